What follows belongs to an exercise in optimizing a design on an open flow for small area, a short achievable clock period and few clock cycles per item; a production flow would make more cautious choices.
Where RTL was checked, it was by simulation tests only, not by an equivalence proof against the original.
Order is by start time. A run may have started before the one above it ended, and the first run may already hold edits.
The series may have gaps, and a smaller design here may also do less where the tests do not look.
Only the layout flow was run in runs 1, 2, 8 to 12, 18 and 19; the RTL was not checked for function there.
Power and IR drop assume default switching activity.

--- flow/run.sh ---
#!/bin/bash
# synth_recipe.tcl (not shown) runs the flow's synth.tcl, then flattens the netlist and writes it again
# the make line also repeats each setting of config.mk as NAME=value (left out here)
make -C /OpenROAD-flow-scripts/flow DESIGN_CONFIG=/design/flow/config.mk WORK_HOME=/design/flow/orfs CLKGATE_MAP_FILE= SYNTH_SCRIPT=/design/flow/synth_recipe.tcl finish
--- flow/config.mk ---
export PLATFORM = sky130hd
export DESIGN_NAME = matrix_pipeline_mac_top
export DESIGN_NICKNAME = matrix_pipeline_mac_top
export VERILOG_FILES = /design/flow/design.v
export SDC_FILE = /design/flow/constraint.sdc
export NUM_CORES = 4
export LEC_CHECK = 0
export CAP_MARGIN = 20
export CORE_MARGIN = 2
export CORE_UTILIZATION = 40
export SLEW_MARGIN = 20
--- flow/constraint.sdc ---
create_clock -name core_clock -period 6.0 [get_ports {clk}]
set_input_delay 1.2000 -clock core_clock [delete_from_list [all_inputs] [get_ports {clk}]]
set_output_delay 1.2000 -clock core_clock [all_outputs]
set_load 0.01 [all_outputs]
--- flow/design.v ---
module mac_dot3 (
    input wire [7:0] x1, x2, x3,
    input wire [7:0] y1, y2, y3,
    output wire [15:0] s
);
    assign s = x1 * y1 + x2 * y2 + x3 * y3;
endmodule
module matrix_pipeline_mac_top (
    input wire clk,
    input wire rst,
    input wire start,
    input wire [7:0] a11, a12, a13,
    input wire [7:0] a21, a22, a23,
    input wire [7:0] a31, a32, a33,
    input wire [7:0] b11, b12, b13,
    input wire [7:0] b21, b22, b23,
    input wire [7:0] b31, b32, b33,
    output reg [15:0] c11, c12, c13,
    output reg [15:0] c21, c22, c23,
    output reg [15:0] c31, c32, c33,
    output reg done
);
    wire [15:0] p11, p12, p13, p21, p22, p23, p31, p32, p33;
    mac_dot3 d11 (.x1(a11), .x2(a12), .x3(a13), .y1(b11), .y2(b21), .y3(b31), .s(p11));
    mac_dot3 d12 (.x1(a11), .x2(a12), .x3(a13), .y1(b12), .y2(b22), .y3(b32), .s(p12));
    mac_dot3 d13 (.x1(a11), .x2(a12), .x3(a13), .y1(b13), .y2(b23), .y3(b33), .s(p13));
    mac_dot3 d21 (.x1(a21), .x2(a22), .x3(a23), .y1(b11), .y2(b21), .y3(b31), .s(p21));
    mac_dot3 d22 (.x1(a21), .x2(a22), .x3(a23), .y1(b12), .y2(b22), .y3(b32), .s(p22));
    mac_dot3 d23 (.x1(a21), .x2(a22), .x3(a23), .y1(b13), .y2(b23), .y3(b33), .s(p23));
    mac_dot3 d31 (.x1(a31), .x2(a32), .x3(a33), .y1(b11), .y2(b21), .y3(b31), .s(p31));
    mac_dot3 d32 (.x1(a31), .x2(a32), .x3(a33), .y1(b12), .y2(b22), .y3(b32), .s(p32));
    mac_dot3 d33 (.x1(a31), .x2(a32), .x3(a33), .y1(b13), .y2(b23), .y3(b33), .s(p33));
    always @(posedge clk) begin
        if (start) begin
            c11 <= p11; c12 <= p12; c13 <= p13;
            c21 <= p21; c22 <= p22; c23 <= p23;
            c31 <= p31; c32 <= p32; c33 <= p33;
        end
    end
    always @(posedge clk or posedge rst) begin
        if (rst)
            done <= 1'b0;
        else if (start)
            done <= 1'b1;
    end
endmodule
==> results of run 1 <==
## cells by family (layout without fill, tap and decap cells)
family | Yosys count | count (layout) | share of synthesized area (%)
AND/OR/NAND/NOR | 1900 | 1900 | 15.9
multiplexers | 3 | 3 | 0.0466
adder cells (fa/ha/maj) | 2241 | 2241 | 60.0
flip-flops | 145 | 145 | 6.74
other | 0 | 12 | 0
buffers and inverters | 2305 | 3529 | 13.4
AO/OA/AOI/OAI | 174 | 174 | 1.78
XOR/XNOR | 150 | 150 | 2.04
## worst max-delay path, cell delays in order
cell and delay (ns):
buf_12 0.10, buf_12 0.12, buf_12 0.12, buf_8 0.13, and2_4 0.14, fa_1 0.48
inv_1 0.05, fa_1 0.48, inv_1 0.05, fa_1 0.48, fa_1 0.60, fa_1 0.46
fa_1 0.50, inv_1 0.05, fa_1 0.51, inv_2 0.05, ha_4 0.22, a21o_1 0.20
a21o_1 0.19, o21ai_2 0.15, or4b_4 0.47, o311ai_2 0.10
## timing repair
item | in CTS | in global routing
cloned | 100 | 7
pin swaps | 446 | 428
endpoints found under the setup margin | 88 | 83
setup buffers | 359 | 88
resized for setup | 1246 | 491
hold buffers | 0 | 0
## state kept, by name (all words and copies together), names as in the netlist
register	count
c33	16
c12	16
c21	16
c11	16
c23	16
done	1
c22	16
c31	16
c32	16
c13	16
## metal layers
| metal | track usage [%] | vias up |
|---|---|---|
| met3 | 4.81 | 605 |
| met2 | 46.7 | 1857 |
| li1 | - | 22300 |
| met1 | 34.8 | 26000 |
| met5 | 0 | - |
| met4 | 18.2 | 6 |
## cell usage after synthesis (3+ instances only)
library cell,instances,share of area (%)
a221oi_1,5,0.068
xor2_1,38,0.52
clkbuf_1,291,1.7
nor4_1,6,0.058
nand2_1,603,3.5
a21oi_1,42,0.33
nor3_1,26,0.20
nor2b_1,18,0.17
o21ai_0,31,0.24
inv_1,2014,12
nand4b_1,3,0.041
o31ai_1,3,0.035
a21o_1,39,0.45
and3_1,7,0.068
fa_1,1422,44
nor2_1,24,0.14
and2_1,1171,11
o21a_1,6,0.070
o221ai_1,3,0.041
or2_2,5,0.049
nand3_1,19,0.15
xnor2_1,112,1.5
edfxtp_1,144,6.7
o211ai_1,5,0.058
nand2b_1,9,0.087
a41oi_1,5,0.068
mux2i_1,3,0.047
a31oi_1,10,0.097
o21bai_1,5,0.058
a21boi_0,4,0.047
ha_1,819,16
## layout by cell type (no fill, tap or decap), types with 49 or more instances in the layout
cell,n
and2_1,965
and2_4,206
buf_12,237
buf_4,738
buf_6,171
bufbuf_16,49
clkdlybuf4s50_1,146
edfxtp_1,144
fa_1,1293
fa_2,129
ha_1,738
ha_4,71
inv_1,1844
inv_2,170
nand2_1,528
nand2_2,56
xnor2_1,100
## area by class of cell
| cell class | instances | area [um2] |
|---|---|---|
| diodes | 12 | 30.0 |
| clock buffers | 17 | 425 |
| clock inverters | 14 | 214 |
| fillers | 13900 | 72800 |
| inverters | 2014 | 7560 |
| multi-input cells | 4468 | 54700 |
| flip-flops and latches | 145 | 4350 |
| well taps | 2160 | 2700 |
| repair buffers | 1484 | 17600 |
## stage by stage
stage,util (%),cell area [um2],cells,setup TNS (ns)
6_report,54.6,87600,10300,-17.90
4_1_cts,53.5,85900,10200,-17.74
5_1_grt,54.6,87600,10300,-27.51
3_5_place_dp,48.4,77600,9769,-105.04
3_3_place_gp,48.4,77600,9769,-102.15
2_1_floorplan,-,66700,6918,-15.58
## worst paths after layout
| kind | slack, ns | startpoint | cells after the start | to |
|---|---|---|---|---|
| max | -0.49 | b32[6] | 22 | c12[13] |
| min | 0.48 | done | 1 | done |
| max reg2reg | 5.22 | done | 1 | done |
| min reg2reg | 0.48 | done | 1 | done |
| max in group asynchronous | 5.15 | rst | 2 | done |
| min in group asynchronous | 0.76 | rst | 2 | done |
==> summary.md, run 1 <==
| Metric | Value |
|---|---|
| Fraction of layout cells with a size suffix above 1 | `26.8%` |
| Post-synthesis sequential area ratio | `6.74%` |
| Min cycle time layout | `6.49 ns` |
| Netlist cell types | `52` |
| Final Hold Slack | `0.479 ns` |
| Met2 Wirelength | `107 mm` |
| Rel. slew slack | `45.7%` |
| Clock Skew | `0 ns` |
| Max-cap violations | `0` |
| Clock slew at reported path FFs | `0.08 ns` |
| Post-route ant nets | `0` |
| Wl on met1 | `87.2 mm` |
| Mapped Nets | `9306` |
| Largest net degree at the start of global routing | `79` |
| Critical Path Sink Type | `register` |
| Vias/cell | `4.92` |
| CP Data Required Time | `6.39 ns` |
| Ys async rst share | `0.690%` |
| Seq cells post-synth | `145` |
| Row cnt | `147` |
| Die Wd | `406 um` |
| Full die area | `0.164 mm2` |
| Initial antenna violation count | `23` |
| EDFF count, synth | `144` |
| Post-synth top flop | `edfxtp_1` |
| Outcome | `complete, but fails checks` |
| Vias in the first global route | `55800` |
| DR iter-0 viols | `3490` |
| H-tree levels | `4` |
| PnR worst setup slack | `-0.486 ns` |
| Core area | `0.160 mm2` |
| Total CTS buffers | `17` |
| Hold Crit Class | `register to register` |
| Area growth, synth to finish | `35.8%` |
| Critical path arrival | `6.88 ns` |
| Die Ht | `406 um` |
| Setup Slack @ Placement | `-1.34 ns` |
| Worst slew pin tran | `0.815 ns` |
| Drt drc | `0` |
| Setup-failing EPs final | `73` |
| Io pins | `292` |
| Initial core utilization | `40.2%` |
| Syn avg cell area | `9.32 um2` |
| Final period util | `108%` |
| Final slew viol count | `0` |
| Top Metal Used | `met5` |
| Yosys warnings | `1` |
| Via count | `50800` |
| DR WL/cell | `22.2 um` |
| CP Class | `input pin to register` |
| CTS max path bufs | `2` |
| Total grt overflow | `0` |
| Estimated wirelength of the detail-placed design | `150 mm` |
| CP Max Fanout | `5` |
| Max Freq | `154 MHz` |
| Final WL | `229 mm` |
| Final GP Congestion | `0.869` |
| Overall routing resource usage | `28.5%` |
| Root buf cell | `clkbuf_16` |
| Post-Synthesis Cells | `6918` |
| Startpoint Class | `input pin` |
| Mapped Area | `0.0645 mm2` |
| Worst skew pair latency | `0.57 ns` |
| Clock Sinks | `145` |
| Hold Vio Cnt, Final | `0` |
| RSZ-0062 raised after global routing | `yes` |
| Fail Reasons | `negative setup slack` |
| CTS tree | `done` |
| Fin nets | `10500` |
| Global-route wire length before repair | `343 mm` |
| Met3 WL | `16.1 mm` |
| Input/output buffers | `291` |
| DR pass1 iterations | `5` |
Power of run 1 is left out: the tool's default activity adds up to more than one toggle a clock period on the data nets, which glitch-free logic cannot reach.
--- run 2: outline of the changes from run 1 ---
flow/design.v: 46 -> 5412 lines; modules unchanged: 0
  fa3: new, 4 lines
  matrix_pipeline_mac_top: edited, 39 -> 5408 lines, shown in part
  removed: mac_dot3
==> module fa3 as of run 2 <==
module fa3 (input wire a, input wire b, input wire c, output wire s, output wire co);
    assign s = a ^ b ^ c;
    assign co = (a & b) | (a & c) | (b & c);
endmodule
==> module matrix_pipeline_mac_top, changes in run 2, first 34 of 5410 lines <==
@@ -10,24 +10,5393 @@
     input wire [7:0] b31, b32, b33,
-    output reg [15:0] c11, c12, c13,
-    output reg [15:0] c21, c22, c23,
-    output reg [15:0] c31, c32, c33,
+    output wire [15:0] c11, c12, c13,
+    output wire [15:0] c21, c22, c23,
+    output wire [15:0] c31, c32, c33,
     output reg done
 );
-    wire [15:0] p11, p12, p13, p21, p22, p23, p31, p32, p33;
-    mac_dot3 d11 (.x1(a11), .x2(a12), .x3(a13), .y1(b11), .y2(b21), .y3(b31), .s(p11));
-    mac_dot3 d12 (.x1(a11), .x2(a12), .x3(a13), .y1(b12), .y2(b22), .y3(b32), .s(p12));
-    mac_dot3 d13 (.x1(a11), .x2(a12), .x3(a13), .y1(b13), .y2(b23), .y3(b33), .s(p13));
-    mac_dot3 d21 (.x1(a21), .x2(a22), .x3(a23), .y1(b11), .y2(b21), .y3(b31), .s(p21));
-    mac_dot3 d22 (.x1(a21), .x2(a22), .x3(a23), .y1(b12), .y2(b22), .y3(b32), .s(p22));
-    mac_dot3 d23 (.x1(a21), .x2(a22), .x3(a23), .y1(b13), .y2(b23), .y3(b33), .s(p23));
-    mac_dot3 d31 (.x1(a31), .x2(a32), .x3(a33), .y1(b11), .y2(b21), .y3(b31), .s(p31));
-    mac_dot3 d32 (.x1(a31), .x2(a32), .x3(a33), .y1(b12), .y2(b22), .y3(b32), .s(p32));
-    mac_dot3 d33 (.x1(a31), .x2(a32), .x3(a33), .y1(b13), .y2(b23), .y3(b33), .s(p33));
+    wire t11_p1_0_0 = ~(a11[0] & b11[0]);
+    wire t11_p1_0_1 = ~(a11[0] & b11[1]);
+    wire t11_p1_0_2 = ~(a11[0] & b11[2]);
+    wire t11_p1_0_3 = ~(a11[0] & b11[3]);
+    wire t11_p1_0_4 = ~(a11[0] & b11[4]);
+    wire t11_p1_0_5 = ~(a11[0] & b11[5]);
+    wire t11_p1_0_6 = ~(a11[0] & b11[6]);
+    wire t11_p1_0_7 = ~(a11[0] & b11[7]);
+    wire t11_p1_1_0 = ~(a11[1] & b11[0]);
+    wire t11_p1_1_1 = ~(a11[1] & b11[1]);
+    wire t11_p1_1_2 = ~(a11[1] & b11[2]);
+    wire t11_p1_1_3 = ~(a11[1] & b11[3]);
+    wire t11_p1_1_4 = ~(a11[1] & b11[4]);
+    wire t11_p1_1_5 = ~(a11[1] & b11[5]);
--- a/flow/config.mk
+++ b/flow/config.mk
@@ -11 +11,3 @@
 export SLEW_MARGIN = 20
+export SYNTH_HIERARCHICAL = 1
+export SYNTH_MINIMUM_KEEP_SIZE = 0
==> summary.md, run 2 <==
| Metric | Value |
|---|---|
| Core area | `0.134 mm2 (was 0.160 mm2)` |
| Peak supply drop | `854 uV` |
| Input/output buffers | `291 (unchanged)` |
| Pwr Total | `28.5 mW` |
| Worst skew pair latency | `0.63 ns (was 0.57 ns)` |
| Hold Crit Class | `register to register (unchanged)` |
| Netlist cell types | `57 (was 52)` |
| Filler cells | `12300 (was 13900)` |
| Final WL | `174 mm (was 229 mm)` |
| Post-synth top cells | `1647 x nand2_1, 1440 x fa_1, 293 x clkbuf_1, 288 x edfxtp_1, 272 x inv_1 (was 2014 x inv_1, 1422 x fa_1, 1171 x and2_1, 819 x ha_1, 603 x nand2_1)` |
| Initial antenna violation count | `4 (was 23)` |
| Setup TNS | `0 ns (was -17.90 ns)` |
| Commonest non-fill, non-tap cell in the layout | `nand2_1 (was inv_1)` |
| Max-cap violations | `0 (unchanged)` |
| Die Wd | `372 um (was 406 um)` |
| Setup-failing EPs final | `0 (was 73)` |
| Final period util | `85.8% (was 108%)` |
| Top post-synthesis cells by area | `fa_1 53%, edfxtp_1 16%, nand2_1 11% (was fa_1 44%, ha_1 16%, inv_1 12%)` |
| EDFF count, synth | `288 (was 144)` |
| Top cell family by delay on the critical path | `adder cells (unchanged)` |
| Post-synth top flop | `edfxtp_1 (unchanged)` |
| Clock Power Share | `8.0%` |
| CP peak stage delay | `0.91 ns (was 0.60 ns)` |
| Placed cell count | `6901 (was 9769)` |
| Worst slew pin tran | `0.807 ns (was 0.815 ns)` |
| Fin nets | `7004 (was 10500)` |
| Setup Slack @ Placement | `0.254 ns (was -1.34 ns)` |
| Post-synthesis sequential area ratio | `16.1% (was 6.74%)` |
| Final slew viol count | `0 (unchanged)` |
| Critical path arrival | `5.48 ns (was 6.88 ns)` |
| Switch Pwr | `12.8 mW` |
| CTS max path bufs | `3 (was 2)` |
| Post-Synthesis Cells | `4948 (was 6918)` |
| Outcome | `timing/DRC/antenna clean (was complete, but fails checks)` |
| Total grt overflow | `0 (unchanged)` |
| Max Freq | `194 MHz (was 154 MHz)` |
| Pwr/cell area | `461 mW/mm2` |
| DR pass1 iterations | `8 (was 5)` |
| Total CTS buffers | `39 (was 17)` |
| Post-synth top area cell | `fa_1 (unchanged)` |
| Final GP Congestion | `0.898 (was 0.869)` |
| Mapped Area | `0.0540 mm2 (was 0.0645 mm2)` |
| Hold Vio Cnt, Final | `0 (unchanged)` |
| # resized after CTS | `0 (was 1246)` |
| Worst path buffer plus inverter count | `1 (was 8)` |
| Critical Path Sink Type | `register (unchanged)` |
| Startpoint Class | `input pin (unchanged)` |
| Row cnt | `134 (was 147)` |
| Hold Buf Count CTS | `0 (unchanged)` |
| Synth top area share | `53.4% (was 44.1%)` |
| Io pins | `292 (unchanged)` |
| Estimated wirelength of the detail-placed design | `128 mm (was 150 mm)` |
| Drt drc | `0 (unchanged)` |
| Clock Skew | `0 ns (unchanged)` |
| Largest net degree at the start of global routing | `113 (was 79)` |
| Most frequent cell after synthesis | `nand2_1 (was inv_1)` |
| Area after DPL | `0.0607 mm2 (was 0.0776 mm2)` |
| CP Data Required Time | `6.33 ns (was 6.39 ns)` |
| Area growth, synth to finish | `14.5% (was 35.8%)` |
| CP Max Fanout | `5 (unchanged)` |
| Rel. slew slack | `46.2% (was 45.7%)` |
| Vias/cell | `5.64 (was 4.92)` |
| Seq cells post-synth | `289 (was 145)` |
| Highest-count cells in the layout ignoring fill and taps | `1647 x nand2_1, 1440 x fa_1, 290 x clkdlybuf4s50_1, 288 x edfxtp_1, 272 x inv_1 (was 1844 x inv_1, 1293 x fa_1, 965 x and2_1, 738 x ha_1, 738 x buf_4)` |
| CP Class | `input pin to register (unchanged)` |
| Post-route ant nets | `0 (unchanged)` |
| Overall routing resource usage | `25.9% (was 28.5%)` |
| Full die area | `0.138 mm2 (was 0.164 mm2)` |
| Non-filler instance count after layout | `6976 (was 10300)` |
| Root buf cell | `clkbuf_16 (unchanged)` |
| Crit path top cell by count | `fa_1 (unchanged)` |
| Comb pwr share | `76.2%` |
| Vias in the first global route | `44100 (was 55800)` |
| CTS tree | `done (unchanged)` |
| Fin area | `0.0619 mm2 (was 0.0876 mm2)` |
| Clock Sinks | `289 (was 145)` |
| CP max-delay cell | `clkdlybuf4s50_1 (was fa_1)` |
| DR WL/cell | `25.0 um (was 22.2 um)` |
| DR iter-0 viols | `3871 (was 3490)` |
| Lkg Pwr | `22.2 nW` |
| Fraction of layout cells with a size suffix above 1 | `5.38% (was 26.8%)` |
| Mapped Nets | `6778 (was 9306)` |
| Syn avg cell area | `10.9 um2 (was 9.32 um2)` |
| RSZ-0062 raised after global routing | `no (was yes)` |
| Flop pwr share | `15.9%` |
| H-tree levels | `2 (was 4)` |
| Sw Ratio | `44.7%` |
| Clock slew at reported path FFs | `0.07 ns (was 0.08 ns)` |
| Global-route wire length before repair | `267 mm (was 343 mm)` |
| Yosys warnings | `7 (was 1)` |
| Worst path cell trace | `clkdlybuf4s50_1 -> nand2_1 -> fa_1 -> fa_1 -> fa_1 -> fa_1 -> fa_1 -> fa_1 -> fa_1 (was buf_12 -> buf_12 -> buf_12 -> buf_8 -> and2_4 -> fa_1 -> inv_1 -> fa_1 -> inv_1 -> fa_1 -> fa_1 -> fa_1 -> fa_1 -> inv_1 -> fa_1 -> inv_2 -> ha_4 -> a21o_1 -> a21o_1 -> o21ai_2 -> or4b_4 -> o311ai_2)` |
| PnR worst setup slack | `0.855 ns (was -0.486 ns)` |
| Initial core utilization | `40.4% (was 40.2%)` |
| Via count | `39400 (was 50800)` |
| Ys async rst share | `0.346% (was 0.690%)` |
| Internal Pwr Total | `15.8 mW` |
| Die Ht | `372 um (was 406 um)` |
| Setup bufs post-CTS | `0 (was 359)` |
| Min cycle time layout | `5.15 ns (was 6.49 ns)` |
run 2: cell type report:
cell class	instances	area, um2	share of cell area [%]
clock inverter	30	203	0.328
multi-input combinational	4088	43200	69.8
inverter	272	1020	1.65
timing repair buffer	484	5580	9.02
sequential	289	8670	14.0
antenna	3	7.51	0.0121
tap	1768	2210	3.58
clock buffer	42	987	1.60
run 2: cells by family (layout without fill, tap and decap cells):
family | count (synthesis) | in the layout | share of synthesized area (%)
AND/OR/NAND/NOR | 1977 | 1977 | 15.1
adder cells (fa/ha/maj) | 1683 | 1683 | 59.0
buffers and inverters | 571 | 828 | 4.03
AO/OA/AOI/OAI | 310 | 310 | 3.89
flip-flops | 289 | 289 | 16.1
XOR/XNOR | 106 | 106 | 1.72
multiplexers | 12 | 12 | 0.222
other | 0 | 3 | 0
run 2: worst paths after layout:
kind | startpoint | end | slack [ns] | cells after the start
worst max-delay path | b11[0] | t31_r21 | 0.85 | 9
worst min-delay path | done | done | 0.48 | 1
worst max register to register | done | done | 5.22 | 1
worst min register to register | done | done | 0.48 | 1
max in group asynchronous | rst | done | 5.21 | 2
min in group asynchronous | rst | done | 0.70 | 2
run 2: through the flow:
stage	util, %	hold slack (ns)
after global routing	46.2	0.484
after floorplan	-	0.512
after CTS	46.2	0.477
after detailed placement	45.3	0.462
after global placement	45.3	0.456
final	46.2	0.477
run 2: power by group through the flow:
| stage | Clock [mW] | Sequential (mW) | Combinational [mW] |
|---|---|---|---|
| after floorplan | 0 | 4.45 | 13.3 |
| after global placement | 0 | 4.55 | 21.5 |
| after detailed placement | 0 | 4.55 | 21.8 |
| after CTS | 2.35 | 4.53 | 22.0 |
| after global routing | 2.41 | 4.61 | 24.2 |
| final | 2.28 | 4.53 | 21.7 |
run 2: modules after synthesis, one instance, submodules excluded:
| module | cells inside | area (um2) | copies in the design | flops+latches |
|---|---|---|---|---|
| matrix_pipeline_mac_top | 3517 | 25400 | 1 | 289 |
| fa3 | 1 | 20.0 | 1431 | 0 |
run 2: routing by layer:
metal / GRT usage [%] / share of wire, %
met1: 33.6 / 38
met2: 41.6 / 47
met3: 7.02 / 12
met4: 9.34 / 3.7
met5: 0 / 0.0052
==> run 3, diff against run 2 <==
--- a/flow/design.v
+++ b/flow/design.v
@@ -551,2 +551,15 @@
     fa3 t11_u169 (.a(t11_c138), .b(t11_c139), .c(t11_c153), .s(t11_s169), .co(t11_c169));
+    wire t11_s170 = ~(t11_p3_0_0 ^ t11_s154);
+    wire t11_c170 = t11_p3_0_0 | t11_s154;
+    wire t11_s171, t11_c171;
+    fa3 t11_u171 (.a(t11_c154), .b(t11_c170), .c(t11_s155), .s(t11_s171), .co(t11_c171));
+    wire t11_s172, t11_c172;
+    fa3 t11_u172 (.a(t11_c155), .b(t11_c171), .c(t11_s156), .s(t11_s172), .co(t11_c172));
+    wire t11_s173, t11_c173;
+    fa3 t11_u173 (.a(t11_c156), .b(t11_c172), .c(t11_s157), .s(t11_s173), .co(t11_c173));
+    wire t11_s174, t11_c174;
+    fa3 t11_u174 (.a(t11_c157), .b(t11_s158), .c(t11_c173), .s(t11_s174), .co(t11_c174));
+    wire t11_s175, t11_c175;
+    fa3 t11_u175 (.a(t11_c158), .b(t11_s159), .c(t11_c174), .s(t11_s175), .co(t11_c175));
+    wire t11_x2 = ~(t11_s169 ^ t11_c168);
     wire t12_p1_0_0 = ~(a11[0] & b12[0]);
@@ -1083,2 +1096,15 @@
     fa3 t12_u169 (.a(t12_c138), .b(t12_c139), .c(t12_c153), .s(t12_s169), .co(t12_c169));
+    wire t12_s170 = ~(t12_p3_0_0 ^ t12_s154);
+    wire t12_c170 = t12_p3_0_0 | t12_s154;
+    wire t12_s171, t12_c171;
+    fa3 t12_u171 (.a(t12_c154), .b(t12_c170), .c(t12_s155), .s(t12_s171), .co(t12_c171));
+    wire t12_s172, t12_c172;
+    fa3 t12_u172 (.a(t12_c155), .b(t12_c171), .c(t12_s156), .s(t12_s172), .co(t12_c172));
+    wire t12_s173, t12_c173;
+    fa3 t12_u173 (.a(t12_c156), .b(t12_c172), .c(t12_s157), .s(t12_s173), .co(t12_c173));
+    wire t12_s174, t12_c174;
+    fa3 t12_u174 (.a(t12_c157), .b(t12_s158), .c(t12_c173), .s(t12_s174), .co(t12_c174));
+    wire t12_s175, t12_c175;
+    fa3 t12_u175 (.a(t12_c158), .b(t12_s159), .c(t12_c174), .s(t12_s175), .co(t12_c175));
+    wire t12_x2 = ~(t12_s169 ^ t12_c168);
     wire t13_p1_0_0 = ~(a11[0] & b13[0]);
@@ -1615,2 +1641,15 @@
     fa3 t13_u169 (.a(t13_c138), .b(t13_c139), .c(t13_c153), .s(t13_s169), .co(t13_c169));
+    wire t13_s170 = ~(t13_p3_0_0 ^ t13_s154);
+    wire t13_c170 = t13_p3_0_0 | t13_s154;
+    wire t13_s171, t13_c171;
+    fa3 t13_u171 (.a(t13_c154), .b(t13_c170), .c(t13_s155), .s(t13_s171), .co(t13_c171));
+    wire t13_s172, t13_c172;
+    fa3 t13_u172 (.a(t13_c155), .b(t13_c171), .c(t13_s156), .s(t13_s172), .co(t13_c172));
+    wire t13_s173, t13_c173;
+    fa3 t13_u173 (.a(t13_c156), .b(t13_c172), .c(t13_s157), .s(t13_s173), .co(t13_c173));
+    wire t13_s174, t13_c174;
+    fa3 t13_u174 (.a(t13_c157), .b(t13_s158), .c(t13_c173), .s(t13_s174), .co(t13_c174));
+    wire t13_s175, t13_c175;
+    fa3 t13_u175 (.a(t13_c158), .b(t13_s159), .c(t13_c174), .s(t13_s175), .co(t13_c175));
+    wire t13_x2 = ~(t13_s169 ^ t13_c168);
     wire t21_p1_0_0 = ~(a21[0] & b11[0]);
@@ -2147,2 +2186,15 @@
     fa3 t21_u169 (.a(t21_c138), .b(t21_c139), .c(t21_c153), .s(t21_s169), .co(t21_c169));
+    wire t21_s170 = ~(t21_p3_0_0 ^ t21_s154);
+    wire t21_c170 = t21_p3_0_0 | t21_s154;
+    wire t21_s171, t21_c171;
+    fa3 t21_u171 (.a(t21_c154), .b(t21_c170), .c(t21_s155), .s(t21_s171), .co(t21_c171));
+    wire t21_s172, t21_c172;
+    fa3 t21_u172 (.a(t21_c155), .b(t21_c171), .c(t21_s156), .s(t21_s172), .co(t21_c172));
+    wire t21_s173, t21_c173;
+    fa3 t21_u173 (.a(t21_c156), .b(t21_c172), .c(t21_s157), .s(t21_s173), .co(t21_c173));
+    wire t21_s174, t21_c174;
+    fa3 t21_u174 (.a(t21_c157), .b(t21_s158), .c(t21_c173), .s(t21_s174), .co(t21_c174));
+    wire t21_s175, t21_c175;
+    fa3 t21_u175 (.a(t21_c158), .b(t21_s159), .c(t21_c174), .s(t21_s175), .co(t21_c175));
+    wire t21_x2 = ~(t21_s169 ^ t21_c168);
     wire t22_p1_0_0 = ~(a21[0] & b12[0]);
@@ -2679,2 +2731,15 @@
     fa3 t22_u169 (.a(t22_c138), .b(t22_c139), .c(t22_c153), .s(t22_s169), .co(t22_c169));
+    wire t22_s170 = ~(t22_p3_0_0 ^ t22_s154);
+    wire t22_c170 = t22_p3_0_0 | t22_s154;
+    wire t22_s171, t22_c171;
+    fa3 t22_u171 (.a(t22_c154), .b(t22_c170), .c(t22_s155), .s(t22_s171), .co(t22_c171));
+    wire t22_s172, t22_c172;
+    fa3 t22_u172 (.a(t22_c155), .b(t22_c171), .c(t22_s156), .s(t22_s172), .co(t22_c172));
+    wire t22_s173, t22_c173;
+    fa3 t22_u173 (.a(t22_c156), .b(t22_c172), .c(t22_s157), .s(t22_s173), .co(t22_c173));
+    wire t22_s174, t22_c174;
+    fa3 t22_u174 (.a(t22_c157), .b(t22_s158), .c(t22_c173), .s(t22_s174), .co(t22_c174));
+    wire t22_s175, t22_c175;
+    fa3 t22_u175 (.a(t22_c158), .b(t22_s159), .c(t22_c174), .s(t22_s175), .co(t22_c175));
+    wire t22_x2 = ~(t22_s169 ^ t22_c168);
     wire t23_p1_0_0 = ~(a21[0] & b13[0]);
@@ -3211,2 +3276,15 @@
     fa3 t23_u169 (.a(t23_c138), .b(t23_c139), .c(t23_c153), .s(t23_s169), .co(t23_c169));
+    wire t23_s170 = ~(t23_p3_0_0 ^ t23_s154);
+    wire t23_c170 = t23_p3_0_0 | t23_s154;
+    wire t23_s171, t23_c171;
+    fa3 t23_u171 (.a(t23_c154), .b(t23_c170), .c(t23_s155), .s(t23_s171), .co(t23_c171));
+    wire t23_s172, t23_c172;
+    fa3 t23_u172 (.a(t23_c155), .b(t23_c171), .c(t23_s156), .s(t23_s172), .co(t23_c172));
+    wire t23_s173, t23_c173;
+    fa3 t23_u173 (.a(t23_c156), .b(t23_c172), .c(t23_s157), .s(t23_s173), .co(t23_c173));
+    wire t23_s174, t23_c174;
+    fa3 t23_u174 (.a(t23_c157), .b(t23_s158), .c(t23_c173), .s(t23_s174), .co(t23_c174));
+    wire t23_s175, t23_c175;
+    fa3 t23_u175 (.a(t23_c158), .b(t23_s159), .c(t23_c174), .s(t23_s175), .co(t23_c175));
+    wire t23_x2 = ~(t23_s169 ^ t23_c168);
     wire t31_p1_0_0 = ~(a31[0] & b11[0]);
@@ -3743,2 +3821,15 @@
     fa3 t31_u169 (.a(t31_c138), .b(t31_c139), .c(t31_c153), .s(t31_s169), .co(t31_c169));
+    wire t31_s170 = ~(t31_p3_0_0 ^ t31_s154);
+    wire t31_c170 = t31_p3_0_0 | t31_s154;
+    wire t31_s171, t31_c171;
+    fa3 t31_u171 (.a(t31_c154), .b(t31_c170), .c(t31_s155), .s(t31_s171), .co(t31_c171));
+    wire t31_s172, t31_c172;
+    fa3 t31_u172 (.a(t31_c155), .b(t31_c171), .c(t31_s156), .s(t31_s172), .co(t31_c172));
+    wire t31_s173, t31_c173;
+    fa3 t31_u173 (.a(t31_c156), .b(t31_c172), .c(t31_s157), .s(t31_s173), .co(t31_c173));
+    wire t31_s174, t31_c174;
+    fa3 t31_u174 (.a(t31_c157), .b(t31_s158), .c(t31_c173), .s(t31_s174), .co(t31_c174));
+    wire t31_s175, t31_c175;
+    fa3 t31_u175 (.a(t31_c158), .b(t31_s159), .c(t31_c174), .s(t31_s175), .co(t31_c175));
+    wire t31_x2 = ~(t31_s169 ^ t31_c168);
     wire t32_p1_0_0 = ~(a31[0] & b12[0]);
@@ -4275,2 +4366,15 @@
     fa3 t32_u169 (.a(t32_c138), .b(t32_c139), .c(t32_c153), .s(t32_s169), .co(t32_c169));
+    wire t32_s170 = ~(t32_p3_0_0 ^ t32_s154);
+    wire t32_c170 = t32_p3_0_0 | t32_s154;
+    wire t32_s171, t32_c171;
+    fa3 t32_u171 (.a(t32_c154), .b(t32_c170), .c(t32_s155), .s(t32_s171), .co(t32_c171));
+    wire t32_s172, t32_c172;
+    fa3 t32_u172 (.a(t32_c155), .b(t32_c171), .c(t32_s156), .s(t32_s172), .co(t32_c172));
+    wire t32_s173, t32_c173;
+    fa3 t32_u173 (.a(t32_c156), .b(t32_c172), .c(t32_s157), .s(t32_s173), .co(t32_c173));
+    wire t32_s174, t32_c174;
+    fa3 t32_u174 (.a(t32_c157), .b(t32_s158), .c(t32_c173), .s(t32_s174), .co(t32_c174));
+    wire t32_s175, t32_c175;
+    fa3 t32_u175 (.a(t32_c158), .b(t32_s159), .c(t32_c174), .s(t32_s175), .co(t32_c175));
+    wire t32_x2 = ~(t32_s169 ^ t32_c168);
     wire t33_p1_0_0 = ~(a31[0] & b13[0]);
@@ -4807,2 +4911,15 @@
     fa3 t33_u169 (.a(t33_c138), .b(t33_c139), .c(t33_c153), .s(t33_s169), .co(t33_c169));
+    wire t33_s170 = ~(t33_p3_0_0 ^ t33_s154);
+    wire t33_c170 = t33_p3_0_0 | t33_s154;
+    wire t33_s171, t33_c171;
+    fa3 t33_u171 (.a(t33_c154), .b(t33_c170), .c(t33_s155), .s(t33_s171), .co(t33_c171));
+    wire t33_s172, t33_c172;
+    fa3 t33_u172 (.a(t33_c155), .b(t33_c171), .c(t33_s156), .s(t33_s172), .co(t33_c172));
+    wire t33_s173, t33_c173;
+    fa3 t33_u173 (.a(t33_c156), .b(t33_c172), .c(t33_s157), .s(t33_s173), .co(t33_c173));
+    wire t33_s174, t33_c174;
+    fa3 t33_u174 (.a(t33_c157), .b(t33_s158), .c(t33_c173), .s(t33_s174), .co(t33_c174));
+    wire t33_s175, t33_c175;
+    fa3 t33_u175 (.a(t33_c158), .b(t33_s159), .c(t33_c174), .s(t33_s175), .co(t33_c175));
+    wire t33_x2 = ~(t33_s169 ^ t33_c168);
     reg t11_r0;
@@ -4833,8 +4950,2 @@
     reg t11_r25;
-    reg t11_r26;
-    reg t11_r27;
-    reg t11_r28;
-    reg t11_r29;
-    reg t11_r30;
-    reg t11_r31;
     reg t12_r0;
@@ -4865,8 +4976,2 @@
     reg t12_r25;
-    reg t12_r26;
-    reg t12_r27;
-    reg t12_r28;
-    reg t12_r29;
-    reg t12_r30;
-    reg t12_r31;
     reg t13_r0;
@@ -4897,8 +5002,2 @@
     reg t13_r25;
-    reg t13_r26;
-    reg t13_r27;
-    reg t13_r28;
-    reg t13_r29;
-    reg t13_r30;
-    reg t13_r31;
     reg t21_r0;
@@ -4929,8 +5028,2 @@
     reg t21_r25;
-    reg t21_r26;
-    reg t21_r27;
-    reg t21_r28;
-    reg t21_r29;
-    reg t21_r30;
-    reg t21_r31;
     reg t22_r0;
@@ -4961,8 +5054,2 @@
     reg t22_r25;
-    reg t22_r26;
-    reg t22_r27;
-    reg t22_r28;
-    reg t22_r29;
-    reg t22_r30;
-    reg t22_r31;
     reg t23_r0;
@@ -4993,8 +5080,2 @@
     reg t23_r25;
-    reg t23_r26;
-    reg t23_r27;
-    reg t23_r28;
-    reg t23_r29;
-    reg t23_r30;
-    reg t23_r31;
     reg t31_r0;
@@ -5025,8 +5106,2 @@
     reg t31_r25;
-    reg t31_r26;
-    reg t31_r27;
-    reg t31_r28;
-    reg t31_r29;
-    reg t31_r30;
-    reg t31_r31;
     reg t32_r0;
@@ -5057,8 +5132,2 @@
     reg t32_r25;
-    reg t32_r26;
-    reg t32_r27;
-    reg t32_r28;
-    reg t32_r29;
-    reg t32_r30;
-    reg t32_r31;
     reg t33_r0;
@@ -5089,309 +5158,258 @@
     reg t33_r25;
-    reg t33_r26;
-    reg t33_r27;
-    reg t33_r28;
-    reg t33_r29;
-    reg t33_r30;
-    reg t33_r31;
     always @(posedge clk) begin
         if (start) begin
-            t11_r0 <= t11_s154;
-            t11_r1 <= t11_p3_0_0;
-            t11_r2 <= t11_c154;
-            t11_r3 <= t11_s155;
-            t11_r4 <= t11_c155;
-            t11_r5 <= t11_s156;
-            t11_r6 <= t11_c156;
-            t11_r7 <= t11_s157;
-            t11_r8 <= t11_c157;
-            t11_r9 <= t11_s158;
-            t11_r10 <= t11_c158;
-            t11_r11 <= t11_s159;
-            t11_r12 <= t11_c159;
-            t11_r13 <= t11_s160;
-            t11_r14 <= t11_c160;
-            t11_r15 <= t11_s161;
-            t11_r16 <= t11_c161;
-            t11_r17 <= t11_s162;
-            t11_r18 <= t11_c162;
-            t11_r19 <= t11_s163;
-            t11_r20 <= t11_c163;
-            t11_r21 <= t11_s164;
-            t11_r22 <= t11_c164;
-            t11_r23 <= t11_s165;
-            t11_r24 <= t11_c165;
-            t11_r25 <= t11_s166;
-            t11_r26 <= t11_c166;
-            t11_r27 <= t11_s167;
-            t11_r28 <= t11_c167;
-            t11_r29 <= t11_s168;
-            t11_r30 <= t11_c168;
-            t11_r31 <= t11_s169;
-            t12_r0 <= t12_s154;
-            t12_r1 <= t12_p3_0_0;
-            t12_r2 <= t12_c154;
-            t12_r3 <= t12_s155;
-            t12_r4 <= t12_c155;
-            t12_r5 <= t12_s156;
-            t12_r6 <= t12_c156;
-            t12_r7 <= t12_s157;
-            t12_r8 <= t12_c157;
-            t12_r9 <= t12_s158;
-            t12_r10 <= t12_c158;
-            t12_r11 <= t12_s159;
-            t12_r12 <= t12_c159;
-            t12_r13 <= t12_s160;
-            t12_r14 <= t12_c160;
-            t12_r15 <= t12_s161;
-            t12_r16 <= t12_c161;
-            t12_r17 <= t12_s162;
-            t12_r18 <= t12_c162;
-            t12_r19 <= t12_s163;
-            t12_r20 <= t12_c163;
-            t12_r21 <= t12_s164;
-            t12_r22 <= t12_c164;
-            t12_r23 <= t12_s165;
-            t12_r24 <= t12_c165;
-            t12_r25 <= t12_s166;
-            t12_r26 <= t12_c166;
-            t12_r27 <= t12_s167;
-            t12_r28 <= t12_c167;
-            t12_r29 <= t12_s168;
-            t12_r30 <= t12_c168;
-            t12_r31 <= t12_s169;
-            t13_r0 <= t13_s154;
-            t13_r1 <= t13_p3_0_0;
-            t13_r2 <= t13_c154;
-            t13_r3 <= t13_s155;
-            t13_r4 <= t13_c155;
-            t13_r5 <= t13_s156;
-            t13_r6 <= t13_c156;
-            t13_r7 <= t13_s157;
-            t13_r8 <= t13_c157;
-            t13_r9 <= t13_s158;
-            t13_r10 <= t13_c158;
-            t13_r11 <= t13_s159;
-            t13_r12 <= t13_c159;
-            t13_r13 <= t13_s160;
-            t13_r14 <= t13_c160;
-            t13_r15 <= t13_s161;
-            t13_r16 <= t13_c161;
-            t13_r17 <= t13_s162;
-            t13_r18 <= t13_c162;
-            t13_r19 <= t13_s163;
-            t13_r20 <= t13_c163;
-            t13_r21 <= t13_s164;
-            t13_r22 <= t13_c164;
-            t13_r23 <= t13_s165;
-            t13_r24 <= t13_c165;
-            t13_r25 <= t13_s166;
-            t13_r26 <= t13_c166;
-            t13_r27 <= t13_s167;
-            t13_r28 <= t13_c167;
-            t13_r29 <= t13_s168;
-            t13_r30 <= t13_c168;
-            t13_r31 <= t13_s169;
-            t21_r0 <= t21_s154;
-            t21_r1 <= t21_p3_0_0;
-            t21_r2 <= t21_c154;
-            t21_r3 <= t21_s155;
-            t21_r4 <= t21_c155;
-            t21_r5 <= t21_s156;
-            t21_r6 <= t21_c156;
-            t21_r7 <= t21_s157;
-            t21_r8 <= t21_c157;
-            t21_r9 <= t21_s158;
-            t21_r10 <= t21_c158;
-            t21_r11 <= t21_s159;
-            t21_r12 <= t21_c159;
-            t21_r13 <= t21_s160;
-            t21_r14 <= t21_c160;
-            t21_r15 <= t21_s161;
-            t21_r16 <= t21_c161;
-            t21_r17 <= t21_s162;
-            t21_r18 <= t21_c162;
-            t21_r19 <= t21_s163;
-            t21_r20 <= t21_c163;
-            t21_r21 <= t21_s164;
-            t21_r22 <= t21_c164;
-            t21_r23 <= t21_s165;
-            t21_r24 <= t21_c165;
-            t21_r25 <= t21_s166;
-            t21_r26 <= t21_c166;
-            t21_r27 <= t21_s167;
-            t21_r28 <= t21_c167;
-            t21_r29 <= t21_s168;
-            t21_r30 <= t21_c168;
-            t21_r31 <= t21_s169;
-            t22_r0 <= t22_s154;
-            t22_r1 <= t22_p3_0_0;
-            t22_r2 <= t22_c154;
-            t22_r3 <= t22_s155;
-            t22_r4 <= t22_c155;
-            t22_r5 <= t22_s156;
-            t22_r6 <= t22_c156;
-            t22_r7 <= t22_s157;
-            t22_r8 <= t22_c157;
-            t22_r9 <= t22_s158;
-            t22_r10 <= t22_c158;
-            t22_r11 <= t22_s159;
-            t22_r12 <= t22_c159;
-            t22_r13 <= t22_s160;
-            t22_r14 <= t22_c160;
-            t22_r15 <= t22_s161;
-            t22_r16 <= t22_c161;
-            t22_r17 <= t22_s162;
-            t22_r18 <= t22_c162;
-            t22_r19 <= t22_s163;
-            t22_r20 <= t22_c163;
-            t22_r21 <= t22_s164;
-            t22_r22 <= t22_c164;
-            t22_r23 <= t22_s165;
-            t22_r24 <= t22_c165;
-            t22_r25 <= t22_s166;
-            t22_r26 <= t22_c166;
-            t22_r27 <= t22_s167;
-            t22_r28 <= t22_c167;
-            t22_r29 <= t22_s168;
-            t22_r30 <= t22_c168;
-            t22_r31 <= t22_s169;
-            t23_r0 <= t23_s154;
-            t23_r1 <= t23_p3_0_0;
-            t23_r2 <= t23_c154;
-            t23_r3 <= t23_s155;
-            t23_r4 <= t23_c155;
-            t23_r5 <= t23_s156;
-            t23_r6 <= t23_c156;
-            t23_r7 <= t23_s157;
-            t23_r8 <= t23_c157;
-            t23_r9 <= t23_s158;
-            t23_r10 <= t23_c158;
-            t23_r11 <= t23_s159;
-            t23_r12 <= t23_c159;
-            t23_r13 <= t23_s160;
-            t23_r14 <= t23_c160;
-            t23_r15 <= t23_s161;
-            t23_r16 <= t23_c161;
-            t23_r17 <= t23_s162;
-            t23_r18 <= t23_c162;
-            t23_r19 <= t23_s163;
-            t23_r20 <= t23_c163;
-            t23_r21 <= t23_s164;
-            t23_r22 <= t23_c164;
-            t23_r23 <= t23_s165;
-            t23_r24 <= t23_c165;
-            t23_r25 <= t23_s166;
-            t23_r26 <= t23_c166;
-            t23_r27 <= t23_s167;
-            t23_r28 <= t23_c167;
-            t23_r29 <= t23_s168;
-            t23_r30 <= t23_c168;
-            t23_r31 <= t23_s169;
-            t31_r0 <= t31_s154;
-            t31_r1 <= t31_p3_0_0;
-            t31_r2 <= t31_c154;
-            t31_r3 <= t31_s155;
-            t31_r4 <= t31_c155;
-            t31_r5 <= t31_s156;
-            t31_r6 <= t31_c156;
-            t31_r7 <= t31_s157;
-            t31_r8 <= t31_c157;
-            t31_r9 <= t31_s158;
-            t31_r10 <= t31_c158;
-            t31_r11 <= t31_s159;
-            t31_r12 <= t31_c159;
-            t31_r13 <= t31_s160;
-            t31_r14 <= t31_c160;
-            t31_r15 <= t31_s161;
-            t31_r16 <= t31_c161;
-            t31_r17 <= t31_s162;
-            t31_r18 <= t31_c162;
-            t31_r19 <= t31_s163;
-            t31_r20 <= t31_c163;
-            t31_r21 <= t31_s164;
-            t31_r22 <= t31_c164;
-            t31_r23 <= t31_s165;
-            t31_r24 <= t31_c165;
-            t31_r25 <= t31_s166;
-            t31_r26 <= t31_c166;
-            t31_r27 <= t31_s167;
-            t31_r28 <= t31_c167;
-            t31_r29 <= t31_s168;
-            t31_r30 <= t31_c168;
-            t31_r31 <= t31_s169;
-            t32_r0 <= t32_s154;
-            t32_r1 <= t32_p3_0_0;
-            t32_r2 <= t32_c154;
-            t32_r3 <= t32_s155;
-            t32_r4 <= t32_c155;
-            t32_r5 <= t32_s156;
-            t32_r6 <= t32_c156;
-            t32_r7 <= t32_s157;
-            t32_r8 <= t32_c157;
-            t32_r9 <= t32_s158;
-            t32_r10 <= t32_c158;
-            t32_r11 <= t32_s159;
-            t32_r12 <= t32_c159;
-            t32_r13 <= t32_s160;
-            t32_r14 <= t32_c160;
-            t32_r15 <= t32_s161;
-            t32_r16 <= t32_c161;
-            t32_r17 <= t32_s162;
-            t32_r18 <= t32_c162;
-            t32_r19 <= t32_s163;
-            t32_r20 <= t32_c163;
-            t32_r21 <= t32_s164;
-            t32_r22 <= t32_c164;
-            t32_r23 <= t32_s165;
-            t32_r24 <= t32_c165;
-            t32_r25 <= t32_s166;
-            t32_r26 <= t32_c166;
-            t32_r27 <= t32_s167;
-            t32_r28 <= t32_c167;
-            t32_r29 <= t32_s168;
-            t32_r30 <= t32_c168;
-            t32_r31 <= t32_s169;
-            t33_r0 <= t33_s154;
-            t33_r1 <= t33_p3_0_0;
-            t33_r2 <= t33_c154;
-            t33_r3 <= t33_s155;
-            t33_r4 <= t33_c155;
-            t33_r5 <= t33_s156;
-            t33_r6 <= t33_c156;
-            t33_r7 <= t33_s157;
-            t33_r8 <= t33_c157;
-            t33_r9 <= t33_s158;
-            t33_r10 <= t33_c158;
-            t33_r11 <= t33_s159;
-            t33_r12 <= t33_c159;
-            t33_r13 <= t33_s160;
-            t33_r14 <= t33_c160;
-            t33_r15 <= t33_s161;
-            t33_r16 <= t33_c161;
-            t33_r17 <= t33_s162;
-            t33_r18 <= t33_c162;
-            t33_r19 <= t33_s163;
-            t33_r20 <= t33_c163;
-            t33_r21 <= t33_s164;
-            t33_r22 <= t33_c164;
-            t33_r23 <= t33_s165;
-            t33_r24 <= t33_c165;
-            t33_r25 <= t33_s166;
-            t33_r26 <= t33_c166;
-            t33_r27 <= t33_s167;
-            t33_r28 <= t33_c167;
-            t33_r29 <= t33_s168;
-            t33_r30 <= t33_c168;
-            t33_r31 <= t33_s169;
+            t11_r0 <= t11_s170;
+            t11_r1 <= t11_s171;
+            t11_r2 <= t11_s172;
+            t11_r3 <= t11_s173;
+            t11_r4 <= t11_s174;
+            t11_r5 <= t11_s175;
+            t11_r6 <= t11_c159;
+            t11_r7 <= t11_s160;
+            t11_r8 <= t11_c160;
+            t11_r9 <= t11_s161;
+            t11_r10 <= t11_c161;
+            t11_r11 <= t11_s162;
+            t11_r12 <= t11_c162;
+            t11_r13 <= t11_s163;
+            t11_r14 <= t11_c163;
+            t11_r15 <= t11_s164;
+            t11_r16 <= t11_c164;
+            t11_r17 <= t11_s165;
+            t11_r18 <= t11_c165;
+            t11_r19 <= t11_s166;
+            t11_r20 <= t11_c166;
+            t11_r21 <= t11_s167;
+            t11_r22 <= t11_c167;
+            t11_r23 <= t11_s168;
+            t11_r24 <= t11_x2;
+            t11_r25 <= t11_c175;
+            t12_r0 <= t12_s170;
+            t12_r1 <= t12_s171;
+            t12_r2 <= t12_s172;
+            t12_r3 <= t12_s173;
+            t12_r4 <= t12_s174;
+            t12_r5 <= t12_s175;
+            t12_r6 <= t12_c159;
+            t12_r7 <= t12_s160;
+            t12_r8 <= t12_c160;
+            t12_r9 <= t12_s161;
+            t12_r10 <= t12_c161;
+            t12_r11 <= t12_s162;
+            t12_r12 <= t12_c162;
+            t12_r13 <= t12_s163;
+            t12_r14 <= t12_c163;
+            t12_r15 <= t12_s164;
+            t12_r16 <= t12_c164;
+            t12_r17 <= t12_s165;
+            t12_r18 <= t12_c165;
+            t12_r19 <= t12_s166;
+            t12_r20 <= t12_c166;
+            t12_r21 <= t12_s167;
+            t12_r22 <= t12_c167;
+            t12_r23 <= t12_s168;
+            t12_r24 <= t12_x2;
+            t12_r25 <= t12_c175;
+            t13_r0 <= t13_s170;
+            t13_r1 <= t13_s171;
+            t13_r2 <= t13_s172;
+            t13_r3 <= t13_s173;
+            t13_r4 <= t13_s174;
+            t13_r5 <= t13_s175;
+            t13_r6 <= t13_c159;
+            t13_r7 <= t13_s160;
+            t13_r8 <= t13_c160;
+            t13_r9 <= t13_s161;
+            t13_r10 <= t13_c161;
+            t13_r11 <= t13_s162;
+            t13_r12 <= t13_c162;
+            t13_r13 <= t13_s163;
+            t13_r14 <= t13_c163;
+            t13_r15 <= t13_s164;
+            t13_r16 <= t13_c164;
+            t13_r17 <= t13_s165;
+            t13_r18 <= t13_c165;
+            t13_r19 <= t13_s166;
+            t13_r20 <= t13_c166;
+            t13_r21 <= t13_s167;
+            t13_r22 <= t13_c167;
+            t13_r23 <= t13_s168;
+            t13_r24 <= t13_x2;
+            t13_r25 <= t13_c175;
+            t21_r0 <= t21_s170;
+            t21_r1 <= t21_s171;
+            t21_r2 <= t21_s172;
+            t21_r3 <= t21_s173;
+            t21_r4 <= t21_s174;
+            t21_r5 <= t21_s175;
+            t21_r6 <= t21_c159;
+            t21_r7 <= t21_s160;
+            t21_r8 <= t21_c160;
+            t21_r9 <= t21_s161;
+            t21_r10 <= t21_c161;
+            t21_r11 <= t21_s162;
+            t21_r12 <= t21_c162;
+            t21_r13 <= t21_s163;
+            t21_r14 <= t21_c163;
+            t21_r15 <= t21_s164;
+            t21_r16 <= t21_c164;
+            t21_r17 <= t21_s165;
+            t21_r18 <= t21_c165;
+            t21_r19 <= t21_s166;
+            t21_r20 <= t21_c166;
+            t21_r21 <= t21_s167;
+            t21_r22 <= t21_c167;
+            t21_r23 <= t21_s168;
+            t21_r24 <= t21_x2;
+            t21_r25 <= t21_c175;
+            t22_r0 <= t22_s170;
+            t22_r1 <= t22_s171;
+            t22_r2 <= t22_s172;
+            t22_r3 <= t22_s173;
+            t22_r4 <= t22_s174;
+            t22_r5 <= t22_s175;
+            t22_r6 <= t22_c159;
+            t22_r7 <= t22_s160;
+            t22_r8 <= t22_c160;
+            t22_r9 <= t22_s161;
+            t22_r10 <= t22_c161;
+            t22_r11 <= t22_s162;
+            t22_r12 <= t22_c162;
+            t22_r13 <= t22_s163;
+            t22_r14 <= t22_c163;
+            t22_r15 <= t22_s164;
+            t22_r16 <= t22_c164;
+            t22_r17 <= t22_s165;
+            t22_r18 <= t22_c165;
+            t22_r19 <= t22_s166;
+            t22_r20 <= t22_c166;
+            t22_r21 <= t22_s167;
+            t22_r22 <= t22_c167;
+            t22_r23 <= t22_s168;
+            t22_r24 <= t22_x2;
+            t22_r25 <= t22_c175;
+            t23_r0 <= t23_s170;
+            t23_r1 <= t23_s171;
+            t23_r2 <= t23_s172;
+            t23_r3 <= t23_s173;
+            t23_r4 <= t23_s174;
+            t23_r5 <= t23_s175;
+            t23_r6 <= t23_c159;
+            t23_r7 <= t23_s160;
+            t23_r8 <= t23_c160;
+            t23_r9 <= t23_s161;
+            t23_r10 <= t23_c161;
+            t23_r11 <= t23_s162;
+            t23_r12 <= t23_c162;
+            t23_r13 <= t23_s163;
+            t23_r14 <= t23_c163;
+            t23_r15 <= t23_s164;
+            t23_r16 <= t23_c164;
+            t23_r17 <= t23_s165;
+            t23_r18 <= t23_c165;
+            t23_r19 <= t23_s166;
+            t23_r20 <= t23_c166;
+            t23_r21 <= t23_s167;
+            t23_r22 <= t23_c167;
+            t23_r23 <= t23_s168;
+            t23_r24 <= t23_x2;
+            t23_r25 <= t23_c175;
+            t31_r0 <= t31_s170;
+            t31_r1 <= t31_s171;
+            t31_r2 <= t31_s172;
+            t31_r3 <= t31_s173;
+            t31_r4 <= t31_s174;
+            t31_r5 <= t31_s175;
+            t31_r6 <= t31_c159;
+            t31_r7 <= t31_s160;
+            t31_r8 <= t31_c160;
+            t31_r9 <= t31_s161;
+            t31_r10 <= t31_c161;
+            t31_r11 <= t31_s162;
+            t31_r12 <= t31_c162;
+            t31_r13 <= t31_s163;
+            t31_r14 <= t31_c163;
+            t31_r15 <= t31_s164;
+            t31_r16 <= t31_c164;
+            t31_r17 <= t31_s165;
+            t31_r18 <= t31_c165;
+            t31_r19 <= t31_s166;
+            t31_r20 <= t31_c166;
+            t31_r21 <= t31_s167;
+            t31_r22 <= t31_c167;
+            t31_r23 <= t31_s168;
+            t31_r24 <= t31_x2;
+            t31_r25 <= t31_c175;
+            t32_r0 <= t32_s170;
+            t32_r1 <= t32_s171;
+            t32_r2 <= t32_s172;
+            t32_r3 <= t32_s173;
+            t32_r4 <= t32_s174;
+            t32_r5 <= t32_s175;
+            t32_r6 <= t32_c159;
+            t32_r7 <= t32_s160;
+            t32_r8 <= t32_c160;
+            t32_r9 <= t32_s161;
+            t32_r10 <= t32_c161;
+            t32_r11 <= t32_s162;
+            t32_r12 <= t32_c162;
+            t32_r13 <= t32_s163;
+            t32_r14 <= t32_c163;
+            t32_r15 <= t32_s164;
+            t32_r16 <= t32_c164;
+            t32_r17 <= t32_s165;
+            t32_r18 <= t32_c165;
+            t32_r19 <= t32_s166;
+            t32_r20 <= t32_c166;
+            t32_r21 <= t32_s167;
+            t32_r22 <= t32_c167;
+            t32_r23 <= t32_s168;
+            t32_r24 <= t32_x2;
+            t32_r25 <= t32_c175;
+            t33_r0 <= t33_s170;
+            t33_r1 <= t33_s171;
+            t33_r2 <= t33_s172;
+            t33_r3 <= t33_s173;
+            t33_r4 <= t33_s174;
+            t33_r5 <= t33_s175;
+            t33_r6 <= t33_c159;
+            t33_r7 <= t33_s160;
+            t33_r8 <= t33_c160;
+            t33_r9 <= t33_s161;
+            t33_r10 <= t33_c161;
+            t33_r11 <= t33_s162;
+            t33_r12 <= t33_c162;
+            t33_r13 <= t33_s163;
+            t33_r14 <= t33_c163;
+            t33_r15 <= t33_s164;
+            t33_r16 <= t33_c164;
+            t33_r17 <= t33_s165;
+            t33_r18 <= t33_c165;
+            t33_r19 <= t33_s166;
+            t33_r20 <= t33_c166;
+            t33_r21 <= t33_s167;
+            t33_r22 <= t33_c167;
+            t33_r23 <= t33_s168;
+            t33_r24 <= t33_x2;
+            t33_r25 <= t33_c175;
         end
     end
-    wire [15:0] t11_sum = ~({t11_r30, t11_r28, t11_r26, t11_r24, t11_r22, t11_r20, t11_r18, t11_r16, t11_r14, t11_r12, t11_r10, t11_r8, t11_r6, t11_r4, t11_r2, t11_r0} + {t11_r31, t11_r29, t11_r27, t11_r25, t11_r23, t11_r21, t11_r19, t11_r17, t11_r15, t11_r13, t11_r11, t11_r9, t11_r7, t11_r5, t11_r3, t11_r1} + 16'd1);
-    wire [15:0] t12_sum = ~({t12_r30, t12_r28, t12_r26, t12_r24, t12_r22, t12_r20, t12_r18, t12_r16, t12_r14, t12_r12, t12_r10, t12_r8, t12_r6, t12_r4, t12_r2, t12_r0} + {t12_r31, t12_r29, t12_r27, t12_r25, t12_r23, t12_r21, t12_r19, t12_r17, t12_r15, t12_r13, t12_r11, t12_r9, t12_r7, t12_r5, t12_r3, t12_r1} + 16'd1);
-    wire [15:0] t13_sum = ~({t13_r30, t13_r28, t13_r26, t13_r24, t13_r22, t13_r20, t13_r18, t13_r16, t13_r14, t13_r12, t13_r10, t13_r8, t13_r6, t13_r4, t13_r2, t13_r0} + {t13_r31, t13_r29, t13_r27, t13_r25, t13_r23, t13_r21, t13_r19, t13_r17, t13_r15, t13_r13, t13_r11, t13_r9, t13_r7, t13_r5, t13_r3, t13_r1} + 16'd1);
-    wire [15:0] t21_sum = ~({t21_r30, t21_r28, t21_r26, t21_r24, t21_r22, t21_r20, t21_r18, t21_r16, t21_r14, t21_r12, t21_r10, t21_r8, t21_r6, t21_r4, t21_r2, t21_r0} + {t21_r31, t21_r29, t21_r27, t21_r25, t21_r23, t21_r21, t21_r19, t21_r17, t21_r15, t21_r13, t21_r11, t21_r9, t21_r7, t21_r5, t21_r3, t21_r1} + 16'd1);
-    wire [15:0] t22_sum = ~({t22_r30, t22_r28, t22_r26, t22_r24, t22_r22, t22_r20, t22_r18, t22_r16, t22_r14, t22_r12, t22_r10, t22_r8, t22_r6, t22_r4, t22_r2, t22_r0} + {t22_r31, t22_r29, t22_r27, t22_r25, t22_r23, t22_r21, t22_r19, t22_r17, t22_r15, t22_r13, t22_r11, t22_r9, t22_r7, t22_r5, t22_r3, t22_r1} + 16'd1);
-    wire [15:0] t23_sum = ~({t23_r30, t23_r28, t23_r26, t23_r24, t23_r22, t23_r20, t23_r18, t23_r16, t23_r14, t23_r12, t23_r10, t23_r8, t23_r6, t23_r4, t23_r2, t23_r0} + {t23_r31, t23_r29, t23_r27, t23_r25, t23_r23, t23_r21, t23_r19, t23_r17, t23_r15, t23_r13, t23_r11, t23_r9, t23_r7, t23_r5, t23_r3, t23_r1} + 16'd1);
-    wire [15:0] t31_sum = ~({t31_r30, t31_r28, t31_r26, t31_r24, t31_r22, t31_r20, t31_r18, t31_r16, t31_r14, t31_r12, t31_r10, t31_r8, t31_r6, t31_r4, t31_r2, t31_r0} + {t31_r31, t31_r29, t31_r27, t31_r25, t31_r23, t31_r21, t31_r19, t31_r17, t31_r15, t31_r13, t31_r11, t31_r9, t31_r7, t31_r5, t31_r3, t31_r1} + 16'd1);
-    wire [15:0] t32_sum = ~({t32_r30, t32_r28, t32_r26, t32_r24, t32_r22, t32_r20, t32_r18, t32_r16, t32_r14, t32_r12, t32_r10, t32_r8, t32_r6, t32_r4, t32_r2, t32_r0} + {t32_r31, t32_r29, t32_r27, t32_r25, t32_r23, t32_r21, t32_r19, t32_r17, t32_r15, t32_r13, t32_r11, t32_r9, t32_r7, t32_r5, t32_r3, t32_r1} + 16'd1);
-    wire [15:0] t33_sum = ~({t33_r30, t33_r28, t33_r26, t33_r24, t33_r22, t33_r20, t33_r18, t33_r16, t33_r14, t33_r12, t33_r10, t33_r8, t33_r6, t33_r4, t33_r2, t33_r0} + {t33_r31, t33_r29, t33_r27, t33_r25, t33_r23, t33_r21, t33_r19, t33_r17, t33_r15, t33_r13, t33_r11, t33_r9, t33_r7, t33_r5, t33_r3, t33_r1} + 16'd1);
+    wire [9:0] t11_hi = {t11_r24, t11_r22, t11_r20, t11_r18, t11_r16, t11_r14, t11_r12, t11_r10, t11_r8, t11_r6} + {1'b1, t11_r23, t11_r21, t11_r19, t11_r17, t11_r15, t11_r13, t11_r11, t11_r9, t11_r7} + {9'd0, t11_r25};
+    wire [15:0] t11_sum = ~{t11_hi, {t11_r5, t11_r4, t11_r3, t11_r2, t11_r1, t11_r0}};
+    wire [9:0] t12_hi = {t12_r24, t12_r22, t12_r20, t12_r18, t12_r16, t12_r14, t12_r12, t12_r10, t12_r8, t12_r6} + {1'b1, t12_r23, t12_r21, t12_r19, t12_r17, t12_r15, t12_r13, t12_r11, t12_r9, t12_r7} + {9'd0, t12_r25};
+    wire [15:0] t12_sum = ~{t12_hi, {t12_r5, t12_r4, t12_r3, t12_r2, t12_r1, t12_r0}};
+    wire [9:0] t13_hi = {t13_r24, t13_r22, t13_r20, t13_r18, t13_r16, t13_r14, t13_r12, t13_r10, t13_r8, t13_r6} + {1'b1, t13_r23, t13_r21, t13_r19, t13_r17, t13_r15, t13_r13, t13_r11, t13_r9, t13_r7} + {9'd0, t13_r25};
+    wire [15:0] t13_sum = ~{t13_hi, {t13_r5, t13_r4, t13_r3, t13_r2, t13_r1, t13_r0}};
+    wire [9:0] t21_hi = {t21_r24, t21_r22, t21_r20, t21_r18, t21_r16, t21_r14, t21_r12, t21_r10, t21_r8, t21_r6} + {1'b1, t21_r23, t21_r21, t21_r19, t21_r17, t21_r15, t21_r13, t21_r11, t21_r9, t21_r7} + {9'd0, t21_r25};
+    wire [15:0] t21_sum = ~{t21_hi, {t21_r5, t21_r4, t21_r3, t21_r2, t21_r1, t21_r0}};
+    wire [9:0] t22_hi = {t22_r24, t22_r22, t22_r20, t22_r18, t22_r16, t22_r14, t22_r12, t22_r10, t22_r8, t22_r6} + {1'b1, t22_r23, t22_r21, t22_r19, t22_r17, t22_r15, t22_r13, t22_r11, t22_r9, t22_r7} + {9'd0, t22_r25};
+    wire [15:0] t22_sum = ~{t22_hi, {t22_r5, t22_r4, t22_r3, t22_r2, t22_r1, t22_r0}};
+    wire [9:0] t23_hi = {t23_r24, t23_r22, t23_r20, t23_r18, t23_r16, t23_r14, t23_r12, t23_r10, t23_r8, t23_r6} + {1'b1, t23_r23, t23_r21, t23_r19, t23_r17, t23_r15, t23_r13, t23_r11, t23_r9, t23_r7} + {9'd0, t23_r25};
+    wire [15:0] t23_sum = ~{t23_hi, {t23_r5, t23_r4, t23_r3, t23_r2, t23_r1, t23_r0}};
+    wire [9:0] t31_hi = {t31_r24, t31_r22, t31_r20, t31_r18, t31_r16, t31_r14, t31_r12, t31_r10, t31_r8, t31_r6} + {1'b1, t31_r23, t31_r21, t31_r19, t31_r17, t31_r15, t31_r13, t31_r11, t31_r9, t31_r7} + {9'd0, t31_r25};
+    wire [15:0] t31_sum = ~{t31_hi, {t31_r5, t31_r4, t31_r3, t31_r2, t31_r1, t31_r0}};
+    wire [9:0] t32_hi = {t32_r24, t32_r22, t32_r20, t32_r18, t32_r16, t32_r14, t32_r12, t32_r10, t32_r8, t32_r6} + {1'b1, t32_r23, t32_r21, t32_r19, t32_r17, t32_r15, t32_r13, t32_r11, t32_r9, t32_r7} + {9'd0, t32_r25};
+    wire [15:0] t32_sum = ~{t32_hi, {t32_r5, t32_r4, t32_r3, t32_r2, t32_r1, t32_r0}};
+    wire [9:0] t33_hi = {t33_r24, t33_r22, t33_r20, t33_r18, t33_r16, t33_r14, t33_r12, t33_r10, t33_r8, t33_r6} + {1'b1, t33_r23, t33_r21, t33_r19, t33_r17, t33_r15, t33_r13, t33_r11, t33_r9, t33_r7} + {9'd0, t33_r25};
+    wire [15:0] t33_sum = ~{t33_hi, {t33_r5, t33_r4, t33_r3, t33_r2, t33_r1, t33_r0}};
     assign c11 = t11_sum;
==> summary.md, run 3 <==
| Metric | Value |
|---|---|
| Outcome | `timing/DRC/antenna clean (unchanged)` |
| Io pins | `292 (unchanged)` |
| Top post-synthesis cells by area | `fa_1 59%, edfxtp_1 14%, nand2_1 12% (was fa_1 53%, edfxtp_1 16%, nand2_1 11%)` |
| Clock Sinks | `235 (was 289)` |
| Yosys warnings | `7 (unchanged)` |
| Mapped Nets | `6422 (was 6778)` |
| Seq cells post-synth | `235 (was 289)` |
| Peak supply drop | `542 uV (was 854 uV)` |
| Critical path arrival | `3.88 ns (was 5.48 ns)` |
| Setup bufs post-CTS | `0 (unchanged)` |
| Worst slew pin tran | `0.907 ns (was 0.807 ns)` |
| CP peak stage delay | `0.68 ns (was 0.91 ns)` |
| Synth top area share | `58.8% (was 53.4%)` |
| Setup-failing EPs final | `0 (unchanged)` |
| Non-filler instance count after layout | `6495 (was 6976)` |
| RSZ-0062 raised after global routing | `no (unchanged)` |
| Full die area | `0.130 mm2 (was 0.138 mm2)` |
| DR pass1 iterations | `7 (was 8)` |
| Hold Vio Cnt, Final | `0 (unchanged)` |
| HP Start | `done (unchanged)` |
| Final GP Congestion | `0.897 (was 0.898)` |
| Initial core utilization | `40.4% (about the same)` |
| Post-synth top flop | `edfxtp_1 (unchanged)` |
| Drt drc | `0 (unchanged)` |
| Top cell family by delay on the critical path | `adder cells (unchanged)` |
| Ys async rst share | `0.426% (was 0.346%)` |
| Most frequent cell after synthesis | `nand2_1 (unchanged)` |
| Area growth, synth to finish | `15.6% (was 14.5%)` |
| Max Freq | `197 MHz (was 194 MHz)` |
| Placed cell count | `6427 (was 6901)` |
| Commonest non-fill, non-tap cell in the layout | `nand2_1 (unchanged)` |
| Fin nets | `6637 (was 7004)` |
| Global-route wire length before repair | `254 mm (was 267 mm)` |
| Crit path top cell by count | `fa_1 (unchanged)` |
| Die Ht | `361 um (was 372 um)` |
| Clock slew at reported path FFs | `0.05 ns (was 0.07 ns)` |
| Fraction of layout cells with a size suffix above 1 | `5.37% (was 5.38%)` |
| Total grt overflow | `0 (unchanged)` |
| CTS tree | `done (unchanged)` |
| Total CTS buffers | `37 (was 39)` |
| Netlist cell types | `36 (was 57)` |
| Pwr Total | `26.3 mW (was 28.5 mW)` |
| DR iter-0 viols | `3420 (was 3871)` |
| DR WL/cell | `25.5 um (was 25.0 um)` |
| Row cnt | `130 (was 134)` |
| Mapped Area | `0.0509 mm2 (was 0.0540 mm2)` |
| Overall routing resource usage | `26.0% (was 25.9%)` |
| Worst skew pair latency | `0.61 ns (was 0.63 ns)` |
| Setup TNS | `0 ns (unchanged)` |
| R2R Path Start | `done (unchanged)` |
| Core area | `0.126 mm2 (was 0.134 mm2)` |
| Largest net degree at the start of global routing | `101 (was 113)` |
| Vias/cell | `5.70 (was 5.64)` |
| CP max-delay cell | `clkdlybuf4s50_1 (unchanged)` |
| Post-route ant nets | `0 (unchanged)` |
| Root buf cell | `clkbuf_16 (unchanged)` |
| Post-synth top cells | `1593 x nand2_1, 1494 x fa_1, 316 x inv_1, 288 x clkbuf_1, 234 x edfxtp_1 (was 1647 x nand2_1, 1440 x fa_1, 293 x clkbuf_1, 288 x edfxtp_1, 272 x inv_1)` |
| Lkg Pwr | `21.1 nW (was 22.2 nW)` |
| Post-synth top area cell | `fa_1 (unchanged)` |
| Area after DPL | `0.0576 mm2 (was 0.0607 mm2)` |
| Fin area | `0.0588 mm2 (was 0.0619 mm2)` |
| Initial antenna violation count | `9 (was 4)` |
| CP Max Fanout | `3 (was 5)` |
| Input/output buffers | `291 (unchanged)` |
| Vias in the first global route | `42400 (was 44100)` |
| Pwr/cell area | `447 mW/mm2 (was 461 mW/mm2)` |
| Highest-count cells in the layout ignoring fill and taps | `1593 x nand2_1, 1494 x fa_1, 316 x inv_1, 290 x clkdlybuf4s50_1, 234 x edfxtp_1 (was 1647 x nand2_1, 1440 x fa_1, 290 x clkdlybuf4s50_1, 288 x edfxtp_1, 272 x inv_1)` |
| Rel. slew slack | `39.4% (was 46.2%)` |
| Fin util | `46.7% (was 46.2%)` |
| H-tree levels | `2 (unchanged)` |
| EDFF count, synth | `234 (was 288)` |
| Clock Skew | `0 ns (unchanged)` |
| Worst path cell trace | `fa_1 -> fa_1 -> a21oi_1 -> o2111ai_1 -> a31oi_1 -> xor2_1 -> clkdlybuf4s50_1 (was clkdlybuf4s50_1 -> nand2_1 -> fa_1 -> fa_1 -> fa_1 -> fa_1 -> fa_1 -> fa_1 -> fa_1)` |
| Max-cap violations | `0 (unchanged)` |
| Syn avg cell area | `11.1 um2 (was 10.9 um2)` |
| CP Class | `register to output port (was input pin to register)` |
| Startpoint Class | `register (was input pin)` |
| Critical Path Sink Type | `output port (was register)` |
| # resized after CTS | `0 (unchanged)` |
| Final period util | `84.6% (was 85.8%)` |
| Hold Buf Count CTS | `0 (unchanged)` |
| Beginning of the critical path | `t22_r6 (was b11[0])` |
| CTS max path bufs | `3 (unchanged)` |
| Min cycle time layout | `5.08 ns (was 5.15 ns)` |
| Die Wd | `361 um (was 372 um)` |
| Post-Synthesis Cells | `4601 (was 4948)` |
| Post-synthesis sequential area ratio | `13.9% (was 16.1%)` |
| Worst path buffer plus inverter count | `1 (unchanged)` |
| Estimated wirelength of the detail-placed design | `119 mm (was 128 mm)` |
| Via count | `37000 (was 39400)` |
| CP Data Required Time | `4.80 ns (was 6.33 ns)` |
| Final WL | `166 mm (was 174 mm)` |
| Hold Crit Class | `register to register (unchanged)` |
| Final slew viol count | `0 (unchanged)` |
==> run 3: cell families after synthesis <==
family	after synthesis	share of synthesized area [%]
simple gates	1885	15.2
fa+ha+maj	1674	63.2
buf+inv	604	4.46
flops	235	13.9
compound gates	131	2.03
xor+xnor	72	1.24
==> run 3: final timing paths <==
path	end	depth (start not counted)	slack [ns]
worst max-delay path	c22[14]	7	0.92
worst min-delay path	done	1	0.47
worst max register to register	done	1	5.22
worst min register to register	done	1	0.47
max in group asynchronous	done	2	5.18
min in group asynchronous	done	2	0.73
==> run 3: final cells by class <==
type                            count  area, um2
Inverter                          316       1190
Clock inverter                     25        229
Antenna cell                        2       5.00
Tap cell                         1650       2060
Timing Repair Buffer              464       5760
Clock buffer                       41        941
Fill cell                       11600      67100
Sequential cell                   235       7050
Multi-Input combinational cell   3762      41600
==> run 3: per-layer routing <==
layer | GRT usage (%) | vias to the layer above | share of wire, %
met4 | 10.9 | 12 | 4.7
met5 | 0 | - | 0.039
met1 | 32.5 | 19500 | 37
met3 | 7.50 | 598 | 11
li1 | - | 14400 | -
met2 | 42.2 | 2494 | 47
==> run 3: metrics by stage <==
step | hold WS, ns | setup slack [ns]
2_1_floorplan | 0.512 | 1.09
3_3_place_gp | 0.461 | 0.398
5_1_grt | 0.490 | 0.832
4_1_cts | 0.479 | 0.972
3_5_place_dp | 0.466 | 0.343
6_report | 0.474 | 0.923
==> run 3: modules after synthesis (local to each module, per instance) <==
module	cells inside	times used	flip-flops and latches	cell area, um2
fa3	1	1476	0	20.0
matrix_pipeline_mac_top	3125	1	235	21300
==> run 3: power breakdown <==
part           switching [mW]  leakage (nW)  total, mW  internal [mW]
logic                    10.5          18.2       19.9           9.41
clock network           0.913         0.574       2.18           1.27
registers               0.351          2.31       4.22           3.87
Testbench counts for the RTL of run 3, summed over its fixed seeds: cycles 960, items 960.
==> run 4, diff against run 3 <==
--- a/flow/config.mk
+++ b/flow/config.mk
@@ -10,2 +10,3 @@
 export CORE_UTILIZATION = 40
+export GPL_TIMING_DRIVEN = 0
 export SLEW_MARGIN = 20
==> summary.md, run 4 <==
| Metric | Value |
|---|---|
| Post-synth top area cell | `fa_1 (unchanged)` |
| Fraction of layout cells with a size suffix above 1 | `1.60% (was 5.37%)` |
| Switch Pwr | `11.8 mW (about the same)` |
| Total grt overflow | `0 (unchanged)` |
| Largest net degree at the start of global routing | `98 (was 101)` |
| Input/output buffers | `291 (unchanged)` |
| RSZ-0062 raised after global routing | `no (unchanged)` |
| Pwr Total | `26.1 mW (was 26.3 mW)` |
| Wl on met1 | `69.1 mm (was 60.6 mm)` |
| Root buf cell | `clkbuf_16 (unchanged)` |
| Worst skew pair latency | `0.63 ns (was 0.61 ns)` |
| EDFF count, synth | `234 (unchanged)` |
| Total CTS buffers | `30 (was 37)` |
| HP Start | `done (unchanged)` |
| CTS max path bufs | `3 (unchanged)` |
| Mapped Area | `0.0509 mm2 (unchanged)` |
| Setup crit end | `t22_r5 (was c22[14])` |
| Compound-gate portion of the synthesized area | `2.03% (unchanged)` |
| Post-synthesis sequential area ratio | `13.9% (unchanged)` |
| Final period util | `102% (was 84.6%)` |
| Critical path arrival | `6.45 ns (was 3.88 ns)` |
| Multiplexer share of the synthesized area | `0% (unchanged)` |
| Final slew viol count | `0 (unchanged)` |
| Rel. slew slack | `16.7% (was 39.4%)` |
| Max-cap violations | `0 (unchanged)` |
| Main combinational cell family by area after synthesis | `adder cells (unchanged)` |
| Simple-Gate Fraction of Synth Area | `15.2% (unchanged)` |
| Yosys warnings | `7 (unchanged)` |
| CP Max Fanout | `10 (was 3)` |
| Fin area | `0.0569 mm2 (was 0.0588 mm2)` |
| Flop pwr share | `16.0% (about the same)` |
| Hold Crit Class | `register to register (unchanged)` |
| Pwr/cell area | `459 mW/mm2 (was 447 mW/mm2)` |
| Clock Sinks | `235 (unchanged)` |
| Internal Pwr Total | `14.3 mW (was 14.5 mW)` |
| DR pass1 iterations | `8 (was 7)` |
| CP Class | `input pin to register (was register to output port)` |
| Via count | `37900 (was 37000)` |
| Post-route ant nets | `0 (unchanged)` |
| Most frequent cell after synthesis | `nand2_1 (unchanged)` |
| Synth top area share | `58.8% (unchanged)` |
| Peak supply drop | `605 uV (was 542 uV)` |
| Worst slew pin tran | `1.25 ns (was 0.907 ns)` |
| Drt drc | `0 (unchanged)` |
| Comb pwr share | `77.1% (was 75.7%)` |
| Reg2reg setup slack | `5.23 ns (was 5.22 ns)` |
| Synth Area in Adders | `63.2% (unchanged)` |
| Hold Vio Cnt, Final | `0 (unchanged)` |
| Critical Path Sink Type | `register (was output port)` |
| Setup TNS | `-0.229 ns (was 0 ns)` |
| Setup-failing EPs final | `3 (was 0)` |
| Seq cells post-synth | `235 (unchanged)` |
| Full die area | `0.130 mm2 (unchanged)` |
| Post-synth top cells | `1593 x nand2_1, 1494 x fa_1, 316 x inv_1, 288 x clkbuf_1, 234 x edfxtp_1 (unchanged)` |
| Commonest non-fill, non-tap cell in the layout | `nand2_1 (unchanged)` |
| Global-route wire length before repair | `277 mm (was 254 mm)` |
| R2R Path Start | `done (unchanged)` |
| Fin util | `45.2% (was 46.7%)` |
| Top Metal Used | `met5 (unchanged)` |
| Post-Synthesis Cells | `4601 (unchanged)` |
| Beginning of the critical path | `b22[1] (was t22_r6)` |
| DR iter-0 viols | `3953 (was 3420)` |
| Highest-count cells in the layout ignoring fill and taps | `1593 x nand2_1, 1494 x fa_1, 316 x inv_1, 289 x clkdlybuf4s50_1, 287 x clkbuf_1 (was 1593 x nand2_1, 1494 x fa_1, 316 x inv_1, 290 x clkdlybuf4s50_1, 234 x edfxtp_1)` |
| Startpoint Class | `input pin (was register)` |
| Clock Skew | `0 ns (unchanged)` |
| DR WL/cell | `28.6 um (was 25.5 um)` |
| CP Data Required Time | `6.34 ns (was 4.80 ns)` |
| Max Freq | `163 MHz (was 197 MHz)` |
| Met2 Wirelength | `82.7 mm (was 78.6 mm)` |
| Fail Reasons | `negative setup slack` |
| Estimated wirelength of the detail-placed design | `155 mm (was 119 mm)` |
| Top post-synthesis cells by area | `fa_1 59%, edfxtp_1 14%, nand2_1 12% (unchanged)` |
| Io pins | `292 (unchanged)` |
| Vias/cell | `5.72 (was 5.70)` |
| Final GP Congestion | `1.00 (was 0.897)` |
| Reg2reg end | `done (unchanged)` |
| Outcome | `complete, but fails checks (was timing/DRC/antenna clean)` |
| PnR worst setup slack | `-0.117 ns (was 0.923 ns)` |
| Clock Power Share | `6.9% (was 8.3%)` |
| Filler cells | `12000 (was 11600)` |
| Met3 WL | `25.8 mm (was 18.8 mm)` |
| Die Ht | `361 um (unchanged)` |
| XOR/XNOR Fraction of Synth Area | `1.24% (unchanged)` |
| Min cycle time layout | `6.12 ns (was 5.08 ns)` |
| Setup bufs post-CTS | `0 (unchanged)` |
| Overall routing resource usage | `29.5% (was 26.0%)` |
| R2R cell count | `1 (unchanged)` |
| Row cnt | `130 (unchanged)` |
| Fin nets | `6747 (was 6637)` |
| Initial core utilization | `40.4% (unchanged)` |
| Area growth, synth to finish | `11.8% (was 15.6%)` |
| Mapped Nets | `6422 (unchanged)` |
| CTS tree | `done (unchanged)` |
| Die Wd | `361 um (unchanged)` |
| Ys async rst share | `0.426% (unchanged)` |
| Clock slew at reported path FFs | `0.06 ns (was 0.05 ns)` |
| H-tree levels | `1 (was 2)` |
| Post-synth top flop | `edfxtp_1 (unchanged)` |
| Core area | `0.126 mm2 (unchanged)` |
| Area after DPL | `0.0559 mm2 (was 0.0576 mm2)` |
| Vias in the first global route | `42200 (was 42400)` |
| Netlist cell types | `36 (unchanged)` |
| Lkg Pwr | `20.0 nW (was 21.1 nW)` |
| Final WL | `189 mm (was 166 mm)` |
| Initial antenna violation count | `33 (was 9)` |
| Syn avg cell area | `11.1 um2 (unchanged)` |
| Sw Ratio | `45.3% (was 44.7%)` |
## run 4: worst min path at each step
| stage | slack, ns | end | depth (start not counted) |
|---|---|---|---|
| floorplan | 0.51 | done | 1 |
| global placement | 0.46 | done | 1 |
| detailed placement | 0.47 | done | 1 |
| CTS | 0.48 | done | 1 |
| global route | 0.51 | done | 1 |
| finish | 0.47 | done | 1 |
## run 4: area by class of cell
class | count | area, um2 | share of cell area, %
flip-flops and latches | 235 | 7050 | 12.4
clock buffers | 39 | 806 | 1.42
plain buffers | 288 | 1090 | 1.92
clock inverters | 17 | 134 | 0.235
diodes | 16 | 40.0 | 0.0704
inverters | 316 | 1190 | 2.08
well taps | 1650 | 2060 | 3.63
repair buffers | 293 | 2980 | 5.23
multi-input cells | 3762 | 41600 | 73.0
## run 4: cells by family after synthesis
group / after synthesis
fa+ha+maj: 1674
flops: 235
xor+xnor: 72
buf+inv: 604
simple gates: 1885
compound gates: 131
## run 4: power by group through the flow
stage                     registers [mW]  clock network, mW  logic, mW
after floorplan                     4.12                  0       12.0
after global placement              4.24                  0       20.0
after detailed placement            4.22                  0       20.3
after CTS                           4.20               1.87       20.4
after global routing                4.28               1.93       22.5
final                               4.18               1.81       20.2
## run 4: modules after synthesis, one instance, submodules excluded
module / times used / flops+latches / cell area, um2 / cells
matrix_pipeline_mac_top: 1 / 235 / 21300 / 3125
fa3: 1476 / 0 / 20.0 / 1
## run 4: routing by layer
layer	global-route usage, %	vias to the layer above
li1	-	14700
met1	37.6	19800
met2	43.8	2689
met3	11.6	612
met4	14.8	42
met5	0	-
## run 4: stage by stage
| step | worst slack (ns) | hold WS, ns | std cells |
|---|---|---|---|
| after floorplan | 1.09 | 0.512 | 4601 |
| after global placement | -4.77 | 0.456 | 6542 |
| after detailed placement | -0.634 | 0.466 | 6544 |
| after CTS | 0.0375 | 0.481 | 6600 |
| after global routing | 0.00815 | 0.512 | 6601 |
| final | -0.117 | 0.470 | 6616 |
## run 4: critical path, stage by stage
cell and delay [ns]:
clkdlybuf4s50_1 0.94, clkbuf_1 0.64, nand2_1 0.17, fa_1 0.54, fa_1 0.53, fa_1 0.54, fa_1 0.47, fa_1 0.43
fa_1 0.41, fa_1 0.57
## run 4: what timing repair did
item	CTS	global route
resized for setup	0	21
endpoints found under the setup margin	0	11
hold buffers	0	0
==> run 5, diff against run 4 <==
==> flow/flow/run.sh (new file) <==
#!/bin/bash
# The standard layout, with sky130_fd_sc_hd__buf_4 as the port buffers
# (ORFS otherwise buffers the ports with the slow clkdlybuf4s50_1 delay cell).
set -o pipefail
bash standard.sh BUFFER_PORTS_ARGS="-buffer_cell sky130_fd_sc_hd__buf_4" finish 2>&1 | tee standard_make.log
==> flow/standard.sh (new file) <==
#!/bin/bash
# synth_recipe.tcl (not shown) runs the flow's synth.tcl, then flattens the netlist and writes it again
# the make line also repeats each setting of config.mk as NAME=value (left out here)
make -C /OpenROAD-flow-scripts/flow DESIGN_CONFIG=/design/flow/config.mk WORK_HOME=/design/flow/orfs CLKGATE_MAP_FILE= SYNTH_SCRIPT=/design/flow/synth_recipe.tcl "${@:-finish}"
--- a/flow/config.mk
+++ b/flow/config.mk
@@ -10,3 +10,2 @@
 export CORE_UTILIZATION = 40
-export GPL_TIMING_DRIVEN = 0
 export SLEW_MARGIN = 20
removed: flow/run.sh
==> summary.md, run 5 <==
| Metric | Value |
|---|---|
| Drt drc | `0 (unchanged)` |
| H-tree levels | `2 (was 1)` |
| Fraction of layout cells with a size suffix above 1 | `8.33% (was 1.60%)` |
| Seq cells post-synth | `235 (unchanged)` |
| Synth top area share | `58.8% (unchanged)` |
| Max Freq | `215 MHz (was 163 MHz)` |
| XOR/XNOR Fraction of Synth Area | `1.24% (unchanged)` |
| Clock Skew | `0 ns (unchanged)` |
| Yosys warnings | `7 (unchanged)` |
| Setup Slack @ Placement | `0.800 ns (was -0.634 ns)` |
| Simple-Gate Fraction of Synth Area | `15.2% (unchanged)` |
| Most frequent cell after synthesis | `nand2_1 (unchanged)` |
| Row cnt | `130 (unchanged)` |
| EDFF count, synth | `234 (unchanged)` |
| Max-cap violations | `0 (unchanged)` |
| Critical path arrival | `4.98 ns (was 6.45 ns)` |
| Initial antenna violation count | `19 (was 33)` |
| Rel. slew slack | `45.1% (was 16.7%)` |
| Root buf cell | `clkbuf_16 (unchanged)` |
| Total CTS buffers | `35 (was 30)` |
| Area growth, synth to finish | `8.79% (was 11.8%)` |
| Critical Path Sink Type | `register (unchanged)` |
| Final WL | `163 mm (was 189 mm)` |
| Highest-count cells in the layout ignoring fill and taps | `1593 x nand2_1, 1494 x fa_1, 316 x inv_1, 306 x buf_4, 234 x edfxtp_1 (was 1593 x nand2_1, 1494 x fa_1, 316 x inv_1, 289 x clkdlybuf4s50_1, 287 x clkbuf_1)` |
| Clock Sinks | `235 (unchanged)` |
| Total grt overflow | `0 (unchanged)` |
| Mapped Area | `0.0509 mm2 (unchanged)` |
| Post-synth top area cell | `fa_1 (unchanged)` |
| Multiplexer share of the synthesized area | `0% (unchanged)` |
| Post-synth top flop | `edfxtp_1 (unchanged)` |
| Vias in the first global route | `40700 (was 42200)` |
| Vias/cell | `5.66 (was 5.72)` |
| CP Max Fanout | `24 (was 10)` |
| Setup-failing EPs final | `0 (was 3)` |
| CTS tree | `done (unchanged)` |
| DR WL/cell | `25.7 um (was 28.6 um)` |
| Ys async rst share | `0.426% (unchanged)` |
| PnR worst setup slack | `1.35 ns (was -0.117 ns)` |
| Hold Crit Class | `input pin to asynchronous set/reset pin (was register to register)` |
| DR iter-0 viols | `3318 (was 3953)` |
| Setup bufs post-CTS | `0 (unchanged)` |
| Min cycle time layout | `4.65 ns (was 6.12 ns)` |
| CP Data Required Time | `6.33 ns (was 6.34 ns)` |
| CTS max path bufs | `3 (unchanged)` |
| Peak supply drop | `446 uV (was 605 uV)` |
| Compound-gate portion of the synthesized area | `2.03% (unchanged)` |
| Io pins | `292 (unchanged)` |
| Synth Area in Adders | `63.2% (unchanged)` |
| # resized after CTS | `0 (unchanged)` |
| Filler cells | `11800 (was 12000)` |
| Main combinational cell family by area after synthesis | `adder cells (unchanged)` |
| Top post-synthesis cells by area | `fa_1 59%, edfxtp_1 14%, nand2_1 12% (unchanged)` |
| Outcome | `timing/DRC/antenna clean (was complete, but fails checks)` |
| Post-Synthesis Cells | `4601 (unchanged)` |
| Clock slew at reported path FFs | `0.06 ns (about the same)` |
| Die Ht | `361 um (unchanged)` |
| Worst skew pair latency | `0.61 ns (was 0.63 ns)` |
| Startpoint Class | `input pin (unchanged)` |
| RSZ-0062 raised after global routing | `no (unchanged)` |
| Overall routing resource usage | `25.7% (was 29.5%)` |
| Largest net degree at the start of global routing | `130 (was 98)` |
| Fin nets | `6479 (was 6747)` |
| Commonest non-fill, non-tap cell in the layout | `nand2_1 (unchanged)` |
| Worst slew pin tran | `0.824 ns (was 1.25 ns)` |
| Estimated wirelength of the detail-placed design | `117 mm (was 155 mm)` |
| Final period util | `77.6% (was 102%)` |
| Mapped Nets | `6422 (unchanged)` |
| Full die area | `0.130 mm2 (unchanged)` |
| Initial core utilization | `40.4% (unchanged)` |
| Input/output buffers | `291 (unchanged)` |
| Die Wd | `361 um (unchanged)` |
| Netlist cell types | `36 (unchanged)` |
| Global-route wire length before repair | `250 mm (was 277 mm)` |
| DR pass1 iterations | `6 (was 8)` |
| Setup TNS | `0 ns (was -0.229 ns)` |
| Syn avg cell area | `11.1 um2 (unchanged)` |
| Lkg Pwr | `20.0 nW (about the same)` |
| Pwr/cell area | `457 mW/mm2 (was 459 mW/mm2)` |
| FF/Latch Area | `0.00705 mm2 (unchanged)` |
| Post-synthesis sequential area ratio | `13.9% (unchanged)` |
| Hold Vio Cnt, Final | `0 (unchanged)` |
| Hold Buf Count CTS | `0 (unchanged)` |
| CP Class | `input pin to register (unchanged)` |
| Final slew viol count | `0 (unchanged)` |
| Via count | `35900 (was 37900)` |
| Area of the multi-input gates | `0.0416 mm2 (unchanged)` |
| Core area | `0.126 mm2 (unchanged)` |
| Post-route ant nets | `0 (unchanged)` |
| Post-synth top cells | `1593 x nand2_1, 1494 x fa_1, 316 x inv_1, 288 x clkbuf_1, 234 x edfxtp_1 (unchanged)` |
| Final GP Congestion | `0.881 (was 1.00)` |
-- run 5: cell count changes in the layout (fill, tap and decap cells not counted), moves of 5 or more --
cell	before	now
clkdlybuf4s50_1	289	0
clkbuf_16	31	37
clkbuf_1	287	4
buf_4	0	306
clkinv_1	9	4
clkbuf_2	7	0
diode_2	16	7
-- run 5: modules after synthesis, one instance, submodules excluded --
| module | cell area [um2] | cells inside | flops+latches |
|---|---|---|---|
| fa3 | 20.0 | 1 | 0 |
| matrix_pipeline_mac_top | 21300 | 3125 | 235 |
-- run 5: path summary, 6_finish.rpt --
check | from | to | slack, ns | cells past startpoint
max | b13[3] | t33_r5 | 1.35 | 9
min | rst | done | 0.42 | 2
max reg2reg | done | done | 5.22 | 1
min reg2reg | done | done | 0.48 | 1
max in group asynchronous | rst | done | 5.49 | 2
min in group core_clock | done | done | 0.48 | 1
-- run 5: kinds of logic after synthesis --
| logic type | count (synthesis) |
|---|---|
| AND/OR/NAND/NOR | 1885 |
| AO/OA/AOI/OAI | 131 |
| flip-flops | 235 |
| adder cells (fa/ha/maj) | 1674 |
| XOR/XNOR | 72 |
| buffers and inverters | 604 |
-- run 5: final cells by class --
cell class	count	area share, %
multi-input combinational	3762	75.1
timing repair buffer	308	4.21
tap	1650	3.73
inverter	316	2.14
antenna	7	0.0316
clock buffer	43	1.75
sequential	235	12.7
clock inverter	17	0.310
-- run 5: through the flow --
step / utilization [%] / hold slack, ns / total power [mW] / instance area (um2) / cells
floorplan: - / 0.512 / 16.1 / 50900 / 4601
global placement: 43.0 / 0.461 / 23.1 / 54200 / 6271
detailed placement: 43.0 / 0.463 / 23.5 / 54200 / 6271
CTS: 43.9 / 0.387 / 25.7 / 55300 / 6331
global route: 43.9 / 0.421 / 28.0 / 55300 / 6331
finish: 44.0 / 0.423 / 25.3 / 55300 / 6338
-- run 5: power by group --
part,total (mW),internal [mW],leakage (nW),switching (mW)
sequential,4.23,3.87,2.31,0.361
clock,2.15,1.27,0.557,0.882
combinational,18.9,8.57,17.2,10.4
-- run 5: worst max-delay path: stages --
cell	delay [ns]
buf_4	0.36
nand2_1	0.16
fa_1	0.61
fa_1	0.46
fa_1	0.52
fa_1	0.43
fa_1	0.39
fa_1	0.39
fa_1	0.45
-- run 5: layer usage --
layer	global-route usage (%)	vias up	share of wire [%]
met3	7.37	394	11
met2	41.4	2095	47
met5	0	-	0.097
met4	9.11	28	3.6
met1	33.1	19300	38
li1	-	14100	-
==> run 6, diff against run 5 <==
==> flow/flow/run.sh (replaced) <==
#!/bin/bash
# The standard layout, with sky130_fd_sc_hd__buf_2 as the port buffers
# (ORFS otherwise buffers the ports with the slow clkdlybuf4s50_1 delay cell).
set -o pipefail
bash standard.sh BUFFER_PORTS_ARGS="-buffer_cell sky130_fd_sc_hd__buf_2" finish 2>&1 | tee standard_make.log
==> summary.md, run 6 <==
| Metric | Value |
|---|---|
| Outcome | `timing/DRC/antenna clean (unchanged)` |
| Critical path arrival | `5.19 ns (was 4.98 ns)` |
| H-tree levels | `1 (was 2)` |
| Worst slew pin tran | `0.926 ns (was 0.824 ns)` |
| Top post-synthesis cells by area | `fa_1 59%, edfxtp_1 14%, nand2_1 12% (unchanged)` |
| Seq cells post-synth | `235 (unchanged)` |
| Core area | `0.126 mm2 (unchanged)` |
| Post-synth top flop | `edfxtp_1 (unchanged)` |
| Final period util | `79.6% (was 77.6%)` |
| Reg2reg end | `done (unchanged)` |
| Vias/cell | `5.59 (was 5.66)` |
| Mapped Area | `0.0509 mm2 (unchanged)` |
| Pwr Total | `24.6 mW (was 25.3 mW)` |
| CTS tree | `done (unchanged)` |
| Hold Vio Cnt, Final | `0 (unchanged)` |
| Via count | `36500 (was 35900)` |
| Syn avg cell area | `11.1 um2 (unchanged)` |
| Commonest non-fill, non-tap cell in the layout | `nand2_1 (unchanged)` |
| Input/output buffers | `291 (unchanged)` |
| DR pass1 iterations | `7 (was 6)` |
| CTS max path bufs | `3 (unchanged)` |
| Startpoint Class | `input pin (unchanged)` |
| Fraction of layout cells with a size suffix above 1 | `12.0% (was 8.33%)` |
| Pwr/cell area | `438 mW/mm2 (was 457 mW/mm2)` |
| EDFF count, synth | `234 (unchanged)` |
| Estimated wirelength of the detail-placed design | `127 mm (was 117 mm)` |
| Global-route wire length before repair | `253 mm (was 250 mm)` |
| Vias in the first global route | `40700 (about the same)` |
| DR iter-0 viols | `3454 (was 3318)` |
| Post-synthesis sequential area ratio | `13.9% (unchanged)` |
| Initial core utilization | `40.4% (unchanged)` |
| Peak supply drop | `374 uV (was 446 uV)` |
| Die Wd | `361 um (unchanged)` |
| Max Freq | `209 MHz (was 215 MHz)` |
| Post-route ant nets | `0 (unchanged)` |
| Clock Skew | `0 ns (unchanged)` |
| Met3 WL | `19.2 mm (was 17.8 mm)` |
| Non-filler instance count after layout | `6526 (was 6338)` |
| Full die area | `0.130 mm2 (unchanged)` |
| Top Metal Used | `met5 (unchanged)` |
| Rel. slew slack | `38.3% (was 45.1%)` |
| Setup bufs post-CTS | `0 (unchanged)` |
| Final WL | `167 mm (was 163 mm)` |
| Reg2reg setup slack | `5.23 ns (was 5.22 ns)` |
| DR WL/cell | `25.6 um (was 25.7 um)` |
| # resized after CTS | `0 (unchanged)` |
| Total grt overflow | `0 (unchanged)` |
| Min cycle time layout | `4.78 ns (was 4.65 ns)` |
| Post-synth top area cell | `fa_1 (unchanged)` |
| CP Max Fanout | `24 (unchanged)` |
| Placed cell count | `6462 (was 6271)` |
| RSZ-0062 raised after global routing | `no (unchanged)` |
| Area growth, synth to finish | `10.2% (was 8.79%)` |
| Fin nets | `6666 (was 6479)` |
| Max-cap violations | `0 (unchanged)` |
| Met2 Wirelength | `78.5 mm (was 77.0 mm)` |
| Io pins | `292 (unchanged)` |
| Clock Sinks | `235 (unchanged)` |
| R2R cell count | `1 (unchanged)` |
| R2R Path Start | `done (unchanged)` |
| Critical Path Sink Type | `register (unchanged)` |
| Hold Buf Count CTS | `0 (unchanged)` |
| Synth top area share | `58.8% (unchanged)` |
| Fin area | `0.0561 mm2 (was 0.0553 mm2)` |
| Setup-failing EPs final | `0 (unchanged)` |
| Most frequent cell after synthesis | `nand2_1 (unchanged)` |
| Root buf cell | `clkbuf_16 (unchanged)` |
| Setup TNS | `0 ns (unchanged)` |
| Netlist cell types | `36 (unchanged)` |
| Final Hold Slack | `0.356 ns (was 0.423 ns)` |
| Total CTS buffers | `31 (was 35)` |
| Lkg Pwr | `20.7 nW (was 20.0 nW)` |
| Post-synth top cells | `1593 x nand2_1, 1494 x fa_1, 316 x inv_1, 288 x clkbuf_1, 234 x edfxtp_1 (unchanged)` |
| Post-Synthesis Cells | `4601 (unchanged)` |
| Worst skew pair latency | `0.66 ns (was 0.61 ns)` |
| Area after DPL | `0.0549 mm2 (was 0.0542 mm2)` |
| Yosys warnings | `7 (unchanged)` |
| Overall routing resource usage | `26.2% (was 25.7%)` |
| Largest net degree at the start of global routing | `93 (was 130)` |
| CP Class | `input pin to register (unchanged)` |
| Hold Crit Class | `input pin to asynchronous set/reset pin (unchanged)` |
| Wl on met1 | `62.9 mm (was 61.9 mm)` |
| Drt drc | `0 (unchanged)` |
| Mapped Nets | `6422 (unchanged)` |
| Highest-count cells in the layout ignoring fill and taps | `1593 x nand2_1, 1494 x fa_1, 316 x inv_1, 290 x buf_2, 234 x edfxtp_1 (was 1593 x nand2_1, 1494 x fa_1, 316 x inv_1, 306 x buf_4, 234 x edfxtp_1)` |
| Final slew viol count | `0 (unchanged)` |
| Die Ht | `361 um (unchanged)` |
| Initial antenna violation count | `29 (was 19)` |
| Ys async rst share | `0.426% (unchanged)` |
| Clock slew at reported path FFs | `0.06 ns (about the same)` |
| Row cnt | `130 (unchanged)` |
| CP Data Required Time | `6.41 ns (was 6.33 ns)` |
| Final GP Congestion | `0.903 (was 0.881)` |
[run 6: cell counts after synthesis]
Identical to the previous run, type by type.
[run 6: area by class of cell]
class,count,area [um2]
fillers,11800,69800
multi-input cells,3762,41600
flip-flops and latches,235,7050
repair buffers,499,3080
well taps,1650,2060
inverters,316,1190
clock buffers,32,779
clock inverters,25,325
diodes,7,17.5
[run 6: per-module statistics from Yosys, one instance, submodules excluded]
module                   flip-flops and latches  times used
fa3                                           0        1476
matrix_pipeline_mac_top                     235           1
[run 6: kinds of logic after synthesis]
kind of cell               count (synthesis)  synth area share [%]
AOI/OAI and AO/OA                        131                  2.03
buffers and inverters                    604                  4.46
adders and majority gates               1674                  63.2
xor gates and xnor gates                  72                  1.24
DFF                                      235                  13.9
and+or+nand+nor                         1885                  15.2
[run 6: worst max-delay path, stage by stage]
cell and delay (ns):
buf_2 0.50, nand2_1 0.21, fa_1 0.47, fa_1 0.46, fa_1 0.53, fa_1 0.44, fa_1 0.41, fa_1 0.53
fa_1 0.41
[run 6: worst max-delay path by stage]
| stage | from | endpoint | slack, ns | cells after the start |
|---|---|---|---|---|
| floorplan | b12[4] | t12_r15 | 1.09 | 9 |
| global placement | a31[0] | t32_r13 | 0.62 | 9 |
| detailed placement | a31[0] | t32_r13 | 0.56 | 9 |
| CTS | a31[0] | t32_r13 | 1.31 | 9 |
| global route | a31[0] | t32_r5 | 1.15 | 9 |
| finish | a31[0] | t32_r13 | 1.22 | 9 |
[run 6: per-stage QoR]
stage | worst slack (ns) | util [%]
after CTS | 1.31 | 44.5
after floorplan | 1.09 | -
after global routing | 1.15 | 44.5
after global placement | 0.617 | 43.6
final | 1.22 | 44.5
after detailed placement | 0.564 | 43.6
[run 6: report_power, final]
| group | internal [mW] | switching (mW) |
|---|---|---|
| clock | 1.24 | 0.858 |
| combinational | 7.90 | 10.3 |
| sequential | 3.87 | 0.372 |
| total | 13.0 | 11.5 |
[run 6: layer usage]
metal  global-route usage (%)  vias up
li1                         -    14500
met4                     8.53       36
met1                     33.8    19300
met3                     8.18      449
met5                    0.259        -
met2                     42.1     2254
==> run 7, diff against run 6 <==
==> flow/flow/run.sh (replaced) <==
#!/bin/bash
# The standard layout, with sky130_fd_sc_hd__buf_4 as the port buffers
# (ORFS otherwise buffers the ports with the slow clkdlybuf4s50_1 delay cell).
set -o pipefail
bash standard.sh BUFFER_PORTS_ARGS="-buffer_cell sky130_fd_sc_hd__buf_4" finish 2>&1 | tee standard_make.log
--- a/flow/config.mk
+++ b/flow/config.mk
@@ -9,3 +9,3 @@
 export CORE_MARGIN = 2
-export CORE_UTILIZATION = 40
+export CORE_UTILIZATION = 65
 export SLEW_MARGIN = 20
==> summary.md, run 7 <==
| Metric | Value |
|---|---|
| Clock Sinks | `235 (unchanged)` |
| Hold Crit Class | `input pin to asynchronous set/reset pin (unchanged)` |
| N_diodes | `0 (was 7)` |
| EDFF count, synth | `234 (unchanged)` |
| H-tree levels | `1 (unchanged)` |
| Seq cells post-synth | `235 (unchanged)` |
| Rel. slew slack | `48.4% (was 38.3%)` |
| Post-synth top cells | `1593 x nand2_1, 1494 x fa_1, 316 x inv_1, 288 x clkbuf_1, 234 x edfxtp_1 (unchanged)` |
| Via count | `35900 (was 36500)` |
| Setup crit end | `t33_r13 (was t32_r13)` |
| Highest-count cells in the layout ignoring fill and taps | `1593 x nand2_1, 1494 x fa_1, 316 x inv_1, 294 x buf_4, 234 x edfxtp_1 (was 1593 x nand2_1, 1494 x fa_1, 316 x inv_1, 290 x buf_2, 234 x edfxtp_1)` |
| Vias/cell | `6.29 (was 5.59)` |
| Row cnt | `102 (was 130)` |
| CP Data Required Time | `6.36 ns (was 6.41 ns)` |
| Max Freq | `218 MHz (was 209 MHz)` |
| Commonest non-fill, non-tap cell in the layout | `nand2_1 (unchanged)` |
| Post-route ant nets | `0 (unchanged)` |
| R2R cell count | `1 (unchanged)` |
| Mapped Area | `0.0509 mm2 (unchanged)` |
| Clock Power Share | `8.3% (was 8.6%)` |
| Total CTS buffers | `31 (unchanged)` |
| Full die area | `0.0805 mm2 (was 0.130 mm2)` |
| Die Wd | `284 um (was 361 um)` |
| CTS tree | `done (unchanged)` |
| Lkg Pwr | `19.9 nW (was 20.7 nW)` |
| Initial antenna violation count | `0 (was 29)` |
| Worst skew pair latency | `0.62 ns (was 0.66 ns)` |
| Area growth, synth to finish | `7.00% (was 10.2%)` |
| Startpoint Class | `input pin (unchanged)` |
| Hold Vio Cnt, Final | `0 (unchanged)` |
| Flop pwr share | `17.1% (was 17.3%)` |
| Beginning of the critical path | `b13[7] (was a31[0])` |
| Root buf cell | `clkbuf_16 (unchanged)` |
| Clock slew at reported path FFs | `0.06 ns (about the same)` |
| Critical path arrival | `4.96 ns (was 5.19 ns)` |
| Peak supply drop | `604 uV (was 374 uV)` |
| Fin nets | `6463 (was 6666)` |
| Total grt overflow | `0 (unchanged)` |
| Post-Synthesis Cells | `4601 (unchanged)` |
| Most frequent cell after synthesis | `nand2_1 (unchanged)` |
| DR iter-0 viols | `3408 (was 3454)` |
| Post-synth top area cell | `fa_1 (unchanged)` |
| Final period util | `76.6% (was 79.6%)` |
| Synth top area share | `58.8% (unchanged)` |
| DR WL/cell | `26.0 um (was 25.6 um)` |
| Yosys warnings | `7 (unchanged)` |
| Pwr/cell area | `453 mW/mm2 (was 438 mW/mm2)` |
| Max-cap violations | `0 (unchanged)` |
| Top post-synthesis cells by area | `fa_1 59%, edfxtp_1 14%, nand2_1 12% (unchanged)` |
| Worst slew pin tran | `0.775 ns (was 0.926 ns)` |
| Ys async rst share | `0.426% (unchanged)` |
| Final WL | `148 mm (was 167 mm)` |
| Critical Path Sink Type | `register (unchanged)` |
| Min cycle time layout | `4.60 ns (was 4.78 ns)` |
| CP Class | `input pin to register (unchanged)` |
| Comb pwr share | `74.6% (was 74.2%)` |
| R2R Path Start | `done (unchanged)` |
| Largest net degree at the start of global routing | `105 (was 93)` |
| Die Ht | `284 um (was 361 um)` |
| Core area | `0.0775 mm2 (was 0.126 mm2)` |
| Final slew viol count | `0 (unchanged)` |
| Syn avg cell area | `11.1 um2 (unchanged)` |
| PnR worst setup slack | `1.40 ns (was 1.22 ns)` |
| Final GP Congestion | `0.877 (was 0.903)` |
| Mapped Nets | `6422 (unchanged)` |
| Switch Pwr | `11.0 mW (was 11.5 mW)` |
| Vias in the first global route | `40600 (was 40700)` |
| Sw Ratio | `44.6% (was 47.0%)` |
| Global-route wire length before repair | `232 mm (was 253 mm)` |
| Post-synth top flop | `edfxtp_1 (unchanged)` |
| Reg2reg setup slack | `5.23 ns (about the same)` |
| Netlist cell types | `36 (unchanged)` |
| Setup TNS | `0 ns (unchanged)` |
| Setup-failing EPs final | `0 (unchanged)` |
| Fraction of layout cells with a size suffix above 1 | `8.08% (was 12.0%)` |
| # resized after CTS | `0 (unchanged)` |
| Input/output buffers | `291 (unchanged)` |
| Setup Slack @ Placement | `0.827 ns (was 0.564 ns)` |
| Outcome | `timing/DRC/antenna clean (unchanged)` |
| Reg2reg end | `done (unchanged)` |
| DR pass1 iterations | `6 (was 7)` |
| Internal Pwr Total | `13.7 mW (was 13.0 mW)` |
| Clock Skew | `0 ns (unchanged)` |
| Post-synthesis sequential area ratio | `13.9% (unchanged)` |
| RSZ-0062 raised after global routing | `no (unchanged)` |
| Io pins | `292 (unchanged)` |
| Overall routing resource usage | `38.4% (was 26.2%)` |
| CP Max Fanout | `24 (unchanged)` |
| Setup bufs post-CTS | `0 (unchanged)` |
| CTS max path bufs | `3 (unchanged)` |
| Initial core utilization | `65.7% (was 40.4%)` |
| Estimated wirelength of the detail-placed design | `104 mm (was 127 mm)` |
| Drt drc | `0 (unchanged)` |
| Hold Buf Count CTS | `0 (unchanged)` |
| Pwr Total | `24.7 mW (was 24.6 mW)` |
-- run 7: cell counts after synthesis --
Identical to the previous run, type by type.
-- run 7: cells by family after synthesis --
| kind of cell | share of synthesized area (%) |
|---|---|
| fa+ha+maj | 63.2 |
| compound gates | 2.03 |
| flops | 13.9 |
| simple gates | 15.2 |
| xor+xnor | 1.24 |
| buf+inv | 4.46 |
-- run 7: layer usage --
metal	share of wire, %	up-vias	track usage, %	routed length, um
met3	11	610	8.48	15700
met5	0	-	0	0
met1	35	18700	49.2	51600
li1	-	14100	-	-
met4	6.1	0	20.3	9040
met2	48	2503	62.1	71700
-- run 7: modules after synthesis (local to each module, per instance) --
module	cells	area (um2)	copies in the design
matrix_pipeline_mac_top	3125	21300	1
fa3	1	20.0	1476
-- run 7: worst min-delay path by stage --
| stage | from | depth (start not counted) | endpoint |
|---|---|---|---|
| floorplan | done | 1 | done |
| global placement | done | 1 | done |
| detailed placement | done | 1 | done |
| CTS | rst | 2 | done |
| global route | rst | 2 | done |
| finish | rst | 2 | done |
-- run 7: stage by stage --
stage | hold WS [ns] | std cells | utilization (%) | instance area [um2]
after floorplan | 0.512 | 4601 | - | 50900
after global placement | 0.458 | 5649 | 68.9 | 53300
after detailed placement | 0.460 | 5649 | 68.9 | 53300
after CTS | 0.370 | 5705 | 70.3 | 54400
after global routing | 0.402 | 5705 | 70.3 | 54400
final | 0.407 | 5705 | 70.3 | 54400
-- run 7: final cells by class --
| type | instances | area, um2 |
|---|---|---|
| clock inverter | 21 | 300 |
| timing repair buffer | 296 | 2240 |
| sequential | 235 | 7050 |
| multi-input combinational | 3762 | 41600 |
| fill | 5847 | 23000 |
| inverter | 316 | 1190 |
| clock buffer | 35 | 801 |
| tap | 1040 | 1300 |
-- run 7: critical path, cell delays in order --
cell	delay (ns)
buf_4	0.35
nand2_1	0.15
fa_1	0.48
fa_1	0.52
fa_1	0.43
fa_1	0.47
fa_1	0.40
fa_1	0.52
fa_1	0.42
-- run 7: power groups by stage --
stage | Sequential (mW) | Clock [mW] | Combinational [mW]
4_1_cts | 4.22 | 2.11 | 18.5
3_5_place_dp | 4.25 | 0 | 18.4
3_3_place_gp | 4.23 | 0 | 17.8
5_1_grt | 4.30 | 2.15 | 20.6
6_report | 4.21 | 2.06 | 18.4
2_1_floorplan | 4.12 | 0 | 12.0
==> run 8, diff against run 7 <==
--- a/flow/design.v
+++ b/flow/design.v
@@ -5396,19 +5396,28 @@
     end
-    wire [9:0] t11_hi = {t11_r24, t11_r22, t11_r20, t11_r18, t11_r16, t11_r14, t11_r12, t11_r10, t11_r8, t11_r6} + {1'b1, t11_r23, t11_r21, t11_r19, t11_r17, t11_r15, t11_r13, t11_r11, t11_r9, t11_r7} + {9'd0, t11_r25};
+    wire [10:0] t11_hx = {{t11_r24, t11_r22, t11_r20, t11_r18, t11_r16, t11_r14, t11_r12, t11_r10, t11_r8, t11_r6}, 1'b1} + {{1'b1, t11_r23, t11_r21, t11_r19, t11_r17, t11_r15, t11_r13, t11_r11, t11_r9, t11_r7}, t11_r25};
+    wire [9:0] t11_hi = t11_hx[10:1];
     wire [15:0] t11_sum = ~{t11_hi, {t11_r5, t11_r4, t11_r3, t11_r2, t11_r1, t11_r0}};
-    wire [9:0] t12_hi = {t12_r24, t12_r22, t12_r20, t12_r18, t12_r16, t12_r14, t12_r12, t12_r10, t12_r8, t12_r6} + {1'b1, t12_r23, t12_r21, t12_r19, t12_r17, t12_r15, t12_r13, t12_r11, t12_r9, t12_r7} + {9'd0, t12_r25};
+    wire [10:0] t12_hx = {{t12_r24, t12_r22, t12_r20, t12_r18, t12_r16, t12_r14, t12_r12, t12_r10, t12_r8, t12_r6}, 1'b1} + {{1'b1, t12_r23, t12_r21, t12_r19, t12_r17, t12_r15, t12_r13, t12_r11, t12_r9, t12_r7}, t12_r25};
+    wire [9:0] t12_hi = t12_hx[10:1];
     wire [15:0] t12_sum = ~{t12_hi, {t12_r5, t12_r4, t12_r3, t12_r2, t12_r1, t12_r0}};
-    wire [9:0] t13_hi = {t13_r24, t13_r22, t13_r20, t13_r18, t13_r16, t13_r14, t13_r12, t13_r10, t13_r8, t13_r6} + {1'b1, t13_r23, t13_r21, t13_r19, t13_r17, t13_r15, t13_r13, t13_r11, t13_r9, t13_r7} + {9'd0, t13_r25};
+    wire [10:0] t13_hx = {{t13_r24, t13_r22, t13_r20, t13_r18, t13_r16, t13_r14, t13_r12, t13_r10, t13_r8, t13_r6}, 1'b1} + {{1'b1, t13_r23, t13_r21, t13_r19, t13_r17, t13_r15, t13_r13, t13_r11, t13_r9, t13_r7}, t13_r25};
+    wire [9:0] t13_hi = t13_hx[10:1];
     wire [15:0] t13_sum = ~{t13_hi, {t13_r5, t13_r4, t13_r3, t13_r2, t13_r1, t13_r0}};
-    wire [9:0] t21_hi = {t21_r24, t21_r22, t21_r20, t21_r18, t21_r16, t21_r14, t21_r12, t21_r10, t21_r8, t21_r6} + {1'b1, t21_r23, t21_r21, t21_r19, t21_r17, t21_r15, t21_r13, t21_r11, t21_r9, t21_r7} + {9'd0, t21_r25};
+    wire [10:0] t21_hx = {{t21_r24, t21_r22, t21_r20, t21_r18, t21_r16, t21_r14, t21_r12, t21_r10, t21_r8, t21_r6}, 1'b1} + {{1'b1, t21_r23, t21_r21, t21_r19, t21_r17, t21_r15, t21_r13, t21_r11, t21_r9, t21_r7}, t21_r25};
+    wire [9:0] t21_hi = t21_hx[10:1];
     wire [15:0] t21_sum = ~{t21_hi, {t21_r5, t21_r4, t21_r3, t21_r2, t21_r1, t21_r0}};
-    wire [9:0] t22_hi = {t22_r24, t22_r22, t22_r20, t22_r18, t22_r16, t22_r14, t22_r12, t22_r10, t22_r8, t22_r6} + {1'b1, t22_r23, t22_r21, t22_r19, t22_r17, t22_r15, t22_r13, t22_r11, t22_r9, t22_r7} + {9'd0, t22_r25};
+    wire [10:0] t22_hx = {{t22_r24, t22_r22, t22_r20, t22_r18, t22_r16, t22_r14, t22_r12, t22_r10, t22_r8, t22_r6}, 1'b1} + {{1'b1, t22_r23, t22_r21, t22_r19, t22_r17, t22_r15, t22_r13, t22_r11, t22_r9, t22_r7}, t22_r25};
+    wire [9:0] t22_hi = t22_hx[10:1];
     wire [15:0] t22_sum = ~{t22_hi, {t22_r5, t22_r4, t22_r3, t22_r2, t22_r1, t22_r0}};
-    wire [9:0] t23_hi = {t23_r24, t23_r22, t23_r20, t23_r18, t23_r16, t23_r14, t23_r12, t23_r10, t23_r8, t23_r6} + {1'b1, t23_r23, t23_r21, t23_r19, t23_r17, t23_r15, t23_r13, t23_r11, t23_r9, t23_r7} + {9'd0, t23_r25};
+    wire [10:0] t23_hx = {{t23_r24, t23_r22, t23_r20, t23_r18, t23_r16, t23_r14, t23_r12, t23_r10, t23_r8, t23_r6}, 1'b1} + {{1'b1, t23_r23, t23_r21, t23_r19, t23_r17, t23_r15, t23_r13, t23_r11, t23_r9, t23_r7}, t23_r25};
+    wire [9:0] t23_hi = t23_hx[10:1];
     wire [15:0] t23_sum = ~{t23_hi, {t23_r5, t23_r4, t23_r3, t23_r2, t23_r1, t23_r0}};
-    wire [9:0] t31_hi = {t31_r24, t31_r22, t31_r20, t31_r18, t31_r16, t31_r14, t31_r12, t31_r10, t31_r8, t31_r6} + {1'b1, t31_r23, t31_r21, t31_r19, t31_r17, t31_r15, t31_r13, t31_r11, t31_r9, t31_r7} + {9'd0, t31_r25};
+    wire [10:0] t31_hx = {{t31_r24, t31_r22, t31_r20, t31_r18, t31_r16, t31_r14, t31_r12, t31_r10, t31_r8, t31_r6}, 1'b1} + {{1'b1, t31_r23, t31_r21, t31_r19, t31_r17, t31_r15, t31_r13, t31_r11, t31_r9, t31_r7}, t31_r25};
+    wire [9:0] t31_hi = t31_hx[10:1];
     wire [15:0] t31_sum = ~{t31_hi, {t31_r5, t31_r4, t31_r3, t31_r2, t31_r1, t31_r0}};
-    wire [9:0] t32_hi = {t32_r24, t32_r22, t32_r20, t32_r18, t32_r16, t32_r14, t32_r12, t32_r10, t32_r8, t32_r6} + {1'b1, t32_r23, t32_r21, t32_r19, t32_r17, t32_r15, t32_r13, t32_r11, t32_r9, t32_r7} + {9'd0, t32_r25};
+    wire [10:0] t32_hx = {{t32_r24, t32_r22, t32_r20, t32_r18, t32_r16, t32_r14, t32_r12, t32_r10, t32_r8, t32_r6}, 1'b1} + {{1'b1, t32_r23, t32_r21, t32_r19, t32_r17, t32_r15, t32_r13, t32_r11, t32_r9, t32_r7}, t32_r25};
+    wire [9:0] t32_hi = t32_hx[10:1];
     wire [15:0] t32_sum = ~{t32_hi, {t32_r5, t32_r4, t32_r3, t32_r2, t32_r1, t32_r0}};
-    wire [9:0] t33_hi = {t33_r24, t33_r22, t33_r20, t33_r18, t33_r16, t33_r14, t33_r12, t33_r10, t33_r8, t33_r6} + {1'b1, t33_r23, t33_r21, t33_r19, t33_r17, t33_r15, t33_r13, t33_r11, t33_r9, t33_r7} + {9'd0, t33_r25};
+    wire [10:0] t33_hx = {{t33_r24, t33_r22, t33_r20, t33_r18, t33_r16, t33_r14, t33_r12, t33_r10, t33_r8, t33_r6}, 1'b1} + {{1'b1, t33_r23, t33_r21, t33_r19, t33_r17, t33_r15, t33_r13, t33_r11, t33_r9, t33_r7}, t33_r25};
+    wire [9:0] t33_hi = t33_hx[10:1];
     wire [15:0] t33_sum = ~{t33_hi, {t33_r5, t33_r4, t33_r3, t33_r2, t33_r1, t33_r0}};
==> summary.md, run 8 <==
| Metric | Value |
|---|---|
| Largest net degree at the start of global routing | `117 (was 105)` |
| Estimated wirelength of the detail-placed design | `107 mm (was 104 mm)` |
| Drt drc | `0 (unchanged)` |
| Vias in the first global route | `41700 (was 40600)` |
| Die Wd | `284 um (about the same)` |
| Crit path top cell by count | `fa_1 (unchanged)` |
| Multiplexer share of the synthesized area | `0% (unchanged)` |
| Initial core utilization | `65.6% (was 65.7%)` |
| Peak supply drop | `800 uV (was 604 uV)` |
| EDFF count, synth | `234 (unchanged)` |
| CP Data Required Time | `6.38 ns (was 6.36 ns)` |
| Io pins | `292 (unchanged)` |
| R2R cell count | `1 (unchanged)` |
| RSZ-0062 raised after global routing | `no (unchanged)` |
| Area growth, synth to finish | `7.08% (was 7.00%)` |
| CP Max Fanout | `24 (unchanged)` |
| Die Ht | `284 um (about the same)` |
| Yosys warnings | `7 (unchanged)` |
| Full die area | `0.0804 mm2 (was 0.0805 mm2)` |
| DR pass1 iterations | `9 (was 6)` |
| Main combinational cell family by area after synthesis | `adder cells (unchanged)` |
| Mapped Area | `0.0508 mm2 (was 0.0509 mm2)` |
| Synth top area share | `58.5% (was 58.8%)` |
| Rel. slew slack | `49.8% (was 48.4%)` |
| Syn avg cell area | `11.0 um2 (was 11.1 um2)` |
| Post-route ant nets | `0 (unchanged)` |
| Setup bufs post-CTS | `0 (unchanged)` |
| Vias/cell | `6.40 (was 6.29)` |
| Fin area | `0.0544 mm2 (about the same)` |
| Simple-Gate Fraction of Synth Area | `15.1% (was 15.2%)` |
| Input/output buffers | `291 (unchanged)` |
| Min cycle time layout | `4.59 ns (was 4.60 ns)` |
| DR iter-0 viols | `3465 (was 3408)` |
| Initial antenna violation count | `6 (was 0)` |
| Total grt overflow | `0 (unchanged)` |
| Netlist cell types | `37 (was 36)` |
| Fin util | `70.2% (was 70.3%)` |
| Pwr/cell area | `464 mW/mm2 (was 453 mW/mm2)` |
| Hold Buf Count CTS | `0 (unchanged)` |
| Compound-gate portion of the synthesized area | `1.83% (was 2.03%)` |
| Placed cell count | `5678 (was 5649)` |
| Mapped Nets | `6447 (was 6422)` |
| H-tree levels | `1 (unchanged)` |
| CP peak stage delay | `0.61 ns (was 0.52 ns)` |
| Commonest non-fill, non-tap cell in the layout | `nand2_1 (unchanged)` |
| Area after DPL | `0.0533 mm2 (about the same)` |
| Total CTS buffers | `31 (unchanged)` |
| Outcome | `timing/DRC/antenna clean (unchanged)` |
| Worst path cell trace | `buf_4 -> nand2_1 -> fa_1 -> fa_1 -> fa_1 -> fa_1 -> fa_1 -> fa_1 -> fa_1 (unchanged)` |
| DR WL/cell | `27.0 um (was 26.0 um)` |
| Global-route wire length before repair | `241 mm (was 232 mm)` |
| Root buf cell | `clkbuf_16 (unchanged)` |
| Post-synth top flop | `edfxtp_1 (unchanged)` |
| R2R Path Start | `done (unchanged)` |
| Filler cells | `5817 (was 5847)` |
| CTS max path bufs | `3 (unchanged)` |
| Overall routing resource usage | `40.1% (was 38.4%)` |
| Worst skew pair latency | `0.64 ns (was 0.62 ns)` |
| Setup crit end | `t23_r5 (was t33_r13)` |
| Seq cells post-synth | `235 (unchanged)` |
| Max Freq | `218 MHz (about the same)` |
| Lkg Pwr | `20.1 nW (was 19.9 nW)` |
| Startpoint Class | `input pin (unchanged)` |
| Max-cap violations | `0 (unchanged)` |
| Critical Path Sink Type | `register (unchanged)` |
| Fin nets | `6492 (was 6463)` |
| Core area | `0.0775 mm2 (unchanged)` |
| # resized after CTS | `0 (unchanged)` |
| XOR/XNOR Fraction of Synth Area | `1.55% (was 1.24%)` |
| Critical path arrival | `4.97 ns (was 4.96 ns)` |
| Final WL | `155 mm (was 148 mm)` |
| Post-synth top cells | `1612 x nand2_1, 1485 x fa_1, 323 x inv_1, 288 x clkbuf_1, 234 x edfxtp_1 (was 1593 x nand2_1, 1494 x fa_1, 316 x inv_1, 288 x clkbuf_1, 234 x edfxtp_1)` |
| Final period util | `76.6% (about the same)` |
| Synth Area in Adders | `63.2% (about the same)` |
| Reg2reg setup slack | `5.22 ns (was 5.23 ns)` |
| Hold Vio Cnt, Final | `0 (unchanged)` |
| Final GP Congestion | `0.892 (was 0.877)` |
| Clock slew at reported path FFs | `0.06 ns (about the same)` |
| CTS tree | `done (unchanged)` |
| Clock Sinks | `235 (unchanged)` |
| Setup TNS | `0 ns (unchanged)` |
| Setup-failing EPs final | `0 (unchanged)` |
| Row cnt | `102 (unchanged)` |
| Most frequent cell after synthesis | `nand2_1 (unchanged)` |
| Hold Crit Class | `input pin to asynchronous set/reset pin (unchanged)` |
| Top post-synthesis cells by area | `fa_1 58%, edfxtp_1 14%, nand2_1 12% (was fa_1 59%, edfxtp_1 14%, nand2_1 12%)` |
| Clock Skew | `0 ns (unchanged)` |
| Worst slew pin tran | `0.753 ns (was 0.775 ns)` |
| Reg2reg end | `done (unchanged)` |
| CP Class | `input pin to register (unchanged)` |
| Ys async rst share | `0.426% (unchanged)` |
| Beginning of the critical path | `b13[2] (was b13[7])` |
| Highest-count cells in the layout ignoring fill and taps | `1612 x nand2_1, 1485 x fa_1, 323 x inv_1, 298 x buf_4, 234 x edfxtp_1 (was 1593 x nand2_1, 1494 x fa_1, 316 x inv_1, 294 x buf_4, 234 x edfxtp_1)` |
| Post-synthesis sequential area ratio | `13.9% (about the same)` |
| Via count | `36800 (was 35900)` |
| Post-synth top area cell | `fa_1 (unchanged)` |
| Post-Synthesis Cells | `4626 (was 4601)` |
| Non-filler instance count after layout | `5739 (was 5705)` |
| Final slew viol count | `0 (unchanged)` |
| CP max-delay cell | `fa_1 (unchanged)` |
| Fraction of layout cells with a size suffix above 1 | `8.13% (was 8.08%)` |
## run 8: cell count changes after synthesis, sizes merged, moves of 10 or more
| cell | change |
|---|---|
| o21a | +10 |
| a2111oi | -17 |
| nor3 | -12 |
| o21ai | +15 |
| xor2 | +18 |
| nand3 | +10 |
| nand2 | +23 |
| nor2b | +12 |
## run 8: cells by family (layout without fill, tap and decap cells)
family	Yosys count	in the layout
AO/OA/AOI/OAI	133	133
buffers and inverters	611	681
flip-flops	235	235
XOR/XNOR	90	90
AND/OR/NAND/NOR	1883	1883
other	0	3
adder cells (fa/ha/maj)	1674	1674
## run 8: Yosys stat by module, one instance, submodules excluded
module                   cell area (um2)  times used
matrix_pipeline_mac_top            21300           1
fa3                                 20.0        1476
## run 8: per-stage QoR
stage / setup slack, ns / hold WS [ns] / power, mW
CTS: 1.46 / 0.359 / 25.2
global route: 1.34 / 0.384 / 27.5
floorplan: 1.09 / 0.512 / 16.2
finish: 1.41 / 0.393 / 25.3
global placement: 0.872 / 0.456 / 22.3
detailed placement: 0.803 / 0.457 / 23.0
## run 8: where the power goes
group	switching, mW	internal (mW)
Sequential	0.312	3.86
Combinational	10.3	8.74
Clock	0.859	1.21
## run 8: cell type report
cell class                 count  area [um2]  area share (%)
clock buffer                  34         787            1.45
antenna                        3        7.51          0.0138
inverter                     323        1210            2.23
clock inverter                24         312           0.573
tap                         1040        1300            2.39
timing repair buffer         300        2270            4.18
sequential                   235        7050            13.0
multi-input combinational   3780       41500            76.2
## run 8: worst max-delay path, delay by kind of cell
family / cells / cell delay [ns]
fa+ha+maj: 7 / 3.23
buf+inv: 1 / 0.37
simple gates: 1 / 0.16
## run 8: metal layers
metal	routed length [um]	vias to the layer above	global-route usage, %
met5	27	-	0
met4	9990	4	21.8
li1	-	14100	-
met2	74000	2757	64.6
met3	17400	779	9.73
met1	53300	19100	50.8
## run 8: worst min path at each step
stage          cells after the start  slack, ns  start  endpoint
2_1_floorplan                      1       0.51   done      done
3_3_place_gp                       1       0.46   done      done
3_5_place_dp                       1       0.46   done      done
4_1_cts                            2       0.36    rst      done
5_1_grt                            2       0.38    rst      done
6_report                           2       0.39    rst      done
==> run 9, diff against run 8 <==
--- a/flow/config.mk
+++ b/flow/config.mk
@@ -9,3 +9,3 @@
 export CORE_MARGIN = 2
-export CORE_UTILIZATION = 65
+export CORE_UTILIZATION = 80
 export SLEW_MARGIN = 20
==> summary.md, run 9 <==
| Metric | Value |
|---|---|
| CTS max path bufs | `3 (unchanged)` |
| Final slew viol count | `0 (unchanged)` |
| Post-synth top cells | `1612 x nand2_1, 1485 x fa_1, 323 x inv_1, 288 x clkbuf_1, 234 x edfxtp_1 (unchanged)` |
| Highest-count cells in the layout ignoring fill and taps | `1612 x nand2_1, 1485 x fa_1, 323 x inv_1, 294 x buf_4, 234 x edfxtp_1 (was 1612 x nand2_1, 1485 x fa_1, 323 x inv_1, 298 x buf_4, 234 x edfxtp_1)` |
| Switch Pwr | `12.0 mW (was 11.4 mW)` |
| Critical Path Sink Type | `register (unchanged)` |
| Mapped Area | `0.0508 mm2 (unchanged)` |
| Final WL | `158 mm (was 155 mm)` |
| DR pass1 iterations | `7 (was 9)` |
| CP Max Fanout | `20 (was 24)` |
| Core area | `0.0630 mm2 (was 0.0775 mm2)` |
| Yosys warnings | `7 (unchanged)` |
| Hold Buf Count CTS | `0 (unchanged)` |
| Vias in the first global route | `44100 (was 41700)` |
| CTS tree | `done (unchanged)` |
| Via count | `38900 (was 36800)` |
| Clock Power Share | `7.9% (was 8.2%)` |
| Most frequent cell after synthesis | `nand2_1 (unchanged)` |
| RSZ-0062 raised after global routing | `no (unchanged)` |
| H-tree levels | `1 (unchanged)` |
| Setup Slack @ Placement | `0.780 ns (was 0.803 ns)` |
| Area growth, synth to finish | `6.48% (was 7.08%)` |
| Min cycle time layout | `4.65 ns (was 4.59 ns)` |
| Rel. slew slack | `52.2% (was 49.8%)` |
| Largest net degree at the start of global routing | `105 (was 117)` |
| Input/output buffers | `291 (unchanged)` |
| Row cnt | `92 (was 102)` |
| Vias/cell | `7.03 (was 6.40)` |
| Hold Crit Class | `input pin to asynchronous set/reset pin (unchanged)` |
| Worst slew pin tran | `0.717 ns (was 0.753 ns)` |
| Flop pwr share | `16.2% (was 16.5%)` |
| Comb pwr share | `75.9% (was 75.3%)` |
| Final period util | `77.5% (was 76.6%)` |
| Filler cells | `3198 (was 5817)` |
| Full die area | `0.0656 mm2 (was 0.0804 mm2)` |
| DR iter-0 viols | `5588 (was 3465)` |
| Post-Synthesis Cells | `4626 (unchanged)` |
| Mapped Nets | `6447 (unchanged)` |
| Clock Skew | `0 ns (unchanged)` |
| Worst skew pair latency | `0.63 ns (was 0.64 ns)` |
| Overall routing resource usage | `50.3% (was 40.1%)` |
| Total grt overflow | `0 (unchanged)` |
| Die Ht | `256 um (was 284 um)` |
| Setup-failing EPs final | `0 (unchanged)` |
| Top post-synthesis cells by area | `fa_1 58%, edfxtp_1 14%, nand2_1 12% (unchanged)` |
| Lkg Pwr | `20.0 nW (was 20.1 nW)` |
| Netlist cell types | `37 (unchanged)` |
| Commonest non-fill, non-tap cell in the layout | `nand2_1 (unchanged)` |
| Outcome | `timing/DRC/antenna clean (unchanged)` |
| Fraction of layout cells with a size suffix above 1 | `8.06% (was 8.13%)` |
| Hold Vio Cnt, Final | `0 (unchanged)` |
| Pwr/cell area | `479 mW/mm2 (was 464 mW/mm2)` |
| # resized after CTS | `0 (unchanged)` |
| Max Freq | `215 MHz (was 218 MHz)` |
| Fin nets | `6488 (was 6492)` |
| CP Class | `input pin to register (unchanged)` |
| Io pins | `292 (unchanged)` |
| Initial antenna violation count | `6 (unchanged)` |
| Internal Pwr Total | `14.0 mW (was 13.8 mW)` |
| Setup TNS | `0 ns (unchanged)` |
| Max-cap violations | `0 (unchanged)` |
| Global-route wire length before repair | `244 mm (was 241 mm)` |
| Final GP Congestion | `0.926 (was 0.892)` |
| Setup bufs post-CTS | `0 (unchanged)` |
| Die Wd | `256 um (was 284 um)` |
| Critical path arrival | `5.02 ns (was 4.97 ns)` |
| Initial core utilization | `80.7% (was 65.6%)` |
| Ys async rst share | `0.426% (unchanged)` |
| Clock Sinks | `235 (unchanged)` |
| Startpoint Class | `input pin (unchanged)` |
| DR WL/cell | `28.5 um (was 27.0 um)` |
| Sw Ratio | `46.1% (was 45.3%)` |
| PnR worst setup slack | `1.35 ns (was 1.41 ns)` |
| Post-synthesis sequential area ratio | `13.9% (unchanged)` |
| Post-synth top flop | `edfxtp_1 (unchanged)` |
| Clock slew at reported path FFs | `0.06 ns (about the same)` |
| Peak supply drop | `705 uV (was 800 uV)` |
| Seq cells post-synth | `235 (unchanged)` |
| Post-route ant nets | `0 (unchanged)` |
| Root buf cell | `clkbuf_16 (unchanged)` |
| Estimated wirelength of the detail-placed design | `107 mm (about the same)` |
| CP Data Required Time | `6.37 ns (was 6.38 ns)` |
| Drt drc | `0 (unchanged)` |
| Syn avg cell area | `11.0 um2 (unchanged)` |
| Total CTS buffers | `31 (unchanged)` |
| Post-synth top area cell | `fa_1 (unchanged)` |
| Synth top area share | `58.5% (unchanged)` |
| EDFF count, synth | `234 (unchanged)` |
[run 9: changes by cell type in the layout (fill, tap and decap cells not counted)]
cell / previous run / this run
buf_4: 298 / 294
clkinv_1: 3 / 1
bufinv_16: 6 / 5
clkbuf_1: 3 / 2
clkinv_4: 2 / 3
inv_6: 1 / 2
inv_8: 1 / 0
[run 9: final cells by class]
class                      count  area (um2)  area share, %
multi-input combinational   3780       41500           76.6
sequential                   235        7050           13.0
timing repair buffer         296        2240           4.14
inverter                     323        1210           2.24
tap                          846        1060           1.96
clock buffer                  33         783           1.45
clock inverter                22         280          0.518
antenna                        3        7.51         0.0139
[run 9: path summary, 6_finish.rpt]
path                       startpoint       to  slack (ns)  cells after the start
max reg2reg                      done     done        5.22                      1
min in group core_clock          done     done        0.48                      1
min                               rst     done        0.40                      2
min reg2reg                      done     done        0.48                      1
max                            b13[7]  t13_r13        1.35                      9
max in group asynchronous         rst     done        5.52                      2
[run 9: modules after synthesis, one instance, submodules excluded]
module	area [um2]	flip-flops and latches	cells
fa3	20.0	0	1
matrix_pipeline_mac_top	21300	235	3150
[run 9: per-layer routing]
| layer | GRT usage [%] | wire length (um) | part of all wire (%) |
|---|---|---|---|
| met1 | 60.6 | 46600 | 29 |
| met2 | 76.7 | 71700 | 45 |
| met3 | 17.5 | 24700 | 16 |
| met4 | 36.0 | 14900 | 9.4 |
| met5 | 0 | 59 | 0.037 |
[run 9: stage by stage]
| step | hold slack (ns) | utilization [%] | std cells | total power [mW] | instance area, um2 |
|---|---|---|---|---|---|
| 2_1_floorplan | 0.512 | - | 4626 | 16.2 | 50800 |
| 3_3_place_gp | 0.459 | 84.2 | 5480 | 21.9 | 53000 |
| 3_5_place_dp | 0.468 | 84.2 | 5480 | 23.2 | 53000 |
| 4_1_cts | 0.380 | 85.9 | 5535 | 25.4 | 54100 |
| 5_1_grt | 0.394 | 85.9 | 5536 | 27.7 | 54100 |
| 6_report | 0.397 | 85.9 | 5538 | 25.9 | 54100 |
[run 9: cell families after synthesis]
| logic type | share of synthesized area, % |
|---|---|
| simple gates | 15.1 |
| fa+ha+maj | 63.2 |
| buf+inv | 4.51 |
| flops | 13.9 |
| compound gates | 1.83 |
| xor+xnor | 1.55 |
[run 9: critical path, stage by stage]
cell and delay, ns:
buf_4 0.32, nand2_1 0.14, fa_1 0.46, fa_1 0.47
fa_1 0.55, fa_1 0.46, fa_1 0.43, fa_1 0.54
fa_1 0.44
[run 9: power by group through the flow]
| stage | Clock, mW | Sequential (mW) | Combinational, mW |
|---|---|---|---|
| floorplan | 0 | 4.07 | 12.1 |
| global placement | 0 | 4.18 | 17.8 |
| detailed placement | 0 | 4.21 | 18.9 |
| CTS | 2.04 | 4.19 | 19.2 |
| global route | 2.09 | 4.28 | 21.4 |
| finish | 2.04 | 4.21 | 19.7 |
==> run 10, diff against run 9 <==
--- a/flow/config.mk
+++ b/flow/config.mk
@@ -9,3 +9,4 @@
 export CORE_MARGIN = 2
-export CORE_UTILIZATION = 80
+export CORE_UTILIZATION = 65
+export SETUP_SLACK_MARGIN = 1.7
 export SLEW_MARGIN = 20
==> summary.md, run 10 <==
| Metric | Value |
|---|---|
| Outcome | `timing/DRC/antenna clean (unchanged)` |
| CP max-delay cell | `fa_1 (unchanged)` |
| Total grt overflow | `0 (unchanged)` |
| Netlist cell types | `37 (unchanged)` |
| Max-cap violations | `0 (unchanged)` |
| Min cycle time layout | `4.32 ns (was 4.65 ns)` |
| DR pass1 iterations | `6 (was 7)` |
| Critical Path Sink Type | `register (unchanged)` |
| Highest-count cells in the layout ignoring fill and taps | `1502 x nand2_1, 1147 x fa_1, 338 x fa_2, 316 x inv_1, 234 x edfxtp_1 (was 1612 x nand2_1, 1485 x fa_1, 323 x inv_1, 294 x buf_4, 234 x edfxtp_1)` |
| Clock Sinks | `235 (unchanged)` |
| Estimated wirelength of the detail-placed design | `105 mm (was 107 mm)` |
| Area growth, synth to finish | `11.3% (was 6.48%)` |
| Fraction of layout cells with a size suffix above 1 | `18.1% (was 8.06%)` |
| Rel. slew slack | `42.5% (was 52.2%)` |
| Max Freq | `232 MHz (was 215 MHz)` |
| CP Max Fanout | `24 (was 20)` |
| Fin area | `0.0566 mm2 (was 0.0541 mm2)` |
| Post-synth top flop | `edfxtp_1 (unchanged)` |
| Drt drc | `0 (unchanged)` |
| Top post-synthesis cells by area | `fa_1 58%, edfxtp_1 14%, nand2_1 12% (unchanged)` |
| Setup Slack @ Placement | `0.824 ns (was 0.780 ns)` |
| Vias in the first global route | `40700 (was 44100)` |
| H-tree levels | `1 (unchanged)` |
| Pwr/cell area | `455 mW/mm2 (was 479 mW/mm2)` |
| CTS max path bufs | `3 (unchanged)` |
| Worst slew pin tran | `0.863 ns (was 0.717 ns)` |
| Sw Ratio | `44.3% (was 46.1%)` |
| Filler cells | `5516 (was 3198)` |
| Most frequent cell after synthesis | `nand2_1 (unchanged)` |
| DR WL/cell | `26.6 um (was 28.5 um)` |
| Yosys warnings | `7 (unchanged)` |
| Final period util | `72.0% (was 77.5%)` |
| Initial antenna violation count | `2 (was 6)` |
| Full die area | `0.0804 mm2 (was 0.0656 mm2)` |
| Fin nets | `6488 (unchanged)` |
| CP Class | `input pin to register (unchanged)` |
| Largest net degree at the start of global routing | `101 (was 105)` |
| Ys async rst share | `0.426% (unchanged)` |
| Global-route wire length before repair | `234 mm (was 244 mm)` |
| CTS tree | `done (unchanged)` |
| Io pins | `292 (unchanged)` |
| Setup-failing EPs final | `0 (unchanged)` |
| Syn avg cell area | `11.0 um2 (unchanged)` |
| Top cell family by delay on the critical path | `adder cells (unchanged)` |
| Pwr Total | `25.7 mW (was 25.9 mW)` |
| Fin util | `73.0% (was 85.9%)` |
| Initial core utilization | `65.6% (was 80.7%)` |
| Mapped Nets | `6447 (unchanged)` |
| Worst path cell trace | `buf_4 -> nand2_1 -> fa_1 -> fa_1 -> fa_2 -> fa_2 -> fa_1 -> fa_2 (was buf_4 -> nand2_1 -> fa_1 -> fa_1 -> fa_1 -> fa_1 -> fa_1 -> fa_1 -> fa_1)` |
| Internal Pwr Total | `14.3 mW (was 14.0 mW)` |
| DR iter-0 viols | `3557 (was 5588)` |
| Worst skew pair latency | `0.65 ns (was 0.63 ns)` |
| Clock Skew | `0 ns (unchanged)` |
| Row cnt | `102 (was 92)` |
| Peak supply drop | `709 uV (was 705 uV)` |
| Die Wd | `284 um (was 256 um)` |
| Clock slew at reported path FFs | `0.06 ns (about the same)` |
| PnR worst setup slack | `1.68 ns (was 1.35 ns)` |
| Total CTS buffers | `31 (unchanged)` |
| Post-Synthesis Cells | `4626 (unchanged)` |
| Post-route ant nets | `0 (unchanged)` |
| Seq cells post-synth | `235 (unchanged)` |
| Synth top area share | `58.5% (unchanged)` |
| Comb pwr share | `76.0% (was 75.9%)` |
| Root buf cell | `clkbuf_16 (unchanged)` |
| Hold Vio Cnt, Final | `0 (unchanged)` |
| Lkg Pwr | `20.4 nW (was 20.0 nW)` |
| Overall routing resource usage | `39.0% (was 50.3%)` |
| Area after DPL | `0.0546 mm2 (was 0.0530 mm2)` |
| Flop pwr share | `16.2% (about the same)` |
| Hold Crit Class | `input pin to asynchronous set/reset pin (unchanged)` |
| Input/output buffers | `291 (unchanged)` |
| Via count | `36300 (was 38900)` |
| Post-synthesis sequential area ratio | `13.9% (unchanged)` |
| EDFF count, synth | `234 (unchanged)` |
| Mapped Area | `0.0508 mm2 (unchanged)` |
| Clock Power Share | `7.8% (was 7.9%)` |
| Vias/cell | `6.34 (was 7.03)` |
| Final WL | `153 mm (was 158 mm)` |
| Hold Buf Count CTS | `0 (unchanged)` |
| Post-synth top cells | `1612 x nand2_1, 1485 x fa_1, 323 x inv_1, 288 x clkbuf_1, 234 x edfxtp_1 (unchanged)` |
| Final slew viol count | `0 (unchanged)` |
| Setup TNS | `0 ns (unchanged)` |
| Post-synth top area cell | `fa_1 (unchanged)` |
| CP Data Required Time | `6.37 ns (about the same)` |
| Commonest non-fill, non-tap cell in the layout | `nand2_1 (unchanged)` |
| Switch Pwr | `11.4 mW (was 12.0 mW)` |
| Final GP Congestion | `0.892 (was 0.926)` |
| Core area | `0.0775 mm2 (was 0.0630 mm2)` |
| Worst path buffer plus inverter count | `1 (unchanged)` |
| Beginning of the critical path | `a13[6] (was b13[7])` |
| Die Ht | `284 um (was 256 um)` |
| Startpoint Class | `input pin (unchanged)` |
| R2R Path Start | `done (unchanged)` |
| N_diodes | `0 (was 3)` |
| CP peak stage delay | `0.59 ns (was 0.55 ns)` |
| RSZ-0062 raised after global routing | `yes (was no)` |
| Critical path arrival | `4.69 ns (was 5.02 ns)` |
[run 10: changes by cell type in the layout (fill, tap and decap cells not counted), sizes merged]
| cell | change |
|---|---|
| clkinv | +1 |
| diode | -3 |
| clkbuf | +6 |
| buf | -3 |
| inv | +1 |
| clkinvlp | -2 |
[run 10: logic make-up (layout without fill, tap and decap cells)]
logic type | Yosys count | in the layout | share of synthesized area [%]
compound gates | 133 | 133 | 1.83
xor+xnor | 90 | 90 | 1.55
fa+ha+maj | 1674 | 1674 | 63.2
buf+inv | 611 | 677 | 4.51
flops | 235 | 235 | 13.9
simple gates | 1883 | 1883 | 15.1
[run 10: path summary, 6_finish.rpt]
kind	endpoint	slack [ns]	cells past startpoint
setup / recovery	t12_r11	1.68	8
hold / removal	done	0.38	2
setup reg to reg	done	5.22	1
hold reg to reg	done	0.48	1
max in group asynchronous	done	5.53	2
min in group core_clock	done	0.48	1
[run 10: cell type report]
| type | count | area [um2] | area share (%) |
|---|---|---|---|
| clock inverters | 22 | 277 | 0.489 |
| flip-flops and latches | 235 | 7050 | 12.5 |
| well taps | 1040 | 1300 | 2.30 |
| inverters | 323 | 1210 | 2.14 |
| clock buffers | 36 | 795 | 1.40 |
| multi-input cells | 3780 | 42800 | 75.7 |
| repair buffers | 296 | 3090 | 5.46 |
[run 10: stage by stage]
stage               hold slack [ns]  cells
floorplan                     0.512   4626
CTS                           0.356   5729
global placement              0.457   5671
detailed placement            0.463   5671
finish                        0.383   5732
global route                  0.384   5732
[run 10: what timing repair did]
action / CTS / global route
setup endpoints to repair: 43 / 54
resized for setup: 66 / 136
pin swaps: 0 / 1
buffers inserted: 0 / 0
cloned: 0 / 3
[run 10: routing by layer]
layer | track usage [%] | up-vias | wire length, um
li1 | - | 14100 | -
met1 | 50.3 | 19000 | 52800
met2 | 63.2 | 2637 | 73900
met3 | 8.72 | 596 | 17400
met4 | 19.3 | 4 | 8410
met5 | 0 | - | 26
[run 10: Yosys stat by module, one instance, submodules excluded]
| module | cells | times used | flip-flops and latches |
|---|---|---|---|
| matrix_pipeline_mac_top | 3150 | 1 | 235 |
| fa3 | 1 | 1476 | 0 |
[run 10: power by group through the flow]
stage	logic (mW)	registers (mW)	clock network (mW)
6_report	19.5	4.17	2.01
5_1_grt	21.8	4.25	2.10
4_1_cts	19.5	4.17	2.05
3_5_place_dp	19.4	4.19	0
3_3_place_gp	18.8	4.18	0
2_1_floorplan	12.9	4.07	0
==> run 11, diff against run 10 <==
==> flow/flow/run.sh (replaced) <==
#!/bin/bash
# The standard layout, with sky130_fd_sc_hd__buf_8 as the input port buffers
# and sky130_fd_sc_hd__buf_2 as the output port buffers (ORFS otherwise buffers
# every port with the slow clkdlybuf4s50_1 delay cell).  The output buffers
# are added right after global placement (flow/post_gpl.tcl), since the
# timing-driven global placement removes buffers before it buffers the ports.
set -o pipefail
bash standard.sh BUFFER_PORTS_ARGS="-inputs -buffer_cell sky130_fd_sc_hd__buf_8" \
    POST_GLOBAL_PLACE_TCL="$PWD/flow/post_gpl.tcl" finish 2>&1 | tee standard_make.log
==> flow/flow/post_gpl.tcl (new file) <==
# Buffer the output ports after global placement, with a small buffer: the
# output paths have slack to spare.
buffer_ports -outputs -buffer_cell sky130_fd_sc_hd__buf_2
--- a/flow/config.mk
+++ b/flow/config.mk
@@ -10,3 +10,2 @@
 export CORE_UTILIZATION = 65
-export SETUP_SLACK_MARGIN = 1.7
 export SLEW_MARGIN = 20
==> summary.md, run 11 <==
| Metric | Value |
|---|---|
| CP Max Fanout | `24 (unchanged)` |
| Total grt overflow | `0 (unchanged)` |
| Seq cells post-synth | `235 (unchanged)` |
| Final WL | `153 mm (about the same)` |
| Input/output buffers | `291 (unchanged)` |
| Final period util | `74.7% (was 72.0%)` |
| Fin area | `0.0550 mm2 (was 0.0566 mm2)` |
| Setup bufs post-CTS | `0 (unchanged)` |
| PnR worst setup slack | `1.52 ns (was 1.68 ns)` |
| Startpoint Class | `input pin (unchanged)` |
| Lkg Pwr | `20.3 nW (was 20.4 nW)` |
| Rel. slew slack | `52.7% (was 42.5%)` |
| Filler cells | `5689 (was 5516)` |
| Worst path buffer plus inverter count | `1 (unchanged)` |
| Final slew viol count | `0 (unchanged)` |
| RSZ-0062 raised after global routing | `no (was yes)` |
| Fin util | `71.1% (was 73.0%)` |
| DR WL/cell | `26.8 um (was 26.6 um)` |
| Netlist cell types | `37 (unchanged)` |
| Outcome | `timing/DRC/antenna clean (unchanged)` |
| CP Class | `input pin to register (unchanged)` |
| Max-cap violations | `0 (unchanged)` |
| Vias in the first global route | `40800 (was 40700)` |
| Setup TNS | `0 ns (unchanged)` |
| Fin nets | `6484 (was 6488)` |
| Top cell family by delay on the critical path | `adder cells (unchanged)` |
| Critical path arrival | `4.84 ns (was 4.69 ns)` |
| Mapped Nets | `6447 (unchanged)` |
| CP Data Required Time | `6.36 ns (was 6.37 ns)` |
| Worst path cell trace | `buf_8 -> nand2_1 -> fa_1 -> fa_1 -> fa_1 -> fa_1 -> fa_1 -> fa_1 -> fa_1 (was buf_4 -> nand2_1 -> fa_1 -> fa_1 -> fa_2 -> fa_2 -> fa_1 -> fa_2)` |
| Die Ht | `284 um (unchanged)` |
| Syn avg cell area | `11.0 um2 (unchanged)` |
| Crit path top cell by count | `fa_1` |
| Row cnt | `102 (unchanged)` |
| Hold Crit Class | `input pin to asynchronous set/reset pin (unchanged)` |
| CTS max path bufs | `3 (unchanged)` |
| Mapped Area | `0.0508 mm2 (unchanged)` |
| Most frequent cell after synthesis | `nand2_1 (unchanged)` |
| Full die area | `0.0804 mm2 (unchanged)` |
| CP max-delay cell | `fa_1 (unchanged)` |
| Via count | `36500 (was 36300)` |
| Initial core utilization | `65.6% (unchanged)` |
| Overall routing resource usage | `39.7% (was 39.0%)` |
| DR iter-0 viols | `3529 (was 3557)` |
| Clock slew at reported path FFs | `0.06 ns (about the same)` |
| Root buf cell | `clkbuf_16 (unchanged)` |
| Post-route ant nets | `0 (unchanged)` |
| CTS tree | `done (unchanged)` |
| Setup-failing EPs final | `0 (unchanged)` |
| DR pass1 iterations | `8 (was 6)` |
| Top post-synthesis cells by area | `fa_1 58%, edfxtp_1 14%, nand2_1 12% (unchanged)` |
| Max Freq | `223 MHz (was 232 MHz)` |
| Min cycle time layout | `4.48 ns (was 4.32 ns)` |
| H-tree levels | `1 (unchanged)` |
| Setup Slack @ Placement | `0.924 ns (was 0.824 ns)` |
| Peak supply drop | `585 uV (was 709 uV)` |
| Total CTS buffers | `30 (was 31)` |
| EDFF count, synth | `234 (unchanged)` |
| Estimated wirelength of the detail-placed design | `106 mm (was 105 mm)` |
| Post-Synthesis Cells | `4626 (unchanged)` |
| Ys async rst share | `0.426% (unchanged)` |
| Pwr/cell area | `444 mW/mm2 (was 455 mW/mm2)` |
| Commonest non-fill, non-tap cell in the layout | `nand2_1 (unchanged)` |
| Highest-count cells in the layout ignoring fill and taps | `1612 x nand2_1, 1485 x fa_1, 323 x inv_1, 234 x edfxtp_1, 189 x ha_1 (was 1502 x nand2_1, 1147 x fa_1, 338 x fa_2, 316 x inv_1, 234 x edfxtp_1)` |
| Io pins | `292 (unchanged)` |
| Yosys warnings | `7 (unchanged)` |
| Initial antenna violation count | `1 (was 2)` |
| Vias/cell | `6.38 (was 6.34)` |
| Area after DPL | `0.0540 mm2 (was 0.0546 mm2)` |
| Hold Vio Cnt, Final | `0 (unchanged)` |
| Fraction of layout cells with a size suffix above 1 | `7.96% (was 18.1%)` |
| Core area | `0.0775 mm2 (unchanged)` |
| Worst slew pin tran | `0.710 ns (was 0.863 ns)` |
| Clock Skew | `0 ns (unchanged)` |
| Area growth, synth to finish | `8.31% (was 11.3%)` |
| Post-synth top cells | `1612 x nand2_1, 1485 x fa_1, 323 x inv_1, 288 x clkbuf_1, 234 x edfxtp_1 (unchanged)` |
| Drt drc | `0 (unchanged)` |
| Post-synth top flop | `edfxtp_1 (unchanged)` |
| Post-synth top area cell | `fa_1 (unchanged)` |
| Clock Sinks | `235 (unchanged)` |
| Die Wd | `284 um (unchanged)` |
| Synth top area share | `58.5% (unchanged)` |
| Largest net degree at the start of global routing | `114 (was 101)` |
| Global-route wire length before repair | `239 mm (was 234 mm)` |
| Worst skew pair latency | `0.63 ns (was 0.65 ns)` |
| Post-synthesis sequential area ratio | `13.9% (unchanged)` |
| Hold Buf Count CTS | `0 (unchanged)` |
| # resized after CTS | `0 (was 66)` |
| Critical Path Sink Type | `register (unchanged)` |
| CP peak stage delay | `0.54 ns (was 0.59 ns)` |
-- run 11: cell counts after synthesis --
No cell type changed its count.
-- run 11: metal layers --
layer	wire, um	vias up	track usage [%]
li1	-	14100	-
met1	54300	19200	52.5
met2	74300	2681	63.8
met3	17100	544	8.55
met4	7830	0	18.5
met5	0	-	0
-- run 11: layout make-up --
class	count	area (um2)	area share, %
Clock inverter	17	223	0.405
Timing Repair Buffer	293	2960	5.37
Sequential cell	235	7050	12.8
Multi-Input combinational cell	3780	41500	75.3
Inverter	323	1210	2.20
Tap cell	1040	1300	2.36
Clock buffer	38	821	1.49
Antenna cell	1	2.50	0.00455
-- run 11: metrics by stage --
stage / cells / hold slack, ns / power (mW)
after detailed placement: 5671 / 0.464 / 22.3
after global placement: 5526 / 0.532 / 20.5
after global routing: 5726 / 0.370 / 26.7
final: 5727 / 0.375 / 24.4
after floorplan: 4626 / 0.512 / 16.2
after CTS: 5726 / 0.358 / 24.4
-- run 11: worst paths after layout --
path,slack (ns),depth (start not counted),to,start
worst min register to register,0.48,1,done,done
worst min-delay path,0.37,2,done,rst
worst max-delay path,1.52,9,t31_r15,b11[4]
worst max register to register,5.22,1,done,done
max in group asynchronous,5.54,2,done,rst
min in group core_clock,0.48,1,done,done
-- run 11: cells by family after synthesis --
family | after synthesis | synth area share, %
xor gates and xnor gates | 90 | 1.55
adders and majority gates | 1674 | 63.2
DFF | 235 | 13.9
and+or+nand+nor | 1883 | 15.1
AOI/OAI and AO/OA | 133 | 1.83
buffers and inverters | 611 | 4.51
-- run 11: report_power, final --
| part | switching [mW] | internal [mW] |
|---|---|---|
| combinational | 10.2 | 8.08 |
| clock | 0.831 | 1.14 |
| sequential | 0.302 | 3.86 |
-- run 11: per-module statistics from Yosys, one instance, submodules excluded --
module / cells / copies in the design
matrix_pipeline_mac_top: 3150 / 1
fa3: 1 / 1476
==> run 12, diff against run 11 <==
--- a/flow/config.mk
+++ b/flow/config.mk
@@ -10,2 +10,3 @@
 export CORE_UTILIZATION = 65
+export SETUP_SLACK_MARGIN = 1.8
 export SLEW_MARGIN = 20
==> summary.md, run 12 <==
| Metric | Value |
|---|---|
| Commonest non-fill, non-tap cell in the layout | `nand2_1 (unchanged)` |
| Core area | `0.0775 mm2 (unchanged)` |
| Placed cell count | `5671 (unchanged)` |
| Total CTS buffers | `30 (unchanged)` |
| Post-route ant nets | `0 (unchanged)` |
| Peak supply drop | `766 uV (was 585 uV)` |
| Pwr/cell area | `435 mW/mm2 (was 444 mW/mm2)` |
| Setup TNS | `0 ns (unchanged)` |
| Post-synthesis sequential area ratio | `13.9% (unchanged)` |
| DR iter-0 viols | `4548 (was 3529)` |
| Root buf cell | `clkbuf_16 (unchanged)` |
| Hold Crit Class | `input pin to asynchronous set/reset pin (unchanged)` |
| Outcome | `timing/DRC/antenna clean (unchanged)` |
| R2R cell count | `1 (unchanged)` |
| Global-route wire length before repair | `242 mm (was 239 mm)` |
| Mapped Area | `0.0508 mm2 (unchanged)` |
| Top post-synthesis cells by area | `fa_1 58%, edfxtp_1 14%, nand2_1 12% (unchanged)` |
| Rel. slew slack | `47.6% (was 52.7%)` |
| Wl on met1 | `55.3 mm (was 54.3 mm)` |
| Critical path arrival | `4.65 ns (was 4.84 ns)` |
| Clock Sinks | `235 (unchanged)` |
| Syn avg cell area | `11.0 um2 (unchanged)` |
| Met2 Wirelength | `78.1 mm (was 74.3 mm)` |
| Final period util | `71.7% (was 74.7%)` |
| Synth top area share | `58.5% (unchanged)` |
| Critical Path Sink Type | `register (unchanged)` |
| Fin nets | `6523 (was 6484)` |
| CP Class | `input pin to register (unchanged)` |
| Max-cap violations | `0 (unchanged)` |
| Post-synth top cells | `1612 x nand2_1, 1485 x fa_1, 323 x inv_1, 288 x clkbuf_1, 234 x edfxtp_1 (unchanged)` |
| Area growth, synth to finish | `14.6% (was 8.31%)` |
| N_diodes | `0 (was 1)` |
| CTS tree | `done (unchanged)` |
| Post-Synthesis Cells | `4626 (unchanged)` |
| Vias in the first global route | `41500 (was 40800)` |
| Overall routing resource usage | `40.5% (was 39.7%)` |
| Final slew viol count | `0 (unchanged)` |
| Final WL | `164 mm (was 153 mm)` |
| Worst skew pair latency | `0.61 ns (was 0.63 ns)` |
| Hold Vio Cnt, Final | `0 (unchanged)` |
| Hold Buf Count CTS | `0 (unchanged)` |
| Main combinational cell family by area after synthesis | `adder cells (unchanged)` |
| Highest-count cells in the layout ignoring fill and taps | `1466 x nand2_1, 1074 x fa_1, 411 x fa_2, 316 x inv_1, 234 x edfxtp_1 (was 1612 x nand2_1, 1485 x fa_1, 323 x inv_1, 234 x edfxtp_1, 189 x ha_1)` |
| Full die area | `0.0804 mm2 (unchanged)` |
| Final Hold Slack | `0.415 ns (was 0.375 ns)` |
| Largest net degree at the start of global routing | `114 (unchanged)` |
| Initial core utilization | `65.6% (unchanged)` |
| CP Max Fanout | `24 (unchanged)` |
| Non-filler instance count after layout | `5764 (was 5727)` |
| Lkg Pwr | `21.2 nW (was 20.3 nW)` |
| DR WL/cell | `28.4 um (was 26.8 um)` |
| Netlist cell types | `37 (unchanged)` |
| Multiplexer share of the synthesized area | `0% (unchanged)` |
| R2R Path Start | `done (unchanged)` |
| Pwr Total | `25.4 mW (was 24.4 mW)` |
| Total grt overflow | `0 (unchanged)` |
| EDFF count, synth | `234 (unchanged)` |
| Setup-failing EPs final | `0 (unchanged)` |
| Fin util | `75.2% (was 71.1%)` |
| Seq cells post-synth | `235 (unchanged)` |
| RSZ-0062 raised after global routing | `yes (was no)` |
| Via count | `37400 (was 36500)` |
| Most frequent cell after synthesis | `nand2_1 (unchanged)` |
| Yosys warnings | `7 (unchanged)` |
| Startpoint Class | `input pin (unchanged)` |
| Reg2reg end | `done (unchanged)` |
| Vias/cell | `6.50 (was 6.38)` |
| Compound-gate portion of the synthesized area | `1.83% (unchanged)` |
| Die Ht | `284 um (unchanged)` |
| Simple-Gate Fraction of Synth Area | `15.1% (unchanged)` |
| Reg2reg setup slack | `5.19 ns (was 5.22 ns)` |
| Ys async rst share | `0.426% (unchanged)` |
| Estimated wirelength of the detail-placed design | `108 mm (was 106 mm)` |
| Max Freq | `232 MHz (was 223 MHz)` |
| H-tree levels | `1 (unchanged)` |
| Met3 WL | `20.2 mm (was 17.1 mm)` |
| DR pass1 iterations | `8 (unchanged)` |
| Min cycle time layout | `4.30 ns (was 4.48 ns)` |
| CTS max path bufs | `3 (unchanged)` |
| Die Wd | `284 um (unchanged)` |
| Post-synth top flop | `edfxtp_1 (unchanged)` |
| Mapped Nets | `6447 (unchanged)` |
| Post-synth top area cell | `fa_1 (unchanged)` |
| Worst slew pin tran | `0.785 ns (was 0.710 ns)` |
| Drt drc | `0 (unchanged)` |
| Top Metal Used | `met5 (was met4)` |
| Synth Area in Adders | `63.2% (unchanged)` |
| XOR/XNOR Fraction of Synth Area | `1.55% (unchanged)` |
| Row cnt | `102 (unchanged)` |
| Fraction of layout cells with a size suffix above 1 | `21.0% (was 7.96%)` |
| Io pins | `292 (unchanged)` |
| Input/output buffers | `291 (unchanged)` |
| Clock Skew | `0 ns (unchanged)` |
| Clock slew at reported path FFs | `0.06 ns (about the same)` |
| Initial antenna violation count | `2 (was 1)` |
| CP Data Required Time | `6.34 ns (was 6.36 ns)` |
==> run 12: cell counts after synthesis <==
Identical to the previous run, type by type.
==> run 12: per-layer routing <==
metal  GRT usage, %  vias up
met3           9.70      704
li1               -    14200
met5              0        -
met4           20.6        2
met1           51.7    19500
met2           65.6     3074
==> run 12: power breakdown <==
group | internal [mW] | switching [mW] | total, mW
clock network | 1.01 | 0.824 | 1.83
registers | 3.86 | 0.317 | 4.18
logic | 8.88 | 10.5 | 19.4
==> run 12: metrics by stage <==
step | instance area [um2] | setup WS (ns)
after floorplan | 55300 | 1.28
after global placement | 55000 | 1.05
after detailed placement | 55700 | 1.00
after CTS | 57500 | 1.77
after global routing | 58300 | 1.69
final | 58300 | 1.70
==> run 12: layout make-up <==
cell class | instances | area (um2)
fill | 5205 | 19200
clock buffer | 36 | 795
sequential | 235 | 7050
tap | 1040 | 1300
multi-input combinational | 3780 | 43200
timing repair buffer | 332 | 4500
clock inverter | 18 | 179
inverter | 323 | 1210
==> run 12: timing repair <==
action                     in CTS  in global routing
setup endpoints to repair      25                 37
resized for setup              64                 56
setup buffers                   3                  6
gates cloned                   12                 18
pin swaps                       2                 13
==> run 12: modules after synthesis (local to each module, per instance) <==
module | cells | flip-flops and latches | copies in the design
matrix_pipeline_mac_top | 3150 | 235 | 1
fa3 | 1 | 0 | 1476
==> run 12: worst max-delay path by stage <==
stage / depth (start not counted) / to / start
floorplan: 9 / t31_r15 / a31[1]
global placement: 9 / t31_r13 / b11[7]
CTS: 10 / t12_r13 / b12[1]
detailed placement: 9 / t33_r15 / b13[7]
finish: 10 / t31_r13 / a31[7]
global route: 9 / t21_r15 / a21[2]
==> run 12: kinds of logic after synthesis <==
| family | count (synthesis) |
|---|---|
| fa+ha+maj | 1674 |
| xor+xnor | 90 |
| simple gates | 1883 |
| compound gates | 133 |
| buf+inv | 611 |
| flops | 235 |
==> run 12: critical path, cell delays in order <==
cell	delay (ns)
buf_12	0.14
and2_4	0.18
ha_4	0.25
inv_2	0.03
fa_2	0.44
fa_2	0.58
fa_2	0.46
fa_2	0.37
fa_2	0.54
fa_2	0.43
==> run 13, diff against run 12 <==
--- a/flow/design.v
+++ b/flow/design.v
@@ -4,2 +4,8 @@
 endmodule
+module xnor2m (input wire a, input wire b, output wire y);
+    assign y = ~(a ^ b);
+endmodule
+module or2m (input wire a, input wire b, output wire y);
+    assign y = a | b;
+endmodule
 module matrix_pipeline_mac_top (
@@ -223,4 +229,5 @@
     fa3 t11_u5 (.a(t11_p1_4_4), .b(t11_p1_5_3), .c(t11_p1_6_2), .s(t11_s5), .co(t11_c5));
-    wire t11_s6 = ~(t11_p1_7_1 ^ t11_p2_1_7);
-    wire t11_c6 = t11_p1_7_1 | t11_p2_1_7;
+    wire t11_s6, t11_c6;
+    xnor2m t11_h7 (.a(t11_p1_7_1), .b(t11_p2_1_7), .y(t11_s6));
+    or2m t11_o7 (.a(t11_p1_7_1), .b(t11_p2_1_7), .y(t11_c6));
     wire t11_s7, t11_c7;
@@ -243,4 +250,5 @@
     fa3 t11_u15 (.a(t11_p2_5_1), .b(t11_p2_6_0), .c(t11_p3_0_6), .s(t11_s15), .co(t11_c15));
-    wire t11_s16 = ~(t11_p3_1_5 ^ t11_p3_2_4);
-    wire t11_c16 = t11_p3_1_5 | t11_p3_2_4;
+    wire t11_s16, t11_c16;
+    xnor2m t11_h17 (.a(t11_p3_1_5), .b(t11_p3_2_4), .y(t11_s16));
+    or2m t11_o17 (.a(t11_p3_1_5), .b(t11_p3_2_4), .y(t11_c16));
     wire t11_s17, t11_c17;
@@ -255,4 +263,5 @@
     fa3 t11_u21 (.a(t11_p3_5_2), .b(t11_p3_6_1), .c(t11_p3_7_0), .s(t11_s21), .co(t11_c21));
-    wire t11_s22 = ~(t11_c0 ^ t11_s1);
-    wire t11_c22 = t11_c0 | t11_s1;
+    wire t11_s22, t11_c22;
+    xnor2m t11_h23 (.a(t11_c0), .b(t11_s1), .y(t11_s22));
+    or2m t11_o23 (.a(t11_c0), .b(t11_s1), .y(t11_c22));
     wire t11_s23, t11_c23;
@@ -289,4 +298,5 @@
     fa3 t11_u38 (.a(t11_p2_7_3), .b(t11_p3_3_7), .c(t11_p3_4_6), .s(t11_s38), .co(t11_c38));
-    wire t11_s39 = ~(t11_p3_5_5 ^ t11_p3_6_4);
-    wire t11_c39 = t11_p3_5_5 | t11_p3_6_4;
+    wire t11_s39, t11_c39;
+    xnor2m t11_h40 (.a(t11_p3_5_5), .b(t11_p3_6_4), .y(t11_s39));
+    or2m t11_o40 (.a(t11_p3_5_5), .b(t11_p3_6_4), .y(t11_c39));
     wire t11_s40, t11_c40;
@@ -297,4 +307,5 @@
     fa3 t11_u42 (.a(t11_p1_0_3), .b(t11_p1_1_2), .c(t11_p1_2_1), .s(t11_s42), .co(t11_c42));
-    wire t11_s43 = ~(t11_p1_3_0 ^ t11_p2_0_3);
-    wire t11_c43 = t11_p1_3_0 | t11_p2_0_3;
+    wire t11_s43, t11_c43;
+    xnor2m t11_h44 (.a(t11_p1_3_0), .b(t11_p2_0_3), .y(t11_s43));
+    or2m t11_o44 (.a(t11_p1_3_0), .b(t11_p2_0_3), .y(t11_c43));
     wire t11_s44, t11_c44;
@@ -311,4 +322,5 @@
     fa3 t11_u49 (.a(t11_p3_3_2), .b(t11_p3_4_1), .c(t11_p3_5_0), .s(t11_s49), .co(t11_c49));
-    wire t11_s50 = ~(t11_c8 ^ t11_s10);
-    wire t11_c50 = t11_c8 | t11_s10;
+    wire t11_s50, t11_c50;
+    xnor2m t11_h51 (.a(t11_c8), .b(t11_s10), .y(t11_s50));
+    or2m t11_o51 (.a(t11_c8), .b(t11_s10), .y(t11_c50));
     wire t11_s51, t11_c51;
@@ -369,4 +381,5 @@
     fa3 t11_u78 (.a(t11_p1_0_2), .b(t11_p1_1_1), .c(t11_p1_2_0), .s(t11_s78), .co(t11_c78));
-    wire t11_s79 = ~(t11_p2_0_2 ^ t11_p2_1_1);
-    wire t11_c79 = t11_p2_0_2 | t11_p2_1_1;
+    wire t11_s79, t11_c79;
+    xnor2m t11_h80 (.a(t11_p2_0_2), .b(t11_p2_1_1), .y(t11_s79));
+    or2m t11_o80 (.a(t11_p2_0_2), .b(t11_p2_1_1), .y(t11_c79));
     wire t11_s80, t11_c80;
@@ -375,4 +388,5 @@
     fa3 t11_u81 (.a(t11_p3_0_3), .b(t11_p3_1_2), .c(t11_p3_2_1), .s(t11_s81), .co(t11_c81));
-    wire t11_s82 = ~(t11_p3_3_0 ^ t11_s43);
-    wire t11_c82 = t11_p3_3_0 | t11_s43;
+    wire t11_s82, t11_c82;
+    xnor2m t11_h83 (.a(t11_p3_3_0), .b(t11_s43), .y(t11_s82));
+    or2m t11_o83 (.a(t11_p3_3_0), .b(t11_s43), .y(t11_c82));
     wire t11_s83, t11_c83;
@@ -396,3 +410,3 @@
     wire t11_s92, t11_c92;
-    fa3 t11_u92 (.a(t11_c51), .b(t11_c52), .c(t11_s22), .s(t11_s92), .co(t11_c92));
+    fa3 t11_u92 (.a(t11_c51), .b(t11_s22), .c(t11_c52), .s(t11_s92), .co(t11_c92));
     wire t11_s93, t11_c93;
@@ -441,4 +455,5 @@
     fa3 t11_u114 (.a(t11_p2_2_0), .b(t11_p3_0_2), .c(t11_p3_1_1), .s(t11_s114), .co(t11_c114));
-    wire t11_s115 = ~(t11_p3_2_0 ^ t11_s79);
-    wire t11_c115 = t11_p3_2_0 | t11_s79;
+    wire t11_s115, t11_c115;
+    xnor2m t11_h116 (.a(t11_p3_2_0), .b(t11_s79), .y(t11_s115));
+    or2m t11_o116 (.a(t11_p3_2_0), .b(t11_s79), .y(t11_c115));
     wire t11_s116, t11_c116;
@@ -474,3 +489,3 @@
     wire t11_s131, t11_c131;
-    fa3 t11_u131 (.a(t11_s102), .b(t11_c100), .c(t11_s103), .s(t11_s131), .co(t11_c131));
+    fa3 t11_u131 (.a(t11_s102), .b(t11_s103), .c(t11_c100), .s(t11_s131), .co(t11_c131));
     wire t11_s132, t11_c132;
@@ -491,4 +506,5 @@
     fa3 t11_u139 (.a(t11_c110), .b(t11_c111), .c(t11_c112), .s(t11_s139), .co(t11_c139));
-    wire t11_s140 = ~(t11_p2_1_0 ^ t11_p3_0_1);
-    wire t11_c140 = t11_p2_1_0 | t11_p3_0_1;
+    wire t11_s140, t11_c140;
+    xnor2m t11_h141 (.a(t11_p2_1_0), .b(t11_p3_0_1), .y(t11_s140));
+    or2m t11_o141 (.a(t11_p2_1_0), .b(t11_p3_0_1), .y(t11_c140));
     wire t11_s141, t11_c141;
@@ -512,3 +528,3 @@
     wire t11_s150, t11_c150;
-    fa3 t11_u150 (.a(t11_c130), .b(t11_s132), .c(t11_c131), .s(t11_s150), .co(t11_c150));
+    fa3 t11_u150 (.a(t11_s132), .b(t11_c130), .c(t11_c131), .s(t11_s150), .co(t11_c150));
     wire t11_s151, t11_c151;
@@ -516,7 +532,8 @@
     wire t11_s152, t11_c152;
-    fa3 t11_u152 (.a(t11_s136), .b(t11_c134), .c(t11_c135), .s(t11_s152), .co(t11_c152));
+    fa3 t11_u152 (.a(t11_s136), .b(t11_c134), .c(t11_s137), .s(t11_s152), .co(t11_c152));
     wire t11_s153, t11_c153;
     fa3 t11_u153 (.a(t11_s138), .b(t11_c136), .c(t11_s139), .s(t11_s153), .co(t11_c153));
-    wire t11_s154 = ~(t11_p1_0_0 ^ t11_p2_0_0);
-    wire t11_c154 = t11_p1_0_0 | t11_p2_0_0;
+    wire t11_s154, t11_c154;
+    xnor2m t11_h155 (.a(t11_p1_0_0), .b(t11_p2_0_0), .y(t11_s154));
+    or2m t11_o155 (.a(t11_p1_0_0), .b(t11_p2_0_0), .y(t11_c154));
     wire t11_s155, t11_c155;
@@ -546,3 +563,3 @@
     wire t11_s167, t11_c167;
-    fa3 t11_u167 (.a(t11_s137), .b(t11_c151), .c(t11_s152), .s(t11_s167), .co(t11_c167));
+    fa3 t11_u167 (.a(t11_c135), .b(t11_c151), .c(t11_s152), .s(t11_s167), .co(t11_c167));
     wire t11_s168, t11_c168;
@@ -551,4 +568,5 @@
     fa3 t11_u169 (.a(t11_c138), .b(t11_c139), .c(t11_c153), .s(t11_s169), .co(t11_c169));
-    wire t11_s170 = ~(t11_p3_0_0 ^ t11_s154);
-    wire t11_c170 = t11_p3_0_0 | t11_s154;
+    wire t11_s170, t11_c170;
+    xnor2m t11_h171 (.a(t11_p3_0_0), .b(t11_s154), .y(t11_s170));
+    or2m t11_o171 (.a(t11_p3_0_0), .b(t11_s154), .y(t11_c170));
     wire t11_s171, t11_c171;
@@ -768,4 +786,5 @@
     fa3 t12_u5 (.a(t12_p1_4_4), .b(t12_p1_5_3), .c(t12_p1_6_2), .s(t12_s5), .co(t12_c5));
-    wire t12_s6 = ~(t12_p1_7_1 ^ t12_p2_1_7);
-    wire t12_c6 = t12_p1_7_1 | t12_p2_1_7;
+    wire t12_s6, t12_c6;
+    xnor2m t12_h7 (.a(t12_p1_7_1), .b(t12_p2_1_7), .y(t12_s6));
+    or2m t12_o7 (.a(t12_p1_7_1), .b(t12_p2_1_7), .y(t12_c6));
     wire t12_s7, t12_c7;
@@ -788,4 +807,5 @@
     fa3 t12_u15 (.a(t12_p2_5_1), .b(t12_p2_6_0), .c(t12_p3_0_6), .s(t12_s15), .co(t12_c15));
-    wire t12_s16 = ~(t12_p3_1_5 ^ t12_p3_2_4);
-    wire t12_c16 = t12_p3_1_5 | t12_p3_2_4;
+    wire t12_s16, t12_c16;
+    xnor2m t12_h17 (.a(t12_p3_1_5), .b(t12_p3_2_4), .y(t12_s16));
+    or2m t12_o17 (.a(t12_p3_1_5), .b(t12_p3_2_4), .y(t12_c16));
     wire t12_s17, t12_c17;
@@ -800,4 +820,5 @@
     fa3 t12_u21 (.a(t12_p3_5_2), .b(t12_p3_6_1), .c(t12_p3_7_0), .s(t12_s21), .co(t12_c21));
-    wire t12_s22 = ~(t12_c0 ^ t12_s1);
-    wire t12_c22 = t12_c0 | t12_s1;
+    wire t12_s22, t12_c22;
+    xnor2m t12_h23 (.a(t12_c0), .b(t12_s1), .y(t12_s22));
+    or2m t12_o23 (.a(t12_c0), .b(t12_s1), .y(t12_c22));
     wire t12_s23, t12_c23;
@@ -834,4 +855,5 @@
     fa3 t12_u38 (.a(t12_p2_7_3), .b(t12_p3_3_7), .c(t12_p3_4_6), .s(t12_s38), .co(t12_c38));
-    wire t12_s39 = ~(t12_p3_5_5 ^ t12_p3_6_4);
-    wire t12_c39 = t12_p3_5_5 | t12_p3_6_4;
+    wire t12_s39, t12_c39;
+    xnor2m t12_h40 (.a(t12_p3_5_5), .b(t12_p3_6_4), .y(t12_s39));
+    or2m t12_o40 (.a(t12_p3_5_5), .b(t12_p3_6_4), .y(t12_c39));
     wire t12_s40, t12_c40;
@@ -842,4 +864,5 @@
     fa3 t12_u42 (.a(t12_p1_0_3), .b(t12_p1_1_2), .c(t12_p1_2_1), .s(t12_s42), .co(t12_c42));
-    wire t12_s43 = ~(t12_p1_3_0 ^ t12_p2_0_3);
-    wire t12_c43 = t12_p1_3_0 | t12_p2_0_3;
+    wire t12_s43, t12_c43;
+    xnor2m t12_h44 (.a(t12_p1_3_0), .b(t12_p2_0_3), .y(t12_s43));
+    or2m t12_o44 (.a(t12_p1_3_0), .b(t12_p2_0_3), .y(t12_c43));
     wire t12_s44, t12_c44;
@@ -856,4 +879,5 @@
     fa3 t12_u49 (.a(t12_p3_3_2), .b(t12_p3_4_1), .c(t12_p3_5_0), .s(t12_s49), .co(t12_c49));
-    wire t12_s50 = ~(t12_c8 ^ t12_s10);
-    wire t12_c50 = t12_c8 | t12_s10;
+    wire t12_s50, t12_c50;
+    xnor2m t12_h51 (.a(t12_c8), .b(t12_s10), .y(t12_s50));
+    or2m t12_o51 (.a(t12_c8), .b(t12_s10), .y(t12_c50));
     wire t12_s51, t12_c51;
@@ -914,4 +938,5 @@
     fa3 t12_u78 (.a(t12_p1_0_2), .b(t12_p1_1_1), .c(t12_p1_2_0), .s(t12_s78), .co(t12_c78));
-    wire t12_s79 = ~(t12_p2_0_2 ^ t12_p2_1_1);
-    wire t12_c79 = t12_p2_0_2 | t12_p2_1_1;
+    wire t12_s79, t12_c79;
+    xnor2m t12_h80 (.a(t12_p2_0_2), .b(t12_p2_1_1), .y(t12_s79));
+    or2m t12_o80 (.a(t12_p2_0_2), .b(t12_p2_1_1), .y(t12_c79));
     wire t12_s80, t12_c80;
@@ -920,4 +945,5 @@
     fa3 t12_u81 (.a(t12_p3_0_3), .b(t12_p3_1_2), .c(t12_p3_2_1), .s(t12_s81), .co(t12_c81));
-    wire t12_s82 = ~(t12_p3_3_0 ^ t12_s43);
-    wire t12_c82 = t12_p3_3_0 | t12_s43;
+    wire t12_s82, t12_c82;
+    xnor2m t12_h83 (.a(t12_p3_3_0), .b(t12_s43), .y(t12_s82));
+    or2m t12_o83 (.a(t12_p3_3_0), .b(t12_s43), .y(t12_c82));
     wire t12_s83, t12_c83;
@@ -941,3 +967,3 @@
     wire t12_s92, t12_c92;
-    fa3 t12_u92 (.a(t12_c51), .b(t12_c52), .c(t12_s22), .s(t12_s92), .co(t12_c92));
+    fa3 t12_u92 (.a(t12_c51), .b(t12_s22), .c(t12_c52), .s(t12_s92), .co(t12_c92));
     wire t12_s93, t12_c93;
@@ -986,4 +1012,5 @@
     fa3 t12_u114 (.a(t12_p2_2_0), .b(t12_p3_0_2), .c(t12_p3_1_1), .s(t12_s114), .co(t12_c114));
-    wire t12_s115 = ~(t12_p3_2_0 ^ t12_s79);
-    wire t12_c115 = t12_p3_2_0 | t12_s79;
+    wire t12_s115, t12_c115;
+    xnor2m t12_h116 (.a(t12_p3_2_0), .b(t12_s79), .y(t12_s115));
+    or2m t12_o116 (.a(t12_p3_2_0), .b(t12_s79), .y(t12_c115));
     wire t12_s116, t12_c116;
@@ -1019,3 +1046,3 @@
     wire t12_s131, t12_c131;
-    fa3 t12_u131 (.a(t12_s102), .b(t12_c100), .c(t12_s103), .s(t12_s131), .co(t12_c131));
+    fa3 t12_u131 (.a(t12_s102), .b(t12_s103), .c(t12_c100), .s(t12_s131), .co(t12_c131));
     wire t12_s132, t12_c132;
@@ -1036,4 +1063,5 @@
     fa3 t12_u139 (.a(t12_c110), .b(t12_c111), .c(t12_c112), .s(t12_s139), .co(t12_c139));
-    wire t12_s140 = ~(t12_p2_1_0 ^ t12_p3_0_1);
-    wire t12_c140 = t12_p2_1_0 | t12_p3_0_1;
+    wire t12_s140, t12_c140;
+    xnor2m t12_h141 (.a(t12_p2_1_0), .b(t12_p3_0_1), .y(t12_s140));
+    or2m t12_o141 (.a(t12_p2_1_0), .b(t12_p3_0_1), .y(t12_c140));
     wire t12_s141, t12_c141;
@@ -1057,3 +1085,3 @@
     wire t12_s150, t12_c150;
-    fa3 t12_u150 (.a(t12_c130), .b(t12_s132), .c(t12_c131), .s(t12_s150), .co(t12_c150));
+    fa3 t12_u150 (.a(t12_s132), .b(t12_c130), .c(t12_c131), .s(t12_s150), .co(t12_c150));
     wire t12_s151, t12_c151;
@@ -1061,7 +1089,8 @@
     wire t12_s152, t12_c152;
-    fa3 t12_u152 (.a(t12_s136), .b(t12_c134), .c(t12_c135), .s(t12_s152), .co(t12_c152));
+    fa3 t12_u152 (.a(t12_s136), .b(t12_c134), .c(t12_s137), .s(t12_s152), .co(t12_c152));
     wire t12_s153, t12_c153;
     fa3 t12_u153 (.a(t12_s138), .b(t12_c136), .c(t12_s139), .s(t12_s153), .co(t12_c153));
-    wire t12_s154 = ~(t12_p1_0_0 ^ t12_p2_0_0);
-    wire t12_c154 = t12_p1_0_0 | t12_p2_0_0;
+    wire t12_s154, t12_c154;
+    xnor2m t12_h155 (.a(t12_p1_0_0), .b(t12_p2_0_0), .y(t12_s154));
+    or2m t12_o155 (.a(t12_p1_0_0), .b(t12_p2_0_0), .y(t12_c154));
     wire t12_s155, t12_c155;
@@ -1091,3 +1120,3 @@
     wire t12_s167, t12_c167;
-    fa3 t12_u167 (.a(t12_s137), .b(t12_c151), .c(t12_s152), .s(t12_s167), .co(t12_c167));
+    fa3 t12_u167 (.a(t12_c135), .b(t12_c151), .c(t12_s152), .s(t12_s167), .co(t12_c167));
     wire t12_s168, t12_c168;
@@ -1096,4 +1125,5 @@
     fa3 t12_u169 (.a(t12_c138), .b(t12_c139), .c(t12_c153), .s(t12_s169), .co(t12_c169));
-    wire t12_s170 = ~(t12_p3_0_0 ^ t12_s154);
-    wire t12_c170 = t12_p3_0_0 | t12_s154;
+    wire t12_s170, t12_c170;
+    xnor2m t12_h171 (.a(t12_p3_0_0), .b(t12_s154), .y(t12_s170));
+    or2m t12_o171 (.a(t12_p3_0_0), .b(t12_s154), .y(t12_c170));
     wire t12_s171, t12_c171;
@@ -1313,4 +1343,5 @@
     fa3 t13_u5 (.a(t13_p1_4_4), .b(t13_p1_5_3), .c(t13_p1_6_2), .s(t13_s5), .co(t13_c5));
-    wire t13_s6 = ~(t13_p1_7_1 ^ t13_p2_1_7);
-    wire t13_c6 = t13_p1_7_1 | t13_p2_1_7;
+    wire t13_s6, t13_c6;
+    xnor2m t13_h7 (.a(t13_p1_7_1), .b(t13_p2_1_7), .y(t13_s6));
+    or2m t13_o7 (.a(t13_p1_7_1), .b(t13_p2_1_7), .y(t13_c6));
     wire t13_s7, t13_c7;
@@ -1333,4 +1364,5 @@
     fa3 t13_u15 (.a(t13_p2_5_1), .b(t13_p2_6_0), .c(t13_p3_0_6), .s(t13_s15), .co(t13_c15));
-    wire t13_s16 = ~(t13_p3_1_5 ^ t13_p3_2_4);
-    wire t13_c16 = t13_p3_1_5 | t13_p3_2_4;
+    wire t13_s16, t13_c16;
+    xnor2m t13_h17 (.a(t13_p3_1_5), .b(t13_p3_2_4), .y(t13_s16));
+    or2m t13_o17 (.a(t13_p3_1_5), .b(t13_p3_2_4), .y(t13_c16));
     wire t13_s17, t13_c17;
@@ -1345,4 +1377,5 @@
     fa3 t13_u21 (.a(t13_p3_5_2), .b(t13_p3_6_1), .c(t13_p3_7_0), .s(t13_s21), .co(t13_c21));
-    wire t13_s22 = ~(t13_c0 ^ t13_s1);
-    wire t13_c22 = t13_c0 | t13_s1;
+    wire t13_s22, t13_c22;
+    xnor2m t13_h23 (.a(t13_c0), .b(t13_s1), .y(t13_s22));
+    or2m t13_o23 (.a(t13_c0), .b(t13_s1), .y(t13_c22));
     wire t13_s23, t13_c23;
@@ -1379,4 +1412,5 @@
     fa3 t13_u38 (.a(t13_p2_7_3), .b(t13_p3_3_7), .c(t13_p3_4_6), .s(t13_s38), .co(t13_c38));
-    wire t13_s39 = ~(t13_p3_5_5 ^ t13_p3_6_4);
-    wire t13_c39 = t13_p3_5_5 | t13_p3_6_4;
+    wire t13_s39, t13_c39;
+    xnor2m t13_h40 (.a(t13_p3_5_5), .b(t13_p3_6_4), .y(t13_s39));
+    or2m t13_o40 (.a(t13_p3_5_5), .b(t13_p3_6_4), .y(t13_c39));
     wire t13_s40, t13_c40;
@@ -1387,4 +1421,5 @@
     fa3 t13_u42 (.a(t13_p1_0_3), .b(t13_p1_1_2), .c(t13_p1_2_1), .s(t13_s42), .co(t13_c42));
-    wire t13_s43 = ~(t13_p1_3_0 ^ t13_p2_0_3);
-    wire t13_c43 = t13_p1_3_0 | t13_p2_0_3;
+    wire t13_s43, t13_c43;
+    xnor2m t13_h44 (.a(t13_p1_3_0), .b(t13_p2_0_3), .y(t13_s43));
+    or2m t13_o44 (.a(t13_p1_3_0), .b(t13_p2_0_3), .y(t13_c43));
     wire t13_s44, t13_c44;
@@ -1401,4 +1436,5 @@
     fa3 t13_u49 (.a(t13_p3_3_2), .b(t13_p3_4_1), .c(t13_p3_5_0), .s(t13_s49), .co(t13_c49));
-    wire t13_s50 = ~(t13_c8 ^ t13_s10);
-    wire t13_c50 = t13_c8 | t13_s10;
+    wire t13_s50, t13_c50;
+    xnor2m t13_h51 (.a(t13_c8), .b(t13_s10), .y(t13_s50));
+    or2m t13_o51 (.a(t13_c8), .b(t13_s10), .y(t13_c50));
     wire t13_s51, t13_c51;
@@ -1459,4 +1495,5 @@
     fa3 t13_u78 (.a(t13_p1_0_2), .b(t13_p1_1_1), .c(t13_p1_2_0), .s(t13_s78), .co(t13_c78));
-    wire t13_s79 = ~(t13_p2_0_2 ^ t13_p2_1_1);
-    wire t13_c79 = t13_p2_0_2 | t13_p2_1_1;
+    wire t13_s79, t13_c79;
+    xnor2m t13_h80 (.a(t13_p2_0_2), .b(t13_p2_1_1), .y(t13_s79));
+    or2m t13_o80 (.a(t13_p2_0_2), .b(t13_p2_1_1), .y(t13_c79));
     wire t13_s80, t13_c80;
@@ -1465,4 +1502,5 @@
     fa3 t13_u81 (.a(t13_p3_0_3), .b(t13_p3_1_2), .c(t13_p3_2_1), .s(t13_s81), .co(t13_c81));
-    wire t13_s82 = ~(t13_p3_3_0 ^ t13_s43);
-    wire t13_c82 = t13_p3_3_0 | t13_s43;
+    wire t13_s82, t13_c82;
+    xnor2m t13_h83 (.a(t13_p3_3_0), .b(t13_s43), .y(t13_s82));
+    or2m t13_o83 (.a(t13_p3_3_0), .b(t13_s43), .y(t13_c82));
     wire t13_s83, t13_c83;
@@ -1486,3 +1524,3 @@
     wire t13_s92, t13_c92;
-    fa3 t13_u92 (.a(t13_c51), .b(t13_c52), .c(t13_s22), .s(t13_s92), .co(t13_c92));
+    fa3 t13_u92 (.a(t13_c51), .b(t13_s22), .c(t13_c52), .s(t13_s92), .co(t13_c92));
     wire t13_s93, t13_c93;
@@ -1531,4 +1569,5 @@
     fa3 t13_u114 (.a(t13_p2_2_0), .b(t13_p3_0_2), .c(t13_p3_1_1), .s(t13_s114), .co(t13_c114));
-    wire t13_s115 = ~(t13_p3_2_0 ^ t13_s79);
-    wire t13_c115 = t13_p3_2_0 | t13_s79;
+    wire t13_s115, t13_c115;
+    xnor2m t13_h116 (.a(t13_p3_2_0), .b(t13_s79), .y(t13_s115));
+    or2m t13_o116 (.a(t13_p3_2_0), .b(t13_s79), .y(t13_c115));
     wire t13_s116, t13_c116;
@@ -1564,3 +1603,3 @@
     wire t13_s131, t13_c131;
-    fa3 t13_u131 (.a(t13_s102), .b(t13_c100), .c(t13_s103), .s(t13_s131), .co(t13_c131));
+    fa3 t13_u131 (.a(t13_s102), .b(t13_s103), .c(t13_c100), .s(t13_s131), .co(t13_c131));
     wire t13_s132, t13_c132;
@@ -1581,4 +1620,5 @@
     fa3 t13_u139 (.a(t13_c110), .b(t13_c111), .c(t13_c112), .s(t13_s139), .co(t13_c139));
-    wire t13_s140 = ~(t13_p2_1_0 ^ t13_p3_0_1);
-    wire t13_c140 = t13_p2_1_0 | t13_p3_0_1;
+    wire t13_s140, t13_c140;
+    xnor2m t13_h141 (.a(t13_p2_1_0), .b(t13_p3_0_1), .y(t13_s140));
+    or2m t13_o141 (.a(t13_p2_1_0), .b(t13_p3_0_1), .y(t13_c140));
     wire t13_s141, t13_c141;
@@ -1602,3 +1642,3 @@
     wire t13_s150, t13_c150;
-    fa3 t13_u150 (.a(t13_c130), .b(t13_s132), .c(t13_c131), .s(t13_s150), .co(t13_c150));
+    fa3 t13_u150 (.a(t13_s132), .b(t13_c130), .c(t13_c131), .s(t13_s150), .co(t13_c150));
     wire t13_s151, t13_c151;
@@ -1606,7 +1646,8 @@
     wire t13_s152, t13_c152;
-    fa3 t13_u152 (.a(t13_s136), .b(t13_c134), .c(t13_c135), .s(t13_s152), .co(t13_c152));
+    fa3 t13_u152 (.a(t13_s136), .b(t13_c134), .c(t13_s137), .s(t13_s152), .co(t13_c152));
     wire t13_s153, t13_c153;
     fa3 t13_u153 (.a(t13_s138), .b(t13_c136), .c(t13_s139), .s(t13_s153), .co(t13_c153));
-    wire t13_s154 = ~(t13_p1_0_0 ^ t13_p2_0_0);
-    wire t13_c154 = t13_p1_0_0 | t13_p2_0_0;
+    wire t13_s154, t13_c154;
+    xnor2m t13_h155 (.a(t13_p1_0_0), .b(t13_p2_0_0), .y(t13_s154));
+    or2m t13_o155 (.a(t13_p1_0_0), .b(t13_p2_0_0), .y(t13_c154));
     wire t13_s155, t13_c155;
@@ -1636,3 +1677,3 @@
     wire t13_s167, t13_c167;
-    fa3 t13_u167 (.a(t13_s137), .b(t13_c151), .c(t13_s152), .s(t13_s167), .co(t13_c167));
+    fa3 t13_u167 (.a(t13_c135), .b(t13_c151), .c(t13_s152), .s(t13_s167), .co(t13_c167));
     wire t13_s168, t13_c168;
@@ -1641,4 +1682,5 @@
     fa3 t13_u169 (.a(t13_c138), .b(t13_c139), .c(t13_c153), .s(t13_s169), .co(t13_c169));
-    wire t13_s170 = ~(t13_p3_0_0 ^ t13_s154);
-    wire t13_c170 = t13_p3_0_0 | t13_s154;
+    wire t13_s170, t13_c170;
+    xnor2m t13_h171 (.a(t13_p3_0_0), .b(t13_s154), .y(t13_s170));
+    or2m t13_o171 (.a(t13_p3_0_0), .b(t13_s154), .y(t13_c170));
     wire t13_s171, t13_c171;
@@ -1858,4 +1900,5 @@
     fa3 t21_u5 (.a(t21_p1_4_4), .b(t21_p1_5_3), .c(t21_p1_6_2), .s(t21_s5), .co(t21_c5));
-    wire t21_s6 = ~(t21_p1_7_1 ^ t21_p2_1_7);
-    wire t21_c6 = t21_p1_7_1 | t21_p2_1_7;
+    wire t21_s6, t21_c6;
+    xnor2m t21_h7 (.a(t21_p1_7_1), .b(t21_p2_1_7), .y(t21_s6));
+    or2m t21_o7 (.a(t21_p1_7_1), .b(t21_p2_1_7), .y(t21_c6));
     wire t21_s7, t21_c7;
@@ -1878,4 +1921,5 @@
     fa3 t21_u15 (.a(t21_p2_5_1), .b(t21_p2_6_0), .c(t21_p3_0_6), .s(t21_s15), .co(t21_c15));
-    wire t21_s16 = ~(t21_p3_1_5 ^ t21_p3_2_4);
-    wire t21_c16 = t21_p3_1_5 | t21_p3_2_4;
+    wire t21_s16, t21_c16;
+    xnor2m t21_h17 (.a(t21_p3_1_5), .b(t21_p3_2_4), .y(t21_s16));
+    or2m t21_o17 (.a(t21_p3_1_5), .b(t21_p3_2_4), .y(t21_c16));
     wire t21_s17, t21_c17;
@@ -1890,4 +1934,5 @@
     fa3 t21_u21 (.a(t21_p3_5_2), .b(t21_p3_6_1), .c(t21_p3_7_0), .s(t21_s21), .co(t21_c21));
-    wire t21_s22 = ~(t21_c0 ^ t21_s1);
-    wire t21_c22 = t21_c0 | t21_s1;
+    wire t21_s22, t21_c22;
+    xnor2m t21_h23 (.a(t21_c0), .b(t21_s1), .y(t21_s22));
+    or2m t21_o23 (.a(t21_c0), .b(t21_s1), .y(t21_c22));
     wire t21_s23, t21_c23;
@@ -1924,4 +1969,5 @@
     fa3 t21_u38 (.a(t21_p2_7_3), .b(t21_p3_3_7), .c(t21_p3_4_6), .s(t21_s38), .co(t21_c38));
-    wire t21_s39 = ~(t21_p3_5_5 ^ t21_p3_6_4);
-    wire t21_c39 = t21_p3_5_5 | t21_p3_6_4;
+    wire t21_s39, t21_c39;
+    xnor2m t21_h40 (.a(t21_p3_5_5), .b(t21_p3_6_4), .y(t21_s39));
+    or2m t21_o40 (.a(t21_p3_5_5), .b(t21_p3_6_4), .y(t21_c39));
     wire t21_s40, t21_c40;
@@ -1932,4 +1978,5 @@
     fa3 t21_u42 (.a(t21_p1_0_3), .b(t21_p1_1_2), .c(t21_p1_2_1), .s(t21_s42), .co(t21_c42));
-    wire t21_s43 = ~(t21_p1_3_0 ^ t21_p2_0_3);
-    wire t21_c43 = t21_p1_3_0 | t21_p2_0_3;
+    wire t21_s43, t21_c43;
+    xnor2m t21_h44 (.a(t21_p1_3_0), .b(t21_p2_0_3), .y(t21_s43));
+    or2m t21_o44 (.a(t21_p1_3_0), .b(t21_p2_0_3), .y(t21_c43));
     wire t21_s44, t21_c44;
@@ -1946,4 +1993,5 @@
     fa3 t21_u49 (.a(t21_p3_3_2), .b(t21_p3_4_1), .c(t21_p3_5_0), .s(t21_s49), .co(t21_c49));
-    wire t21_s50 = ~(t21_c8 ^ t21_s10);
-    wire t21_c50 = t21_c8 | t21_s10;
+    wire t21_s50, t21_c50;
+    xnor2m t21_h51 (.a(t21_c8), .b(t21_s10), .y(t21_s50));
+    or2m t21_o51 (.a(t21_c8), .b(t21_s10), .y(t21_c50));
     wire t21_s51, t21_c51;
@@ -2004,4 +2052,5 @@
     fa3 t21_u78 (.a(t21_p1_0_2), .b(t21_p1_1_1), .c(t21_p1_2_0), .s(t21_s78), .co(t21_c78));
-    wire t21_s79 = ~(t21_p2_0_2 ^ t21_p2_1_1);
-    wire t21_c79 = t21_p2_0_2 | t21_p2_1_1;
+    wire t21_s79, t21_c79;
+    xnor2m t21_h80 (.a(t21_p2_0_2), .b(t21_p2_1_1), .y(t21_s79));
+    or2m t21_o80 (.a(t21_p2_0_2), .b(t21_p2_1_1), .y(t21_c79));
     wire t21_s80, t21_c80;
@@ -2010,4 +2059,5 @@
     fa3 t21_u81 (.a(t21_p3_0_3), .b(t21_p3_1_2), .c(t21_p3_2_1), .s(t21_s81), .co(t21_c81));
-    wire t21_s82 = ~(t21_p3_3_0 ^ t21_s43);
-    wire t21_c82 = t21_p3_3_0 | t21_s43;
+    wire t21_s82, t21_c82;
+    xnor2m t21_h83 (.a(t21_p3_3_0), .b(t21_s43), .y(t21_s82));
+    or2m t21_o83 (.a(t21_p3_3_0), .b(t21_s43), .y(t21_c82));
     wire t21_s83, t21_c83;
@@ -2031,3 +2081,3 @@
     wire t21_s92, t21_c92;
-    fa3 t21_u92 (.a(t21_c51), .b(t21_c52), .c(t21_s22), .s(t21_s92), .co(t21_c92));
+    fa3 t21_u92 (.a(t21_c51), .b(t21_s22), .c(t21_c52), .s(t21_s92), .co(t21_c92));
     wire t21_s93, t21_c93;
@@ -2076,4 +2126,5 @@
     fa3 t21_u114 (.a(t21_p2_2_0), .b(t21_p3_0_2), .c(t21_p3_1_1), .s(t21_s114), .co(t21_c114));
-    wire t21_s115 = ~(t21_p3_2_0 ^ t21_s79);
-    wire t21_c115 = t21_p3_2_0 | t21_s79;
+    wire t21_s115, t21_c115;
+    xnor2m t21_h116 (.a(t21_p3_2_0), .b(t21_s79), .y(t21_s115));
+    or2m t21_o116 (.a(t21_p3_2_0), .b(t21_s79), .y(t21_c115));
     wire t21_s116, t21_c116;
@@ -2109,3 +2160,3 @@
     wire t21_s131, t21_c131;
-    fa3 t21_u131 (.a(t21_s102), .b(t21_c100), .c(t21_s103), .s(t21_s131), .co(t21_c131));
+    fa3 t21_u131 (.a(t21_s102), .b(t21_s103), .c(t21_c100), .s(t21_s131), .co(t21_c131));
     wire t21_s132, t21_c132;
@@ -2126,4 +2177,5 @@
     fa3 t21_u139 (.a(t21_c110), .b(t21_c111), .c(t21_c112), .s(t21_s139), .co(t21_c139));
-    wire t21_s140 = ~(t21_p2_1_0 ^ t21_p3_0_1);
-    wire t21_c140 = t21_p2_1_0 | t21_p3_0_1;
+    wire t21_s140, t21_c140;
+    xnor2m t21_h141 (.a(t21_p2_1_0), .b(t21_p3_0_1), .y(t21_s140));
+    or2m t21_o141 (.a(t21_p2_1_0), .b(t21_p3_0_1), .y(t21_c140));
     wire t21_s141, t21_c141;
@@ -2147,3 +2199,3 @@
     wire t21_s150, t21_c150;
-    fa3 t21_u150 (.a(t21_c130), .b(t21_s132), .c(t21_c131), .s(t21_s150), .co(t21_c150));
+    fa3 t21_u150 (.a(t21_s132), .b(t21_c130), .c(t21_c131), .s(t21_s150), .co(t21_c150));
     wire t21_s151, t21_c151;
@@ -2151,7 +2203,8 @@
     wire t21_s152, t21_c152;
-    fa3 t21_u152 (.a(t21_s136), .b(t21_c134), .c(t21_c135), .s(t21_s152), .co(t21_c152));
+    fa3 t21_u152 (.a(t21_s136), .b(t21_c134), .c(t21_s137), .s(t21_s152), .co(t21_c152));
     wire t21_s153, t21_c153;
     fa3 t21_u153 (.a(t21_s138), .b(t21_c136), .c(t21_s139), .s(t21_s153), .co(t21_c153));
-    wire t21_s154 = ~(t21_p1_0_0 ^ t21_p2_0_0);
-    wire t21_c154 = t21_p1_0_0 | t21_p2_0_0;
+    wire t21_s154, t21_c154;
+    xnor2m t21_h155 (.a(t21_p1_0_0), .b(t21_p2_0_0), .y(t21_s154));
+    or2m t21_o155 (.a(t21_p1_0_0), .b(t21_p2_0_0), .y(t21_c154));
     wire t21_s155, t21_c155;
@@ -2181,3 +2234,3 @@
     wire t21_s167, t21_c167;
-    fa3 t21_u167 (.a(t21_s137), .b(t21_c151), .c(t21_s152), .s(t21_s167), .co(t21_c167));
+    fa3 t21_u167 (.a(t21_c135), .b(t21_c151), .c(t21_s152), .s(t21_s167), .co(t21_c167));
     wire t21_s168, t21_c168;
@@ -2186,4 +2239,5 @@
     fa3 t21_u169 (.a(t21_c138), .b(t21_c139), .c(t21_c153), .s(t21_s169), .co(t21_c169));
-    wire t21_s170 = ~(t21_p3_0_0 ^ t21_s154);
-    wire t21_c170 = t21_p3_0_0 | t21_s154;
+    wire t21_s170, t21_c170;
+    xnor2m t21_h171 (.a(t21_p3_0_0), .b(t21_s154), .y(t21_s170));
+    or2m t21_o171 (.a(t21_p3_0_0), .b(t21_s154), .y(t21_c170));
     wire t21_s171, t21_c171;
@@ -2403,4 +2457,5 @@
     fa3 t22_u5 (.a(t22_p1_4_4), .b(t22_p1_5_3), .c(t22_p1_6_2), .s(t22_s5), .co(t22_c5));
-    wire t22_s6 = ~(t22_p1_7_1 ^ t22_p2_1_7);
-    wire t22_c6 = t22_p1_7_1 | t22_p2_1_7;
+    wire t22_s6, t22_c6;
+    xnor2m t22_h7 (.a(t22_p1_7_1), .b(t22_p2_1_7), .y(t22_s6));
+    or2m t22_o7 (.a(t22_p1_7_1), .b(t22_p2_1_7), .y(t22_c6));
     wire t22_s7, t22_c7;
@@ -2423,4 +2478,5 @@
     fa3 t22_u15 (.a(t22_p2_5_1), .b(t22_p2_6_0), .c(t22_p3_0_6), .s(t22_s15), .co(t22_c15));
-    wire t22_s16 = ~(t22_p3_1_5 ^ t22_p3_2_4);
-    wire t22_c16 = t22_p3_1_5 | t22_p3_2_4;
+    wire t22_s16, t22_c16;
+    xnor2m t22_h17 (.a(t22_p3_1_5), .b(t22_p3_2_4), .y(t22_s16));
+    or2m t22_o17 (.a(t22_p3_1_5), .b(t22_p3_2_4), .y(t22_c16));
     wire t22_s17, t22_c17;
@@ -2435,4 +2491,5 @@
     fa3 t22_u21 (.a(t22_p3_5_2), .b(t22_p3_6_1), .c(t22_p3_7_0), .s(t22_s21), .co(t22_c21));
-    wire t22_s22 = ~(t22_c0 ^ t22_s1);
-    wire t22_c22 = t22_c0 | t22_s1;
+    wire t22_s22, t22_c22;
+    xnor2m t22_h23 (.a(t22_c0), .b(t22_s1), .y(t22_s22));
+    or2m t22_o23 (.a(t22_c0), .b(t22_s1), .y(t22_c22));
     wire t22_s23, t22_c23;
@@ -2469,4 +2526,5 @@
     fa3 t22_u38 (.a(t22_p2_7_3), .b(t22_p3_3_7), .c(t22_p3_4_6), .s(t22_s38), .co(t22_c38));
-    wire t22_s39 = ~(t22_p3_5_5 ^ t22_p3_6_4);
-    wire t22_c39 = t22_p3_5_5 | t22_p3_6_4;
+    wire t22_s39, t22_c39;
+    xnor2m t22_h40 (.a(t22_p3_5_5), .b(t22_p3_6_4), .y(t22_s39));
+    or2m t22_o40 (.a(t22_p3_5_5), .b(t22_p3_6_4), .y(t22_c39));
     wire t22_s40, t22_c40;
@@ -2477,4 +2535,5 @@
     fa3 t22_u42 (.a(t22_p1_0_3), .b(t22_p1_1_2), .c(t22_p1_2_1), .s(t22_s42), .co(t22_c42));
-    wire t22_s43 = ~(t22_p1_3_0 ^ t22_p2_0_3);
-    wire t22_c43 = t22_p1_3_0 | t22_p2_0_3;
+    wire t22_s43, t22_c43;
+    xnor2m t22_h44 (.a(t22_p1_3_0), .b(t22_p2_0_3), .y(t22_s43));
+    or2m t22_o44 (.a(t22_p1_3_0), .b(t22_p2_0_3), .y(t22_c43));
     wire t22_s44, t22_c44;
@@ -2491,4 +2550,5 @@
     fa3 t22_u49 (.a(t22_p3_3_2), .b(t22_p3_4_1), .c(t22_p3_5_0), .s(t22_s49), .co(t22_c49));
-    wire t22_s50 = ~(t22_c8 ^ t22_s10);
-    wire t22_c50 = t22_c8 | t22_s10;
+    wire t22_s50, t22_c50;
+    xnor2m t22_h51 (.a(t22_c8), .b(t22_s10), .y(t22_s50));
+    or2m t22_o51 (.a(t22_c8), .b(t22_s10), .y(t22_c50));
     wire t22_s51, t22_c51;
@@ -2549,4 +2609,5 @@
     fa3 t22_u78 (.a(t22_p1_0_2), .b(t22_p1_1_1), .c(t22_p1_2_0), .s(t22_s78), .co(t22_c78));
-    wire t22_s79 = ~(t22_p2_0_2 ^ t22_p2_1_1);
-    wire t22_c79 = t22_p2_0_2 | t22_p2_1_1;
+    wire t22_s79, t22_c79;
+    xnor2m t22_h80 (.a(t22_p2_0_2), .b(t22_p2_1_1), .y(t22_s79));
+    or2m t22_o80 (.a(t22_p2_0_2), .b(t22_p2_1_1), .y(t22_c79));
     wire t22_s80, t22_c80;
@@ -2555,4 +2616,5 @@
     fa3 t22_u81 (.a(t22_p3_0_3), .b(t22_p3_1_2), .c(t22_p3_2_1), .s(t22_s81), .co(t22_c81));
-    wire t22_s82 = ~(t22_p3_3_0 ^ t22_s43);
-    wire t22_c82 = t22_p3_3_0 | t22_s43;
+    wire t22_s82, t22_c82;
+    xnor2m t22_h83 (.a(t22_p3_3_0), .b(t22_s43), .y(t22_s82));
+    or2m t22_o83 (.a(t22_p3_3_0), .b(t22_s43), .y(t22_c82));
     wire t22_s83, t22_c83;
@@ -2576,3 +2638,3 @@
     wire t22_s92, t22_c92;
-    fa3 t22_u92 (.a(t22_c51), .b(t22_c52), .c(t22_s22), .s(t22_s92), .co(t22_c92));
+    fa3 t22_u92 (.a(t22_c51), .b(t22_s22), .c(t22_c52), .s(t22_s92), .co(t22_c92));
     wire t22_s93, t22_c93;
@@ -2621,4 +2683,5 @@
     fa3 t22_u114 (.a(t22_p2_2_0), .b(t22_p3_0_2), .c(t22_p3_1_1), .s(t22_s114), .co(t22_c114));
-    wire t22_s115 = ~(t22_p3_2_0 ^ t22_s79);
-    wire t22_c115 = t22_p3_2_0 | t22_s79;
+    wire t22_s115, t22_c115;
+    xnor2m t22_h116 (.a(t22_p3_2_0), .b(t22_s79), .y(t22_s115));
+    or2m t22_o116 (.a(t22_p3_2_0), .b(t22_s79), .y(t22_c115));
     wire t22_s116, t22_c116;
@@ -2654,3 +2717,3 @@
     wire t22_s131, t22_c131;
-    fa3 t22_u131 (.a(t22_s102), .b(t22_c100), .c(t22_s103), .s(t22_s131), .co(t22_c131));
+    fa3 t22_u131 (.a(t22_s102), .b(t22_s103), .c(t22_c100), .s(t22_s131), .co(t22_c131));
     wire t22_s132, t22_c132;
@@ -2671,4 +2734,5 @@
     fa3 t22_u139 (.a(t22_c110), .b(t22_c111), .c(t22_c112), .s(t22_s139), .co(t22_c139));
-    wire t22_s140 = ~(t22_p2_1_0 ^ t22_p3_0_1);
-    wire t22_c140 = t22_p2_1_0 | t22_p3_0_1;
+    wire t22_s140, t22_c140;
+    xnor2m t22_h141 (.a(t22_p2_1_0), .b(t22_p3_0_1), .y(t22_s140));
+    or2m t22_o141 (.a(t22_p2_1_0), .b(t22_p3_0_1), .y(t22_c140));
     wire t22_s141, t22_c141;
@@ -2692,3 +2756,3 @@
     wire t22_s150, t22_c150;
-    fa3 t22_u150 (.a(t22_c130), .b(t22_s132), .c(t22_c131), .s(t22_s150), .co(t22_c150));
+    fa3 t22_u150 (.a(t22_s132), .b(t22_c130), .c(t22_c131), .s(t22_s150), .co(t22_c150));
     wire t22_s151, t22_c151;
@@ -2696,7 +2760,8 @@
     wire t22_s152, t22_c152;
-    fa3 t22_u152 (.a(t22_s136), .b(t22_c134), .c(t22_c135), .s(t22_s152), .co(t22_c152));
+    fa3 t22_u152 (.a(t22_s136), .b(t22_c134), .c(t22_s137), .s(t22_s152), .co(t22_c152));
     wire t22_s153, t22_c153;
     fa3 t22_u153 (.a(t22_s138), .b(t22_c136), .c(t22_s139), .s(t22_s153), .co(t22_c153));
-    wire t22_s154 = ~(t22_p1_0_0 ^ t22_p2_0_0);
-    wire t22_c154 = t22_p1_0_0 | t22_p2_0_0;
+    wire t22_s154, t22_c154;
+    xnor2m t22_h155 (.a(t22_p1_0_0), .b(t22_p2_0_0), .y(t22_s154));
+    or2m t22_o155 (.a(t22_p1_0_0), .b(t22_p2_0_0), .y(t22_c154));
     wire t22_s155, t22_c155;
@@ -2726,3 +2791,3 @@
     wire t22_s167, t22_c167;
-    fa3 t22_u167 (.a(t22_s137), .b(t22_c151), .c(t22_s152), .s(t22_s167), .co(t22_c167));
+    fa3 t22_u167 (.a(t22_c135), .b(t22_c151), .c(t22_s152), .s(t22_s167), .co(t22_c167));
     wire t22_s168, t22_c168;
@@ -2731,4 +2796,5 @@
     fa3 t22_u169 (.a(t22_c138), .b(t22_c139), .c(t22_c153), .s(t22_s169), .co(t22_c169));
-    wire t22_s170 = ~(t22_p3_0_0 ^ t22_s154);
-    wire t22_c170 = t22_p3_0_0 | t22_s154;
+    wire t22_s170, t22_c170;
+    xnor2m t22_h171 (.a(t22_p3_0_0), .b(t22_s154), .y(t22_s170));
+    or2m t22_o171 (.a(t22_p3_0_0), .b(t22_s154), .y(t22_c170));
     wire t22_s171, t22_c171;
@@ -2948,4 +3014,5 @@
     fa3 t23_u5 (.a(t23_p1_4_4), .b(t23_p1_5_3), .c(t23_p1_6_2), .s(t23_s5), .co(t23_c5));
-    wire t23_s6 = ~(t23_p1_7_1 ^ t23_p2_1_7);
-    wire t23_c6 = t23_p1_7_1 | t23_p2_1_7;
+    wire t23_s6, t23_c6;
+    xnor2m t23_h7 (.a(t23_p1_7_1), .b(t23_p2_1_7), .y(t23_s6));
+    or2m t23_o7 (.a(t23_p1_7_1), .b(t23_p2_1_7), .y(t23_c6));
     wire t23_s7, t23_c7;
@@ -2968,4 +3035,5 @@
     fa3 t23_u15 (.a(t23_p2_5_1), .b(t23_p2_6_0), .c(t23_p3_0_6), .s(t23_s15), .co(t23_c15));
-    wire t23_s16 = ~(t23_p3_1_5 ^ t23_p3_2_4);
-    wire t23_c16 = t23_p3_1_5 | t23_p3_2_4;
+    wire t23_s16, t23_c16;
+    xnor2m t23_h17 (.a(t23_p3_1_5), .b(t23_p3_2_4), .y(t23_s16));
+    or2m t23_o17 (.a(t23_p3_1_5), .b(t23_p3_2_4), .y(t23_c16));
     wire t23_s17, t23_c17;
@@ -2980,4 +3048,5 @@
     fa3 t23_u21 (.a(t23_p3_5_2), .b(t23_p3_6_1), .c(t23_p3_7_0), .s(t23_s21), .co(t23_c21));
-    wire t23_s22 = ~(t23_c0 ^ t23_s1);
-    wire t23_c22 = t23_c0 | t23_s1;
+    wire t23_s22, t23_c22;
+    xnor2m t23_h23 (.a(t23_c0), .b(t23_s1), .y(t23_s22));
+    or2m t23_o23 (.a(t23_c0), .b(t23_s1), .y(t23_c22));
     wire t23_s23, t23_c23;
@@ -3014,4 +3083,5 @@
     fa3 t23_u38 (.a(t23_p2_7_3), .b(t23_p3_3_7), .c(t23_p3_4_6), .s(t23_s38), .co(t23_c38));
-    wire t23_s39 = ~(t23_p3_5_5 ^ t23_p3_6_4);
-    wire t23_c39 = t23_p3_5_5 | t23_p3_6_4;
+    wire t23_s39, t23_c39;
+    xnor2m t23_h40 (.a(t23_p3_5_5), .b(t23_p3_6_4), .y(t23_s39));
+    or2m t23_o40 (.a(t23_p3_5_5), .b(t23_p3_6_4), .y(t23_c39));
     wire t23_s40, t23_c40;
@@ -3022,4 +3092,5 @@
     fa3 t23_u42 (.a(t23_p1_0_3), .b(t23_p1_1_2), .c(t23_p1_2_1), .s(t23_s42), .co(t23_c42));
-    wire t23_s43 = ~(t23_p1_3_0 ^ t23_p2_0_3);
-    wire t23_c43 = t23_p1_3_0 | t23_p2_0_3;
+    wire t23_s43, t23_c43;
+    xnor2m t23_h44 (.a(t23_p1_3_0), .b(t23_p2_0_3), .y(t23_s43));
+    or2m t23_o44 (.a(t23_p1_3_0), .b(t23_p2_0_3), .y(t23_c43));
     wire t23_s44, t23_c44;
@@ -3036,4 +3107,5 @@
     fa3 t23_u49 (.a(t23_p3_3_2), .b(t23_p3_4_1), .c(t23_p3_5_0), .s(t23_s49), .co(t23_c49));
-    wire t23_s50 = ~(t23_c8 ^ t23_s10);
-    wire t23_c50 = t23_c8 | t23_s10;
+    wire t23_s50, t23_c50;
+    xnor2m t23_h51 (.a(t23_c8), .b(t23_s10), .y(t23_s50));
+    or2m t23_o51 (.a(t23_c8), .b(t23_s10), .y(t23_c50));
     wire t23_s51, t23_c51;
@@ -3094,4 +3166,5 @@
     fa3 t23_u78 (.a(t23_p1_0_2), .b(t23_p1_1_1), .c(t23_p1_2_0), .s(t23_s78), .co(t23_c78));
-    wire t23_s79 = ~(t23_p2_0_2 ^ t23_p2_1_1);
-    wire t23_c79 = t23_p2_0_2 | t23_p2_1_1;
+    wire t23_s79, t23_c79;
+    xnor2m t23_h80 (.a(t23_p2_0_2), .b(t23_p2_1_1), .y(t23_s79));
+    or2m t23_o80 (.a(t23_p2_0_2), .b(t23_p2_1_1), .y(t23_c79));
     wire t23_s80, t23_c80;
@@ -3100,4 +3173,5 @@
     fa3 t23_u81 (.a(t23_p3_0_3), .b(t23_p3_1_2), .c(t23_p3_2_1), .s(t23_s81), .co(t23_c81));
-    wire t23_s82 = ~(t23_p3_3_0 ^ t23_s43);
-    wire t23_c82 = t23_p3_3_0 | t23_s43;
+    wire t23_s82, t23_c82;
+    xnor2m t23_h83 (.a(t23_p3_3_0), .b(t23_s43), .y(t23_s82));
+    or2m t23_o83 (.a(t23_p3_3_0), .b(t23_s43), .y(t23_c82));
     wire t23_s83, t23_c83;
@@ -3121,3 +3195,3 @@
     wire t23_s92, t23_c92;
-    fa3 t23_u92 (.a(t23_c51), .b(t23_c52), .c(t23_s22), .s(t23_s92), .co(t23_c92));
+    fa3 t23_u92 (.a(t23_c51), .b(t23_s22), .c(t23_c52), .s(t23_s92), .co(t23_c92));
     wire t23_s93, t23_c93;
@@ -3166,4 +3240,5 @@
     fa3 t23_u114 (.a(t23_p2_2_0), .b(t23_p3_0_2), .c(t23_p3_1_1), .s(t23_s114), .co(t23_c114));
-    wire t23_s115 = ~(t23_p3_2_0 ^ t23_s79);
-    wire t23_c115 = t23_p3_2_0 | t23_s79;
+    wire t23_s115, t23_c115;
+    xnor2m t23_h116 (.a(t23_p3_2_0), .b(t23_s79), .y(t23_s115));
+    or2m t23_o116 (.a(t23_p3_2_0), .b(t23_s79), .y(t23_c115));
     wire t23_s116, t23_c116;
@@ -3199,3 +3274,3 @@
     wire t23_s131, t23_c131;
-    fa3 t23_u131 (.a(t23_s102), .b(t23_c100), .c(t23_s103), .s(t23_s131), .co(t23_c131));
+    fa3 t23_u131 (.a(t23_s102), .b(t23_s103), .c(t23_c100), .s(t23_s131), .co(t23_c131));
     wire t23_s132, t23_c132;
@@ -3216,4 +3291,5 @@
     fa3 t23_u139 (.a(t23_c110), .b(t23_c111), .c(t23_c112), .s(t23_s139), .co(t23_c139));
-    wire t23_s140 = ~(t23_p2_1_0 ^ t23_p3_0_1);
-    wire t23_c140 = t23_p2_1_0 | t23_p3_0_1;
+    wire t23_s140, t23_c140;
+    xnor2m t23_h141 (.a(t23_p2_1_0), .b(t23_p3_0_1), .y(t23_s140));
+    or2m t23_o141 (.a(t23_p2_1_0), .b(t23_p3_0_1), .y(t23_c140));
     wire t23_s141, t23_c141;
@@ -3237,3 +3313,3 @@
     wire t23_s150, t23_c150;
-    fa3 t23_u150 (.a(t23_c130), .b(t23_s132), .c(t23_c131), .s(t23_s150), .co(t23_c150));
+    fa3 t23_u150 (.a(t23_s132), .b(t23_c130), .c(t23_c131), .s(t23_s150), .co(t23_c150));
     wire t23_s151, t23_c151;
@@ -3241,7 +3317,8 @@
     wire t23_s152, t23_c152;
-    fa3 t23_u152 (.a(t23_s136), .b(t23_c134), .c(t23_c135), .s(t23_s152), .co(t23_c152));
+    fa3 t23_u152 (.a(t23_s136), .b(t23_c134), .c(t23_s137), .s(t23_s152), .co(t23_c152));
     wire t23_s153, t23_c153;
     fa3 t23_u153 (.a(t23_s138), .b(t23_c136), .c(t23_s139), .s(t23_s153), .co(t23_c153));
-    wire t23_s154 = ~(t23_p1_0_0 ^ t23_p2_0_0);
-    wire t23_c154 = t23_p1_0_0 | t23_p2_0_0;
+    wire t23_s154, t23_c154;
+    xnor2m t23_h155 (.a(t23_p1_0_0), .b(t23_p2_0_0), .y(t23_s154));
+    or2m t23_o155 (.a(t23_p1_0_0), .b(t23_p2_0_0), .y(t23_c154));
     wire t23_s155, t23_c155;
@@ -3271,3 +3348,3 @@
     wire t23_s167, t23_c167;
-    fa3 t23_u167 (.a(t23_s137), .b(t23_c151), .c(t23_s152), .s(t23_s167), .co(t23_c167));
+    fa3 t23_u167 (.a(t23_c135), .b(t23_c151), .c(t23_s152), .s(t23_s167), .co(t23_c167));
     wire t23_s168, t23_c168;
@@ -3276,4 +3353,5 @@
     fa3 t23_u169 (.a(t23_c138), .b(t23_c139), .c(t23_c153), .s(t23_s169), .co(t23_c169));
-    wire t23_s170 = ~(t23_p3_0_0 ^ t23_s154);
-    wire t23_c170 = t23_p3_0_0 | t23_s154;
+    wire t23_s170, t23_c170;
+    xnor2m t23_h171 (.a(t23_p3_0_0), .b(t23_s154), .y(t23_s170));
+    or2m t23_o171 (.a(t23_p3_0_0), .b(t23_s154), .y(t23_c170));
     wire t23_s171, t23_c171;
@@ -3493,4 +3571,5 @@
     fa3 t31_u5 (.a(t31_p1_4_4), .b(t31_p1_5_3), .c(t31_p1_6_2), .s(t31_s5), .co(t31_c5));
-    wire t31_s6 = ~(t31_p1_7_1 ^ t31_p2_1_7);
-    wire t31_c6 = t31_p1_7_1 | t31_p2_1_7;
+    wire t31_s6, t31_c6;
+    xnor2m t31_h7 (.a(t31_p1_7_1), .b(t31_p2_1_7), .y(t31_s6));
+    or2m t31_o7 (.a(t31_p1_7_1), .b(t31_p2_1_7), .y(t31_c6));
     wire t31_s7, t31_c7;
@@ -3513,4 +3592,5 @@
     fa3 t31_u15 (.a(t31_p2_5_1), .b(t31_p2_6_0), .c(t31_p3_0_6), .s(t31_s15), .co(t31_c15));
-    wire t31_s16 = ~(t31_p3_1_5 ^ t31_p3_2_4);
-    wire t31_c16 = t31_p3_1_5 | t31_p3_2_4;
+    wire t31_s16, t31_c16;
+    xnor2m t31_h17 (.a(t31_p3_1_5), .b(t31_p3_2_4), .y(t31_s16));
+    or2m t31_o17 (.a(t31_p3_1_5), .b(t31_p3_2_4), .y(t31_c16));
     wire t31_s17, t31_c17;
@@ -3525,4 +3605,5 @@
     fa3 t31_u21 (.a(t31_p3_5_2), .b(t31_p3_6_1), .c(t31_p3_7_0), .s(t31_s21), .co(t31_c21));
-    wire t31_s22 = ~(t31_c0 ^ t31_s1);
-    wire t31_c22 = t31_c0 | t31_s1;
+    wire t31_s22, t31_c22;
+    xnor2m t31_h23 (.a(t31_c0), .b(t31_s1), .y(t31_s22));
+    or2m t31_o23 (.a(t31_c0), .b(t31_s1), .y(t31_c22));
     wire t31_s23, t31_c23;
@@ -3559,4 +3640,5 @@
     fa3 t31_u38 (.a(t31_p2_7_3), .b(t31_p3_3_7), .c(t31_p3_4_6), .s(t31_s38), .co(t31_c38));
-    wire t31_s39 = ~(t31_p3_5_5 ^ t31_p3_6_4);
-    wire t31_c39 = t31_p3_5_5 | t31_p3_6_4;
+    wire t31_s39, t31_c39;
+    xnor2m t31_h40 (.a(t31_p3_5_5), .b(t31_p3_6_4), .y(t31_s39));
+    or2m t31_o40 (.a(t31_p3_5_5), .b(t31_p3_6_4), .y(t31_c39));
     wire t31_s40, t31_c40;
@@ -3567,4 +3649,5 @@
     fa3 t31_u42 (.a(t31_p1_0_3), .b(t31_p1_1_2), .c(t31_p1_2_1), .s(t31_s42), .co(t31_c42));
-    wire t31_s43 = ~(t31_p1_3_0 ^ t31_p2_0_3);
-    wire t31_c43 = t31_p1_3_0 | t31_p2_0_3;
+    wire t31_s43, t31_c43;
+    xnor2m t31_h44 (.a(t31_p1_3_0), .b(t31_p2_0_3), .y(t31_s43));
+    or2m t31_o44 (.a(t31_p1_3_0), .b(t31_p2_0_3), .y(t31_c43));
     wire t31_s44, t31_c44;
@@ -3581,4 +3664,5 @@
     fa3 t31_u49 (.a(t31_p3_3_2), .b(t31_p3_4_1), .c(t31_p3_5_0), .s(t31_s49), .co(t31_c49));
-    wire t31_s50 = ~(t31_c8 ^ t31_s10);
-    wire t31_c50 = t31_c8 | t31_s10;
+    wire t31_s50, t31_c50;
+    xnor2m t31_h51 (.a(t31_c8), .b(t31_s10), .y(t31_s50));
+    or2m t31_o51 (.a(t31_c8), .b(t31_s10), .y(t31_c50));
     wire t31_s51, t31_c51;
@@ -3639,4 +3723,5 @@
     fa3 t31_u78 (.a(t31_p1_0_2), .b(t31_p1_1_1), .c(t31_p1_2_0), .s(t31_s78), .co(t31_c78));
-    wire t31_s79 = ~(t31_p2_0_2 ^ t31_p2_1_1);
-    wire t31_c79 = t31_p2_0_2 | t31_p2_1_1;
+    wire t31_s79, t31_c79;
+    xnor2m t31_h80 (.a(t31_p2_0_2), .b(t31_p2_1_1), .y(t31_s79));
+    or2m t31_o80 (.a(t31_p2_0_2), .b(t31_p2_1_1), .y(t31_c79));
     wire t31_s80, t31_c80;
@@ -3645,4 +3730,5 @@
     fa3 t31_u81 (.a(t31_p3_0_3), .b(t31_p3_1_2), .c(t31_p3_2_1), .s(t31_s81), .co(t31_c81));
-    wire t31_s82 = ~(t31_p3_3_0 ^ t31_s43);
-    wire t31_c82 = t31_p3_3_0 | t31_s43;
+    wire t31_s82, t31_c82;
+    xnor2m t31_h83 (.a(t31_p3_3_0), .b(t31_s43), .y(t31_s82));
+    or2m t31_o83 (.a(t31_p3_3_0), .b(t31_s43), .y(t31_c82));
     wire t31_s83, t31_c83;
@@ -3666,3 +3752,3 @@
     wire t31_s92, t31_c92;
-    fa3 t31_u92 (.a(t31_c51), .b(t31_c52), .c(t31_s22), .s(t31_s92), .co(t31_c92));
+    fa3 t31_u92 (.a(t31_c51), .b(t31_s22), .c(t31_c52), .s(t31_s92), .co(t31_c92));
     wire t31_s93, t31_c93;
@@ -3711,4 +3797,5 @@
     fa3 t31_u114 (.a(t31_p2_2_0), .b(t31_p3_0_2), .c(t31_p3_1_1), .s(t31_s114), .co(t31_c114));
-    wire t31_s115 = ~(t31_p3_2_0 ^ t31_s79);
-    wire t31_c115 = t31_p3_2_0 | t31_s79;
+    wire t31_s115, t31_c115;
+    xnor2m t31_h116 (.a(t31_p3_2_0), .b(t31_s79), .y(t31_s115));
+    or2m t31_o116 (.a(t31_p3_2_0), .b(t31_s79), .y(t31_c115));
     wire t31_s116, t31_c116;
@@ -3744,3 +3831,3 @@
     wire t31_s131, t31_c131;
-    fa3 t31_u131 (.a(t31_s102), .b(t31_c100), .c(t31_s103), .s(t31_s131), .co(t31_c131));
+    fa3 t31_u131 (.a(t31_s102), .b(t31_s103), .c(t31_c100), .s(t31_s131), .co(t31_c131));
     wire t31_s132, t31_c132;
@@ -3761,4 +3848,5 @@
     fa3 t31_u139 (.a(t31_c110), .b(t31_c111), .c(t31_c112), .s(t31_s139), .co(t31_c139));
-    wire t31_s140 = ~(t31_p2_1_0 ^ t31_p3_0_1);
-    wire t31_c140 = t31_p2_1_0 | t31_p3_0_1;
+    wire t31_s140, t31_c140;
+    xnor2m t31_h141 (.a(t31_p2_1_0), .b(t31_p3_0_1), .y(t31_s140));
+    or2m t31_o141 (.a(t31_p2_1_0), .b(t31_p3_0_1), .y(t31_c140));
     wire t31_s141, t31_c141;
@@ -3782,3 +3870,3 @@
     wire t31_s150, t31_c150;
-    fa3 t31_u150 (.a(t31_c130), .b(t31_s132), .c(t31_c131), .s(t31_s150), .co(t31_c150));
+    fa3 t31_u150 (.a(t31_s132), .b(t31_c130), .c(t31_c131), .s(t31_s150), .co(t31_c150));
     wire t31_s151, t31_c151;
@@ -3786,7 +3874,8 @@
     wire t31_s152, t31_c152;
-    fa3 t31_u152 (.a(t31_s136), .b(t31_c134), .c(t31_c135), .s(t31_s152), .co(t31_c152));
+    fa3 t31_u152 (.a(t31_s136), .b(t31_c134), .c(t31_s137), .s(t31_s152), .co(t31_c152));
     wire t31_s153, t31_c153;
     fa3 t31_u153 (.a(t31_s138), .b(t31_c136), .c(t31_s139), .s(t31_s153), .co(t31_c153));
-    wire t31_s154 = ~(t31_p1_0_0 ^ t31_p2_0_0);
-    wire t31_c154 = t31_p1_0_0 | t31_p2_0_0;
+    wire t31_s154, t31_c154;
+    xnor2m t31_h155 (.a(t31_p1_0_0), .b(t31_p2_0_0), .y(t31_s154));
+    or2m t31_o155 (.a(t31_p1_0_0), .b(t31_p2_0_0), .y(t31_c154));
     wire t31_s155, t31_c155;
@@ -3816,3 +3905,3 @@
     wire t31_s167, t31_c167;
-    fa3 t31_u167 (.a(t31_s137), .b(t31_c151), .c(t31_s152), .s(t31_s167), .co(t31_c167));
+    fa3 t31_u167 (.a(t31_c135), .b(t31_c151), .c(t31_s152), .s(t31_s167), .co(t31_c167));
     wire t31_s168, t31_c168;
@@ -3821,4 +3910,5 @@
     fa3 t31_u169 (.a(t31_c138), .b(t31_c139), .c(t31_c153), .s(t31_s169), .co(t31_c169));
-    wire t31_s170 = ~(t31_p3_0_0 ^ t31_s154);
-    wire t31_c170 = t31_p3_0_0 | t31_s154;
+    wire t31_s170, t31_c170;
+    xnor2m t31_h171 (.a(t31_p3_0_0), .b(t31_s154), .y(t31_s170));
+    or2m t31_o171 (.a(t31_p3_0_0), .b(t31_s154), .y(t31_c170));
     wire t31_s171, t31_c171;
@@ -4038,4 +4128,5 @@
     fa3 t32_u5 (.a(t32_p1_4_4), .b(t32_p1_5_3), .c(t32_p1_6_2), .s(t32_s5), .co(t32_c5));
-    wire t32_s6 = ~(t32_p1_7_1 ^ t32_p2_1_7);
-    wire t32_c6 = t32_p1_7_1 | t32_p2_1_7;
+    wire t32_s6, t32_c6;
+    xnor2m t32_h7 (.a(t32_p1_7_1), .b(t32_p2_1_7), .y(t32_s6));
+    or2m t32_o7 (.a(t32_p1_7_1), .b(t32_p2_1_7), .y(t32_c6));
     wire t32_s7, t32_c7;
@@ -4058,4 +4149,5 @@
     fa3 t32_u15 (.a(t32_p2_5_1), .b(t32_p2_6_0), .c(t32_p3_0_6), .s(t32_s15), .co(t32_c15));
-    wire t32_s16 = ~(t32_p3_1_5 ^ t32_p3_2_4);
-    wire t32_c16 = t32_p3_1_5 | t32_p3_2_4;
+    wire t32_s16, t32_c16;
+    xnor2m t32_h17 (.a(t32_p3_1_5), .b(t32_p3_2_4), .y(t32_s16));
+    or2m t32_o17 (.a(t32_p3_1_5), .b(t32_p3_2_4), .y(t32_c16));
     wire t32_s17, t32_c17;
@@ -4070,4 +4162,5 @@
     fa3 t32_u21 (.a(t32_p3_5_2), .b(t32_p3_6_1), .c(t32_p3_7_0), .s(t32_s21), .co(t32_c21));
-    wire t32_s22 = ~(t32_c0 ^ t32_s1);
-    wire t32_c22 = t32_c0 | t32_s1;
+    wire t32_s22, t32_c22;
+    xnor2m t32_h23 (.a(t32_c0), .b(t32_s1), .y(t32_s22));
+    or2m t32_o23 (.a(t32_c0), .b(t32_s1), .y(t32_c22));
     wire t32_s23, t32_c23;
@@ -4104,4 +4197,5 @@
     fa3 t32_u38 (.a(t32_p2_7_3), .b(t32_p3_3_7), .c(t32_p3_4_6), .s(t32_s38), .co(t32_c38));
-    wire t32_s39 = ~(t32_p3_5_5 ^ t32_p3_6_4);
-    wire t32_c39 = t32_p3_5_5 | t32_p3_6_4;
+    wire t32_s39, t32_c39;
+    xnor2m t32_h40 (.a(t32_p3_5_5), .b(t32_p3_6_4), .y(t32_s39));
+    or2m t32_o40 (.a(t32_p3_5_5), .b(t32_p3_6_4), .y(t32_c39));
     wire t32_s40, t32_c40;
@@ -4112,4 +4206,5 @@
     fa3 t32_u42 (.a(t32_p1_0_3), .b(t32_p1_1_2), .c(t32_p1_2_1), .s(t32_s42), .co(t32_c42));
-    wire t32_s43 = ~(t32_p1_3_0 ^ t32_p2_0_3);
-    wire t32_c43 = t32_p1_3_0 | t32_p2_0_3;
+    wire t32_s43, t32_c43;
+    xnor2m t32_h44 (.a(t32_p1_3_0), .b(t32_p2_0_3), .y(t32_s43));
+    or2m t32_o44 (.a(t32_p1_3_0), .b(t32_p2_0_3), .y(t32_c43));
     wire t32_s44, t32_c44;
@@ -4126,4 +4221,5 @@
     fa3 t32_u49 (.a(t32_p3_3_2), .b(t32_p3_4_1), .c(t32_p3_5_0), .s(t32_s49), .co(t32_c49));
-    wire t32_s50 = ~(t32_c8 ^ t32_s10);
-    wire t32_c50 = t32_c8 | t32_s10;
+    wire t32_s50, t32_c50;
+    xnor2m t32_h51 (.a(t32_c8), .b(t32_s10), .y(t32_s50));
+    or2m t32_o51 (.a(t32_c8), .b(t32_s10), .y(t32_c50));
     wire t32_s51, t32_c51;
@@ -4184,4 +4280,5 @@
     fa3 t32_u78 (.a(t32_p1_0_2), .b(t32_p1_1_1), .c(t32_p1_2_0), .s(t32_s78), .co(t32_c78));
-    wire t32_s79 = ~(t32_p2_0_2 ^ t32_p2_1_1);
-    wire t32_c79 = t32_p2_0_2 | t32_p2_1_1;
+    wire t32_s79, t32_c79;
+    xnor2m t32_h80 (.a(t32_p2_0_2), .b(t32_p2_1_1), .y(t32_s79));
+    or2m t32_o80 (.a(t32_p2_0_2), .b(t32_p2_1_1), .y(t32_c79));
     wire t32_s80, t32_c80;
@@ -4190,4 +4287,5 @@
     fa3 t32_u81 (.a(t32_p3_0_3), .b(t32_p3_1_2), .c(t32_p3_2_1), .s(t32_s81), .co(t32_c81));
-    wire t32_s82 = ~(t32_p3_3_0 ^ t32_s43);
-    wire t32_c82 = t32_p3_3_0 | t32_s43;
+    wire t32_s82, t32_c82;
+    xnor2m t32_h83 (.a(t32_p3_3_0), .b(t32_s43), .y(t32_s82));
+    or2m t32_o83 (.a(t32_p3_3_0), .b(t32_s43), .y(t32_c82));
     wire t32_s83, t32_c83;
@@ -4211,3 +4309,3 @@
     wire t32_s92, t32_c92;
-    fa3 t32_u92 (.a(t32_c51), .b(t32_c52), .c(t32_s22), .s(t32_s92), .co(t32_c92));
+    fa3 t32_u92 (.a(t32_c51), .b(t32_s22), .c(t32_c52), .s(t32_s92), .co(t32_c92));
     wire t32_s93, t32_c93;
@@ -4256,4 +4354,5 @@
     fa3 t32_u114 (.a(t32_p2_2_0), .b(t32_p3_0_2), .c(t32_p3_1_1), .s(t32_s114), .co(t32_c114));
-    wire t32_s115 = ~(t32_p3_2_0 ^ t32_s79);
-    wire t32_c115 = t32_p3_2_0 | t32_s79;
+    wire t32_s115, t32_c115;
+    xnor2m t32_h116 (.a(t32_p3_2_0), .b(t32_s79), .y(t32_s115));
+    or2m t32_o116 (.a(t32_p3_2_0), .b(t32_s79), .y(t32_c115));
     wire t32_s116, t32_c116;
@@ -4289,3 +4388,3 @@
     wire t32_s131, t32_c131;
-    fa3 t32_u131 (.a(t32_s102), .b(t32_c100), .c(t32_s103), .s(t32_s131), .co(t32_c131));
+    fa3 t32_u131 (.a(t32_s102), .b(t32_s103), .c(t32_c100), .s(t32_s131), .co(t32_c131));
     wire t32_s132, t32_c132;
@@ -4306,4 +4405,5 @@
     fa3 t32_u139 (.a(t32_c110), .b(t32_c111), .c(t32_c112), .s(t32_s139), .co(t32_c139));
-    wire t32_s140 = ~(t32_p2_1_0 ^ t32_p3_0_1);
-    wire t32_c140 = t32_p2_1_0 | t32_p3_0_1;
+    wire t32_s140, t32_c140;
+    xnor2m t32_h141 (.a(t32_p2_1_0), .b(t32_p3_0_1), .y(t32_s140));
+    or2m t32_o141 (.a(t32_p2_1_0), .b(t32_p3_0_1), .y(t32_c140));
     wire t32_s141, t32_c141;
@@ -4327,3 +4427,3 @@
     wire t32_s150, t32_c150;
-    fa3 t32_u150 (.a(t32_c130), .b(t32_s132), .c(t32_c131), .s(t32_s150), .co(t32_c150));
+    fa3 t32_u150 (.a(t32_s132), .b(t32_c130), .c(t32_c131), .s(t32_s150), .co(t32_c150));
     wire t32_s151, t32_c151;
@@ -4331,7 +4431,8 @@
     wire t32_s152, t32_c152;
-    fa3 t32_u152 (.a(t32_s136), .b(t32_c134), .c(t32_c135), .s(t32_s152), .co(t32_c152));
+    fa3 t32_u152 (.a(t32_s136), .b(t32_c134), .c(t32_s137), .s(t32_s152), .co(t32_c152));
     wire t32_s153, t32_c153;
     fa3 t32_u153 (.a(t32_s138), .b(t32_c136), .c(t32_s139), .s(t32_s153), .co(t32_c153));
-    wire t32_s154 = ~(t32_p1_0_0 ^ t32_p2_0_0);
-    wire t32_c154 = t32_p1_0_0 | t32_p2_0_0;
+    wire t32_s154, t32_c154;
+    xnor2m t32_h155 (.a(t32_p1_0_0), .b(t32_p2_0_0), .y(t32_s154));
+    or2m t32_o155 (.a(t32_p1_0_0), .b(t32_p2_0_0), .y(t32_c154));
     wire t32_s155, t32_c155;
@@ -4361,3 +4462,3 @@
     wire t32_s167, t32_c167;
-    fa3 t32_u167 (.a(t32_s137), .b(t32_c151), .c(t32_s152), .s(t32_s167), .co(t32_c167));
+    fa3 t32_u167 (.a(t32_c135), .b(t32_c151), .c(t32_s152), .s(t32_s167), .co(t32_c167));
     wire t32_s168, t32_c168;
@@ -4366,4 +4467,5 @@
     fa3 t32_u169 (.a(t32_c138), .b(t32_c139), .c(t32_c153), .s(t32_s169), .co(t32_c169));
-    wire t32_s170 = ~(t32_p3_0_0 ^ t32_s154);
-    wire t32_c170 = t32_p3_0_0 | t32_s154;
+    wire t32_s170, t32_c170;
+    xnor2m t32_h171 (.a(t32_p3_0_0), .b(t32_s154), .y(t32_s170));
+    or2m t32_o171 (.a(t32_p3_0_0), .b(t32_s154), .y(t32_c170));
     wire t32_s171, t32_c171;
@@ -4583,4 +4685,5 @@
     fa3 t33_u5 (.a(t33_p1_4_4), .b(t33_p1_5_3), .c(t33_p1_6_2), .s(t33_s5), .co(t33_c5));
-    wire t33_s6 = ~(t33_p1_7_1 ^ t33_p2_1_7);
-    wire t33_c6 = t33_p1_7_1 | t33_p2_1_7;
+    wire t33_s6, t33_c6;
+    xnor2m t33_h7 (.a(t33_p1_7_1), .b(t33_p2_1_7), .y(t33_s6));
+    or2m t33_o7 (.a(t33_p1_7_1), .b(t33_p2_1_7), .y(t33_c6));
     wire t33_s7, t33_c7;
@@ -4603,4 +4706,5 @@
     fa3 t33_u15 (.a(t33_p2_5_1), .b(t33_p2_6_0), .c(t33_p3_0_6), .s(t33_s15), .co(t33_c15));
-    wire t33_s16 = ~(t33_p3_1_5 ^ t33_p3_2_4);
-    wire t33_c16 = t33_p3_1_5 | t33_p3_2_4;
+    wire t33_s16, t33_c16;
+    xnor2m t33_h17 (.a(t33_p3_1_5), .b(t33_p3_2_4), .y(t33_s16));
+    or2m t33_o17 (.a(t33_p3_1_5), .b(t33_p3_2_4), .y(t33_c16));
     wire t33_s17, t33_c17;
@@ -4615,4 +4719,5 @@
     fa3 t33_u21 (.a(t33_p3_5_2), .b(t33_p3_6_1), .c(t33_p3_7_0), .s(t33_s21), .co(t33_c21));
-    wire t33_s22 = ~(t33_c0 ^ t33_s1);
-    wire t33_c22 = t33_c0 | t33_s1;
+    wire t33_s22, t33_c22;
+    xnor2m t33_h23 (.a(t33_c0), .b(t33_s1), .y(t33_s22));
+    or2m t33_o23 (.a(t33_c0), .b(t33_s1), .y(t33_c22));
     wire t33_s23, t33_c23;
@@ -4649,4 +4754,5 @@
     fa3 t33_u38 (.a(t33_p2_7_3), .b(t33_p3_3_7), .c(t33_p3_4_6), .s(t33_s38), .co(t33_c38));
-    wire t33_s39 = ~(t33_p3_5_5 ^ t33_p3_6_4);
-    wire t33_c39 = t33_p3_5_5 | t33_p3_6_4;
+    wire t33_s39, t33_c39;
+    xnor2m t33_h40 (.a(t33_p3_5_5), .b(t33_p3_6_4), .y(t33_s39));
+    or2m t33_o40 (.a(t33_p3_5_5), .b(t33_p3_6_4), .y(t33_c39));
     wire t33_s40, t33_c40;
@@ -4657,4 +4763,5 @@
     fa3 t33_u42 (.a(t33_p1_0_3), .b(t33_p1_1_2), .c(t33_p1_2_1), .s(t33_s42), .co(t33_c42));
-    wire t33_s43 = ~(t33_p1_3_0 ^ t33_p2_0_3);
-    wire t33_c43 = t33_p1_3_0 | t33_p2_0_3;
+    wire t33_s43, t33_c43;
+    xnor2m t33_h44 (.a(t33_p1_3_0), .b(t33_p2_0_3), .y(t33_s43));
+    or2m t33_o44 (.a(t33_p1_3_0), .b(t33_p2_0_3), .y(t33_c43));
     wire t33_s44, t33_c44;
@@ -4671,4 +4778,5 @@
     fa3 t33_u49 (.a(t33_p3_3_2), .b(t33_p3_4_1), .c(t33_p3_5_0), .s(t33_s49), .co(t33_c49));
-    wire t33_s50 = ~(t33_c8 ^ t33_s10);
-    wire t33_c50 = t33_c8 | t33_s10;
+    wire t33_s50, t33_c50;
+    xnor2m t33_h51 (.a(t33_c8), .b(t33_s10), .y(t33_s50));
+    or2m t33_o51 (.a(t33_c8), .b(t33_s10), .y(t33_c50));
     wire t33_s51, t33_c51;
@@ -4729,4 +4837,5 @@
     fa3 t33_u78 (.a(t33_p1_0_2), .b(t33_p1_1_1), .c(t33_p1_2_0), .s(t33_s78), .co(t33_c78));
-    wire t33_s79 = ~(t33_p2_0_2 ^ t33_p2_1_1);
-    wire t33_c79 = t33_p2_0_2 | t33_p2_1_1;
+    wire t33_s79, t33_c79;
+    xnor2m t33_h80 (.a(t33_p2_0_2), .b(t33_p2_1_1), .y(t33_s79));
+    or2m t33_o80 (.a(t33_p2_0_2), .b(t33_p2_1_1), .y(t33_c79));
     wire t33_s80, t33_c80;
@@ -4735,4 +4844,5 @@
     fa3 t33_u81 (.a(t33_p3_0_3), .b(t33_p3_1_2), .c(t33_p3_2_1), .s(t33_s81), .co(t33_c81));
-    wire t33_s82 = ~(t33_p3_3_0 ^ t33_s43);
-    wire t33_c82 = t33_p3_3_0 | t33_s43;
+    wire t33_s82, t33_c82;
+    xnor2m t33_h83 (.a(t33_p3_3_0), .b(t33_s43), .y(t33_s82));
+    or2m t33_o83 (.a(t33_p3_3_0), .b(t33_s43), .y(t33_c82));
     wire t33_s83, t33_c83;
@@ -4756,3 +4866,3 @@
     wire t33_s92, t33_c92;
-    fa3 t33_u92 (.a(t33_c51), .b(t33_c52), .c(t33_s22), .s(t33_s92), .co(t33_c92));
+    fa3 t33_u92 (.a(t33_c51), .b(t33_s22), .c(t33_c52), .s(t33_s92), .co(t33_c92));
     wire t33_s93, t33_c93;
@@ -4801,4 +4911,5 @@
     fa3 t33_u114 (.a(t33_p2_2_0), .b(t33_p3_0_2), .c(t33_p3_1_1), .s(t33_s114), .co(t33_c114));
-    wire t33_s115 = ~(t33_p3_2_0 ^ t33_s79);
-    wire t33_c115 = t33_p3_2_0 | t33_s79;
+    wire t33_s115, t33_c115;
+    xnor2m t33_h116 (.a(t33_p3_2_0), .b(t33_s79), .y(t33_s115));
+    or2m t33_o116 (.a(t33_p3_2_0), .b(t33_s79), .y(t33_c115));
     wire t33_s116, t33_c116;
@@ -4834,3 +4945,3 @@
     wire t33_s131, t33_c131;
-    fa3 t33_u131 (.a(t33_s102), .b(t33_c100), .c(t33_s103), .s(t33_s131), .co(t33_c131));
+    fa3 t33_u131 (.a(t33_s102), .b(t33_s103), .c(t33_c100), .s(t33_s131), .co(t33_c131));
     wire t33_s132, t33_c132;
@@ -4851,4 +4962,5 @@
     fa3 t33_u139 (.a(t33_c110), .b(t33_c111), .c(t33_c112), .s(t33_s139), .co(t33_c139));
-    wire t33_s140 = ~(t33_p2_1_0 ^ t33_p3_0_1);
-    wire t33_c140 = t33_p2_1_0 | t33_p3_0_1;
+    wire t33_s140, t33_c140;
+    xnor2m t33_h141 (.a(t33_p2_1_0), .b(t33_p3_0_1), .y(t33_s140));
+    or2m t33_o141 (.a(t33_p2_1_0), .b(t33_p3_0_1), .y(t33_c140));
     wire t33_s141, t33_c141;
@@ -4872,3 +4984,3 @@
     wire t33_s150, t33_c150;
-    fa3 t33_u150 (.a(t33_c130), .b(t33_s132), .c(t33_c131), .s(t33_s150), .co(t33_c150));
+    fa3 t33_u150 (.a(t33_s132), .b(t33_c130), .c(t33_c131), .s(t33_s150), .co(t33_c150));
     wire t33_s151, t33_c151;
@@ -4876,7 +4988,8 @@
     wire t33_s152, t33_c152;
-    fa3 t33_u152 (.a(t33_s136), .b(t33_c134), .c(t33_c135), .s(t33_s152), .co(t33_c152));
+    fa3 t33_u152 (.a(t33_s136), .b(t33_c134), .c(t33_s137), .s(t33_s152), .co(t33_c152));
     wire t33_s153, t33_c153;
     fa3 t33_u153 (.a(t33_s138), .b(t33_c136), .c(t33_s139), .s(t33_s153), .co(t33_c153));
-    wire t33_s154 = ~(t33_p1_0_0 ^ t33_p2_0_0);
-    wire t33_c154 = t33_p1_0_0 | t33_p2_0_0;
+    wire t33_s154, t33_c154;
+    xnor2m t33_h155 (.a(t33_p1_0_0), .b(t33_p2_0_0), .y(t33_s154));
+    or2m t33_o155 (.a(t33_p1_0_0), .b(t33_p2_0_0), .y(t33_c154));
     wire t33_s155, t33_c155;
@@ -4906,3 +5019,3 @@
     wire t33_s167, t33_c167;
-    fa3 t33_u167 (.a(t33_s137), .b(t33_c151), .c(t33_s152), .s(t33_s167), .co(t33_c167));
+    fa3 t33_u167 (.a(t33_c135), .b(t33_c151), .c(t33_s152), .s(t33_s167), .co(t33_c167));
     wire t33_s168, t33_c168;
@@ -4911,4 +5024,5 @@
     fa3 t33_u169 (.a(t33_c138), .b(t33_c139), .c(t33_c153), .s(t33_s169), .co(t33_c169));
-    wire t33_s170 = ~(t33_p3_0_0 ^ t33_s154);
-    wire t33_c170 = t33_p3_0_0 | t33_s154;
+    wire t33_s170, t33_c170;
+    xnor2m t33_h171 (.a(t33_p3_0_0), .b(t33_s154), .y(t33_s170));
+    or2m t33_o171 (.a(t33_p3_0_0), .b(t33_s154), .y(t33_c170));
     wire t33_s171, t33_c171;
@@ -5397,28 +5511,19 @@
     wire [10:0] t11_hx = {{t11_r24, t11_r22, t11_r20, t11_r18, t11_r16, t11_r14, t11_r12, t11_r10, t11_r8, t11_r6}, 1'b1} + {{1'b1, t11_r23, t11_r21, t11_r19, t11_r17, t11_r15, t11_r13, t11_r11, t11_r9, t11_r7}, t11_r25};
-    wire [9:0] t11_hi = t11_hx[10:1];
-    wire [15:0] t11_sum = ~{t11_hi, {t11_r5, t11_r4, t11_r3, t11_r2, t11_r1, t11_r0}};
+    wire [15:0] t11_sum = ~{t11_hx[10:1], {t11_r5, t11_r4, t11_r3, t11_r2, t11_r1, t11_r0}};
     wire [10:0] t12_hx = {{t12_r24, t12_r22, t12_r20, t12_r18, t12_r16, t12_r14, t12_r12, t12_r10, t12_r8, t12_r6}, 1'b1} + {{1'b1, t12_r23, t12_r21, t12_r19, t12_r17, t12_r15, t12_r13, t12_r11, t12_r9, t12_r7}, t12_r25};
-    wire [9:0] t12_hi = t12_hx[10:1];
-    wire [15:0] t12_sum = ~{t12_hi, {t12_r5, t12_r4, t12_r3, t12_r2, t12_r1, t12_r0}};
+    wire [15:0] t12_sum = ~{t12_hx[10:1], {t12_r5, t12_r4, t12_r3, t12_r2, t12_r1, t12_r0}};
     wire [10:0] t13_hx = {{t13_r24, t13_r22, t13_r20, t13_r18, t13_r16, t13_r14, t13_r12, t13_r10, t13_r8, t13_r6}, 1'b1} + {{1'b1, t13_r23, t13_r21, t13_r19, t13_r17, t13_r15, t13_r13, t13_r11, t13_r9, t13_r7}, t13_r25};
-    wire [9:0] t13_hi = t13_hx[10:1];
-    wire [15:0] t13_sum = ~{t13_hi, {t13_r5, t13_r4, t13_r3, t13_r2, t13_r1, t13_r0}};
+    wire [15:0] t13_sum = ~{t13_hx[10:1], {t13_r5, t13_r4, t13_r3, t13_r2, t13_r1, t13_r0}};
     wire [10:0] t21_hx = {{t21_r24, t21_r22, t21_r20, t21_r18, t21_r16, t21_r14, t21_r12, t21_r10, t21_r8, t21_r6}, 1'b1} + {{1'b1, t21_r23, t21_r21, t21_r19, t21_r17, t21_r15, t21_r13, t21_r11, t21_r9, t21_r7}, t21_r25};
-    wire [9:0] t21_hi = t21_hx[10:1];
-    wire [15:0] t21_sum = ~{t21_hi, {t21_r5, t21_r4, t21_r3, t21_r2, t21_r1, t21_r0}};
+    wire [15:0] t21_sum = ~{t21_hx[10:1], {t21_r5, t21_r4, t21_r3, t21_r2, t21_r1, t21_r0}};
     wire [10:0] t22_hx = {{t22_r24, t22_r22, t22_r20, t22_r18, t22_r16, t22_r14, t22_r12, t22_r10, t22_r8, t22_r6}, 1'b1} + {{1'b1, t22_r23, t22_r21, t22_r19, t22_r17, t22_r15, t22_r13, t22_r11, t22_r9, t22_r7}, t22_r25};
-    wire [9:0] t22_hi = t22_hx[10:1];
-    wire [15:0] t22_sum = ~{t22_hi, {t22_r5, t22_r4, t22_r3, t22_r2, t22_r1, t22_r0}};
+    wire [15:0] t22_sum = ~{t22_hx[10:1], {t22_r5, t22_r4, t22_r3, t22_r2, t22_r1, t22_r0}};
     wire [10:0] t23_hx = {{t23_r24, t23_r22, t23_r20, t23_r18, t23_r16, t23_r14, t23_r12, t23_r10, t23_r8, t23_r6}, 1'b1} + {{1'b1, t23_r23, t23_r21, t23_r19, t23_r17, t23_r15, t23_r13, t23_r11, t23_r9, t23_r7}, t23_r25};
-    wire [9:0] t23_hi = t23_hx[10:1];
-    wire [15:0] t23_sum = ~{t23_hi, {t23_r5, t23_r4, t23_r3, t23_r2, t23_r1, t23_r0}};
+    wire [15:0] t23_sum = ~{t23_hx[10:1], {t23_r5, t23_r4, t23_r3, t23_r2, t23_r1, t23_r0}};
     wire [10:0] t31_hx = {{t31_r24, t31_r22, t31_r20, t31_r18, t31_r16, t31_r14, t31_r12, t31_r10, t31_r8, t31_r6}, 1'b1} + {{1'b1, t31_r23, t31_r21, t31_r19, t31_r17, t31_r15, t31_r13, t31_r11, t31_r9, t31_r7}, t31_r25};
-    wire [9:0] t31_hi = t31_hx[10:1];
-    wire [15:0] t31_sum = ~{t31_hi, {t31_r5, t31_r4, t31_r3, t31_r2, t31_r1, t31_r0}};
+    wire [15:0] t31_sum = ~{t31_hx[10:1], {t31_r5, t31_r4, t31_r3, t31_r2, t31_r1, t31_r0}};
     wire [10:0] t32_hx = {{t32_r24, t32_r22, t32_r20, t32_r18, t32_r16, t32_r14, t32_r12, t32_r10, t32_r8, t32_r6}, 1'b1} + {{1'b1, t32_r23, t32_r21, t32_r19, t32_r17, t32_r15, t32_r13, t32_r11, t32_r9, t32_r7}, t32_r25};
-    wire [9:0] t32_hi = t32_hx[10:1];
-    wire [15:0] t32_sum = ~{t32_hi, {t32_r5, t32_r4, t32_r3, t32_r2, t32_r1, t32_r0}};
+    wire [15:0] t32_sum = ~{t32_hx[10:1], {t32_r5, t32_r4, t32_r3, t32_r2, t32_r1, t32_r0}};
     wire [10:0] t33_hx = {{t33_r24, t33_r22, t33_r20, t33_r18, t33_r16, t33_r14, t33_r12, t33_r10, t33_r8, t33_r6}, 1'b1} + {{1'b1, t33_r23, t33_r21, t33_r19, t33_r17, t33_r15, t33_r13, t33_r11, t33_r9, t33_r7}, t33_r25};
-    wire [9:0] t33_hi = t33_hx[10:1];
-    wire [15:0] t33_sum = ~{t33_hi, {t33_r5, t33_r4, t33_r3, t33_r2, t33_r1, t33_r0}};
+    wire [15:0] t33_sum = ~{t33_hx[10:1], {t33_r5, t33_r4, t33_r3, t33_r2, t33_r1, t33_r0}};
     assign c11 = t11_sum;
--- a/flow/config.mk
+++ b/flow/config.mk
@@ -10,3 +10,2 @@
 export CORE_UTILIZATION = 65
-export SETUP_SLACK_MARGIN = 1.8
 export SLEW_MARGIN = 20
==> summary.md, run 13 <==
| Metric | Value |
|---|---|
| Min cycle time layout | `4.53 ns (was 4.30 ns)` |
| Filler cells | `5533 (was 5205)` |
| Initial antenna violation count | `6 (was 2)` |
| # resized after CTS | `0 (was 64)` |
| Pwr/cell area | `456 mW/mm2 (was 435 mW/mm2)` |
| Vias/cell | `6.42 (was 6.50)` |
| Critical Path Sink Type | `register (unchanged)` |
| Netlist cell types | `24 (was 37)` |
| FF/Latch Area | `0.00705 mm2 (unchanged)` |
| Clock slew at reported path FFs | `0.06 ns (about the same)` |
| Post-route ant nets | `0 (unchanged)` |
| CTS tree | `done (unchanged)` |
| Total CTS buffers | `34 (was 30)` |
| Reg2reg setup slack | `5.21 ns (was 5.19 ns)` |
| Hold Crit Class | `input pin to asynchronous set/reset pin (unchanged)` |
| Post-synth top area cell | `fa_1 (unchanged)` |
| Initial core utilization | `65.7% (was 65.6%)` |
| Startpoint Class | `input pin (unchanged)` |
| CP Max Fanout | `24 (unchanged)` |
| Setup Slack @ Placement | `0.965 ns (was 1.00 ns)` |
| Final Hold Slack | `0.458 ns (was 0.415 ns)` |
| Pwr Total | `24.7 mW (was 25.4 mW)` |
| RSZ-0062 raised after global routing | `no (was yes)` |
| Via count | `36200 (was 37400)` |
| Syn avg cell area | `11.0 um2 (about the same)` |
| Beginning of the critical path | `b11[7] (was a31[7])` |
| Rel. slew slack | `49.6% (was 47.6%)` |
| Mapped Nets | `6252 (was 6447)` |
| Commonest non-fill, non-tap cell in the layout | `nand2_1 (unchanged)` |
| Largest net degree at the start of global routing | `105 (was 114)` |
| DR pass1 iterations | `6 (was 8)` |
| CP max-delay cell | `fa_1 (was fa_2)` |
| Input/output buffers | `291 (unchanged)` |
| Clock Sinks | `235 (unchanged)` |
| DR iter-0 viols | `3806 (was 4548)` |
| Seq cells post-synth | `235 (unchanged)` |
| Row cnt | `101 (was 102)` |
| Final period util | `75.5% (was 71.7%)` |
| PnR worst setup slack | `1.47 ns (was 1.70 ns)` |
| Global-route wire length before repair | `234 mm (was 242 mm)` |
| Die Wd | `281 um (was 284 um)` |
| Peak supply drop | `823 uV (was 766 uV)` |
| Vias in the first global route | `40400 (was 41500)` |
| Post-synthesis sequential area ratio | `14.1% (was 13.9%)` |
| Fraction of layout cells with a size suffix above 1 | `8.28% (was 21.0%)` |
| Most frequent cell after synthesis | `nand2_1 (unchanged)` |
| Ys async rst share | `0.426% (unchanged)` |
| CP peak stage delay | `0.54 ns (was 0.58 ns)` |
| Lkg Pwr | `19.0 nW (was 21.2 nW)` |
| Die Ht | `281 um (was 284 um)` |
| Post-synth top flop | `edfxtp_1 (unchanged)` |
| Drt drc | `0 (unchanged)` |
| Worst path cell trace | `buf_8 -> nand2_1 -> fa_1 -> fa_1 -> fa_1 -> fa_1 -> fa_1 -> fa_1 -> fa_1 (was buf_12 -> and2_4 -> ha_4 -> inv_2 -> fa_2 -> fa_2 -> fa_2 -> fa_2 -> fa_2 -> fa_2)` |
| CTS max path bufs | `3 (unchanged)` |
| Max-cap violations | `0 (unchanged)` |
| Reg2reg end | `done (unchanged)` |
| Critical path arrival | `4.81 ns (was 4.65 ns)` |
| Full die area | `0.0790 mm2 (was 0.0804 mm2)` |
| Top post-synthesis cells by area | `fa_1 60%, edfxtp_1 14%, nand2_1 13% (was fa_1 58%, edfxtp_1 14%, nand2_1 12%)` |
| Area growth, synth to finish | `8.70% (was 14.6%)` |
| Hold Vio Cnt, Final | `0 (unchanged)` |
| Placed cell count | `5574 (was 5671)` |
| Fin nets | `6293 (was 6523)` |
| Max Freq | `221 MHz (was 232 MHz)` |
| Area of the multi-input gates | `0.0413 mm2 (was 0.0432 mm2)` |
| Non-filler instance count after layout | `5635 (was 5764)` |
| CP Data Required Time | `6.28 ns (was 6.34 ns)` |
| Highest-count cells in the layout ignoring fill and taps | `1782 x nand2_1, 1485 x fa_1, 234 x edfxtp_1, 146 x buf_8, 145 x buf_2 (was 1466 x nand2_1, 1074 x fa_1, 411 x fa_2, 316 x inv_1, 234 x edfxtp_1)` |
| Synth top area share | `59.6% (was 58.5%)` |
| Total grt overflow | `0 (unchanged)` |
| Overall routing resource usage | `40.3% (was 40.5%)` |
| Fin area | `0.0542 mm2 (was 0.0583 mm2)` |
| Root buf cell | `clkbuf_16 (unchanged)` |
| R2R Path Start | `done (unchanged)` |
| Final slew viol count | `0 (unchanged)` |
| Clock Skew | `0 ns (unchanged)` |
| EDFF count, synth | `234 (unchanged)` |
| Crit path top cell by count | `fa_1 (was fa_2)` |
| Estimated wirelength of the detail-placed design | `106 mm (was 108 mm)` |
| Mapped Area | `0.0499 mm2 (was 0.0508 mm2)` |
| Worst skew pair latency | `0.56 ns (was 0.61 ns)` |
| Setup-failing EPs final | `0 (unchanged)` |
| Outcome | `timing/DRC/antenna clean (unchanged)` |
| Core area | `0.0759 mm2 (was 0.0775 mm2)` |
| Area after DPL | `0.0530 mm2 (was 0.0557 mm2)` |
| Io pins | `292 (unchanged)` |
| Post-Synthesis Cells | `4539 (was 4626)` |
| CP Class | `input pin to register (unchanged)` |
| Setup bufs post-CTS | `0 (was 3)` |
| Setup TNS | `0 ns (unchanged)` |
| Worst slew pin tran | `0.751 ns (was 0.785 ns)` |
| DR WL/cell | `26.8 um (was 28.4 um)` |
| Final WL | `151 mm (was 164 mm)` |
| H-tree levels | `2 (was 1)` |
| Fin util | `71.4% (was 75.2%)` |
| R2R cell count | `1 (unchanged)` |
| Post-synth top cells | `1782 x nand2_1, 1485 x fa_1, 288 x clkbuf_1, 234 x edfxtp_1, 144 x xnor2_1 (was 1612 x nand2_1, 1485 x fa_1, 323 x inv_1, 288 x clkbuf_1, 234 x edfxtp_1)` |
| Yosys warnings | `7 (unchanged)` |
| Hold Buf Count CTS | `0 (unchanged)` |
[run 13: final cells by class]
class / instances / area share, %
tap: 1030 / 2.38
timing repair buffer: 293 / 5.43
clock buffer: 42 / 1.70
sequential: 235 / 13.0
antenna: 2 / 0.00923
multi-input combinational: 3907 / 76.2
inverter: 109 / 0.755
clock inverter: 17 / 0.475
[run 13: cells by family (layout without fill, tap and decap cells)]
group,count (synthesis),count (layout),synth area share (%)
buffers and inverters,397,461,2.99
AO/OA/AOI/OAI,135,135,1.83
flip-flops,235,235,14.1
other,0,2,0
XOR/XNOR,198,198,3.48
adder cells (fa/ha/maj),1566,1566,61.6
AND/OR/NAND/NOR,2008,2008,15.9
[run 13: Yosys stat by module (local to each module, per instance)]
module                   cell area, um2  copies in the design  flops+latches  cells inside
fa3                                20.0                  1476              0             1
or2m                               6.26                   108              0             1
matrix_pipeline_mac_top           18700                     1            235          2847
xnor2m                             8.76                   108              0             1
[run 13: worst max-delay path by stage]
| stage | endpoint | depth (start not counted) |
|---|---|---|
| 2_1_floorplan | t31_r15 | 9 |
| 3_3_place_gp | t32_r15 | 9 |
| 3_5_place_dp | t12_r13 | 9 |
| 4_1_cts | t31_r13 | 9 |
| 5_1_grt | t21_r15 | 9 |
| 6_report | t21_r15 | 9 |
[run 13: power breakdown]
group / internal [mW] / switching [mW]
combinational: 7.98 / 10.4
clock: 1.35 / 0.827
sequential: 3.87 / 0.318
[run 13: worst max-delay path, delay by kind of cell]
family | cells | cell delay (ns)
buffers and inverters | 1 | 0.20
adder cells (fa/ha/maj) | 7 | 3.27
AND/OR/NAND/NOR | 1 | 0.12
[run 13: layer usage]
layer / vias up / GRT usage, % / wire length (um)
met5: - / 0 / 50
met4: 8 / 18.3 / 7820
met3: 560 / 10.6 / 18200
met2: 2713 / 64.2 / 72400
li1: 13900 / - / -
met1: 19000 / 52.8 / 52500
Testbench counts for the RTL of run 13, summed over its fixed seeds: cycles 960, items 960.
==> run 14, diff against run 13 <==
--- a/flow/config.mk
+++ b/flow/config.mk
@@ -10,2 +10,3 @@
 export CORE_UTILIZATION = 65
+export CTS_BUF_LIST = sky130_fd_sc_hd__clkbuf_4
 export SLEW_MARGIN = 20
==> summary.md, run 14 <==
| Metric | Value |
|---|---|
| Top cell family by delay on the critical path | `compound AO/OA/AOI/OAI gates (was adder cells)` |
| Drt drc | `0 (unchanged)` |
| # resized after CTS | `0 (unchanged)` |
| Final WL | `151 mm (about the same)` |
| DR iter-0 viols | `3786 (was 3806)` |
| Worst path buffer plus inverter count | `1 (unchanged)` |
| H-tree levels | `3 (was 2)` |
| Setup bufs post-CTS | `0 (unchanged)` |
| Pwr/cell area | `447 mW/mm2 (was 456 mW/mm2)` |
| Clock Skew | `0 ns (unchanged)` |
| Setup TNS | `0 ns (unchanged)` |
| Post-synth top area cell | `fa_1 (unchanged)` |
| Root buf cell | `clkbuf_4 (was clkbuf_16)` |
| Final period util | `73.7% (was 75.5%)` |
| Setup-failing EPs final | `0 (unchanged)` |
| Yosys warnings | `7 (unchanged)` |
| Critical path arrival | `3.22 ns (was 4.81 ns)` |
| Die Wd | `281 um (unchanged)` |
| Full die area | `0.0790 mm2 (unchanged)` |
| DR WL/cell | `26.4 um (was 26.8 um)` |
| CP peak stage delay | `0.63 ns (was 0.54 ns)` |
| Fin nets | `6332 (was 6293)` |
| Post-synth top flop | `edfxtp_1 (unchanged)` |
| RSZ-0062 raised after global routing | `no (unchanged)` |
| Total grt overflow | `0 (unchanged)` |
| XOR/XNOR Fraction of Synth Area | `3.48% (unchanged)` |
| Estimated wirelength of the detail-placed design | `106 mm (unchanged)` |
| EDFF count, synth | `234 (unchanged)` |
| Critical Path Sink Type | `output port (was register)` |
| Via count | `36300 (was 36200)` |
| Core area | `0.0759 mm2 (unchanged)` |
| CTS max path bufs | `3 (unchanged)` |
| CP Max Fanout | `3 (was 24)` |
| Post-Synthesis Cells | `4539 (unchanged)` |
| Io pins | `292 (unchanged)` |
| Worst slew pin tran | `0.895 ns (was 0.751 ns)` |
| Vias in the first global route | `40700 (was 40400)` |
| Fin area | `0.0540 mm2 (was 0.0542 mm2)` |
| CP max-delay cell | `xor2_1 (was fa_1)` |
| Post-route ant nets | `0 (unchanged)` |
| Synth Area in Adders | `61.6% (unchanged)` |
| DR pass1 iterations | `7 (was 6)` |
| Crit path top cell by count | `a21oi_2 (was fa_1)` |
| Rel. slew slack | `39.9% (was 49.6%)` |
| Max Freq | `226 MHz (was 221 MHz)` |
| Die Ht | `281 um (unchanged)` |
| Mapped Nets | `6252 (unchanged)` |
| Most frequent cell after synthesis | `nand2_1 (unchanged)` |
| Hold Vio Cnt, Final | `0 (unchanged)` |
| CTS tree | `done (unchanged)` |
| Seq cells post-synth | `235 (unchanged)` |
| Hold Crit Class | `input pin to asynchronous set/reset pin (unchanged)` |
| Min cycle time layout | `4.42 ns (was 4.53 ns)` |
| Hold Buf Count CTS | `0 (unchanged)` |
| CP Class | `register to output port (was input pin to register)` |
| Clock slew at reported path FFs | `0.06 ns (about the same)` |
| Startpoint Class | `register (was input pin)` |
| Initial core utilization | `65.7% (unchanged)` |
| Initial antenna violation count | `8 (was 6)` |
| Area after DPL | `0.0530 mm2 (unchanged)` |
| Synth top area share | `59.6% (unchanged)` |
| Syn avg cell area | `11.0 um2 (unchanged)` |
| CP Data Required Time | `4.80 ns (was 6.28 ns)` |
| Post-synth top cells | `1782 x nand2_1, 1485 x fa_1, 288 x clkbuf_1, 234 x edfxtp_1, 144 x xnor2_1 (unchanged)` |
| Area growth, synth to finish | `8.16% (was 8.70%)` |
| Netlist cell types | `24 (unchanged)` |
| Ys async rst share | `0.426% (unchanged)` |
| Max-cap violations | `0 (unchanged)` |
| Clock Sinks | `235 (unchanged)` |
| Vias/cell | `6.36 (was 6.42)` |
| Worst skew pair latency | `0.87 ns (was 0.56 ns)` |
| Simple-Gate Fraction of Synth Area | `15.9% (unchanged)` |
| Outcome | `timing/DRC/antenna clean (unchanged)` |
| Final slew viol count | `0 (unchanged)` |
| Compound-gate portion of the synthesized area | `1.83% (unchanged)` |
| Multiplexer share of the synthesized area | `0% (unchanged)` |
| Post-synthesis sequential area ratio | `14.1% (unchanged)` |
| Row cnt | `101 (unchanged)` |
| Overall routing resource usage | `40.4% (was 40.3%)` |
| Peak supply drop | `825 uV (was 823 uV)` |
| Input/output buffers | `291 (unchanged)` |
| Mapped Area | `0.0499 mm2 (unchanged)` |
| Lkg Pwr | `18.9 nW (was 19.0 nW)` |
| Total CTS buffers | `73 (was 34)` |
| Worst path cell trace | `ha_1 -> a21oi_2 -> o2111ai_2 -> a21o_1 -> a21oi_2 -> xor2_1 -> buf_2 (was buf_8 -> nand2_1 -> fa_1 -> fa_1 -> fa_1 -> fa_1 -> fa_1 -> fa_1 -> fa_1)` |
| Largest net degree at the start of global routing | `105 (unchanged)` |
| Fraction of layout cells with a size suffix above 1 | `9.36% (was 8.28%)` |
| Highest-count cells in the layout ignoring fill and taps | `1782 x nand2_1, 1485 x fa_1, 234 x edfxtp_1, 146 x buf_8, 145 x buf_2 (unchanged)` |
| Top post-synthesis cells by area | `fa_1 60%, edfxtp_1 14%, nand2_1 13% (unchanged)` |
| Commonest non-fill, non-tap cell in the layout | `nand2_1 (unchanged)` |
| Global-route wire length before repair | `234 mm (about the same)` |
| Main combinational cell family by area after synthesis | `adder cells (unchanged)` |
## run 14: cell count changes in the layout (fill, tap and decap cells not counted), moves of 3 or more
cell / previous run / this run
bufinv_16: 6 / 2
clkinv_1: 3 / 20
clkbuf_1: 5 / 0
diode_2: 2 / 8
clkinv_2: 0 / 7
clkbuf_16: 35 / 0
clkinv_4: 3 / 0
clkbuf_4: 0 / 95
## run 14: cell families after synthesis
family	count (synthesis)
compound gates	135
xor+xnor	198
fa+ha+maj	1566
buf+inv	397
flops	235
simple gates	2008
## run 14: final timing paths
path                            slack, ns  startpoint  depth (start not counted)  endpoint
worst max-delay path                 1.58      t22_r6                          7   c22[12]
worst min-delay path                 0.14         rst                          2      done
worst max register to register       5.21        done                          1      done
worst min register to register       0.50        done                          1      done
max in group asynchronous            5.76         rst                          2      done
min in group core_clock              0.50        done                          1      done
## run 14: area by class of cell
| cell class | instances | area (um2) |
|---|---|---|
| Antenna cell | 8 | 20.0 |
| Clock buffer | 95 | 713 |
| Clock inverter | 32 | 185 |
| Fill cell | 5602 | 22000 |
| Inverter | 109 | 409 |
| Multi-Input combinational cell | 3907 | 41300 |
| Sequential cell | 235 | 7050 |
| Tap cell | 1030 | 1290 |
| Timing Repair Buffer | 293 | 2950 |
## run 14: where the power goes
| group | leakage [nW] | switching [mW] | internal (mW) |
|---|---|---|---|
| Sequential | 2.31 | 0.316 | 3.87 |
| Combinational | 16.1 | 10.3 | 7.95 |
| Clock | 0.533 | 0.849 | 0.824 |
| Total | 18.9 | 11.5 | 12.6 |
## run 14: per-module statistics from Yosys (local to each module, per instance)
module / times used / flip-flops and latches
xnor2m: 108 / 0
matrix_pipeline_mac_top: 1 / 235
or2m: 108 / 0
fa3: 1476 / 0
## run 14: stage by stage
step	hold slack, ns	utilization (%)	instances	worst slack, ns	power, mW
after floorplan	0.512	-	4539	1.09	16.3
after global placement	0.538	68.9	5429	0.998	20.8
after detailed placement	0.479	69.8	5574	0.965	22.5
after CTS	0.0760	71.0	5701	1.62	24.3
after global routing	0.100	71.0	5705	1.45	26.6
final	0.144	71.0	5709	1.58	24.1
## run 14: routing by layer
layer | global-route usage [%] | up-vias | part of all wire [%]
li1 | - | 14100 | -
met1 | 52.7 | 19000 | 35
met2 | 64.2 | 2664 | 48
met3 | 11.0 | 556 | 12
met4 | 18.3 | 8 | 5.0
met5 | 0 | - | 0.038
==> run 15, diff against run 14 <==
==> flow/flow/run.sh (replaced) <==
#!/bin/bash
# The standard layout, with sky130_fd_sc_hd__buf_6 as the input port buffers
# and sky130_fd_sc_hd__buf_2 as the output port buffers (ORFS otherwise buffers
# every port with the slow clkdlybuf4s50_1 delay cell).  The output buffers
# are added right after global placement (flow/post_gpl.tcl), since the
# timing-driven global placement removes buffers before it buffers the ports.
set -o pipefail
bash standard.sh BUFFER_PORTS_ARGS="-inputs -buffer_cell sky130_fd_sc_hd__buf_6" \
    POST_GLOBAL_PLACE_TCL="$PWD/flow/post_gpl.tcl" finish 2>&1 | tee standard_make.log
--- a/flow/config.mk
+++ b/flow/config.mk
@@ -10,3 +10,3 @@
 export CORE_UTILIZATION = 65
-export CTS_BUF_LIST = sky130_fd_sc_hd__clkbuf_4
+export CTS_BUF_LIST = sky130_fd_sc_hd__clkbuf_8
 export SLEW_MARGIN = 20
==> summary.md, run 15 <==
| Metric | Value |
|---|---|
| Final WL | `151 mm (about the same)` |
| Initial antenna violation count | `8 (unchanged)` |
| DR pass1 iterations | `7 (unchanged)` |
| Switch Pwr | `11.4 mW (was 11.5 mW)` |
| DR WL/cell | `26.7 um (was 26.4 um)` |
| CTS tree | `done (unchanged)` |
| Netlist cell types | `24 (unchanged)` |
| Fraction of layout cells with a size suffix above 1 | `8.54% (was 9.36%)` |
| Post-synth top flop | `edfxtp_1 (unchanged)` |
| Estimated wirelength of the detail-placed design | `107 mm (was 106 mm)` |
| Total CTS buffers | `46 (was 73)` |
| PnR worst setup slack | `1.50 ns (was 1.58 ns)` |
| Initial core utilization | `65.7% (unchanged)` |
| CP Max Fanout | `24 (was 3)` |
| Crit path top cell by count | `fa_1 (was a21oi_2)` |
| Worst skew pair latency | `0.66 ns (was 0.87 ns)` |
| Post-synth top cells | `1782 x nand2_1, 1485 x fa_1, 288 x clkbuf_1, 234 x edfxtp_1, 144 x xnor2_1 (unchanged)` |
| Total grt overflow | `0 (unchanged)` |
| Clock Skew | `0 ns (unchanged)` |
| # resized after CTS | `0 (unchanged)` |
| Setup TNS | `0 ns (unchanged)` |
| Lkg Pwr | `18.7 nW (was 18.9 nW)` |
| Mapped Nets | `6252 (unchanged)` |
| Io pins | `292 (unchanged)` |
| Max-cap violations | `0 (unchanged)` |
| Area growth, synth to finish | `7.05% (was 8.16%)` |
| Setup bufs post-CTS | `0 (unchanged)` |
| EDFF count, synth | `234 (unchanged)` |
| Ys async rst share | `0.426% (unchanged)` |
| Flop pwr share | `17.4% (was 17.3%)` |
| Outcome | `timing/DRC/antenna clean (unchanged)` |
| Root buf cell | `clkbuf_8 (was clkbuf_4)` |
| Final period util | `75.0% (was 73.7%)` |
| Post-route ant nets | `0 (unchanged)` |
| Max Freq | `222 MHz (was 226 MHz)` |
| Vias in the first global route | `40200 (was 40700)` |
| Full die area | `0.0790 mm2 (unchanged)` |
| Clock slew at reported path FFs | `0.06 ns (about the same)` |
| Hold Vio Cnt, Final | `0 (unchanged)` |
| Seq cells post-synth | `235 (unchanged)` |
| Drt drc | `0 (unchanged)` |
| Largest net degree at the start of global routing | `118 (was 105)` |
| CP max-delay cell | `fa_1 (was xor2_1)` |
| Worst path cell trace | `buf_6 -> nand2_1 -> fa_1 -> fa_1 -> fa_1 -> fa_1 -> fa_1 -> fa_1 -> fa_1 (was ha_1 -> a21oi_2 -> o2111ai_2 -> a21o_1 -> a21oi_2 -> xor2_1 -> buf_2)` |
| Worst slew pin tran | `0.799 ns (was 0.895 ns)` |
| Peak supply drop | `558 uV (was 825 uV)` |
| Most frequent cell after synthesis | `nand2_1 (unchanged)` |
| Startpoint Class | `input pin (was register)` |
| Via count | `36300 (about the same)` |
| Pwr Total | `24.1 mW (about the same)` |
| Setup Slack @ Placement | `0.865 ns (was 0.965 ns)` |
| Clock Power Share | `6.9% (about the same)` |
| Die Wd | `281 um (unchanged)` |
| Setup-failing EPs final | `0 (unchanged)` |
| Global-route wire length before repair | `233 mm (was 234 mm)` |
| Synth top area share | `59.6% (unchanged)` |
| Pwr/cell area | `452 mW/mm2 (was 447 mW/mm2)` |
| Min cycle time layout | `4.50 ns (was 4.42 ns)` |
| CTS max path bufs | `3 (unchanged)` |
| RSZ-0062 raised after global routing | `no (unchanged)` |
| DR iter-0 viols | `3673 (was 3786)` |
| Critical Path Sink Type | `register (was output port)` |
| Area after DPL | `0.0525 mm2 (was 0.0530 mm2)` |
| Clock Sinks | `235 (unchanged)` |
| Highest-count cells in the layout ignoring fill and taps | `1782 x nand2_1, 1485 x fa_1, 234 x edfxtp_1, 145 x buf_6, 145 x buf_2 (was 1782 x nand2_1, 1485 x fa_1, 234 x edfxtp_1, 146 x buf_8, 145 x buf_2)` |
| Final slew viol count | `0 (unchanged)` |
| Worst path buffer plus inverter count | `1 (unchanged)` |
| CP Data Required Time | `6.39 ns (was 4.80 ns)` |
| Vias/cell | `6.42 (was 6.36)` |
| Yosys warnings | `7 (unchanged)` |
| Post-synthesis sequential area ratio | `14.1% (unchanged)` |
| Hold Buf Count CTS | `0 (unchanged)` |
| Die Ht | `281 um (unchanged)` |
| Hold Crit Class | `input pin to asynchronous set/reset pin (unchanged)` |
| Reg2reg setup slack | `5.23 ns (was 5.21 ns)` |
| Post-synth top area cell | `fa_1 (unchanged)` |
| CP Class | `input pin to register (was register to output port)` |
| R2R Path Start | `done (unchanged)` |
| Comb pwr share | `75.7% (about the same)` |
| Post-Synthesis Cells | `4539 (unchanged)` |
| Syn avg cell area | `11.0 um2 (unchanged)` |
| Sw Ratio | `47.4% (was 47.6%)` |
| Reg2reg end | `done (unchanged)` |
| Critical path arrival | `4.89 ns (was 3.22 ns)` |
| Overall routing resource usage | `40.1% (was 40.4%)` |
| Row cnt | `101 (unchanged)` |
| Internal Pwr Total | `12.7 mW (was 12.6 mW)` |
| CP peak stage delay | `0.53 ns (was 0.63 ns)` |
| Commonest non-fill, non-tap cell in the layout | `nand2_1 (unchanged)` |
| Fin area | `0.0534 mm2 (was 0.0540 mm2)` |
| Mapped Area | `0.0499 mm2 (unchanged)` |
| R2R cell count | `1 (unchanged)` |
| Fin nets | `6305 (was 6332)` |
| Input/output buffers | `291 (unchanged)` |
| H-tree levels | `2 (was 3)` |
| Rel. slew slack | `46.7% (was 39.9%)` |
| Core area | `0.0759 mm2 (unchanged)` |
| Top post-synthesis cells by area | `fa_1 60%, edfxtp_1 14%, nand2_1 13% (unchanged)` |
| Top cell family by delay on the critical path | `adder cells (was compound AO/OA/AOI/OAI gates)` |
[run 15: cell types whose count changed in the layout (fill, tap and decap cells not counted), sizes merged]
cell,previous run,this run
diode,8,4
clkbuf,95,53
inv,111,115
clkinv,27,18
[run 15: final cells by class]
type | instances | area (um2)
diodes | 4 | 10.0
clock buffers | 53 | 729
clock inverters | 27 | 169
fillers | 5630 | 22500
inverters | 109 | 409
multi-input cells | 3907 | 41300
flip-flops and latches | 235 | 7050
well taps | 1030 | 1290
repair buffers | 293 | 2400
[run 15: worst max path at each step]
| stage | from | to | slack (ns) | depth (start not counted) |
|---|---|---|---|---|
| after floorplan | a31[3] | t31_r15 | 1.09 | 9 |
| after global placement | b12[3] | t32_r5 | 0.96 | 9 |
| after detailed placement | a11[1] | t11_r15 | 0.87 | 9 |
| after CTS | a11[1] | t11_r15 | 1.58 | 9 |
| after global routing | a11[1] | t11_r15 | 1.47 | 9 |
| final | a11[1] | t11_r15 | 1.50 | 9 |
[run 15: cells by family after synthesis]
family | synth area share (%)
and+or+nand+nor | 15.9
adders and majority gates | 61.6
buffers and inverters | 2.99
DFF | 14.1
xor gates and xnor gates | 3.48
AOI/OAI and AO/OA | 1.83
[run 15: power groups by stage]
stage / logic (mW) / clock network, mW / registers [mW]
floorplan: 12.2 / 0 / 4.08
global placement: 16.6 / 0 / 4.21
detailed placement: 18.2 / 0 / 4.22
CTS: 18.3 / 1.71 / 4.20
global route: 20.5 / 1.77 / 4.27
finish: 18.3 / 1.68 / 4.20
[run 15: modules after synthesis, one instance, submodules excluded]
module,cells inside,flip-flops and latches,cell area [um2],copies in the design
matrix_pipeline_mac_top,2847,235,18700,1
fa3,1,0,20.0,1476
xnor2m,1,0,8.76,108
or2m,1,0,6.26,108
[run 15: through the flow]
stage | util (%) | hold slack (ns) | instances
6_report | 70.3 | 0.353 | 5658
4_1_cts | 70.3 | 0.323 | 5654
3_5_place_dp | 69.1 | 0.459 | 5574
5_1_grt | 70.3 | 0.347 | 5655
2_1_floorplan | - | 0.512 | 4539
3_3_place_gp | 68.2 | 0.535 | 5429
[run 15: layer usage]
metal | part of all wire [%] | vias up | global-route usage (%)
li1 | - | 14000 | -
met1 | 35 | 19100 | 52.6
met2 | 48 | 2701 | 63.3
met4 | 5.5 | 10 | 19.6
met5 | 0.13 | - | 1.44
met3 | 12 | 547 | 10.2
==> run 16, diff against run 15 <==
==> flow/flow/run.sh (replaced) <==
#!/bin/bash
# The standard layout, with sky130_fd_sc_hd__buf_8 as the input port buffers
# and sky130_fd_sc_hd__buf_2 as the output port buffers (ORFS otherwise buffers
# every port with the slow clkdlybuf4s50_1 delay cell).  The output buffers
# are added right after global placement (flow/post_gpl.tcl), since the
# timing-driven global placement removes buffers before it buffers the ports.
set -o pipefail
bash standard.sh BUFFER_PORTS_ARGS="-inputs -buffer_cell sky130_fd_sc_hd__buf_8" \
    POST_GLOBAL_PLACE_TCL="$PWD/flow/post_gpl.tcl" finish 2>&1 | tee standard_make.log
==> summary.md, run 16 <==
| Metric | Value |
|---|---|
| Post-synth top area cell | `fa_1 (unchanged)` |
| Max Freq | `225 MHz (was 222 MHz)` |
| CTS tree | `done (unchanged)` |
| H-tree levels | `2 (unchanged)` |
| Fin nets | `6304 (was 6305)` |
| Fraction of layout cells with a size suffix above 1 | `8.55% (was 8.54%)` |
| Mapped Area | `0.0499 mm2 (unchanged)` |
| EDFF count, synth | `234 (unchanged)` |
| DR WL/cell | `26.6 um (was 26.7 um)` |
| CP Data Required Time | `6.35 ns (was 6.39 ns)` |
| CP max-delay cell | `fa_1 (unchanged)` |
| Final slew viol count | `0 (unchanged)` |
| Critical path arrival | `4.79 ns (was 4.89 ns)` |
| Post-route ant nets | `0 (unchanged)` |
| Hold Crit Class | `input pin to asynchronous set/reset pin (unchanged)` |
| Placed cell count | `5574 (unchanged)` |
| Non-filler instance count after layout | `5655 (was 5658)` |
| Largest net degree at the start of global routing | `105 (was 118)` |
| Hold Vio Cnt, Final | `0 (unchanged)` |
| Peak supply drop | `817 uV (was 558 uV)` |
| Row cnt | `101 (unchanged)` |
| Estimated wirelength of the detail-placed design | `106 mm (was 107 mm)` |
| CP Depth | `9 (unchanged)` |
| Final period util | `73.9% (was 75.0%)` |
| Total CTS buffers | `45 (was 46)` |
| Netlist cell types | `24 (unchanged)` |
| Top cell family by delay on the critical path | `adder cells (unchanged)` |
| Clock Skew | `0 ns (unchanged)` |
| Crit path top cell by count | `fa_1 (unchanged)` |
| Post-synth top cells | `1782 x nand2_1, 1485 x fa_1, 288 x clkbuf_1, 234 x edfxtp_1, 144 x xnor2_1 (unchanged)` |
| Mapped Nets | `6252 (unchanged)` |
| CP Max Fanout | `24 (unchanged)` |
| Highest-count cells in the layout ignoring fill and taps | `1782 x nand2_1, 1485 x fa_1, 234 x edfxtp_1, 146 x buf_8, 145 x buf_2 (was 1782 x nand2_1, 1485 x fa_1, 234 x edfxtp_1, 145 x buf_6, 145 x buf_2)` |
| Startpoint Class | `input pin (unchanged)` |
| Setup-failing EPs final | `0 (unchanged)` |
| Worst path cell trace | `buf_8 -> nand2_1 -> fa_1 -> fa_1 -> fa_1 -> fa_1 -> fa_1 -> fa_1 -> fa_1 (was buf_6 -> nand2_1 -> fa_1 -> fa_1 -> fa_1 -> fa_1 -> fa_1 -> fa_1 -> fa_1)` |
| Input/output buffers | `291 (unchanged)` |
| Worst slew pin tran | `0.769 ns (was 0.799 ns)` |
| CTS max path bufs | `3 (unchanged)` |
| Max-cap violations | `0 (unchanged)` |
| Post-synthesis sequential area ratio | `14.1% (unchanged)` |
| Min cycle time layout | `4.44 ns (was 4.50 ns)` |
| Commonest non-fill, non-tap cell in the layout | `nand2_1 (unchanged)` |
| Initial antenna violation count | `4 (was 8)` |
| Final Hold Slack | `0.366 ns (was 0.353 ns)` |
| Worst path buffer plus inverter count | `1 (unchanged)` |
| Rel. slew slack | `48.4% (was 46.7%)` |
| Overall routing resource usage | `40.3% (was 40.1%)` |
| R2R cell count | `1 (unchanged)` |
| Area growth, synth to finish | `8.27% (was 7.05%)` |
| Outcome | `timing/DRC/antenna clean (unchanged)` |
| Drt drc | `0 (unchanged)` |
| Die Wd | `281 um (unchanged)` |
| Vias in the first global route | `40500 (was 40200)` |
| Global-route wire length before repair | `234 mm (was 233 mm)` |
| CP peak stage delay | `0.58 ns (was 0.53 ns)` |
| Final WL | `151 mm (about the same)` |
| Initial core utilization | `65.7% (unchanged)` |
| Io pins | `292 (unchanged)` |
| DR iter-0 viols | `3734 (was 3673)` |
| Via count | `36200 (was 36300)` |
| Core area | `0.0759 mm2 (unchanged)` |
| Lkg Pwr | `18.9 nW (was 18.7 nW)` |
| Post-synth top flop | `edfxtp_1 (unchanged)` |
| Most frequent cell after synthesis | `nand2_1 (unchanged)` |
| RSZ-0062 raised after global routing | `no (unchanged)` |
| Setup bufs post-CTS | `0 (unchanged)` |
| DR pass1 iterations | `8 (was 7)` |
| Total grt overflow | `0 (unchanged)` |
| Critical Path Sink Type | `register (unchanged)` |
| Synth top area share | `59.6% (unchanged)` |
| Setup TNS | `0 ns (unchanged)` |
| CP Class | `input pin to register (unchanged)` |
| Vias/cell | `6.40 (was 6.42)` |
| Hold Buf Count CTS | `0 (unchanged)` |
| Pwr/cell area | `451 mW/mm2 (was 452 mW/mm2)` |
| Full die area | `0.0790 mm2 (unchanged)` |
| Die Ht | `281 um (unchanged)` |
| Filler cells | `5571 (was 5630)` |
| Seq cells post-synth | `235 (unchanged)` |
| Clock Sinks | `235 (unchanged)` |
| Clock slew at reported path FFs | `0.06 ns (about the same)` |
| Ys async rst share | `0.426% (unchanged)` |
| Root buf cell | `clkbuf_8 (unchanged)` |
| Top post-synthesis cells by area | `fa_1 60%, edfxtp_1 14%, nand2_1 13% (unchanged)` |
| Worst skew pair latency | `0.65 ns (was 0.66 ns)` |
| Post-Synthesis Cells | `4539 (unchanged)` |
| Syn avg cell area | `11.0 um2 (unchanged)` |
| Yosys warnings | `7 (unchanged)` |
| # resized after CTS | `0 (unchanged)` |
## run 16: changes by cell type in the layout (fill, tap and decap cells not counted)
cell       change
clkinv_1       -3
buf_8        +145
inv_1          +1
clkinv_2       +1
buf_6        -145
diode_2        -1
bufinv_16      +5
clkbuf_8       -6
## run 16: cell families (layout without fill, tap and decap cells)
kind of cell               count (synthesis)  in the layout  synth area share [%]
other                                      0              3                     0
buffers and inverters                    397            480                  2.99
xor gates and xnor gates                 198            198                  3.48
DFF                                      235            235                  14.1
AOI/OAI and AO/OA                        135            135                  1.83
adders and majority gates               1566           1566                  61.6
and+or+nand+nor                         2008           2008                  15.9
## run 16: report_power, final
| part | internal [mW] | total [mW] | switching, mW |
|---|---|---|---|
| logic | 7.97 | 18.3 | 10.4 |
| clock network | 1.02 | 1.81 | 0.788 |
| registers | 3.87 | 4.19 | 0.319 |
## run 16: modules after synthesis (local to each module, per instance)
module,cells inside,area (um2)
matrix_pipeline_mac_top,2847,18700
xnor2m,1,8.76
or2m,1,6.26
fa3,1,20.0
## run 16: stage by stage
step	setup WS, ns	power (mW)	util, %	instance area (um2)
final	1.56	24.3	71.1	54000
after CTS	1.64	24.4	71.1	54000
after floorplan	1.09	16.3	-	49900
after global routing	1.52	26.8	71.1	54000
after global placement	0.998	20.8	68.9	52300
after detailed placement	0.965	22.5	69.8	53000
## run 16: layout make-up
| type | instances | area (um2) | share of cell area [%] |
|---|---|---|---|
| Timing Repair Buffer | 293 | 2950 | 5.45 |
| Clock buffer | 47 | 647 | 1.20 |
| Multi-Input combinational cell | 3907 | 41300 | 76.5 |
| Sequential cell | 235 | 7050 | 13.1 |
| Antenna cell | 3 | 7.51 | 0.0139 |
| Clock inverter | 31 | 317 | 0.586 |
| Inverter | 109 | 409 | 0.758 |
| Tap cell | 1030 | 1290 | 2.39 |
## run 16: routing by layer
layer	track usage, %	vias to the layer above	wire (um)
met3	10.7	541	18500
met1	52.7	19000	52400
met5	0	-	13
met4	17.5	2	7330
li1	-	14000	-
met2	64.3	2723	72500
## run 16: final timing paths
kind	startpoint	endpoint	slack [ns]
min in group core_clock	done	done	0.50
worst max-delay path	b12[3]	t32_r5	1.56
worst max register to register	done	done	5.21
worst min-delay path	rst	done	0.37
worst min register to register	done	done	0.50
max in group asynchronous	rst	done	5.54
==> run 17, diff against run 16 <==
--- a/flow/config.mk
+++ b/flow/config.mk
@@ -9,3 +9,3 @@
 export CORE_MARGIN = 2
-export CORE_UTILIZATION = 65
+export CORE_UTILIZATION = 55
 export CTS_BUF_LIST = sky130_fd_sc_hd__clkbuf_8
==> summary.md, run 17 <==
| Metric | Value |
|---|---|
| Area growth, synth to finish | `8.62% (was 8.27%)` |
| Global-route wire length before repair | `237 mm (was 234 mm)` |
| RSZ-0062 raised after global routing | `no (unchanged)` |
| Final slew viol count | `0 (unchanged)` |
| Min cycle time layout | `4.37 ns (was 4.44 ns)` |
| Core area | `0.0900 mm2 (was 0.0759 mm2)` |
| Max Freq | `229 MHz (was 225 MHz)` |
| Io pins | `292 (unchanged)` |
| Hold Buf Count CTS | `0 (unchanged)` |
| Setup bufs post-CTS | `0 (unchanged)` |
| Mapped Area | `0.0499 mm2 (unchanged)` |
| Clock slew at reported path FFs | `0.05 ns (was 0.06 ns)` |
| Die Wd | `305 um (was 281 um)` |
| Final Hold Slack | `0.297 ns (was 0.366 ns)` |
| Full die area | `0.0931 mm2 (was 0.0790 mm2)` |
| Clock Sinks | `235 (unchanged)` |
| Post-synth top cells | `1782 x nand2_1, 1485 x fa_1, 288 x clkbuf_1, 234 x edfxtp_1, 144 x xnor2_1 (unchanged)` |
| Root buf cell | `clkbuf_8 (unchanged)` |
| Critical Path Sink Type | `register (unchanged)` |
| Row cnt | `110 (was 101)` |
| Peak supply drop | `419 uV (was 817 uV)` |
| Synth top area share | `59.6% (unchanged)` |
| FF/Latch Area | `0.00705 mm2 (unchanged)` |
| Worst skew pair latency | `0.72 ns (was 0.65 ns)` |
| Fraction of layout cells with a size suffix above 1 | `8.47% (was 8.55%)` |
| Initial core utilization | `55.4% (was 65.7%)` |
| Total grt overflow | `0 (unchanged)` |
| Post-route ant nets | `0 (unchanged)` |
| Setup-failing EPs final | `0 (unchanged)` |
| Post-synthesis sequential area ratio | `14.1% (unchanged)` |
| Lkg Pwr | `18.9 nW (about the same)` |
| Most frequent cell after synthesis | `nand2_1 (unchanged)` |
| Syn avg cell area | `11.0 um2 (unchanged)` |
| EDFF count, synth | `234 (unchanged)` |
| Yosys warnings | `7 (unchanged)` |
| Pwr/cell area | `444 mW/mm2 (was 451 mW/mm2)` |
| Top post-synthesis cells by area | `fa_1 60%, edfxtp_1 14%, nand2_1 13% (unchanged)` |
| Startpoint Class | `input pin (unchanged)` |
| CP Max Fanout | `24 (unchanged)` |
| Area after DPL | `0.0532 mm2 (was 0.0530 mm2)` |
| Total CTS buffers | `49 (was 45)` |
| Commonest non-fill, non-tap cell in the layout | `nand2_1 (unchanged)` |
| Estimated wirelength of the detail-placed design | `109 mm (was 106 mm)` |
| Worst slew pin tran | `0.782 ns (was 0.769 ns)` |
| CTS max path bufs | `3 (unchanged)` |
| CP Class | `input pin to register (unchanged)` |
| Rel. slew slack | `47.5% (was 48.4%)` |
| Hold Crit Class | `input pin to asynchronous set/reset pin (unchanged)` |
| Highest-count cells in the layout ignoring fill and taps | `1782 x nand2_1, 1485 x fa_1, 234 x edfxtp_1, 146 x buf_8, 145 x buf_2 (unchanged)` |
| Vias/cell | `6.10 (was 6.40)` |
| Seq cells post-synth | `235 (unchanged)` |
| Drt drc | `0 (unchanged)` |
| Post-synth top area cell | `fa_1 (unchanged)` |
| H-tree levels | `2 (unchanged)` |
| Die Ht | `305 um (was 281 um)` |
| Non-filler instance count after layout | `5804 (was 5655)` |
| Overall routing resource usage | `34.3% (was 40.3%)` |
| Initial antenna violation count | `5 (was 4)` |
| Placed cell count | `5720 (was 5574)` |
| DR pass1 iterations | `5 (was 8)` |
| CTS tree | `done (unchanged)` |
| Area of the multi-input gates | `0.0413 mm2 (unchanged)` |
| Fin nets | `6308 (was 6304)` |
| Input/output buffers | `291 (unchanged)` |
| Fin util | `60.2% (was 71.1%)` |
| Via count | `35400 (was 36200)` |
| DR iter-0 viols | `3084 (was 3734)` |
| Post-synth top flop | `edfxtp_1 (unchanged)` |
| Hold Vio Cnt, Final | `0 (unchanged)` |
| Outcome | `timing/DRC/antenna clean (unchanged)` |
| # resized after CTS | `0 (unchanged)` |
| Fin area | `0.0542 mm2 (was 0.0540 mm2)` |
| Vias in the first global route | `40100 (was 40500)` |
| DR WL/cell | `26.5 um (was 26.6 um)` |
| Final WL | `154 mm (was 151 mm)` |
| CP Data Required Time | `6.44 ns (was 6.35 ns)` |
| Clock Skew | `0 ns (unchanged)` |
| Ys async rst share | `0.426% (unchanged)` |
| Critical path arrival | `4.81 ns (was 4.79 ns)` |
| Final period util | `72.9% (was 73.9%)` |
| Max-cap violations | `0 (unchanged)` |
| Setup TNS | `0 ns (unchanged)` |
| Filler cells | `7462 (was 5571)` |
| Netlist cell types | `24 (unchanged)` |
| Mapped Nets | `6252 (unchanged)` |
| Post-Synthesis Cells | `4539 (unchanged)` |
| Largest net degree at the start of global routing | `124 (was 105)` |
## run 17: cell counts after synthesis
No cell type changed its count.
## run 17: cell type report
type | count | share of cell area [%]
diodes | 2 | 0.00924
clock buffers | 49 | 1.24
clock inverters | 33 | 0.529
inverters | 109 | 0.755
multi-input cells | 3907 | 76.3
flip-flops and latches | 235 | 13.0
well taps | 1176 | 2.72
repair buffers | 293 | 5.44
## run 17: modules after synthesis, one instance, submodules excluded
module / cells / flops+latches / copies in the design
fa3: 1 / 0 / 1476
xnor2m: 1 / 0 / 108
matrix_pipeline_mac_top: 2847 / 235 / 1
or2m: 1 / 0 / 108
## run 17: worst paths after layout
kind	from	endpoint	slack, ns	depth (start not counted)
worst min-delay path	rst	done	0.30	2
max in group asynchronous	rst	done	5.62	2
min in group core_clock	done	done	0.47	1
worst max-delay path	b11[7]	t31_r15	1.63	9
worst max register to register	done	done	5.23	1
worst min register to register	done	done	0.47	1
## run 17: logic make-up after synthesis
kind of cell	after synthesis	share of synthesized area, %
DFF	235	14.1
adders and majority gates	1566	61.6
buffers and inverters	397	2.99
and+or+nand+nor	2008	15.9
xor gates and xnor gates	198	3.48
AOI/OAI and AO/OA	135	1.83
## run 17: metrics by stage
stage	setup WS (ns)	power, mW
6_report	1.63	24.0
5_1_grt	1.51	26.5
4_1_cts	1.63	24.3
3_5_place_dp	0.945	22.5
3_3_place_gp	0.994	20.9
2_1_floorplan	1.09	16.3
## run 17: report_power, final
group | switching [mW] | total [mW] | internal (mW)
clock | 0.803 | 1.78 | 0.974
sequential | 0.300 | 4.17 | 3.87
combinational | 10.2 | 18.1 | 7.92
## run 17: critical path, stage by stage
cell and delay [ns]:
buf_8 0.20, nand2_1 0.12, fa_1 0.51, fa_1 0.41
fa_1 0.57, fa_1 0.44, fa_1 0.40, fa_1 0.51
fa_1 0.42
## run 17: layer usage
layer	wire, um	track usage [%]
met1	57300	44.9
met5	26	0
met2	76700	57.6
met4	5400	12.2
met3	14400	6.88
--- run 18: outline of the changes from run 17 ---
flow/design.v: 5544 -> 5490 lines; modules unchanged: 3
  matrix_pipeline_mac_top: edited, 5534 -> 5480 lines, shown in part
==> module matrix_pipeline_mac_top, changes in run 18, first 30 of 4233 lines <==
@@ -220,4 +220,3 @@
     wire t11_s6, t11_c6;
-    xnor2m t11_h7 (.a(t11_p1_7_1), .b(t11_p2_1_7), .y(t11_s6));
-    or2m t11_o7 (.a(t11_p1_7_1), .b(t11_p2_1_7), .y(t11_c6));
+    fa3 t11_u6 (.a(t11_p1_7_1), .b(t11_p2_1_7), .c(t11_p2_2_6), .s(t11_s6), .co(t11_c6));
     wire t11_s7, t11_c7;
@@ -241,4 +240,3 @@
     wire t11_s16, t11_c16;
-    xnor2m t11_h17 (.a(t11_p3_1_5), .b(t11_p3_2_4), .y(t11_s16));
-    or2m t11_o17 (.a(t11_p3_1_5), .b(t11_p3_2_4), .y(t11_c16));
+    fa3 t11_u16 (.a(t11_p3_1_5), .b(t11_p3_2_4), .c(t11_p3_3_3), .s(t11_s16), .co(t11_c16));
     wire t11_s17, t11_c17;
@@ -254,16 +252,15 @@
     wire t11_s22, t11_c22;
-    xnor2m t11_h23 (.a(t11_c0), .b(t11_s1), .y(t11_s22));
-    or2m t11_o23 (.a(t11_c0), .b(t11_s1), .y(t11_c22));
+    fa3 t11_u22 (.a(t11_c0), .b(t11_s1), .c(t11_s2), .s(t11_s22), .co(t11_c22));
     wire t11_s23, t11_c23;
-    fa3 t11_u23 (.a(t11_p2_2_6), .b(t11_p2_3_5), .c(t11_p2_4_4), .s(t11_s23), .co(t11_c23));
+    fa3 t11_u23 (.a(t11_p2_3_5), .b(t11_p2_4_4), .c(t11_p2_5_3), .s(t11_s23), .co(t11_c23));
     wire t11_s24, t11_c24;
-    fa3 t11_u24 (.a(t11_p2_5_3), .b(t11_p2_6_2), .c(t11_p2_7_1), .s(t11_s24), .co(t11_c24));
+    fa3 t11_u24 (.a(t11_p2_6_2), .b(t11_p2_7_1), .c(t11_p3_1_7), .s(t11_s24), .co(t11_c24));
     wire t11_s25, t11_c25;
-    fa3 t11_u25 (.a(t11_p3_1_7), .b(t11_p3_2_6), .c(t11_p3_3_5), .s(t11_s25), .co(t11_c25));
+    fa3 t11_u25 (.a(t11_p3_2_6), .b(t11_p3_3_5), .c(t11_p3_4_4), .s(t11_s25), .co(t11_c25));
     wire t11_s26, t11_c26;
-    fa3 t11_u26 (.a(t11_p3_4_4), .b(t11_p3_5_3), .c(t11_p3_6_2), .s(t11_s26), .co(t11_c26));
+    fa3 t11_u26 (.a(t11_p3_5_3), .b(t11_p3_6_2), .c(t11_p3_7_1), .s(t11_s26), .co(t11_c26));
     wire t11_s27, t11_c27;
==> summary.md, run 18 <==
| Metric | Value |
|---|---|
| Min cycle time layout | `4.53 ns (was 4.37 ns)` |
| Fraction of layout cells with a size suffix above 1 | `8.62% (was 8.47%)` |
| Mapped Area | `0.0496 mm2 (was 0.0499 mm2)` |
| Clock Sinks | `235 (unchanged)` |
| Rel. slew slack | `54.2% (was 47.5%)` |
| Setup-failing EPs final | `0 (unchanged)` |
| DR WL/cell | `27.6 um (was 26.5 um)` |
| EDFF count, synth | `234 (unchanged)` |
| Mapped Nets | `6216 (was 6252)` |
| Critical Path Sink Type | `output port (was register)` |
| Estimated wirelength of the detail-placed design | `115 mm (was 109 mm)` |
| Max-cap violations | `0 (unchanged)` |
| H-tree levels | `2 (unchanged)` |
| Most frequent cell after synthesis | `nand2_1 (unchanged)` |
| DR iter-0 viols | `3253 (was 3084)` |
| Placed cell count | `5685 (was 5720)` |
| Pwr Total | `26.1 mW (was 24.0 mW)` |
| CTS tree | `done (unchanged)` |
| Drt drc | `0 (unchanged)` |
| Full die area | `0.0926 mm2 (was 0.0931 mm2)` |
| Multiplexer share of the synthesized area | `0% (unchanged)` |
| Post-synthesis sequential area ratio | `14.2% (was 14.1%)` |
| DR pass1 iterations | `6 (was 5)` |
| # resized after CTS | `0 (unchanged)` |
| Clock Skew | `0 ns (unchanged)` |
| Core area | `0.0897 mm2 (was 0.0900 mm2)` |
| Fin nets | `6274 (was 6308)` |
| RSZ-0062 raised after global routing | `no (unchanged)` |
| CP Class | `register to output port (was input pin to register)` |
| Setup Slack @ Placement | `0.872 ns (was 0.945 ns)` |
| Initial antenna violation count | `4 (was 5)` |
| Non-filler instance count after layout | `5780 (was 5804)` |
| Post-synth top area cell | `fa_1 (unchanged)` |
| Area of the multi-input gates | `0.0411 mm2 (was 0.0413 mm2)` |
| FF/Latch Area | `0.00705 mm2 (unchanged)` |
| Final period util | `75.5% (was 72.9%)` |
| Hold Buf Count CTS | `0 (unchanged)` |
| XOR/XNOR Fraction of Synth Area | `3.18% (was 3.48%)` |
| CP Data Required Time | `4.80 ns (was 6.44 ns)` |
| Compound-gate portion of the synthesized area | `1.84% (was 1.83%)` |
| PnR worst setup slack | `1.47 ns (was 1.63 ns)` |
| Io pins | `292 (unchanged)` |
| Post-synth top cells | `1782 x nand2_1, 1485 x fa_1, 288 x clkbuf_1, 234 x edfxtp_1, 126 x xnor2_1 (was 1782 x nand2_1, 1485 x fa_1, 288 x clkbuf_1, 234 x edfxtp_1, 144 x xnor2_1)` |
| Synth top area share | `59.9% (was 59.6%)` |
| Netlist cell types | `24 (unchanged)` |
| Largest net degree at the start of global routing | `90 (was 124)` |
| Filler cells | `7473 (was 7462)` |
| Final slew viol count | `0 (unchanged)` |
| Commonest non-fill, non-tap cell in the layout | `nand2_1 (unchanged)` |
| Seq cells post-synth | `235 (unchanged)` |
| Hold Vio Cnt, Final | `0 (unchanged)` |
| Post-synth top flop | `edfxtp_1 (unchanged)` |
| Post-Synthesis Cells | `4503 (was 4539)` |
| Total grt overflow | `0 (unchanged)` |
| Main combinational cell family by area after synthesis | `adder cells (unchanged)` |
| Area growth, synth to finish | `8.80% (was 8.62%)` |
| Top post-synthesis cells by area | `fa_1 60%, edfxtp_1 14%, nand2_1 13% (unchanged)` |
| Total CTS buffers | `50 (was 49)` |
| Row cnt | `110 (unchanged)` |
| Max Freq | `221 MHz (was 229 MHz)` |
| Pwr/cell area | `483 mW/mm2 (was 444 mW/mm2)` |
| Setup TNS | `0 ns (unchanged)` |
| Peak supply drop | `548 uV (was 419 uV)` |
| Ys async rst share | `0.426% (unchanged)` |
| Outcome | `timing/DRC/antenna clean (unchanged)` |
| CP Max Fanout | `2 (was 24)` |
| Critical path arrival | `3.33 ns (was 4.81 ns)` |
| Startpoint Class | `register (was input pin)` |
| CTS max path bufs | `3 (unchanged)` |
| Input/output buffers | `291 (unchanged)` |
| Synth Area in Adders | `62.0% (was 61.6%)` |
| Worst skew pair latency | `0.70 ns (was 0.72 ns)` |
| Hold Crit Class | `input pin to asynchronous set/reset pin (unchanged)` |
| Vias/cell | `6.11 (was 6.10)` |
| Die Wd | `304 um (was 305 um)` |
| Global-route wire length before repair | `245 mm (was 237 mm)` |
| Beginning of the critical path | `t22_r25 (was b11[7])` |
| R2R Path Start | `done (unchanged)` |
| Clock slew at reported path FFs | `0.07 ns (was 0.05 ns)` |
| Vias in the first global route | `39700 (was 40100)` |
| Post-route ant nets | `0 (unchanged)` |
| Simple-Gate Fraction of Synth Area | `15.8% (was 15.9%)` |
| Yosys warnings | `7 (unchanged)` |
| Syn avg cell area | `11.0 um2 (about the same)` |
| Overall routing resource usage | `35.8% (was 34.3%)` |
| Final WL | `160 mm (was 154 mm)` |
| Worst slew pin tran | `0.683 ns (was 0.782 ns)` |
| Root buf cell | `clkbuf_8 (unchanged)` |
| Highest-count cells in the layout ignoring fill and taps | `1782 x nand2_1, 1485 x fa_1, 234 x edfxtp_1, 146 x buf_8, 145 x buf_2 (unchanged)` |
| Die Ht | `304 um (was 305 um)` |
| Lkg Pwr | `18.8 nW (was 18.9 nW)` |
| Setup bufs post-CTS | `0 (unchanged)` |
| Via count | `35300 (was 35400)` |
| Initial core utilization | `55.3% (was 55.4%)` |
[run 18: cell types whose count changed in the layout (fill, tap and decap cells not counted), moves of 5 or more]
cell,previous run,this run
xnor2_1,144,126
or2_1,108,90
clkinvlp_4,1,6
clkinv_1,10,18
[run 18: routing by layer]
metal	track usage (%)	up-vias	share of wire, %
met2	56.1	2183	47
met4	12.0	4	3.4
met5	0	-	0.014
met1	49.7	19000	39
li1	-	13800	-
met3	8.62	322	11
[run 18: worst paths after layout]
path	slack (ns)	endpoint	cells past startpoint
hold / removal	0.32	done	2
max in group asynchronous	5.60	done	2
setup reg to reg	5.23	done	1
min in group core_clock	0.46	done	1
hold reg to reg	0.46	done	1
setup / recovery	1.47	c22[15]	8
[run 18: critical path: stages, from the launching register on]
cell and delay, ns:
edfxtp_1 0.53, inv_1 0.09, fa_1 0.40, nand2b_1 0.18
a21oi_1 0.44, nor2_1 0.12, a21oi_1 0.20, xor2_1 0.40
buf_2 0.22
[run 18: per-stage QoR]
stage | area [um2] | utilization (%) | hold slack [ns]
after floorplan | 49600 | - | 0.512
after global placement | 52200 | 58.2 | 0.535
after detailed placement | 53000 | 59.0 | 0.450
after CTS | 54000 | 60.2 | 0.269
after global routing | 54000 | 60.2 | 0.300
final | 54000 | 60.2 | 0.316
[run 18: report_power, final]
group          switching, mW  internal (mW)  total (mW)
clock                  0.879          0.997        1.88
combinational           11.3           8.56        19.9
sequential             0.349           3.95        4.30
total                   12.6           13.5        26.1
[run 18: logic make-up after synthesis]
family                     count (synthesis)
buffers and inverters                    397
DFF                                      235
xor gates and xnor gates                 180
and+or+nand+nor                         1990
AOI/OAI and AO/OA                        135
adders and majority gates               1566
[run 18: layout make-up]
cell class / instances / area share, %
multi-input cells: 3871 / 76.1
flip-flops and latches: 235 / 13.1
repair buffers: 294 / 5.47
clock inverters: 44 / 0.617
clock buffers: 50 / 1.27
well taps: 1176 / 2.73
diodes: 1 / 0.00464
inverters: 109 / 0.758
[run 18: modules after synthesis, one instance, submodules excluded]
module	copies in the design	cells inside
xnor2m	90	1
fa3	1476	1
matrix_pipeline_mac_top	1	2847
or2m	90	1
==> run 19, diff against run 18 <==
--- a/flow/flow/run.sh
+++ b/flow/flow/run.sh
@@ -2,3 +2,3 @@
 # The standard layout, with sky130_fd_sc_hd__buf_8 as the input port buffers
-# and sky130_fd_sc_hd__buf_2 as the output port buffers (ORFS otherwise buffers
+# and sky130_fd_sc_hd__buf_1 as the output port buffers (ORFS otherwise buffers
 # every port with the slow clkdlybuf4s50_1 delay cell).  The output buffers
==> flow/flow/post_gpl.tcl (replaced) <==
# Buffer the output ports after global placement, with a small buffer: the
# output paths have slack to spare.
buffer_ports -outputs -buffer_cell sky130_fd_sc_hd__buf_1
==> summary.md, run 19 <==
| Metric | Value |
|---|---|
| Seq cells post-synth | `235 (unchanged)` |
| Drt drc | `0 (unchanged)` |
| Reg2reg setup slack | `5.23 ns (about the same)` |
| Clock slew at reported path FFs | `0.07 ns (about the same)` |
| Highest-count cells in the layout ignoring fill and taps | `1782 x nand2_1, 1485 x fa_1, 234 x edfxtp_1, 146 x buf_8, 145 x buf_1 (was 1782 x nand2_1, 1485 x fa_1, 234 x edfxtp_1, 146 x buf_8, 145 x buf_2)` |
| # resized after CTS | `0 (unchanged)` |
| Commonest non-fill, non-tap cell in the layout | `nand2_1 (unchanged)` |
| Critical Path Sink Type | `output port (unchanged)` |
| Pwr/cell area | `476 mW/mm2 (was 483 mW/mm2)` |
| Crit path top cell by count | `a21oi_1 (unchanged)` |
| Syn avg cell area | `11.0 um2 (unchanged)` |
| Worst skew pair latency | `0.69 ns (was 0.70 ns)` |
| Startpoint Class | `register (unchanged)` |
| CP peak stage delay | `0.53 ns (about the same)` |
| Input/output buffers | `291 (unchanged)` |
| Filler cells | `7494 (was 7473)` |
| Die Wd | `304 um (unchanged)` |
| Netlist cell types | `24 (unchanged)` |
| Post-synthesis sequential area ratio | `14.2% (unchanged)` |
| Placed cell count | `5685 (unchanged)` |
| Top post-synthesis cells by area | `fa_1 60%, edfxtp_1 14%, nand2_1 13% (unchanged)` |
| Initial antenna violation count | `7 (was 4)` |
| Overall routing resource usage | `35.7% (was 35.8%)` |
| Max Freq | `225 MHz (was 221 MHz)` |
| Total CTS buffers | `50 (unchanged)` |
| Largest net degree at the start of global routing | `90 (unchanged)` |
| Ys async rst share | `0.426% (unchanged)` |
| DR WL/cell | `27.5 um (was 27.6 um)` |
| CP Max Fanout | `2 (unchanged)` |
| Most frequent cell after synthesis | `nand2_1 (unchanged)` |
| Worst path buffer plus inverter count | `2 (unchanged)` |
| Clock Skew | `0 ns (unchanged)` |
| Critical path arrival | `3.25 ns (was 3.33 ns)` |
| Die Ht | `304 um (unchanged)` |
| Full die area | `0.0926 mm2 (unchanged)` |
| Reg2reg end | `done (unchanged)` |
| Final period util | `74.2% (was 75.5%)` |
| Top cell family by delay on the critical path | `compound AO/OA/AOI/OAI gates (unchanged)` |
| Peak supply drop | `622 uV (was 548 uV)` |
| Setup crit end | `c22[15] (unchanged)` |
| Vias/cell | `6.12 (was 6.11)` |
| Root buf cell | `clkbuf_8 (unchanged)` |
| Min cycle time layout | `4.45 ns (was 4.53 ns)` |
| CP Depth | `8 (unchanged)` |
| Io pins | `292 (unchanged)` |
| Mapped Area | `0.0496 mm2 (unchanged)` |
| Yosys warnings | `7 (unchanged)` |
| Fraction of layout cells with a size suffix above 1 | `5.55% (was 8.62%)` |
| Max-cap violations | `0 (unchanged)` |
| Post-synth top flop | `edfxtp_1 (unchanged)` |
| Estimated wirelength of the detail-placed design | `114 mm (was 115 mm)` |
| Fin nets | `6274 (unchanged)` |
| Post-Synthesis Cells | `4503 (unchanged)` |
| Final slew viol count | `0 (unchanged)` |
| CTS max path bufs | `3 (unchanged)` |
| Area growth, synth to finish | `8.26% (was 8.80%)` |
| EDFF count, synth | `234 (unchanged)` |
| Worst slew pin tran | `0.694 ns (was 0.683 ns)` |
| Lkg Pwr | `18.4 nW (was 18.8 nW)` |
| Final WL | `159 mm (was 160 mm)` |
| Hold Buf Count CTS | `0 (unchanged)` |
| Setup bufs post-CTS | `0 (unchanged)` |
| CP Data Required Time | `4.80 ns (about the same)` |
| Rel. slew slack | `53.4% (was 54.2%)` |
| Synth top area share | `59.9% (unchanged)` |
| Vias in the first global route | `39600 (was 39700)` |
| Mapped Nets | `6216 (unchanged)` |
| Worst path cell trace | `inv_1 -> fa_1 -> nand2b_1 -> a21oi_1 -> nor2_1 -> a21oi_1 -> xor2_1 -> buf_1 (was inv_1 -> fa_1 -> nand2b_1 -> a21oi_1 -> nor2_1 -> a21oi_1 -> xor2_1 -> buf_2)` |
| Pwr Total | `25.6 mW (was 26.1 mW)` |
| Initial core utilization | `55.3% (unchanged)` |
| Fin area | `0.0537 mm2 (was 0.0540 mm2)` |
| Beginning of the critical path | `t22_r25 (unchanged)` |
| Setup TNS | `0 ns (unchanged)` |
| Setup-failing EPs final | `0 (unchanged)` |
| Core area | `0.0897 mm2 (unchanged)` |
| DR pass1 iterations | `6 (unchanged)` |
| Outcome | `timing/DRC/antenna clean (unchanged)` |
| R2R cell count | `1 (unchanged)` |
| Hold Crit Class | `input pin to asynchronous set/reset pin (unchanged)` |
| CP max-delay cell | `edfxtp_1 (unchanged)` |
| Post-route ant nets | `0 (unchanged)` |
| RSZ-0062 raised after global routing | `no (unchanged)` |
| Post-synth top area cell | `fa_1 (unchanged)` |
| R2R Path Start | `done (unchanged)` |
| CTS tree | `done (unchanged)` |
| Hold Vio Cnt, Final | `0 (unchanged)` |
| Global-route wire length before repair | `244 mm (was 245 mm)` |
| Via count | `35300 (about the same)` |
| H-tree levels | `2 (unchanged)` |
| Clock Sinks | `235 (unchanged)` |
| DR iter-0 viols | `3278 (was 3253)` |
| Post-synth top cells | `1782 x nand2_1, 1485 x fa_1, 288 x clkbuf_1, 234 x edfxtp_1, 126 x xnor2_1 (unchanged)` |
| CP Class | `register to output port (unchanged)` |
| Non-filler instance count after layout | `5775 (was 5780)` |
| Row cnt | `110 (unchanged)` |
| Total grt overflow | `0 (unchanged)` |
| Area after DPL | `0.0528 mm2 (was 0.0530 mm2)` |
run 19: per-layer routing:
metal  part of all wire (%)  GRT usage, %
met1                     39          49.7
met2                     47          56.3
met3                     10          7.97
met4                    3.5          12.1
met5                  0.021             0
run 19: Yosys stat by module, one instance, submodules excluded:
module	flops+latches	cell area [um2]	cells inside	copies in the design
fa3	0	20.0	1	1476
xnor2m	0	8.76	1	90
or2m	0	6.26	1	90
matrix_pipeline_mac_top	235	18700	2847	1
run 19: cell type report:
cell class / instances / area [um2] / area share, %
Tap cell: 1176 / 1470 / 2.74
Clock inverter: 39 / 244 / 0.454
Multi-Input combinational cell: 3871 / 41100 / 76.5
Sequential cell: 235 / 7050 / 13.1
Timing Repair Buffer: 294 / 2770 / 5.16
Clock buffer: 50 / 688 / 1.28
Antenna cell: 1 / 2.50 / 0.00466
Inverter: 109 / 409 / 0.762
run 19: worst min path at each step:
stage | from | endpoint | slack, ns | cells past startpoint
after floorplan | done | done | 0.51 | 1
after global placement | done | done | 0.53 | 1
after detailed placement | done | done | 0.45 | 1
after CTS | rst | done | 0.27 | 2
after global routing | rst | done | 0.30 | 2
final | rst | done | 0.32 | 2
run 19: logic make-up after synthesis:
family | share of synthesized area, %
simple gates | 15.8
compound gates | 1.84
flops | 14.2
buf+inv | 3.00
xor+xnor | 3.18
fa+ha+maj | 62.0
run 19: per-stage QoR:
stage          hold WS, ns  setup slack, ns  utilization (%)
6_report             0.321             1.55             59.9
5_1_grt              0.302             1.16             59.9
2_1_floorplan        0.512             1.02                -
4_1_cts              0.269             1.45             59.9
3_3_place_gp         0.535            0.916             58.2
3_5_place_dp         0.454            0.873             58.8
run 19: where the power goes:
part | leakage [nW] | internal [mW] | switching, mW
clock | 0.502 | 0.866 | 0.851
sequential | 2.31 | 3.95 | 0.345
combinational | 15.6 | 8.18 | 11.4
total | 18.4 | 13.0 | 12.6
==> run 20, diff against run 19 <==
==> flow/design.v: back to that of run 13 <==
==> summary.md, run 20 <==
| Metric | Value |
|---|---|
| PnR worst setup slack | `1.62 ns (was 1.55 ns)` |
| Core area | `0.0900 mm2 (was 0.0897 mm2)` |
| Syn avg cell area | `11.0 um2 (about the same)` |
| Max-cap violations | `0 (unchanged)` |
| R2R Path Start | `done (unchanged)` |
| Area after DPL | `0.0530 mm2 (was 0.0528 mm2)` |
| Mapped Nets | `6252 (was 6216)` |
| Rel. slew slack | `47.1% (was 53.4%)` |
| Total CTS buffers | `48 (was 50)` |
| Setup TNS | `0 ns (unchanged)` |
| Fin util | `60.0% (was 59.9%)` |
| Total grt overflow | `0 (unchanged)` |
| Drt drc | `0 (unchanged)` |
| Non-filler instance count after layout | `5804 (was 5775)` |
| CP Data Required Time | `6.43 ns (was 4.80 ns)` |
| FF/Latch Area | `0.00705 mm2 (unchanged)` |
| DR iter-0 viols | `3112 (was 3278)` |
| EDFF count, synth | `234 (unchanged)` |
| Worst path buffer plus inverter count | `1 (was 2)` |
| Vias in the first global route | `39900 (was 39600)` |
| Min cycle time layout | `4.38 ns (was 4.45 ns)` |
| Startpoint Class | `input pin (was register)` |
| Full die area | `0.0931 mm2 (was 0.0926 mm2)` |
| RSZ-0062 raised after global routing | `no (unchanged)` |
| Fin area | `0.0540 mm2 (was 0.0537 mm2)` |
| Hold Buf Count CTS | `0 (unchanged)` |
| Area of the multi-input gates | `0.0413 mm2 (was 0.0411 mm2)` |
| CP Max Fanout | `24 (was 2)` |
| Clock Sinks | `235 (unchanged)` |
| DR pass1 iterations | `5 (was 6)` |
| Worst slew pin tran | `0.788 ns (was 0.694 ns)` |
| Post-synthesis sequential area ratio | `14.1% (was 14.2%)` |
| Critical Path Sink Type | `register (was output port)` |
| Ys async rst share | `0.426% (unchanged)` |
| GR peak layer | `met2 (unchanged)` |
| Commonest non-fill, non-tap cell in the layout | `nand2_1 (unchanged)` |
| Final slew viol count | `0 (unchanged)` |
| H-tree levels | `2 (unchanged)` |
| Met1 usage | `45.0% (was 49.7%)` |
| Clock slew at reported path FFs | `0.05 ns (was 0.07 ns)` |
| Initial antenna violation count | `2 (was 7)` |
| Post-route ant nets | `0 (unchanged)` |
| Fraction of layout cells with a size suffix above 1 | `5.34% (was 5.55%)` |
| Via count | `35400 (was 35300)` |
| Setup-failing EPs final | `0 (unchanged)` |
| Mapped Area | `0.0499 mm2 (was 0.0496 mm2)` |
| Worst path cell trace | `buf_8 -> nand2_1 -> fa_1 -> fa_1 -> fa_1 -> fa_1 -> fa_1 -> fa_1 -> fa_1 (was inv_1 -> fa_1 -> nand2b_1 -> a21oi_1 -> nor2_1 -> a21oi_1 -> xor2_1 -> buf_1)` |
| Highest-count cells in the layout ignoring fill and taps | `1782 x nand2_1, 1485 x fa_1, 234 x edfxtp_1, 146 x buf_8, 145 x buf_1 (unchanged)` |
| Max Freq | `228 MHz (was 225 MHz)` |
| Outcome | `timing/DRC/antenna clean (unchanged)` |
| Setup Slack @ Placement | `0.933 ns (was 0.873 ns)` |
| Die Wd | `305 um (was 304 um)` |
| Initial core utilization | `55.4% (was 55.3%)` |
| Setup bufs post-CTS | `0 (unchanged)` |
| Placed cell count | `5720 (was 5685)` |
| # resized after CTS | `0 (unchanged)` |
| Seq cells post-synth | `235 (unchanged)` |
| Global-route wire length before repair | `237 mm (was 244 mm)` |
| Io pins | `292 (unchanged)` |
| Die Ht | `305 um (was 304 um)` |
| Top post-synthesis cells by area | `fa_1 60%, edfxtp_1 14%, nand2_1 13% (unchanged)` |
| CP max-delay cell | `fa_1 (was edfxtp_1)` |
| Peak supply drop | `369 uV (was 622 uV)` |
| CP peak stage delay | `0.56 ns (was 0.53 ns)` |
| Fin nets | `6307 (was 6274)` |
| Post-synth top cells | `1782 x nand2_1, 1485 x fa_1, 288 x clkbuf_1, 234 x edfxtp_1, 144 x xnor2_1 (was 1782 x nand2_1, 1485 x fa_1, 288 x clkbuf_1, 234 x edfxtp_1, 126 x xnor2_1)` |
| Synth top area share | `59.6% (was 59.9%)` |
| Final Hold Slack | `0.313 ns (was 0.321 ns)` |
| Crit path top cell by count | `fa_1 (was a21oi_1)` |
| Post-Synthesis Cells | `4539 (was 4503)` |
| Hold Vio Cnt, Final | `0 (unchanged)` |
| Final WL | `153 mm (was 159 mm)` |
| Area growth, synth to finish | `8.18% (was 8.26%)` |
| DR WL/cell | `26.4 um (was 27.5 um)` |
| Input/output buffers | `291 (unchanged)` |
| Most frequent cell after synthesis | `nand2_1 (unchanged)` |
| Netlist cell types | `24 (unchanged)` |
| Estimated wirelength of the detail-placed design | `109 mm (was 114 mm)` |
| Yosys warnings | `7 (unchanged)` |
| Overall routing resource usage | `34.3% (was 35.7%)` |
| Final period util | `73.1% (was 74.2%)` |
| Worst skew pair latency | `0.70 ns (was 0.69 ns)` |
| Hold Crit Class | `input pin to asynchronous set/reset pin (unchanged)` |
| Met2 GRT Util | `56.8% (was 56.3%)` |
| Root buf cell | `clkbuf_8 (unchanged)` |
| CP Class | `input pin to register (was register to output port)` |
| Filler cells | `7474 (was 7494)` |
| Post-synth top area cell | `fa_1 (unchanged)` |
| Beginning of the critical path | `a31[3] (was t22_r25)` |
| CTS max path bufs | `3 (unchanged)` |
| Critical path arrival | `4.82 ns (was 3.25 ns)` |
| CTS tree | `done (unchanged)` |
| Largest net degree at the start of global routing | `124 (was 90)` |
| Lkg Pwr | `18.5 nW (was 18.4 nW)` |
| Pwr/cell area | `438 mW/mm2 (was 476 mW/mm2)` |
| Pwr Total | `23.7 mW (was 25.6 mW)` |
| Row cnt | `110 (unchanged)` |
| Top cell family by delay on the critical path | `adder cells (was compound AO/OA/AOI/OAI gates)` |
| Clock Skew | `0 ns (unchanged)` |
| Post-synth top flop | `edfxtp_1 (unchanged)` |
| Vias/cell | `6.09 (was 6.12)` |
| Met3 Resource Use GR | `6.79% (was 7.97%)` |
-- run 20: where the power goes --
group | switching, mW | total, mW | internal [mW] | leakage (nW)
sequential | 0.298 | 4.17 | 3.87 | 2.31
combinational | 10.2 | 17.8 | 7.55 | 15.7
clock | 0.791 | 1.71 | 0.915 | 0.516
total | 11.3 | 23.7 | 12.3 | 18.5
-- run 20: logic make-up (layout without fill, tap and decap cells) --
group	after synthesis	after routing	share of synthesized area, %
and+or+nand+nor	2008	2008	15.9
adders and majority gates	1566	1566	61.6
buffers and inverters	397	484	2.99
DFF	235	235	14.1
xor gates and xnor gates	198	198	3.48
AOI/OAI and AO/OA	135	135	1.83
other	0	2	0
-- run 20: cell type report --
| cell class | count | area share [%] |
|---|---|---|
| Clock inverter | 34 | 0.482 |
| Antenna cell | 2 | 0.00927 |
| Clock buffer | 48 | 1.22 |
| Multi-Input combinational cell | 3907 | 76.6 |
| Sequential cell | 235 | 13.1 |
| Inverter | 109 | 0.758 |
| Timing Repair Buffer | 293 | 5.12 |
| Tap cell | 1176 | 2.73 |
-- run 20: routing by layer --
metal  wire length [um]  part of all wire [%]  vias to the layer above
met5                  0                     0                        -
met4               6370                   4.2                        0
met3              14000                   9.1                      383
met2              75300                    49                     2064
met1              57700                    38                    19000
li1                   -                     -                    13900
-- run 20: worst paths after layout --
| check | end | slack [ns] | cells after the start |
|---|---|---|---|
| worst min register to register | done | 0.47 | 1 |
| worst max-delay path | t31_r15 | 1.62 | 9 |
| worst max register to register | done | 5.23 | 1 |
| max in group asynchronous | done | 5.60 | 2 |
| min in group core_clock | done | 0.47 | 1 |
| worst min-delay path | done | 0.31 | 2 |
-- run 20: Yosys stat by module, one instance, submodules excluded --
module	cells inside	area, um2	times used	flops+latches
fa3	1	20.0	1476	0
xnor2m	1	8.76	108	0
matrix_pipeline_mac_top	2847	18700	1	235
or2m	1	6.26	108	0
Testbench counts for the RTL of run 20, summed over its fixed seeds: cycles 960, items 960.
==> run 21, diff against run 20 <==
--- a/flow/config.mk
+++ b/flow/config.mk
@@ -11,2 +11,3 @@
 export CTS_BUF_LIST = sky130_fd_sc_hd__clkbuf_8
+export SETUP_SLACK_MARGIN = 1.7
 export SLEW_MARGIN = 20
==> summary.md, run 21 <==
| Metric | Value |
|---|---|
| Most frequent cell after synthesis | `nand2_1 (unchanged)` |
| Hold Buf Count CTS | `0 (unchanged)` |
| Commonest non-fill, non-tap cell in the layout | `nand2_1 (unchanged)` |
| Yosys warnings | `7 (unchanged)` |
| Root buf cell | `clkbuf_8 (unchanged)` |
| CP Data Required Time | `6.42 ns (was 6.43 ns)` |
| Netlist cell types | `24 (unchanged)` |
| Vias in the first global route | `39700 (was 39900)` |
| Critical path arrival | `4.72 ns (was 4.82 ns)` |
| Syn avg cell area | `11.0 um2 (unchanged)` |
| Min cycle time layout | `4.30 ns (was 4.38 ns)` |
| Peak supply drop | `594 uV (was 369 uV)` |
| CP Max Fanout | `24 (unchanged)` |
| Final period util | `71.7% (was 73.1%)` |
| Post-Synthesis Cells | `4539 (unchanged)` |
| H-tree levels | `2 (unchanged)` |
| Pwr/cell area | `448 mW/mm2 (was 438 mW/mm2)` |
| Largest net degree at the start of global routing | `102 (was 124)` |
| Setup TNS | `0 ns (unchanged)` |
| Global-route wire length before repair | `242 mm (was 237 mm)` |
| Max-cap violations | `0 (unchanged)` |
| Mapped Nets | `6252 (unchanged)` |
| Multiplexer share of the synthesized area | `0% (unchanged)` |
| Worst slew pin tran | `0.864 ns (was 0.788 ns)` |
| Lkg Pwr | `18.6 nW (was 18.5 nW)` |
| Total CTS buffers | `49 (was 48)` |
| XOR/XNOR Fraction of Synth Area | `3.48% (unchanged)` |
| Highest-count cells in the layout ignoring fill and taps | `1662 x nand2_1, 1155 x fa_1, 330 x fa_2, 234 x edfxtp_1, 145 x buf_1 (was 1782 x nand2_1, 1485 x fa_1, 234 x edfxtp_1, 146 x buf_8, 145 x buf_1)` |
| Final WL | `159 mm (was 153 mm)` |
| Outcome | `timing/DRC/antenna clean (unchanged)` |
| GR peak layer | `met2 (unchanged)` |
| Crit path top cell by count | `fa_2 (was fa_1)` |
| Simple-Gate Fraction of Synth Area | `15.9% (unchanged)` |
| Overall routing resource usage | `35.3% (was 34.3%)` |
| Pwr Total | `24.8 mW (was 23.7 mW)` |
| Estimated wirelength of the detail-placed design | `112 mm (was 109 mm)` |
| Critical Path Sink Type | `register (unchanged)` |
| Clock Skew | `0 ns (unchanged)` |
| Input/output buffers | `291 (unchanged)` |
| CTS max path bufs | `3 (unchanged)` |
| EDFF count, synth | `234 (unchanged)` |
| PnR worst setup slack | `1.70 ns (was 1.62 ns)` |
| Die Ht | `305 um (unchanged)` |
| Rel. slew slack | `42.4% (was 47.1%)` |
| Area after DPL | `0.0543 mm2 (was 0.0530 mm2)` |
| RSZ-0062 raised after global routing | `yes (was no)` |
| Post-synth top cells | `1782 x nand2_1, 1485 x fa_1, 288 x clkbuf_1, 234 x edfxtp_1, 144 x xnor2_1 (unchanged)` |
| Seq cells post-synth | `235 (unchanged)` |
| Ys async rst share | `0.426% (unchanged)` |
| Drt drc | `0 (unchanged)` |
| Row cnt | `110 (unchanged)` |
| Compound-gate portion of the synthesized area | `1.83% (unchanged)` |
| Synth Area in Adders | `61.6% (unchanged)` |
| Io pins | `292 (unchanged)` |
| Worst skew pair latency | `0.64 ns (was 0.70 ns)` |
| Vias/cell | `6.10 (was 6.09)` |
| Hold Crit Class | `input pin to asynchronous set/reset pin (unchanged)` |
| DR WL/cell | `27.3 um (was 26.4 um)` |
| Fin area | `0.0553 mm2 (was 0.0540 mm2)` |
| Post-route ant nets | `0 (unchanged)` |
| CP peak stage delay | `0.55 ns (was 0.56 ns)` |
| Reg2reg setup slack | `5.22 ns (was 5.23 ns)` |
| Synth top area share | `59.6% (unchanged)` |
| Final slew viol count | `0 (unchanged)` |
| Die Wd | `305 um (unchanged)` |
| Hold Vio Cnt, Final | `0 (unchanged)` |
| Met1 usage | `49.5% (was 45.0%)` |
| Post-synth top flop | `edfxtp_1 (unchanged)` |
| Worst path cell trace | `buf_8 -> nand2_1 -> fa_1 -> fa_2 -> fa_2 -> fa_2 -> fa_2 -> fa_2 -> fa_1 (was buf_8 -> nand2_1 -> fa_1 -> fa_1 -> fa_1 -> fa_1 -> fa_1 -> fa_1 -> fa_1)` |
| Fin util | `61.4% (was 60.0%)` |
| Clock Sinks | `235 (unchanged)` |
| Full die area | `0.0931 mm2 (unchanged)` |
| Main combinational cell family by area after synthesis | `adder cells (unchanged)` |
| Initial core utilization | `55.4% (unchanged)` |
| DR iter-0 viols | `2993 (was 3112)` |
| CTS tree | `done (unchanged)` |
| Area growth, synth to finish | `10.9% (was 8.18%)` |
| Via count | `35400 (about the same)` |
| Setup-failing EPs final | `0 (unchanged)` |
| Setup Slack @ Placement | `1.01 ns (was 0.933 ns)` |
| Top post-synthesis cells by area | `fa_1 60%, edfxtp_1 14%, nand2_1 13% (unchanged)` |
| Met3 Resource Use GR | `5.83% (was 6.79%)` |
| Met2 GRT Util | `57.0% (was 56.8%)` |
| Post-synth top area cell | `fa_1 (unchanged)` |
| Total grt overflow | `0 (unchanged)` |
| Startpoint Class | `input pin (unchanged)` |
| DR pass1 iterations | `6 (was 5)` |
| Initial antenna violation count | `1 (was 2)` |
| CP max-delay cell | `fa_2 (was fa_1)` |
| Fraction of layout cells with a size suffix above 1 | `15.3% (was 5.34%)` |
| Max Freq | `233 MHz (was 228 MHz)` |
| Clock slew at reported path FFs | `0.06 ns (was 0.05 ns)` |
| Fin nets | `6309 (was 6307)` |
| Mapped Area | `0.0499 mm2 (unchanged)` |
| Post-synthesis sequential area ratio | `14.1% (unchanged)` |
| CP Class | `input pin to register (unchanged)` |
| Core area | `0.0900 mm2 (unchanged)` |
==> run 21: cell count changes in the layout (fill, tap and decap cells not counted), moves of 2 or more <==
| cell | before | now |
|---|---|---|
| clkinv_1 | 7 | 3 |
| inv_1 | 122 | 120 |
| buf_8 | 146 | 135 |
| nand2_4 | 0 | 24 |
| nand2_2 | 0 | 96 |
| clkinv_2 | 6 | 10 |
| fa_2 | 0 | 330 |
| nand2_1 | 1782 | 1662 |
| buf_12 | 1 | 11 |
| fa_1 | 1485 | 1155 |
| clkinvlp_4 | 2 | 6 |
==> run 21: metal layers <==
metal  wire length (um)  share of wire (%)
met1              62400                 39
met2              76000                 48
met3              14800                9.3
met4               5610                3.5
met5                  0                  0
==> run 21: cells by family after synthesis <==
logic type | Yosys count
flip-flops | 235
AO/OA/AOI/OAI | 135
XOR/XNOR | 198
AND/OR/NAND/NOR | 2008
adder cells (fa/ha/maj) | 1566
buffers and inverters | 397
==> run 21: cell type report <==
cell class,instances,area (um2)
multi-input cells,3907,42600
clock buffers,49,674
clock inverters,34,268
inverters,109,409
fillers,7388,34700
diodes,1,2.50
well taps,1176,1470
flip-flops and latches,235,7050
repair buffers,294,2830
==> run 21: metrics by stage <==
| stage | hold WS, ns | instances |
|---|---|---|
| 4_1_cts | 0.323 | 5804 |
| 3_3_place_gp | 0.535 | 5576 |
| 6_report | 0.371 | 5805 |
| 2_1_floorplan | 0.512 | 4539 |
| 3_5_place_dp | 0.467 | 5721 |
| 5_1_grt | 0.335 | 5805 |
==> run 21: critical path: cells and delay by family <==
| kind | cells | cell delay [ns] |
|---|---|---|
| adder cells (fa/ha/maj) | 7 | 3.14 |
| AND/OR/NAND/NOR | 1 | 0.12 |
| buffers and inverters | 1 | 0.21 |
==> run 21: final timing paths <==
| check | from | end | depth (start not counted) |
|---|---|---|---|
| min in group core_clock | done | done | 1 |
| max in group asynchronous | rst | done | 2 |
| worst min register to register | done | done | 1 |
| worst max register to register | done | done | 1 |
| worst min-delay path | rst | done | 2 |
| worst max-delay path | b12[6] | t32_r15 | 9 |
==> run 21: repair_timing <==
| item | 4_1_cts | 5_1_grt |
|---|---|---|
| gates resized for setup | 0 | 13 |
| endpoints found under the setup margin | 0 | 7 |
| setup buffers | 0 | 0 |
==> run 21: where the power goes <==
| group | internal, mW | switching, mW | leakage [nW] | total, mW |
|---|---|---|---|---|
| logic | 8.28 | 10.6 | 15.8 | 18.8 |
| registers | 3.87 | 0.330 | 2.31 | 4.20 |
| clock network | 0.931 | 0.812 | 0.512 | 1.74 |
| total | 13.1 | 11.7 | 18.6 | 24.8 |
==> run 21: Yosys stat by module (local to each module, per instance) <==
module / copies in the design / flops+latches / cells inside / area (um2)
fa3: 1476 / 0 / 1 / 20.0
xnor2m: 108 / 0 / 1 / 8.76
matrix_pipeline_mac_top: 1 / 235 / 2847 / 18700
or2m: 108 / 0 / 1 / 6.26
==> run 22, diff against run 21 <==
--- a/flow/config.mk
+++ b/flow/config.mk
@@ -11,3 +11,3 @@
 export CTS_BUF_LIST = sky130_fd_sc_hd__clkbuf_8
-export SETUP_SLACK_MARGIN = 1.7
+export GPL_ROUTABILITY_DRIVEN = 0
 export SLEW_MARGIN = 20
==> summary.md, run 22 <==
| Metric | Value |
|---|---|
| Yosys warnings | `7 (unchanged)` |
| Total grt overflow | `0 (unchanged)` |
| Sw Ratio | `47.8% (was 47.2%)` |
| Critical path arrival | `4.82 ns (was 4.72 ns)` |
| Clock Sinks | `235 (unchanged)` |
| Area after DPL | `0.0530 mm2 (was 0.0543 mm2)` |
| Top post-synthesis cells by area | `fa_1 60%, edfxtp_1 14%, nand2_1 13% (unchanged)` |
| Largest net degree at the start of global routing | `124 (was 102)` |
| Final period util | `73.1% (was 71.7%)` |
| Max-cap violations | `0 (unchanged)` |
| Hold Vio Cnt, Final | `0 (unchanged)` |
| Die Ht | `305 um (unchanged)` |
| Worst path cell trace | `buf_8 -> nand2_1 -> fa_1 -> fa_1 -> fa_1 -> fa_1 -> fa_1 -> fa_1 -> fa_1 (was buf_8 -> nand2_1 -> fa_1 -> fa_2 -> fa_2 -> fa_2 -> fa_2 -> fa_2 -> fa_1)` |
| Switch Pwr | `11.3 mW (was 11.7 mW)` |
| Setup Slack @ Placement | `0.933 ns (was 1.01 ns)` |
| Min cycle time layout | `4.38 ns (was 4.30 ns)` |
| Clock Skew | `0 ns (unchanged)` |
| # resized after CTS | `0 (unchanged)` |
| Commonest non-fill, non-tap cell in the layout | `nand2_1 (unchanged)` |
| Synth top area share | `59.6% (unchanged)` |
| Highest-count cells in the layout ignoring fill and taps | `1782 x nand2_1, 1485 x fa_1, 234 x edfxtp_1, 146 x buf_8, 145 x buf_1 (was 1662 x nand2_1, 1155 x fa_1, 330 x fa_2, 234 x edfxtp_1, 145 x buf_1)` |
| Fin area | `0.0540 mm2 (was 0.0553 mm2)` |
| CTS max path bufs | `3 (unchanged)` |
| Estimated wirelength of the detail-placed design | `109 mm (was 112 mm)` |
| Rel. slew slack | `47.1% (was 42.4%)` |
| Hold Crit Class | `input pin to asynchronous set/reset pin (unchanged)` |
| CP peak stage delay | `0.56 ns (was 0.55 ns)` |
| Initial antenna violation count | `2 (was 1)` |
| Max Freq | `228 MHz (was 233 MHz)` |
| Post-synthesis sequential area ratio | `14.1% (unchanged)` |
| H-tree levels | `2 (unchanged)` |
| Critical Path Sink Type | `register (unchanged)` |
| Vias in the first global route | `39900 (was 39700)` |
| CP Class | `input pin to register (unchanged)` |
| Final WL | `153 mm (was 159 mm)` |
| Post-synth top flop | `edfxtp_1 (unchanged)` |
| Mapped Nets | `6252 (unchanged)` |
| Clock Power Share | `7.2% (was 7.0%)` |
| Filler cells | `7474 (was 7388)` |
| Post-synth top cells | `1782 x nand2_1, 1485 x fa_1, 288 x clkbuf_1, 234 x edfxtp_1, 144 x xnor2_1 (unchanged)` |
| Initial core utilization | `55.4% (unchanged)` |
| CP Max Fanout | `24 (unchanged)` |
| Startpoint Class | `input pin (unchanged)` |
| Die Wd | `305 um (unchanged)` |
| Drt drc | `0 (unchanged)` |
| Hold Buf Count CTS | `0 (unchanged)` |
| Setup bufs post-CTS | `0 (unchanged)` |
| Flop pwr share | `17.6% (was 16.9%)` |
| Mapped Area | `0.0499 mm2 (unchanged)` |
| Crit path top cell by count | `fa_1 (was fa_2)` |
| Top cell family by delay on the critical path | `adder cells (unchanged)` |
| DR WL/cell | `26.4 um (was 27.3 um)` |
| Post-synth top area cell | `fa_1 (unchanged)` |
| Input/output buffers | `291 (unchanged)` |
| DR iter-0 viols | `3112 (was 2993)` |
| Pwr/cell area | `438 mW/mm2 (was 448 mW/mm2)` |
| CP max-delay cell | `fa_1 (was fa_2)` |
| Comb pwr share | `75.2% (was 76.0%)` |
| Seq cells post-synth | `235 (unchanged)` |
| Root buf cell | `clkbuf_8 (unchanged)` |
| Full die area | `0.0931 mm2 (unchanged)` |
| Total CTS buffers | `48 (was 49)` |
| Via count | `35400 (about the same)` |
| Placed cell count | `5720 (was 5721)` |
| Vias/cell | `6.09 (was 6.10)` |
| Lkg Pwr | `18.5 nW (was 18.6 nW)` |
| Non-filler instance count after layout | `5804 (was 5805)` |
| Worst skew pair latency | `0.70 ns (was 0.64 ns)` |
| Syn avg cell area | `11.0 um2 (unchanged)` |
| Final slew viol count | `0 (unchanged)` |
| EDFF count, synth | `234 (unchanged)` |
| Fin nets | `6307 (was 6309)` |
| Overall routing resource usage | `34.3% (was 35.3%)` |
| Fraction of layout cells with a size suffix above 1 | `5.34% (was 15.3%)` |
| Setup TNS | `0 ns (unchanged)` |
| Most frequent cell after synthesis | `nand2_1 (unchanged)` |
| Area growth, synth to finish | `8.18% (was 10.9%)` |
| Peak supply drop | `369 uV (was 594 uV)` |
| DR pass1 iterations | `5 (was 6)` |
| PnR worst setup slack | `1.62 ns (was 1.70 ns)` |
| Post-route ant nets | `0 (unchanged)` |
| Outcome | `timing/DRC/antenna clean (unchanged)` |
| Setup-failing EPs final | `0 (unchanged)` |
| CTS tree | `done (unchanged)` |
| Global-route wire length before repair | `237 mm (was 242 mm)` |
| Ys async rst share | `0.426% (unchanged)` |
| RSZ-0062 raised after global routing | `no (was yes)` |
| Post-Synthesis Cells | `4539 (unchanged)` |
| Fin util | `60.0% (was 61.4%)` |
| Internal Pwr Total | `12.3 mW (was 13.1 mW)` |
| Pwr Total | `23.7 mW (was 24.8 mW)` |
| Final Hold Slack | `0.313 ns (was 0.371 ns)` |
| Clock slew at reported path FFs | `0.05 ns (was 0.06 ns)` |
| Worst slew pin tran | `0.788 ns (was 0.864 ns)` |
| Worst path buffer plus inverter count | `1 (unchanged)` |
| Row cnt | `110 (unchanged)` |
| Netlist cell types | `24 (unchanged)` |
| Core area | `0.0900 mm2 (unchanged)` |
| Io pins | `292 (unchanged)` |
| CP Data Required Time | `6.43 ns (was 6.42 ns)` |
[run 22: path summary, 6_finish.rpt]
path | from | endpoint | slack, ns | cells past startpoint
max in group asynchronous | rst | done | 5.60 | 2
max reg2reg | done | done | 5.23 | 1
min reg2reg | done | done | 0.47 | 1
min in group core_clock | done | done | 0.47 | 1
min | rst | done | 0.31 | 2
max | a31[3] | t31_r15 | 1.62 | 9
[run 22: area by class of cell]
type | count | area, um2 | share of cell area (%)
antenna | 2 | 5.00 | 0.00927
clock buffer | 48 | 661 | 1.22
clock inverter | 34 | 260 | 0.482
inverter | 109 | 409 | 0.758
multi-input combinational | 3907 | 41300 | 76.6
sequential | 235 | 7050 | 13.1
tap | 1176 | 1470 | 2.73
timing repair buffer | 293 | 2760 | 5.12
[run 22: per-module statistics from Yosys (local to each module, per instance)]
module | cells | flip-flops and latches | times used | area, um2
matrix_pipeline_mac_top | 2847 | 235 | 1 | 18700
xnor2m | 1 | 0 | 108 | 8.76
or2m | 1 | 0 | 108 | 6.26
fa3 | 1 | 0 | 1476 | 20.0
[run 22: layer usage]
layer / share of wire (%) / global-route usage, %
met5: 0 / 0
met1: 38 / 45.0
met2: 49 / 56.8
met3: 9.1 / 6.79
met4: 4.2 / 13.7
[run 22: cells by family (layout without fill, tap and decap cells)]
family                   Yosys count  in the layout  synth area share [%]
AND/OR/NAND/NOR                 2008           2008                  15.9
other                              0              2                     0
AO/OA/AOI/OAI                    135            135                  1.83
XOR/XNOR                         198            198                  3.48
adder cells (fa/ha/maj)         1566           1566                  61.6
buffers and inverters            397            484                  2.99
flip-flops                       235            235                  14.1
[run 22: power by group through the flow]
| stage | clock network, mW | registers, mW | logic, mW |
|---|---|---|---|
| 6_report | 1.71 | 4.17 | 17.8 |
| 5_1_grt | 1.83 | 4.26 | 20.1 |
| 4_1_cts | 1.78 | 4.18 | 18.0 |
| 3_5_place_dp | 0 | 4.20 | 17.9 |
| 3_3_place_gp | 0 | 4.20 | 16.7 |
| 2_1_floorplan | 0 | 4.08 | 12.2 |
==> run 23, diff against run 22 <==
--- a/flow/config.mk
+++ b/flow/config.mk
@@ -11,3 +11,3 @@
 export CTS_BUF_LIST = sky130_fd_sc_hd__clkbuf_8
-export GPL_ROUTABILITY_DRIVEN = 0
+export PLACE_DENSITY = 0.75
 export SLEW_MARGIN = 20
==> summary.md, run 23 <==
| Metric | Value |
|---|---|
| Vias/cell | `6.34 (was 6.09)` |
| Post-synthesis sequential area ratio | `14.1% (unchanged)` |
| Netlist cell types | `24 (unchanged)` |
| PnR worst setup slack | `1.63 ns (was 1.62 ns)` |
| Syn avg cell area | `11.0 um2 (unchanged)` |
| Min cycle time layout | `4.37 ns (was 4.38 ns)` |
| Hold Vio Cnt, Final | `0 (unchanged)` |
| Setup bufs post-CTS | `0 (unchanged)` |
| Clock slew at reported path FFs | `0.06 ns (was 0.05 ns)` |
| CTS max path bufs | `3 (unchanged)` |
| EDFF count, synth | `234 (unchanged)` |
| Reg2reg setup slack | `5.23 ns (about the same)` |
| Peak supply drop | `537 uV (was 369 uV)` |
| H-tree levels | `2 (unchanged)` |
| Die Ht | `305 um (unchanged)` |
| Setup Slack @ Placement | `0.956 ns (was 0.933 ns)` |
| Hold Buf Count CTS | `0 (unchanged)` |
| Max-cap violations | `0 (unchanged)` |
| DR pass1 iterations | `9 (was 5)` |
| Post-synth top flop | `edfxtp_1 (unchanged)` |
| Post-synth top area cell | `fa_1 (unchanged)` |
| Worst slew pin tran | `0.935 ns (was 0.788 ns)` |
| Setup-failing EPs final | `0 (unchanged)` |
| Fraction of layout cells with a size suffix above 1 | `5.59% (was 5.34%)` |
| Setup TNS | `0 ns (unchanged)` |
| Commonest non-fill, non-tap cell in the layout | `nand2_1 (unchanged)` |
| Initial antenna violation count | `2 (unchanged)` |
| Overall routing resource usage | `34.2% (was 34.3%)` |
| DR iter-0 viols | `4320 (was 3112)` |
| Clock Sinks | `235 (unchanged)` |
| RSZ-0062 raised after global routing | `no (unchanged)` |
| Initial core utilization | `55.4% (unchanged)` |
| Rel. slew slack | `37.6% (was 47.1%)` |
| R2R cell count | `1 (unchanged)` |
| Row cnt | `110 (unchanged)` |
| Root buf cell | `clkbuf_8 (unchanged)` |
| Post-Synthesis Cells | `4539 (unchanged)` |
| Input/output buffers | `291 (unchanged)` |
| Mapped Nets | `6252 (unchanged)` |
| Io pins | `292 (unchanged)` |
| Seq cells post-synth | `235 (unchanged)` |
| Post-synth top cells | `1782 x nand2_1, 1485 x fa_1, 288 x clkbuf_1, 234 x edfxtp_1, 144 x xnor2_1 (unchanged)` |
| Startpoint Class | `input pin (unchanged)` |
| Fin util | `60.1% (was 60.0%)` |
| Area growth, synth to finish | `8.51% (was 8.18%)` |
| Worst skew pair latency | `0.70 ns (about the same)` |
| Largest net degree at the start of global routing | `102 (was 124)` |
| DR WL/cell | `26.4 um (about the same)` |
| Beginning of the critical path | `b11[7] (was a31[3])` |
| Vias in the first global route | `41300 (was 39900)` |
| CP Max Fanout | `24 (unchanged)` |
| Fin nets | `6309 (was 6307)` |
| Full die area | `0.0931 mm2 (unchanged)` |
| Via count | `36900 (was 35400)` |
| Final slew viol count | `0 (unchanged)` |
| Die Wd | `305 um (unchanged)` |
| Estimated wirelength of the detail-placed design | `108 mm (was 109 mm)` |
| # resized after CTS | `0 (unchanged)` |
| Lkg Pwr | `18.6 nW (was 18.5 nW)` |
| Hold Crit Class | `input pin to asynchronous set/reset pin (unchanged)` |
| Ys async rst share | `0.426% (unchanged)` |
| Total grt overflow | `0 (unchanged)` |
| Reg2reg end | `done (unchanged)` |
| Highest-count cells in the layout ignoring fill and taps | `1782 x nand2_1, 1485 x fa_1, 234 x edfxtp_1, 146 x buf_8, 145 x buf_1 (unchanged)` |
| Most frequent cell after synthesis | `nand2_1 (unchanged)` |
| Clock Skew | `0 ns (unchanged)` |
| Final WL | `153 mm (about the same)` |
| Outcome | `timing/DRC/antenna clean (unchanged)` |
| CTS tree | `done (unchanged)` |
| Final period util | `72.9% (was 73.1%)` |
| R2R Path Start | `done (unchanged)` |
| Total CTS buffers | `50 (was 48)` |
| Critical path arrival | `4.80 ns (was 4.82 ns)` |
| Core area | `0.0900 mm2 (unchanged)` |
| Top post-synthesis cells by area | `fa_1 60%, edfxtp_1 14%, nand2_1 13% (unchanged)` |
| Synth top area share | `59.6% (unchanged)` |
| CP Data Required Time | `6.43 ns (about the same)` |
| Pwr/cell area | `448 mW/mm2 (was 438 mW/mm2)` |
| Global-route wire length before repair | `239 mm (was 237 mm)` |
| Drt drc | `0 (unchanged)` |
| Max Freq | `229 MHz (was 228 MHz)` |
| Yosys warnings | `7 (unchanged)` |
| Post-route ant nets | `0 (unchanged)` |
| CP Class | `input pin to register (unchanged)` |
| Critical Path Sink Type | `register (unchanged)` |
| Mapped Area | `0.0499 mm2 (unchanged)` |
-- run 23: cell counts after synthesis --
Identical to the previous run, type by type.
-- run 23: cells by family after synthesis --
kind of cell | share of synthesized area, %
flip-flops | 14.1
XOR/XNOR | 3.48
buffers and inverters | 2.99
AND/OR/NAND/NOR | 15.9
adder cells (fa/ha/maj) | 61.6
AO/OA/AOI/OAI | 1.83
-- run 23: final cells by class --
cell class,instances,area (um2)
multi-input cells,3907,41300
fillers,7190,35900
flip-flops and latches,235,7050
repair buffers,293,2760
well taps,1176,1470
clock buffers,51,702
inverters,109,409
clock inverters,42,387
diodes,2,5.00
-- run 23: through the flow --
step	power, mW	area [um2]	instances	hold slack [ns]
6_report	24.2	54100	5815	0.311
5_1_grt	26.7	54100	5814	0.288
4_1_cts	24.4	54100	5813	0.287
3_5_place_dp	22.3	53000	5720	0.457
3_3_place_gp	20.8	52500	5575	0.530
2_1_floorplan	16.3	49900	4539	0.512
-- run 23: how the worst max path moves through the flow --
| stage | cells after the start | endpoint |
|---|---|---|
| 2_1_floorplan | 9 | t31_r15 |
| 3_3_place_gp | 9 | t21_r13 |
| 3_5_place_dp | 9 | t31_r15 |
| 4_1_cts | 9 | t31_r15 |
| 5_1_grt | 9 | t31_r15 |
| 6_report | 9 | t31_r15 |
-- run 23: critical path, stage by stage --
cell and delay (ns):
buf_8 0.23, nand2_1 0.12, fa_1 0.51, fa_1 0.44
fa_1 0.52, fa_1 0.42, fa_1 0.39, fa_1 0.52
fa_1 0.42
-- run 23: modules after synthesis (local to each module, per instance) --
module / flip-flops and latches / area [um2] / copies in the design
matrix_pipeline_mac_top: 235 / 18700 / 1
xnor2m: 0 / 8.76 / 108
fa3: 0 / 20.0 / 1476
or2m: 0 / 6.26 / 108
-- run 23: where the power goes --
part	switching [mW]	leakage [nW]	internal (mW)
logic	10.4	15.7	7.62
registers	0.323	2.31	3.87
clock network	0.899	0.571	1.10
-- run 23: metal layers --
layer | up-vias | GRT usage (%) | wire length [um]
met2 | 3206 | 52.6 | 70800
met4 | 0 | 17.1 | 9210
met3 | 693 | 11.1 | 21000
li1 | 14000 | - | -
met5 | - | 0.207 | 0
met1 | 19000 | 44.0 | 52400

## port drivers added, routing unchanged
No port has a modelled driver above. Below, the same layouts with a new extraction and two added sets of constraints.
Step 1 (the two cells are an assumption about what drives the block):
set clk [get_ports {clk}]
set_driving_cell -lib_cell sky130_fd_sc_hd__clkbuf_16 $clk
set_driving_cell -lib_cell sky130_fd_sc_hd__buf_2 [delete_from_list [all_inputs] $clk]
Step 2 adds t to the input delays and takes it off the output delays; t is the mean of the earliest and latest rising clock arrival at the registers after step 1. Input paths then give back, and output paths get back, about the clock's delay inside the block.
Three values: ideal ports, drivers, drivers and shift; two values: the first two.
run	t, ns	setup WS [ns]	worst setup path after step 2	worst register clock-pin slew, ns	worst slew at a driven data input, ns
run 1	0.657	-0.486 / -0.452 / -1.108	input to register	0.09 / 0.09	0.17
run 2	0.689	0.855 / 0.816 / 0.215	input to register	0.08 / 0.08	0.14
run 3	0.680	0.923 / 0.847 / 0.212	input to register	0.07 / 0.07	0.17
run 4	0.705	-0.117 / -0.073 / -0.778	input to register	0.07 / 0.07	0.18
run 5	0.675	1.346 / 1.368 / 0.693	input to register	0.07 / 0.07	0.18
run 6	0.714	1.224 / 1.226 / 0.512	input to register	0.07 / 0.07	0.18
run 7	0.680	1.404 / 1.423 / 0.742	input to register	0.07 / 0.07	0.11
run 8	0.715	1.405 / 1.399 / 0.684	input to register	0.07 / 0.07	0.12
run 9	0.712	1.350 / 1.374 / 0.662	input to register	0.07 / 0.07	0.12
run 10	0.706	1.681 / 1.606 / 0.900	input to register	0.08 / 0.08	0.20
run 11	0.703	1.520 / 1.536 / 0.833	input to register	0.07 / 0.07	0.14
run 12	0.691	1.696 / 1.561 / 0.870	input to register	0.07 / 0.07	0.27
run 13	0.625	1.472 / 1.474 / 0.849	input to register	0.06 / 0.06	0.10
run 14	0.923	1.581 / 1.513 / 0.868	input to register	0.08 / 0.08	0.09
run 15	0.716	1.503 / 1.514 / 0.799	input to register	0.07 / 0.07	0.08
run 16	0.703	1.564 / 1.583 / 0.880	input to register	0.07 / 0.07	0.09
run 17	0.775	1.627 / 1.615 / 0.869	input to register	0.07 / 0.07	0.10
run 18	0.793	1.469 / 1.406 / 0.779	input to register	0.07 / 0.07	0.13
run 19	0.779	1.547 / 1.481 / 0.774	input to register	0.07 / 0.07	0.12
run 20	0.764	1.615 / 1.630 / 0.866	input to register	0.07 / 0.07	0.10
run 21	0.738	1.699 / 1.720 / 0.982	input to register	0.08 / 0.08	0.12
run 22	0.764	1.615 / 1.630 / 0.866	input to register	0.07 / 0.07	0.10
run 23	0.776	1.628 / 1.606 / 0.830	input to register	0.08 / 0.08	0.10
The setup slack of run 12, which loses most, moves by -0.135 ns with the drivers and by -0.826 ns with both steps.
